What follows belongs to an exercise in optimizing a design on an open flow for small area; a production flow would make more cautious choices. RTL that was checked went through simulation tests only; none was proved equivalent to the original. Runs are listed by start time; runs that overlapped did not see each other's results, and the first one shown may already differ from the original design. The series may have gaps, and a smaller design here may also do less where the tests do not look. No functional check of the RTL was part of runs 1 to 4, 8, 9, 13, 14 and 16 to 18. The clock port is modelled as an ideal driver; clocking choices that lean on that would not hold on a real chip.

## flow/design.v

```verilog
`timescale 1ns/1ps
module fir_12bit(
	input clk,
	input rst,
	input wire signed [11:0] signal_in,
	output wire signed [11:0] signal_out
);
reg signed [29:0] unit;
reg signed [11:0] delay_pipeline[63:0];
wire signed [15:0] coef[63:0];
    assign coef[0] = 3;
    assign coef[1] = -37;
    assign coef[2] = -33;
    assign coef[3] = -17;
    assign coef[4] = 22;
    assign coef[5] = 64;
    assign coef[6] = 77;
    assign coef[7] = 38;
    assign coef[8] = -46;
    assign coef[9] = -131;
    assign coef[10] = -154;
    assign coef[11] = -74;
    assign coef[12] = 87;
    assign coef[13] = 242;
    assign coef[14] = 279;
    assign coef[15] = 133;
    assign coef[16] = -153;
    assign coef[17] = -421;
    assign coef[18] = -482;
    assign coef[19] = -228;
    assign coef[20] = 262;
    assign coef[21] = 727;
    assign coef[22] = 838;
    assign coef[23] = 403;
    assign coef[24] = -473;
    assign coef[25] = -1357;
    assign coef[26] = -1645;
    assign coef[27] = -850;
    assign coef[28] = 1112;
    assign coef[29] = 3805;
    assign coef[30] = 6394;
    assign coef[31] = 7978;
    assign coef[32] = 7978;
    assign coef[33] = 6394;
    assign coef[34] = 3805;
    assign coef[35] = 1112;
    assign coef[36] = -850;
    assign coef[37] = -1645;
    assign coef[38] = -1357;
    assign coef[39] = -473;
    assign coef[40] = 403;
    assign coef[41] = 838;
    assign coef[42] = 727;
    assign coef[43] = 262;
    assign coef[44] = -228;
    assign coef[45] = -482;
    assign coef[46] = -421;
    assign coef[47] = -153;
    assign coef[48] = 133;
    assign coef[49] = 279;
    assign coef[50] = 242;
    assign coef[51] = 87;
    assign coef[52] = -74;
    assign coef[53] = -154;
    assign coef[54] = -131;
    assign coef[55] = -46;
    assign coef[56] = 38;
    assign coef[57] = 77;
    assign coef[58] = 64;
    assign coef[59] = 22;
    assign coef[60] = -17;
    assign coef[61] = -33;
    assign coef[62] = -37;
    assign coef[63] = 3;
   reg signed [29:0] product[63:0];
   reg signed [29:0] sum_buf;
   reg signed [11:0] data_in_buf;
   always @(posedge clk or negedge rst) begin
		if(!rst) begin
			data_in_buf <= 0;
		end
        else begin
		    data_in_buf <= signal_in;
		end
	end
	always @(posedge clk or negedge rst) begin
		if (!rst) begin
            delay_pipeline[0] <= 0;
	        delay_pipeline[1] <= 0;
			delay_pipeline[2] <= 0;
			delay_pipeline[3] <= 0;
			delay_pipeline[4] <= 0;
			delay_pipeline[5] <= 0;
			delay_pipeline[6] <= 0;
			delay_pipeline[7] <= 0;
			delay_pipeline[8] <= 0;
	        delay_pipeline[9] <= 0;
			delay_pipeline[10] <= 0;
			delay_pipeline[11] <= 0;
			delay_pipeline[12] <= 0;
			delay_pipeline[13] <= 0;
			delay_pipeline[14] <= 0;
			delay_pipeline[15] <= 0;
			delay_pipeline[16] <= 0;
	        delay_pipeline[17] <= 0;
			delay_pipeline[18] <= 0;
			delay_pipeline[19] <= 0;
			delay_pipeline[20] <= 0;
			delay_pipeline[21] <= 0;
			delay_pipeline[22] <= 0;
			delay_pipeline[23] <= 0;
			delay_pipeline[24] <= 0;
	        delay_pipeline[25] <= 0;
			delay_pipeline[26] <= 0;
			delay_pipeline[27] <= 0;
			delay_pipeline[28] <= 0;
			delay_pipeline[29] <= 0;
			delay_pipeline[30] <= 0;
			delay_pipeline[31] <= 0;
			delay_pipeline[32] <= 0;
	        delay_pipeline[33] <= 0;
			delay_pipeline[34] <= 0;
			delay_pipeline[35] <= 0;
			delay_pipeline[36] <= 0;
			delay_pipeline[37] <= 0;
			delay_pipeline[38] <= 0;
			delay_pipeline[39] <= 0;
			delay_pipeline[40] <= 0;
	        delay_pipeline[41] <= 0;
			delay_pipeline[42] <= 0;
			delay_pipeline[43] <= 0;
			delay_pipeline[44] <= 0;
			delay_pipeline[45] <= 0;
			delay_pipeline[46] <= 0;
			delay_pipeline[47] <= 0;
			delay_pipeline[48] <= 0;
	        delay_pipeline[49] <= 0;
			delay_pipeline[50] <= 0;
			delay_pipeline[51] <= 0;
			delay_pipeline[52] <= 0;
			delay_pipeline[53] <= 0;
			delay_pipeline[54] <= 0;
			delay_pipeline[55] <= 0;
			delay_pipeline[56] <= 0;
	        delay_pipeline[57] <= 0;
			delay_pipeline[58] <= 0;
			delay_pipeline[59] <= 0;
			delay_pipeline[60] <= 0;
			delay_pipeline[61] <= 0;
			delay_pipeline[62] <= 0;
			delay_pipeline[63] <= 0;
		end
		else begin
			delay_pipeline[0] <= data_in_buf;
	        delay_pipeline[1] <= delay_pipeline[0] ;
			delay_pipeline[2] <= delay_pipeline[1] ;
			delay_pipeline[3] <= delay_pipeline[2] ;
			delay_pipeline[4] <= delay_pipeline[3] ;
			delay_pipeline[5] <= delay_pipeline[4] ;
			delay_pipeline[6] <= delay_pipeline[5] ;
			delay_pipeline[7] <= delay_pipeline[6] ;
			delay_pipeline[8] <= delay_pipeline[7] ;
	        delay_pipeline[9] <= delay_pipeline[8] ;
			delay_pipeline[10] <=delay_pipeline[9] ;
			delay_pipeline[11] <=delay_pipeline[10];
			delay_pipeline[12] <=delay_pipeline[11];
			delay_pipeline[13] <=delay_pipeline[12];
			delay_pipeline[14] <=delay_pipeline[13];
			delay_pipeline[15] <=delay_pipeline[14];
			delay_pipeline[16] <=delay_pipeline[15];
	        delay_pipeline[17] <=delay_pipeline[16];
			delay_pipeline[18] <=delay_pipeline[17];
			delay_pipeline[19] <=delay_pipeline[18];
			delay_pipeline[20] <=delay_pipeline[19];
			delay_pipeline[21] <=delay_pipeline[20];
			delay_pipeline[22] <=delay_pipeline[21];
			delay_pipeline[23] <=delay_pipeline[22];
			delay_pipeline[24] <=delay_pipeline[23];
	        delay_pipeline[25] <=delay_pipeline[24];
			delay_pipeline[26] <=delay_pipeline[25];
			delay_pipeline[27] <=delay_pipeline[26];
			delay_pipeline[28] <=delay_pipeline[27];
			delay_pipeline[29] <=delay_pipeline[28];
			delay_pipeline[30] <=delay_pipeline[29];
			delay_pipeline[31] <=delay_pipeline[30];
			delay_pipeline[32] <=delay_pipeline[31];
	        delay_pipeline[33] <=delay_pipeline[32];
			delay_pipeline[34] <=delay_pipeline[33];
			delay_pipeline[35] <=delay_pipeline[34];
			delay_pipeline[36] <=delay_pipeline[35];
			delay_pipeline[37] <=delay_pipeline[36];
			delay_pipeline[38] <=delay_pipeline[37];
			delay_pipeline[39] <=delay_pipeline[38];
			delay_pipeline[40] <=delay_pipeline[39];
	        delay_pipeline[41] <=delay_pipeline[40];
			delay_pipeline[42] <=delay_pipeline[41];
			delay_pipeline[43] <=delay_pipeline[42];
			delay_pipeline[44] <=delay_pipeline[43];
			delay_pipeline[45] <=delay_pipeline[44];
			delay_pipeline[46] <=delay_pipeline[45];
			delay_pipeline[47] <=delay_pipeline[46];
			delay_pipeline[48] <=delay_pipeline[47];
	        delay_pipeline[49] <=delay_pipeline[48];
			delay_pipeline[50] <=delay_pipeline[49];
			delay_pipeline[51] <=delay_pipeline[50];
			delay_pipeline[52] <=delay_pipeline[51];
			delay_pipeline[53] <=delay_pipeline[52];
			delay_pipeline[54] <=delay_pipeline[53];
			delay_pipeline[55] <=delay_pipeline[54];
			delay_pipeline[56] <=delay_pipeline[55];
	        delay_pipeline[57] <=delay_pipeline[56];
			delay_pipeline[58] <=delay_pipeline[57];
			delay_pipeline[59] <=delay_pipeline[58];
			delay_pipeline[60] <=delay_pipeline[59];
			delay_pipeline[61] <=delay_pipeline[60];
			delay_pipeline[62] <=delay_pipeline[61];
			delay_pipeline[63] <=delay_pipeline[62];	
		end
	end
	always @(posedge clk or negedge rst) begin
		if (!rst) begin
			product[0] <= 0;
			product[1] <= 0;
			product[2] <= 0;
			product[3] <= 0;
			product[4] <= 0;
			product[5] <= 0;
			product[6] <= 0;
			product[7] <= 0;
			product[8] <= 0;
			product[9] <= 0;
			product[10] <= 0;
			product[11] <= 0;
			product[12] <= 0;
			product[13] <= 0;
			product[14] <= 0;
			product[15] <= 0;
			product[16] <= 0;
			product[17] <= 0;
			product[18] <= 0;
			product[19] <= 0;
			product[20] <= 0;
			product[21] <= 0;
			product[22] <= 0;
			product[23] <= 0;
			product[24] <= 0;
			product[25] <= 0;
			product[26] <= 0;
			product[27] <= 0;
			product[28] <= 0;
			product[29] <= 0;
			product[30] <= 0;
			product[31] <= 0;
			product[32] <= 0;
			product[33] <= 0;
			product[34] <= 0;
			product[35] <= 0;
			product[36] <= 0;
			product[37] <= 0;
			product[38] <= 0;
			product[39] <= 0;
			product[40] <= 0;
			product[41] <= 0;
			product[42] <= 0;
			product[43] <= 0;
			product[44] <= 0;
			product[45] <= 0;
			product[46] <= 0;
			product[47] <= 0;
			product[48] <= 0;
			product[49] <= 0;
			product[50] <= 0;
			product[51] <= 0;
			product[52] <= 0;
			product[53] <= 0;
			product[54] <= 0;
			product[55] <= 0;
			product[56] <= 0;
			product[57] <= 0;
			product[58] <= 0;
			product[59] <= 0;
			product[60] <= 0;
			product[61] <= 0;
			product[62] <= 0;
			product[63] <= 0;
		end
		else begin
			product[0] <=  coef[0]* delay_pipeline[0] ;
		    product[1] <=  coef[1]* delay_pipeline[1] ;
            product[2] <=  coef[2]* delay_pipeline[2] ;
            product[3] <=  coef[3]* delay_pipeline[3] ;
            product[4] <=  coef[4]* delay_pipeline[4] ;
            product[5] <=  coef[5]* delay_pipeline[5] ;
            product[6] <=  coef[6]* delay_pipeline[6] ;
            product[7] <=  coef[7]* delay_pipeline[7] ;
            product[8] <=  coef[8]* delay_pipeline[8] ;
            product[9] <=  coef[9]* delay_pipeline[9] ;
            product[10] <= coef[10]*delay_pipeline[10]; 
            product[11] <= coef[11]*delay_pipeline[11]; 
            product[12] <= coef[12]*delay_pipeline[12];
            product[13] <= coef[13]*delay_pipeline[13];
            product[14] <= coef[14]*delay_pipeline[14];
            product[15] <= coef[15]*delay_pipeline[15];
            product[16] <= coef[16]*delay_pipeline[16];
            product[17] <= coef[17]*delay_pipeline[17];
            product[18] <= coef[18]*delay_pipeline[18];
            product[19] <= coef[19]*delay_pipeline[19];
            product[20] <= coef[20]*delay_pipeline[20];
            product[21] <= coef[21]*delay_pipeline[21];
            product[22] <= coef[22]*delay_pipeline[22];
            product[23] <= coef[23]*delay_pipeline[23];
            product[24] <= coef[24]*delay_pipeline[24];
            product[25] <= coef[25]*delay_pipeline[25];
            product[26] <= coef[26]*delay_pipeline[26];
            product[27] <= coef[27]*delay_pipeline[27];
            product[28] <= coef[28]*delay_pipeline[28];
            product[29] <= coef[29]*delay_pipeline[29];
            product[30] <= coef[30]*delay_pipeline[30];
            product[31] <= coef[31]*delay_pipeline[31];
            product[32] <= coef[32]*delay_pipeline[32];
            product[33] <= coef[33]*delay_pipeline[33];
            product[34] <= coef[34]*delay_pipeline[34];
            product[35] <= coef[35]*delay_pipeline[35];
            product[36] <= coef[36]*delay_pipeline[36];
            product[37] <= coef[37]*delay_pipeline[37];
            product[38] <= coef[38]*delay_pipeline[38];
            product[39] <= coef[39]*delay_pipeline[39];
            product[40] <= coef[40]*delay_pipeline[40];
            product[41] <= coef[41]*delay_pipeline[41];
            product[42] <= coef[42]*delay_pipeline[42];
            product[43] <= coef[43]*delay_pipeline[43];
            product[44] <= coef[44]*delay_pipeline[44];
            product[45] <= coef[45]*delay_pipeline[45];
            product[46] <= coef[46]*delay_pipeline[46];
            product[47] <= coef[47]*delay_pipeline[47];
            product[48] <= coef[48]*delay_pipeline[48];
            product[49] <= coef[49]*delay_pipeline[49];
            product[50] <= coef[50]*delay_pipeline[50];
            product[51] <= coef[51]*delay_pipeline[51];
            product[52] <= coef[52]*delay_pipeline[52];
            product[53] <= coef[53]*delay_pipeline[53];
            product[54] <= coef[54]*delay_pipeline[54];
            product[55] <= coef[55]*delay_pipeline[55];
            product[56] <= coef[56]*delay_pipeline[56];
            product[57] <= coef[57]*delay_pipeline[57];
            product[58] <= coef[58]*delay_pipeline[58];
            product[59] <= coef[59]*delay_pipeline[59];
            product[60] <= coef[60]*delay_pipeline[60];
            product[61] <= coef[61]*delay_pipeline[61];
            product[62] <= coef[62]*delay_pipeline[62];
            product[63] <= coef[63]*delay_pipeline[63];
		end
	end
    always @(posedge clk or negedge rst) begin
		if (!rst) begin
			sum_buf <= 0;
		end
		else begin
			sum_buf <= product[0]+ product[1]+ product[2]+ product[3]
			+product[4]+product[5]+product[6]+product[7]
			+product[8]+product[9]+product[10]+product[11]
			+product[12]+product[13]+product[14]+product[15]
			+product[16]+product[17]+product[18]+product[19]
			+product[20]+product[21]+product[22]+product[23]
			+product[24]+product[25]+product[26]+product[27]
			+product[28]+product[29]+product[30]+product[31]
			+product[32]+product[33]+product[34]+product[35]
			+product[36]+product[37]+product[38]+product[39]
			+product[40]+product[41]+product[42]+product[43]
			+product[44]+product[45]+product[46]+product[47]
			+product[48]+product[49]+product[50]+product[51]
			+product[52]+product[53]+product[54]+product[55]
			+product[56]+product[57]+product[58]+product[59]
			+product[60]+product[61]+product[62]+product[63];
		end
	end	
	always @(*) begin
		if (!rst) begin
			unit = 0;
		end
		else begin
		    unit = (sum_buf >> 15);
		end
	end
	assign signal_out = unit[11:0];
endmodule	
```

## flow/run.sh

```bash
#!/bin/bash
# synth_recipe.tcl (not shown) runs the flow's synth.tcl, then flattens the netlist and writes it again
# the make line also repeats each setting of config.mk as NAME=value (left out here)
make -C /OpenROAD-flow-scripts/flow DESIGN_CONFIG=/design/flow/config.mk WORK_HOME=/design/flow/orfs CLKGATE_MAP_FILE= SYNTH_SCRIPT=/design/flow/synth_recipe.tcl finish
```

## flow/config.mk

```make
export PLATFORM = sky130hd
export DESIGN_NAME = fir_12bit
export DESIGN_NICKNAME = fir_12bit
export VERILOG_FILES = /design/flow/design.v
export SDC_FILE = /design/flow/constraint.sdc
export NUM_CORES = 4
export LEC_CHECK = 0
export CAP_MARGIN = 20
export CORE_MARGIN = 2
export CORE_UTILIZATION = 40
export SLEW_MARGIN = 20
```

## flow/constraint.sdc

```tcl
create_clock -name core_clock -period 12.0 [get_ports {clk}]
set_input_delay 2.4000 -clock core_clock [delete_from_list [all_inputs] [get_ports {clk}]]
set_output_delay 2.4000 -clock core_clock [all_outputs]
set_load 0.01 [all_outputs]
```

==> results of run 1 <==
## final cells by class
class                      instances  area (sq um)
timing repair buffer              64           643
antenna                            5          12.5
inverter                        6113         22900
tap                             7234          9050
clock buffer                     288          6450
fill                           51600        308000
multi-input combinational      11800        146000
clock inverter                   149          1940
sequential                      2003         50100
## worst max-delay path, delay by kind of cell (launching register included)
family                   cells  cell delay [ns]
XOR/XNOR                     2             0.28
flip-flops                   1             0.32
adder cells (fa/ha/maj)     14             6.41
AND/OR/NAND/NOR              2             0.24
AO/OA/AOI/OAI               11             2.73
buffers and inverters        4             0.19
## metal layers
layer / global-route usage / vias to the layer above / routed length [um] / share of wire
met5: 0 / - / 121 / 0.00022
met4: 0.0595 / 20 / 18700 / 0.034
met3: 0.0385 / 650 / 31500 / 0.057
met2: 0.330 / 2140 / 251000 / 0.46
met1: 0.285 / 67300 / 248000 / 0.45
li1: - / 61700 / - / -
## cell usage in the layout (no fill, tap or decap), types with 34 or more instances in the layout
cell / n
sky130_fd_sc_hd__a31oi_1: 91
sky130_fd_sc_hd__o21a_1: 106
sky130_fd_sc_hd__nor2_1: 459
sky130_fd_sc_hd__and3_1: 118
sky130_fd_sc_hd__ha_1: 3774
sky130_fd_sc_hd__bufinv_16: 34
sky130_fd_sc_hd__a21oi_1: 535
sky130_fd_sc_hd__clkbuf_16: 239
sky130_fd_sc_hd__o21ai_0: 148
sky130_fd_sc_hd__xnor2_1: 950
sky130_fd_sc_hd__or3_1: 90
sky130_fd_sc_hd__nor2b_1: 94
sky130_fd_sc_hd__xor2_1: 244
sky130_fd_sc_hd__o21bai_1: 134
sky130_fd_sc_hd__and2_1: 47
sky130_fd_sc_hd__nand2b_1: 67
sky130_fd_sc_hd__nand3_1: 210
sky130_fd_sc_hd__nand2_1: 254
sky130_fd_sc_hd__a21o_1: 190
sky130_fd_sc_hd__fa_1: 3358
sky130_fd_sc_hd__dfrtp_1: 2003
sky130_fd_sc_hd__nor3_1: 212
sky130_fd_sc_hd__a211o_1: 39
sky130_fd_sc_hd__o21ai_1: 85
sky130_fd_sc_hd__clkinv_2: 39
sky130_fd_sc_hd__inv_1: 6112
sky130_fd_sc_hd__or2_2: 98
sky130_fd_sc_hd__a211oi_1: 57
## kinds of logic after synthesis
kind of cell    synth area share
fa+ha+maj                  0.523
buf+inv                    0.105
flops                      0.229
simple gates              0.0394
compound gates            0.0522
xor+xnor                  0.0478
mux                      0.00275
## state kept, by name (all words and copies together), names as in the netlist
register / count
product: 1213
delay_pipeline: 766
data_in_buf: 12
sum_buf: 12
## path summary, 6_finish.rpt
path / startpoint / end / slack, ns / depth (start not counted)
worst max-delay path: product[0][2]$_DFF_PN0_ / sum_buf[26]$_DFF_PN0_ / 1.71 / 33
worst min-delay path: data_in_buf[5]$_DFF_PN0_ / delay_pipeline[0][5]$_DFF_PN0_ / 0.33 / 0
worst max register to register: product[0][2]$_DFF_PN0_ / sum_buf[26]$_DFF_PN0_ / 1.71 / 33
worst min register to register: data_in_buf[5]$_DFF_PN0_ / delay_pipeline[0][5]$_DFF_PN0_ / 0.33 / 0
max in group asynchronous: rst / delay_pipeline[13][5]$_DFF_PN0_ / 6.58 / 7
min in group asynchronous: rst / delay_pipeline[55][9]$_DFF_PN0_ / 1.26 / 1
## per-stage QoR
step / util / area (sq um) / cells / hold slack (ns) / setup slack (ns)
4_1_cts: 0.435 / 237000 / 27700 / 0.317 / 1.65
3_5_place_dp: 0.419 / 228000 / 27200 / 0.335 / 1.70
3_3_place_gp: 0.419 / 228000 / 27200 / 0.333 / 1.67
5_1_grt: 0.435 / 237000 / 27700 / 0.334 / 1.15
6_report: 0.435 / 237000 / 27700 / 0.326 / 1.71
2_1_floorplan: - / 219000 / 20000 / 0.331 / 2.62
==> results.txt, run 1 <==
Drt
After detailed routing, the number of vias per cell comes to 4.76. The average routed wire per standard cell is 19.8 um. The DRC marker count from the first detailed-route iteration is 7464.

The DRC violations left is 0. Wires add up to 549000 um. The number of vias after detailed routing is 132000.

In this run the remaining antenna-violating nets after routing total 0. The number of search-and-repair iterations in the first detailed-routing pass is 5.

Clocking
The later pin in the worst-skew pair is clocked with a latency of 1.00 ns. The largest buffer count on any clock path is 4. The CTS tree is yes. Clock-pin slew was measured on the worst setup and hold paths at 0.07 ns.

The total CTS buffers is 238. The root buffer selected by CTS is sky130_fd_sc_hd__clkbuf_16. Buffers inserted to repair hold after CTS numbered 0. Once the clock tree was built, the setup fixing pass inserted 0 buffers. The number of sinks on the clock net is 2003.

In this run the number of H-tree levels came out at 4. Post-CTS repair changed the size of 0 cells.

Worst setup path
The worst-path cell with the longest stage delay is sky130_fd_sc_hd__a221oi_1. The critical path's largest stage delay is 0.56 ns. Counting stages on the worst path, the most repeated cell is sky130_fd_sc_hd__fa_1. The startpoint type of the worst setup path is a register. The worst setup path is of the reg -> reg kind. The critical path data arrival time is 11.17 ns.

The kind of end point of the critical path is a register. The required time of the critical path is 12.89 ns. In this run the worst path has a maximum fanout of 4.

Global route
In the global route stage, overall resource usage came out at 0.206. For this run the aggregate overflow at the end of global routing stands at 0. The initial antenna violation count is 38. Entering global routing, the biggest net connects 143 pins. The first global-routing pass estimated 861000 um of wire.

The number of global-route vias before repair came to 143000.

Logic synthesis
Synthesis inferred 2003 register bits. The commonest cells after synthesis are sky130_fd_sc_hd__inv_1 (6112), sky130_fd_sc_hd__ha_1 (3774), sky130_fd_sc_hd__fa_1 (3358). The fraction of synthesis flops using an asynchronous set or reset pin is 1.00.

By area the synthesized netlist is led by sky130_fd_sc_hd__fa_1 (31%), sky130_fd_sc_hd__dfrtp_1 (23%), sky130_fd_sc_hd__ha_1 (22%). The proportion of netlist area held by the largest area contributor is 0.307. By instance count, the leading cell after synthesis is sky130_fd_sc_hd__inv_1.

The top flip-flop cell by instance count after synthesis is sky130_fd_sc_hd__dfrtp_1. In the synthesized netlist, the number of instances is 20000. In this run, synthesis inferred 0 flip-flops with an integrated enable.

In this run, distinct cell masters in the synthesized netlist total 84. The cell accounting for the most synthesized area is sky130_fd_sc_hd__fa_1. The Yosys step of the flow raised 3 warnings. The area of the mapped netlist is 219000 sq um. The average cell area after synthesis is 11.0 sq um.

For this run, the register share of the synthesized area comes to 0.229.

Floorplan
The starting density of the core is 0.402. The floorplan core area is 545000 sq um. From bottom edge to top edge, the die measures 743 um.

The floorplan step defined a die boundary enclosing 553000 sq um. The horizontal die dimension is 743 um. The number of top-level design ports is 26.

After floorplanning, the core was divided into 271 placement rows.

Timing
The count of endpoints failing hold in the final timing report is 0. The setup violation total in the final timing report is 0. The portion of the clock cycle consumed by the worst path in the final layout is 0.857. Setup total negative slack on the finished layout was measured at 0 ns. For the pin with the worst max-slew slack, the measured transition is 1.10 ns. The clock skew is 0.108 ns. Static timing analysis puts the maximum clock frequency at 0.0972 GHz.

Setup repair after global routing left no endpoint under its margin. The max-slew violation count is 0. The worst path needs 10.29 ns of the cycle, external delays included. Measured against its own limit, the worst slew margin works out to 0.260.

Place
Port buffering added 25 buffers. The placer congestion estimate is 0.991. The HPWL after detailed placement is 473000 um.

Outcome
The flow ran to the end and the layout has no timing, DRC or antenna violations.

Job
The tool flagged a number of max-cap violations equal to 0.

Finish
The final-stage net count is 27400. In the final layout, the share of cells above drive strength 1 is 0.0307. The area growth from synthesis to final layout is 8.23%.

Min path
The path class of the tightest hold or removal check is reg -> reg.
Power of run 1 is left out: the tool's default activity adds up to more than one toggle a clock period on the data nets, which glitch-free logic cannot reach.
## Run 2: large edit since run 1, in outline
flow/design.v: 386 -> 8087 lines; modules unchanged: 0
  fir_12bit: edited, 385 -> 8086 lines, shown in part
==> module fir_12bit, changes in run 2, first 65 of 8470 lines <==
@@ -1,385 +1,8086 @@
 module fir_12bit(
-	input clk,
-	input rst,
-	input wire signed [11:0] signal_in,
-	output wire signed [11:0] signal_out
+  input clk,
+  input rst,
+  input wire signed [11:0] signal_in,
+  output wire signed [11:0] signal_out
 );
-reg signed [29:0] unit;
-reg signed [11:0] delay_pipeline[63:0];
-wire signed [15:0] coef[63:0];
-    assign coef[0] = 3;
-    assign coef[1] = -37;
-    assign coef[2] = -33;
-    assign coef[3] = -17;
-    assign coef[4] = 22;
-    assign coef[5] = 64;
-    assign coef[6] = 77;
-    assign coef[7] = 38;
-    assign coef[8] = -46;
-    assign coef[9] = -131;
-    assign coef[10] = -154;
-    assign coef[11] = -74;
-    assign coef[12] = 87;
-    assign coef[13] = 242;
-    assign coef[14] = 279;
-    assign coef[15] = 133;
-    assign coef[16] = -153;
-    assign coef[17] = -421;
-    assign coef[18] = -482;
-    assign coef[19] = -228;
-    assign coef[20] = 262;
-    assign coef[21] = 727;
-    assign coef[22] = 838;
-    assign coef[23] = 403;
-    assign coef[24] = -473;
-    assign coef[25] = -1357;
-    assign coef[26] = -1645;
-    assign coef[27] = -850;
-    assign coef[28] = 1112;
-    assign coef[29] = 3805;
-    assign coef[30] = 6394;
-    assign coef[31] = 7978;
-    assign coef[32] = 7978;
-    assign coef[33] = 6394;
-    assign coef[34] = 3805;
-    assign coef[35] = 1112;
-    assign coef[36] = -850;
-    assign coef[37] = -1645;
-    assign coef[38] = -1357;
-    assign coef[39] = -473;
-    assign coef[40] = 403;
-    assign coef[41] = 838;
-    assign coef[42] = 727;
-    assign coef[43] = 262;
-    assign coef[44] = -228;
-    assign coef[45] = -482;
-    assign coef[46] = -421;
-    assign coef[47] = -153;
-    assign coef[48] = 133;
-    assign coef[49] = 279;
-    assign coef[50] = 242;
==> results.txt, run 2 <==
Outcome
The run finished, with violations left. The violated checks flagged are negative setup slack.

Drt
The number of search-and-repair iterations in the first detailed-routing pass came to 5 (unchanged). The via count normalized by instance count is 4.53 (-4.8%). The DRC violations left came to 0 (unchanged). The remaining antenna violation count after routing is 0 (unchanged). The total wire length is 236000 um (-57%). The average routed wire per standard cell is 29.5 um (+49%).

The number of vias after detailed routing is 36300 (-72%). The DRC marker count from the first detailed-route iteration is 2605 (-65%).

Global route
The number of global-route vias before repair came to 43400 (-70%). The wire length of the first global-routing pass came to 335000 um (-61%). The initial antenna violation count is 5 (-87%). The maximum number of pins on one net before global-route repair is 168 (+17%). The global route total overflow is 0 (unchanged). The global-route total usage across every layer came to 0.296 (+0.0900).

Timing
The worst-case hold slack is 0.312 ns (-0.0141 ns). The max-slew violation count is 0 (unchanged). The setup slack after layout came to -1.73 ns (-3.45 ns). The clock skew is 0.0991 ns (-0.00868 ns).

The transition time at the pin with the least slew margin came to 0.946 ns (-0.156 ns). The time the worst path needs with I/O delays and setup came to 13.73 ns (+3.45 ns). The relative max-transition margin was 0.370 (+0.109). The count of endpoints failing hold in the final timing report came to 0 (unchanged). The portion of the clock cycle consumed by the worst path in the final layout was 1.14 (+0.287). The achievable frequency came to 0.0728 GHz (-25%). The setup violation total in the final timing report is 9 (+9). Setup repair after global routing could not meet its margin everywhere.

Logic synthesis
The part of the Yosys area used for sequential elements is 0.303 (+0.0737). The post-synthesis cell type count is 17 (-80%). The average cell area after synthesis is 13.7 sq um (+25%). The area of the mapped netlist is 66400 sq um (-70%). The number of register bits inferred by synthesis is 804 (-60%). In the synthesized netlist, the cells that appear most often are sky130_fd_sc_hd__inv_1 (2076), sky130_fd_sc_hd__fa_1 (1870), sky130_fd_sc_hd__dfrtp_1 (804). The fraction of synthesis flops using an asynchronous set or reset pin is 1.00 (unchanged).

The post-synthesis instance total is 4847 (-76%). The most frequently used cell type in the post-synthesis netlist is sky130_fd_sc_hd__inv_1. The number of flops mapped to enable cells by yosys is 0 (unchanged). The proportion of netlist area held by the largest area contributor is 0.564 (+0.256).

For this run, the leading register cell type out of synthesis is sky130_fd_sc_hd__dfrtp_1. The yosys synthesis warning count is 1 (-2). Yosys attributes the largest share of cell area to sky130_fd_sc_hd__fa_1 (56%), sky130_fd_sc_hd__dfrtp_1 (30%), sky130_fd_sc_hd__inv_1 (12%). sky130_fd_sc_hd__fa_1 takes more of the synthesized area than any other cell.

Place
The instance count after placement with tap cells included was 7807 (-71%). The placer congestion estimate was 1.04 (+4.7%). The number of buffers added on ports is 25 (unchanged). The worst slack at placement was -2.41 ns (-4.12 ns).

The HPWL after detailed placement is 218000 um (-54%).

Worst setup path
The count of buffering cells on the critical path with inverters included is 10 (+6). The worst register-to-register path begins at r40[0]$_DFF_PN0_. The setup slack of the most critical reg-to-reg path was -1.73 ns (-3.45 ns). The critical path data arrival time came to 14.40 ns (+3.23 ns). The required time of the critical path came to 12.67 ns (-0.22 ns). The family with the most delay on the worst path is adder cells. The worst-path cell with the longest stage delay is sky130_fd_sc_hd__fa_2. The critical path's largest stage delay came to 0.61 ns (+0.05 ns). The cell seen most often among critical-path stages is sky130_fd_sc_hd__fa_2. The category of the most critical setup path is reg -> reg. The startpoint type of the worst setup path is a register. The worst register-to-register path ends at yout[11]$_DFF_PN0_. The maximum fanout encountered on the critical timing path is 4 (unchanged). The kind of end point of the critical path is a register. The number of cells on the worst reg-to-reg path is 46 (+39%).

Clocking
The root buffer selected by CTS is sky130_fd_sc_hd__clkbuf_16. The hold-fix buffer count after cts is 0 (unchanged). The insertion delay of the later-clocked pin in the worst-skew pair came to 0.75 ns (-0.25 ns). The number of sinks on the clock net came to 804 (-60%). The CTS H-tree depth is 3 (-1). The total CTS buffers is 89 (-63%).

The largest buffer count on any clock path is 3 (-1). The CTS tree is yes. The clock slew at the register clock pins of the worst setup and hold paths is 0.06 ns (about the same).

Min path
The worst hold path begins at r33[5]$_DFF_PN0_. The terminating pin of the worst hold path is r34[5]$_DFF_PN0_. The number of cells on the worst hold path is 0 (unchanged). The worst min-delay path class is reg -> reg.

Finish
The library cells used most frequently in the layout, excluding fill and tap cells, are sky130_fd_sc_hd__inv_1 (1993), sky130_fd_sc_hd__fa_1 (1580), sky130_fd_sc_hd__dfrtp_1 (802). The final-stage net count is 7691 (-72%). The library cell used most frequently in the layout, excluding fill and tap cells, is sky130_fd_sc_hd__inv_1. The post-route non-filler standard cell count is 8004 (-71%).

The area growth from synthesis to final layout is 20.0%. The fraction of final layout cells with drive strength greater than 1 came to 0.228 (+0.197).

Floorplan
The number of top-level design ports is 26 (unchanged). The horizontal die dimension is 411 um (-45%). The floorplan core area is 165000 sq um (-70%). The starting density of the core came to 0.403 (+0.000955). The die height is 411 um (-45%).

The standard-cell row count is 149 (-45%). The die area was 169000 sq um (-69%).

Job
The count of max-cap constraint violations is 0 (unchanged).
==> run 2: cell types whose count changed in the layout (fill, tap and decap cells not counted), moves of 709 or more <==
cell	before	now
sky130_fd_sc_hd__dfrtp_1	2003	802
sky130_fd_sc_hd__inv_1	6112	1993
sky130_fd_sc_hd__ha_1	3774	50
sky130_fd_sc_hd__fa_1	3358	1580
sky130_fd_sc_hd__xnor2_1	950	5
sky130_fd_sc_hd__buf_4	33	742
==> run 2: layout make-up <==
| cell class | instances | area (sq um) |
|---|---|---|
| fillers | 14700 | 85300 |
| multi-input cells | 1967 | 39500 |
| flip-flops and latches | 804 | 20100 |
| inverters | 2076 | 7800 |
| repair buffers | 798 | 6420 |
| well taps | 2189 | 2740 |
| clock buffers | 124 | 2560 |
| clock inverters | 41 | 597 |
| diodes | 5 | 12.5 |
==> run 2: logic make-up after synthesis <==
family | share of synthesized area
xor+xnor | 0.00105
compound gates | 0.00104
buf+inv | 0.117
simple gates | 0.000640
flops | 0.303
fa+ha+maj | 0.577
==> run 2: stage by stage <==
step	utilization	instance area (sq um)	setup TNS, ns
floorplan	-	66700	-2.32
global placement	0.458	75600	-12.13
detailed placement	0.458	75600	-13.08
CTS	0.481	79300	-7.60
global route	0.483	79700	-8.93
finish	0.483	79700	-6.90
==> run 2: timing repair <==
action / 4_1_cts / 5_1_grt
setup buffers: 15 / 11
pin swaps: 73 / 98
gates resized for setup: 196 / 129
endpoints found under the setup margin: 10 / 10
==> run 2: how the worst max path moves through the flow <==
stage / from / endpoint / slack, ns / depth (start not counted)
2_1_floorplan: r36[0]$_DFF_PN0_ / yout[11]$_DFF_PN0_ / -0.99 / 45
3_3_place_gp: r47[0]$_DFF_PN0_ / yout[11]$_DFF_PN0_ / -2.29 / 45
3_5_place_dp: r47[0]$_DFF_PN0_ / yout[11]$_DFF_PN0_ / -2.41 / 44
4_1_cts: r40[0]$_DFF_PN0_ / yout[11]$_DFF_PN0_ / -1.85 / 47
5_1_grt: r20[0]$_DFF_PN0_ / yout[11]$_DFF_PN0_ / -2.01 / 44
6_report: r40[0]$_DFF_PN0_ / yout[11]$_DFF_PN0_ / -1.73 / 46
==> run 2: per-layer routing <==
metal  vias to the layer above  track usage  share of wire
met5                         -            0       0.000059
met4                         2        0.179          0.081
met3                       490       0.0402          0.047
met2                      1140        0.489           0.49
met1                     20200        0.372           0.39
li1                      14500            -              -
Power of run 2 is left out for the same reason.
==> run 3: too many edits to list; what changed since run 2 <==
flow/design.v: 8087 -> 6510 lines; modules unchanged: 0
  fir_12bit: edited, 8086 -> 6501 lines, shown in part
  fir_fa: new, 4 lines
  fir_ha: new, 4 lines
==> module fir_12bit, changes in run 3, first 65 of 11752 lines <==
@@ -72,3 +72,21 @@
   reg [11:0] r65;
-  reg [11:0] yout;
+  reg q0;
+  reg q1;
+  reg q2;
+  reg q3;
+  reg q4;
+  reg q5;
+  reg q6;
+  reg q7;
+  reg q8;
+  reg q9;
+  reg q10;
+  reg q11;
+  reg q12;
+  reg q13;
+  reg q14;
+  reg q15;
+  reg q16;
+  reg q17;
+  reg q18;
   wire [26:0] sum;
@@ -76,48 +94,36 @@
   wire c2;
-  assign s1 = r2[0] ^ r65[0];
-  assign c2 = r2[0] & r65[0];
+  fir_ha u2 (.a(r2[0]), .b(r65[0]), .s(s1), .co(c2));
   wire s3;
   wire c4;
-  assign s3 = r2[1] ^ r65[1] ^ c2;
-  assign c4 = (r2[1] & r65[1]) | (c2 & (r2[1] ^ r65[1]));
+  fir_fa u4 (.a(r2[1]), .b(r65[1]), .c(c2), .s(s3), .co(c4));
   wire s5;
   wire c6;
-  assign s5 = r2[2] ^ r65[2] ^ c4;
-  assign c6 = (r2[2] & r65[2]) | (c4 & (r2[2] ^ r65[2]));
+  fir_fa u6 (.a(r2[2]), .b(r65[2]), .c(c4), .s(s5), .co(c6));
   wire s7;
   wire c8;
-  assign s7 = r2[3] ^ r65[3] ^ c6;
-  assign c8 = (r2[3] & r65[3]) | (c6 & (r2[3] ^ r65[3]));
+  fir_fa u8 (.a(r2[3]), .b(r65[3]), .c(c6), .s(s7), .co(c8));
   wire s9;
   wire c10;
-  assign s9 = r2[4] ^ r65[4] ^ c8;
-  assign c10 = (r2[4] & r65[4]) | (c8 & (r2[4] ^ r65[4]));
+  fir_fa u10 (.a(r2[4]), .b(r65[4]), .c(c8), .s(s9), .co(c10));
   wire s11;
   wire c12;
-  assign s11 = r2[5] ^ r65[5] ^ c10;
-  assign c12 = (r2[5] & r65[5]) | (c10 & (r2[5] ^ r65[5]));
+  fir_fa u12 (.a(r2[5]), .b(r65[5]), .c(c10), .s(s11), .co(c12));
   wire s13;
   wire c14;
-  assign s13 = r2[6] ^ r65[6] ^ c12;
-  assign c14 = (r2[6] & r65[6]) | (c12 & (r2[6] ^ r65[6]));
+  fir_fa u14 (.a(r2[6]), .b(r65[6]), .c(c12), .s(s13), .co(c14));
   wire s15;
   wire c16;
-  assign s15 = r2[7] ^ r65[7] ^ c14;
-  assign c16 = (r2[7] & r65[7]) | (c14 & (r2[7] ^ r65[7]));
+  fir_fa u16 (.a(r2[7]), .b(r65[7]), .c(c14), .s(s15), .co(c16));
   wire s17;
   wire c18;
==> module fir_fa as of run 3 <==
module fir_fa(input a, input b, input c, output s, output co);
  assign s = a ^ b ^ c;
  assign co = (a & b) | (c & (a ^ b));
endmodule
==> module fir_ha as of run 3 <==
module fir_ha(input a, input b, output s, output co);
  assign s = a ^ b;
  assign co = a & b;
endmodule
--- a/flow/config.mk
+++ b/flow/config.mk
@@ -11 +11,2 @@
 export SLEW_MARGIN = 20
+export SYNTH_HIERARCHICAL = 1
==> results.txt, run 3 <==
Outcome
The run finished with no timing, DRC or antenna violations.

Finish
The number of antenna cells inserted is 0 (-5). The most common cell after layout, fill and taps aside is sky130_fd_sc_hd__fa_1. The post-route non-filler standard cell count is 5297 (-34%). The share of the core filled with cells in the final layout came to 0.449 (-0.0343). The register area is 20300 sq um (+0.86%).

The library cells used most frequently in the layout, excluding fill and tap cells, are sky130_fd_sc_hd__fa_1 (1899), sky130_fd_sc_hd__dfrtp_1 (811), sky130_fd_sc_hd__inv_1 (156). The fraction of final layout cells with drive strength greater than 1 is 0.0859 (-0.142). The area growth from synthesis to final layout is 11.4%. The number of filler cells placed in the layout was 12700 (-13%). The area occupied by multi-input gates is 39400 sq um (about the same). The final-stage net count is 5176 (-33%).

Logic synthesis
The area of the mapped netlist is 60400 sq um (-9.1%). The average cell area after synthesis is 20.4 sq um (+49%). The fraction of synthesis flops using an asynchronous set or reset pin is 1.00 (unchanged). The yosys synthesis warning count is 7 (+6).

The part of the Yosys area used for sequential elements is 0.336 (+0.0333). Yosys instantiated no cell more often than sky130_fd_sc_hd__fa_1. The number of flops mapped to enable cells by yosys is 0 (unchanged).

The proportion of netlist area held by the largest area contributor came to 0.630 (+0.0663). The cell accounting for the most synthesized area is sky130_fd_sc_hd__fa_1. After synthesis, the most frequently instantiated cells are sky130_fd_sc_hd__fa_1 (1899), sky130_fd_sc_hd__dfrtp_1 (811), sky130_fd_sc_hd__inv_1 (156).

The number of register bits inferred by synthesis was 811 (+0.87%). For this run, the leading register cell type out of synthesis is sky130_fd_sc_hd__dfrtp_1. By area the synthesized netlist is led by sky130_fd_sc_hd__fa_1 (63%), sky130_fd_sc_hd__dfrtp_1 (34%), sky130_fd_sc_hd__xor3_1 (1.3%). The post-synthesis instance total came to 2959 (-39%). The post-synthesis cell type count was 8 (-9).

Worst setup path
The worst-path cell with the longest stage delay is sky130_fd_sc_hd__fa_1. The beginning of the worst register-to-register path is r27[0]$_DFF_PN0_. The number of cells on the worst reg-to-reg path is 25 (-46%). The worst reg2reg path endpoint is q10$_DFF_PN0_. The critical path's largest stage delay was 1.00 ns (+0.39 ns). The kind of end point of the critical path is a register. The most critical setup path has its startpoint at r27[0]$_DFF_PN0_. The startpoint type of the worst setup path is a register. The setup path with the least slack is of type reg -> reg. The required time of the critical path came to 12.56 ns (-0.11 ns). Among the stages of the critical path, the cell type that occurs most often is sky130_fd_sc_hd__fa_1. The setup slack of the most critical reg-to-reg path came to 0.35 ns (+2.08 ns).

The critical path data arrival time is 12.21 ns (-2.19 ns). The maximum fanout encountered on the critical timing path is 6 (+2).

Floorplan
The number of top-level design ports is 26 (unchanged). The die height is 392 um (-4.6%). The horizontal die dimension is 392 um (-4.6%).

The die area is 154000 sq um (-9.0%). The standard-cell row count is 142 (-4.7%). The starting density of the core was 0.403 (about the same).

The floorplan core area is 150000 sq um (-9.2%).

Min path
The tightest min-delay check is of the reg -> reg type. The worst hold path begins at r0[11]$_DFF_PN0_. The terminating pin of the worst hold path is r1[11]$_DFF_PN0_. The number of cells on the worst hold path is 0 (unchanged).

Place
The placer congestion estimate is 1.02 (-1.6%). The instance count after placement with tap cells included is 5139 (-34%). The number of buffers added on ports is 25 (unchanged). The HPWL after detailed placement is 183000 um (-16%). The worst slack at placement is 0.302 ns (+2.72 ns).

Clocking
The largest buffer count on any clock path is 3 (unchanged). The number of sinks on the clock net came to 811 (+0.87%). The CTS tree is yes. The clock slew at the register clock pins of the worst setup and hold paths is 0.06 ns (about the same). The setup fix buffers added after clock tree synthesis was 0 (-15).

The insertion delay of the later-clocked pin in the worst-skew pair is 0.72 ns (-0.03 ns). The hold-fix buffer count after cts is 0 (unchanged). The number of instances resized during post-cts repair is 0 (-100%). The CTS H-tree depth is 3 (unchanged). In this run the clock root is driven by a sky130_fd_sc_hd__clkbuf_16. The total CTS buffers is 90 (+1.1%).

Drt
The DRC violations left is 0 (unchanged). The total routed wire length on the met1 layer is 90400 um (-0.99%). The met3 wire length was 22900 um (+110%). The number of search-and-repair iterations in the first detailed-routing pass was 5 (unchanged).

The highest layer touched by signal routing is met4. The via count normalized by instance count is 5.22 (+15%). The remaining antenna violation count after routing was 0 (unchanged). The average routed wire per standard cell was 38.3 um (+30%). The DRC marker count from the first detailed-route iteration is 2996 (+15%). The number of vias after detailed routing is 27700 (-24%). The routed wire length on met2 was 86200 um (-25%). The total wire length was 203000 um (-14%).

Timing
The clock skew is 0.0314 ns (-0.0677 ns). The max-slew violation count is 0 (unchanged). Setup repair after global routing left no endpoint under its margin. The final sum of negative setup slack is 0 ns (+6.90 ns). The setup slack after layout is 0.348 ns (+2.08 ns). The portion of the clock cycle consumed by the worst path in the final layout is 0.971 (-0.173). The setup violation total in the final timing report is 0 (-9).

The count of endpoints failing hold in the final timing report came to 0 (unchanged). The relative max-transition margin is 0.343 (-0.0270). The achievable frequency was 0.0858 GHz (+18%). The transition time at the pin with the least slew margin is 0.986 ns (+0.0405 ns). The time the worst path needs with I/O delays and setup is 11.65 ns (-2.08 ns).

Global route
The global-route total usage across every layer came to 0.280 (-0.0161). The wire length of the first global-routing pass is 279000 um (-17%). The maximum number of pins on one net before global-route repair is 190 (+13%). The initial antenna violation count came to 3 (-2). The number of global-route vias before repair is 33800 (-22%).

The global route total overflow is 0 (unchanged).

Job
The count of max-cap constraint violations is 0 (unchanged).
run 3: cell count changes in the layout (fill, tap and decap cells not counted), moves of 17 or more:
cell and delta:
sky130_fd_sc_hd__buf_12 -23, sky130_fd_sc_hd__inv_2 -81, sky130_fd_sc_hd__fa_1 +319, sky130_fd_sc_hd__fa_2 -290
sky130_fd_sc_hd__inv_1 -1837, sky130_fd_sc_hd__conb_1 +17, sky130_fd_sc_hd__buf_4 -609, sky130_fd_sc_hd__xor3_1 +32
run 3: cell families (layout without fill, tap and decap cells):
group / after synthesis / in the layout / synth area share
other: 2 / 17 / 0.000124
DFF: 811 / 811 / 0.336
xor gates and xnor gates: 33 / 33 / 0.0130
adders and majority gates: 1945 / 1945 / 0.639
buffers and inverters: 168 / 475 / 0.0112
run 3: critical path: cells and delay by family (launching register included):
family                   cells  cell delay (ns)
adder cells (fa/ha/maj)     24            11.07
buffers and inverters        1             0.05
flip-flops                   1             0.38
run 3: worst max-delay path by stage:
| stage | to |
|---|---|
| after floorplan | q10$_DFF_PN0_ |
| after global placement | q14$_DFF_PN0_ |
| after detailed placement | q14$_DFF_PN0_ |
| after CTS | q10$_DFF_PN0_ |
| after global routing | q10$_DFF_PN0_ |
| final | q10$_DFF_PN0_ |
run 3: routing by layer:
| metal | track usage | vias to the layer above |
|---|---|---|
| li1 | - | 9407 |
| met1 | 0.434 | 16800 |
| met2 | 0.383 | 1300 |
| met3 | 0.100 | 152 |
| met4 | 0.0482 | 0 |
| met5 | 0 | - |
run 3: final cells by class:
class,count,area share
multi-input combinational,1995,0.587
sequential,811,0.302
clock buffer,122,0.0383
tap,2016,0.0375
timing repair buffer,163,0.0204
inverter,156,0.00871
clock inverter,34,0.00655
run 3: stage by stage:
stage | area, sq um | hold slack [ns]
after CTS | 67200 | 0.350
after floorplan | 60400 | 0.331
after global placement | 64200 | 0.340
final | 67200 | 0.347
after detailed placement | 64200 | 0.336
after global routing | 67200 | 0.358
run 3: per-module statistics from Yosys, one instance, submodules excluded:
module | cell area [sq um] | flip-flops and latches
fir_ha | 12.5 | 0
fir_12bit | 21800 | 811
fir_fa | 20.0 | 0
Power of run 3 is left out for the same reason.
==> run 4: too many edits to list; what changed since run 3 <==
flow/design.v: 6510 -> 5659 lines; modules unchanged: 1
  fir_12bit: edited, 6501 -> 5654 lines, shown in part
  removed: fir_ha
==> module fir_12bit, changes in run 4, first 62 of 8703 lines <==
@@ -93,4 +93,5 @@
   wire s1;
+  assign s1 = r2[0] ^ r65[0];
   wire c2;
-  fir_ha u2 (.a(r2[0]), .b(r65[0]), .s(s1), .co(c2));
+  assign c2 = r2[0] & r65[0];
   wire s3;
@@ -125,10 +126,11 @@
   fir_fa u22 (.a(r2[10]), .b(r65[10]), .c(c20), .s(s21), .co(c22));
-  wire s23;
-  wire c24;
-  fir_fa u24 (.a(r2[11]), .b(r65[11]), .c(c22), .s(s23), .co(c24));
-  wire s25;
-  assign s25 = r2[11] ^ r65[11] ^ c24;
+  wire i23;
+  assign i23 = ~c22;
+  wire s24;
+  wire c25;
+  fir_fa u25 (.a(r2[11]), .b(r65[11]), .c(i23), .s(s24), .co(c25));
   wire s26;
+  assign s26 = r3[0] ^ r64[0];
   wire c27;
-  fir_ha u27 (.a(r3[0]), .b(r64[0]), .s(s26), .co(c27));
+  assign c27 = r3[0] & r64[0];
   wire s28;
@@ -163,10 +165,11 @@
   fir_fa u47 (.a(r3[10]), .b(r64[10]), .c(c45), .s(s46), .co(c47));
-  wire s48;
-  wire c49;
-  fir_fa u49 (.a(r3[11]), .b(r64[11]), .c(c47), .s(s48), .co(c49));
-  wire s50;
-  assign s50 = r3[11] ^ r64[11] ^ c49;
+  wire i48;
+  assign i48 = ~c47;
+  wire s49;
+  wire c50;
+  fir_fa u50 (.a(r3[11]), .b(r64[11]), .c(i48), .s(s49), .co(c50));
   wire s51;
+  assign s51 = r4[0] ^ r63[0];
   wire c52;
-  fir_ha u52 (.a(r4[0]), .b(r63[0]), .s(s51), .co(c52));
+  assign c52 = r4[0] & r63[0];
   wire s53;
@@ -201,10 +204,11 @@
   fir_fa u72 (.a(r4[10]), .b(r63[10]), .c(c70), .s(s71), .co(c72));
-  wire s73;
-  wire c74;
-  fir_fa u74 (.a(r4[11]), .b(r63[11]), .c(c72), .s(s73), .co(c74));
-  wire s75;
-  assign s75 = r4[11] ^ r63[11] ^ c74;
+  wire i73;
+  assign i73 = ~c72;
+  wire s74;
+  wire c75;
+  fir_fa u75 (.a(r4[11]), .b(r63[11]), .c(i73), .s(s74), .co(c75));
   wire s76;
+  assign s76 = r5[0] ^ r62[0];
   wire c77;
-  fir_ha u77 (.a(r5[0]), .b(r62[0]), .s(s76), .co(c77));
+  assign c77 = r5[0] & r62[0];
   wire s78;
@@ -239,10 +243,11 @@
==> results.txt, run 4 <==
Worst setup path
The category of the most critical setup path is reg -> reg. The kind of end point of the critical path is a register. The critical path data arrival time came to 12.42 ns (+0.21 ns). The cell seen most often among critical-path stages is sky130_fd_sc_hd__fa_1. The critical path's largest stage delay is 0.66 ns (-0.34 ns). The family with the most delay on the worst path is adder cells. The beginning of the worst register-to-register path is r41[0]$_DFF_PN0_. The number of cells on the worst reg-to-reg path came to 27 (+8.0%). Among all stages on the critical path, the largest delay is contributed by sky130_fd_sc_hd__fa_1. The required time of the critical path came to 12.65 ns (+0.09 ns). The maximum fanout encountered on the critical timing path is 2 (-4).

STA classifies the critical path startpoint as a register. The total stage count of the critical path is 27 (+8.0%). The launching element of the worst setup path is r41[0]$_DFF_PN0_. The count of buffering cells on the critical path with inverters included is 2 (+1).

Floorplan
The die height is 362 um (-7.6%). The horizontal die dimension was 362 um (-7.6%). The starting density of the core is 0.403 (about the same). The die area is 131000 sq um (-15%). The number of top-level design ports is 26 (unchanged). The floorplan core area came to 128000 sq um (-15%). The standard-cell row count is 131 (-7.7%).

Timing
The portion of the clock cycle consumed by the worst path in the final layout is 0.981 (+0.0103). Setup repair after global routing could not meet its margin everywhere. The relative max-transition margin is 0.359 (+0.0159). The achievable frequency is 0.0849 GHz (-1.1%). The max-slew violation count came to 0 (unchanged). The transition time at the pin with the least slew margin was 0.962 ns (-0.0239 ns). The count of endpoints failing hold in the final timing report is 0 (unchanged).

The clock skew came to 0.0435 ns (+0.0121 ns). The time the worst path needs with I/O delays and setup came to 11.78 ns (+0.124 ns). The setup violation total in the final timing report came to 0 (unchanged).

Clocking
The root buffer selected by CTS is sky130_fd_sc_hd__clkbuf_16. The CTS tree is yes. The largest buffer count on any clock path is 3 (unchanged). The CTS H-tree depth came to 3 (unchanged).

The insertion delay of the later-clocked pin in the worst-skew pair is 0.73 ns (about the same). The total CTS buffers is 88 (-2.2%). The clock slew at the register clock pins of the worst setup and hold paths is 0.06 ns (about the same). The number of sinks on the clock net is 811 (unchanged). The hold-fix buffer count after cts is 0 (unchanged).

Place
The placer congestion estimate is 0.972 (-4.8%). The HPWL after detailed placement came to 145000 um (-21%). The number of buffers added on ports was 25 (unchanged). The instance count after placement with tap cells included is 4804 (-6.5%).

Logic synthesis
The part of the Yosys area used for sequential elements is 0.395 (+0.0586). The proportion of netlist area held by the largest area contributor came to 0.549 (-0.0807). Among all flip-flop cells after synthesis, the most frequent one is sky130_fd_sc_hd__dfrtp_1. The most frequently used cell type in the post-synthesis netlist is sky130_fd_sc_hd__fa_1. The yosys synthesis warning count came to 7 (unchanged). The cell accounting for the most synthesized area is sky130_fd_sc_hd__fa_1.

Ranked by total cell area, the synthesized netlist is headed by sky130_fd_sc_hd__fa_1 (55%), sky130_fd_sc_hd__dfrtp_1 (39%), sky130_fd_sc_hd__inv_1 (3.1%). After synthesis, the most frequently instantiated cells are sky130_fd_sc_hd__fa_1 (1410), sky130_fd_sc_hd__dfrtp_1 (811), sky130_fd_sc_hd__inv_1 (418). The fraction of synthesis flops using an asynchronous set or reset pin came to 1.00 (unchanged). The average cell area after synthesis came to 18.7 sq um (-8.4%).

The post-synthesis cell type count is 10 (+2). The area of the mapped netlist is 51400 sq um (-15%). The number of register bits inferred by synthesis is 811 (unchanged). The number of flops mapped to enable cells by yosys is 0 (unchanged). The post-synthesis instance total came to 2750 (-7.1%).

Global route
The initial antenna violation count is 6 (+3). The number of global-route vias before repair came to 30100 (-11%). The wire length of the first global-routing pass was 228000 um (-18%).

The global-route total usage across every layer is 0.261 (-0.0189). The maximum number of pins on one net before global-route repair came to 202 (+6.3%). The global route total overflow is 0 (unchanged).

Drt
The remaining antenna violation count after routing was 0 (unchanged). The DRC marker count from the first detailed-route iteration was 1650 (-45%). The average routed wire per standard cell is 32.7 um (-15%). The via count normalized by instance count came to 4.81 (-7.9%). The number of search-and-repair iterations in the first detailed-routing pass was 5 (unchanged). The number of vias after detailed routing is 23900 (-14%). The total wire length is 163000 um (-20%).

The DRC violations left is 0 (unchanged).

Finish
The post-route non-filler standard cell count is 4974 (-6.1%). The final-stage net count is 4757 (-8.1%). The register area is 20300 sq um (unchanged).

The share of the core filled with cells in the final layout was 0.472 (+0.0235). The number of filler cells placed in the layout came to 10800 (-15%). The library cell used most frequently in the layout, excluding fill and tap cells, is sky130_fd_sc_hd__fa_1. The area occupied by multi-input gates was 29800 sq um (-24%). Relative to the synthesized area, the layout overhead comes to 17.2%. The fraction of final layout cells with drive strength greater than 1 is 0.207 (+0.121). In the layout the commonest cells are sky130_fd_sc_hd__fa_1 (1264), sky130_fd_sc_hd__dfrtp_1 (811), sky130_fd_sc_hd__inv_1 (410).

Min path
The worst hold path belongs to the class reg -> reg. In this run the most critical hold path is launched from r0[11]$_DFF_PN0_. The number of cells on the worst hold path came to 0 (unchanged).

Job
The count of max-cap constraint violations was 0 (unchanged).

Outcome
The flow ran to the end and the layout has no timing, DRC or antenna violations.
## run 4: cell types whose count changed in the layout (fill, tap and decap cells not counted), sizes merged, moves of 3 or more
cell / delta
buf: +249
clkbuf: +3
clkinv: +7
clkinvlp: -3
conb: -17
fa: -489
ha: +47
inv: +258
xor3: -32
## run 4: path summary, 6_finish.rpt
check / end / slack, ns
setup reg to reg: q12$_DFF_PN0_ / 0.22
max in group asynchronous: r13[2]$_DFF_PN0_ / 7.75
hold reg to reg: r1[11]$_DFF_PN0_ / 0.35
hold / removal: r1[11]$_DFF_PN0_ / 0.35
min in group asynchronous: r32[11]$_DFF_PN0_ / 1.75
setup / recovery: q12$_DFF_PN0_ / 0.22
## run 4: area by class of cell
cell class                 count  share of cell area
clock buffer                 125              0.0415
clock inverter                36             0.00908
inverter                     418              0.0261
multi-input combinational   1509               0.495
tap                         1662              0.0345
timing repair buffer         412              0.0565
antenna                        1           0.0000415
sequential                   811               0.337
## run 4: timing repair
| item | 4_1_cts | 5_1_grt |
|---|---|---|
| endpoints found under the setup margin | 5 | 7 |
| gates resized for setup | 56 | 100 |
| pin swaps | 6 | 21 |
| setup buffers | 0 | 7 |
| gates cloned | 0 | 0 |
## run 4: worst register-to-register path, cell delays in order (launching register included)
cell	delay (ns)
sky130_fd_sc_hd__dfrtp_1	0.41
sky130_fd_sc_hd__ha_1	0.22
sky130_fd_sc_hd__fa_1	0.41
sky130_fd_sc_hd__fa_1	0.41
sky130_fd_sc_hd__fa_1	0.40
sky130_fd_sc_hd__fa_1	0.46
sky130_fd_sc_hd__fa_1	0.43
sky130_fd_sc_hd__fa_1	0.42
sky130_fd_sc_hd__fa_1	0.41
sky130_fd_sc_hd__fa_1	0.42
sky130_fd_sc_hd__fa_1	0.66
sky130_fd_sc_hd__fa_1	0.60
sky130_fd_sc_hd__fa_1	0.55
sky130_fd_sc_hd__fa_1	0.62
sky130_fd_sc_hd__fa_2	0.49
sky130_fd_sc_hd__fa_1	0.44
sky130_fd_sc_hd__fa_1	0.45
sky130_fd_sc_hd__fa_1	0.42
sky130_fd_sc_hd__fa_1	0.44
sky130_fd_sc_hd__fa_2	0.38
sky130_fd_sc_hd__fa_1	0.42
sky130_fd_sc_hd__fa_1	0.45
sky130_fd_sc_hd__fa_1	0.40
sky130_fd_sc_hd__fa_1	0.44
sky130_fd_sc_hd__fa_1	0.38
sky130_fd_sc_hd__inv_1	0.10
sky130_fd_sc_hd__fa_1	0.42
sky130_fd_sc_hd__inv_1	0.06
## run 4: layer usage
metal  track usage  vias to the layer above  share of wire
met5             0                        -        0.00015
met1         0.378                    14000           0.44
met2         0.379                      723           0.45
met4        0.0465                        4          0.015
met3         0.102                      126          0.099
li1              -                     9052              -
## run 4: per-stage QoR
stage,setup WS (ns),hold WS (ns),TNS [ns],cell area [sq um]
after global placement,-0.190,0.344,-0.397,56700
after floorplan,0.716,0.331,0,51400
after detailed placement,-0.278,0.336,-0.669,56700
after global routing,-0.0231,0.358,-0.0248,60200
final,0.225,0.346,0,60200
after CTS,0.00179,0.348,0,59900
## run 4: cells by family after synthesis
kind of cell,synth area share
adders and majority gates,0.572
DFF,0.395
buffers and inverters,0.0323
AOI/OAI and AO/OA,0.000341
xor gates and xnor gates,0.000341
and+or+nand+nor,0.000389
## run 4: modules after synthesis (local to each module, per instance)
module	copies in the design	area, sq um
fir_fa	1410	20.0
fir_12bit	1	23200
Power of run 4 is left out for the same reason.
--- run 5: outline of the changes from run 4 ---
flow/design.v: 5659 -> 5640 lines; modules unchanged: 1
  fir_12bit: edited, 5654 -> 5635 lines, shown in part
==> module fir_12bit, changes in run 5, first 54 of 6319 lines <==
@@ -91,2 +91,3 @@
   reg q18;
+  reg q19;
   wire [26:0] sum;
@@ -1898,3581 +1899,3559 @@
   wire s1140;
-  assign s1140 = c50 ^ s299;
+  assign s1140 = c200 ^ s1132;
   wire c1141;
-  assign c1141 = c50 & s299;
+  assign c1141 = ~c200 | s1132;
   wire s1142;
-  assign s1142 = s28 ^ s276;
+  assign s1142 = c1141 ^ s1134;
   wire c1143;
-  assign c1143 = s28 & s276;
+  assign c1143 = c1141 | s1134;
   wire s1144;
+  assign s1144 = c1143 ^ s1136;
   wire c1145;
-  fir_fa u1145 (.a(s30), .b(s278), .c(c1143), .s(s1144), .co(c1145));
+  assign c1145 = c1143 | ~s1136;
   wire s1146;
+  assign s1146 = c1145 ^ s1138;
   wire c1147;
-  fir_fa u1147 (.a(s32), .b(s280), .c(c1145), .s(s1146), .co(c1147));
+  assign c1147 = c1145 | s1138;
   wire s1148;
+  assign s1148 = s178 ^ s828;
   wire c1149;
-  fir_fa u1149 (.a(s34), .b(s282), .c(c1147), .s(s1148), .co(c1149));
+  assign c1149 = s178 & s828;
   wire s1150;
   wire c1151;
-  fir_fa u1151 (.a(s36), .b(s284), .c(c1149), .s(s1150), .co(c1151));
+  fir_fa u1151 (.a(s180), .b(s1102), .c(c1149), .s(s1150), .co(c1151));
   wire s1152;
   wire c1153;
-  fir_fa u1153 (.a(s38), .b(s286), .c(c1151), .s(s1152), .co(c1153));
+  fir_fa u1153 (.a(s182), .b(s1105), .c(c1151), .s(s1152), .co(c1153));
   wire s1154;
   wire c1155;
-  fir_fa u1155 (.a(s40), .b(s288), .c(c1153), .s(s1154), .co(c1155));
+  fir_fa u1155 (.a(s184), .b(s1108), .c(c1153), .s(s1154), .co(c1155));
   wire s1156;
   wire c1157;
-  fir_fa u1157 (.a(s42), .b(s290), .c(c1155), .s(s1156), .co(c1157));
+  fir_fa u1157 (.a(s186), .b(s1111), .c(c1155), .s(s1156), .co(c1157));
   wire s1158;
   wire c1159;
-  fir_fa u1159 (.a(s44), .b(s292), .c(c1157), .s(s1158), .co(c1159));
+  fir_fa u1159 (.a(s188), .b(s1114), .c(c1157), .s(s1158), .co(c1159));
   wire s1160;
   wire c1161;
==> results.txt, run 5 <==
Logic synthesis
The number of register bits inferred by synthesis came to 812 (+0.12%). The proportion of netlist area held by the largest area contributor is 0.535 (-0.0137). The top flip-flop cell by instance count after synthesis is sky130_fd_sc_hd__dfrtp_1. The average cell area after synthesis is 18.4 sq um (-1.8%).

The commonest cells after synthesis are sky130_fd_sc_hd__fa_1 (1356), sky130_fd_sc_hd__dfrtp_1 (812), sky130_fd_sc_hd__inv_1 (466). The number of flops mapped to enable cells by yosys was 0 (unchanged). The fraction of synthesis flops using an asynchronous set or reset pin is 1.00 (unchanged). The part of the Yosys area used for sequential elements is 0.401 (+0.00596). The post-synthesis instance total is 2761 (+0.40%). The area of the mapped netlist is 50700 sq um (-1.4%). The cell accounting for the most synthesized area is sky130_fd_sc_hd__fa_1. The post-synthesis cell type count is 12 (+2). sky130_fd_sc_hd__fa_1 is the most common cell in the netlist. After synthesis, the cell types taking the most area are sky130_fd_sc_hd__fa_1 (54%), sky130_fd_sc_hd__dfrtp_1 (40%), sky130_fd_sc_hd__inv_1 (3.5%). The yosys synthesis warning count is 7 (unchanged).

Floorplan
The standard-cell row count is 130 (-0.76%). The starting density of the core is 0.403 (about the same). The die area is 130000 sq um (-1.4%). The horizontal die dimension is 360 um (-0.68%). The number of top-level design ports was 26 (unchanged). The die height is 360 um (-0.68%). The floorplan core area was 126000 sq um (-1.4%).

Worst setup path
On the critical path the largest part of the delay comes from adder cells. The most critical setup path has its endpoint at q8$_DFF_PN0_. The critical path data arrival time is 12.40 ns (-0.02 ns). The count of buffering cells on the critical path with inverters included was 3 (+1). The endpoint identified for the worst register-to-register timing path is q8$_DFF_PN0_.

In this design, the critical path's most frequently occurring cell is sky130_fd_sc_hd__fa_1. The maximum fanout encountered on the critical timing path is 2 (unchanged). The slowest stage of the critical path is the sky130_fd_sc_hd__fa_1 cell.

Tracing the worst setup path back leads to its startpoint at r7[0]$_DFF_PN0_. The total stage count of the critical path was 27 (unchanged). The number of cells on the worst reg-to-reg path was 27 (unchanged). The setup slack of the most critical reg-to-reg path is 0.16 ns (-0.07 ns). The worst setup path is launched from a register.

The startpoint identified for the worst register-to-register timing path is r7[0]$_DFF_PN0_. STA classifies the critical path endpoint as a register. The critical path's largest stage delay is 0.59 ns (-0.07 ns). The category of the most critical setup path is reg -> reg. The required time of the critical path is 12.56 ns (-0.09 ns).

Place
The HPWL after detailed placement is 146000 um (+0.96%). The number of buffers added on ports is 25 (unchanged). The placer congestion estimate is 0.982 (+1.1%). The instance area after placement came to 56000 sq um (-1.2%).

Finish
The final cell area excluding filler cells is 60100 sq um (-0.16%). The number of filler cells placed in the layout is 10600 (-1.5%). The fraction of final layout cells with drive strength greater than 1 was 0.252 (+0.0454).

The number of antenna cells inserted is 0 (-1). The library cell used most frequently in the layout, excluding fill and tap cells, is sky130_fd_sc_hd__fa_1. The final-stage net count is 4731 (-0.55%). The library cells used most frequently in the layout, excluding fill and tap cells, are sky130_fd_sc_hd__fa_1 (1079), sky130_fd_sc_hd__dfrtp_1 (812), sky130_fd_sc_hd__inv_1 (454). The area growth from synthesis to final layout is 18.6%.

Timing
The max-slew violation count is 0 (unchanged). The count of endpoints failing hold in the final timing report came to 0 (unchanged). The clock skew is 0.0367 ns (-0.00686 ns). The transition time at the pin with the least slew margin is 1.17 ns (+0.209 ns).

The final sum of negative setup slack is 0 ns (unchanged). The achievable frequency is 0.0845 GHz (-0.56%). The relative max-transition margin is 0.219 (-0.140). Setup repair after global routing could not meet its margin everywhere. The setup violation total in the final timing report is 0 (unchanged). The portion of the clock cycle consumed by the worst path in the final layout is 0.987 (+0.00550). The time the worst path needs with I/O delays and setup was 11.84 ns (+0.0660 ns).

Clocking
TritonCTS built the clock tree. The number of sinks on the clock net is 812 (+0.12%). The hold-fix buffer count after cts came to 0 (unchanged). The cell sitting at the root of the clock tree is a sky130_fd_sc_hd__clkbuf_16.

The CTS H-tree depth is 3 (unchanged). The insertion delay of the later-clocked pin in the worst-skew pair was 0.72 ns (about the same). The total CTS buffers is 91 (+3.4%). The largest buffer count on any clock path was 3 (unchanged).

The clock slew at the register clock pins of the worst setup and hold paths came to 0.06 ns (about the same).

Min path
The tightest min-delay check is of the reg -> reg type. The hold path startpoint is r0[10]$_DFF_PN0_. The number of cells on the worst hold path is 0 (unchanged).

Global route
The initial antenna violation count is 1 (-5). The global-route total usage across every layer was 0.267 (+0.00658). The number of global-route vias before repair is 29800 (-0.94%). The wire length of the first global-routing pass is 236000 um (+3.7%). The maximum number of pins on one net before global-route repair is 184 (-8.9%).

The global route total overflow came to 0 (unchanged).

Job
The count of max-cap constraint violations is 0 (unchanged).

Drt
The DRC marker count from the first detailed-route iteration came to 1510 (-8.5%). The total wire length is 162000 um (-0.39%). The number of vias after detailed routing is 23700 (-1.1%). The DRC violations left is 0 (unchanged). The average routed wire per standard cell is 32.5 um (-0.51%). The number of search-and-repair iterations in the first detailed-routing pass is 5 (unchanged).

The remaining antenna violation count after routing was 0 (unchanged). The via count normalized by instance count is 4.75 (-1.2%).

Outcome
The run finished with no timing, DRC or antenna violations.
[run 5: per-layer routing]
layer	routed length [um]	global-route usage	vias to the layer above
li1	-	-	9048
met1	64700	0.353	13800
met2	83600	0.451	537
met3	6520	0.0439	242
met4	7140	0.0950	2
met5	14	0	-
[run 5: how the worst min path moves through the flow]
stage | slack, ns | endpoint
finish | 0.34 | r1[10]$_DFF_PN0_
CTS | 0.35 | r2[7]$_DFF_PN0_
floorplan | 0.33 | r1[0]$_DFF_PN0_
detailed placement | 0.34 | r1[9]$_DFF_PN0_
global placement | 0.33 | r2[10]$_DFF_PN0_
global route | 0.35 | r2[8]$_DFF_PN0_
[run 5: cells by family after synthesis]
kind of cell               synth area share
adders and majority gates             0.562
AOI/OAI and AO/OA                  0.000271
DFF                                   0.401
xor gates and xnor gates           0.000346
and+or+nand+nor                    0.000444
buffers and inverters                0.0363
[run 5: worst register-to-register path, cell delays in order, from the launching register on]
cell and delay [ns]:
sky130_fd_sc_hd__dfrtp_1 0.41, sky130_fd_sc_hd__ha_1 0.23, sky130_fd_sc_hd__fa_1 0.46, sky130_fd_sc_hd__fa_1 0.47, sky130_fd_sc_hd__fa_1 0.44, sky130_fd_sc_hd__fa_1 0.49, sky130_fd_sc_hd__buf_12 0.16, sky130_fd_sc_hd__fa_1 0.53
sky130_fd_sc_hd__fa_1 0.46, sky130_fd_sc_hd__fa_1 0.42, sky130_fd_sc_hd__fa_1 0.45, sky130_fd_sc_hd__fa_1 0.55, sky130_fd_sc_hd__fa_1 0.57, sky130_fd_sc_hd__fa_1 0.43, sky130_fd_sc_hd__fa_1 0.48, sky130_fd_sc_hd__fa_1 0.59
sky130_fd_sc_hd__fa_1 0.45, sky130_fd_sc_hd__fa_1 0.39, sky130_fd_sc_hd__fa_1 0.50, sky130_fd_sc_hd__inv_1 0.05, sky130_fd_sc_hd__fa_2 0.34, sky130_fd_sc_hd__fa_1 0.51, sky130_fd_sc_hd__inv_1 0.05, sky130_fd_sc_hd__fa_1 0.55
sky130_fd_sc_hd__fa_1 0.46, sky130_fd_sc_hd__fa_2 0.39, sky130_fd_sc_hd__fa_2 0.37, sky130_fd_sc_hd__fa_1 0.49
[run 5: final cells by class]
type | instances | area, sq um | area share
Inverter | 466 | 1750 | 0.0292
Timing Repair Buffer | 412 | 3510 | 0.0584
Clock buffer | 120 | 2540 | 0.0422
Clock inverter | 49 | 646 | 0.0107
Sequential cell | 812 | 20300 | 0.338
Tap cell | 1650 | 2060 | 0.0343
Multi-Input combinational cell | 1471 | 29300 | 0.487
[run 5: per-module statistics from Yosys (local to each module, per instance)]
| module | cells inside | copies in the design | flops+latches |
|---|---|---|---|
| fir_fa | 1 | 1356 | 0 |
| fir_12bit | 1405 | 1 | 812 |
[run 5: timing repair]
item,4_1_cts,5_1_grt
pin swaps,64,53
buffers inserted,9,11
setup endpoints to repair,10,8
resized for setup,193,106
gates cloned,0,0
[run 5: per-stage QoR]
step           hold WS [ns]  cells   util  setup slack (ns)
6_report              0.344   4980  0.478             0.159
5_1_grt               0.353   4980  0.478           -0.0740
4_1_cts               0.351   4968  0.475           0.00325
3_5_place_dp          0.337   4792  0.446            -0.745
3_3_place_gp          0.334   4792  0.446            -0.721
2_1_floorplan         0.331   2761      -             0.433
Power of run 5 is left out for the same reason.
==> inputs of run 6 (changes only) <==
--- a/flow/config.mk
+++ b/flow/config.mk
@@ -10,2 +10,6 @@
 export CORE_UTILIZATION = 40
+export CTS_BUF_LIST = sky130_fd_sc_hd__clkbuf_8
+export CTS_CLUSTER_SIZE = 30
+export GPL_TIMING_DRIVEN = 0
+export SETUP_SLACK_MARGIN = 0.05
 export SLEW_MARGIN = 20
==> results.txt, run 6 <==
Floorplan
The standard-cell row count is 130 (unchanged). The die height came to 360 um (unchanged). The die area is 130000 sq um (unchanged). The horizontal die dimension is 360 um (unchanged). The floorplan core area was 126000 sq um (unchanged). The number of top-level design ports is 26 (unchanged).

The starting density of the core is 0.403 (unchanged).

Clocking
The CTS H-tree depth is 4 (+1). The largest buffer count on any clock path is 3 (unchanged). The root buffer cell chosen for the clock tree is sky130_fd_sc_hd__clkbuf_8.

The number of sinks on the clock net came to 812 (unchanged). The hold-fix buffer count after cts is 0 (unchanged). The clock slew at the register clock pins of the worst setup and hold paths was 0.06 ns (about the same). The CTS tree is yes. The total CTS buffers is 139 (+53%). The insertion delay of the later-clocked pin in the worst-skew pair came to 0.93 ns (+0.21 ns).

Logic synthesis
In the synthesized netlist the dominant register cell turns out to be sky130_fd_sc_hd__dfrtp_1. The commonest cells after synthesis are sky130_fd_sc_hd__fa_1 (1356), sky130_fd_sc_hd__dfrtp_1 (812), sky130_fd_sc_hd__inv_1 (466). The area of the mapped netlist is 50700 sq um (unchanged). The post-synthesis cell type count is 12 (unchanged). The number of register bits inferred by synthesis is 812 (unchanged).

The yosys synthesis warning count is 7 (unchanged). The proportion of netlist area held by the largest area contributor is 0.535 (unchanged). The average cell area after synthesis came to 18.4 sq um (unchanged).

The part of the Yosys area used for sequential elements was 0.401 (unchanged). The fraction of synthesis flops using an asynchronous set or reset pin is 1.00 (unchanged). The most frequently used cell type in the post-synthesis netlist is sky130_fd_sc_hd__fa_1.

By area the synthesized netlist is led by sky130_fd_sc_hd__fa_1 (54%), sky130_fd_sc_hd__dfrtp_1 (40%), sky130_fd_sc_hd__inv_1 (3.5%). The cell accounting for the most synthesized area is sky130_fd_sc_hd__fa_1. The number of flops mapped to enable cells by yosys is 0 (unchanged). The post-synthesis instance total is 2761 (unchanged).

Place
The number of buffers added on ports is 25 (unchanged). The placer congestion estimate is 0.978 (-0.42%). The HPWL after detailed placement is 133000 um (-8.5%). The instance count after placement with tap cells included is 4444 (-7.3%).

Worst setup path
The maximum fanout encountered on the critical timing path is 2 (unchanged). The critical path's largest stage delay was 0.70 ns (+0.11 ns). The category of the most critical setup path is reg -> reg. The worst-path cell with the longest stage delay is sky130_fd_sc_hd__fa_2. The critical path data arrival time came to 12.61 ns (+0.21 ns). The cell seen most often among critical-path stages is sky130_fd_sc_hd__fa_2. The required time of the critical path is 12.77 ns (+0.21 ns). The kind of end point of the critical path is a register. The startpoint type of the worst setup path is a register.

Global route
The global route total overflow was 0 (unchanged). The wire length of the first global-routing pass came to 221000 um (-6.3%). The initial antenna violation count is 5 (+4). The number of global-route vias before repair is 28800 (-3.2%). The maximum number of pins on one net before global-route repair is 115 (-38%).

The global-route total usage across every layer is 0.250 (-0.0171).

Timing
The relative max-transition margin is 0.628 (+0.409). The worst-case hold slack is 0.347 ns (+0.00286 ns). The transition time at the pin with the least slew margin is 0.558 ns (-0.614 ns). Setup repair after global routing could not meet its margin everywhere. The portion of the clock cycle consumed by the worst path in the final layout was 0.987 (about the same).

The final sum of negative setup slack is 0 ns (unchanged). The time the worst path needs with I/O delays and setup was 11.84 ns (-0.00128 ns). The achievable frequency is 0.0845 GHz (about the same). The max-slew violation count is 0 (unchanged). The count of endpoints failing hold in the final timing report was 0 (unchanged). The clock skew is 0.0696 ns (+0.0329 ns). The setup violation total in the final timing report was 0 (unchanged).

Finish
Compared with the post-synthesis result, the final layout area differs by 14.0%. The library cell used most frequently in the layout, excluding fill and tap cells, is sky130_fd_sc_hd__fa_1. The final-stage net count was 4498 (-4.9%). The fraction of final layout cells with drive strength greater than 1 was 0.213 (-0.0387). The library cells used most frequently in the layout, excluding fill and tap cells, are sky130_fd_sc_hd__fa_1 (1034), sky130_fd_sc_hd__dfrtp_1 (812), sky130_fd_sc_hd__inv_1 (483).

The post-route non-filler standard cell count is 4779 (-4.0%).

Job
The count of max-cap constraint violations was 0 (unchanged).

Drt
The remaining antenna violation count after routing was 0 (unchanged). The number of vias after detailed routing is 22900 (-3.4%). The DRC violations left is 0 (unchanged). The average routed wire per standard cell is 31.4 um (-3.4%). The number of search-and-repair iterations in the first detailed-routing pass is 5 (unchanged). The routed wire length on met2 was 76400 um (-8.6%). The total wire length is 150000 um (-7.3%). The met3 wire length is 7470 um (+14%). The via count normalized by instance count was 4.79 (+0.67%).

The highest layer touched by signal routing is met5. The total routed wire length on the met1 layer is 60100 um (-7.1%). The DRC marker count from the first detailed-route iteration was 1673 (+11%).

Min path
The worst min-delay path class is reg -> reg.

Outcome
The flow ran to the end and the layout has no timing, DRC or antenna violations.
[run 6: cell counts after synthesis]
Identical to the previous run, type by type.
[run 6: cells by family after synthesis]
kind of cell	synth area share
adders and majority gates	0.562
DFF	0.401
buffers and inverters	0.0363
and+or+nand+nor	0.000444
AOI/OAI and AO/OA	0.000271
xor gates and xnor gates	0.000346
[run 6: cell type report]
class                   instances  area, sq um
plain buffers                  12         90.1
multi-input cells            1471        29400
repair buffers                119         1170
flip-flops and latches        812        20300
well taps                    1650         2060
clock inverters                79          663
clock buffers                 164         2260
fillers                     10700        68000
diodes                          6         15.0
inverters                     466         1760
[run 6: through the flow]
stage	instance area, sq um	setup WS [ns]	util
finish	57800	0.160	0.460
CTS	57100	0.00506	0.454
floorplan	50700	0.433	-
global placement	53000	-24.82	0.422
global route	57800	-0.0582	0.459
detailed placement	53200	-1.07	0.423
[run 6: metal layers]
layer  vias up  track usage
li1       8616            -
met1     13300        0.335
met2       659        0.410
met3       255       0.0472
met4         2       0.0947
met5         -            0
[run 6: path summary, 6_finish.rpt]
check / start / endpoint / slack (ns) / cells after the start
worst min-delay path: r0[6]$_DFF_PN0_ / r1[6]$_DFF_PN0_ / 0.35 / 0
worst max register to register: r14[0]$_DFF_PN0_ / q6$_DFF_PN0_ / 0.16 / 28
min in group asynchronous: rst / r2[6]$_DFF_PN0_ / 1.45 / 1
worst max-delay path: r14[0]$_DFF_PN0_ / q6$_DFF_PN0_ / 0.16 / 28
max in group asynchronous: rst / r25[11]$_DFF_PN0_ / 8.23 / 5
worst min register to register: r0[6]$_DFF_PN0_ / r1[6]$_DFF_PN0_ / 0.35 / 0
[run 6: worst max-delay path: cells and delay by family (launching register included)]
kind	cells	cell delay (ns)
fa+ha+maj	25	11.20
buf+inv	3	0.11
flops	1	0.40
[run 6: per-module statistics from Yosys, one instance, submodules excluded]
module,copies in the design,flops+latches,cells inside
fir_12bit,1,812,1405
fir_fa,1356,0,1
[run 6: what timing repair did]
item | 4_1_cts | 5_1_grt
buffers inserted | 47 | 39
resized for setup | 231 | 130
setup endpoints to repair | 11 | 9
endpoints found under the hold margin | 0 | 0
pin swaps | 64 | 102
Power of run 6 is left out for the same reason.
--- run 7: outline of the changes from run 6 ---
flow/design.v: 5640 -> 5458 lines; modules unchanged: 1
  fir_12bit: edited, 5635 -> 5453 lines, shown in part
==> module fir_12bit, changes in run 7, first 73 of 6281 lines <==
@@ -92,2 +92,21 @@
   reg q19;
+  reg q20;
+  reg q21;
+  reg q22;
+  reg q23;
+  reg q24;
+  reg q25;
+  reg q26;
+  reg q27;
+  reg q28;
+  reg q29;
+  reg q30;
+  reg q31;
+  reg q32;
+  reg q33;
+  reg q34;
+  reg q35;
+  reg q36;
+  reg q37;
+  reg q38;
   wire [26:0] sum;
@@ -1767,1347 +1786,1309 @@
   wire s1061;
-  assign s1061 = s751 ^ s866;
+  assign s1061 = c50 ^ s299;
   wire c1062;
-  assign c1062 = ~s751 | s866;
-  wire i1063;
-  assign i1063 = ~s753;
-  wire s1064;
-  wire c1065;
-  fir_fa u1065 (.a(i1063), .b(c1062), .c(s868), .s(s1064), .co(c1065));
-  wire i1066;
-  assign i1066 = ~s755;
+  assign c1062 = c50 & s299;
+  wire s1063;
+  assign s1063 = s28 ^ s276;
+  wire c1064;
+  assign c1064 = s28 & s276;
+  wire s1065;
+  wire c1066;
+  fir_fa u1066 (.a(s30), .b(s278), .c(c1064), .s(s1065), .co(c1066));
   wire s1067;
   wire c1068;
-  fir_fa u1068 (.a(i1066), .b(s870), .c(c1065), .s(s1067), .co(c1068));
-  wire i1069;
-  assign i1069 = ~s757;
-  wire s1070;
-  wire c1071;
-  fir_fa u1071 (.a(i1069), .b(s872), .c(c1068), .s(s1070), .co(c1071));
-  wire i1072;
-  assign i1072 = ~s759;
+  fir_fa u1068 (.a(s32), .b(s280), .c(c1066), .s(s1067), .co(c1068));
+  wire s1069;
+  wire c1070;
+  fir_fa u1070 (.a(s34), .b(s282), .c(c1068), .s(s1069), .co(c1070));
+  wire s1071;
+  wire c1072;
+  fir_fa u1072 (.a(s36), .b(s284), .c(c1070), .s(s1071), .co(c1072));
   wire s1073;
   wire c1074;
-  fir_fa u1074 (.a(i1072), .b(s874), .c(c1071), .s(s1073), .co(c1074));
-  wire i1075;
-  assign i1075 = ~s761;
-  wire s1076;
-  wire c1077;
-  fir_fa u1077 (.a(i1075), .b(s876), .c(c1074), .s(s1076), .co(c1077));
-  wire i1078;
-  assign i1078 = ~s763;
+  fir_fa u1074 (.a(s38), .b(s286), .c(c1072), .s(s1073), .co(c1074));
+  wire s1075;
+  wire c1076;
--- a/flow/config.mk
+++ b/flow/config.mk
@@ -10,4 +10,5 @@
 export CORE_UTILIZATION = 40
-export CTS_BUF_LIST = sky130_fd_sc_hd__clkbuf_8
-export CTS_CLUSTER_SIZE = 30
+export CTS_BUF_LIST = sky130_fd_sc_hd__clkbuf_16
+export CTS_CLUSTER_DIAMETER = 120
+export CTS_CLUSTER_SIZE = 25
 export GPL_TIMING_DRIVEN = 0
==> results.txt, run 7 <==
Worst setup path
Tracing the worst setup path back leads to its startpoint at r28[0]$_DFF_PN0_. The count of buffering cells on the critical path with inverters included is 2 (-1). In this run the critical register-to-register path is launched from r28[0]$_DFF_PN0_. The largest individual stage delay along the critical path comes from the cell sky130_fd_sc_hd__fa_2.

The family with the most delay on the worst path is adder cells. The maximum fanout encountered on the critical timing path came to 4 (+2). The number of cells on the worst reg-to-reg path is 27 (-3.6%). The cell seen most often among critical-path stages is sky130_fd_sc_hd__fa_1.

The setup slack of the most critical reg-to-reg path is 0.22 ns (+0.06 ns). The critical path's largest stage delay came to 0.67 ns (-0.03 ns). The critical path is of the reg -> reg type.

The critical path data arrival time came to 12.33 ns (-0.28 ns). The endpoint identified for the worst register-to-register timing path is q33$_DFF_PN0_. The startpoint type of the worst setup path is a register. The worst setup path is captured at a register. The required time of the critical path was 12.56 ns (-0.21 ns).

Outcome
The run finished with no timing, DRC or antenna violations.

Logic synthesis
The average cell area after synthesis is 19.4 sq um (+5.6%). After synthesis, the cell types taking the most area are sky130_fd_sc_hd__fa_1 (55%), sky130_fd_sc_hd__dfrtp_1 (40%), sky130_fd_sc_hd__ha_1 (2.2%). The cell accounting for the most synthesized area is sky130_fd_sc_hd__fa_1. The post-synthesis instance total is 2673 (-3.2%). The number of register bits inferred by synthesis is 831 (+2.3%).

The yosys synthesis warning count is 7 (unchanged). The post-synthesis cell type count is 8 (-4). The proportion of netlist area held by the largest area contributor is 0.552 (+0.0165). The number of flops mapped to enable cells by yosys is 0 (unchanged). The fraction of synthesis flops using an asynchronous set or reset pin came to 1.00 (unchanged).

Yosys instantiated no cell more often than sky130_fd_sc_hd__fa_1. For this run, the leading register cell type out of synthesis is sky130_fd_sc_hd__dfrtp_1. Ranked by instance count, the synthesized netlist is headed by sky130_fd_sc_hd__fa_1 (1429), sky130_fd_sc_hd__dfrtp_1 (831), sky130_fd_sc_hd__inv_1 (304). The area of the mapped netlist is 51800 sq um (+2.2%). The part of the Yosys area used for sequential elements is 0.401 (+0.000407).

Floorplan
The floorplan core area was 129000 sq um (+2.6%). The horizontal die dimension came to 364 um (+1.1%). The standard-cell row count is 132 (+1.5%). The starting density of the core came to 0.402 (-0.00139). The die height is 364 um (+1.1%). The number of top-level design ports is 26 (unchanged). The die area is 132000 sq um (+2.2%).

Drt
The total wire length is 153000 um (+2.1%). The via count normalized by instance count is 4.89 (+2.3%). The DRC marker count from the first detailed-route iteration is 1753 (+4.8%). The number of vias after detailed routing is 22000 (-3.7%). The average routed wire per standard cell came to 34.1 um (+8.5%).

The number of search-and-repair iterations in the first detailed-routing pass is 4 (-1). The DRC violations left is 0 (unchanged). The remaining antenna violation count after routing is 0 (unchanged).

Timing
The clock skew came to 0.0410 ns (-0.0286 ns). The max-slew violation count is 0 (unchanged). The transition time at the pin with the least slew margin came to 0.649 ns (+0.0906 ns). The worst-case hold slack is 0.353 ns (+0.00657 ns). The portion of the clock cycle consumed by the worst path in the final layout is 0.981 (-0.00530).

The achievable frequency is 0.0849 GHz (+0.54%). Setup repair after global routing left no endpoint under its margin. The count of endpoints failing hold in the final timing report is 0 (unchanged). The relative max-transition margin came to 0.567 (-0.0605).

The time the worst path needs with I/O delays and setup is 11.78 ns (-0.0636 ns). The final sum of negative setup slack is 0 ns (unchanged). The setup violation total in the final timing report is 0 (unchanged).

Clocking
The total CTS buffers is 41 (-71%). The CTS tree is yes. The hold-fix buffer count after cts was 0 (unchanged).

The cell sitting at the root of the clock tree is a sky130_fd_sc_hd__clkbuf_16. The number of sinks on the clock net came to 831 (+2.3%). The setup fix buffers added after clock tree synthesis is 0 (-100%). The CTS H-tree depth is 2 (-2). The clock slew at the register clock pins of the worst setup and hold paths came to 0.10 ns (+0.04 ns). The largest buffer count on any clock path was 3 (unchanged). The insertion delay of the later-clocked pin in the worst-skew pair came to 0.68 ns (-0.25 ns).

Min path
The worst hold path begins at r0[10]$_DFF_PN0_. The number of cells on the worst hold path is 0 (unchanged). The worst hold path belongs to the class reg -> reg. The terminating pin of the worst hold path is r1[10]$_DFF_PN0_.

Finish
The final-stage net count is 4285 (-4.7%). The area growth from synthesis to final layout is 7.45%. The library cells used most frequently in the layout, excluding fill and tap cells, are sky130_fd_sc_hd__fa_1 (1417), sky130_fd_sc_hd__dfrtp_1 (831), sky130_fd_sc_hd__inv_1 (304). Leaving out fill and tap cells, the most frequent cell in the layout is sky130_fd_sc_hd__fa_1.

The number of filler cells placed in the layout is 11200 (+4.3%). The fraction of final layout cells with drive strength greater than 1 came to 0.0305 (-0.183). The final cell area excluding filler cells was 55700 sq um (-3.6%).

Place
The number of buffers added on ports is 25 (unchanged). The placer congestion estimate is 0.976 (-0.26%). The instance area after placement is 54500 sq um (+2.3%). The HPWL after detailed placement came to 137000 um (+2.9%).

Global route
The initial antenna violation count came to 5 (unchanged). The global-route total usage across every layer is 0.245 (-0.00492). The number of global-route vias before repair is 28300 (-1.8%). The global route total overflow is 0 (unchanged). The maximum number of pins on one net before global-route repair is 114 (-0.87%).

The wire length of the first global-routing pass came to 215000 um (-2.7%).

Job
The count of max-cap constraint violations is 0 (unchanged).
[run 7: cell types whose count changed after synthesis, sizes merged, moves of 2 or more]
| cell | change |
|---|---|
| dfrtp | +19 |
| fa | +73 |
| xor2 | -2 |
| inv | -162 |
| ha | -14 |
[run 7: worst max-delay path by stage]
stage               slack, ns               to  depth (start not counted)
global route             0.06    q33$_DFF_PN0_                         27
CTS                      0.10    q33$_DFF_PN0_                         26
finish                   0.22    q33$_DFF_PN0_                         27
detailed placement       0.06    q33$_DFF_PN0_                         27
floorplan                1.33    q33$_DFF_PN0_                         27
global placement       -25.55  r0[0]$_DFF_PN0_                          1
[run 7: final cells by class]
type	count	area (sq um)	area share
Timing Repair Buffer	33	475	0.00854
Multi-Input combinational cell	1526	29800	0.536
Antenna cell	1	2.50	0.0000449
Inverter	304	1140	0.0205
Clock inverter	8	120	0.00216
Tap cell	1742	2180	0.0391
Sequential cell	831	20800	0.373
Clock buffer	42	1050	0.0189
Buffer	12	90.1	0.00162
[run 7: per-stage QoR]
stage / worst slack (ns) / cells / util
after global routing: 0.0609 / 4498 / 0.432
after global placement: -25.55 / 4440 / 0.421
after floorplan: 1.33 / 2673 / -
after CTS: 0.102 / 4498 / 0.432
final: 0.224 / 4499 / 0.432
after detailed placement: 0.0583 / 4448 / 0.422
[run 7: cell families after synthesis]
kind of cell               synth area share
adders and majority gates             0.574
DFF                                   0.401
buffers and inverters                0.0238
and+or+nand+nor                    0.000362
AOI/OAI and AO/OA                  0.000290
[run 7: worst reg2reg max path, stage by stage, from the launching register on]
cell                      delay [ns]
sky130_fd_sc_hd__dfrtp_1        0.40
sky130_fd_sc_hd__ha_1           0.22
sky130_fd_sc_hd__fa_1           0.54
sky130_fd_sc_hd__fa_2           0.67
sky130_fd_sc_hd__ha_2           0.41
sky130_fd_sc_hd__fa_1           0.49
sky130_fd_sc_hd__fa_1           0.41
sky130_fd_sc_hd__fa_1           0.42
sky130_fd_sc_hd__fa_1           0.42
sky130_fd_sc_hd__fa_1           0.43
sky130_fd_sc_hd__fa_1           0.58
sky130_fd_sc_hd__fa_1           0.44
sky130_fd_sc_hd__fa_1           0.41
sky130_fd_sc_hd__fa_1           0.42
sky130_fd_sc_hd__fa_1           0.45
sky130_fd_sc_hd__fa_1           0.56
sky130_fd_sc_hd__fa_1           0.49
sky130_fd_sc_hd__fa_1           0.48
sky130_fd_sc_hd__fa_1           0.47
sky130_fd_sc_hd__fa_1           0.46
sky130_fd_sc_hd__fa_1           0.39
sky130_fd_sc_hd__fa_1           0.39
sky130_fd_sc_hd__fa_1           0.47
sky130_fd_sc_hd__fa_1           0.43
sky130_fd_sc_hd__fa_1           0.49
sky130_fd_sc_hd__inv_1          0.04
sky130_fd_sc_hd__ha_1           0.26
sky130_fd_sc_hd__inv_1          0.04
[run 7: modules after synthesis (local to each module, per instance)]
module | area [sq um] | copies in the design | cells
fir_12bit | 23200 | 1 | 1244
fir_fa | 20.0 | 1429 | 1
[run 7: per-layer routing]
layer	vias up	GRT usage	share of wire
met3	80	0.0714	0.079
met5	-	0	0.000085
met1	13400	0.366	0.45
li1	7998	-	-
met2	552	0.369	0.46
met4	2	0.0305	0.011
[run 7: timing repair]
action,CTS,global route
pin swaps,0,1
resized for setup,1,12
setup endpoints to repair,1,3
cloned,0,0
Power of run 7 is left out for the same reason.
==> run 8: too many edits to list; what changed since run 7 <==
flow/design.v: 5458 -> 5380 lines; modules unchanged: 1
  fir_12bit: edited, 5453 -> 5375 lines, shown in part
==> module fir_12bit, changes in run 8, first 58 of 6578 lines <==
@@ -1405,63 +1405,63 @@
   wire c829;
-  assign c829 = s151 | ~s626;
+  assign c829 = ~(s151 | ~s626);
   wire i830;
-  assign i830 = ~s628;
+  assign i830 = ~s153;
   wire s831;
   wire c832;
-  fir_fa u832 (.a(c829), .b(s153), .c(i830), .s(s831), .co(c832));
+  fir_fa u832 (.a(c829), .b(i830), .c(s628), .s(s831), .co(c832));
   wire i833;
-  assign i833 = ~s630;
+  assign i833 = ~s155;
   wire s834;
   wire c835;
-  fir_fa u835 (.a(s155), .b(i833), .c(c832), .s(s834), .co(c835));
+  fir_fa u835 (.a(i833), .b(s630), .c(c832), .s(s834), .co(c835));
   wire i836;
-  assign i836 = ~s632;
+  assign i836 = ~s157;
   wire s837;
   wire c838;
-  fir_fa u838 (.a(s157), .b(i836), .c(c835), .s(s837), .co(c838));
+  fir_fa u838 (.a(i836), .b(s632), .c(c835), .s(s837), .co(c838));
   wire i839;
-  assign i839 = ~s634;
+  assign i839 = ~s159;
   wire s840;
   wire c841;
-  fir_fa u841 (.a(s159), .b(i839), .c(c838), .s(s840), .co(c841));
+  fir_fa u841 (.a(i839), .b(s634), .c(c838), .s(s840), .co(c841));
   wire i842;
-  assign i842 = ~s636;
+  assign i842 = ~s161;
   wire s843;
   wire c844;
-  fir_fa u844 (.a(s161), .b(i842), .c(c841), .s(s843), .co(c844));
+  fir_fa u844 (.a(i842), .b(s636), .c(c841), .s(s843), .co(c844));
   wire i845;
-  assign i845 = ~s638;
+  assign i845 = ~s163;
   wire s846;
   wire c847;
-  fir_fa u847 (.a(s163), .b(i845), .c(c844), .s(s846), .co(c847));
+  fir_fa u847 (.a(i845), .b(s638), .c(c844), .s(s846), .co(c847));
   wire i848;
-  assign i848 = ~s640;
+  assign i848 = ~s165;
   wire s849;
   wire c850;
-  fir_fa u850 (.a(s165), .b(i848), .c(c847), .s(s849), .co(c850));
+  fir_fa u850 (.a(i848), .b(s640), .c(c847), .s(s849), .co(c850));
   wire i851;
-  assign i851 = ~s642;
+  assign i851 = ~s167;
   wire s852;
   wire c853;
==> results.txt, run 8 <==
Floorplan
The number of top-level design ports came to 26 (unchanged). The die area is 132000 sq um (-0.37%). The die height was 363 um (-0.19%).

The horizontal die dimension was 363 um (-0.19%). The floorplan core area is 128000 sq um (-0.88%). The standard-cell row count is 131 (-0.76%).

The starting density of the core came to 0.404 (+0.00206).

Finish
Compared with the post-synthesis result, the final layout area differs by 7.97%. The number of antenna cells inserted was 0 (-1). Leaving out fill and tap cells, the most frequent cell in the layout is sky130_fd_sc_hd__fa_1. The fraction of final layout cells with drive strength greater than 1 is 0.0704 (+0.0399).

The final cell area excluding filler cells came to 55800 sq um (+0.11%). The final-stage net count is 4258 (-0.63%). In the layout the commonest cells are sky130_fd_sc_hd__fa_1 (1337), sky130_fd_sc_hd__dfrtp_1 (831), sky130_fd_sc_hd__inv_1 (249).

Timing
The count of endpoints failing hold in the final timing report is 0 (unchanged). The time the worst path needs with I/O delays and setup was 11.75 ns (-0.0215 ns). Setup repair after global routing left no endpoint under its margin.

The achievable frequency came to 0.0851 GHz (+0.18%). The relative max-transition margin was 0.561 (-0.00581). The portion of the clock cycle consumed by the worst path in the final layout is 0.980 (-0.00179). The transition time at the pin with the least slew margin is 0.657 ns (+0.00870 ns). The clock skew was 0.0291 ns (-0.0119 ns). The setup violation total in the final timing report is 0 (unchanged). The max-slew violation count is 0 (unchanged).

Min path
The hold path startpoint is r0[4]$_DFF_PN0_. The worst min-delay path class is reg -> reg. The number of cells on the worst hold path was 0 (unchanged).

The terminating pin of the worst hold path is r1[4]$_DFF_PN0_.

Logic synthesis
The yosys synthesis warning count is 7 (unchanged). The commonest cells after synthesis are sky130_fd_sc_hd__fa_1 (1429), sky130_fd_sc_hd__dfrtp_1 (831), sky130_fd_sc_hd__inv_1 (252). The number of flops mapped to enable cells by yosys is 0 (unchanged). In the synthesized netlist the dominant register cell turns out to be sky130_fd_sc_hd__dfrtp_1. By area the synthesized netlist is led by sky130_fd_sc_hd__fa_1 (55%), sky130_fd_sc_hd__dfrtp_1 (40%), sky130_fd_sc_hd__ha_1 (2.3%). The part of the Yosys area used for sequential elements is 0.403 (+0.00152). The area of the mapped netlist is 51600 sq um (-0.38%). The most frequently used cell type in the post-synthesis netlist is sky130_fd_sc_hd__fa_1. The average cell area after synthesis is 19.7 sq um (+1.6%). The post-synthesis instance total came to 2622 (-1.9%).

The number of register bits inferred by synthesis is 831 (unchanged). The post-synthesis cell type count was 9 (+1). The proportion of netlist area held by the largest area contributor is 0.554 (+0.00209). The fraction of synthesis flops using an asynchronous set or reset pin is 1.00 (unchanged).

The cell accounting for the most synthesized area is sky130_fd_sc_hd__fa_1.

Drt
The DRC violations left is 0 (unchanged). The total wire length is 154000 um (+0.34%). The DRC marker count from the first detailed-route iteration came to 1757 (+0.23%). The average routed wire per standard cell is 35.0 um (+2.8%). The remaining antenna violation count after routing came to 0 (unchanged). The via count normalized by instance count is 5.04 (+3.1%). The number of search-and-repair iterations in the first detailed-routing pass is 6 (+2). The number of vias after detailed routing is 22100 (+0.58%).

Clocking
The number of sinks on the clock net is 831 (unchanged). Clock tree synthesis selected as its root buffer the cell sky130_fd_sc_hd__clkbuf_16. The insertion delay of the later-clocked pin in the worst-skew pair is 0.67 ns (about the same). The CTS H-tree depth came to 2 (unchanged). The total CTS buffers is 40 (-2.4%).

The largest buffer count on any clock path came to 3 (unchanged). The clock slew at the register clock pins of the worst setup and hold paths came to 0.11 ns (about the same). The CTS tree is yes.

Global route
The global-route total usage across every layer was 0.250 (+0.00453). The wire length of the first global-routing pass is 222000 um (+3.0%). The global route total overflow is 0 (unchanged). The maximum number of pins on one net before global-route repair came to 101 (-11%). The initial antenna violation count is 3 (-2).

The number of global-route vias before repair is 28000 (-1.3%).

Worst setup path
The required time of the critical path is 12.55 ns (about the same). The worst setup path is captured at a register. The worst reg2reg path endpoint is q33$_DFF_PN0_.

The critical path data arrival time is 12.30 ns (-0.03 ns). The category of the most critical setup path is reg -> reg. The beginning of the worst register-to-register path is r18[0]$_DFF_PN0_. The maximum fanout encountered on the critical timing path is 3 (-1). The number of cells on the worst reg-to-reg path is 32 (+19%).

The slowest stage of the critical path belongs to the cell sky130_fd_sc_hd__fa_1. The critical path's largest stage delay was 0.73 ns (+0.06 ns). The startpoint type of the worst setup path is a register. The setup slack of the most critical reg-to-reg path was 0.25 ns (+0.02 ns). By instance count, the cell type seen most on the critical path is sky130_fd_sc_hd__fa_1.

Place
The HPWL after detailed placement came to 140000 um (+1.8%). The instance area after placement was 54200 sq um (-0.49%). The number of buffers added on ports is 25 (unchanged). The placer congestion estimate is 1.05 (+7.3%).

Outcome
The flow ran to the end and the layout has no timing, DRC or antenna violations.

Job
The count of max-cap constraint violations is 0 (unchanged).
-- run 8: cell count changes in the layout (fill, tap and decap cells not counted), moves of 2 or more --
cell and change:
sky130_fd_sc_hd__buf_4 +23, sky130_fd_sc_hd__clkbuf_16 -2, sky130_fd_sc_hd__clkinv_8 -3, sky130_fd_sc_hd__fa_1 -80, sky130_fd_sc_hd__fa_2 +80, sky130_fd_sc_hd__inv_1 -55
sky130_fd_sc_hd__inv_16 -2, sky130_fd_sc_hd__inv_2 +3, sky130_fd_sc_hd__inv_6 +3
-- run 8: kinds of logic (layout without fill, tap and decap cells) --
family	count (synthesis)	count (layout)	synth area share
adder cells (fa/ha/maj)	1522	1522	0.577
buffers and inverters	264	371	0.0201
AND/OR/NAND/NOR	4	4	0.000557
AO/OA/AOI/OAI	1	1	0.0000968
flip-flops	831	831	0.403
-- run 8: area by class of cell --
type | count | area (sq um)
repair buffers | 58 | 696
clock buffers | 40 | 1000
flip-flops and latches | 831 | 20800
fillers | 11100 | 72100
plain buffers | 12 | 90.1
inverters | 252 | 946
well taps | 1662 | 2080
multi-input cells | 1527 | 30000
clock inverters | 9 | 104
-- run 8: layer usage --
layer,track usage,share of wire
met2,0.398,0.49
met5,0,0.000065
met1,0.348,0.41
met4,0.0836,0.039
met3,0.0501,0.062
-- run 8: worst max path at each step --
stage	startpoint	to	slack, ns
final	r18[0]$_DFF_PN0_	q33$_DFF_PN0_	0.25
after global routing	r9[0]$_DFF_PN0_	q33$_DFF_PN0_	0.05
after CTS	r21[0]$_DFF_PN0_	q33$_DFF_PN0_	0.006
after detailed placement	r27[0]$_DFF_PN0_	q33$_DFF_PN0_	-0.22
after global placement	rst	r61[0]$_DFF_PN0_	-26.50
after floorplan	r18[0]$_DFF_PN0_	q33$_DFF_PN0_	1.06
-- run 8: modules after synthesis (local to each module, per instance) --
module	flip-flops and latches	cell area (sq um)	copies in the design
fir_12bit	831	23000	1
fir_fa	0	20.0	1429
-- run 8: worst max-delay path, delay by kind of cell (launching register included) --
family / cells / cell delay (ns)
buffers and inverters: 7 / 0.56
adder cells (fa/ha/maj): 25 / 10.64
flip-flops: 1 / 0.41
-- run 8: repair_timing --
item / in CTS / in global routing
cloned: 0 / 0
hold endpoints to repair: 0 / 0
resized for setup: 29 / 68
endpoints found under the setup margin: 4 / 4
buffers inserted: 0 / 24
pin swaps: 1 / 17
hold buffers: 0 / 0
-- run 8: stage by stage --
stage | hold slack, ns | cells | utilization | TNS (ns) | worst slack (ns)
2_1_floorplan | 0.331 | 2622 | - | 0 | 1.06
3_3_place_gp | 0.334 | 4309 | 0.422 | - | -26.50
3_5_place_dp | 0.336 | 4318 | 0.424 | -0.300 | -0.217
4_1_cts | 0.361 | 4367 | 0.433 | 0 | 0.00578
5_1_grt | 0.365 | 4391 | 0.436 | 0 | 0.0510
6_report | 0.358 | 4391 | 0.436 | 0 | 0.245
Power of run 8 is left out for the same reason.
==> inputs of run 9 (changes only) <==
--- a/flow/config.mk
+++ b/flow/config.mk
@@ -11,4 +11,4 @@
 export CTS_BUF_LIST = sky130_fd_sc_hd__clkbuf_16
-export CTS_CLUSTER_DIAMETER = 120
-export CTS_CLUSTER_SIZE = 25
+export CTS_CLUSTER_DIAMETER = 140
+export CTS_CLUSTER_SIZE = 30
 export GPL_TIMING_DRIVEN = 0
==> results.txt, run 9 <==
Outcome
The flow ran to the end and the layout has no timing, DRC or antenna violations.

Global route
The initial antenna violation count was 3 (unchanged). The wire length of the first global-routing pass is 223000 um (+0.37%). The global route total overflow is 0 (unchanged). The global-route total usage across every layer is 0.250 (about the same). The maximum number of pins on one net before global-route repair is 101 (unchanged).

The number of global-route vias before repair is 28000 (+0.039%).

Drt
The total wire length is 153000 um (-0.25%). The remaining antenna violation count after routing is 0 (unchanged). The via count normalized by instance count is 5.05 (about the same). The DRC marker count from the first detailed-route iteration is 1903 (+8.3%). The average routed wire per standard cell was 35.0 um (-0.12%). The DRC violations left came to 0 (unchanged).

The number of search-and-repair iterations in the first detailed-routing pass is 5 (-1). The number of vias after detailed routing is 22100 (-0.086%).

Timing
The setup violation total in the final timing report is 0 (unchanged). The time the worst path needs with I/O delays and setup came to 11.74 ns (-0.0133 ns). The clock skew is 0.0482 ns (+0.0191 ns).

The transition time at the pin with the least slew margin came to 0.652 ns (-0.00485 ns). The count of endpoints failing hold in the final timing report is 0 (unchanged). The portion of the clock cycle consumed by the worst path in the final layout is 0.978 (-0.00111). The max-slew violation count is 0 (unchanged). The relative max-transition margin was 0.565 (+0.00324). Setup repair after global routing left no endpoint under its margin.

The achievable frequency is 0.0852 GHz (+0.11%).

Floorplan
The die height is 363 um (unchanged). The standard-cell row count is 131 (unchanged). The horizontal die dimension was 363 um (unchanged). The die area came to 132000 sq um (unchanged). The starting density of the core is 0.404 (unchanged). The number of top-level design ports is 26 (unchanged). The floorplan core area is 128000 sq um (unchanged).

Logic synthesis
The part of the Yosys area used for sequential elements is 0.403 (unchanged). The number of flops mapped to enable cells by yosys is 0 (unchanged). The fraction of synthesis flops using an asynchronous set or reset pin is 1.00 (unchanged). The proportion of netlist area held by the largest area contributor was 0.554 (unchanged). The number of register bits inferred by synthesis was 831 (unchanged). By count the netlist is led by sky130_fd_sc_hd__fa_1 (1429), sky130_fd_sc_hd__dfrtp_1 (831), sky130_fd_sc_hd__inv_1 (252).

The yosys synthesis warning count is 7 (unchanged). The post-synthesis instance total was 2622 (unchanged). Yosys instantiated no cell more often than sky130_fd_sc_hd__fa_1. The average cell area after synthesis was 19.7 sq um (unchanged). By area the synthesized netlist is led by sky130_fd_sc_hd__fa_1 (55%), sky130_fd_sc_hd__dfrtp_1 (40%), sky130_fd_sc_hd__ha_1 (2.3%). Among all flip-flop cells after synthesis, the most frequent one is sky130_fd_sc_hd__dfrtp_1.

The post-synthesis cell type count is 9 (unchanged). The area of the mapped netlist is 51600 sq um (unchanged). The cell accounting for the most synthesized area is sky130_fd_sc_hd__fa_1.

Place
The instance area after placement is 54200 sq um (unchanged). The placer congestion estimate is 1.05 (unchanged). The number of buffers added on ports was 25 (unchanged). The HPWL after detailed placement was 140000 um (unchanged).

Clocking
The clock slew at the register clock pins of the worst setup and hold paths is 0.12 ns (about the same). The CTS H-tree depth is 2 (unchanged). The insertion delay of the later-clocked pin in the worst-skew pair is 0.64 ns (-0.03 ns). The cell sitting at the root of the clock tree is a sky130_fd_sc_hd__clkbuf_16.

TritonCTS built the clock tree. The total CTS buffers is 35 (-13%). The hold-fix buffer count after cts is 0 (unchanged). The number of sinks on the clock net is 831 (unchanged).

The largest buffer count on any clock path is 3 (unchanged).

Worst setup path
The startpoint type of the worst setup path is a register. The critical path's largest stage delay is 0.67 ns (-0.06 ns). The maximum fanout encountered on the critical timing path is 2 (-1).

The largest individual stage delay along the critical path comes from the cell sky130_fd_sc_hd__fa_2. The setup slack of the most critical reg-to-reg path is 0.26 ns (about the same). The cell seen most often among critical-path stages is sky130_fd_sc_hd__fa_1. The worst setup path is captured at a register.

The required time of the critical path was 12.53 ns (-0.02 ns). The critical path data arrival time is 12.27 ns (-0.03 ns). The category of the most critical setup path is reg -> reg.

Finish
The final-stage net count is 4253 (-0.12%). The number of antenna cells inserted came to 0 (unchanged). The area growth from synthesis to final layout is 7.73%. The most common cell after layout, fill and taps aside is sky130_fd_sc_hd__fa_1. The fraction of final layout cells with drive strength greater than 1 came to 0.0701 (-0.000212). The number of filler cells placed in the layout is 11100 (-0.063%).

The final cell area excluding filler cells is 55600 sq um (-0.22%). Leaving out fill and tap cells, the most frequent cells in the layout are sky130_fd_sc_hd__fa_1 (1333), sky130_fd_sc_hd__dfrtp_1 (831), sky130_fd_sc_hd__inv_1 (249).

Job
The count of max-cap constraint violations is 0 (unchanged).

Min path
In this run the worst hold path is classified as reg -> reg.
[run 9: changes by cell type in the layout (fill, tap and decap cells not counted), sizes merged]
cell	before	now
clkbuf	40	35
clkinv	3	4
clkinvlp	1	0
inv	257	256
[run 9: timing repair]
action	CTS	global route
resized for setup	30	71
buffers inserted	0	24
setup endpoints to repair	4	4
pin swaps	1	19
[run 9: cell type report]
type                            count  area (sq um)  share of cell area
Clock buffer                       35           876              0.0157
Multi-Input combinational cell   1527         30100               0.540
Sequential cell                   831         20800               0.374
Tap cell                         1662          2080              0.0374
Clock inverter                      8          95.1             0.00171
Buffer                             12          90.1             0.00162
Inverter                          252           946              0.0170
Timing Repair Buffer               58           696              0.0125
[run 9: worst max-delay path: cells and delay by family, from the launching register on]
| kind | cells | cell delay [ns] |
|---|---|---|
| fa+ha+maj | 25 | 10.96 |
| buf+inv | 4 | 0.28 |
| flops | 1 | 0.40 |
[run 9: worst paths after layout]
check / start / to / cells past startpoint
setup / recovery: r16[0]$_DFF_PN0_ / q33$_DFF_PN0_ / 29
hold / removal: r0[1]$_DFF_PN0_ / r1[1]$_DFF_PN0_ / 0
setup reg to reg: r16[0]$_DFF_PN0_ / q33$_DFF_PN0_ / 29
hold reg to reg: r0[1]$_DFF_PN0_ / r1[1]$_DFF_PN0_ / 0
max in group asynchronous: rst / r62[3]$_DFF_PN0_ / 5
min in group asynchronous: rst / r38[11]$_DFF_PN0_ / 1
[run 9: Yosys stat by module (local to each module, per instance)]
module     cells  flops+latches  area [sq um]
fir_12bit   1193            831         23000
fir_fa         1              0          20.0
[run 9: per-layer routing]
layer | share of wire | up-vias | track usage | wire (um)
li1 | - | 7941 | - | -
met1 | 0.41 | 13300 | 0.354 | 63300
met2 | 0.49 | 694 | 0.397 | 75000
met3 | 0.058 | 210 | 0.0435 | 8940
met4 | 0.040 | 2 | 0.0823 | 6140
met5 | 0.000078 | - | 0 | 12
[run 9: through the flow]
step | util | cells | hold slack [ns] | TNS, ns | setup slack [ns]
detailed placement | 0.424 | 4318 | 0.336 | -0.300 | -0.217
finish | 0.435 | 4385 | 0.346 | 0 | 0.258
global placement | 0.422 | 4309 | 0.334 | - | -26.50
floorplan | - | 2622 | 0.331 | 0 | 1.06
global route | 0.435 | 4385 | 0.366 | 0 | 0.0366
CTS | 0.432 | 4361 | 0.352 | 0 | 0.0154
[run 9: cell families after synthesis]
family / share of synthesized area
AO/OA/AOI/OAI: 0.0000968
adder cells (fa/ha/maj): 0.577
buffers and inverters: 0.0201
flip-flops: 0.403
AND/OR/NAND/NOR: 0.000557
Power of run 9 is left out for the same reason.
==> inputs of run 10 (changes only) <==
==> flow/design.v: back to that of run 7 <==
==> flow/config.mk (replaced) <==
export PLATFORM = sky130hd
export DESIGN_NAME = fir_12bit
export DESIGN_NICKNAME = fir_12bit
export VERILOG_FILES = /design/flow/design.v
export SDC_FILE = /design/flow/constraint.sdc
export NUM_CORES = 4
export LEC_CHECK = 0
export CAP_MARGIN = 5
export CORE_MARGIN = 2
export CORE_UTILIZATION = 55
export CTS_BUF_LIST = sky130_fd_sc_hd__clkbuf_16
export CTS_CLUSTER_DIAMETER = 120
export CTS_CLUSTER_SIZE = 25
export GPL_TIMING_DRIVEN = 0
export SETUP_SLACK_MARGIN = 0.05
export SLEW_MARGIN = 5
export SYNTH_HIERARCHICAL = 1
==> results.txt, run 10 <==
Outcome
The run finished with no timing, DRC or antenna violations.

Logic synthesis
The xor and xnor fraction of the mapped netlist area came to 0 (unchanged). The yosys synthesis warning count came to 7 (unchanged). The adder-cell share of the synthesized area is 0.574 (-0.00217). The part of the Yosys area used for sequential elements was 0.401 (-0.00152). The simple logic cell fraction of the synthesized area is 0.000362 (-0.000195). After synthesis, the most frequently instantiated cells are sky130_fd_sc_hd__fa_1 (1429), sky130_fd_sc_hd__dfrtp_1 (831), sky130_fd_sc_hd__inv_1 (304). By instance count, the leading cell after synthesis is sky130_fd_sc_hd__fa_1. The cell accounting for the most synthesized area is sky130_fd_sc_hd__fa_1. Among all flip-flop cells after synthesis, the most frequent one is sky130_fd_sc_hd__dfrtp_1.

The average cell area after synthesis was 19.4 sq um (-1.5%). The number of register bits inferred by synthesis is 831 (unchanged). The fraction of synthesis flops using an asynchronous set or reset pin was 1.00 (unchanged). The post-synthesis cell type count is 8 (-1). The synthesized-area fraction occupied by ao, oa, aoi and oai cells was 0.000290 (+0.000193). The area of the mapped netlist came to 51800 sq um (+0.38%). The proportion of synthesized area in mux cells came to 0 (unchanged). After synthesis, the largest family of logic cells by area is adder cells. The post-synthesis instance total was 2673 (+1.9%). The proportion of netlist area held by the largest area contributor is 0.552 (-0.00209). By area the synthesized netlist is led by sky130_fd_sc_hd__fa_1 (55%), sky130_fd_sc_hd__dfrtp_1 (40%), sky130_fd_sc_hd__ha_1 (2.2%). The number of flops mapped to enable cells by yosys is 0 (unchanged).

Global route
The maximum number of pins on one net before global-route repair is 126 (+25%). The number of global-route vias before repair is 28000 (+0.061%). The global-route total usage across every layer came to 0.362 (+0.112).

The global route total overflow is 0 (unchanged). The initial antenna violation count is 5 (+2). The wire length of the first global-routing pass is 228000 um (+2.4%).

Drt
The total wire length came to 163000 um (+6.4%). The average routed wire per standard cell is 40.6 um (+16%). The met3 wire length came to 20300 um (+130%). The routed wire length on met2 is 68700 um (-8.4%).

The via count normalized by instance count was 5.76 (+14%). The remaining antenna violation count after routing is 0 (unchanged). The DRC marker count from the first detailed-route iteration is 2565 (+35%). Routed signal wires occupy layers up through met5. The number of vias after detailed routing is 23100 (+4.6%).

The number of search-and-repair iterations in the first detailed-routing pass is 5 (unchanged). The total routed wire length on the met1 layer was 70700 um (+12%). The DRC violations left was 0 (unchanged).

Worst setup path
The critical path's largest stage delay came to 0.60 ns (-0.07 ns). The worst setup path is launched from a register. The worst-path cell with the longest stage delay is sky130_fd_sc_hd__fa_1. The worst setup path is captured at a register.

The required time of the critical path is 12.55 ns (+0.02 ns). The category of the most critical setup path is reg -> reg. The critical path data arrival time is 12.32 ns (+0.05 ns). The cell that appears most often on the critical path is sky130_fd_sc_hd__fa_1. The maximum fanout encountered on the critical timing path was 2 (unchanged).

Clocking
The largest buffer count on any clock path is 3 (unchanged). TritonCTS built the clock tree. The insertion delay of the later-clocked pin in the worst-skew pair is 0.66 ns (+0.02 ns).

The clock slew at the register clock pins of the worst setup and hold paths is 0.10 ns (-0.02 ns). The number of sinks on the clock net is 831 (unchanged). The total CTS buffers is 42 (+20%). The root buffer selected by CTS is sky130_fd_sc_hd__clkbuf_16. The CTS H-tree depth is 2 (unchanged).

Timing
The relative max-transition margin came to 0.439 (-0.126). The worst-case hold slack came to 0.353 ns (+0.00736 ns). The setup violation total in the final timing report is 0 (unchanged). The portion of the clock cycle consumed by the worst path in the final layout came to 0.981 (+0.00224). The time the worst path needs with I/O delays and setup is 11.77 ns (+0.0269 ns). The setup slack after layout is 0.232 ns (-0.0269 ns). The count of endpoints failing hold in the final timing report is 0 (unchanged). The transition time at the pin with the least slew margin is 0.842 ns (+0.189 ns). The max-slew violation count is 0 (unchanged). The clock skew is 0.0291 ns (-0.0191 ns).

The achievable frequency came to 0.0850 GHz (-0.23%). Setup repair after global routing left no endpoint under its margin.

Finish
Compared with the post-synthesis result, the final layout area differs by 6.56%. The fraction of final layout cells with drive strength greater than 1 is 0.0445 (-0.0256). Leaving out fill and tap cells, the most frequent cells in the layout are sky130_fd_sc_hd__fa_1 (1385), sky130_fd_sc_hd__dfrtp_1 (831), sky130_fd_sc_hd__inv_1 (304). The most common cell after layout, fill and taps aside is sky130_fd_sc_hd__fa_1. The register area came to 20800 sq um (unchanged). The number of filler cells placed in the layout was 6854 (-38%). The area occupied by multi-input gates came to 29900 sq um (-0.44%). The post-route non-filler standard cell count is 4017 (-8.4%). The final-stage net count came to 4292 (+0.92%).

Floorplan
The standard-cell row count came to 112 (-15%). The horizontal die dimension is 311 um (-14%). The die height is 311 um (-14%). The die area was 96700 sq um (-27%). The floorplan core area came to 93300 sq um (-27%).

The number of top-level design ports was 26 (unchanged). The starting density of the core is 0.555 (+0.151).

Place
The instance count after placement with tap cells included was 3959 (-8.3%). The placer congestion estimate is 1.08 (+3.3%). The number of buffers added on ports is 25 (unchanged). The HPWL after detailed placement is 148000 um (+6.2%). The worst slack at placement came to -0.166 ns (+0.0516 ns).

Job
The count of max-cap constraint violations is 0 (unchanged).

Min path
The tightest min-delay check is of the reg -> reg type.
## run 10: cell types whose count changed in the layout (fill, tap and decap cells not counted), sizes merged
cell and change:
o21ai -1, buf -19, inv +50, nor3 -1, a2111oi +1, diode +1, clkbuf +7, clkinv +2
## run 10: final cells by class
cell class                      instances  share of cell area
Multi-Input combinational cell       1526               0.542
Buffer                                 12             0.00163
Tap cell                             1254              0.0284
Antenna cell                            1           0.0000453
Clock buffer                           42              0.0190
Inverter                              304              0.0207
Timing Repair Buffer                   39             0.00906
Clock inverter                          8             0.00297
Sequential cell                       831               0.377
## run 10: Yosys stat by module, one instance, submodules excluded
module | area [sq um] | cells
fir_12bit | 23200 | 1244
fir_fa | 20.0 | 1
## run 10: kinds of logic (layout without fill, tap and decap cells)
family | after synthesis | in the layout
adder cells (fa/ha/maj) | 1522 | 1522
buffers and inverters | 316 | 405
AO/OA/AOI/OAI | 1 | 1
AND/OR/NAND/NOR | 3 | 3
other | 0 | 1
flip-flops | 831 | 831
## run 10: routing by layer
| layer | global-route usage | vias to the layer above |
|---|---|---|
| li1 | - | 8010 |
| met1 | 0.570 | 13800 |
| met2 | 0.486 | 1108 |
| met3 | 0.145 | 186 |
| met4 | 0.0707 | 6 |
| met5 | 0 | - |
## run 10: what timing repair did
action,4_1_cts,5_1_grt
pin swaps,0,5
endpoints found under the setup margin,2,4
hold buffers,0,0
resized for setup,2,43
setup buffers,0,7
cloned,0,0
## run 10: final timing paths
kind | startpoint | end | slack, ns | depth (start not counted)
max in group asynchronous | rst | r2[5]$_DFF_PN0_ | 7.77 | 5
min | r1[11]$_DFF_PN0_ | r2[11]$_DFF_PN0_ | 0.35 | 0
max | r6[0]$_DFF_PN0_ | q33$_DFF_PN0_ | 0.23 | 27
min in group asynchronous | rst | q32$_DFF_PN0_ | 1.72 | 1
max reg2reg | r6[0]$_DFF_PN0_ | q33$_DFF_PN0_ | 0.23 | 27
min reg2reg | r1[11]$_DFF_PN0_ | r2[11]$_DFF_PN0_ | 0.35 | 0
## run 10: worst max-delay path: cells and delay by family, from the launching register on
kind	cells	cell delay, ns
DFF	1	0.40
buffers and inverters	2	0.07
adders and majority gates	25	11.17
## run 10: through the flow
stage	TNS, ns	util	instance area (sq um)
3_5_place_dp	-0.205	0.577	53800
5_1_grt	0	0.592	55200
4_1_cts	0	0.590	55100
2_1_floorplan	0	-	51800
6_report	0	0.592	55200
3_3_place_gp	-	0.575	53700
Power of run 10 is left out for the same reason.
==> inputs of run 11 (changes only) <==
==> flow/config.mk (replaced) <==
export PLATFORM = sky130hd
export DESIGN_NAME = fir_12bit
export DESIGN_NICKNAME = fir_12bit
export VERILOG_FILES = /design/flow/design.v
export SDC_FILE = /design/flow/constraint.sdc
export NUM_CORES = 4
export LEC_CHECK = 0
export CAP_MARGIN = 20
export CORE_MARGIN = 2
export CORE_UTILIZATION = 40
export CTS_BUF_LIST = sky130_fd_sc_hd__clkbuf_8
export CTS_CLUSTER_DIAMETER = 90
export CTS_CLUSTER_SIZE = 16
export GPL_TIMING_DRIVEN = 0
export SETUP_SLACK_MARGIN = 0.05
export SLEW_MARGIN = 20
export SYNTH_HIERARCHICAL = 1
==> results.txt, run 11 <==
Timing
The transition time at the pin with the least slew margin is 0.699 ns (-0.143 ns). The count of endpoints failing hold in the final timing report is 0 (unchanged). The clock skew came to 0.0642 ns (+0.0351 ns).

The relative max-transition margin is 0.534 (+0.0946). The max-slew violation count was 0 (unchanged). Setup repair after global routing left no endpoint under its margin.

The setup violation total in the final timing report is 0 (unchanged). The time the worst path needs with I/O delays and setup was 11.79 ns (+0.0190 ns). The achievable frequency is 0.0848 GHz (-0.16%). The final sum of negative setup slack was 0 ns (unchanged).

The portion of the clock cycle consumed by the worst path in the final layout is 0.982 (+0.00158).

Clocking
The insertion delay of the later-clocked pin in the worst-skew pair is 0.82 ns (+0.16 ns). The number of instances resized during post-cts repair was 0 (-2). The largest buffer count on any clock path is 3 (unchanged). The setup fix buffers added after clock tree synthesis came to 0 (unchanged). The number of sinks on the clock net is 831 (unchanged). The CTS tree is yes. The hold-fix buffer count after cts is 0 (unchanged). The clock slew at the register clock pins of the worst setup and hold paths is 0.10 ns (about the same). The root buffer selected by CTS is sky130_fd_sc_hd__clkbuf_8. The CTS H-tree depth is 2 (unchanged). The total CTS buffers is 61 (+45%).

Global route
The number of global-route vias before repair is 28500 (+1.8%). The wire length of the first global-routing pass is 216000 um (-5.3%). The global-route total usage across every layer came to 0.246 (-0.116). The global route total overflow is 0 (unchanged). The initial antenna violation count came to 6 (+1). The maximum number of pins on one net before global-route repair is 114 (-9.5%).

Logic synthesis
The area of the mapped netlist is 51800 sq um (unchanged). The top flip-flop cell by instance count after synthesis is sky130_fd_sc_hd__dfrtp_1. The average cell area after synthesis is 19.4 sq um (unchanged). The yosys synthesis warning count is 7 (unchanged). The post-synthesis cell type count is 8 (unchanged). The cell accounting for the most synthesized area is sky130_fd_sc_hd__fa_1. The number of register bits inferred by synthesis came to 831 (unchanged).

The part of the Yosys area used for sequential elements is 0.401 (unchanged). By count the netlist is led by sky130_fd_sc_hd__fa_1 (1429), sky130_fd_sc_hd__dfrtp_1 (831), sky130_fd_sc_hd__inv_1 (304). The number of flops mapped to enable cells by yosys is 0 (unchanged).

The proportion of netlist area held by the largest area contributor is 0.552 (unchanged). Sorting the synthesized cells by area gives the leading types as sky130_fd_sc_hd__fa_1 (55%), sky130_fd_sc_hd__dfrtp_1 (40%), sky130_fd_sc_hd__ha_1 (2.2%). The fraction of synthesis flops using an asynchronous set or reset pin came to 1.00 (unchanged). The post-synthesis instance total came to 2673 (unchanged). By instance count, the leading cell after synthesis is sky130_fd_sc_hd__fa_1.

Outcome
The run finished with no timing, DRC or antenna violations.

Job
The count of max-cap constraint violations is 0 (unchanged).

Worst setup path
The category of the most critical setup path is reg -> reg. The worst setup path is captured at a register. In this run the critical register-to-register path is launched from r28[0]$_DFF_PN0_. The critical path's largest stage delay is 0.68 ns (+0.08 ns). The critical path data arrival time is 12.51 ns (+0.19 ns). The worst-path cell with the longest stage delay is sky130_fd_sc_hd__fa_2. Counting stages on the worst path, the most repeated cell is sky130_fd_sc_hd__fa_1.

STA classifies the critical path startpoint as a register. The maximum fanout encountered on the critical timing path is 4 (+2). On the critical path the largest part of the delay comes from adder cells. The count of buffering cells on the critical path with inverters included is 2 (unchanged). The most critical setup path has its startpoint at r28[0]$_DFF_PN0_. The required time of the critical path is 12.72 ns (+0.17 ns).

Drt
The remaining antenna violation count after routing is 0 (unchanged). The via count normalized by instance count is 4.89 (-15%). The DRC marker count from the first detailed-route iteration is 1772 (-31%).

The total wire length came to 153000 um (-6.0%). The number of search-and-repair iterations in the first detailed-routing pass is 4 (-1). The number of vias after detailed routing is 22100 (-4.3%). The average routed wire per standard cell is 33.9 um (-17%). The DRC violations left is 0 (unchanged).

Floorplan
The die area is 132000 sq um (+37%). The starting density of the core is 0.402 (-0.154). The standard-cell row count is 132 (+18%). The floorplan core area is 129000 sq um (+38%).

The horizontal die dimension is 364 um (+17%). The die height is 364 um (+17%). The number of top-level design ports is 26 (unchanged).

Min path
The hold path startpoint is r0[10]$_DFF_PN0_. The worst hold path belongs to the class reg -> reg.

Finish
The fraction of final layout cells with drive strength greater than 1 is 0.0392 (-0.00534). Leaving out fill and tap cells, the most frequent cell in the layout is sky130_fd_sc_hd__fa_1. The area occupied by multi-input gates was 29800 sq um (-0.27%). In the layout the commonest cells are sky130_fd_sc_hd__fa_1 (1417), sky130_fd_sc_hd__dfrtp_1 (831), sky130_fd_sc_hd__inv_1 (305). The area growth from synthesis to final layout is 7.17%. The number of filler cells placed in the layout is 11200 (+64%). The final-stage net count came to 4305 (+0.30%). The register area is 20800 sq um (unchanged). The post-route non-filler standard cell count is 4525 (+13%).

Place
The HPWL after detailed placement came to 137000 um (-7.5%). The placer congestion estimate is 0.976 (-9.8%). The instance count after placement with tap cells included is 4448 (+12%). The number of buffers added on ports is 25 (unchanged).
-- run 11: cell counts after synthesis --
Identical to the previous run, type by type.
-- run 11: cell families after synthesis --
group	share of synthesized area
AOI/OAI and AO/OA	0.000290
adders and majority gates	0.574
buffers and inverters	0.0238
DFF	0.401
and+or+nand+nor	0.000362
-- run 11: worst paths after layout --
check	to	slack (ns)	cells after the start
setup / recovery	q33$_DFF_PN0_	0.21	27
hold / removal	r1[10]$_DFF_PN0_	0.36	0
setup reg to reg	q33$_DFF_PN0_	0.21	27
hold reg to reg	r1[10]$_DFF_PN0_	0.36	0
max in group asynchronous	r0[0]$_DFF_PN0_	7.74	6
min in group asynchronous	q38$_DFF_PN0_	1.48	1
-- run 11: cell type report --
type	instances	share of cell area
multi-input combinational	1526	0.537
sequential	831	0.374
tap	1742	0.0392
inverter	304	0.0205
clock buffer	62	0.0154
timing repair buffer	33	0.00856
clock inverter	13	0.00309
buffer	12	0.00162
antenna	2	0.0000901
-- run 11: per-layer routing --
layer	wire (um)	global-route usage	up-vias	part of all wire
met1	69300	0.368	13500	0.45
met2	70900	0.369	506	0.46
met4	1690	0.0306	2	0.011
met5	13	0	-	0.000085
met3	11500	0.0710	78	0.075
li1	-	-	8048	-
-- run 11: modules after synthesis (local to each module, per instance) --
| module | cell area, sq um | times used |
|---|---|---|
| fir_12bit | 23200 | 1 |
| fir_fa | 20.0 | 1429 |
-- run 11: worst register-to-register path: cells and delay by family, from the launching register on --
kind | cells | cell delay, ns
buffers and inverters | 2 | 0.07
DFF | 1 | 0.40
adders and majority gates | 25 | 11.23
-- run 11: per-stage QoR --
stage / hold WS, ns / util / area (sq um) / worst slack (ns)
after floorplan: 0.331 / - / 51800 / 1.33
after global placement: 0.342 / 0.421 / 54300 / -25.55
after detailed placement: 0.336 / 0.422 / 54500 / 0.0583
after CTS: 0.361 / 0.430 / 55500 / 0.0539
after global routing: 0.365 / 0.431 / 55500 / 0.0627
final: 0.356 / 0.431 / 55500 / 0.213
Power of run 11 is left out for the same reason.
==> inputs of run 12 (changes only) <==
--- a/flow/config.mk
+++ b/flow/config.mk
@@ -14,2 +14,3 @@
 export GPL_TIMING_DRIVEN = 0
+export PLACE_DENSITY = 0.7
 export SETUP_SLACK_MARGIN = 0.05
==> results.txt, run 12 <==
Logic synthesis
The post-synthesis instance total is 2673 (unchanged). The average cell area after synthesis is 19.4 sq um (unchanged). Sorting the synthesized cells by how often they occur yields sky130_fd_sc_hd__fa_1 (1429), sky130_fd_sc_hd__dfrtp_1 (831), sky130_fd_sc_hd__inv_1 (304).

The part of the Yosys area used for sequential elements is 0.401 (unchanged). The area of the mapped netlist is 51800 sq um (unchanged). The xor and xnor fraction of the mapped netlist area came to 0 (unchanged). The fraction of synthesis flops using an asynchronous set or reset pin was 1.00 (unchanged). The yosys synthesis warning count is 7 (unchanged). The number of flops mapped to enable cells by yosys is 0 (unchanged).

The top flip-flop cell by instance count after synthesis is sky130_fd_sc_hd__dfrtp_1. The main combinational cell family by area after synthesis is adder cells. sky130_fd_sc_hd__fa_1 takes more of the synthesized area than any other cell. The adder-cell share of the synthesized area came to 0.574 (unchanged). The simple logic cell fraction of the synthesized area came to 0.000362 (unchanged). The proportion of synthesized area in mux cells was 0 (unchanged). The synthesized-area fraction occupied by ao, oa, aoi and oai cells is 0.000290 (unchanged). The number of register bits inferred by synthesis came to 831 (unchanged).

The most frequently used cell type in the post-synthesis netlist is sky130_fd_sc_hd__fa_1. In the post-synthesis netlist, the biggest area contributors are sky130_fd_sc_hd__fa_1 (55%), sky130_fd_sc_hd__dfrtp_1 (40%), sky130_fd_sc_hd__ha_1 (2.2%). The post-synthesis cell type count is 8 (unchanged).

The proportion of netlist area held by the largest area contributor is 0.552 (unchanged).

Clocking
The CTS H-tree depth is 2 (unchanged). The total CTS buffers is 60 (-1.6%). The number of sinks on the clock net is 831 (unchanged). The largest buffer count on any clock path came to 3 (unchanged). The hold-fix buffer count after cts was 0 (unchanged). The CTS tree is yes.

The insertion delay of the later-clocked pin in the worst-skew pair was 0.85 ns (+0.03 ns). The clock slew at the register clock pins of the worst setup and hold paths is 0.10 ns (about the same). The root buffer selected by CTS is sky130_fd_sc_hd__clkbuf_8.

Drt
The via count normalized by instance count is 4.96 (+1.4%). The number of vias after detailed routing is 22400 (+1.3%). The average routed wire per standard cell is 32.2 um (-5.2%). The DRC marker count from the first detailed-route iteration is 2099 (+18%). The DRC violations left is 0 (unchanged). The remaining antenna violation count after routing is 0 (unchanged). The total wire length was 145000 um (-5.2%). The number of search-and-repair iterations in the first detailed-routing pass is 5 (+1).

Finish
The area growth from synthesis to final layout is 7.05%. The fraction of final layout cells with drive strength greater than 1 came to 0.0382 (-0.00101). The number of filler cells placed in the layout was 11200 (-0.036%). The final-stage net count is 4303 (-0.046%). The most common cell after layout, fill and taps aside is sky130_fd_sc_hd__fa_1. The top cell types in the final layout, fill and taps aside, are sky130_fd_sc_hd__fa_1 (1415), sky130_fd_sc_hd__dfrtp_1 (831), sky130_fd_sc_hd__inv_1 (304).

Timing
The max-slew violation count is 0 (unchanged). The relative max-transition margin is 0.506 (-0.0278). Setup repair after global routing left no endpoint under its margin.

The final sum of negative setup slack is 0 ns (unchanged). The achievable frequency was 0.0855 GHz (+0.75%). The setup violation total in the final timing report came to 0 (unchanged).

The portion of the clock cycle consumed by the worst path in the final layout is 0.975 (-0.00727). The worst-case hold slack is 0.351 ns (-0.00492 ns). The count of endpoints failing hold in the final timing report came to 0 (unchanged). The transition time at the pin with the least slew margin is 0.741 ns (+0.0424 ns). The clock skew is 0.0845 ns (+0.0203 ns).

The time the worst path needs with I/O delays and setup is 11.70 ns (-0.0872 ns).

Floorplan
The floorplan core area came to 129000 sq um (unchanged). The die area was 132000 sq um (unchanged). The standard-cell row count was 132 (unchanged). The die height is 364 um (unchanged). The number of top-level design ports is 26 (unchanged). The horizontal die dimension is 364 um (unchanged). The starting density of the core is 0.402 (unchanged).

Worst setup path
The count of buffering cells on the critical path with inverters included was 3 (+1). The category of the most critical setup path is reg -> reg. The kind of end point of the critical path is a register. The maximum fanout encountered on the critical timing path is 4 (unchanged). Among the stages of the critical path, the cell type that occurs most often is sky130_fd_sc_hd__fa_1. Among cell families on the critical path, the largest total delay comes from adder cells. The required time of the critical path came to 12.68 ns (-0.04 ns). The worst-path cell with the longest stage delay is sky130_fd_sc_hd__fa_1. The critical path's largest stage delay is 0.73 ns (+0.05 ns). The critical path data arrival time is 12.38 ns (-0.13 ns).

The startpoint type of the worst setup path is a register.

Place
The HPWL after detailed placement is 132000 um (-4.2%). The number of buffers added on ports is 25 (unchanged). The placer congestion estimate is 1.02 (+4.8%).

Outcome
The run finished with no timing, DRC or antenna violations.

Min path
The worst min-delay path class is reg -> reg.

Global route
The maximum number of pins on one net before global-route repair was 139 (+22%). The initial antenna violation count came to 6 (unchanged). The global-route total usage across every layer is 0.236 (-0.00959). The wire length of the first global-routing pass is 211000 um (-2.2%).

The number of global-route vias before repair came to 27700 (-2.8%). The global route total overflow is 0 (unchanged).

Job
The count of max-cap constraint violations came to 0 (unchanged).
-- run 12: logic make-up (layout without fill, tap and decap cells) --
family,count (synthesis),in the layout
compound gates,1,1
buf+inv,316,419
other cells,0,4
flops,831,831
fa+ha+maj,1522,1522
simple gates,3,3
-- run 12: layout make-up --
| class | instances | area [sq um] | share of cell area |
|---|---|---|---|
| Antenna cell | 4 | 10.0 | 0.000180 |
| Tap cell | 1742 | 2180 | 0.0393 |
| Clock buffer | 61 | 840 | 0.0151 |
| Inverter | 304 | 1140 | 0.0206 |
| Clock inverter | 10 | 158 | 0.00284 |
| Buffer | 12 | 90.1 | 0.00162 |
| Timing Repair Buffer | 32 | 433 | 0.00780 |
| Multi-Input combinational cell | 1526 | 29800 | 0.538 |
| Sequential cell | 831 | 20800 | 0.375 |
-- run 12: modules after synthesis, one instance, submodules excluded --
module / cells / times used / cell area (sq um) / flops+latches
fir_12bit: 1244 / 1 / 23200 / 831
fir_fa: 1 / 1429 / 20.0 / 0
-- run 12: final timing paths --
kind	slack (ns)	cells past startpoint	from	endpoint
max	0.30	27	r27[0]$_DFF_PN0_	q33$_DFF_PN0_
min reg2reg	0.35	0	r1[3]$_DFF_PN0_	r2[3]$_DFF_PN0_
max in group asynchronous	7.79	5	rst	r10[1]$_DFF_PN0_
min in group asynchronous	1.52	1	rst	r0[11]$_DFF_PN0_
max reg2reg	0.30	27	r27[0]$_DFF_PN0_	q33$_DFF_PN0_
min	0.35	0	r1[3]$_DFF_PN0_	r2[3]$_DFF_PN0_
-- run 12: what timing repair did --
action,in CTS,in global routing
setup buffers,0,1
gates cloned,0,0
setup endpoints to repair,1,2
resized for setup,3,12
pin swaps,0,1
-- run 12: metrics by stage --
stage	utilization	setup WS, ns	area [sq um]	std cells
2_1_floorplan	-	1.33	51800	2673
6_report	0.430	0.300	55500	4522
5_1_grt	0.430	0.0522	55500	4521
3_5_place_dp	0.422	0.0692	54400	4446
3_3_place_gp	0.421	-27.82	54300	4440
4_1_cts	0.430	0.0632	55400	4517
-- run 12: per-layer routing --
| layer | vias up | GRT usage | routed length, um |
|---|---|---|---|
| li1 | 8046 | - | - |
| met1 | 13200 | 0.329 | 58600 |
| met2 | 845 | 0.359 | 68900 |
| met3 | 288 | 0.0621 | 11400 |
| met4 | 4 | 0.0906 | 6450 |
| met5 | - | 0 | 33 |
Power of run 12 is left out for the same reason.
==> inputs of run 13 (changes only) <==
--- a/flow/design.v
+++ b/flow/design.v
@@ -111,3 +111,2 @@
   reg q37;
-  reg q38;
   wire [26:0] sum;
@@ -4396,785 +4395,785 @@
   fir_fa u2738 (.a(s2729), .b(c2631), .c(s2733), .s(s2737), .co(c2738));
-  wire i2739;
-  assign i2739 = ~s782;
-  wire s2740;
-  wire c2741;
-  fir_fa u2741 (.a(i2739), .b(s661), .c(s638), .s(s2740), .co(c2741));
+  wire s2739;
+  wire c2740;
+  fir_fa u2740 (.a(c2629), .b(s2735), .c(c2634), .s(s2739), .co(c2740));
+  wire i2741;
+  assign i2741 = ~s782;
   wire s2742;
   wire c2743;
-  fir_fa u2743 (.a(s688), .b(c2642), .c(c2644), .s(s2742), .co(c2743));
+  fir_fa u2743 (.a(i2741), .b(s661), .c(s638), .s(s2742), .co(c2743));
   wire s2744;
   wire c2745;
-  fir_fa u2745 (.a(s1464), .b(s440), .c(c2646), .s(s2744), .co(c2745));
+  fir_fa u2745 (.a(s688), .b(c2642), .c(c2644), .s(s2744), .co(c2745));
   wire s2746;
   wire c2747;
-  fir_fa u2747 (.a(s2740), .b(s2742), .c(s492), .s(s2746), .co(c2747));
+  fir_fa u2747 (.a(s1464), .b(s440), .c(c2646), .s(s2746), .co(c2747));
   wire s2748;
   wire c2749;
-  fir_fa u2749 (.a(s542), .b(s642), .c(c2648), .s(s2748), .co(c2749));
+  fir_fa u2749 (.a(s2742), .b(s2744), .c(s492), .s(s2748), .co(c2749));
   wire s2750;
   wire c2751;
-  fir_fa u2751 (.a(s767), .b(s719), .c(c2652), .s(s2750), .co(c2751));
+  fir_fa u2751 (.a(s542), .b(s642), .c(c2648), .s(s2750), .co(c2751));
   wire s2752;
   wire c2753;
-  fir_fa u2753 (.a(c2650), .b(s1373), .c(c2654), .s(s2752), .co(c2753));
+  fir_fa u2753 (.a(s767), .b(s719), .c(c2652), .s(s2752), .co(c2753));
   wire s2754;
   wire c2755;
-  fir_fa u2755 (.a(s2744), .b(s1185), .c(c2656), .s(s2754), .co(c2755));
+  fir_fa u2755 (.a(c2650), .b(s1373), .c(c2654), .s(s2754), .co(c2755));
   wire s2756;
   wire c2757;
-  fir_fa u2757 (.a(s2746), .b(s2748), .c(c2658), .s(s2756), .co(c2757));
+  fir_fa u2757 (.a(s2746), .b(s1185), .c(c2656), .s(s2756), .co(c2757));
   wire s2758;
   wire c2759;
-  fir_fa u2759 (.a(s878), .b(s1020), .c(s146), .s(s2758), .co(c2759));
+  fir_fa u2759 (.a(s2748), .b(s2750), .c(c2658), .s(s2758), .co(c2759));
   wire s2760;
   wire c2761;
-  fir_fa u2761 (.a(s2752), .b(s1115), .c(c2662), .s(s2760), .co(c2761));
+  fir_fa u2761 (.a(s878), .b(s1020), .c(s146), .s(s2760), .co(c2761));
   wire s2762;
   wire c2763;
-  fir_fa u2763 (.a(s571), .b(c2660), .c(c2664), .s(s2762), .co(c2763));
+  fir_fa u2763 (.a(s2754), .b(s1115), .c(c2662), .s(s2762), .co(c2763));
   wire s2764;
   wire c2765;
-  fir_fa u2765 (.a(s2750), .b(c100), .c(s424), .s(s2764), .co(c2765));
+  fir_fa u2765 (.a(s571), .b(c2660), .c(c2664), .s(s2764), .co(c2765));
   wire s2766;
   wire c2767;
-  fir_fa u2767 (.a(s2754), .b(s2756), .c(c225), .s(s2766), .co(c2767));
+  fir_fa u2767 (.a(s2752), .b(c100), .c(s424), .s(s2766), .co(c2767));
   wire s2768;
   wire c2769;
-  fir_fa u2769 (.a(c2668), .b(s799), .c(s882), .s(s2768), .co(c2769));
+  fir_fa u2769 (.a(s2756), .b(s2758), .c(c225), .s(s2768), .co(c2769));
   wire s2770;
   wire c2771;
-  fir_fa u2771 (.a(c2666), .b(s2758), .c(s2762), .s(s2770), .co(c2771));
+  fir_fa u2771 (.a(c2668), .b(s799), .c(s882), .s(s2770), .co(c2771));
   wire s2772;
   wire c2773;
-  fir_fa u2773 (.a(s982), .b(c2672), .c(s1315), .s(s2772), .co(c2773));
+  fir_fa u2773 (.a(c2666), .b(s2760), .c(s2764), .s(s2772), .co(c2773));
   wire s2774;
   wire c2775;
-  fir_fa u2775 (.a(c2670), .b(s2760), .c(c2676), .s(s2774), .co(c2775));
+  fir_fa u2775 (.a(s982), .b(c2672), .c(s1315), .s(s2774), .co(c2775));
   wire s2776;
   wire c2777;
-  fir_fa u2777 (.a(c2674), .b(c2678), .c(c2680), .s(s2776), .co(c2777));
+  fir_fa u2777 (.a(c2670), .b(s2762), .c(c2676), .s(s2776), .co(c2777));
   wire s2778;
   wire c2779;
-  fir_fa u2779 (.a(s2766), .b(s1355), .c(s1382), .s(s2778), .co(c2779));
+  fir_fa u2779 (.a(c2674), .b(c2678), .c(c2680), .s(s2778), .co(c2779));
   wire s2780;
   wire c2781;
-  fir_fa u2781 (.a(s2764), .b(s2770), .c(s921), .s(s2780), .co(c2781));
+  fir_fa u2781 (.a(s2768), .b(s1355), .c(s1382), .s(s2780), .co(c2781));
   wire s2782;
   wire c2783;
-  fir_fa u2783 (.a(c2684), .b(s2772), .c(c2686), .s(s2782), .co(c2783));
+  fir_fa u2783 (.a(s2766), .b(s2772), .c(s921), .s(s2782), .co(c2783));
   wire s2784;
   wire c2785;
-  fir_fa u2785 (.a(s2768), .b(c2682), .c(s826), .s(s2784), .co(c2785));
+  fir_fa u2785 (.a(c2684), .b(s2774), .c(c2686), .s(s2784), .co(c2785));
   wire s2786;
   wire c2787;
-  fir_fa u2787 (.a(c2688), .b(s2774), .c(c2692), .s(s2786), .co(c2787));
+  fir_fa u2787 (.a(s2770), .b(c2682), .c(s826), .s(s2786), .co(c2787));
   wire s2788;
   wire c2789;
-  fir_fa u2789 (.a(c2690), .b(s2776), .c(s1523), .s(s2788), .co(c2789));
+  fir_fa u2789 (.a(c2688), .b(s2776), .c(c2692), .s(s2788), .co(c2789));
   wire s2790;
   wire c2791;
-  fir_fa u2791 (.a(s2778), .b(s987), .c(s1279), .s(s2790), .co(c2791));
+  fir_fa u2791 (.a(c2690), .b(s2778), .c(s1523), .s(s2790), .co(c2791));
   wire s2792;
   wire c2793;
-  fir_fa u2793 (.a(c2694), .b(s1416), .c(s2780), .s(s2792), .co(c2793));
+  fir_fa u2793 (.a(s2780), .b(s987), .c(s1279), .s(s2792), .co(c2793));
   wire s2794;
   wire c2795;
-  fir_fa u2795 (.a(c1090), .b(c2698), .c(s958), .s(s2794), .co(c2795));
+  fir_fa u2795 (.a(c2694), .b(s1416), .c(s2782), .s(s2794), .co(c2795));
   wire s2796;
   wire c2797;
-  fir_fa u2797 (.a(c2696), .b(s1202), .c(s1165), .s(s2796), .co(c2797));
+  fir_fa u2797 (.a(c1090), .b(c2698), .c(s958), .s(s2796), .co(c2797));
   wire s2798;
   wire c2799;
-  fir_fa u2799 (.a(c2700), .b(s2782), .c(c2702), .s(s2798), .co(c2799));
+  fir_fa u2799 (.a(c2696), .b(s1202), .c(s1165), .s(s2798), .co(c2799));
   wire s2800;
   wire c2801;
-  fir_fa u2801 (.a(s2784), .b(c2704), .c(s2786), .s(s2800), .co(c2801));
+  fir_fa u2801 (.a(c2700), .b(s2784), .c(c2702), .s(s2800), .co(c2801));
   wire s2802;
   wire c2803;
-  fir_fa u2803 (.a(s2788), .b(s926), .c(c2706), .s(s2802), .co(c2803));
+  fir_fa u2803 (.a(s2786), .b(c2704), .c(s2788), .s(s2802), .co(c2803));
   wire s2804;
   wire c2805;
-  fir_fa u2805 (.a(s2790), .b(c2710), .c(c929), .s(s2804), .co(c2805));
+  fir_fa u2805 (.a(s2790), .b(s926), .c(c2706), .s(s2804), .co(c2805));
   wire s2806;
   wire c2807;
-  fir_fa u2807 (.a(s2792), .b(c2708), .c(s2794), .s(s2806), .co(c2807));
+  fir_fa u2807 (.a(s2792), .b(c2710), .c(c929), .s(s2806), .co(c2807));
   wire s2808;
   wire c2809;
-  fir_fa u2809 (.a(c2712), .b(s2798), .c(s1206), .s(s2808), .co(c2809));
+  fir_fa u2809 (.a(s2794), .b(c2708), .c(s2796), .s(s2808), .co(c2809));
   wire s2810;
   wire c2811;
-  fir_fa u2811 (.a(c893), .b(s2796), .c(s2800), .s(s2810), .co(c2811));
+  fir_fa u2811 (.a(c2712), .b(s2800), .c(s1206), .s(s2810), .co(c2811));
   wire s2812;
   wire c2813;
-  fir_fa u2813 (.a(c2714), .b(s1494), .c(c2720), .s(s2812), .co(c2813));
+  fir_fa u2813 (.a(c893), .b(s2798), .c(s2802), .s(s2812), .co(c2813));
   wire s2814;
   wire c2815;
-  fir_fa u2815 (.a(s2802), .b(c2716), .c(s2806), .s(s2814), .co(c2815));
+  fir_fa u2815 (.a(c2714), .b(s1494), .c(c2720), .s(s2814), .co(c2815));
   wire s2816;
   wire c2817;
-  fir_fa u2817 (.a(c2718), .b(s2808), .c(c2724), .s(s2816), .co(c2817));
+  fir_fa u2817 (.a(s2804), .b(c2716), .c(s2808), .s(s2816), .co(c2817));
   wire s2818;
   wire c2819;
-  fir_fa u2819 (.a(s2804), .b(c2722), .c(s1250), .s(s2818), .co(c2819));
+  fir_fa u2819 (.a(c2718), .b(s2810), .c(c2724), .s(s2818), .co(c2819));
   wire s2820;
   wire c2821;
-  fir_fa u2821 (.a(s2810), .b(c2726), .c(s2812), .s(s2820), .co(c2821));
+  fir_fa u2821 (.a(s2806), .b(c2722), .c(s1250), .s(s2820), .co(c2821));
   wire s2822;
   wire c2823;
-  fir_fa u2823 (.a(s2814), .b(c2730), .c(s2816), .s(s2822), .co(c2823));
+  fir_fa u2823 (.a(s2812), .b(c2726), .c(s2814), .s(s2822), .co(c2823));
   wire s2824;
   wire c2825;
-  fir_fa u2825 (.a(c2728), .b(s2818), .c(c2732), .s(s2824), .co(c2825));
+  fir_fa u2825 (.a(s2816), .b(c2730), .c(s2818), .s(s2824), .co(c2825));
   wire s2826;
   wire c2827;
-  fir_fa u2827 (.a(s2820), .b(c2736), .c(s2824), .s(s2826), .co(c2827));
-  wire i2828;
-  assign i2828 = ~s784;
-  wire s2829;
-  wire c2830;
-  fir_fa u2830 (.a(i2828), .b(s663), .c(s640), .s(s2829), .co(c2830));
+  fir_fa u2827 (.a(c2728), .b(s2820), .c(c2732), .s(s2826), .co(c2827));
+  wire s2828;
+  wire c2829;
+  fir_fa u2829 (.a(s2822), .b(c2736), .c(s2826), .s(s2828), .co(c2829));
+  wire i2830;
+  assign i2830 = ~s784;
   wire s2831;
   wire c2832;
-  fir_fa u2832 (.a(s690), .b(c2741), .c(c2743), .s(s2831), .co(c2832));
+  fir_fa u2832 (.a(i2830), .b(s663), .c(s640), .s(s2831), .co(c2832));
   wire s2833;
   wire c2834;
-  fir_fa u2834 (.a(s1467), .b(s442), .c(c2745), .s(s2833), .co(c2834));
+  fir_fa u2834 (.a(s690), .b(c2743), .c(c2745), .s(s2833), .co(c2834));
   wire s2835;
   wire c2836;
-  fir_fa u2836 (.a(s2829), .b(s2831), .c(s494), .s(s2835), .co(c2836));
+  fir_fa u2836 (.a(s1467), .b(s442), .c(c2747), .s(s2835), .co(c2836));
   wire s2837;
   wire c2838;
-  fir_fa u2838 (.a(s544), .b(s644), .c(c2747), .s(s2837), .co(c2838));
+  fir_fa u2838 (.a(s2831), .b(s2833), .c(s494), .s(s2837), .co(c2838));
   wire s2839;
   wire c2840;
-  fir_fa u2840 (.a(s769), .b(s721), .c(c2751), .s(s2839), .co(c2840));
+  fir_fa u2840 (.a(s544), .b(s644), .c(c2749), .s(s2839), .co(c2840));
   wire s2841;
   wire c2842;
-  fir_fa u2842 (.a(c2749), .b(s1375), .c(c2753), .s(s2841), .co(c2842));
+  fir_fa u2842 (.a(s769), .b(s721), .c(c2753), .s(s2841), .co(c2842));
   wire s2843;
   wire c2844;
-  fir_fa u2844 (.a(s2833), .b(s1188), .c(c2755), .s(s2843), .co(c2844));
+  fir_fa u2844 (.a(c2751), .b(s1375), .c(c2755), .s(s2843), .co(c2844));
   wire s2845;
   wire c2846;
-  fir_fa u2846 (.a(s2835), .b(s2837), .c(c2757), .s(s2845), .co(c2846));
+  fir_fa u2846 (.a(s2835), .b(s1188), .c(c2757), .s(s2845), .co(c2846));
   wire s2847;
   wire c2848;
-  fir_fa u2848 (.a(s880), .b(s1023), .c(c425), .s(s2847), .co(c2848));
+  fir_fa u2848 (.a(s2837), .b(s2839), .c(c2759), .s(s2847), .co(c2848));
   wire s2849;
   wire c2850;
-  fir_fa u2850 (.a(s2841), .b(c800), .c(s149), .s(s2849), .co(c2850));
+  fir_fa u2850 (.a(s880), .b(s1023), .c(c425), .s(s2849), .co(c2850));
   wire s2851;
   wire c2852;
-  fir_fa u2852 (.a(c2759), .b(c2763), .c(s2839), .s(s2851), .co(c2852));
+  fir_fa u2852 (.a(s2843), .b(c800), .c(s149), .s(s2851), .co(c2852));
   wire s2853;
   wire c2854;
-  fir_fa u2854 (.a(s574), .b(s1118), .c(c2761), .s(s2853), .co(c2854));
+  fir_fa u2854 (.a(c2761), .b(c2765), .c(s2841), .s(s2853), .co(c2854));
   wire s2855;
   wire c2856;
-  fir_fa u2856 (.a(s2843), .b(s2845), .c(c2767), .s(s2855), .co(c2856));
+  fir_fa u2856 (.a(s574), .b(s1118), .c(c2763), .s(s2855), .co(c2856));
   wire s2857;
   wire c2858;
-  fir_fa u2858 (.a(c2765), .b(s2847), .c(c2771), .s(s2857), .co(c2858));
+  fir_fa u2858 (.a(s2845), .b(s2847), .c(c2769), .s(s2857), .co(c2858));
   wire s2859;
   wire c2860;
-  fir_fa u2860 (.a(s2849), .b(s884), .c(c2769), .s(s2859), .co(c2860));
+  fir_fa u2860 (.a(c2767), .b(s2849), .c(c2773), .s(s2859), .co(c2860));
   wire s2861;
   wire c2862;
-  fir_fa u2862 (.a(s2851), .b(s984), .c(s1318), .s(s2861), .co(c2862));
+  fir_fa u2862 (.a(s2851), .b(s884), .c(c2771), .s(s2861), .co(c2862));
   wire s2863;
   wire c2864;
-  fir_fa u2864 (.a(s2853), .b(c827), .c(c2775), .s(s2863), .co(c2864));
+  fir_fa u2864 (.a(s2853), .b(s984), .c(s1318), .s(s2863), .co(c2864));
   wire s2865;
   wire c2866;
-  fir_fa u2866 (.a(c2773), .b(c2777), .c(s2857), .s(s2865), .co(c2866));
+  fir_fa u2866 (.a(s2855), .b(c827), .c(c2777), .s(s2865), .co(c2866));
   wire s2867;
   wire c2868;
-  fir_fa u2868 (.a(s2855), .b(s1357), .c(s1384), .s(s2867), .co(c2868));
+  fir_fa u2868 (.a(c2775), .b(c2779), .c(s2859), .s(s2867), .co(c2868));
   wire s2869;
   wire c2870;
-  fir_fa u2870 (.a(c2779), .b(s2859), .c(c1166), .s(s2869), .co(c2870));
+  fir_fa u2870 (.a(s2857), .b(s1357), .c(s1384), .s(s2869), .co(c2870));
   wire s2871;
   wire c2872;
-  fir_fa u2872 (.a(c2781), .b(s924), .c(s2861), .s(s2871), .co(c2872));
+  fir_fa u2872 (.a(c2781), .b(s2861), .c(c1166), .s(s2871), .co(c2872));
   wire s2873;
   wire c2874;
-  fir_fa u2874 (.a(c959), .b(c2783), .c(s989), .s(s2873), .co(c2874));
+  fir_fa u2874 (.a(c2783), .b(s924), .c(s2863), .s(s2873), .co(c2874));
   wire s2875;
   wire c2876;
-  fir_fa u2876 (.a(s1281), .b(s1526), .c(c2789), .s(s2875), .co(c2876));
+  fir_fa u2876 (.a(c959), .b(c2785), .c(s989), .s(s2875), .co(c2876));
   wire s2877;
   wire c2878;
-  fir_fa u2878 (.a(c2785), .b(s2863), .c(c2787), .s(s2877), .co(c2878));
+  fir_fa u2878 (.a(s1281), .b(s1526), .c(c2791), .s(s2877), .co(c2878));
   wire s2879;
   wire c2880;
-  fir_fa u2880 (.a(s2867), .b(c2791), .c(s1204), .s(s2879), .co(c2880));
+  fir_fa u2880 (.a(c2787), .b(s2865), .c(c2789), .s(s2879), .co(c2880));
   wire s2881;
   wire c2882;
-  fir_fa u2882 (.a(s1418), .b(s2865), .c(c2793), .s(s2881), .co(c2882));
+  fir_fa u2882 (.a(s2869), .b(c2793), .c(s1204), .s(s2881), .co(c2882));
   wire s2883;
   wire c2884;
-  fir_fa u2884 (.a(s2871), .b(c2795), .c(s2873), .s(s2883), .co(c2884));
+  fir_fa u2884 (.a(s1418), .b(s2867), .c(c2795), .s(s2883), .co(c2884));
   wire s2885;
   wire c2886;
-  fir_fa u2886 (.a(c2797), .b(s2869), .c(c2801), .s(s2885), .co(c2886));
+  fir_fa u2886 (.a(s2873), .b(c2797), .c(s2875), .s(s2885), .co(c2886));
   wire s2887;
   wire c2888;
-  fir_fa u2888 (.a(c2799), .b(s2875), .c(s928), .s(s2887), .co(c2888));
+  fir_fa u2888 (.a(c2799), .b(s2871), .c(c2803), .s(s2887), .co(c2888));
   wire s2889;
   wire c2890;
-  fir_fa u2890 (.a(s2877), .b(s2879), .c(c2805), .s(s2889), .co(c2890));
+  fir_fa u2890 (.a(c2801), .b(s2877), .c(s928), .s(s2889), .co(c2890));
   wire s2891;
   wire c2892;
-  fir_fa u2892 (.a(c1207), .b(c2803), .c(s2881), .s(s2891), .co(c2892));
+  fir_fa u2892 (.a(s2879), .b(s2881), .c(c2807), .s(s2891), .co(c2892));
   wire s2893;
   wire c2894;
-  fir_fa u2894 (.a(c2807), .b(s2883), .c(c2809), .s(s2893), .co(c2894));
+  fir_fa u2894 (.a(c1207), .b(c2805), .c(s2883), .s(s2893), .co(c2894));
   wire s2895;
   wire c2896;
-  fir_fa u2896 (.a(c2811), .b(s2885), .c(c2813), .s(s2895), .co(c2896));
+  fir_fa u2896 (.a(c2809), .b(s2885), .c(c2811), .s(s2895), .co(c2896));
   wire s2897;
   wire c2898;
-  fir_fa u2898 (.a(s2887), .b(s2891), .c(c2815), .s(s2897), .co(c2898));
+  fir_fa u2898 (.a(c2813), .b(s2887), .c(c2815), .s(s2897), .co(c2898));
   wire s2899;
   wire c2900;
-  fir_fa u2900 (.a(s2889), .b(c2819), .c(c2821), .s(s2899), .co(c2900));
+  fir_fa u2900 (.a(s2889), .b(s2893), .c(c2817), .s(s2899), .co(c2900));
   wire s2901;
   wire c2902;
-  fir_fa u2902 (.a(s2893), .b(c2817), .c(s2897), .s(s2901), .co(c2902));
+  fir_fa u2902 (.a(s2891), .b(c2821), .c(c2823), .s(s2901), .co(c2902));
   wire s2903;
   wire c2904;
-  fir_fa u2904 (.a(s2895), .b(c2825), .c(s2899), .s(s2903), .co(c2904));
-  wire i2905;
-  assign i2905 = ~s786;
-  wire s2906;
-  wire c2907;
-  fir_fa u2907 (.a(i2905), .b(s665), .c(s642), .s(s2906), .co(c2907));
+  fir_fa u2904 (.a(s2895), .b(c2819), .c(s2899), .s(s2903), .co(c2904));
+  wire s2905;
+  wire c2906;
+  fir_fa u2906 (.a(s2897), .b(c2827), .c(s2901), .s(s2905), .co(c2906));
+  wire i2907;
+  assign i2907 = ~s786;
   wire s2908;
   wire c2909;
-  fir_fa u2909 (.a(s692), .b(c2830), .c(c2832), .s(s2908), .co(c2909));
+  fir_fa u2909 (.a(i2907), .b(s665), .c(s642), .s(s2908), .co(c2909));
   wire s2910;
   wire c2911;
-  fir_fa u2911 (.a(s1470), .b(s444), .c(c2834), .s(s2910), .co(c2911));
+  fir_fa u2911 (.a(s692), .b(c2832), .c(c2834), .s(s2910), .co(c2911));
   wire s2912;
   wire c2913;
-  fir_fa u2913 (.a(s2906), .b(s2908), .c(s496), .s(s2912), .co(c2913));
+  fir_fa u2913 (.a(s1470), .b(s444), .c(c2836), .s(s2912), .co(c2913));
   wire s2914;
   wire c2915;
-  fir_fa u2915 (.a(s546), .b(s646), .c(c2836), .s(s2914), .co(c2915));
+  fir_fa u2915 (.a(s2908), .b(s2910), .c(s496), .s(s2914), .co(c2915));
   wire s2916;
   wire c2917;
-  fir_fa u2917 (.a(s771), .b(c2840), .c(s882), .s(s2916), .co(c2917));
+  fir_fa u2917 (.a(s546), .b(s646), .c(c2838), .s(s2916), .co(c2917));
   wire s2918;
   wire c2919;
-  fir_fa u2919 (.a(c2838), .b(s1377), .c(c2842), .s(s2918), .co(c2919));
+  fir_fa u2919 (.a(s771), .b(c2842), .c(s882), .s(s2918), .co(c2919));
   wire s2920;
   wire c2921;
-  fir_fa u2921 (.a(s2910), .b(c150), .c(c575), .s(s2920), .co(c2921));
+  fir_fa u2921 (.a(c2840), .b(s1377), .c(c2844), .s(s2920), .co(c2921));
   wire s2922;
   wire c2923;
-  fir_fa u2923 (.a(s724), .b(s1191), .c(c2844), .s(s2922), .co(c2923));
+  fir_fa u2923 (.a(s2912), .b(c150), .c(c575), .s(s2922), .co(c2923));
   wire s2924;
   wire c2925;
-  fir_fa u2925 (.a(s2912), .b(s2914), .c(c2846), .s(s2924), .co(c2925));
+  fir_fa u2925 (.a(s724), .b(s1191), .c(c2846), .s(s2924), .co(c2925));
   wire s2926;
   wire c2927;
-  fir_fa u2927 (.a(s1026), .b(c2848), .c(c2852), .s(s2926), .co(c2927));
+  fir_fa u2927 (.a(s2914), .b(s2916), .c(c2848), .s(s2926), .co(c2927));
   wire s2928;
   wire c2929;
-  fir_fa u2929 (.a(s2918), .b(c2850), .c(s2920), .s(s2928), .co(c2929));
+  fir_fa u2929 (.a(s1026), .b(c2850), .c(c2854), .s(s2928), .co(c2929));
   wire s2930;
   wire c2931;
-  fir_fa u2931 (.a(s1121), .b(s2916), .c(c2858), .s(s2930), .co(c2931));
+  fir_fa u2931 (.a(s2920), .b(c2852), .c(s2922), .s(s2930), .co(c2931));
   wire s2932;
   wire c2933;
-  fir_fa u2933 (.a(c2854), .b(s2922), .c(s2924), .s(s2932), .co(c2933));
+  fir_fa u2933 (.a(s1121), .b(s2918), .c(c2860), .s(s2932), .co(c2933));
   wire s2934;
   wire c2935;
-  fir_fa u2935 (.a(c2856), .b(c1358), .c(c1385), .s(s2934), .co(c2935));
+  fir_fa u2935 (.a(c2856), .b(s2924), .c(s2926), .s(s2934), .co(c2935));
   wire s2936;
   wire c2937;
-  fir_fa u2937 (.a(s2926), .b(s1321), .c(c2862), .s(s2936), .co(c2937));
+  fir_fa u2937 (.a(c2858), .b(c1358), .c(c1385), .s(s2936), .co(c2937));
   wire s2938;
   wire c2939;
-  fir_fa u2939 (.a(s2928), .b(c2860), .c(s887), .s(s2938), .co(c2939));
+  fir_fa u2939 (.a(s2928), .b(s1321), .c(c2864), .s(s2938), .co(c2939));
   wire s2940;
   wire c2941;
-  fir_fa u2941 (.a(s987), .b(c1527), .c(c2866), .s(s2940), .co(c2941));
+  fir_fa u2941 (.a(s2930), .b(c2862), .c(s887), .s(s2940), .co(c2941));
   wire s2942;
   wire c2943;
-  fir_fa u2943 (.a(s2932), .b(c2864), .c(c2868), .s(s2942), .co(c2943));
+  fir_fa u2943 (.a(s987), .b(c1527), .c(c2868), .s(s2942), .co(c2943));
   wire s2944;
   wire c2945;
-  fir_fa u2945 (.a(s2934), .b(s2938), .c(c2870), .s(s2944), .co(c2945));
+  fir_fa u2945 (.a(s2934), .b(c2866), .c(c2870), .s(s2944), .co(c2945));
   wire s2946;
   wire c2947;
-  fir_fa u2947 (.a(s2930), .b(s926), .c(c2872), .s(s2946), .co(c2947));
+  fir_fa u2947 (.a(s2936), .b(s2940), .c(c2872), .s(s2946), .co(c2947));
   wire s2948;
   wire c2949;
-  fir_fa u2949 (.a(s2936), .b(c2874), .c(c2876), .s(s2948), .co(c2949));
+  fir_fa u2949 (.a(s2932), .b(s926), .c(c2874), .s(s2948), .co(c2949));
   wire s2950;
   wire c2951;
-  fir_fa u2951 (.a(c2878), .b(s2942), .c(c2880), .s(s2950), .co(c2951));
+  fir_fa u2951 (.a(s2938), .b(c2876), .c(c2878), .s(s2950), .co(c2951));
   wire s2952;
   wire c2953;
-  fir_fa u2953 (.a(s991), .b(s1283), .c(c929), .s(s2952), .co(c2953));
+  fir_fa u2953 (.a(c2880), .b(s2944), .c(c2882), .s(s2952), .co(c2953));
   wire s2954;
   wire c2955;
-  fir_fa u2955 (.a(s1420), .b(s2940), .c(c2882), .s(s2954), .co(c2955));
+  fir_fa u2955 (.a(s991), .b(s1283), .c(c929), .s(s2954), .co(c2955));
   wire s2956;
   wire c2957;
-  fir_fa u2957 (.a(s1206), .b(s2946), .c(c2884), .s(s2956), .co(c2957));
+  fir_fa u2957 (.a(s1420), .b(s2942), .c(c2884), .s(s2956), .co(c2957));
   wire s2958;
   wire c2959;
-  fir_fa u2959 (.a(c2886), .b(s2944), .c(s2950), .s(s2958), .co(c2959));
+  fir_fa u2959 (.a(s1206), .b(s2948), .c(c2886), .s(s2958), .co(c2959));
   wire s2960;
   wire c2961;
-  fir_fa u2961 (.a(s2948), .b(c2888), .c(s2952), .s(s2960), .co(c2961));
+  fir_fa u2961 (.a(c2888), .b(s2946), .c(s2952), .s(s2960), .co(c2961));
   wire s2962;
   wire c2963;
-  fir_fa u2963 (.a(c2892), .b(s2954), .c(s2956), .s(s2962), .co(c2963));
+  fir_fa u2963 (.a(s2950), .b(c2890), .c(s2954), .s(s2962), .co(c2963));
   wire s2964;
   wire c2965;
-  fir_fa u2965 (.a(c2890), .b(s2958), .c(c2896), .s(s2964), .co(c2965));
+  fir_fa u2965 (.a(c2894), .b(s2956), .c(s2958), .s(s2964), .co(c2965));
   wire s2966;
   wire c2967;
-  fir_fa u2967 (.a(c2894), .b(s2960), .c(c2898), .s(s2966), .co(c2967));
+  fir_fa u2967 (.a(c2892), .b(s2960), .c(c2898), .s(s2966), .co(c2967));
   wire s2968;
   wire c2969;
-  fir_fa u2969 (.a(s2962), .b(c2902), .c(s2966), .s(s2968), .co(c2969));
-  wire i2970;
-  assign i2970 = ~s788;
-  wire s2971;
-  wire c2972;
-  fir_fa u2972 (.a(i2970), .b(s667), .c(s644), .s(s2971), .co(c2972));
+  fir_fa u2969 (.a(c2896), .b(s2962), .c(c2900), .s(s2968), .co(c2969));
+  wire s2970;
+  wire c2971;
+  fir_fa u2971 (.a(s2964), .b(c2904), .c(s2968), .s(s2970), .co(c2971));
+  wire i2972;
+  assign i2972 = ~s788;
   wire s2973;
   wire c2974;
-  fir_fa u2974 (.a(s694), .b(c2907), .c(c2909), .s(s2973), .co(c2974));
+  fir_fa u2974 (.a(i2972), .b(s667), .c(s644), .s(s2973), .co(c2974));
   wire s2975;
   wire c2976;
-  fir_fa u2976 (.a(s1473), .b(s446), .c(c2911), .s(s2975), .co(c2976));
+  fir_fa u2976 (.a(s694), .b(c2909), .c(c2911), .s(s2975), .co(c2976));
   wire s2977;
   wire c2978;
-  fir_fa u2978 (.a(s2971), .b(s2973), .c(c725), .s(s2977), .co(c2978));
+  fir_fa u2978 (.a(s1473), .b(s446), .c(c2913), .s(s2977), .co(c2978));
   wire s2979;
   wire c2980;
-  fir_fa u2980 (.a(c2913), .b(c2915), .c(s774), .s(s2979), .co(c2980));
+  fir_fa u2980 (.a(s2973), .b(s2975), .c(c725), .s(s2979), .co(c2980));
   wire s2981;
   wire c2982;
-  fir_fa u2982 (.a(s499), .b(s549), .c(s649), .s(s2981), .co(c2982));
+  fir_fa u2982 (.a(c2915), .b(c2917), .c(s774), .s(s2981), .co(c2982));
   wire s2983;
   wire c2984;
-  fir_fa u2984 (.a(s1379), .b(c2919), .c(s2975), .s(s2983), .co(c2984));
+  fir_fa u2984 (.a(s499), .b(s549), .c(s649), .s(s2983), .co(c2984));
   wire s2985;
   wire c2986;
-  fir_fa u2986 (.a(c2921), .b(c2923), .c(s2977), .s(s2985), .co(c2986));
+  fir_fa u2986 (.a(s1379), .b(c2921), .c(s2977), .s(s2985), .co(c2986));
   wire s2987;
   wire c2988;
-  fir_fa u2988 (.a(s1194), .b(s2981), .c(s884), .s(s2987), .co(c2988));
+  fir_fa u2988 (.a(c2923), .b(c2925), .c(s2979), .s(s2987), .co(c2988));
   wire s2989;
   wire c2990;
-  fir_fa u2990 (.a(s2979), .b(c2925), .c(s2983), .s(s2989), .co(c2990));
+  fir_fa u2990 (.a(s1194), .b(s2983), .c(s884), .s(s2989), .co(c2990));
   wire s2991;
   wire c2992;
-  fir_fa u2992 (.a(c2917), .b(s1029), .c(c2927), .s(s2991), .co(c2992));
+  fir_fa u2992 (.a(s2981), .b(c2927), .c(s2985), .s(s2991), .co(c2992));
   wire s2993;
   wire c2994;
-  fir_fa u2994 (.a(c2929), .b(s1124), .c(s2985), .s(s2993), .co(c2994));
+  fir_fa u2994 (.a(c2919), .b(s1029), .c(c2929), .s(s2993), .co(c2994));
   wire s2995;
   wire c2996;
-  fir_fa u2996 (.a(s2987), .b(c2931), .c(s2991), .s(s2995), .co(c2996));
+  fir_fa u2996 (.a(c2931), .b(s1124), .c(s2987), .s(s2995), .co(c2996));
   wire s2997;
   wire c2998;
-  fir_fa u2998 (.a(c2933), .b(s2989), .c(c2935), .s(s2997), .co(c2998));
+  fir_fa u2998 (.a(s2989), .b(c2933), .c(s2993), .s(s2997), .co(c2998));
   wire s2999;
   wire c3000;
-  fir_fa u3000 (.a(s989), .b(s2993), .c(c2939), .s(s2999), .co(c3000));
+  fir_fa u3000 (.a(c2935), .b(s2991), .c(c2937), .s(s2999), .co(c3000));
   wire s3001;
   wire c3002;
-  fir_fa u3002 (.a(c2937), .b(s1324), .c(s890), .s(s3001), .co(c3002));
+  fir_fa u3002 (.a(s989), .b(s2995), .c(c2941), .s(s3001), .co(c3002));
   wire s3003;
   wire c3004;
-  fir_fa u3004 (.a(c2943), .b(s2997), .c(s2999), .s(s3003), .co(c3004));
+  fir_fa u3004 (.a(c2939), .b(s1324), .c(s890), .s(s3003), .co(c3004));
   wire s3005;
   wire c3006;
-  fir_fa u3006 (.a(c1421), .b(c2941), .c(s2995), .s(s3005), .co(c3006));
+  fir_fa u3006 (.a(c2945), .b(s2999), .c(s3001), .s(s3005), .co(c3006));
   wire s3007;
   wire c3008;
-  fir_fa u3008 (.a(s928), .b(c1207), .c(c2947), .s(s3007), .co(c3008));
+  fir_fa u3008 (.a(c1421), .b(c2943), .c(s2997), .s(s3007), .co(c3008));
   wire s3009;
   wire c3010;
-  fir_fa u3010 (.a(s3001), .b(c2949), .c(c2953), .s(s3009), .co(c3010));
+  fir_fa u3010 (.a(s928), .b(c1207), .c(c2949), .s(s3009), .co(c3010));
   wire s3011;
   wire c3012;
-  fir_fa u3012 (.a(c2945), .b(s994), .c(s1286), .s(s3011), .co(c3012));
+  fir_fa u3012 (.a(s3003), .b(c2951), .c(c2955), .s(s3011), .co(c3012));
   wire s3013;
   wire c3014;
-  fir_fa u3014 (.a(c2955), .b(s3005), .c(s3007), .s(s3013), .co(c3014));
+  fir_fa u3014 (.a(c2947), .b(s994), .c(s1286), .s(s3013), .co(c3014));
   wire s3015;
   wire c3016;
-  fir_fa u3016 (.a(c2951), .b(s3003), .c(s3011), .s(s3015), .co(c3016));
+  fir_fa u3016 (.a(c2957), .b(s3007), .c(s3009), .s(s3015), .co(c3016));
   wire s3017;
   wire c3018;
-  fir_fa u3018 (.a(c2957), .b(c2961), .c(s3009), .s(s3017), .co(c3018));
+  fir_fa u3018 (.a(c2953), .b(s3005), .c(s3013), .s(s3017), .co(c3018));
   wire s3019;
   wire c3020;
-  fir_fa u3020 (.a(c2959), .b(s3015), .c(c2965), .s(s3019), .co(c3020));
+  fir_fa u3020 (.a(c2959), .b(c2963), .c(s3011), .s(s3019), .co(c3020));
   wire s3021;
   wire c3022;
-  fir_fa u3022 (.a(s3013), .b(c2963), .c(s3017), .s(s3021), .co(c3022));
+  fir_fa u3022 (.a(c2961), .b(s3017), .c(c2967), .s(s3021), .co(c3022));
   wire s3023;
   wire c3024;
-  fir_fa u3024 (.a(c2967), .b(s3021), .c(c2969), .s(s3023), .co(c3024));
+  fir_fa u3024 (.a(s3015), .b(c2965), .c(s3019), .s(s3023), .co(c3024));
   wire s3025;
-  assign s3025 = s3019 ^ s3023;
   wire c3026;
-  assign c3026 = ~s3019 | s3023;
-  wire i3027;
-  assign i3027 = ~s790;
-  wire s3028;
-  wire c3029;
-  fir_fa u3029 (.a(i3027), .b(s669), .c(s646), .s(s3028), .co(c3029));
+  fir_fa u3026 (.a(c2969), .b(s3023), .c(c2971), .s(s3025), .co(c3026));
+  wire s3027;
+  assign s3027 = s3021 ^ s3025;
+  wire c3028;
+  assign c3028 = ~s3021 | s3025;
+  wire i3029;
+  assign i3029 = ~s790;
   wire s3030;
   wire c3031;
-  fir_fa u3031 (.a(s696), .b(c2972), .c(c2974), .s(s3030), .co(c3031));
+  fir_fa u3031 (.a(i3029), .b(s669), .c(s646), .s(s3030), .co(c3031));
   wire s3032;
   wire c3033;
-  fir_fa u3033 (.a(s1476), .b(c775), .c(c2976), .s(s3032), .co(c3033));
+  fir_fa u3033 (.a(s696), .b(c2974), .c(c2976), .s(s3032), .co(c3033));
   wire s3034;
   wire c3035;
-  fir_fa u3035 (.a(c500), .b(c550), .c(c650), .s(s3034), .co(c3035));
+  fir_fa u3035 (.a(s1476), .b(c775), .c(c2978), .s(s3034), .co(c3035));
   wire s3036;
   wire c3037;
-  fir_fa u3037 (.a(s449), .b(c2982), .c(s3034), .s(s3036), .co(c3037));
+  fir_fa u3037 (.a(c500), .b(c550), .c(c650), .s(s3036), .co(c3037));
   wire s3038;
   wire c3039;
-  fir_fa u3039 (.a(s3028), .b(s3030), .c(c2978), .s(s3038), .co(c3039));
+  fir_fa u3039 (.a(s449), .b(c2984), .c(s3036), .s(s3038), .co(c3039));
   wire s3040;
   wire c3041;
-  fir_fa u3041 (.a(c2980), .b(c2984), .c(s3032), .s(s3040), .co(c3041));
+  fir_fa u3041 (.a(s3030), .b(s3032), .c(c2980), .s(s3040), .co(c3041));
   wire s3042;
   wire c3043;
-  fir_fa u3043 (.a(s1382), .b(s3036), .c(c2988), .s(s3042), .co(c3043));
+  fir_fa u3043 (.a(c2982), .b(c2986), .c(s3034), .s(s3042), .co(c3043));
   wire s3044;
   wire c3045;
-  fir_fa u3045 (.a(c2986), .b(s3038), .c(s1196), .s(s3044), .co(c3045));
+  fir_fa u3045 (.a(s1382), .b(s3038), .c(c2990), .s(s3044), .co(c3045));
   wire s3046;
   wire c3047;
-  fir_fa u3047 (.a(s1032), .b(s887), .c(c2992), .s(s3046), .co(c3047));
+  fir_fa u3047 (.a(c2988), .b(s3040), .c(s1196), .s(s3046), .co(c3047));
   wire s3048;
   wire c3049;
-  fir_fa u3049 (.a(c2990), .b(s3040), .c(c2994), .s(s3048), .co(c3049));
+  fir_fa u3049 (.a(s1032), .b(s887), .c(c2994), .s(s3048), .co(c3049));
   wire s3050;
   wire c3051;
-  fir_fa u3051 (.a(s1127), .b(s3042), .c(c2996), .s(s3050), .co(c3051));
+  fir_fa u3051 (.a(c2992), .b(s3042), .c(c2996), .s(s3050), .co(c3051));
   wire s3052;
   wire c3053;
-  fir_fa u3053 (.a(s3044), .b(c2998), .c(s991), .s(s3052), .co(c3053));
+  fir_fa u3053 (.a(s1127), .b(s3044), .c(c2998), .s(s3052), .co(c3053));
   wire s3054;
   wire c3055;
-  fir_fa u3055 (.a(s3046), .b(c929), .c(s892), .s(s3054), .co(c3055));
+  fir_fa u3055 (.a(s3046), .b(c3000), .c(s991), .s(s3054), .co(c3055));
   wire s3056;
   wire c3057;
-  fir_fa u3057 (.a(s3048), .b(c3000), .c(s1328), .s(s3056), .co(c3057));
+  fir_fa u3057 (.a(s3048), .b(c929), .c(s892), .s(s3056), .co(c3057));
   wire s3058;
   wire c3059;
-  fir_fa u3059 (.a(c3002), .b(c3006), .c(s3050), .s(s3058), .co(c3059));
+  fir_fa u3059 (.a(s3050), .b(c3002), .c(s1328), .s(s3058), .co(c3059));
   wire s3060;
   wire c3061;
-  fir_fa u3061 (.a(s3052), .b(c3004), .c(s3056), .s(s3060), .co(c3061));
+  fir_fa u3061 (.a(c3004), .b(c3008), .c(s3052), .s(s3060), .co(c3061));
   wire s3062;
   wire c3063;
-  fir_fa u3063 (.a(c3008), .b(s3054), .c(c3010), .s(s3062), .co(c3063));
+  fir_fa u3063 (.a(s3054), .b(c3006), .c(s3058), .s(s3062), .co(c3063));
   wire s3064;
   wire c3065;
-  fir_fa u3065 (.a(c3012), .b(s3060), .c(c3016), .s(s3064), .co(c3065));
+  fir_fa u3065 (.a(c3010), .b(s3056), .c(c3012), .s(s3064), .co(c3065));
   wire s3066;
   wire c3067;
-  fir_fa u3067 (.a(s3058), .b(c3014), .c(c3018), .s(s3066), .co(c3067));
+  fir_fa u3067 (.a(c3014), .b(s3062), .c(c3018), .s(s3066), .co(c3067));
   wire s3068;
   wire c3069;
-  fir_fa u3069 (.a(s3062), .b(c3022), .c(s3066), .s(s3068), .co(c3069));
-  wire i3070;
-  assign i3070 = ~s3068;
-  wire s3071;
-  wire c3072;
-  fir_fa u3072 (.a(s3064), .b(c3020), .c(i3070), .s(s3071), .co(c3072));
-  wire i3073;
-  assign i3073 = ~s3071;
-  wire s3074;
-  wire c3075;
-  fir_fa u3075 (.a(c3024), .b(c3026), .c(i3073), .s(s3074), .co(c3075));
-  wire i3076;
-  assign i3076 = ~s671;
-  wire s3077;
-  wire c3078;
-  fir_fa u3078 (.a(s792), .b(i3076), .c(c450), .s(s3077), .co(c3078));
+  fir_fa u3069 (.a(s3060), .b(c3016), .c(c3020), .s(s3068), .co(c3069));
+  wire s3070;
+  wire c3071;
+  fir_fa u3071 (.a(s3064), .b(c3024), .c(s3068), .s(s3070), .co(c3071));
+  wire i3072;
+  assign i3072 = ~s3070;
+  wire s3073;
+  wire c3074;
+  fir_fa u3074 (.a(s3066), .b(c3022), .c(i3072), .s(s3073), .co(c3074));
+  wire i3075;
+  assign i3075 = ~s3073;
+  wire s3076;
+  wire c3077;
+  fir_fa u3077 (.a(c3026), .b(c3028), .c(i3075), .s(s3076), .co(c3077));
+  wire i3078;
+  assign i3078 = ~s671;
   wire s3079;
   wire c3080;
-  fir_fa u3080 (.a(c3029), .b(c3031), .c(s1479), .s(s3079), .co(c3080));
+  fir_fa u3080 (.a(s792), .b(i3078), .c(c450), .s(s3079), .co(c3080));
   wire s3081;
   wire c3082;
-  fir_fa u3082 (.a(s649), .b(s699), .c(c3035), .s(s3081), .co(c3082));
+  fir_fa u3082 (.a(c3031), .b(c3033), .c(s1479), .s(s3081), .co(c3082));
   wire s3083;
   wire c3084;
-  fir_fa u3084 (.a(c3033), .b(s3079), .c(c3039), .s(s3083), .co(c3084));
+  fir_fa u3084 (.a(s649), .b(s699), .c(c3037), .s(s3083), .co(c3084));
   wire s3085;
   wire c3086;
-  fir_fa u3086 (.a(s3077), .b(c3037), .c(s3081), .s(s3085), .co(c3086));
+  fir_fa u3086 (.a(c3035), .b(s3081), .c(c3041), .s(s3085), .co(c3086));
   wire s3087;
   wire c3088;
-  fir_fa u3088 (.a(c1033), .b(s1384), .c(c1128), .s(s3087), .co(c3088));
+  fir_fa u3088 (.a(s3079), .b(c3039), .c(s3083), .s(s3087), .co(c3088));
   wire s3089;
   wire c3090;
-  fir_fa u3090 (.a(c3041), .b(s3083), .c(c3045), .s(s3089), .co(c3090));
+  fir_fa u3090 (.a(c1033), .b(s1384), .c(c1128), .s(s3089), .co(c3090));
   wire s3091;
   wire c3092;
-  fir_fa u3092 (.a(s3085), .b(c3043), .c(s1202), .s(s3091), .co(c3092));
+  fir_fa u3092 (.a(c3043), .b(s3085), .c(c3047), .s(s3091), .co(c3092));
   wire s3093;
   wire c3094;
-  fir_fa u3094 (.a(s890), .b(c3049), .c(s3089), .s(s3093), .co(c3094));
+  fir_fa u3094 (.a(s3087), .b(c3045), .c(s1202), .s(s3093), .co(c3094));
   wire s3095;
   wire c3096;
-  fir_fa u3096 (.a(c3047), .b(s3087), .c(s3091), .s(s3095), .co(c3096));
+  fir_fa u3096 (.a(s890), .b(c3051), .c(s3091), .s(s3095), .co(c3096));
   wire s3097;
   wire c3098;
-  fir_fa u3098 (.a(c893), .b(c3051), .c(s994), .s(s3097), .co(c3098));
+  fir_fa u3098 (.a(c3049), .b(s3089), .c(s3093), .s(s3097), .co(c3098));
   wire s3099;
   wire c3100;
-  fir_fa u3100 (.a(c3053), .b(s3093), .c(c3057), .s(s3099), .co(c3100));
+  fir_fa u3100 (.a(c893), .b(c3053), .c(s994), .s(s3099), .co(c3100));
   wire s3101;
   wire c3102;
-  fir_fa u3102 (.a(s3095), .b(c3055), .c(c3059), .s(s3101), .co(c3102));
+  fir_fa u3102 (.a(c3055), .b(s3095), .c(c3059), .s(s3101), .co(c3102));
   wire s3103;
   wire c3104;
-  fir_fa u3104 (.a(s1330), .b(c3061), .c(s3099), .s(s3103), .co(c3104));
+  fir_fa u3104 (.a(s3097), .b(c3057), .c(c3061), .s(s3103), .co(c3104));
   wire s3105;
   wire c3106;
-  fir_fa u3106 (.a(s3097), .b(c3063), .c(s3101), .s(s3105), .co(c3106));
-  wire i3107;
-  assign i3107 = ~c3067;
-  wire s3108;
-  wire c3109;
-  fir_fa u3109 (.a(s3103), .b(i3107), .c(c3065), .s(s3108), .co(c3109));
+  fir_fa u3106 (.a(s1330), .b(c3063), .c(s3101), .s(s3105), .co(c3106));
+  wire s3107;
+  wire c3108;
+  fir_fa u3108 (.a(s3099), .b(c3065), .c(s3103), .s(s3107), .co(c3108));
+  wire i3109;
+  assign i3109 = ~c3069;
   wire s3110;
   wire c3111;
-  fir_fa u3111 (.a(s794), .b(c650), .c(c700), .s(s3110), .co(c3111));
+  fir_fa u3111 (.a(s3105), .b(i3109), .c(c3067), .s(s3110), .co(c3111));
   wire s3112;
   wire c3113;
-  fir_fa u3113 (.a(s674), .b(c3078), .c(s3110), .s(s3112), .co(c3113));
-  wire i3114;
-  assign i3114 = ~c3080;
-  wire s3115;
-  wire c3116;
-  fir_fa u3116 (.a(i3114), .b(s1482), .c(c3082), .s(s3115), .co(c3116));
+  fir_fa u3113 (.a(s794), .b(c650), .c(c700), .s(s3112), .co(c3113));
+  wire s3114;
+  wire c3115;
+  fir_fa u3115 (.a(s674), .b(c3080), .c(s3112), .s(s3114), .co(c3115));
+  wire i3116;
+  assign i3116 = ~c3082;
   wire s3117;
   wire c3118;
-  fir_fa u3118 (.a(c1385), .b(s3112), .c(c3086), .s(s3117), .co(c3118));
+  fir_fa u3118 (.a(i3116), .b(s1482), .c(c3084), .s(s3117), .co(c3118));
   wire s3119;
   wire c3120;
-  fir_fa u3120 (.a(c3084), .b(c3090), .c(s892), .s(s3119), .co(c3120));
+  fir_fa u3120 (.a(c1385), .b(s3114), .c(c3088), .s(s3119), .co(c3120));
   wire s3121;
   wire c3122;
-  fir_fa u3122 (.a(s3115), .b(s1204), .c(c3088), .s(s3121), .co(c3122));
+  fir_fa u3122 (.a(c3086), .b(c3092), .c(s892), .s(s3121), .co(c3122));
   wire s3123;
   wire c3124;
-  fir_fa u3124 (.a(s3117), .b(c3092), .c(s3121), .s(s3123), .co(c3124));
+  fir_fa u3124 (.a(s3117), .b(s1204), .c(c3090), .s(s3123), .co(c3124));
   wire s3125;
   wire c3126;
-  fir_fa u3126 (.a(c3094), .b(s3119), .c(c3100), .s(s3125), .co(c3126));
+  fir_fa u3126 (.a(s3119), .b(c3094), .c(s3123), .s(s3125), .co(c3126));
   wire s3127;
   wire c3128;
-  fir_fa u3128 (.a(c3096), .b(c3098), .c(s3123), .s(s3127), .co(c3128));
+  fir_fa u3128 (.a(c3096), .b(s3121), .c(c3102), .s(s3127), .co(c3128));
   wire s3129;
   wire c3130;
-  fir_fa u3130 (.a(c3102), .b(s3127), .c(c3106), .s(s3129), .co(c3130));
+  fir_fa u3130 (.a(c3098), .b(c3100), .c(s3125), .s(s3129), .co(c3130));
   wire s3131;
   wire c3132;
-  fir_fa u3132 (.a(c3104), .b(s3125), .c(c3109), .s(s3131), .co(c3132));
+  fir_fa u3132 (.a(c3104), .b(s3129), .c(c3108), .s(s3131), .co(c3132));
   wire s3133;
-  assign s3133 = s3129 ^ s3131;
   wire c3134;
-  assign c3134 = s3129 | ~s3131;
+  fir_fa u3134 (.a(c3106), .b(s3127), .c(c3111), .s(s3133), .co(c3134));
   wire s3135;
+  assign s3135 = s3131 ^ s3133;
   wire c3136;
-  fir_fa u3136 (.a(s796), .b(c675), .c(c3111), .s(s3135), .co(c3136));
+  assign c3136 = s3131 | ~s3133;
   wire s3137;
   wire c3138;
-  fir_fa u3138 (.a(c3113), .b(s3135), .c(c3116), .s(s3137), .co(c3138));
-  wire i3139;
-  assign i3139 = ~s1484;
-  wire s3140;
-  wire c3141;
-  fir_fa u3141 (.a(i3139), .b(c3118), .c(s3137), .s(s3140), .co(c3141));
+  fir_fa u3138 (.a(s796), .b(c675), .c(c3113), .s(s3137), .co(c3138));
+  wire s3139;
+  wire c3140;
+  fir_fa u3140 (.a(c3115), .b(s3137), .c(c3118), .s(s3139), .co(c3140));
+  wire i3141;
+  assign i3141 = ~s1484;
   wire s3142;
   wire c3143;
-  fir_fa u3143 (.a(c893), .b(s1206), .c(c3120), .s(s3142), .co(c3143));
+  fir_fa u3143 (.a(i3141), .b(c3120), .c(s3139), .s(s3142), .co(c3143));
   wire s3144;
   wire c3145;
-  fir_fa u3145 (.a(c3122), .b(s3140), .c(c3124), .s(s3144), .co(c3145));
-  wire i3146;
-  assign i3146 = ~s3142;
-  wire s3147;
-  wire c3148;
-  fir_fa u3148 (.a(i3146), .b(c3128), .c(s3144), .s(s3147), .co(c3148));
-  wire i3149;
-  assign i3149 = ~c3126;
-  wire s3150;
-  wire c3151;
-  fir_fa u3151 (.a(i3149), .b(s3147), .c(c3130), .s(s3150), .co(c3151));
-  wire i3152;
-  assign i3152 = ~c3132;
-  wire s3153;
-  wire c3154;
-  fir_fa u3154 (.a(i3152), .b(s3150), .c(c3134), .s(s3153), .co(c3154));
-  wire i3155;
-  assign i3155 = ~s799;
-  wire s3156;
-  wire c3157;
-  fir_fa u3157 (.a(i3155), .b(c3136), .c(s1490), .s(s3156), .co(c3157));
+  fir_fa u3145 (.a(c893), .b(s1206), .c(c3122), .s(s3144), .co(c3145));
+  wire s3146;
+  wire c3147;
+  fir_fa u3147 (.a(c3124), .b(s3142), .c(c3126), .s(s3146), .co(c3147));
+  wire i3148;
+  assign i3148 = ~s3144;
+  wire s3149;
+  wire c3150;
+  fir_fa u3150 (.a(i3148), .b(c3130), .c(s3146), .s(s3149), .co(c3150));
+  wire i3151;
+  assign i3151 = ~c3128;
+  wire s3152;
+  wire c3153;
+  fir_fa u3153 (.a(i3151), .b(s3149), .c(c3132), .s(s3152), .co(c3153));
+  wire i3154;
+  assign i3154 = ~c3134;
+  wire s3155;
+  wire c3156;
+  fir_fa u3156 (.a(i3154), .b(s3152), .c(c3136), .s(s3155), .co(c3156));
+  wire i3157;
+  assign i3157 = ~s799;
   wire s3158;
   wire c3159;
-  fir_fa u3159 (.a(c3138), .b(c3141), .c(s3156), .s(s3158), .co(c3159));
-  wire i3160;
-  assign i3160 = ~s3158;
-  wire s3161;
-  wire c3162;
-  fir_fa u3162 (.a(c1207), .b(i3160), .c(c3143), .s(s3161), .co(c3162));
-  wire i3163;
-  assign i3163 = ~s3161;
-  wire s3164;
-  wire c3165;
-  fir_fa u3165 (.a(c3145), .b(i3163), .c(c3148), .s(s3164), .co(c3165));
+  fir_fa u3159 (.a(i3157), .b(c3138), .c(s1490), .s(s3158), .co(c3159));
+  wire s3160;
+  wire c3161;
+  fir_fa u3161 (.a(c3140), .b(c3143), .c(s3158), .s(s3160), .co(c3161));
+  wire i3162;
+  assign i3162 = ~s3160;
+  wire s3163;
+  wire c3164;
+  fir_fa u3164 (.a(c1207), .b(i3162), .c(c3145), .s(s3163), .co(c3164));
+  wire i3165;
+  assign i3165 = ~s3163;
   wire s3166;
   wire c3167;
-  fir_fa u3167 (.a(s3164), .b(c3151), .c(c3154), .s(s3166), .co(c3167));
+  fir_fa u3167 (.a(c3147), .b(i3165), .c(c3150), .s(s3166), .co(c3167));
   wire s3168;
-  assign s3168 = s3153 ^ s3166;
   wire c3169;
-  assign c3169 = s3153 | s3166;
-  wire i3170;
-  assign i3170 = ~c800;
-  wire s3171;
-  wire c3172;
-  fir_fa u3172 (.a(i3170), .b(s1492), .c(c3157), .s(s3171), .co(c3172));
-  wire i3173;
-  assign i3173 = ~c3162;
-  wire s3174;
-  wire c3175;
-  fir_fa u3175 (.a(c3159), .b(s3171), .c(i3173), .s(s3174), .co(c3175));
+  fir_fa u3169 (.a(s3166), .b(c3153), .c(c3156), .s(s3168), .co(c3169));
+  wire s3170;
+  assign s3170 = s3155 ^ s3168;
+  wire c3171;
+  assign c3171 = s3155 | s3168;
+  wire i3172;
+  assign i3172 = ~c800;
+  wire s3173;
+  wire c3174;
+  fir_fa u3174 (.a(i3172), .b(s1492), .c(c3159), .s(s3173), .co(c3174));
+  wire i3175;
+  assign i3175 = ~c3164;
   wire s3176;
   wire c3177;
-  fir_fa u3177 (.a(s1494), .b(c3172), .c(c3175), .s(s3176), .co(c3177));
+  fir_fa u3177 (.a(c3161), .b(s3173), .c(i3175), .s(s3176), .co(c3177));
   wire s3178;
-  assign s3178 = s1533 ^ s1535;
   wire c3179;
-  assign c3179 = s1533 & ~s1535;
-  wire i3180;
-  assign i3180 = ~s1551;
-  wire s3181;
-  wire c3182;
-  fir_fa u3182 (.a(s1549), .b(i3180), .c(c3179), .s(s3181), .co(c3182));
-  wire i3183;
-  assign i3183 = ~s1577;
-  wire s3184;
-  wire c3185;
-  fir_fa u3185 (.a(s1573), .b(i3183), .c(c3182), .s(s3184), .co(c3185));
-  wire i3186;
-  assign i3186 = ~s1615;
-  wire s3187;
-  wire c3188;
-  fir_fa u3188 (.a(s1609), .b(i3186), .c(c3185), .s(s3187), .co(c3188));
-  wire i3189;
-  assign i3189 = ~s1663;
-  wire s3190;
-  wire c3191;
-  fir_fa u3191 (.a(s1659), .b(i3189), .c(c3188), .s(s3190), .co(c3191));
+  fir_fa u3179 (.a(s1494), .b(c3174), .c(c3177), .s(s3178), .co(c3179));
+  wire s3180;
+  assign s3180 = s1533 ^ s1535;
+  wire c3181;
+  assign c3181 = s1533 & ~s1535;
+  wire i3182;
+  assign i3182 = ~s1551;
+  wire s3183;
+  wire c3184;
+  fir_fa u3184 (.a(s1549), .b(i3182), .c(c3181), .s(s3183), .co(c3184));
+  wire i3185;
+  assign i3185 = ~s1577;
+  wire s3186;
+  wire c3187;
+  fir_fa u3187 (.a(s1573), .b(i3185), .c(c3184), .s(s3186), .co(c3187));
+  wire i3188;
+  assign i3188 = ~s1615;
+  wire s3189;
+  wire c3190;
+  fir_fa u3190 (.a(s1609), .b(i3188), .c(c3187), .s(s3189), .co(c3190));
+  wire i3191;
+  assign i3191 = ~s1663;
   wire s3192;
-  assign s3192 = s1726 ^ c3191;
   wire c3193;
-  assign c3193 = s1726 & c3191;
-  wire i3194;
-  assign i3194 = ~s1795;
-  wire s3195;
-  wire c3196;
-  fir_fa u3196 (.a(i3194), .b(s1798), .c(c3193), .s(s3195), .co(c3196));
+  fir_fa u3193 (.a(s1659), .b(i3191), .c(c3190), .s(s3192), .co(c3193));
+  wire s3194;
+  assign s3194 = s1726 ^ c3193;
+  wire c3195;
+  assign c3195 = s1726 & c3193;
+  wire i3196;
+  assign i3196 = ~s1795;
   wire s3197;
-  assign s3197 = s1881 ^ c3196;
   wire c3198;
-  assign c3198 = ~s1881 | c3196;
+  fir_fa u3198 (.a(i3196), .b(s1798), .c(c3195), .s(s3197), .co(c3198));
   wire s3199;
-  assign s3199 = s1974 ^ c3198;
+  assign s3199 = s1881 ^ c3198;
   wire c3200;
-  assign c3200 = ~s1974 & c3198;
+  assign c3200 = ~s1881 | c3198;
   wire s3201;
-  assign s3201 = s2075 ^ c3200;
+  assign s3201 = s1974 ^ c3200;
   wire c3202;
-  assign c3202 = ~s2075 & c3200;
+  assign c3202 = ~s1974 & c3200;
   wire s3203;
-  assign s3203 = s2182 ^ c3202;
+  assign s3203 = s2075 ^ c3202;
   wire c3204;
-  assign c3204 = ~s2182 & c3202;
-  wire i3205;
-  assign i3205 = ~s2293;
-  wire s3206;
-  wire c3207;
-  fir_fa u3207 (.a(s2291), .b(i3205), .c(c3204), .s(s3206), .co(c3207));
-  assign sum[0] = ~s3178;
-  assign sum[1] = s3181;
-  assign sum[2] = s3184;
-  assign sum[3] = s3187;
-  assign sum[4] = s3190;
-  assign sum[5] = s3192;
-  assign sum[6] = s3195;
-  assign sum[7] = s3197;
-  assign sum[8] = ~s3199;
-  assign sum[9] = ~s3201;
-  assign sum[10] = ~s3203;
-  assign sum[11] = s3206;
+  assign c3204 = ~s2075 & c3202;
+  wire s3205;
+  assign s3205 = s2182 ^ c3204;
+  wire c3206;
+  assign c3206 = ~s2182 & c3204;
+  wire i3207;
+  assign i3207 = ~s2293;
   wire s3208;
   wire c3209;
-  fir_fa u3209 (.a(q0), .b(q1), .c(q2), .s(s3208), .co(c3209));
+  fir_fa u3209 (.a(s2291), .b(i3207), .c(c3206), .s(s3208), .co(c3209));
+  assign sum[0] = ~s3180;
+  assign sum[1] = s3183;
+  assign sum[2] = s3186;
+  assign sum[3] = s3189;
+  assign sum[4] = s3192;
+  assign sum[5] = s3194;
+  assign sum[6] = s3197;
+  assign sum[7] = s3199;
+  assign sum[8] = ~s3201;
+  assign sum[9] = ~s3203;
+  assign sum[10] = ~s3205;
+  assign sum[11] = s3208;
   wire s3210;
   wire c3211;
-  fir_fa u3211 (.a(q5), .b(q6), .c(q7), .s(s3210), .co(c3211));
+  fir_fa u3211 (.a(q0), .b(q1), .c(q2), .s(s3210), .co(c3211));
   wire s3212;
   wire c3213;
-  fir_fa u3213 (.a(q8), .b(q9), .c(q10), .s(s3212), .co(c3213));
+  fir_fa u3213 (.a(q5), .b(q6), .c(q7), .s(s3212), .co(c3213));
   wire s3214;
   wire c3215;
-  fir_fa u3215 (.a(q11), .b(q12), .c(q13), .s(s3214), .co(c3215));
+  fir_fa u3215 (.a(q9), .b(q10), .c(q11), .s(s3214), .co(c3215));
   wire s3216;
   wire c3217;
-  fir_fa u3217 (.a(q14), .b(c3211), .c(c3213), .s(s3216), .co(c3217));
+  fir_fa u3217 (.a(q12), .b(q13), .c(c3213), .s(s3216), .co(c3217));
   wire s3218;
   wire c3219;
-  fir_fa u3219 (.a(q15), .b(q16), .c(q17), .s(s3218), .co(c3219));
+  fir_fa u3219 (.a(q14), .b(q15), .c(q16), .s(s3218), .co(c3219));
   wire s3220;
   wire c3221;
-  fir_fa u3221 (.a(q18), .b(c3215), .c(s3218), .s(s3220), .co(c3221));
+  fir_fa u3221 (.a(q17), .b(c3215), .c(s3218), .s(s3220), .co(c3221));
   wire s3222;
   wire c3223;
-  fir_fa u3223 (.a(q19), .b(q20), .c(q21), .s(s3222), .co(c3223));
+  fir_fa u3223 (.a(q18), .b(q19), .c(q20), .s(s3222), .co(c3223));
   wire s3224;
   wire c3225;
-  fir_fa u3225 (.a(q22), .b(c3219), .c(s3222), .s(s3224), .co(c3225));
+  fir_fa u3225 (.a(q21), .b(c3219), .c(s3222), .s(s3224), .co(c3225));
   wire s3226;
   wire c3227;
-  fir_fa u3227 (.a(q23), .b(c3223), .c(c3225), .s(s3226), .co(c3227));
+  fir_fa u3227 (.a(q22), .b(c3223), .c(c3225), .s(s3226), .co(c3227));
   wire s3228;
   wire c3229;
-  fir_fa u3229 (.a(q25), .b(q26), .c(q27), .s(s3228), .co(c3229));
+  fir_fa u3229 (.a(q24), .b(q25), .c(q26), .s(s3228), .co(c3229));
   wire s3230;
   wire c3231;
-  fir_fa u3231 (.a(q28), .b(q29), .c(q30), .s(s3230), .co(c3231));
+  fir_fa u3231 (.a(q27), .b(q28), .c(q29), .s(s3230), .co(c3231));
   wire s3232;
   wire c3233;
-  fir_fa u3233 (.a(q31), .b(c3229), .c(c3231), .s(s3232), .co(c3233));
+  fir_fa u3233 (.a(q30), .b(c3229), .c(c3231), .s(s3232), .co(c3233));
   wire s3234;
   wire c3235;
-  fir_fa u3235 (.a(q34), .b(q35), .c(q36), .s(s3234), .co(c3235));
+  fir_fa u3235 (.a(q33), .b(q34), .c(q35), .s(s3234), .co(c3235));
   wire s3236;
-  assign s3236 = q3 ^ c3209;
+  assign s3236 = q3 ^ c3211;
   wire c3237;
-  assign c3237 = q3 & c3209;
+  assign c3237 = q3 & c3211;
   wire s3238;
@@ -5185,3 +5184,3 @@
   wire c3241;
-  fir_fa u3241 (.a(s3210), .b(s3212), .c(c3239), .s(s3240), .co(c3241));
+  fir_fa u3241 (.a(q8), .b(s3212), .c(c3239), .s(s3240), .co(c3241));
   wire s3242;
@@ -5201,3 +5200,3 @@
   wire c3251;
-  fir_fa u3251 (.a(q24), .b(c3227), .c(c3249), .s(s3250), .co(c3251));
+  fir_fa u3251 (.a(q23), .b(c3227), .c(c3249), .s(s3250), .co(c3251));
   wire s3252;
@@ -5211,14 +5210,14 @@
   wire c3257;
-  fir_fa u3257 (.a(q32), .b(c3233), .c(c3255), .s(s3256), .co(c3257));
+  fir_fa u3257 (.a(q31), .b(c3233), .c(c3255), .s(s3256), .co(c3257));
   wire s3258;
-  assign s3258 = q33 ^ c3257;
+  assign s3258 = q32 ^ c3257;
   wire c3259;
-  assign c3259 = q33 & c3257;
+  assign c3259 = q32 & c3257;
   wire s3260;
   wire c3261;
-  fir_fa u3261 (.a(q37), .b(s3234), .c(c3259), .s(s3260), .co(c3261));
+  fir_fa u3261 (.a(q36), .b(s3234), .c(c3259), .s(s3260), .co(c3261));
   wire s3262;
   wire c3263;
-  fir_fa u3263 (.a(q38), .b(c3235), .c(c3261), .s(s3262), .co(c3263));
-  assign sum[12] = s3208;
+  fir_fa u3263 (.a(q37), .b(c3235), .c(c3261), .s(s3262), .co(c3263));
+  assign sum[12] = s3210;
   assign sum[13] = s3236;
@@ -5343,3 +5342,2 @@
       q37 <= 1'b0;
-      q38 <= 1'b0;
     end else begin
@@ -5411,3 +5409,3 @@
       r65 <= r64;
-      q0 <= c3207;
+      q0 <= c3209;
       q1 <= ~c2294;
@@ -5416,36 +5414,35 @@
       q4 <= s2638;
-      q5 <= ~c2629;
-      q6 <= ~c2634;
-      q7 <= ~c2637;
-      q8 <= c2639;
-      q9 <= ~s2735;
-      q10 <= s2737;
-      q11 <= c2734;
-      q12 <= c2738;
-      q13 <= s2822;
-      q14 <= ~s2826;
-      q15 <= c2823;
-      q16 <= ~c2827;
-      q17 <= s2901;
-      q18 <= ~s2903;
-      q19 <= ~c2900;
-      q20 <= ~c2904;
-      q21 <= ~s2964;
-      q22 <= s2968;
-      q23 <= s3025;
-      q24 <= ~s3074;
-      q25 <= c3069;
-      q26 <= ~c3072;
-      q27 <= c3075;
-      q28 <= s3074;
-      q29 <= s3105;
-      q30 <= ~s3108;
-      q31 <= s3133;
-      q32 <= ~s3153;
-      q33 <= ~s3168;
-      q34 <= c3165;
-      q35 <= c3167;
-      q36 <= c3169;
-      q37 <= s3174;
-      q38 <= ~s3176;
+      q5 <= ~c2637;
+      q6 <= c2639;
+      q7 <= s2737;
+      q8 <= ~s2739;
+      q9 <= c2734;
+      q10 <= c2738;
+      q11 <= ~c2740;
+      q12 <= s2824;
+      q13 <= ~s2828;
+      q14 <= c2825;
+      q15 <= ~c2829;
+      q16 <= s2903;
+      q17 <= ~s2905;
+      q18 <= ~c2902;
+      q19 <= ~c2906;
+      q20 <= ~s2966;
+      q21 <= s2970;
+      q22 <= s3027;
+      q23 <= ~s3076;
+      q24 <= c3071;
+      q25 <= ~c3074;
+      q26 <= c3077;
+      q27 <= s3076;
+      q28 <= s3107;
+      q29 <= ~s3110;
+      q30 <= s3135;
+      q31 <= ~s3155;
+      q32 <= ~s3170;
+      q33 <= c3167;
+      q34 <= c3169;
+      q35 <= c3171;
+      q36 <= s3176;
+      q37 <= ~s3178;
     end
==> results.txt, run 13 <==
Timing
The relative max-transition margin is 0.559 (+0.0537). The achievable frequency is 0.0853 GHz (-0.22%). The setup violation total in the final timing report is 0 (unchanged). The portion of the clock cycle consumed by the worst path in the final layout is 0.977 (+0.00214). The transition time at the pin with the least slew margin was 0.660 ns (-0.0814 ns). Setup repair after global routing left no endpoint under its margin.

The worst-case hold slack was 0.320 ns (-0.0309 ns). The max-slew violation count was 0 (unchanged). The time the worst path needs with I/O delays and setup is 11.73 ns (+0.0257 ns). The count of endpoints failing hold in the final timing report is 0 (unchanged). The clock skew is 0.102 ns (+0.0170 ns).

Logic synthesis
The fraction of synthesis flops using an asynchronous set or reset pin is 1.00 (unchanged). The post-synthesis cell type count is 8 (unchanged). The area of the mapped netlist is 51800 sq um (about the same).

The synthesized-area fraction occupied by ao, oa, aoi and oai cells came to 0.000290 (about the same). The xor and xnor fraction of the mapped netlist area is 0 (unchanged). The number of register bits inferred by synthesis came to 830 (-0.12%).

The part of the Yosys area used for sequential elements is 0.401 (about the same). The top flip-flop cell by instance count after synthesis is sky130_fd_sc_hd__dfrtp_1. The yosys synthesis warning count was 7 (unchanged). The most frequently used cell type in the post-synthesis netlist is sky130_fd_sc_hd__fa_1. The simple logic cell fraction of the synthesized area is 0.000362 (about the same).

The cell accounting for the most synthesized area is sky130_fd_sc_hd__fa_1. The adder-cell share of the synthesized area was 0.575 (about the same). The average cell area after synthesis is 19.4 sq um (about the same). Ranked by total cell area, the synthesized netlist is headed by sky130_fd_sc_hd__fa_1 (55%), sky130_fd_sc_hd__dfrtp_1 (40%), sky130_fd_sc_hd__ha_1 (2.2%). The post-synthesis instance total is 2671 (-0.075%). The number of flops mapped to enable cells by yosys is 0 (unchanged). In the synthesized netlist, the cells that appear most often are sky130_fd_sc_hd__fa_1 (1429), sky130_fd_sc_hd__dfrtp_1 (830), sky130_fd_sc_hd__inv_1 (303).

The proportion of synthesized area in mux cells came to 0 (unchanged). The proportion of netlist area held by the largest area contributor is 0.552 (about the same). By area, the combinational part of the netlist is dominated by adder cells.

Drt
The average routed wire per standard cell is 32.1 um (-0.15%). The number of vias after detailed routing came to 22700 (+1.2%). The via count normalized by instance count was 5.02 (+1.3%). The remaining antenna violation count after routing is 0 (unchanged). The total wire length is 145000 um (-0.24%).

The DRC marker count from the first detailed-route iteration is 1869 (-11%). The number of search-and-repair iterations in the first detailed-routing pass is 7 (+2). The DRC violations left is 0 (unchanged).

Worst setup path
The maximum fanout encountered on the critical timing path is 4 (unchanged). The worst register-to-register path ends at q32$_DFF_PN0_. The beginning of the worst register-to-register path is r28[0]$_DFF_PN0_.

The startpoint type of the worst setup path is a register. The count of buffering cells on the critical path with inverters included is 3 (unchanged). The setup slack of the most critical reg-to-reg path is 0.27 ns (-0.03 ns).

The critical path's largest stage delay is 0.85 ns (+0.12 ns). In this design, the largest share of critical-path delay is due to adder cells. The critical path data arrival time was 12.38 ns (about the same). The number of cells on the worst reg-to-reg path came to 28 (+3.7%).

The kind of end point of the critical path is a register. The total stage count of the critical path is 28 (+3.7%). The cell seen most often among critical-path stages is sky130_fd_sc_hd__fa_1. The critical path is of the reg -> reg type. On the critical path, the stage with the largest delay is an instance of sky130_fd_sc_hd__fa_1. The required time of the critical path is 12.66 ns (-0.02 ns).

Finish
The share of the core filled with cells in the final layout is 0.430 (about the same). The final-stage net count came to 4304 (+0.023%). The area growth from synthesis to final layout was 7.05% (about the same). The top cell types in the final layout, fill and taps aside, are sky130_fd_sc_hd__fa_1 (1410), sky130_fd_sc_hd__dfrtp_1 (830), sky130_fd_sc_hd__inv_1 (302). The post-route non-filler standard cell count is 4518 (-0.088%).

The register area came to 20800 sq um (-0.12%). The library cell used most frequently in the layout, excluding fill and tap cells, is sky130_fd_sc_hd__fa_1. The final cell area excluding filler cells is 55500 sq um (about the same).

The number of filler cells placed in the layout is 11200 (-0.40%). The area occupied by multi-input gates is 29900 sq um (about the same). The fraction of final layout cells with drive strength greater than 1 is 0.0407 (+0.00254).

Floorplan
The floorplan core area is 129000 sq um (unchanged). The die area is 132000 sq um (about the same). The horizontal die dimension is 364 um (about the same). The standard-cell row count came to 132 (unchanged).

The die height is 364 um (about the same). The starting density of the core is 0.402 (about the same). The number of top-level design ports is 26 (unchanged).

Global route
The number of global-route vias before repair was 27800 (+0.32%). The wire length of the first global-routing pass came to 210000 um (-0.68%). The maximum number of pins on one net before global-route repair is 104 (-25%). The global-route total usage across every layer is 0.234 (-0.00181). The global route total overflow is 0 (unchanged).

The initial antenna violation count came to 4 (-2).

Clocking
The root buffer selected by CTS is sky130_fd_sc_hd__clkbuf_8. The CTS tree is yes. The insertion delay of the later-clocked pin in the worst-skew pair is 0.82 ns (-0.03 ns). The largest buffer count on any clock path is 3 (unchanged). The number of sinks on the clock net came to 830 (-0.12%). The clock slew at the register clock pins of the worst setup and hold paths came to 0.10 ns (about the same). The hold-fix buffer count after cts is 0 (unchanged).

The CTS H-tree depth was 2 (unchanged). The total CTS buffers is 60 (unchanged).

Job
The count of max-cap constraint violations came to 0 (unchanged).

Min path
The min-delay analysis places its worst path in the category reg -> reg. The number of cells on the worst hold path is 0 (unchanged). The worst hold path terminates at r1[1]$_DFF_PN0_. The worst hold path begins at r0[1]$_DFF_PN0_.

Outcome
The run finished with no timing, DRC or antenna violations.

Place
The placer congestion estimate is 1.02 (-0.29%). The number of buffers added on ports came to 25 (unchanged). The HPWL after detailed placement is 131000 um (-0.41%). The instance count after placement with tap cells included came to 4446 (unchanged). The instance area after placement is 54500 sq um (about the same).
## run 13: per-stage QoR
step                setup TNS, ns  setup WS, ns
CTS                             0        0.0557
global route                    0        0.0560
detailed placement        -0.0451       -0.0451
finish                          0         0.274
global placement                -        -27.52
floorplan                       0          1.33
## run 13: repair_timing
item                                   CTS  global route
setup endpoints to repair                2             2
endpoints found under the hold margin    0             0
setup buffers                            1             1
gates resized for setup                  5            15
pin swaps                                1             2
## run 13: layout make-up
class,count,share of cell area
Multi-Input combinational cell,1526,0.538
Sequential cell,830,0.375
Tap cell,1742,0.0393
Inverter,303,0.0205
Clock buffer,60,0.0149
Timing Repair Buffer,35,0.00884
Clock inverter,9,0.00194
Buffer,12,0.00162
Antenna cell,1,0.0000451
## run 13: how the worst max path moves through the flow
stage,from,to,slack [ns]
finish,r28[0]$_DFF_PN0_,q32$_DFF_PN0_,0.27
global placement,rst,r0[10]$_DFF_PN0_,-27.52
detailed placement,r18[0]$_DFF_PN0_,q32$_DFF_PN0_,-0.05
CTS,r18[0]$_DFF_PN0_,q32$_DFF_PN0_,0.06
floorplan,r28[0]$_DFF_PN0_,q32$_DFF_PN0_,1.33
global route,r18[0]$_DFF_PN0_,q32$_DFF_PN0_,0.06
## run 13: cell families (layout without fill, tap and decap cells)
logic type / count (synthesis) / after routing
simple gates: 3 / 3
fa+ha+maj: 1522 / 1522
flops: 830 / 830
other cells: 0 / 1
buf+inv: 315 / 419
compound gates: 1 / 1
## run 13: modules after synthesis (local to each module, per instance)
module | cells | cell area [sq um] | copies in the design
fir_fa | 1 | 20.0 | 1429
fir_12bit | 1242 | 23200 | 1
## run 13: metal layers
layer	global-route usage	vias up	wire, um
li1	-	8061	-
met1	0.324	13400	57800
met2	0.357	927	68300
met3	0.0625	310	12000
met4	0.0923	2	6920
met5	0	-	15
## run 13: worst register-to-register path, delay by kind of cell (launching register included)
family                     cells  cell delay, ns
adders and majority gates     25           11.04
buffers and inverters          3            0.12
DFF                            1            0.41
Power of run 13 is left out for the same reason.
==> inputs of run 14 (changes only) <==
--- a/flow/design.v
+++ b/flow/design.v
@@ -105,8 +105,2 @@
   reg q31;
-  reg q32;
-  reg q33;
-  reg q34;
-  reg q35;
-  reg q36;
-  reg q37;
   wire [26:0] sum;
@@ -4532,706 +4526,714 @@
   fir_fa u2829 (.a(s2822), .b(c2736), .c(s2826), .s(s2828), .co(c2829));
-  wire i2830;
-  assign i2830 = ~s784;
-  wire s2831;
-  wire c2832;
-  fir_fa u2832 (.a(i2830), .b(s663), .c(s640), .s(s2831), .co(c2832));
+  wire s2830;
+  wire c2831;
+  fir_fa u2831 (.a(c2734), .b(s2824), .c(c2738), .s(s2830), .co(c2831));
+  wire i2832;
+  assign i2832 = ~s784;
   wire s2833;
   wire c2834;
-  fir_fa u2834 (.a(s690), .b(c2743), .c(c2745), .s(s2833), .co(c2834));
+  fir_fa u2834 (.a(i2832), .b(s663), .c(s640), .s(s2833), .co(c2834));
   wire s2835;
   wire c2836;
-  fir_fa u2836 (.a(s1467), .b(s442), .c(c2747), .s(s2835), .co(c2836));
+  fir_fa u2836 (.a(s690), .b(c2743), .c(c2745), .s(s2835), .co(c2836));
   wire s2837;
   wire c2838;
-  fir_fa u2838 (.a(s2831), .b(s2833), .c(s494), .s(s2837), .co(c2838));
+  fir_fa u2838 (.a(s1467), .b(s442), .c(c2747), .s(s2837), .co(c2838));
   wire s2839;
   wire c2840;
-  fir_fa u2840 (.a(s544), .b(s644), .c(c2749), .s(s2839), .co(c2840));
+  fir_fa u2840 (.a(s2833), .b(s2835), .c(s494), .s(s2839), .co(c2840));
   wire s2841;
   wire c2842;
-  fir_fa u2842 (.a(s769), .b(s721), .c(c2753), .s(s2841), .co(c2842));
+  fir_fa u2842 (.a(s544), .b(s644), .c(c2749), .s(s2841), .co(c2842));
   wire s2843;
   wire c2844;
-  fir_fa u2844 (.a(c2751), .b(s1375), .c(c2755), .s(s2843), .co(c2844));
+  fir_fa u2844 (.a(s769), .b(s721), .c(c2753), .s(s2843), .co(c2844));
   wire s2845;
   wire c2846;
-  fir_fa u2846 (.a(s2835), .b(s1188), .c(c2757), .s(s2845), .co(c2846));
+  fir_fa u2846 (.a(c2751), .b(s1375), .c(c2755), .s(s2845), .co(c2846));
   wire s2847;
   wire c2848;
-  fir_fa u2848 (.a(s2837), .b(s2839), .c(c2759), .s(s2847), .co(c2848));
+  fir_fa u2848 (.a(s2837), .b(s1188), .c(c2757), .s(s2847), .co(c2848));
   wire s2849;
   wire c2850;
-  fir_fa u2850 (.a(s880), .b(s1023), .c(c425), .s(s2849), .co(c2850));
+  fir_fa u2850 (.a(s2839), .b(s2841), .c(c2759), .s(s2849), .co(c2850));
   wire s2851;
   wire c2852;
-  fir_fa u2852 (.a(s2843), .b(c800), .c(s149), .s(s2851), .co(c2852));
+  fir_fa u2852 (.a(s880), .b(s1023), .c(c425), .s(s2851), .co(c2852));
   wire s2853;
   wire c2854;
-  fir_fa u2854 (.a(c2761), .b(c2765), .c(s2841), .s(s2853), .co(c2854));
+  fir_fa u2854 (.a(s2845), .b(c800), .c(s149), .s(s2853), .co(c2854));
   wire s2855;
   wire c2856;
-  fir_fa u2856 (.a(s574), .b(s1118), .c(c2763), .s(s2855), .co(c2856));
+  fir_fa u2856 (.a(c2761), .b(c2765), .c(s2843), .s(s2855), .co(c2856));
   wire s2857;
   wire c2858;
-  fir_fa u2858 (.a(s2845), .b(s2847), .c(c2769), .s(s2857), .co(c2858));
+  fir_fa u2858 (.a(s574), .b(s1118), .c(c2763), .s(s2857), .co(c2858));
   wire s2859;
   wire c2860;
-  fir_fa u2860 (.a(c2767), .b(s2849), .c(c2773), .s(s2859), .co(c2860));
+  fir_fa u2860 (.a(s2847), .b(s2849), .c(c2769), .s(s2859), .co(c2860));
   wire s2861;
   wire c2862;
-  fir_fa u2862 (.a(s2851), .b(s884), .c(c2771), .s(s2861), .co(c2862));
+  fir_fa u2862 (.a(c2767), .b(s2851), .c(c2773), .s(s2861), .co(c2862));
   wire s2863;
   wire c2864;
-  fir_fa u2864 (.a(s2853), .b(s984), .c(s1318), .s(s2863), .co(c2864));
+  fir_fa u2864 (.a(s2853), .b(s884), .c(c2771), .s(s2863), .co(c2864));
   wire s2865;
   wire c2866;
-  fir_fa u2866 (.a(s2855), .b(c827), .c(c2777), .s(s2865), .co(c2866));
+  fir_fa u2866 (.a(s2855), .b(s984), .c(s1318), .s(s2865), .co(c2866));
   wire s2867;
   wire c2868;
-  fir_fa u2868 (.a(c2775), .b(c2779), .c(s2859), .s(s2867), .co(c2868));
+  fir_fa u2868 (.a(s2857), .b(c827), .c(c2777), .s(s2867), .co(c2868));
   wire s2869;
   wire c2870;
-  fir_fa u2870 (.a(s2857), .b(s1357), .c(s1384), .s(s2869), .co(c2870));
+  fir_fa u2870 (.a(c2775), .b(c2779), .c(s2861), .s(s2869), .co(c2870));
   wire s2871;
   wire c2872;
-  fir_fa u2872 (.a(c2781), .b(s2861), .c(c1166), .s(s2871), .co(c2872));
+  fir_fa u2872 (.a(s2859), .b(s1357), .c(s1384), .s(s2871), .co(c2872));
   wire s2873;
   wire c2874;
-  fir_fa u2874 (.a(c2783), .b(s924), .c(s2863), .s(s2873), .co(c2874));
+  fir_fa u2874 (.a(c2781), .b(s2863), .c(c1166), .s(s2873), .co(c2874));
   wire s2875;
   wire c2876;
-  fir_fa u2876 (.a(c959), .b(c2785), .c(s989), .s(s2875), .co(c2876));
+  fir_fa u2876 (.a(c2783), .b(s924), .c(s2865), .s(s2875), .co(c2876));
   wire s2877;
   wire c2878;
-  fir_fa u2878 (.a(s1281), .b(s1526), .c(c2791), .s(s2877), .co(c2878));
+  fir_fa u2878 (.a(c959), .b(c2785), .c(s989), .s(s2877), .co(c2878));
   wire s2879;
   wire c2880;
-  fir_fa u2880 (.a(c2787), .b(s2865), .c(c2789), .s(s2879), .co(c2880));
+  fir_fa u2880 (.a(s1281), .b(s1526), .c(c2791), .s(s2879), .co(c2880));
   wire s2881;
   wire c2882;
-  fir_fa u2882 (.a(s2869), .b(c2793), .c(s1204), .s(s2881), .co(c2882));
+  fir_fa u2882 (.a(c2787), .b(s2867), .c(c2789), .s(s2881), .co(c2882));
   wire s2883;
   wire c2884;
-  fir_fa u2884 (.a(s1418), .b(s2867), .c(c2795), .s(s2883), .co(c2884));
+  fir_fa u2884 (.a(s2871), .b(c2793), .c(s1204), .s(s2883), .co(c2884));
   wire s2885;
   wire c2886;
-  fir_fa u2886 (.a(s2873), .b(c2797), .c(s2875), .s(s2885), .co(c2886));
+  fir_fa u2886 (.a(s1418), .b(s2869), .c(c2795), .s(s2885), .co(c2886));
   wire s2887;
   wire c2888;
-  fir_fa u2888 (.a(c2799), .b(s2871), .c(c2803), .s(s2887), .co(c2888));
+  fir_fa u2888 (.a(s2875), .b(c2797), .c(s2877), .s(s2887), .co(c2888));
   wire s2889;
   wire c2890;
-  fir_fa u2890 (.a(c2801), .b(s2877), .c(s928), .s(s2889), .co(c2890));
+  fir_fa u2890 (.a(c2799), .b(s2873), .c(c2803), .s(s2889), .co(c2890));
   wire s2891;
   wire c2892;
-  fir_fa u2892 (.a(s2879), .b(s2881), .c(c2807), .s(s2891), .co(c2892));
+  fir_fa u2892 (.a(c2801), .b(s2879), .c(s928), .s(s2891), .co(c2892));
   wire s2893;
   wire c2894;
-  fir_fa u2894 (.a(c1207), .b(c2805), .c(s2883), .s(s2893), .co(c2894));
+  fir_fa u2894 (.a(s2881), .b(s2883), .c(c2807), .s(s2893), .co(c2894));
   wire s2895;
   wire c2896;
-  fir_fa u2896 (.a(c2809), .b(s2885), .c(c2811), .s(s2895), .co(c2896));
+  fir_fa u2896 (.a(c1207), .b(c2805), .c(s2885), .s(s2895), .co(c2896));
   wire s2897;
   wire c2898;
-  fir_fa u2898 (.a(c2813), .b(s2887), .c(c2815), .s(s2897), .co(c2898));
+  fir_fa u2898 (.a(c2809), .b(s2887), .c(c2811), .s(s2897), .co(c2898));
   wire s2899;
   wire c2900;
-  fir_fa u2900 (.a(s2889), .b(s2893), .c(c2817), .s(s2899), .co(c2900));
+  fir_fa u2900 (.a(c2813), .b(s2889), .c(c2815), .s(s2899), .co(c2900));
   wire s2901;
   wire c2902;
-  fir_fa u2902 (.a(s2891), .b(c2821), .c(c2823), .s(s2901), .co(c2902));
+  fir_fa u2902 (.a(s2891), .b(s2895), .c(c2817), .s(s2901), .co(c2902));
   wire s2903;
   wire c2904;
-  fir_fa u2904 (.a(s2895), .b(c2819), .c(s2899), .s(s2903), .co(c2904));
+  fir_fa u2904 (.a(s2893), .b(c2821), .c(c2823), .s(s2903), .co(c2904));
   wire s2905;
   wire c2906;
-  fir_fa u2906 (.a(s2897), .b(c2827), .c(s2901), .s(s2905), .co(c2906));
-  wire i2907;
-  assign i2907 = ~s786;
-  wire s2908;
-  wire c2909;
-  fir_fa u2909 (.a(i2907), .b(s665), .c(s642), .s(s2908), .co(c2909));
+  fir_fa u2906 (.a(s2897), .b(c2819), .c(s2901), .s(s2905), .co(c2906));
+  wire s2907;
+  wire c2908;
+  fir_fa u2908 (.a(s2899), .b(c2827), .c(s2903), .s(s2907), .co(c2908));
+  wire i2909;
+  assign i2909 = ~c2829;
   wire s2910;
   wire c2911;
-  fir_fa u2911 (.a(s692), .b(c2832), .c(c2834), .s(s2910), .co(c2911));
-  wire s2912;
-  wire c2913;
-  fir_fa u2913 (.a(s1470), .b(s444), .c(c2836), .s(s2912), .co(c2913));
-  wire s2914;
-  wire c2915;
-  fir_fa u2915 (.a(s2908), .b(s2910), .c(s496), .s(s2914), .co(c2915));
-  wire s2916;
-  wire c2917;
-  fir_fa u2917 (.a(s546), .b(s646), .c(c2838), .s(s2916), .co(c2917));
-  wire s2918;
-  wire c2919;
-  fir_fa u2919 (.a(s771), .b(c2842), .c(s882), .s(s2918), .co(c2919));
-  wire s2920;
-  wire c2921;
-  fir_fa u2921 (.a(c2840), .b(s1377), .c(c2844), .s(s2920), .co(c2921));
-  wire s2922;
-  wire c2923;
-  fir_fa u2923 (.a(s2912), .b(c150), .c(c575), .s(s2922), .co(c2923));
-  wire s2924;
-  wire c2925;
-  fir_fa u2925 (.a(s724), .b(s1191), .c(c2846), .s(s2924), .co(c2925));
-  wire s2926;
-  wire c2927;
-  fir_fa u2927 (.a(s2914), .b(s2916), .c(c2848), .s(s2926), .co(c2927));
-  wire s2928;
-  wire c2929;
-  fir_fa u2929 (.a(s1026), .b(c2850), .c(c2854), .s(s2928), .co(c2929));
-  wire s2930;
-  wire c2931;
-  fir_fa u2931 (.a(s2920), .b(c2852), .c(s2922), .s(s2930), .co(c2931));
-  wire s2932;
-  wire c2933;
-  fir_fa u2933 (.a(s1121), .b(s2918), .c(c2860), .s(s2932), .co(c2933));
-  wire s2934;
-  wire c2935;
-  fir_fa u2935 (.a(c2856), .b(s2924), .c(s2926), .s(s2934), .co(c2935));
-  wire s2936;
-  wire c2937;
-  fir_fa u2937 (.a(c2858), .b(c1358), .c(c1385), .s(s2936), .co(c2937));
-  wire s2938;
-  wire c2939;
-  fir_fa u2939 (.a(s2928), .b(s1321), .c(c2864), .s(s2938), .co(c2939));
-  wire s2940;
-  wire c2941;
-  fir_fa u2941 (.a(s2930), .b(c2862), .c(s887), .s(s2940), .co(c2941));
-  wire s2942;
-  wire c2943;
-  fir_fa u2943 (.a(s987), .b(c1527), .c(c2868), .s(s2942), .co(c2943));
-  wire s2944;
-  wire c2945;
-  fir_fa u2945 (.a(s2934), .b(c2866), .c(c2870), .s(s2944), .co(c2945));
-  wire s2946;
-  wire c2947;
-  fir_fa u2947 (.a(s2936), .b(s2940), .c(c2872), .s(s2946), .co(c2947));
-  wire s2948;
-  wire c2949;
-  fir_fa u2949 (.a(s2932), .b(s926), .c(c2874), .s(s2948), .co(c2949));
-  wire s2950;
-  wire c2951;
-  fir_fa u2951 (.a(s2938), .b(c2876), .c(c2878), .s(s2950), .co(c2951));
-  wire s2952;
-  wire c2953;
-  fir_fa u2953 (.a(c2880), .b(s2944), .c(c2882), .s(s2952), .co(c2953));
-  wire s2954;
-  wire c2955;
-  fir_fa u2955 (.a(s991), .b(s1283), .c(c929), .s(s2954), .co(c2955));
-  wire s2956;
-  wire c2957;
-  fir_fa u2957 (.a(s1420), .b(s2942), .c(c2884), .s(s2956), .co(c2957));
-  wire s2958;
-  wire c2959;
-  fir_fa u2959 (.a(s1206), .b(s2948), .c(c2886), .s(s2958), .co(c2959));
-  wire s2960;
-  wire c2961;
-  fir_fa u2961 (.a(c2888), .b(s2946), .c(s2952), .s(s2960), .co(c2961));
-  wire s2962;
-  wire c2963;
-  fir_fa u2963 (.a(s2950), .b(c2890), .c(s2954), .s(s2962), .co(c2963));
-  wire s2964;
-  wire c2965;
-  fir_fa u2965 (.a(c2894), .b(s2956), .c(s2958), .s(s2964), .co(c2965));
-  wire s2966;
-  wire c2967;
-  fir_fa u2967 (.a(c2892), .b(s2960), .c(c2898), .s(s2966), .co(c2967));
-  wire s2968;
-  wire c2969;
-  fir_fa u2969 (.a(c2896), .b(s2962), .c(c2900), .s(s2968), .co(c2969));
-  wire s2970;
-  wire c2971;
-  fir_fa u2971 (.a(s2964), .b(c2904), .c(s2968), .s(s2970), .co(c2971));
-  wire i2972;
-  assign i2972 = ~s788;
+  fir_fa u2911 (.a(c2825), .b(s2905), .c(i2909), .s(s2910), .co(c2911));
+  wire i2912;
+  assign i2912 = ~s786;
+  wire s2913;
+  wire c2914;
+  fir_fa u2914 (.a(i2912), .b(s665), .c(s642), .s(s2913), .co(c2914));
+  wire s2915;
+  wire c2916;
+  fir_fa u2916 (.a(s692), .b(c2834), .c(c2836), .s(s2915), .co(c2916));
+  wire s2917;
+  wire c2918;
+  fir_fa u2918 (.a(s1470), .b(s444), .c(c2838), .s(s2917), .co(c2918));
+  wire s2919;
+  wire c2920;
+  fir_fa u2920 (.a(s2913), .b(s2915), .c(s496), .s(s2919), .co(c2920));
+  wire s2921;
+  wire c2922;
+  fir_fa u2922 (.a(s546), .b(s646), .c(c2840), .s(s2921), .co(c2922));
+  wire s2923;
+  wire c2924;
+  fir_fa u2924 (.a(s771), .b(c2844), .c(s882), .s(s2923), .co(c2924));
+  wire s2925;
+  wire c2926;
+  fir_fa u2926 (.a(c2842), .b(s1377), .c(c2846), .s(s2925), .co(c2926));
+  wire s2927;
+  wire c2928;
+  fir_fa u2928 (.a(s2917), .b(c150), .c(c575), .s(s2927), .co(c2928));
+  wire s2929;
+  wire c2930;
+  fir_fa u2930 (.a(s724), .b(s1191), .c(c2848), .s(s2929), .co(c2930));
+  wire s2931;
+  wire c2932;
+  fir_fa u2932 (.a(s2919), .b(s2921), .c(c2850), .s(s2931), .co(c2932));
+  wire s2933;
+  wire c2934;
+  fir_fa u2934 (.a(s1026), .b(c2852), .c(c2856), .s(s2933), .co(c2934));
+  wire s2935;
+  wire c2936;
+  fir_fa u2936 (.a(s2925), .b(c2854), .c(s2927), .s(s2935), .co(c2936));
+  wire s2937;
+  wire c2938;
+  fir_fa u2938 (.a(s1121), .b(s2923), .c(c2862), .s(s2937), .co(c2938));
+  wire s2939;
+  wire c2940;
+  fir_fa u2940 (.a(c2858), .b(s2929), .c(s2931), .s(s2939), .co(c2940));
+  wire s2941;
+  wire c2942;
+  fir_fa u2942 (.a(c2860), .b(c1358), .c(c1385), .s(s2941), .co(c2942));
+  wire s2943;
+  wire c2944;
+  fir_fa u2944 (.a(s2933), .b(s1321), .c(c2866), .s(s2943), .co(c2944));
+  wire s2945;
+  wire c2946;
+  fir_fa u2946 (.a(s2935), .b(c2864), .c(s887), .s(s2945), .co(c2946));
+  wire s2947;
+  wire c2948;
+  fir_fa u2948 (.a(s987), .b(c1527), .c(c2870), .s(s2947), .co(c2948));
+  wire s2949;
+  wire c2950;
+  fir_fa u2950 (.a(s2939), .b(c2868), .c(c2872), .s(s2949), .co(c2950));
+  wire s2951;
+  wire c2952;
+  fir_fa u2952 (.a(s2941), .b(s2945), .c(c2874), .s(s2951), .co(c2952));
+  wire s2953;
+  wire c2954;
+  fir_fa u2954 (.a(s2937), .b(s926), .c(c2876), .s(s2953), .co(c2954));
+  wire s2955;
+  wire c2956;
+  fir_fa u2956 (.a(s2943), .b(c2878), .c(c2880), .s(s2955), .co(c2956));
+  wire s2957;
+  wire c2958;
+  fir_fa u2958 (.a(c2882), .b(s2949), .c(c2884), .s(s2957), .co(c2958));
+  wire s2959;
+  wire c2960;
+  fir_fa u2960 (.a(s991), .b(s1283), .c(c929), .s(s2959), .co(c2960));
+  wire s2961;
+  wire c2962;
+  fir_fa u2962 (.a(s1420), .b(s2947), .c(c2886), .s(s2961), .co(c2962));
+  wire s2963;
+  wire c2964;
+  fir_fa u2964 (.a(s1206), .b(s2953), .c(c2888), .s(s2963), .co(c2964));
+  wire s2965;
+  wire c2966;
+  fir_fa u2966 (.a(c2890), .b(s2951), .c(s2957), .s(s2965), .co(c2966));
+  wire s2967;
+  wire c2968;
+  fir_fa u2968 (.a(s2955), .b(c2892), .c(s2959), .s(s2967), .co(c2968));
+  wire s2969;
+  wire c2970;
+  fir_fa u2970 (.a(c2896), .b(s2961), .c(s2963), .s(s2969), .co(c2970));
+  wire s2971;
+  wire c2972;
+  fir_fa u2972 (.a(c2894), .b(s2965), .c(c2900), .s(s2971), .co(c2972));
   wire s2973;
   wire c2974;
-  fir_fa u2974 (.a(i2972), .b(s667), .c(s644), .s(s2973), .co(c2974));
+  fir_fa u2974 (.a(c2898), .b(s2967), .c(c2902), .s(s2973), .co(c2974));
   wire s2975;
   wire c2976;
-  fir_fa u2976 (.a(s694), .b(c2909), .c(c2911), .s(s2975), .co(c2976));
+  fir_fa u2976 (.a(s2969), .b(c2906), .c(s2973), .s(s2975), .co(c2976));
   wire s2977;
   wire c2978;
-  fir_fa u2978 (.a(s1473), .b(s446), .c(c2913), .s(s2977), .co(c2978));
-  wire s2979;
-  wire c2980;
-  fir_fa u2980 (.a(s2973), .b(s2975), .c(c725), .s(s2979), .co(c2980));
-  wire s2981;
-  wire c2982;
-  fir_fa u2982 (.a(c2915), .b(c2917), .c(s774), .s(s2981), .co(c2982));
-  wire s2983;
-  wire c2984;
-  fir_fa u2984 (.a(s499), .b(s549), .c(s649), .s(s2983), .co(c2984));
-  wire s2985;
-  wire c2986;
-  fir_fa u2986 (.a(s1379), .b(c2921), .c(s2977), .s(s2985), .co(c2986));
-  wire s2987;
-  wire c2988;
-  fir_fa u2988 (.a(c2923), .b(c2925), .c(s2979), .s(s2987), .co(c2988));
-  wire s2989;
-  wire c2990;
-  fir_fa u2990 (.a(s1194), .b(s2983), .c(s884), .s(s2989), .co(c2990));
-  wire s2991;
-  wire c2992;
-  fir_fa u2992 (.a(s2981), .b(c2927), .c(s2985), .s(s2991), .co(c2992));
-  wire s2993;
-  wire c2994;
-  fir_fa u2994 (.a(c2919), .b(s1029), .c(c2929), .s(s2993), .co(c2994));
-  wire s2995;
-  wire c2996;
-  fir_fa u2996 (.a(c2931), .b(s1124), .c(s2987), .s(s2995), .co(c2996));
-  wire s2997;
-  wire c2998;
-  fir_fa u2998 (.a(s2989), .b(c2933), .c(s2993), .s(s2997), .co(c2998));
-  wire s2999;
-  wire c3000;
-  fir_fa u3000 (.a(c2935), .b(s2991), .c(c2937), .s(s2999), .co(c3000));
-  wire s3001;
-  wire c3002;
-  fir_fa u3002 (.a(s989), .b(s2995), .c(c2941), .s(s3001), .co(c3002));
-  wire s3003;
-  wire c3004;
-  fir_fa u3004 (.a(c2939), .b(s1324), .c(s890), .s(s3003), .co(c3004));
-  wire s3005;
-  wire c3006;
-  fir_fa u3006 (.a(c2945), .b(s2999), .c(s3001), .s(s3005), .co(c3006));
-  wire s3007;
-  wire c3008;
-  fir_fa u3008 (.a(c1421), .b(c2943), .c(s2997), .s(s3007), .co(c3008));
-  wire s3009;
-  wire c3010;
-  fir_fa u3010 (.a(s928), .b(c1207), .c(c2949), .s(s3009), .co(c3010));
-  wire s3011;
-  wire c3012;
-  fir_fa u3012 (.a(s3003), .b(c2951), .c(c2955), .s(s3011), .co(c3012));
-  wire s3013;
-  wire c3014;
-  fir_fa u3014 (.a(c2947), .b(s994), .c(s1286), .s(s3013), .co(c3014));
-  wire s3015;
-  wire c3016;
-  fir_fa u3016 (.a(c2957), .b(s3007), .c(s3009), .s(s3015), .co(c3016));
-  wire s3017;
-  wire c3018;
-  fir_fa u3018 (.a(c2953), .b(s3005), .c(s3013), .s(s3017), .co(c3018));
-  wire s3019;
-  wire c3020;
-  fir_fa u3020 (.a(c2959), .b(c2963), .c(s3011), .s(s3019), .co(c3020));
-  wire s3021;
-  wire c3022;
-  fir_fa u3022 (.a(c2961), .b(s3017), .c(c2967), .s(s3021), .co(c3022));
-  wire s3023;
-  wire c3024;
-  fir_fa u3024 (.a(s3015), .b(c2965), .c(s3019), .s(s3023), .co(c3024));
-  wire s3025;
-  wire c3026;
-  fir_fa u3026 (.a(c2969), .b(s3023), .c(c2971), .s(s3025), .co(c3026));
-  wire s3027;
-  assign s3027 = s3021 ^ s3025;
-  wire c3028;
-  assign c3028 = ~s3021 | s3025;
-  wire i3029;
-  assign i3029 = ~s790;
+  fir_fa u2978 (.a(c2904), .b(s2971), .c(c2908), .s(s2977), .co(c2978));
+  wire i2979;
+  assign i2979 = ~s788;
+  wire s2980;
+  wire c2981;
+  fir_fa u2981 (.a(i2979), .b(s667), .c(s644), .s(s2980), .co(c2981));
+  wire s2982;
+  wire c2983;
+  fir_fa u2983 (.a(s694), .b(c2914), .c(c2916), .s(s2982), .co(c2983));
+  wire s2984;
+  wire c2985;
+  fir_fa u2985 (.a(s1473), .b(s446), .c(c2918), .s(s2984), .co(c2985));
+  wire s2986;
+  wire c2987;
+  fir_fa u2987 (.a(s2980), .b(s2982), .c(c725), .s(s2986), .co(c2987));
+  wire s2988;
+  wire c2989;
+  fir_fa u2989 (.a(c2920), .b(c2922), .c(s774), .s(s2988), .co(c2989));
+  wire s2990;
+  wire c2991;
+  fir_fa u2991 (.a(s499), .b(s549), .c(s649), .s(s2990), .co(c2991));
+  wire s2992;
+  wire c2993;
+  fir_fa u2993 (.a(s1379), .b(c2926), .c(s2984), .s(s2992), .co(c2993));
+  wire s2994;
+  wire c2995;
+  fir_fa u2995 (.a(c2928), .b(c2930), .c(s2986), .s(s2994), .co(c2995));
+  wire s2996;
+  wire c2997;
+  fir_fa u2997 (.a(s1194), .b(s2990), .c(s884), .s(s2996), .co(c2997));
+  wire s2998;
+  wire c2999;
+  fir_fa u2999 (.a(s2988), .b(c2932), .c(s2992), .s(s2998), .co(c2999));
+  wire s3000;
+  wire c3001;
+  fir_fa u3001 (.a(c2924), .b(s1029), .c(c2934), .s(s3000), .co(c3001));
+  wire s3002;
+  wire c3003;
+  fir_fa u3003 (.a(c2936), .b(s1124), .c(s2994), .s(s3002), .co(c3003));
+  wire s3004;
+  wire c3005;
+  fir_fa u3005 (.a(s2996), .b(c2938), .c(s3000), .s(s3004), .co(c3005));
+  wire s3006;
+  wire c3007;
+  fir_fa u3007 (.a(c2940), .b(s2998), .c(c2942), .s(s3006), .co(c3007));
+  wire s3008;
+  wire c3009;
+  fir_fa u3009 (.a(s989), .b(s3002), .c(c2946), .s(s3008), .co(c3009));
+  wire s3010;
+  wire c3011;
+  fir_fa u3011 (.a(c2944), .b(s1324), .c(s890), .s(s3010), .co(c3011));
+  wire s3012;
+  wire c3013;
+  fir_fa u3013 (.a(c2950), .b(s3006), .c(s3008), .s(s3012), .co(c3013));
+  wire s3014;
+  wire c3015;
+  fir_fa u3015 (.a(c1421), .b(c2948), .c(s3004), .s(s3014), .co(c3015));
+  wire s3016;
+  wire c3017;
+  fir_fa u3017 (.a(s928), .b(c1207), .c(c2954), .s(s3016), .co(c3017));
+  wire s3018;
+  wire c3019;
+  fir_fa u3019 (.a(s3010), .b(c2956), .c(c2960), .s(s3018), .co(c3019));
+  wire s3020;
+  wire c3021;
+  fir_fa u3021 (.a(c2952), .b(s994), .c(s1286), .s(s3020), .co(c3021));
+  wire s3022;
+  wire c3023;
+  fir_fa u3023 (.a(c2962), .b(s3014), .c(s3016), .s(s3022), .co(c3023));
+  wire s3024;
+  wire c3025;
+  fir_fa u3025 (.a(c2958), .b(s3012), .c(s3020), .s(s3024), .co(c3025));
+  wire s3026;
+  wire c3027;
+  fir_fa u3027 (.a(c2964), .b(c2968), .c(s3018), .s(s3026), .co(c3027));
+  wire s3028;
+  wire c3029;
+  fir_fa u3029 (.a(c2966), .b(s3024), .c(c2972), .s(s3028), .co(c3029));
   wire s3030;
   wire c3031;
-  fir_fa u3031 (.a(i3029), .b(s669), .c(s646), .s(s3030), .co(c3031));
+  fir_fa u3031 (.a(s3022), .b(c2970), .c(s3026), .s(s3030), .co(c3031));
   wire s3032;
   wire c3033;
-  fir_fa u3033 (.a(s696), .b(c2974), .c(c2976), .s(s3032), .co(c3033));
-  wire s3034;
-  wire c3035;
-  fir_fa u3035 (.a(s1476), .b(c775), .c(c2978), .s(s3034), .co(c3035));
-  wire s3036;
-  wire c3037;
-  fir_fa u3037 (.a(c500), .b(c550), .c(c650), .s(s3036), .co(c3037));
+  fir_fa u3033 (.a(c2974), .b(s3030), .c(c2976), .s(s3032), .co(c3033));
+  wire i3034;
+  assign i3034 = ~s3032;
+  wire s3035;
+  wire c3036;
+  fir_fa u3036 (.a(s3028), .b(c2978), .c(i3034), .s(s3035), .co(c3036));
+  wire i3037;
+  assign i3037 = ~s790;
   wire s3038;
   wire c3039;
-  fir_fa u3039 (.a(s449), .b(c2984), .c(s3036), .s(s3038), .co(c3039));
+  fir_fa u3039 (.a(i3037), .b(s669), .c(s646), .s(s3038), .co(c3039));
   wire s3040;
   wire c3041;
-  fir_fa u3041 (.a(s3030), .b(s3032), .c(c2980), .s(s3040), .co(c3041));
+  fir_fa u3041 (.a(s696), .b(c2981), .c(c2983), .s(s3040), .co(c3041));
   wire s3042;
   wire c3043;
-  fir_fa u3043 (.a(c2982), .b(c2986), .c(s3034), .s(s3042), .co(c3043));
+  fir_fa u3043 (.a(s1476), .b(c775), .c(c2985), .s(s3042), .co(c3043));
   wire s3044;
   wire c3045;
-  fir_fa u3045 (.a(s1382), .b(s3038), .c(c2990), .s(s3044), .co(c3045));
+  fir_fa u3045 (.a(c500), .b(c550), .c(c650), .s(s3044), .co(c3045));
   wire s3046;
   wire c3047;
-  fir_fa u3047 (.a(c2988), .b(s3040), .c(s1196), .s(s3046), .co(c3047));
+  fir_fa u3047 (.a(s449), .b(c2991), .c(s3044), .s(s3046), .co(c3047));
   wire s3048;
   wire c3049;
-  fir_fa u3049 (.a(s1032), .b(s887), .c(c2994), .s(s3048), .co(c3049));
+  fir_fa u3049 (.a(s3038), .b(s3040), .c(c2987), .s(s3048), .co(c3049));
   wire s3050;
   wire c3051;
-  fir_fa u3051 (.a(c2992), .b(s3042), .c(c2996), .s(s3050), .co(c3051));
+  fir_fa u3051 (.a(c2989), .b(c2993), .c(s3042), .s(s3050), .co(c3051));
   wire s3052;
   wire c3053;
-  fir_fa u3053 (.a(s1127), .b(s3044), .c(c2998), .s(s3052), .co(c3053));
+  fir_fa u3053 (.a(s1382), .b(s3046), .c(c2997), .s(s3052), .co(c3053));
   wire s3054;
   wire c3055;
-  fir_fa u3055 (.a(s3046), .b(c3000), .c(s991), .s(s3054), .co(c3055));
+  fir_fa u3055 (.a(c2995), .b(s3048), .c(s1196), .s(s3054), .co(c3055));
   wire s3056;
   wire c3057;
-  fir_fa u3057 (.a(s3048), .b(c929), .c(s892), .s(s3056), .co(c3057));
+  fir_fa u3057 (.a(s1032), .b(s887), .c(c3001), .s(s3056), .co(c3057));
   wire s3058;
   wire c3059;
-  fir_fa u3059 (.a(s3050), .b(c3002), .c(s1328), .s(s3058), .co(c3059));
+  fir_fa u3059 (.a(c2999), .b(s3050), .c(c3003), .s(s3058), .co(c3059));
   wire s3060;
   wire c3061;
-  fir_fa u3061 (.a(c3004), .b(c3008), .c(s3052), .s(s3060), .co(c3061));
+  fir_fa u3061 (.a(s1127), .b(s3052), .c(c3005), .s(s3060), .co(c3061));
   wire s3062;
   wire c3063;
-  fir_fa u3063 (.a(s3054), .b(c3006), .c(s3058), .s(s3062), .co(c3063));
+  fir_fa u3063 (.a(s3054), .b(c3007), .c(s991), .s(s3062), .co(c3063));
   wire s3064;
   wire c3065;
-  fir_fa u3065 (.a(c3010), .b(s3056), .c(c3012), .s(s3064), .co(c3065));
+  fir_fa u3065 (.a(s3056), .b(c929), .c(s892), .s(s3064), .co(c3065));
   wire s3066;
   wire c3067;
-  fir_fa u3067 (.a(c3014), .b(s3062), .c(c3018), .s(s3066), .co(c3067));
+  fir_fa u3067 (.a(s3058), .b(c3009), .c(s1328), .s(s3066), .co(c3067));
   wire s3068;
   wire c3069;
-  fir_fa u3069 (.a(s3060), .b(c3016), .c(c3020), .s(s3068), .co(c3069));
+  fir_fa u3069 (.a(c3011), .b(c3015), .c(s3060), .s(s3068), .co(c3069));
   wire s3070;
   wire c3071;
-  fir_fa u3071 (.a(s3064), .b(c3024), .c(s3068), .s(s3070), .co(c3071));
-  wire i3072;
-  assign i3072 = ~s3070;
-  wire s3073;
-  wire c3074;
-  fir_fa u3074 (.a(s3066), .b(c3022), .c(i3072), .s(s3073), .co(c3074));
-  wire i3075;
-  assign i3075 = ~s3073;
+  fir_fa u3071 (.a(s3062), .b(c3013), .c(s3066), .s(s3070), .co(c3071));
+  wire s3072;
+  wire c3073;
+  fir_fa u3073 (.a(c3017), .b(s3064), .c(c3019), .s(s3072), .co(c3073));
+  wire s3074;
+  wire c3075;
+  fir_fa u3075 (.a(c3021), .b(s3070), .c(c3025), .s(s3074), .co(c3075));
   wire s3076;
   wire c3077;
-  fir_fa u3077 (.a(c3026), .b(c3028), .c(i3075), .s(s3076), .co(c3077));
-  wire i3078;
-  assign i3078 = ~s671;
-  wire s3079;
-  wire c3080;
-  fir_fa u3080 (.a(s792), .b(i3078), .c(c450), .s(s3079), .co(c3080));
+  fir_fa u3077 (.a(s3068), .b(c3023), .c(c3027), .s(s3076), .co(c3077));
+  wire s3078;
+  wire c3079;
+  fir_fa u3079 (.a(s3072), .b(c3031), .c(s3076), .s(s3078), .co(c3079));
+  wire i3080;
+  assign i3080 = ~s3078;
   wire s3081;
   wire c3082;
-  fir_fa u3082 (.a(c3031), .b(c3033), .c(s1479), .s(s3081), .co(c3082));
-  wire s3083;
-  wire c3084;
-  fir_fa u3084 (.a(s649), .b(s699), .c(c3037), .s(s3083), .co(c3084));
-  wire s3085;
-  wire c3086;
-  fir_fa u3086 (.a(c3035), .b(s3081), .c(c3041), .s(s3085), .co(c3086));
-  wire s3087;
-  wire c3088;
-  fir_fa u3088 (.a(s3079), .b(c3039), .c(s3083), .s(s3087), .co(c3088));
+  fir_fa u3082 (.a(s3074), .b(c3029), .c(i3080), .s(s3081), .co(c3082));
+  wire i3083;
+  assign i3083 = ~c3033;
+  wire s3084;
+  wire c3085;
+  fir_fa u3085 (.a(i3083), .b(s3081), .c(c3036), .s(s3084), .co(c3085));
+  wire s3086;
+  assign s3086 = s3035 ^ s3084;
+  wire c3087;
+  assign c3087 = s3035 & s3084;
+  wire i3088;
+  assign i3088 = ~s671;
   wire s3089;
   wire c3090;
-  fir_fa u3090 (.a(c1033), .b(s1384), .c(c1128), .s(s3089), .co(c3090));
+  fir_fa u3090 (.a(s792), .b(i3088), .c(c450), .s(s3089), .co(c3090));
   wire s3091;
   wire c3092;
-  fir_fa u3092 (.a(c3043), .b(s3085), .c(c3047), .s(s3091), .co(c3092));
+  fir_fa u3092 (.a(c3039), .b(c3041), .c(s1479), .s(s3091), .co(c3092));
   wire s3093;
   wire c3094;
-  fir_fa u3094 (.a(s3087), .b(c3045), .c(s1202), .s(s3093), .co(c3094));
+  fir_fa u3094 (.a(s649), .b(s699), .c(c3045), .s(s3093), .co(c3094));
   wire s3095;
   wire c3096;
-  fir_fa u3096 (.a(s890), .b(c3051), .c(s3091), .s(s3095), .co(c3096));
+  fir_fa u3096 (.a(c3043), .b(s3091), .c(c3049), .s(s3095), .co(c3096));
   wire s3097;
   wire c3098;
-  fir_fa u3098 (.a(c3049), .b(s3089), .c(s3093), .s(s3097), .co(c3098));
+  fir_fa u3098 (.a(s3089), .b(c3047), .c(s3093), .s(s3097), .co(c3098));
   wire s3099;
   wire c3100;
-  fir_fa u3100 (.a(c893), .b(c3053), .c(s994), .s(s3099), .co(c3100));
+  fir_fa u3100 (.a(c1033), .b(s1384), .c(c1128), .s(s3099), .co(c3100));
   wire s3101;
   wire c3102;
-  fir_fa u3102 (.a(c3055), .b(s3095), .c(c3059), .s(s3101), .co(c3102));
+  fir_fa u3102 (.a(c3051), .b(s3095), .c(c3055), .s(s3101), .co(c3102));
   wire s3103;
   wire c3104;
-  fir_fa u3104 (.a(s3097), .b(c3057), .c(c3061), .s(s3103), .co(c3104));
+  fir_fa u3104 (.a(s3097), .b(c3053), .c(s1202), .s(s3103), .co(c3104));
   wire s3105;
   wire c3106;
-  fir_fa u3106 (.a(s1330), .b(c3063), .c(s3101), .s(s3105), .co(c3106));
+  fir_fa u3106 (.a(s890), .b(c3059), .c(s3101), .s(s3105), .co(c3106));
   wire s3107;
   wire c3108;
-  fir_fa u3108 (.a(s3099), .b(c3065), .c(s3103), .s(s3107), .co(c3108));
-  wire i3109;
-  assign i3109 = ~c3069;
-  wire s3110;
-  wire c3111;
-  fir_fa u3111 (.a(s3105), .b(i3109), .c(c3067), .s(s3110), .co(c3111));
-  wire s3112;
-  wire c3113;
-  fir_fa u3113 (.a(s794), .b(c650), .c(c700), .s(s3112), .co(c3113));
-  wire s3114;
-  wire c3115;
-  fir_fa u3115 (.a(s674), .b(c3080), .c(s3112), .s(s3114), .co(c3115));
-  wire i3116;
-  assign i3116 = ~c3082;
+  fir_fa u3108 (.a(c3057), .b(s3099), .c(s3103), .s(s3107), .co(c3108));
+  wire s3109;
+  wire c3110;
+  fir_fa u3110 (.a(c893), .b(c3061), .c(s994), .s(s3109), .co(c3110));
+  wire s3111;
+  wire c3112;
+  fir_fa u3112 (.a(c3063), .b(s3105), .c(c3067), .s(s3111), .co(c3112));
+  wire s3113;
+  wire c3114;
+  fir_fa u3114 (.a(s3107), .b(c3065), .c(c3069), .s(s3113), .co(c3114));
+  wire s3115;
+  wire c3116;
+  fir_fa u3116 (.a(s1330), .b(c3071), .c(s3111), .s(s3115), .co(c3116));
   wire s3117;
   wire c3118;
-  fir_fa u3118 (.a(i3116), .b(s1482), .c(c3084), .s(s3117), .co(c3118));
-  wire s3119;
-  wire c3120;
-  fir_fa u3120 (.a(c1385), .b(s3114), .c(c3088), .s(s3119), .co(c3120));
-  wire s3121;
-  wire c3122;
-  fir_fa u3122 (.a(c3086), .b(c3092), .c(s892), .s(s3121), .co(c3122));
+  fir_fa u3118 (.a(s3109), .b(c3073), .c(s3113), .s(s3117), .co(c3118));
+  wire i3119;
+  assign i3119 = ~c3077;
+  wire s3120;
+  wire c3121;
+  fir_fa u3121 (.a(s3115), .b(i3119), .c(c3075), .s(s3120), .co(c3121));
+  wire i3122;
+  assign i3122 = ~s3120;
   wire s3123;
   wire c3124;
-  fir_fa u3124 (.a(s3117), .b(s1204), .c(c3090), .s(s3123), .co(c3124));
+  fir_fa u3124 (.a(s3117), .b(c3079), .c(i3122), .s(s3123), .co(c3124));
   wire s3125;
   wire c3126;
-  fir_fa u3126 (.a(s3119), .b(c3094), .c(s3123), .s(s3125), .co(c3126));
+  fir_fa u3126 (.a(s794), .b(c650), .c(c700), .s(s3125), .co(c3126));
   wire s3127;
   wire c3128;
-  fir_fa u3128 (.a(c3096), .b(s3121), .c(c3102), .s(s3127), .co(c3128));
-  wire s3129;
-  wire c3130;
-  fir_fa u3130 (.a(c3098), .b(c3100), .c(s3125), .s(s3129), .co(c3130));
-  wire s3131;
-  wire c3132;
-  fir_fa u3132 (.a(c3104), .b(s3129), .c(c3108), .s(s3131), .co(c3132));
-  wire s3133;
-  wire c3134;
-  fir_fa u3134 (.a(c3106), .b(s3127), .c(c3111), .s(s3133), .co(c3134));
-  wire s3135;
-  assign s3135 = s3131 ^ s3133;
-  wire c3136;
-  assign c3136 = s3131 | ~s3133;
-  wire s3137;
-  wire c3138;
-  fir_fa u3138 (.a(s796), .b(c675), .c(c3113), .s(s3137), .co(c3138));
-  wire s3139;
-  wire c3140;
-  fir_fa u3140 (.a(c3115), .b(s3137), .c(c3118), .s(s3139), .co(c3140));
-  wire i3141;
-  assign i3141 = ~s1484;
+  fir_fa u3128 (.a(s674), .b(c3090), .c(s3125), .s(s3127), .co(c3128));
+  wire i3129;
+  assign i3129 = ~c3092;
+  wire s3130;
+  wire c3131;
+  fir_fa u3131 (.a(i3129), .b(s1482), .c(c3094), .s(s3130), .co(c3131));
+  wire s3132;
+  wire c3133;
+  fir_fa u3133 (.a(c1385), .b(s3127), .c(c3098), .s(s3132), .co(c3133));
+  wire s3134;
+  wire c3135;
+  fir_fa u3135 (.a(c3096), .b(c3102), .c(s892), .s(s3134), .co(c3135));
+  wire s3136;
+  wire c3137;
+  fir_fa u3137 (.a(s3130), .b(s1204), .c(c3100), .s(s3136), .co(c3137));
+  wire s3138;
+  wire c3139;
+  fir_fa u3139 (.a(s3132), .b(c3104), .c(s3136), .s(s3138), .co(c3139));
+  wire s3140;
+  wire c3141;
+  fir_fa u3141 (.a(c3106), .b(s3134), .c(c3112), .s(s3140), .co(c3141));
   wire s3142;
   wire c3143;
-  fir_fa u3143 (.a(i3141), .b(c3120), .c(s3139), .s(s3142), .co(c3143));
+  fir_fa u3143 (.a(c3108), .b(c3110), .c(s3138), .s(s3142), .co(c3143));
   wire s3144;
   wire c3145;
-  fir_fa u3145 (.a(c893), .b(s1206), .c(c3122), .s(s3144), .co(c3145));
+  fir_fa u3145 (.a(c3114), .b(s3142), .c(c3118), .s(s3144), .co(c3145));
   wire s3146;
   wire c3147;
-  fir_fa u3147 (.a(c3124), .b(s3142), .c(c3126), .s(s3146), .co(c3147));
+  fir_fa u3147 (.a(c3116), .b(s3140), .c(c3121), .s(s3146), .co(c3147));
   wire i3148;
-  assign i3148 = ~s3144;
+  assign i3148 = ~s3146;
   wire s3149;
   wire c3150;
-  fir_fa u3150 (.a(i3148), .b(c3130), .c(s3146), .s(s3149), .co(c3150));
-  wire i3151;
-  assign i3151 = ~c3128;
-  wire s3152;
-  wire c3153;
-  fir_fa u3153 (.a(i3151), .b(s3149), .c(c3132), .s(s3152), .co(c3153));
-  wire i3154;
-  assign i3154 = ~c3134;
-  wire s3155;
-  wire c3156;
-  fir_fa u3156 (.a(i3154), .b(s3152), .c(c3136), .s(s3155), .co(c3156));
-  wire i3157;
-  assign i3157 = ~s799;
+  fir_fa u3150 (.a(s3144), .b(i3148), .c(c3124), .s(s3149), .co(c3150));
+  wire s3151;
+  wire c3152;
+  fir_fa u3152 (.a(s796), .b(c675), .c(c3126), .s(s3151), .co(c3152));
+  wire s3153;
+  wire c3154;
+  fir_fa u3154 (.a(c3128), .b(s3151), .c(c3131), .s(s3153), .co(c3154));
+  wire i3155;
+  assign i3155 = ~s1484;
+  wire s3156;
+  wire c3157;
+  fir_fa u3157 (.a(i3155), .b(c3133), .c(s3153), .s(s3156), .co(c3157));
   wire s3158;
   wire c3159;
-  fir_fa u3159 (.a(i3157), .b(c3138), .c(s1490), .s(s3158), .co(c3159));
+  fir_fa u3159 (.a(c893), .b(s1206), .c(c3135), .s(s3158), .co(c3159));
   wire s3160;
   wire c3161;
-  fir_fa u3161 (.a(c3140), .b(c3143), .c(s3158), .s(s3160), .co(c3161));
+  fir_fa u3161 (.a(c3137), .b(s3156), .c(c3139), .s(s3160), .co(c3161));
   wire i3162;
-  assign i3162 = ~s3160;
+  assign i3162 = ~s3158;
   wire s3163;
   wire c3164;
-  fir_fa u3164 (.a(c1207), .b(i3162), .c(c3145), .s(s3163), .co(c3164));
+  fir_fa u3164 (.a(i3162), .b(c3143), .c(s3160), .s(s3163), .co(c3164));
   wire i3165;
-  assign i3165 = ~s3163;
+  assign i3165 = ~c3141;
   wire s3166;
   wire c3167;
-  fir_fa u3167 (.a(c3147), .b(i3165), .c(c3150), .s(s3166), .co(c3167));
-  wire s3168;
-  wire c3169;
-  fir_fa u3169 (.a(s3166), .b(c3153), .c(c3156), .s(s3168), .co(c3169));
-  wire s3170;
-  assign s3170 = s3155 ^ s3168;
-  wire c3171;
-  assign c3171 = s3155 | s3168;
-  wire i3172;
-  assign i3172 = ~c800;
-  wire s3173;
-  wire c3174;
-  fir_fa u3174 (.a(i3172), .b(s1492), .c(c3159), .s(s3173), .co(c3174));
-  wire i3175;
-  assign i3175 = ~c3164;
+  fir_fa u3167 (.a(i3165), .b(s3163), .c(c3145), .s(s3166), .co(c3167));
+  wire i3168;
+  assign i3168 = ~c3147;
+  wire s3169;
+  wire c3170;
+  fir_fa u3170 (.a(i3168), .b(s3166), .c(c3150), .s(s3169), .co(c3170));
+  wire s3171;
+  assign s3171 = s3149 ^ s3169;
+  wire c3172;
+  assign c3172 = s3149 | s3169;
+  wire i3173;
+  assign i3173 = ~s799;
+  wire s3174;
+  wire c3175;
+  fir_fa u3175 (.a(i3173), .b(c3152), .c(s1490), .s(s3174), .co(c3175));
   wire s3176;
   wire c3177;
-  fir_fa u3177 (.a(c3161), .b(s3173), .c(i3175), .s(s3176), .co(c3177));
-  wire s3178;
-  wire c3179;
-  fir_fa u3179 (.a(s1494), .b(c3174), .c(c3177), .s(s3178), .co(c3179));
-  wire s3180;
-  assign s3180 = s1533 ^ s1535;
-  wire c3181;
-  assign c3181 = s1533 & ~s1535;
-  wire i3182;
-  assign i3182 = ~s1551;
-  wire s3183;
-  wire c3184;
-  fir_fa u3184 (.a(s1549), .b(i3182), .c(c3181), .s(s3183), .co(c3184));
-  wire i3185;
-  assign i3185 = ~s1577;
+  fir_fa u3177 (.a(c3154), .b(c3157), .c(s3174), .s(s3176), .co(c3177));
+  wire i3178;
+  assign i3178 = ~s3176;
+  wire s3179;
+  wire c3180;
+  fir_fa u3180 (.a(c1207), .b(i3178), .c(c3159), .s(s3179), .co(c3180));
+  wire i3181;
+  assign i3181 = ~s3179;
+  wire s3182;
+  wire c3183;
+  fir_fa u3183 (.a(c3161), .b(i3181), .c(c3164), .s(s3182), .co(c3183));
+  wire s3184;
+  wire c3185;
+  fir_fa u3185 (.a(s3182), .b(c3167), .c(c3170), .s(s3184), .co(c3185));
   wire s3186;
+  assign s3186 = c3172 ^ s3184;
   wire c3187;
-  fir_fa u3187 (.a(s1573), .b(i3185), .c(c3184), .s(s3186), .co(c3187));
+  assign c3187 = c3172 | s3184;
   wire i3188;
-  assign i3188 = ~s1615;
+  assign i3188 = ~c800;
   wire s3189;
   wire c3190;
-  fir_fa u3190 (.a(s1609), .b(i3188), .c(c3187), .s(s3189), .co(c3190));
+  fir_fa u3190 (.a(i3188), .b(s1492), .c(c3175), .s(s3189), .co(c3190));
   wire i3191;
-  assign i3191 = ~s1663;
+  assign i3191 = ~c3180;
   wire s3192;
   wire c3193;
-  fir_fa u3193 (.a(s1659), .b(i3191), .c(c3190), .s(s3192), .co(c3193));
+  fir_fa u3193 (.a(c3177), .b(s3189), .c(i3191), .s(s3192), .co(c3193));
   wire s3194;
-  assign s3194 = s1726 ^ c3193;
   wire c3195;
-  assign c3195 = s1726 & c3193;
-  wire i3196;
-  assign i3196 = ~s1795;
-  wire s3197;
-  wire c3198;
-  fir_fa u3198 (.a(i3196), .b(s1798), .c(c3195), .s(s3197), .co(c3198));
+  fir_fa u3195 (.a(s1494), .b(c3190), .c(c3193), .s(s3194), .co(c3195));
+  wire s3196;
+  assign s3196 = s1533 ^ s1535;
+  wire c3197;
+  assign c3197 = s1533 & ~s1535;
+  wire i3198;
+  assign i3198 = ~s1551;
   wire s3199;
-  assign s3199 = s1881 ^ c3198;
   wire c3200;
-  assign c3200 = ~s1881 | c3198;
-  wire s3201;
-  assign s3201 = s1974 ^ c3200;
-  wire c3202;
-  assign c3202 = ~s1974 & c3200;
-  wire s3203;
-  assign s3203 = s2075 ^ c3202;
-  wire c3204;
-  assign c3204 = ~s2075 & c3202;
+  fir_fa u3200 (.a(s1549), .b(i3198), .c(c3197), .s(s3199), .co(c3200));
+  wire i3201;
+  assign i3201 = ~s1577;
+  wire s3202;
+  wire c3203;
+  fir_fa u3203 (.a(s1573), .b(i3201), .c(c3200), .s(s3202), .co(c3203));
+  wire i3204;
+  assign i3204 = ~s1615;
   wire s3205;
-  assign s3205 = s2182 ^ c3204;
   wire c3206;
-  assign c3206 = ~s2182 & c3204;
+  fir_fa u3206 (.a(s1609), .b(i3204), .c(c3203), .s(s3205), .co(c3206));
   wire i3207;
-  assign i3207 = ~s2293;
+  assign i3207 = ~s1663;
   wire s3208;
   wire c3209;
-  fir_fa u3209 (.a(s2291), .b(i3207), .c(c3206), .s(s3208), .co(c3209));
-  assign sum[0] = ~s3180;
-  assign sum[1] = s3183;
-  assign sum[2] = s3186;
-  assign sum[3] = s3189;
-  assign sum[4] = s3192;
-  assign sum[5] = s3194;
-  assign sum[6] = s3197;
-  assign sum[7] = s3199;
-  assign sum[8] = ~s3201;
-  assign sum[9] = ~s3203;
-  assign sum[10] = ~s3205;
-  assign sum[11] = s3208;
+  fir_fa u3209 (.a(s1659), .b(i3207), .c(c3206), .s(s3208), .co(c3209));
   wire s3210;
+  assign s3210 = s1726 ^ c3209;
   wire c3211;
-  fir_fa u3211 (.a(q0), .b(q1), .c(q2), .s(s3210), .co(c3211));
-  wire s3212;
-  wire c3213;
-  fir_fa u3213 (.a(q5), .b(q6), .c(q7), .s(s3212), .co(c3213));
-  wire s3214;
-  wire c3215;
-  fir_fa u3215 (.a(q9), .b(q10), .c(q11), .s(s3214), .co(c3215));
-  wire s3216;
-  wire c3217;
-  fir_fa u3217 (.a(q12), .b(q13), .c(c3213), .s(s3216), .co(c3217));
-  wire s3218;
-  wire c3219;
-  fir_fa u3219 (.a(q14), .b(q15), .c(q16), .s(s3218), .co(c3219));
-  wire s3220;
-  wire c3221;
-  fir_fa u3221 (.a(q17), .b(c3215), .c(s3218), .s(s3220), .co(c3221));
-  wire s3222;
-  wire c3223;
-  fir_fa u3223 (.a(q18), .b(q19), .c(q20), .s(s3222), .co(c3223));
+  assign c3211 = s1726 & c3209;
+  wire i3212;
+  assign i3212 = ~s1795;
+  wire s3213;
+  wire c3214;
+  fir_fa u3214 (.a(i3212), .b(s1798), .c(c3211), .s(s3213), .co(c3214));
+  wire s3215;
+  assign s3215 = s1881 ^ c3214;
+  wire c3216;
+  assign c3216 = ~s1881 | c3214;
+  wire s3217;
+  assign s3217 = s1974 ^ c3216;
+  wire c3218;
+  assign c3218 = ~s1974 & c3216;
+  wire s3219;
+  assign s3219 = s2075 ^ c3218;
+  wire c3220;
+  assign c3220 = ~s2075 & c3218;
+  wire s3221;
+  assign s3221 = s2182 ^ c3220;
+  wire c3222;
+  assign c3222 = ~s2182 & c3220;
+  wire i3223;
+  assign i3223 = ~s2293;
   wire s3224;
   wire c3225;
-  fir_fa u3225 (.a(q21), .b(c3219), .c(s3222), .s(s3224), .co(c3225));
+  fir_fa u3225 (.a(s2291), .b(i3223), .c(c3222), .s(s3224), .co(c3225));
+  assign sum[0] = ~s3196;
+  assign sum[1] = s3199;
+  assign sum[2] = s3202;
+  assign sum[3] = s3205;
+  assign sum[4] = s3208;
+  assign sum[5] = s3210;
+  assign sum[6] = s3213;
+  assign sum[7] = s3215;
+  assign sum[8] = ~s3217;
+  assign sum[9] = ~s3219;
+  assign sum[10] = ~s3221;
+  assign sum[11] = s3224;
   wire s3226;
   wire c3227;
-  fir_fa u3227 (.a(q22), .b(c3223), .c(c3225), .s(s3226), .co(c3227));
+  fir_fa u3227 (.a(q0), .b(q1), .c(q2), .s(s3226), .co(c3227));
   wire s3228;
   wire c3229;
-  fir_fa u3229 (.a(q24), .b(q25), .c(q26), .s(s3228), .co(c3229));
+  fir_fa u3229 (.a(q5), .b(q6), .c(q7), .s(s3228), .co(c3229));
   wire s3230;
   wire c3231;
-  fir_fa u3231 (.a(q27), .b(q28), .c(q29), .s(s3230), .co(c3231));
+  fir_fa u3231 (.a(q9), .b(q10), .c(q11), .s(s3230), .co(c3231));
   wire s3232;
   wire c3233;
-  fir_fa u3233 (.a(q30), .b(c3229), .c(c3231), .s(s3232), .co(c3233));
+  fir_fa u3233 (.a(q12), .b(q13), .c(q14), .s(s3232), .co(c3233));
   wire s3234;
   wire c3235;
-  fir_fa u3235 (.a(q33), .b(q34), .c(q35), .s(s3234), .co(c3235));
+  fir_fa u3235 (.a(q15), .b(q16), .c(q17), .s(s3234), .co(c3235));
   wire s3236;
-  assign s3236 = q3 ^ c3211;
   wire c3237;
-  assign c3237 = q3 & c3211;
+  fir_fa u3237 (.a(q20), .b(q21), .c(q22), .s(s3236), .co(c3237));
   wire s3238;
-  assign s3238 = q4 ^ c3237;
   wire c3239;
-  assign c3239 = q4 & c3237;
+  fir_fa u3239 (.a(q27), .b(q28), .c(q29), .s(s3238), .co(c3239));
   wire s3240;
+  assign s3240 = q3 ^ c3227;
   wire c3241;
-  fir_fa u3241 (.a(q8), .b(s3212), .c(c3239), .s(s3240), .co(c3241));
+  assign c3241 = q3 & c3227;
   wire s3242;
+  assign s3242 = q4 ^ c3241;
   wire c3243;
-  fir_fa u3243 (.a(s3214), .b(s3216), .c(c3241), .s(s3242), .co(c3243));
+  assign c3243 = q4 & c3241;
   wire s3244;
   wire c3245;
-  fir_fa u3245 (.a(c3217), .b(s3220), .c(c3243), .s(s3244), .co(c3245));
+  fir_fa u3245 (.a(q8), .b(s3228), .c(c3243), .s(s3244), .co(c3245));
   wire s3246;
   wire c3247;
-  fir_fa u3247 (.a(c3221), .b(s3224), .c(c3245), .s(s3246), .co(c3247));
+  fir_fa u3247 (.a(c3229), .b(s3230), .c(c3245), .s(s3246), .co(c3247));
   wire s3248;
-  assign s3248 = s3226 ^ c3247;
   wire c3249;
-  assign c3249 = s3226 & c3247;
+  fir_fa u3249 (.a(c3231), .b(s3232), .c(c3247), .s(s3248), .co(c3249));
   wire s3250;
   wire c3251;
-  fir_fa u3251 (.a(q23), .b(c3227), .c(c3249), .s(s3250), .co(c3251));
+  fir_fa u3251 (.a(c3233), .b(s3234), .c(c3249), .s(s3250), .co(c3251));
   wire s3252;
   wire c3253;
-  fir_fa u3253 (.a(s3228), .b(s3230), .c(c3251), .s(s3252), .co(c3253));
+  fir_fa u3253 (.a(q18), .b(c3235), .c(c3251), .s(s3252), .co(c3253));
   wire s3254;
-  assign s3254 = s3232 ^ c3253;
+  assign s3254 = q19 ^ c3253;
   wire c3255;
-  assign c3255 = s3232 & c3253;
+  assign c3255 = q19 & c3253;
   wire s3256;
   wire c3257;
-  fir_fa u3257 (.a(q31), .b(c3233), .c(c3255), .s(s3256), .co(c3257));
+  fir_fa u3257 (.a(q23), .b(s3236), .c(c3255), .s(s3256), .co(c3257));
   wire s3258;
-  assign s3258 = q32 ^ c3257;
   wire c3259;
-  assign c3259 = q32 & c3257;
+  fir_fa u3259 (.a(q24), .b(c3237), .c(c3257), .s(s3258), .co(c3259));
   wire s3260;
+  assign s3260 = q25 ^ c3259;
   wire c3261;
-  fir_fa u3261 (.a(q36), .b(s3234), .c(c3259), .s(s3260), .co(c3261));
+  assign c3261 = q25 & c3259;
   wire s3262;
+  assign s3262 = q26 ^ c3261;
   wire c3263;
-  fir_fa u3263 (.a(q37), .b(c3235), .c(c3261), .s(s3262), .co(c3263));
-  assign sum[12] = s3210;
-  assign sum[13] = s3236;
-  assign sum[14] = s3238;
-  assign sum[15] = s3240;
-  assign sum[16] = s3242;
-  assign sum[17] = s3244;
-  assign sum[18] = s3246;
-  assign sum[19] = s3248;
-  assign sum[20] = s3250;
-  assign sum[21] = s3252;
-  assign sum[22] = s3254;
-  assign sum[23] = s3256;
-  assign sum[24] = s3258;
-  assign sum[25] = s3260;
-  assign sum[26] = s3262;
+  assign c3263 = q26 & c3261;
+  wire s3264;
+  wire c3265;
+  fir_fa u3265 (.a(q30), .b(s3238), .c(c3263), .s(s3264), .co(c3265));
+  wire s3266;
+  wire c3267;
+  fir_fa u3267 (.a(q31), .b(c3239), .c(c3265), .s(s3266), .co(c3267));
+  assign sum[12] = s3226;
+  assign sum[13] = s3240;
+  assign sum[14] = s3242;
+  assign sum[15] = s3244;
+  assign sum[16] = s3246;
+  assign sum[17] = s3248;
+  assign sum[18] = s3250;
+  assign sum[19] = s3252;
+  assign sum[20] = s3254;
+  assign sum[21] = s3256;
+  assign sum[22] = s3258;
+  assign sum[23] = s3260;
+  assign sum[24] = s3262;
+  assign sum[25] = s3264;
+  assign sum[26] = s3266;
   always @(posedge clk or negedge rst) begin
@@ -5336,8 +5338,2 @@
       q31 <= 1'b0;
-      q32 <= 1'b0;
-      q33 <= 1'b0;
-      q34 <= 1'b0;
-      q35 <= 1'b0;
-      q36 <= 1'b0;
-      q37 <= 1'b0;
     end else begin
@@ -5409,3 +5405,3 @@
       r65 <= r64;
-      q0 <= c3209;
+      q0 <= c3225;
       q1 <= ~c2294;
@@ -5418,31 +5414,25 @@
       q8 <= ~s2739;
-      q9 <= c2734;
-      q10 <= c2738;
-      q11 <= ~c2740;
-      q12 <= s2824;
-      q13 <= ~s2828;
-      q14 <= c2825;
-      q15 <= ~c2829;
-      q16 <= s2903;
-      q17 <= ~s2905;
-      q18 <= ~c2902;
-      q19 <= ~c2906;
-      q20 <= ~s2966;
-      q21 <= s2970;
-      q22 <= s3027;
-      q23 <= ~s3076;
-      q24 <= c3071;
-      q25 <= ~c3074;
-      q26 <= c3077;
-      q27 <= s3076;
-      q28 <= s3107;
-      q29 <= ~s3110;
-      q30 <= s3135;
-      q31 <= ~s3155;
-      q32 <= ~s3170;
-      q33 <= c3167;
-      q34 <= c3169;
-      q35 <= c3171;
-      q36 <= s3176;
-      q37 <= ~s3178;
+      q9 <= ~c2740;
+      q10 <= ~s2828;
+      q11 <= s2830;
+      q12 <= c2831;
+      q13 <= ~s2907;
+      q14 <= s2910;
+      q15 <= c2911;
+      q16 <= s2975;
+      q17 <= ~s2977;
+      q18 <= s3035;
+      q19 <= ~s3086;
+      q20 <= ~c3082;
+      q21 <= ~c3085;
+      q22 <= ~c3087;
+      q23 <= s3123;
+      q24 <= ~s3149;
+      q25 <= ~s3171;
+      q26 <= ~s3186;
+      q27 <= c3183;
+      q28 <= c3185;
+      q29 <= c3187;
+      q30 <= s3192;
+      q31 <= ~s3194;
     end
==> results.txt, run 14 <==
Clocking
The largest buffer count on any clock path is 3 (unchanged). The total CTS buffers is 59 (-1.7%). The CTS tree is yes.

The root buffer selected by CTS is sky130_fd_sc_hd__clkbuf_8. The CTS H-tree depth is 2 (unchanged). The insertion delay of the later-clocked pin in the worst-skew pair is 0.79 ns (-0.03 ns). The number of sinks on the clock net came to 824 (-0.72%). The clock slew at the register clock pins of the worst setup and hold paths is 0.11 ns (about the same). The hold-fix buffer count after cts came to 0 (unchanged).

Timing
The portion of the clock cycle consumed by the worst path in the final layout is 0.969 (-0.00804). The setup slack after layout was 0.371 ns (+0.0965 ns). Setup repair after global routing left no endpoint under its margin.

The clock skew was 0.0598 ns (-0.0417 ns). The count of endpoints failing hold in the final timing report was 0 (unchanged). The max-slew violation count is 0 (unchanged). The setup violation total in the final timing report came to 0 (unchanged). The achievable frequency is 0.0860 GHz (+0.83%). The relative max-transition margin is 0.569 (+0.00968). The final sum of negative setup slack is 0 ns (unchanged). The transition time at the pin with the least slew margin was 0.646 ns (-0.0145 ns). The worst-case hold slack was 0.356 ns (+0.0361 ns).

The time the worst path needs with I/O delays and setup is 11.63 ns (-0.0965 ns).

Finish
The area growth from synthesis to final layout is 7.57%. The final-stage net count is 4317 (+0.30%). The most common cell after layout, fill and taps aside is sky130_fd_sc_hd__fa_1. The fraction of final layout cells with drive strength greater than 1 came to 0.0782 (+0.0375). The library cells used most frequently in the layout, excluding fill and tap cells, are sky130_fd_sc_hd__fa_1 (1335), sky130_fd_sc_hd__dfrtp_1 (824), sky130_fd_sc_hd__inv_1 (293).

Global route
The number of global-route vias before repair is 27800 (-0.040%). The global-route total usage across every layer is 0.220 (-0.0144). The maximum number of pins on one net before global-route repair is 105 (+0.96%).

The wire length of the first global-routing pass is 197000 um (-6.3%). The initial antenna violation count is 6 (+2). The global route total overflow came to 0 (unchanged).

Job
The count of max-cap constraint violations was 0 (unchanged).

Logic synthesis
The number of flops mapped to enable cells by yosys is 0 (unchanged). The part of the Yosys area used for sequential elements is 0.399 (-0.00168). The post-synthesis instance total is 2663 (-0.30%). By instance count, the leading cell after synthesis is sky130_fd_sc_hd__fa_1. The fraction of synthesis flops using an asynchronous set or reset pin was 1.00 (unchanged). The area of the mapped netlist is 51600 sq um (-0.30%). The synthesized design spends more area on one cell type than any other, namely sky130_fd_sc_hd__fa_1. The average cell area after synthesis was 19.4 sq um (about the same). The number of register bits inferred by synthesis came to 824 (-0.72%).

The post-synthesis cell type count was 8 (unchanged). The yosys synthesis warning count is 7 (unchanged). The top flip-flop cell by instance count after synthesis is sky130_fd_sc_hd__dfrtp_1. The commonest cells after synthesis are sky130_fd_sc_hd__fa_1 (1429), sky130_fd_sc_hd__dfrtp_1 (824), sky130_fd_sc_hd__inv_1 (301).

Yosys attributes the largest share of cell area to sky130_fd_sc_hd__fa_1 (55%), sky130_fd_sc_hd__dfrtp_1 (40%), sky130_fd_sc_hd__ha_1 (2.3%). The proportion of netlist area held by the largest area contributor was 0.554 (+0.00169).

Floorplan
The die area is 132000 sq um (-0.30%). The horizontal die dimension came to 363 um (-0.15%). The number of top-level design ports is 26 (unchanged). The standard-cell row count is 131 (-0.76%). The die height is 363 um (-0.15%). The floorplan core area is 128000 sq um (-0.88%).

The starting density of the core is 0.404 (+0.00235).

Drt
The DRC violations left is 0 (unchanged). The via count normalized by instance count is 5.01 (-0.21%). The DRC marker count from the first detailed-route iteration is 2329 (+25%). The number of vias after detailed routing was 22300 (-1.7%).

The average routed wire per standard cell is 30.8 um (-4.0%). The total wire length is 137000 um (-5.4%). The remaining antenna violation count after routing is 0 (unchanged). The number of search-and-repair iterations in the first detailed-routing pass is 5 (-2).

Worst setup path
The most critical setup path has its startpoint at r14[0]$_DFF_PN0_. The critical path is of the reg -> reg type. The endpoint identified for the worst register-to-register timing path is q26$_DFF_PN0_. The setup slack of the most critical reg-to-reg path came to 0.37 ns (+0.10 ns). The number of cells on the worst reg-to-reg path is 33 (+18%).

The worst-path cell with the longest stage delay is sky130_fd_sc_hd__fa_2. The worst register-to-register path begins at r14[0]$_DFF_PN0_. The most numerous cell type found on the critical path is sky130_fd_sc_hd__fa_1. The critical path's largest stage delay was 0.68 ns (-0.17 ns). The maximum fanout encountered on the critical timing path came to 3 (-1).

The startpoint type of the worst setup path is a register. STA classifies the critical path endpoint as a register. The critical path data arrival time came to 12.31 ns (-0.07 ns).

The required time of the critical path is 12.68 ns (+0.02 ns).

Place
The HPWL after detailed placement was 122000 um (-7.2%). The placer congestion estimate came to 1.01 (-1.4%). The worst slack at placement was -0.327 ns (-0.282 ns). The number of buffers added on ports is 25 (unchanged).

Min path
The number of cells on the worst hold path is 0 (unchanged). The hold path startpoint is r0[1]$_DFF_PN0_. The worst hold path belongs to the class reg -> reg. The path with the worst hold slack has its endpoint at r1[1]$_DFF_PN0_.

Outcome
The run finished with no timing, DRC or antenna violations.
run 14: changes by cell type after synthesis, sizes merged:
cell,before,now
dfrtp,830,824
inv,303,301
run 14: worst max path at each step:
stage	endpoint	slack, ns	cells after the start
6_report	q26$_DFF_PN0_	0.37	33
5_1_grt	q26$_DFF_PN0_	0.04	29
4_1_cts	q26$_DFF_PN0_	0.05	28
3_5_place_dp	q26$_DFF_PN0_	-0.33	28
3_3_place_gp	r1[1]$_DFF_PN0_	-27.11	1
2_1_floorplan	q26$_DFF_PN0_	0.89	28
run 14: layer usage:
layer / vias to the layer above / GRT usage / wire [um]
met5: - / 0 / 23
met4: 4 / 0.0491 / 3270
met3: 149 / 0.0442 / 10100
met2: 735 / 0.346 / 66200
met1: 13300 / 0.320 / 57600
li1: 8068 / - / -
run 14: logic make-up after synthesis:
group                    after synthesis  share of synthesized area
adder cells (fa/ha/maj)             1522                      0.576
flip-flops                           824                      0.399
buffers and inverters                313                     0.0236
AND/OR/NAND/NOR                        3                   0.000363
AO/OA/AOI/OAI                          1                   0.000291
run 14: Yosys stat by module, one instance, submodules excluded:
module,flip-flops and latches,cells inside,copies in the design
fir_fa,0,1,1429
fir_12bit,824,1234,1
run 14: area by class of cell:
| type | count | area, sq um |
|---|---|---|
| repair buffers | 57 | 656 |
| inverters | 301 | 1140 |
| flip-flops and latches | 824 | 20600 |
| clock buffers | 60 | 826 |
| multi-input cells | 1526 | 30000 |
| fillers | 11100 | 72300 |
| diodes | 1 | 2.50 |
| clock inverters | 8 | 101 |
| well taps | 1662 | 2080 |
| plain buffers | 12 | 90.1 |
run 14: metrics by stage:
| stage | std cells | util | instance area, sq um |
|---|---|---|---|
| floorplan | 2663 | - | 51600 |
| global placement | 4350 | 0.422 | 54000 |
| detailed placement | 4358 | 0.424 | 54200 |
| CTS | 4429 | 0.432 | 55300 |
| global route | 4451 | 0.435 | 55600 |
| finish | 4451 | 0.435 | 55600 |
run 14: worst max-delay path, delay by kind of cell, from the launching register on:
kind       cells  cell delay, ns
flops          1            0.40
fa+ha+maj     27           10.86
buf+inv        6            0.30
run 14: repair_timing:
action	in CTS	in global routing
gates resized for setup	46	59
pin swaps	3	13
setup buffers	3	21
setup endpoints to repair	2	2
Power of run 14 is left out for the same reason.
## Run 15: large edit since run 14, in outline
flow/design.v: 5445 -> 5354 lines; modules unchanged: 1
  fir_12bit: edited, 5440 -> 5349 lines, shown in part
==> module fir_12bit, changes in run 15, first 67 of 5920 lines <==
@@ -92,14 +92,2 @@
   reg q19;
-  reg q20;
-  reg q21;
-  reg q22;
-  reg q23;
-  reg q24;
-  reg q25;
-  reg q26;
-  reg q27;
-  reg q28;
-  reg q29;
-  reg q30;
-  reg q31;
   wire [26:0] sum;
@@ -1779,3460 +1767,3405 @@
   wire s1061;
-  assign s1061 = c50 ^ s299;
+  assign s1061 = s751 ^ s866;
   wire c1062;
-  assign c1062 = c50 & s299;
-  wire s1063;
-  assign s1063 = s28 ^ s276;
-  wire c1064;
-  assign c1064 = s28 & s276;
-  wire s1065;
-  wire c1066;
-  fir_fa u1066 (.a(s30), .b(s278), .c(c1064), .s(s1065), .co(c1066));
+  assign c1062 = ~s751 | s866;
+  wire i1063;
+  assign i1063 = ~s753;
+  wire s1064;
+  wire c1065;
+  fir_fa u1065 (.a(i1063), .b(c1062), .c(s868), .s(s1064), .co(c1065));
+  wire i1066;
+  assign i1066 = ~s755;
   wire s1067;
   wire c1068;
-  fir_fa u1068 (.a(s32), .b(s280), .c(c1066), .s(s1067), .co(c1068));
-  wire s1069;
-  wire c1070;
-  fir_fa u1070 (.a(s34), .b(s282), .c(c1068), .s(s1069), .co(c1070));
-  wire s1071;
-  wire c1072;
-  fir_fa u1072 (.a(s36), .b(s284), .c(c1070), .s(s1071), .co(c1072));
+  fir_fa u1068 (.a(i1066), .b(s870), .c(c1065), .s(s1067), .co(c1068));
+  wire i1069;
+  assign i1069 = ~s757;
+  wire s1070;
+  wire c1071;
+  fir_fa u1071 (.a(i1069), .b(s872), .c(c1068), .s(s1070), .co(c1071));
+  wire i1072;
+  assign i1072 = ~s759;
   wire s1073;
   wire c1074;
-  fir_fa u1074 (.a(s38), .b(s286), .c(c1072), .s(s1073), .co(c1074));
-  wire s1075;
-  wire c1076;
-  fir_fa u1076 (.a(s40), .b(s288), .c(c1074), .s(s1075), .co(c1076));
-  wire s1077;
-  wire c1078;
-  fir_fa u1078 (.a(s42), .b(s290), .c(c1076), .s(s1077), .co(c1078));
+  fir_fa u1074 (.a(i1072), .b(s874), .c(c1071), .s(s1073), .co(c1074));
+  wire i1075;
+  assign i1075 = ~s761;
+  wire s1076;
+  wire c1077;
removed: flow/run.sh
==> flow/flow/run.sh (new file) <==
#!/bin/bash
# The standard layout, with one change after clock-tree synthesis (flow/skew.tcl):
# the clock of the carry-save result registers q* is delayed by a short buffer
# chain, giving the adder tree that feeds them more time (useful skew between
# registers inside the design). Timing repair then runs after global routing.
set -euo pipefail
export SKIP_CTS_REPAIR_TIMING=1
export POST_CTS_TCL="$PWD/flow/skew.tcl"
bash standard.sh > standard.log 2>&1
==> flow/flow/skew.tcl (new file) <==
# Useful skew (run after CTS): the registers q* capture the adder tree's
# carry-save result and only feed the output adder, which has ample slack.
# Each group of q* registers on one clock leaf net gets its clock through a
# chain of delay buffers placed at the group's centroid.
set db [ord::get_db]
set block [ord::get_db_block]
# two delay buffers, then a clock buffer to drive the registers with a sharp edge
set chain [list sky130_fd_sc_hd__clkdlybuf4s50_1 sky130_fd_sc_hd__clkdlybuf4s50_1 sky130_fd_sc_hd__clkbuf_4]
set groups [dict create]
foreach inst [$block getInsts] {
  if {[regexp {^q[0-9]+\$_DFF} [$inst getName]]} {
    set net [[$inst findITerm CLK] getNet]
    dict lappend groups [$net getName] $inst
  }
}
set idx 0
dict for {netname insts} $groups {
  set net [$block findNet $netname]
  set sx 0
  set sy 0
  foreach inst $insts {
    set loc [$inst getLocation]
    set sx [expr {$sx + [lindex $loc 0]}]
    set sy [expr {$sy + [lindex $loc 1]}]
  }
  set n [llength $insts]
  set cx [expr {$sx / $n}]
  set cy [expr {$sy / $n}]
  set prev $net
  set s 0
  foreach cell $chain {
    set buf [odb::dbInst_create $block [$db findMaster $cell] "skew_dly_${idx}_${s}"]
    set out [odb::dbNet_create $block "skew_clk_${idx}_${s}"]
    $out setSigType CLOCK
    [$buf findITerm A] connect $prev
    [$buf findITerm X] connect $out
    $buf setLocation $cx $cy
    $buf setPlacementStatus PLACED
    set prev $out
    incr s
  }
  foreach inst $insts {
    set it [$inst findITerm CLK]
    $it disconnect
    $it connect $prev
  }
  puts "skew: group $idx on $netname: [llength $insts] registers"
  incr idx
}
global_connect
detailed_placement
check_placement -verbose
estimate_parasitics -placement
report_clock_skew
report_worst_slack -max
report_worst_slack -min
==> flow/standard.sh (new file) <==
#!/bin/bash
# synth_recipe.tcl (not shown) runs the flow's synth.tcl, then flattens the netlist and writes it again
# the make line also repeats each setting of config.mk as NAME=value (left out here)
make -C /OpenROAD-flow-scripts/flow DESIGN_CONFIG=/design/flow/config.mk WORK_HOME=/design/flow/orfs CLKGATE_MAP_FILE= SYNTH_SCRIPT=/design/flow/synth_recipe.tcl "${@:-finish}"
==> results.txt, run 15 <==
Drt
The DRC marker count from the first detailed-route iteration came to 1923 (-17%). The average routed wire per standard cell is 28.7 um (-6.7%). The DRC violations left is 0 (unchanged). The via count normalized by instance count is 4.79 (-4.5%). The remaining antenna violation count after routing is 0 (unchanged).

The number of vias after detailed routing is 21100 (-5.2%). The number of search-and-repair iterations in the first detailed-routing pass is 5 (unchanged). The total wire length is 127000 um (-7.4%).

Place
The HPWL after detailed placement is 115000 um (-5.8%). The placer congestion estimate is 0.980 (-2.6%). The number of buffers added on ports is 25 (unchanged). The worst slack at placement is -0.906 ns (-0.578 ns).

Clocking
The clock slew at the register clock pins of the worst setup and hold paths was 0.10 ns (about the same). The insertion delay of the later-clocked pin in the worst-skew pair was 1.85 ns (+1.06 ns). The number of sinks on the clock net is 812 (-1.5%). The CTS tree is yes.

Global route
The wire length of the first global-routing pass is 194000 um (-1.3%). The global-route total usage across every layer came to 0.218 (-0.00233). The maximum number of pins on one net before global-route repair is 100 (-4.8%). The initial antenna violation count was 1 (-5).

The number of global-route vias before repair is 26300 (-5.2%). The global route total overflow came to 0 (unchanged).

Timing
The relative max-transition margin is 0.618 (+0.0491). The setup slack after layout is 0.337 ns (-0.0337 ns). The time the worst path needs with I/O delays and setup is 11.66 ns (+0.0337 ns). The achievable frequency is 0.0857 GHz (-0.29%). Setup repair after global routing left no endpoint under its margin.

The transition time at the pin with the least slew margin is 0.572 ns (-0.0736 ns). The count of endpoints failing hold in the final timing report was 0 (unchanged). The clock skew is 1.11 ns (+1.05 ns). The portion of the clock cycle consumed by the worst path in the final layout is 0.972 (+0.00281).

The setup violation total in the final timing report is 0 (unchanged). The max-slew violation count is 0 (unchanged).

Floorplan
The die area was 129000 sq um (-2.6%). The starting density of the core is 0.402 (-0.00209). The floorplan core area is 125000 sq um (-2.2%). The die height is 358 um (-1.3%).

The number of top-level design ports is 26 (unchanged). The horizontal die dimension came to 358 um (-1.3%). The standard-cell row count is 130 (-0.76%).

Logic synthesis
The post-synthesis instance total came to 2646 (-0.64%). The post-synthesis cell type count is 12 (+4). The part of the Yosys area used for sequential elements is 0.404 (+0.00498). The area of the mapped netlist is 50300 sq um (-2.7%).

The fraction of synthesis flops using an asynchronous set or reset pin is 1.00 (unchanged). The proportion of netlist area held by the largest area contributor was 0.540 (-0.0139). The commonest cells after synthesis are sky130_fd_sc_hd__fa_1 (1356), sky130_fd_sc_hd__dfrtp_1 (812), sky130_fd_sc_hd__inv_1 (351). The number of register bits inferred by synthesis is 812 (-1.5%). The number of flops mapped to enable cells by yosys is 0 (unchanged).

The synthesized design spends more area on one cell type than any other, namely sky130_fd_sc_hd__fa_1. By area the synthesized netlist is led by sky130_fd_sc_hd__fa_1 (54%), sky130_fd_sc_hd__dfrtp_1 (40%), sky130_fd_sc_hd__ha_1 (2.7%). The average cell area after synthesis is 19.0 sq um (-2.0%). In the post-synthesis netlist, the cell with the most instances is sky130_fd_sc_hd__fa_1.

The top flip-flop cell by instance count after synthesis is sky130_fd_sc_hd__dfrtp_1. The yosys synthesis warning count is 7 (unchanged).

Finish
The area growth from synthesis to final layout is 7.32%. The number of filler cells placed in the layout is 10900 (-1.7%). The final-stage net count is 4231 (-2.0%).

The library cell used most frequently in the layout, excluding fill and tap cells, is sky130_fd_sc_hd__fa_1. The share of the core filled with cells in the final layout is 0.431 (-0.00328). Leaving out fill and tap cells, the most frequent cells in the layout are sky130_fd_sc_hd__fa_1 (1353), sky130_fd_sc_hd__dfrtp_1 (812), sky130_fd_sc_hd__inv_1 (352).

The fraction of final layout cells with drive strength greater than 1 is 0.0365 (-0.0417).

Worst setup path
The critical path is of the reg -> reg type. In this design, the critical path's most frequently occurring cell is sky130_fd_sc_hd__fa_1. STA classifies the critical path endpoint as a register.

The beginning of the worst register-to-register path is r28[0]$_DFF_PN0_. The maximum fanout encountered on the critical timing path is 2 (-1). The worst setup path is launched from a register. The number of cells on the worst reg-to-reg path came to 30 (-9.1%). For this design, the slowest cell found on the critical path is sky130_fd_sc_hd__fa_1. The required time of the critical path is 13.73 ns (+1.05 ns). Tracing the worst setup path back leads to its startpoint at r28[0]$_DFF_PN0_.

The critical path's largest stage delay came to 0.76 ns (+0.08 ns). The critical path data arrival time is 13.40 ns (+1.09 ns).

Outcome
The run finished with no timing, DRC or antenna violations.

Min path
The hold path startpoint is r1[8]$_DFF_PN0_. The min-delay analysis places its worst path in the category reg -> reg. The number of cells on the worst hold path is 0 (unchanged).

Job
The count of max-cap constraint violations is 0 (unchanged).
## run 15: worst max-delay path, delay by kind of cell, from the launching register on
kind                     cells  cell delay [ns]
adder cells (fa/ha/maj)     26            12.01
flip-flops                   1             0.41
buffers and inverters        4             0.21
## run 15: routing by layer
metal	vias up	GRT usage	share of wire
li1	7956	-	-
met1	12400	0.309	0.41
met2	678	0.352	0.50
met3	145	0.0410	0.060
met4	0	0.0531	0.028
met5	-	0	0
## run 15: Yosys stat by module, one instance, submodules excluded
| module | area (sq um) | copies in the design | flops+latches | cells |
|---|---|---|---|---|
| fir_fa | 20.0 | 1356 | 0 | 1 |
| fir_12bit | 23100 | 1 | 812 | 1290 |
## run 15: path summary, 6_finish.rpt
path	endpoint	slack [ns]
min in group asynchronous	r4[2]$_DFF_PN0_	1.52
hold reg to reg	r2[8]$_DFF_PN0_	0.35
setup reg to reg	q8$_DFF_PN0_	0.34
setup / recovery	q8$_DFF_PN0_	0.34
hold / removal	r2[8]$_DFF_PN0_	0.35
max in group asynchronous	r37[11]$_DFF_PN0_	8.36
## run 15: cell families (layout without fill, tap and decap cells)
family,count (synthesis),count (layout),share of synthesized area
AOI/OAI and AO/OA,2,2,0.000274
DFF,812,812,0.404
xor gates and xnor gates,2,2,0.000349
and+or+nand+nor,4,4,0.000448
buffers and inverters,363,482,0.0280
adders and majority gates,1463,1463,0.567
other,0,2,0
## run 15: stage by stage
step	cells	hold slack (ns)	cell area [sq um]	setup TNS [ns]
after global routing	4417	0.363	53900	0
final	4417	0.351	53900	0
after detailed placement	4330	0.335	52800	-6.62
after floorplan	2646	0.331	50300	0
after global placement	4321	0.334	52600	-
## run 15: cell type report, without the clock buffers
type | count | area, sq um | area share
Sequential cell | 812 | 20300 | 0.377
Clock inverter | 13 | 163 | 0.00302
Inverter | 351 | 1320 | 0.0244
Timing Repair Buffer | 34 | 503 | 0.00932
Multi-Input combinational cell | 1471 | 28500 | 0.529
Antenna cell | 2 | 5.00 | 0.0000928
Buffer | 24 | 200 | 0.00371
Tap cell | 1650 | 2060 | 0.0383
Power of run 15 is left out for the same reason.
--- run 16: outline of the changes from run 15 ---
flow/design.v: 5354 -> 5312 lines; modules unchanged: 1
  fir_12bit: edited, 5349 -> 5307 lines, shown in part
==> module fir_12bit, changes in run 16, first 64 of 6288 lines <==
@@ -90,4 +90,2 @@
   reg q17;
-  reg q18;
-  reg q19;
   wire [26:0] sum;
@@ -1492,1030 +1490,1029 @@
   wire s894;
-  assign s894 = s251 ^ s831;
+  assign s894 = s26 ^ s426;
   wire c895;
-  assign c895 = ~s251 | s831;
-  wire i896;
-  assign i896 = ~s253;
-  wire s897;
-  wire c898;
-  fir_fa u898 (.a(i896), .b(c895), .c(s834), .s(s897), .co(c898));
-  wire i899;
-  assign i899 = ~s255;
+  assign c895 = s26 & s426;
+  wire s896;
+  wire c897;
+  fir_fa u897 (.a(s28), .b(s428), .c(c895), .s(s896), .co(c897));
+  wire s898;
+  wire c899;
+  fir_fa u899 (.a(s30), .b(s430), .c(c897), .s(s898), .co(c899));
   wire s900;
   wire c901;
-  fir_fa u901 (.a(i899), .b(s837), .c(c898), .s(s900), .co(c901));
-  wire i902;
-  assign i902 = ~s257;
-  wire s903;
-  wire c904;
-  fir_fa u904 (.a(i902), .b(s840), .c(c901), .s(s903), .co(c904));
-  wire i905;
-  assign i905 = ~s259;
+  fir_fa u901 (.a(s32), .b(s432), .c(c899), .s(s900), .co(c901));
+  wire s902;
+  wire c903;
+  fir_fa u903 (.a(s34), .b(s434), .c(c901), .s(s902), .co(c903));
+  wire s904;
+  wire c905;
+  fir_fa u905 (.a(s36), .b(s436), .c(c903), .s(s904), .co(c905));
   wire s906;
   wire c907;
-  fir_fa u907 (.a(i905), .b(s843), .c(c904), .s(s906), .co(c907));
-  wire i908;
-  assign i908 = ~s261;
-  wire s909;
-  wire c910;
-  fir_fa u910 (.a(i908), .b(s846), .c(c907), .s(s909), .co(c910));
-  wire i911;
-  assign i911 = ~s263;
+  fir_fa u907 (.a(s38), .b(s438), .c(c905), .s(s906), .co(c907));
+  wire s908;
+  wire c909;
+  fir_fa u909 (.a(s40), .b(s440), .c(c907), .s(s908), .co(c909));
+  wire s910;
+  wire c911;
+  fir_fa u911 (.a(s42), .b(s442), .c(c909), .s(s910), .co(c911));
   wire s912;
   wire c913;
-  fir_fa u913 (.a(i911), .b(s849), .c(c910), .s(s912), .co(c913));
-  wire i914;
-  assign i914 = ~s265;
--- a/flow/flow/skew.tcl
+++ b/flow/flow/skew.tcl
@@ -6,4 +6,4 @@
 set block [ord::get_db_block]
-# two delay buffers, then a clock buffer to drive the registers with a sharp edge
-set chain [list sky130_fd_sc_hd__clkdlybuf4s50_1 sky130_fd_sc_hd__clkdlybuf4s50_1 sky130_fd_sc_hd__clkbuf_4]
+# four delay buffers, then a clock buffer to drive the registers with a sharp edge
+set chain [list sky130_fd_sc_hd__clkdlybuf4s50_1 sky130_fd_sc_hd__clkdlybuf4s50_1 sky130_fd_sc_hd__clkdlybuf4s50_1 sky130_fd_sc_hd__clkdlybuf4s50_1 sky130_fd_sc_hd__clkbuf_4]
 set groups [dict create]
==> results.txt, run 16 <==
Drt
The number of search-and-repair iterations in the first detailed-routing pass came to 7 (+2). The via count normalized by instance count is 4.93 (+3.0%). The number of vias after detailed routing is 21800 (+2.9%). The total wire length is 125000 um (-1.3%). The remaining antenna violation count after routing is 0 (unchanged). The DRC violations left is 0 (unchanged). The average routed wire per standard cell came to 28.4 um (-1.2%). The DRC marker count from the first detailed-route iteration is 1911 (-0.62%).

Timing
The relative max-transition margin came to 0.518 (-0.101). The clock skew is 2.15 ns (+1.03 ns). The setup slack after layout is 0.599 ns (+0.262 ns). The max-slew violation count was 0 (unchanged). The setup violation total in the final timing report came to 0 (unchanged). The portion of the clock cycle consumed by the worst path in the final layout was 0.950 (-0.0219).

The time the worst path needs with I/O delays and setup was 11.40 ns (-0.262 ns). The transition time at the pin with the least slew margin is 0.724 ns (+0.152 ns). The count of endpoints failing hold in the final timing report is 5 (+5).

The achievable frequency is 0.0877 GHz (+2.3%). Setup repair after global routing left no endpoint under its margin. The worst-case hold slack was -0.104 ns (-0.455 ns).

Finish
The share of the core filled with cells in the final layout is 0.436 (+0.00511). The area growth from synthesis to final layout is 8.27%. The fraction of final layout cells with drive strength greater than 1 is 0.0725 (+0.0359). The post-route non-filler standard cell count came to 4413 (-0.091%).

The final-stage net count was 4227 (-0.095%). The top cell types in the final layout, fill and taps aside, are sky130_fd_sc_hd__fa_1 (1235), sky130_fd_sc_hd__dfrtp_1 (810), sky130_fd_sc_hd__inv_1 (352). Leaving out fill and tap cells, the most frequent cell in the layout is sky130_fd_sc_hd__fa_1.

Worst setup path
The critical path's largest stage delay is 0.76 ns (about the same). The maximum fanout encountered on the critical timing path is 3 (+1). The critical path data arrival time is 14.18 ns (+0.78 ns). The launching element of the worst setup path is r19[0]$_DFF_PN0_. The required time of the critical path is 14.78 ns (+1.05 ns). The setup slack of the most critical reg-to-reg path is 0.60 ns (+0.26 ns). The kind of end point of the critical path is a register. The worst reg2reg path endpoint is q9$_DFF_PN0_. The count of buffering cells on the critical path with inverters included is 3 (-1). The total stage count of the critical path was 33 (+10%).

By instance count, the cell type seen most on the critical path is sky130_fd_sc_hd__fa_1. STA classifies the critical path startpoint as a register. The worst-path cell with the longest stage delay is sky130_fd_sc_hd__fa_1.

The category of the most critical setup path is reg -> reg. The number of cells on the worst reg-to-reg path came to 33 (+10%). The startpoint identified for the worst register-to-register timing path is r19[0]$_DFF_PN0_. The destination of the critical timing path is q9$_DFF_PN0_. The kind of cell with the highest combined delay along the critical path is adder cells.

Place
The worst slack at placement came to -1.50 ns (-0.591 ns). The placer congestion estimate is 0.963 (-1.7%). The number of buffers added on ports is 25 (unchanged). The instance count after placement with tap cells included is 4300 (-0.69%). The HPWL after detailed placement was 111000 um (-3.2%).

Min path
The worst min-delay path class is reg -> reg.

Global route
The global route total overflow is 0 (unchanged). The initial antenna violation count came to 2 (+1). The wire length of the first global-routing pass is 183000 um (-5.8%). The maximum number of pins on one net before global-route repair was 102 (+2.0%). The number of global-route vias before repair was 26900 (+2.4%).

The global-route total usage across every layer is 0.209 (-0.00867).

Logic synthesis
By area the synthesized netlist is led by sky130_fd_sc_hd__fa_1 (54%), sky130_fd_sc_hd__dfrtp_1 (41%), sky130_fd_sc_hd__ha_1 (2.8%). The yosys synthesis warning count was 7 (unchanged). Counting instances in the post-synthesis netlist gives the leading cell types as sky130_fd_sc_hd__fa_1 (1336), sky130_fd_sc_hd__dfrtp_1 (810), sky130_fd_sc_hd__inv_1 (351).

The post-synthesis cell type count came to 11 (-1). The area of the mapped netlist is 49900 sq um (-0.73%). In the post-synthesis netlist, the cell with the most instances is sky130_fd_sc_hd__fa_1.

The proportion of netlist area held by the largest area contributor is 0.536 (-0.00403). The post-synthesis instance total is 2630 (-0.60%). The most used flip-flop cell after synthesis is sky130_fd_sc_hd__dfrtp_1.

The part of the Yosys area used for sequential elements came to 0.406 (+0.00199). The number of flops mapped to enable cells by yosys is 0 (unchanged). The fraction of synthesis flops using an asynchronous set or reset pin is 1.00 (unchanged). The cell accounting for the most synthesized area is sky130_fd_sc_hd__fa_1. The number of register bits inferred by synthesis is 810 (-0.25%).

The average cell area after synthesis is 19.0 sq um (-0.13%).

Floorplan
The die height is 357 um (-0.36%). The floorplan core area is 124000 sq um (-1.0%). The die area is 128000 sq um (-0.73%).

The horizontal die dimension came to 357 um (-0.36%). The starting density of the core is 0.403 (+0.00119). The standard-cell row count is 129 (-0.77%). The number of top-level design ports came to 26 (unchanged).

Clocking
The number of sinks on the clock net was 810 (-0.25%). The insertion delay of the later-clocked pin in the worst-skew pair is 2.85 ns (+1.00 ns). TritonCTS built the clock tree. The clock slew at the register clock pins of the worst setup and hold paths was 0.10 ns (about the same).

Job
The count of max-cap constraint violations is 0 (unchanged).

Outcome
The run did not pass the layout checks because of negative hold slack. The run finished, with violations left.
-- run 16: changes by cell type in the layout (fill, tap and decap cells not counted), moves of 2 or more --
cell	before	now
sky130_fd_sc_hd__fa_1	1353	1235
sky130_fd_sc_hd__ha_1	107	109
sky130_fd_sc_hd__nand2b_1	0	2
sky130_fd_sc_hd__ha_2	0	3
sky130_fd_sc_hd__dlygate4sd3_1	0	15
sky130_fd_sc_hd__clkdlybuf4s50_1	32	44
sky130_fd_sc_hd__fa_2	3	101
sky130_fd_sc_hd__bufinv_16	2	0
sky130_fd_sc_hd__dfrtp_1	812	810
sky130_fd_sc_hd__inv_12	0	3
sky130_fd_sc_hd__inv_6	6	2
sky130_fd_sc_hd__o211ai_1	0	2
-- run 16: stage by stage --
stage	hold WS [ns]	area [sq um]	TNS (ns)
after global routing	0.0247	54000	0
after global placement	0.335	52500	-
final	-0.104	54000	0
after detailed placement	0.339	52700	-12.79
after floorplan	0.331	50200	-1.98
-- run 16: kinds of logic after synthesis --
kind of cell	Yosys count	synth area share
adder cells (fa/ha/maj)	1448	0.564
XOR/XNOR	2	0.000351
AO/OA/AOI/OAI	3	0.000451
buffers and inverters	363	0.0282
flip-flops	810	0.406
AND/OR/NAND/NOR	4	0.000652
-- run 16: per-module statistics from Yosys (local to each module, per instance) --
module | flip-flops and latches | cell area (sq um)
fir_12bit | 810 | 23200
fir_fa | 0 | 20.0
-- run 16: worst min-delay path by stage --
stage	cells past startpoint	from	end	slack (ns)
final	8	r24[11]$_DFF_PN0_	q13$_DFF_PN0_	-0.10
after global routing	5	r44[11]$_DFF_PN0_	q15$_DFF_PN0_	0.02
after detailed placement	0	r1[0]$_DFF_PN0_	r2[0]$_DFF_PN0_	0.34
after global placement	0	r0[1]$_DFF_PN0_	r1[1]$_DFF_PN0_	0.33
after floorplan	0	r0[0]$_DFF_PN0_	r1[0]$_DFF_PN0_	0.33
-- run 16: tightest hold or removal path: cells and delay by family (launching register included) --
family,cells,cell delay (ns)
fa+ha+maj,7,1.51
flops,1,0.41
buf+inv,1,0.04
-- run 16: layout make-up, without the clock buffers --
cell class	instances	area, sq um
fill	10600	69800
multi-input combinational	1457	28500
sequential	810	20300
tap	1637	2050
inverter	351	1320
timing repair buffer	48	626
buffer	37	328
clock inverter	10	110
antenna	2	5.00
-- run 16: routing by layer --
layer | global-route usage | wire length (um)
met1 | 0.302 | 51600
met3 | 0.0418 | 9840
met2 | 0.330 | 60800
met4 | 0.0504 | 3080
met5 | 0 | 0
Power of run 16 is left out for the same reason.
==> run 17: too many edits to list; what changed since run 16 <==
flow/design.v: 5312 -> 5236 lines; modules unchanged: 1
  fir_12bit: edited, 5307 -> 5231 lines, shown in part
==> module fir_12bit, changes in run 17, first 58 of 6261 lines <==
@@ -1384,63 +1384,63 @@
   wire c829;
-  assign c829 = s151 | ~s626;
+  assign c829 = ~(s151 | ~s626);
   wire i830;
-  assign i830 = ~s628;
+  assign i830 = ~s153;
   wire s831;
   wire c832;
-  fir_fa u832 (.a(c829), .b(s153), .c(i830), .s(s831), .co(c832));
+  fir_fa u832 (.a(c829), .b(i830), .c(s628), .s(s831), .co(c832));
   wire i833;
-  assign i833 = ~s630;
+  assign i833 = ~s155;
   wire s834;
   wire c835;
-  fir_fa u835 (.a(s155), .b(i833), .c(c832), .s(s834), .co(c835));
+  fir_fa u835 (.a(i833), .b(s630), .c(c832), .s(s834), .co(c835));
   wire i836;
-  assign i836 = ~s632;
+  assign i836 = ~s157;
   wire s837;
   wire c838;
-  fir_fa u838 (.a(s157), .b(i836), .c(c835), .s(s837), .co(c838));
+  fir_fa u838 (.a(i836), .b(s632), .c(c835), .s(s837), .co(c838));
   wire i839;
-  assign i839 = ~s634;
+  assign i839 = ~s159;
   wire s840;
   wire c841;
-  fir_fa u841 (.a(s159), .b(i839), .c(c838), .s(s840), .co(c841));
+  fir_fa u841 (.a(i839), .b(s634), .c(c838), .s(s840), .co(c841));
   wire i842;
-  assign i842 = ~s636;
+  assign i842 = ~s161;
   wire s843;
   wire c844;
-  fir_fa u844 (.a(s161), .b(i842), .c(c841), .s(s843), .co(c844));
+  fir_fa u844 (.a(i842), .b(s636), .c(c841), .s(s843), .co(c844));
   wire i845;
-  assign i845 = ~s638;
+  assign i845 = ~s163;
   wire s846;
   wire c847;
-  fir_fa u847 (.a(s163), .b(i845), .c(c844), .s(s846), .co(c847));
+  fir_fa u847 (.a(i845), .b(s638), .c(c844), .s(s846), .co(c847));
   wire i848;
-  assign i848 = ~s640;
+  assign i848 = ~s165;
   wire s849;
   wire c850;
-  fir_fa u850 (.a(s165), .b(i848), .c(c847), .s(s849), .co(c850));
+  fir_fa u850 (.a(i848), .b(s640), .c(c847), .s(s849), .co(c850));
   wire i851;
-  assign i851 = ~s642;
+  assign i851 = ~s167;
   wire s852;
   wire c853;
--- a/flow/flow/run.sh
+++ b/flow/flow/run.sh
@@ -7,2 +7,4 @@
 export SKIP_CTS_REPAIR_TIMING=1
+# no setup repair on the unplaced netlist (the skew is added after CTS)
+export REMOVE_ABC_BUFFERS=1
 export POST_CTS_TCL="$PWD/flow/skew.tcl"
--- a/flow/flow/skew.tcl
+++ b/flow/flow/skew.tcl
@@ -6,4 +6,4 @@
 set block [ord::get_db_block]
-# four delay buffers, then a clock buffer to drive the registers with a sharp edge
-set chain [list sky130_fd_sc_hd__clkdlybuf4s50_1 sky130_fd_sc_hd__clkdlybuf4s50_1 sky130_fd_sc_hd__clkdlybuf4s50_1 sky130_fd_sc_hd__clkdlybuf4s50_1 sky130_fd_sc_hd__clkbuf_4]
+# three delay buffers, then a clock buffer to drive the registers with a sharp edge
+set chain [list sky130_fd_sc_hd__clkdlybuf4s50_1 sky130_fd_sc_hd__clkdlybuf4s50_1 sky130_fd_sc_hd__clkdlybuf4s50_1 sky130_fd_sc_hd__clkbuf_4]
 set groups [dict create]
--- a/flow/config.mk
+++ b/flow/config.mk
@@ -14,2 +14,3 @@
 export GPL_TIMING_DRIVEN = 0
+export HOLD_SLACK_MARGIN = 0.05
 export PLACE_DENSITY = 0.7
==> results.txt, run 17 <==
Floorplan
The die area is 127000 sq um (-0.39%). The die height is 356 um (-0.20%). The standard-cell row count came to 129 (unchanged). The horizontal die dimension was 356 um (-0.20%). The number of top-level design ports is 26 (unchanged). The floorplan core area was 123000 sq um (-0.26%).

The starting density of the core was 0.402 (-0.000557).

Min path
The startpoint identified for the worst hold timing path is r43[11]$_DFF_PN0_. The worst min-delay path class is reg -> reg.

Drt
The remaining antenna violation count after routing is 0 (unchanged). The average routed wire per standard cell is 28.9 um (+1.7%). The total wire length was 125000 um (-0.15%). The DRC marker count from the first detailed-route iteration was 1709 (-11%). The number of vias after detailed routing is 21100 (-3.0%). The DRC violations left is 0 (unchanged). The via count normalized by instance count came to 4.87 (-1.2%).

The number of search-and-repair iterations in the first detailed-routing pass is 5 (-2).

Place
The HPWL after detailed placement is 110000 um (-0.48%). The placer congestion estimate is 0.949 (-1.5%). The worst slack at placement is -1.61 ns (-0.113 ns). The number of buffers added on ports is 25 (unchanged).

Logic synthesis
The area of the mapped netlist came to 49700 sq um (-0.40%). The average cell area after synthesis came to 19.3 sq um (+1.6%). After synthesis, the cell types taking the most area are sky130_fd_sc_hd__fa_1 (54%), sky130_fd_sc_hd__dfrtp_1 (41%), sky130_fd_sc_hd__ha_1 (2.8%).

By count the netlist is led by sky130_fd_sc_hd__fa_1 (1336), sky130_fd_sc_hd__dfrtp_1 (810), sky130_fd_sc_hd__inv_1 (298). The number of register bits inferred by synthesis is 810 (unchanged). The fraction of synthesis flops using an asynchronous set or reset pin is 1.00 (unchanged). The part of the Yosys area used for sequential elements was 0.408 (+0.00163). The number of flops mapped to enable cells by yosys is 0 (unchanged). The synthesized design spends more area on one cell type than any other, namely sky130_fd_sc_hd__fa_1. The yosys synthesis warning count came to 7 (unchanged).

The proportion of netlist area held by the largest area contributor was 0.538 (+0.00215). The most frequently used cell type in the post-synthesis netlist is sky130_fd_sc_hd__fa_1. The post-synthesis instance total is 2578 (-2.0%). For this run, the leading register cell type out of synthesis is sky130_fd_sc_hd__dfrtp_1.

The post-synthesis cell type count came to 12 (+1).

Finish
The most common cell after layout, fill and taps aside is sky130_fd_sc_hd__fa_1. From synthesis to final layout, the design area changed by 7.37%. In the layout the commonest cells are sky130_fd_sc_hd__fa_1 (1308), sky130_fd_sc_hd__dfrtp_1 (810), sky130_fd_sc_hd__inv_1 (299). The final-stage net count is 4146 (-1.9%). The fraction of final layout cells with drive strength greater than 1 is 0.0430 (-0.0294). The share of the core filled with cells in the final layout is 0.432 (-0.00423).

Timing
The setup violation total in the final timing report is 0 (unchanged). The worst-case hold slack is -0.0168 ns (+0.0871 ns). The max-slew violation count is 0 (unchanged). Setup repair after global routing could not meet its margin everywhere. The count of endpoints failing hold in the final timing report is 1 (-4). The portion of the clock cycle consumed by the worst path in the final layout is 0.973 (+0.0232). The achievable frequency was 0.0856 GHz (-2.4%). The setup slack after layout is 0.320 ns (-0.279 ns). The clock skew is 1.66 ns (-0.482 ns). The transition time at the pin with the least slew margin was 0.607 ns (-0.117 ns). The time the worst path needs with I/O delays and setup is 11.68 ns (+0.279 ns).

The relative max-transition margin is 0.595 (+0.0775).

Worst setup path
The critical path's largest stage delay was 0.89 ns (+0.13 ns). STA classifies the critical path endpoint as a register. The critical path data arrival time is 13.94 ns (-0.24 ns). The cell seen most often among critical-path stages is sky130_fd_sc_hd__fa_1. The startpoint type of the worst setup path is a register. The required time of the critical path was 14.26 ns (-0.52 ns). The slowest stage of the critical path is the sky130_fd_sc_hd__fa_1 cell. The count of buffering cells on the critical path with inverters included is 2 (-1). The worst register-to-register path begins at r27[0]$_DFF_PN0_. The maximum fanout encountered on the critical timing path is 3 (unchanged). The critical path starts at r27[0]$_DFF_PN0_. Grouping stages by cell kind, the critical path spends the most delay in adder cells. The category of the most critical setup path is reg -> reg.

Clocking
The CTS tree is yes. The clock slew at the register clock pins of the worst setup and hold paths is 0.09 ns (about the same). The number of sinks on the clock net is 810 (unchanged).

The insertion delay of the later-clocked pin in the worst-skew pair is 2.39 ns (-0.46 ns).

Global route
The global-route total usage across every layer is 0.210 (+0.00102). The maximum number of pins on one net before global-route repair is 104 (+2.0%). The global route total overflow is 0 (unchanged).

The wire length of the first global-routing pass is 183000 um (-0.22%). The initial antenna violation count is 1 (-1). The number of global-route vias before repair is 27000 (+0.34%).

Job
The count of max-cap constraint violations is 0 (unchanged).

Outcome
The run finished, with violations left. The checks that failed were negative hold slack.
run 17: cell types whose count changed after synthesis, sizes merged:
| cell | before | now |
|---|---|---|
| inv | 351 | 298 |
| o211ai | 2 | 0 |
| a21o | 0 | 1 |
| a221oi | 0 | 1 |
| nand2b | 2 | 3 |
| nand3 | 1 | 0 |
| nand4bb | 0 | 1 |
| nor2 | 0 | 1 |
| nor3 | 0 | 1 |
| nor4b | 1 | 0 |
| o21bai | 1 | 0 |
run 17: cell type report, without the clock buffers:
class                   instances  area [sq um]
repair buffers                 36           500
multi-input cells            1458         28300
clock inverters                13           118
fillers                     10700         70100
well taps                    1637          2050
inverters                     298          1120
flip-flops and latches        810         20300
plain buffers                  20           188
diodes                          1          2.50
run 17: worst reg2reg max path, delay by kind of cell, from the launching register on:
kind	cells	cell delay (ns)
adder cells (fa/ha/maj)	29	12.72
buffers and inverters	2	0.08
flip-flops	1	0.40
run 17: through the flow:
step | cells | hold WS [ns] | instance area, sq um | setup TNS (ns)
3_5_place_dp | 4236 | 0.336 | 52100 | -12.04
3_3_place_gp | 4228 | 0.336 | 51900 | -
6_report | 4333 | -0.0168 | 53400 | 0
2_1_floorplan | 2566 | 0.331 | 49600 | -0.983
5_1_grt | 4333 | 0.0952 | 53400 | 0
run 17: kinds of logic (layout without fill, tap and decap cells):
| group | after synthesis | count (layout) | synth area share |
|---|---|---|---|
| AO/OA/AOI/OAI | 2 | 2 | 0.000327 |
| XOR/XNOR | 2 | 2 | 0.000353 |
| adder cells (fa/ha/maj) | 1448 | 1448 | 0.566 |
| buffers and inverters | 310 | 427 | 0.0243 |
| flip-flops | 810 | 810 | 0.408 |
| other | 0 | 1 | 0 |
| AND/OR/NAND/NOR | 6 | 6 | 0.000780 |
run 17: worst paths after layout:
| kind | to | slack (ns) | cells after the start |
|---|---|---|---|
| setup / recovery | q11$_DFF_PN0_ | 0.32 | 31 |
| hold / removal | q15$_DFF_PN0_ | -0.02 | 6 |
| setup reg to reg | q11$_DFF_PN0_ | 0.32 | 31 |
| hold reg to reg | q15$_DFF_PN0_ | -0.02 | 6 |
| max in group asynchronous | r0[0]$_DFF_PN0_ | 7.14 | 7 |
| min in group asynchronous | q16$_DFF_PN0_ | 0.59 | 2 |
run 17: routing by layer:
| layer | share of wire | up-vias | wire length, um | global-route usage |
|---|---|---|---|---|
| met5 | 0 | - | 0 | 0 |
| met4 | 0.030 | 0 | 3730 | 0.0554 |
| met3 | 0.098 | 184 | 12200 | 0.0723 |
| met2 | 0.48 | 701 | 60200 | 0.328 |
| met1 | 0.39 | 12400 | 48900 | 0.283 |
| li1 | - | 7846 | - | - |
run 17: per-module statistics from Yosys (local to each module, per instance):
module | flops+latches | copies in the design | cells | area, sq um
fir_12bit | 810 | 1 | 1242 | 23000
fir_fa | 0 | 1336 | 1 | 20.0
Power of run 17 is left out for the same reason.
==> inputs of run 18 (changes only) <==
--- a/flow/config.mk
+++ b/flow/config.mk
@@ -14,3 +14,3 @@
 export GPL_TIMING_DRIVEN = 0
-export HOLD_SLACK_MARGIN = 0.05
+export HOLD_SLACK_MARGIN = 0.15
 export PLACE_DENSITY = 0.7
==> results.txt, run 18 <==
Floorplan
The floorplan core area was 123000 sq um (unchanged). The horizontal die dimension is 356 um (unchanged). The standard-cell row count came to 129 (unchanged). The starting density of the core came to 0.402 (unchanged). The number of top-level design ports came to 26 (unchanged). The die area is 127000 sq um (unchanged). The die height came to 356 um (unchanged).

Timing
The time the worst path needs with I/O delays and setup is 11.66 ns (-0.0159 ns). The relative max-transition margin is 0.617 (+0.0219). The clock skew came to 1.67 ns (+0.00397 ns). The portion of the clock cycle consumed by the worst path in the final layout came to 0.972 (-0.00132). The max-slew violation count came to 0 (unchanged). The transition time at the pin with the least slew margin is 0.574 ns (-0.0327 ns). Setup repair after global routing could not meet its margin everywhere. The worst-case hold slack is 0.0704 ns (+0.0871 ns).

The achievable frequency was 0.0857 GHz (+0.14%). The setup violation total in the final timing report was 0 (unchanged). The setup slack after layout is 0.336 ns (+0.0159 ns). The count of endpoints failing hold in the final timing report came to 0 (-1).

Logic synthesis
The proportion of netlist area held by the largest area contributor came to 0.538 (unchanged). The yosys synthesis warning count is 7 (unchanged). The biggest area contributor in the post-synthesis netlist is sky130_fd_sc_hd__fa_1. The post-synthesis instance total is 2578 (unchanged). The fraction of synthesis flops using an asynchronous set or reset pin is 1.00 (unchanged). The post-synthesis cell type count came to 12 (unchanged). The average cell area after synthesis came to 19.3 sq um (unchanged).

sky130_fd_sc_hd__fa_1 is the most common cell in the netlist. The area of the mapped netlist is 49700 sq um (unchanged). The number of flops mapped to enable cells by yosys is 0 (unchanged).

Sorting the synthesized cells by area gives the leading types as sky130_fd_sc_hd__fa_1 (54%), sky130_fd_sc_hd__dfrtp_1 (41%), sky130_fd_sc_hd__ha_1 (2.8%). The commonest cells after synthesis are sky130_fd_sc_hd__fa_1 (1336), sky130_fd_sc_hd__dfrtp_1 (810), sky130_fd_sc_hd__inv_1 (298). The top flip-flop cell by instance count after synthesis is sky130_fd_sc_hd__dfrtp_1. The number of register bits inferred by synthesis is 810 (unchanged). The part of the Yosys area used for sequential elements is 0.408 (unchanged).

Min path
The number of cells on the worst hold path was 6 (unchanged). The terminating pin of the worst hold path is q17$_DFF_PN0_. The worst min-delay path class is reg -> reg. The hold path startpoint is r39[11]$_DFF_PN0_.

Worst setup path
The category of the most critical setup path is reg -> reg. In this run the critical register-to-register path is launched from r28[0]$_DFF_PN0_. Counting stages on the worst path, the most repeated cell is sky130_fd_sc_hd__fa_1. The critical path data arrival time came to 13.92 ns (-0.02 ns). The worst register-to-register path ends at q11$_DFF_PN0_. The number of cells on the worst reg-to-reg path is 29 (-6.5%). The required time of the critical path was 14.26 ns (about the same). The startpoint type of the worst setup path is a register.

The maximum fanout encountered on the critical timing path is 2 (-1). The worst-path cell with the longest stage delay is sky130_fd_sc_hd__fa_2. The setup slack of the most critical reg-to-reg path came to 0.34 ns (+0.02 ns). The critical path's largest stage delay is 0.64 ns (-0.25 ns). The kind of end point of the critical path is a register.

Drt
The total wire length is 125000 um (about the same). The number of vias after detailed routing is 21100 (+0.0047%). The remaining antenna violation count after routing came to 0 (unchanged). The via count normalized by instance count was 4.87 (about the same). The average routed wire per standard cell is 28.9 um (about the same). The DRC violations left is 0 (unchanged). The DRC marker count from the first detailed-route iteration is 1741 (+1.9%). The number of search-and-repair iterations in the first detailed-routing pass is 5 (unchanged).

Global route
The wire length of the first global-routing pass is 183000 um (unchanged). The initial antenna violation count came to 1 (unchanged). The global-route total usage across every layer is 0.210 (unchanged). The global route total overflow is 0 (unchanged).

The number of global-route vias before repair came to 27000 (unchanged). The maximum number of pins on one net before global-route repair came to 104 (unchanged).

Clocking
The CTS tree is yes. The insertion delay of the later-clocked pin in the worst-skew pair was 2.39 ns (about the same). The number of sinks on the clock net is 810 (unchanged). The clock slew at the register clock pins of the worst setup and hold paths is 0.11 ns (+0.02 ns).

Outcome
The run finished with no timing, DRC or antenna violations.

Finish
The fraction of final layout cells with drive strength greater than 1 is 0.0430 (about the same). The most common cell after layout, fill and taps aside is sky130_fd_sc_hd__fa_1. The area growth from synthesis to final layout came to 7.41% (about the same). In the layout the commonest cells are sky130_fd_sc_hd__fa_1 (1308), sky130_fd_sc_hd__dfrtp_1 (810), sky130_fd_sc_hd__inv_1 (299). The final-stage net count is 4148 (+0.048%).

Place
The placer congestion estimate is 0.949 (unchanged). The number of buffers added on ports is 25 (unchanged). The HPWL after detailed placement is 110000 um (unchanged).

The worst slack at placement came to -1.61 ns (unchanged).

Job
The count of max-cap constraint violations is 0 (unchanged).
## run 18: how the worst max path moves through the flow
stage / start / end / slack (ns) / cells after the start
2_1_floorplan: r28[0]$_DFF_PN0_ / q11$_DFF_PN0_ / -0.38 / 29
3_3_place_gp: rst / r3[0]$_DFF_PN0_ / -26.42 / 1
3_5_place_dp: r27[0]$_DFF_PN0_ / q11$_DFF_PN0_ / -1.61 / 31
5_1_grt: r28[0]$_DFF_PN0_ / q11$_DFF_PN0_ / 0.02 / 29
6_report: r28[0]$_DFF_PN0_ / q11$_DFF_PN0_ / 0.34 / 29
## run 18: final cells by class, without the clock buffers
type,count,area (sq um)
diodes,1,2.50
plain buffers,20,188
clock inverters,13,118
fillers,10700,70100
inverters,298,1120
multi-input cells,1458,28300
flip-flops and latches,810,20300
well taps,1637,2050
repair buffers,38,520
## run 18: cells by family after synthesis
family / count (synthesis) / share of synthesized area
fa+ha+maj: 1448 / 0.566
compound gates: 2 / 0.000327
buf+inv: 310 / 0.0243
xor+xnor: 2 / 0.000353
simple gates: 6 / 0.000780
flops: 810 / 0.408
## run 18: critical path: cells and delay by family (launching register included)
kind	cells	cell delay [ns]
adder cells (fa/ha/maj)	28	12.71
flip-flops	1	0.41
buffers and inverters	1	0.04
## run 18: per-module statistics from Yosys (local to each module, per instance)
module	cell area [sq um]	cells inside
fir_12bit	23000	1242
fir_fa	20.0	1
## run 18: metal layers
layer | global-route usage | wire (um) | part of all wire
met1 | 0.283 | 49100 | 0.39
met2 | 0.328 | 60200 | 0.48
met3 | 0.0723 | 12000 | 0.096
met4 | 0.0554 | 3770 | 0.030
met5 | 0 | 0 | 0
## run 18: through the flow
stage               area [sq um]  utilization  TNS (ns)  cells
finish                     53400        0.432         0   4335
global route               53400        0.432         0   4335
floorplan                  49600            -    -0.983   2566
global placement           51900        0.420         -   4228
detailed placement         52100        0.422    -12.04   4236
Power of run 18 is left out for the same reason.
## Run 19: large edit since run 18, in outline
flow/design.v: 5236 -> 5210 lines; modules unchanged: 1
  fir_12bit: edited, 5231 -> 5205 lines, shown in part
==> module fir_12bit, changes in run 19, first 60 of 6285 lines <==
@@ -90,2 +90,4 @@
   reg q17;
+  reg q18;
+  reg q19;
   wire [26:0] sum;
@@ -1384,63 +1386,63 @@
   wire c829;
-  assign c829 = ~(s151 | ~s626);
+  assign c829 = s151 | ~s626;
   wire i830;
-  assign i830 = ~s153;
+  assign i830 = ~s628;
   wire s831;
   wire c832;
-  fir_fa u832 (.a(c829), .b(i830), .c(s628), .s(s831), .co(c832));
+  fir_fa u832 (.a(c829), .b(s153), .c(i830), .s(s831), .co(c832));
   wire i833;
-  assign i833 = ~s155;
+  assign i833 = ~s630;
   wire s834;
   wire c835;
-  fir_fa u835 (.a(i833), .b(s630), .c(c832), .s(s834), .co(c835));
+  fir_fa u835 (.a(s155), .b(i833), .c(c832), .s(s834), .co(c835));
   wire i836;
-  assign i836 = ~s157;
+  assign i836 = ~s632;
   wire s837;
   wire c838;
-  fir_fa u838 (.a(i836), .b(s632), .c(c835), .s(s837), .co(c838));
+  fir_fa u838 (.a(s157), .b(i836), .c(c835), .s(s837), .co(c838));
   wire i839;
-  assign i839 = ~s159;
+  assign i839 = ~s634;
   wire s840;
   wire c841;
-  fir_fa u841 (.a(i839), .b(s634), .c(c838), .s(s840), .co(c841));
+  fir_fa u841 (.a(s159), .b(i839), .c(c838), .s(s840), .co(c841));
   wire i842;
-  assign i842 = ~s161;
+  assign i842 = ~s636;
   wire s843;
   wire c844;
-  fir_fa u844 (.a(i842), .b(s636), .c(c841), .s(s843), .co(c844));
+  fir_fa u844 (.a(s161), .b(i842), .c(c841), .s(s843), .co(c844));
   wire i845;
-  assign i845 = ~s163;
+  assign i845 = ~s638;
   wire s846;
   wire c847;
-  fir_fa u847 (.a(i845), .b(s638), .c(c844), .s(s846), .co(c847));
+  fir_fa u847 (.a(s163), .b(i845), .c(c844), .s(s846), .co(c847));
   wire i848;
-  assign i848 = ~s165;
+  assign i848 = ~s640;
   wire s849;
   wire c850;
-  fir_fa u850 (.a(i848), .b(s640), .c(c847), .s(s849), .co(c850));
+  fir_fa u850 (.a(s165), .b(i848), .c(c847), .s(s849), .co(c850));
   wire i851;
-  assign i851 = ~s167;
==> results.txt, run 19 <==
Finish
The final-stage net count came to 4122 (-0.63%). The most common cell after layout, fill and taps aside is sky130_fd_sc_hd__fa_1. Relative to the synthesized area, the layout overhead comes to 7.54%. In the layout the commonest cells are sky130_fd_sc_hd__fa_1 (1302), sky130_fd_sc_hd__dfrtp_1 (812), sky130_fd_sc_hd__inv_1 (337). The share of the core filled with cells in the final layout is 0.434 (+0.00189). The fraction of final layout cells with drive strength greater than 1 came to 0.0333 (-0.00971).

Floorplan
The floorplan core area is 122000 sq um (-1.3%). The starting density of the core is 0.404 (+0.00125). The die height is 355 um (-0.49%).

The die area is 126000 sq um (-0.97%). The horizontal die dimension is 355 um (-0.49%). The standard-cell row count is 128 (-0.78%). The number of top-level design ports is 26 (unchanged).

Worst setup path
The beginning of the worst register-to-register path is r14[0]$_DFF_PN0_. The count of buffering cells on the critical path with inverters included is 3 (+2). STA classifies the critical path startpoint as a register. The maximum fanout encountered on the critical timing path came to 2 (unchanged). The worst setup path is of the reg -> reg kind. The critical path's largest stage delay is 0.76 ns (+0.12 ns). In this design, the largest share of critical-path delay is due to adder cells. The launching element of the worst setup path is r14[0]$_DFF_PN0_. The required time of the critical path is 14.21 ns (-0.05 ns). The cell that appears most often on the critical path is sky130_fd_sc_hd__fa_1. For this design, the slowest cell found on the critical path is sky130_fd_sc_hd__fa_1. The kind of end point of the critical path is a register. The critical path data arrival time is 13.84 ns (-0.08 ns).

Global route
The initial antenna violation count is 2 (+1). The met2 demand-to-capacity share in global routing is 0.318 (-0.00935). The maximum number of pins on one net before global-route repair is 105 (+0.96%). The met1 routing resource usage after global routing was 0.305 (+0.0219). The met3 routing resource usage after global routing came to 0.0408 (-0.0315). The peak-usage layer in the global routing report is met2.

The wire length of the first global-routing pass is 179000 um (-2.0%). The global route total overflow is 0 (unchanged). The global-route total usage across every layer was 0.205 (-0.00457). The number of global-route vias before repair is 26300 (-2.9%).

Logic synthesis
The part of the Yosys area used for sequential elements is 0.413 (+0.00508). The fraction of synthesis flops using an asynchronous set or reset pin is 1.00 (unchanged). The top flip-flop cell by instance count after synthesis is sky130_fd_sc_hd__dfrtp_1. The area of the mapped netlist is 49200 sq um (-0.99%).

The number of flops mapped to enable cells by yosys was 0 (unchanged). The most frequently used cell type in the post-synthesis netlist is sky130_fd_sc_hd__fa_1. The post-synthesis instance total is 2582 (+0.16%).

The number of register bits inferred by synthesis is 812 (+0.25%). The proportion of netlist area held by the largest area contributor is 0.530 (-0.00847). After synthesis, the cell types taking the most area are sky130_fd_sc_hd__fa_1 (53%), sky130_fd_sc_hd__dfrtp_1 (41%), sky130_fd_sc_hd__ha_1 (2.9%). The average cell area after synthesis is 19.1 sq um (-1.1%).

Of all cell types, the one taking the most synthesized area is sky130_fd_sc_hd__fa_1. The yosys synthesis warning count is 7 (unchanged). The post-synthesis cell type count was 10 (-2). Ranked by instance count, the synthesized netlist is headed by sky130_fd_sc_hd__fa_1 (1302), sky130_fd_sc_hd__dfrtp_1 (812), sky130_fd_sc_hd__inv_1 (337).

Timing
The setup violation total in the final timing report was 0 (unchanged). Setup repair after global routing left no endpoint under its margin. The relative max-transition margin is 0.630 (+0.0135). The clock skew is 1.62 ns (-0.0497 ns).

The achievable frequency is 0.0860 GHz (+0.32%). The transition time at the pin with the least slew margin is 0.554 ns (-0.0202 ns). The count of endpoints failing hold in the final timing report was 0 (unchanged). The time the worst path needs with I/O delays and setup is 11.63 ns (-0.0373 ns). The max-slew violation count is 0 (unchanged). The portion of the clock cycle consumed by the worst path in the final layout came to 0.969 (-0.00311).

Drt
The DRC violations left is 0 (unchanged). The remaining antenna violation count after routing was 0 (unchanged). The DRC marker count from the first detailed-route iteration is 2128 (+22%).

The average routed wire per standard cell is 28.0 um (-2.8%). The number of vias after detailed routing was 21100 (+0.14%). The via count normalized by instance count came to 4.88 (+0.28%). The number of search-and-repair iterations in the first detailed-routing pass is 5 (unchanged).

The total wire length is 121000 um (-3.0%).

Outcome
The flow ran to the end and the layout has no timing, DRC or antenna violations.

Clocking
The insertion delay of the later-clocked pin in the worst-skew pair is 2.34 ns (-0.05 ns). The number of sinks on the clock net is 812 (+0.25%). The CTS tree is yes.

The clock slew at the register clock pins of the worst setup and hold paths is 0.09 ns (-0.02 ns).

Place
The number of buffers added on ports is 25 (unchanged). The placer congestion estimate is 0.959 (+1.1%). The HPWL after detailed placement was 108000 um (-2.3%).

Min path
The hold path startpoint is r47[11]$_DFF_PN0_. The worst min-delay path class is reg -> reg.

Job
The count of max-cap constraint violations is 0 (unchanged).
==> run 19: final cells by class, without the clock buffers <==
cell class	instances	area, sq um
diodes	1	2.50
plain buffers	20	188
clock inverters	11	149
fillers	10500	69000
inverters	337	1260
multi-input cells	1421	27500
flip-flops and latches	812	20300
well taps	1625	2030
repair buffers	41	591
==> run 19: logic make-up (layout without fill, tap and decap cells) <==
logic type / Yosys count / in the layout / share of synthesized area
AOI/OAI and AO/OA: 1 / 1 / 0.000102
xor gates and xnor gates: 2 / 2 / 0.000356
DFF: 812 / 812 / 0.413
adders and majority gates: 1415 / 1415 / 0.558
and+or+nand+nor: 3 / 3 / 0.000635
other: 0 / 1 / 0
buffers and inverters: 349 / 470 / 0.0275
==> run 19: worst paths after layout <==
kind / end / slack, ns / depth (start not counted)
worst min register to register: q17$_DFF_PN0_ / 0.16 / 5
worst max register to register: q6$_DFF_PN0_ / 0.37 / 31
worst min-delay path: q17$_DFF_PN0_ / 0.16 / 5
max in group asynchronous: r7[1]$_DFF_PN0_ / 7.93 / 6
worst max-delay path: q6$_DFF_PN0_ / 0.37 / 31
min in group asynchronous: q18$_DFF_PN0_ / 0.27 / 2
==> run 19: Yosys stat by module, one instance, submodules excluded <==
module | area [sq um] | copies in the design | cells
fir_12bit | 23100 | 1 | 1280
fir_fa | 20.0 | 1302 | 1
==> run 19: layer usage <==
layer  part of all wire  vias up
li1                   -     7800
met1               0.42    12600
met2               0.48      644
met3              0.075      128
met4              0.022        0
met5                  0        -
==> run 19: worst reg2reg max path, delay by kind of cell, from the launching register on <==
| kind | cells | cell delay (ns) |
|---|---|---|
| adder cells (fa/ha/maj) | 28 | 12.54 |
| buffers and inverters | 3 | 0.15 |
| flip-flops | 1 | 0.41 |
==> run 19: through the flow <==
step	std cells	worst slack, ns	instance area [sq um]	hold WS (ns)	TNS (ns)
detailed placement	4230	-1.24	51700	0.335	-12.05
finish	4329	0.374	52900	0.162	0
global placement	4220	-26.73	51400	0.336	-
floorplan	2570	-0.131	49100	0.331	-0.131
global route	4329	0.111	52900	0.193	0
Power of run 19 is left out for the same reason.
==> inputs of run 20 (changes only) <==
--- a/flow/flow/skew.tcl
+++ b/flow/flow/skew.tcl
@@ -49,2 +49,16 @@
 }
+# The port buffers need no delay cell: use a small buffer instead.
+set small [$db findMaster sky130_fd_sc_hd__buf_2]
+foreach inst [$block getInsts] {
+  if {[regexp {^(input|output)[0-9]+$} [$inst getName]] &&
+      [[$inst getMaster] getName] eq "sky130_fd_sc_hd__clkdlybuf4s50_1"} {
+    $inst swapMaster $small
+  }
+}
+# Drop the clock tree's dummy loads (cells that only load a clock net).
+foreach inst [$block getInsts] {
+  if {[regexp {^clkload[0-9]+$} [$inst getName]]} {
+    odb::dbInst_destroy $inst
+  }
+}
 global_connect
==> results.txt, run 20 <==
Worst setup path
The setup slack of the most critical reg-to-reg path was 0.38 ns (about the same). In this run the critical register-to-register path is launched from r53[0]$_DFF_PN0_. The maximum fanout encountered on the critical timing path came to 2 (unchanged). The required time of the critical path is 14.14 ns (-0.07 ns). The worst reg2reg path endpoint is q6$_DFF_PN0_. The startpoint type of the worst setup path is a register. The number of cells on the worst reg-to-reg path is 31 (unchanged). The critical path is of the reg -> reg type. The cell that appears most often on the critical path is sky130_fd_sc_hd__fa_1.

The worst-path cell with the longest stage delay is sky130_fd_sc_hd__fa_1. The critical path's largest stage delay is 0.73 ns (-0.03 ns). The kind of end point of the critical path is a register.

The critical path data arrival time is 13.76 ns (-0.08 ns).

Place
The instance area after placement is 51700 sq um (unchanged). The number of buffers added on ports is 25 (unchanged). The HPWL after detailed placement is 108000 um (unchanged). The placer congestion estimate is 0.959 (unchanged).

Timing
The clock skew is 1.64 ns (+0.0183 ns). The portion of the clock cycle consumed by the worst path in the final layout is 0.968 (about the same). The relative max-transition margin came to 0.632 (+0.00143). The time the worst path needs with I/O delays and setup is 11.62 ns (-0.00747 ns). The transition time at the pin with the least slew margin is 0.551 ns (-0.00315 ns).

The setup violation total in the final timing report came to 0 (unchanged). The max-slew violation count is 0 (unchanged). The achievable frequency was 0.0861 GHz (about the same). The count of endpoints failing hold in the final timing report was 0 (unchanged).

Setup repair after global routing left no endpoint under its margin.

Logic synthesis
Ranked by total cell area, the synthesized netlist is headed by sky130_fd_sc_hd__fa_1 (53%), sky130_fd_sc_hd__dfrtp_1 (41%), sky130_fd_sc_hd__ha_1 (2.9%). The post-synthesis cell type count was 10 (unchanged). The proportion of synthesized area in mux cells is 0 (unchanged). In the synthesized netlist the dominant register cell turns out to be sky130_fd_sc_hd__dfrtp_1. The cell accounting for the most synthesized area is sky130_fd_sc_hd__fa_1.

The main combinational cell family by area after synthesis is adder cells. The fraction of synthesis flops using an asynchronous set or reset pin came to 1.00 (unchanged). The part of the Yosys area used for sequential elements came to 0.413 (unchanged). The xor and xnor fraction of the mapped netlist area is 0.000356 (unchanged). The simple logic cell fraction of the synthesized area was 0.000636 (unchanged). The proportion of netlist area held by the largest area contributor is 0.530 (unchanged).

The area of the mapped netlist was 49200 sq um (unchanged). The post-synthesis instance total was 2582 (unchanged). The average cell area after synthesis is 19.1 sq um (unchanged). The number of flops mapped to enable cells by yosys came to 0 (unchanged).

Counting instances in the post-synthesis netlist gives the leading cell types as sky130_fd_sc_hd__fa_1 (1302), sky130_fd_sc_hd__dfrtp_1 (812), sky130_fd_sc_hd__inv_1 (337). The number of register bits inferred by synthesis is 812 (unchanged). The most common cell in the synthesized netlist is sky130_fd_sc_hd__fa_1. The yosys synthesis warning count is 7 (unchanged). The adder-cell share of the synthesized area is 0.558 (unchanged). The synthesized-area fraction occupied by ao, oa, aoi and oai cells is 0.000102 (unchanged).

Global route
The global route total overflow was 0 (unchanged). The peak-usage layer in the global routing report is met2. The number of global-route vias before repair is 26200 (-0.38%). The met1 routing resource usage after global routing came to 0.306 (+0.000360). The global-route total usage across every layer is 0.205 (about the same). The initial antenna violation count came to 2 (unchanged).

The wire length of the first global-routing pass is 179000 um (-0.13%). The met3 routing resource usage after global routing is 0.0402 (-0.000566). The maximum number of pins on one net before global-route repair is 105 (unchanged).

The met2 demand-to-capacity share in global routing is 0.319 (+0.000508).

Floorplan
The starting density of the core is 0.404 (unchanged). The die height is 355 um (unchanged). The floorplan core area was 122000 sq um (unchanged).

The die area is 126000 sq um (unchanged). The standard-cell row count is 128 (unchanged). The number of top-level design ports is 26 (unchanged). The horizontal die dimension is 355 um (unchanged).

Clocking
The number of sinks on the clock net is 812 (unchanged). The CTS tree is yes. The clock slew at the register clock pins of the worst setup and hold paths is 0.10 ns (about the same). The insertion delay of the later-clocked pin in the worst-skew pair is 2.30 ns (-0.04 ns).

Job
The count of max-cap constraint violations was 0 (unchanged).

Finish
The most common cell after layout, fill and taps aside is sky130_fd_sc_hd__fa_1. The final cell area excluding filler cells is 52600 sq um (-0.52%). The final-stage net count is 4122 (unchanged). The fraction of final layout cells with drive strength greater than 1 is 0.0386 (+0.00535). The top cell types in the final layout, fill and taps aside, are sky130_fd_sc_hd__fa_1 (1300), sky130_fd_sc_hd__dfrtp_1 (812), sky130_fd_sc_hd__inv_1 (337).

The area growth from synthesis to final layout is 6.98%.

Min path
The worst min-delay path class is reg -> reg. The number of cells on the worst hold path is 5 (unchanged). The startpoint identified for the worst hold timing path is r47[11]$_DFF_PN0_. For hold timing, the worst endpoint is q17$_DFF_PN0_.

Outcome
The run finished with no timing, DRC or antenna violations.

Drt
The number of search-and-repair iterations in the first detailed-routing pass came to 5 (unchanged). The total wire length is 121000 um (-0.20%). The average routed wire per standard cell came to 28.1 um (about the same). The via count normalized by instance count is 4.89 (about the same). The remaining antenna violation count after routing came to 0 (unchanged).

The DRC marker count from the first detailed-route iteration is 2081 (-2.2%). The DRC violations left is 0 (unchanged). The number of vias after detailed routing is 21100 (-0.24%).
-- run 20: cell counts after synthesis --
No cell type changed its count.
-- run 20: cell type report, without the clock buffers --
class | instances | area, sq um
tap | 1625 | 2030
fill | 10600 | 69200
multi-input combinational | 1421 | 27500
inverter | 337 | 1260
timing repair buffer | 41 | 470
antenna | 1 | 2.50
buffer | 20 | 188
sequential | 812 | 20300
-- run 20: cell families (layout without fill, tap and decap cells) --
| logic type | count (synthesis) | in the layout |
|---|---|---|
| and+or+nand+nor | 3 | 3 |
| DFF | 812 | 812 |
| buffers and inverters | 349 | 458 |
| adders and majority gates | 1415 | 1415 |
| xor gates and xnor gates | 2 | 2 |
| other | 0 | 1 |
| AOI/OAI and AO/OA | 1 | 1 |
-- run 20: modules after synthesis (local to each module, per instance) --
module     flip-flops and latches  cells inside
fir_12bit                     812          1280
fir_fa                          0             1
-- run 20: how the worst max path moves through the flow --
stage	start	endpoint	slack [ns]	cells past startpoint
after detailed placement	r14[0]$_DFF_PN0_	q6$_DFF_PN0_	-1.24	31
after floorplan	r14[0]$_DFF_PN0_	q6$_DFF_PN0_	-0.13	31
final	r53[0]$_DFF_PN0_	q6$_DFF_PN0_	0.38	31
after global placement	rst	r1[1]$_DFF_PN0_	-26.73	1
after global routing	r27[0]$_DFF_PN0_	q6$_DFF_PN0_	0.05	32
-- run 20: critical path, delay by kind of cell, from the launching register on --
kind,cells,cell delay [ns]
fa+ha+maj,28,12.43
buf+inv,3,0.15
flops,1,0.39
-- run 20: stage by stage --
stage / setup slack (ns) / setup TNS, ns / hold WS, ns / util / std cells
2_1_floorplan: -0.131 / -0.131 / 0.331 / - / 2570
3_3_place_gp: -26.73 / - / 0.336 / 0.422 / 4220
3_5_place_dp: -1.24 / -12.05 / 0.335 / 0.424 / 4230
5_1_grt: 0.0509 / 0 / 0.193 / 0.432 / 4317
6_report: 0.381 / 0 / 0.178 / 0.432 / 4317
-- run 20: routing by layer --
| metal | wire length [um] | share of wire |
|---|---|---|
| met4 | 2450 | 0.020 |
| met5 | 0 | 0 |
| met1 | 51900 | 0.43 |
| met3 | 8560 | 0.071 |
| met2 | 58200 | 0.48 |
Power of run 20 is left out for the same reason.
==> inputs of run 21 (changes only) <==
--- a/flow/config.mk
+++ b/flow/config.mk
@@ -15,3 +15,3 @@
 export HOLD_SLACK_MARGIN = 0.15
-export PLACE_DENSITY = 0.7
+export PLACE_DENSITY = 0.75
 export SETUP_SLACK_MARGIN = 0.05
==> results.txt, run 21 <==
Finish
The fraction of final layout cells with drive strength greater than 1 came to 0.0401 (+0.00150). The area growth from synthesis to final layout is 6.93% (about the same). The most common cell after layout, fill and taps aside is sky130_fd_sc_hd__fa_1. The area occupied by multi-input gates is 27600 sq um (about the same). The final-stage net count came to 4121 (-0.024%). In the layout the commonest cells are sky130_fd_sc_hd__fa_1 (1295), sky130_fd_sc_hd__dfrtp_1 (812), sky130_fd_sc_hd__inv_1 (337).

The register area came to 20300 sq um (unchanged). The number of filler cells placed in the layout is 10500 (-0.63%).

Drt
The DRC marker count from the first detailed-route iteration was 1766 (-15%). The number of vias after detailed routing was 20900 (-1.0%). The number of search-and-repair iterations in the first detailed-routing pass is 5 (unchanged). The via count normalized by instance count is 4.84 (-1.0%). The total wire length is 120000 um (-1.0%). The remaining antenna violation count after routing was 0 (unchanged).

The average routed wire per standard cell was 27.8 um (-1.0%). The DRC violations left is 0 (unchanged).

Logic synthesis
The simple logic cell fraction of the synthesized area is 0.000636 (unchanged). The yosys synthesis warning count is 7 (unchanged). The adder-cell share of the synthesized area is 0.558 (unchanged). The main combinational cell family by area after synthesis is adder cells. The top flip-flop cell by instance count after synthesis is sky130_fd_sc_hd__dfrtp_1. The post-synthesis cell type count is 10 (unchanged).

The post-synthesis instance total is 2582 (unchanged). The cell accounting for the most synthesized area is sky130_fd_sc_hd__fa_1. By area the synthesized netlist is led by sky130_fd_sc_hd__fa_1 (53%), sky130_fd_sc_hd__dfrtp_1 (41%), sky130_fd_sc_hd__ha_1 (2.9%).

The xor and xnor fraction of the mapped netlist area is 0.000356 (unchanged). The proportion of netlist area held by the largest area contributor is 0.530 (unchanged). The commonest cells after synthesis are sky130_fd_sc_hd__fa_1 (1302), sky130_fd_sc_hd__dfrtp_1 (812), sky130_fd_sc_hd__inv_1 (337). The number of register bits inferred by synthesis is 812 (unchanged). The most frequently used cell type in the post-synthesis netlist is sky130_fd_sc_hd__fa_1. The proportion of synthesized area in mux cells was 0 (unchanged).

The fraction of synthesis flops using an asynchronous set or reset pin is 1.00 (unchanged). The average cell area after synthesis is 19.1 sq um (unchanged). The part of the Yosys area used for sequential elements was 0.413 (unchanged). The area of the mapped netlist is 49200 sq um (unchanged). The synthesized-area fraction occupied by ao, oa, aoi and oai cells is 0.000102 (unchanged). The number of flops mapped to enable cells by yosys was 0 (unchanged).

Worst setup path
The startpoint type of the worst setup path is a register. The critical path in this run is classified as reg -> reg. The critical path's largest stage delay is 0.68 ns (-0.05 ns). The maximum fanout encountered on the critical timing path is 2 (unchanged). The critical path data arrival time is 13.84 ns (+0.08 ns).

The worst setup path is captured at a register. The required time of the critical path is 14.15 ns (about the same). The worst-path cell with the longest stage delay is sky130_fd_sc_hd__fa_1. The cell seen most often among critical-path stages is sky130_fd_sc_hd__fa_1.

Floorplan
The floorplan core area came to 122000 sq um (unchanged). The horizontal die dimension is 355 um (unchanged). The number of top-level design ports is 26 (unchanged).

The die height is 355 um (unchanged). The starting density of the core is 0.404 (unchanged). The standard-cell row count was 128 (unchanged).

The die area is 126000 sq um (unchanged).

Global route
The number of global-route vias before repair was 26500 (+1.1%). The global route total overflow came to 0 (unchanged). The maximum number of pins on one net before global-route repair is 107 (+1.9%).

The wire length of the first global-routing pass is 176000 um (-1.6%). The global-route total usage across every layer is 0.202 (-0.00325). The initial antenna violation count is 1 (-1).

Place
The HPWL after detailed placement is 106000 um (-1.6%). The number of buffers added on ports is 25 (unchanged). The worst slack at placement is -1.32 ns (-0.0849 ns).

The placer congestion estimate came to 0.975 (+1.7%).

Timing
The portion of the clock cycle consumed by the worst path in the final layout is 0.974 (+0.00605). The final sum of negative setup slack came to 0 ns (unchanged). The time the worst path needs with I/O delays and setup is 11.69 ns (+0.0726 ns).

The setup slack after layout is 0.308 ns (-0.0727 ns). The transition time at the pin with the least slew margin is 0.615 ns (+0.0641 ns). The count of endpoints failing hold in the final timing report is 0 (unchanged). The max-slew violation count came to 0 (unchanged). Setup repair after global routing left no endpoint under its margin.

The relative max-transition margin is 0.590 (-0.0416). The clock skew is 1.66 ns (+0.0233 ns). The setup violation total in the final timing report was 0 (unchanged). The achievable frequency came to 0.0855 GHz (-0.62%).

Clocking
The insertion delay of the later-clocked pin in the worst-skew pair is 2.32 ns (+0.02 ns). The clock slew at the register clock pins of the worst setup and hold paths is 0.09 ns (about the same). The number of sinks on the clock net is 812 (unchanged). TritonCTS built the clock tree.

Job
The count of max-cap constraint violations is 0 (unchanged).

Min path
The worst min-delay path class is reg -> reg.

Outcome
The run finished with no timing, DRC or antenna violations.
run 21: cell types whose count changed in the layout (fill, tap and decap cells not counted), sizes merged:
cell / previous run / this run
buf: 35 / 33
clkbuf: 65 / 66
diode: 1 / 2
run 21: final timing paths:
path / start / end / slack, ns / cells after the start
max: r14[0]$_DFF_PN0_ / q6$_DFF_PN0_ / 0.31 / 31
min reg2reg: r34[11]$_DFF_PN0_ / q18$_DFF_PN0_ / 0.17 / 6
min: r34[11]$_DFF_PN0_ / q18$_DFF_PN0_ / 0.17 / 6
min in group asynchronous: rst / q19$_DFF_PN0_ / 0.61 / 2
max reg2reg: r14[0]$_DFF_PN0_ / q6$_DFF_PN0_ / 0.31 / 31
max in group asynchronous: rst / r22[1]$_DFF_PN0_ / 7.15 / 7
run 21: final cells by class, without the clock buffers:
cell class,count,share of cell area
buffer,20,0.00357
antenna,2,0.0000951
tap,1625,0.0386
timing repair buffer,39,0.00789
multi-input combinational,1421,0.524
sequential,812,0.386
inverter,337,0.0240
run 21: critical path: cells and delay by family (launching register included):
family / cells / cell delay (ns)
fa+ha+maj: 28 / 12.48
flops: 1 / 0.40
buf+inv: 3 / 0.17
run 21: routing by layer:
| layer | global-route usage | share of wire | vias up |
|---|---|---|---|
| met2 | 0.316 | 0.48 | 686 |
| li1 | - | - | 7789 |
| met3 | 0.0671 | 0.095 | 155 |
| met5 | 0 | 0 | - |
| met4 | 0.0512 | 0.027 | 0 |
| met1 | 0.274 | 0.40 | 12200 |
run 21: stage by stage:
| step | util | cell area, sq um | hold slack [ns] | instances |
|---|---|---|---|---|
| after global routing | 0.432 | 52600 | 0.200 | 4316 |
| final | 0.432 | 52600 | 0.172 | 4317 |
| after floorplan | - | 49100 | 0.331 | 2570 |
| after detailed placement | 0.424 | 51600 | 0.335 | 4228 |
| after global placement | 0.422 | 51400 | 0.336 | 4220 |
run 21: cells by family (layout without fill, tap and decap cells):
| group | Yosys count | count (layout) |
|---|---|---|
| flip-flops | 812 | 812 |
| XOR/XNOR | 2 | 2 |
| other | 0 | 2 |
| adder cells (fa/ha/maj) | 1415 | 1415 |
| buffers and inverters | 349 | 457 |
| AND/OR/NAND/NOR | 3 | 3 |
| AO/OA/AOI/OAI | 1 | 1 |
run 21: modules after synthesis, one instance, submodules excluded:
module	flops+latches	cells inside
fir_12bit	812	1280
fir_fa	0	1
Power of run 21 is left out for the same reason.
==> inputs of run 22 (changes only) <==
--- a/flow/config.mk
+++ b/flow/config.mk
@@ -11,7 +11,7 @@
 export CTS_BUF_LIST = sky130_fd_sc_hd__clkbuf_8
-export CTS_CLUSTER_DIAMETER = 90
-export CTS_CLUSTER_SIZE = 16
+export CTS_CLUSTER_DIAMETER = 95
+export CTS_CLUSTER_SIZE = 18
 export GPL_TIMING_DRIVEN = 0
 export HOLD_SLACK_MARGIN = 0.15
-export PLACE_DENSITY = 0.75
+export PLACE_DENSITY = 0.7
 export SETUP_SLACK_MARGIN = 0.05
==> results.txt, run 22 <==
Timing
The transition time at the pin with the least slew margin is 0.554 ns (-0.0603 ns). The max-slew violation count came to 0 (unchanged). The portion of the clock cycle consumed by the worst path in the final layout is 0.968 (-0.00651).

The achievable frequency is 0.0861 GHz (+0.67%). Setup repair after global routing left no endpoint under its margin. The relative max-transition margin came to 0.630 (+0.0398).

The time the worst path needs with I/O delays and setup is 11.61 ns (-0.0781 ns). The setup violation total in the final timing report came to 0 (unchanged). The clock skew is 1.63 ns (-0.0301 ns).

The count of endpoints failing hold in the final timing report is 0 (unchanged).

Outcome
The flow ran to the end and the layout has no timing, DRC or antenna violations.

Min path
The path class of the tightest hold or removal check is reg -> reg. The terminating pin of the worst hold path is q17$_DFF_PN0_. The hold path startpoint is r47[11]$_DFF_PN0_. The number of cells on the worst hold path is 5 (-1).

Clocking
The number of sinks on the clock net is 812 (unchanged). The clock slew at the register clock pins of the worst setup and hold paths is 0.10 ns (about the same). TritonCTS built the clock tree.

The insertion delay of the later-clocked pin in the worst-skew pair is 2.30 ns (-0.02 ns).

Worst setup path
The category of the most critical setup path is reg -> reg. The critical path's largest stage delay was 0.68 ns (about the same). The worst setup path is captured at a register. In this design, the critical path's most frequently occurring cell is sky130_fd_sc_hd__fa_1.

The required time of the critical path is 14.11 ns (-0.04 ns). The number of cells on the worst reg-to-reg path is 31 (unchanged). The setup slack of the most critical reg-to-reg path is 0.39 ns (+0.08 ns). For this design, the slowest cell found on the critical path is sky130_fd_sc_hd__fa_1. The worst setup path is launched from a register. The critical path data arrival time is 13.73 ns (-0.11 ns). In this run the critical register-to-register path is launched from r19[0]$_DFF_PN0_. The maximum fanout encountered on the critical timing path came to 2 (unchanged). The worst reg2reg path endpoint is q6$_DFF_PN0_.

Place
The number of buffers added on ports is 25 (unchanged). The HPWL after detailed placement is 108000 um (+1.6%). The placer congestion estimate is 0.959 (-1.6%).

The instance area after placement is 51700 sq um (+0.11%).

Drt
The total wire length is 121000 um (+1.0%). The number of vias after detailed routing is 21100 (+1.1%). The DRC marker count from the first detailed-route iteration came to 1879 (+6.4%). The via count normalized by instance count is 4.89 (+1.2%). The number of search-and-repair iterations in the first detailed-routing pass is 5 (unchanged). The DRC violations left is 0 (unchanged). The average routed wire per standard cell came to 28.1 um (+1.2%). The remaining antenna violation count after routing was 0 (unchanged).

Logic synthesis
The part of the Yosys area used for sequential elements is 0.413 (unchanged). The cell accounting for the most synthesized area is sky130_fd_sc_hd__fa_1. The proportion of netlist area held by the largest area contributor was 0.530 (unchanged). The top flip-flop cell by instance count after synthesis is sky130_fd_sc_hd__dfrtp_1. The yosys synthesis warning count is 7 (unchanged). The number of register bits inferred by synthesis came to 812 (unchanged). By area the synthesized netlist is led by sky130_fd_sc_hd__fa_1 (53%), sky130_fd_sc_hd__dfrtp_1 (41%), sky130_fd_sc_hd__ha_1 (2.9%). The average cell area after synthesis is 19.1 sq um (unchanged).

The post-synthesis cell type count is 10 (unchanged). The most frequently used cell type in the post-synthesis netlist is sky130_fd_sc_hd__fa_1. The commonest cells after synthesis are sky130_fd_sc_hd__fa_1 (1302), sky130_fd_sc_hd__dfrtp_1 (812), sky130_fd_sc_hd__inv_1 (337). The post-synthesis instance total is 2582 (unchanged). The number of flops mapped to enable cells by yosys is 0 (unchanged). The area of the mapped netlist is 49200 sq um (unchanged).

The fraction of synthesis flops using an asynchronous set or reset pin is 1.00 (unchanged).

Finish
The top cell types in the final layout, fill and taps aside, are sky130_fd_sc_hd__fa_1 (1286), sky130_fd_sc_hd__dfrtp_1 (812), sky130_fd_sc_hd__inv_1 (337). The fraction of final layout cells with drive strength greater than 1 was 0.0421 (+0.00192). The final-stage net count was 4117 (-0.097%).

Leaving out fill and tap cells, the most frequent cell in the layout is sky130_fd_sc_hd__fa_1. The final cell area excluding filler cells is 52600 sq um (about the same). The area growth from synthesis to final layout is 6.91% (about the same).

Global route
The initial antenna violation count is 2 (+1). The met1 routing resource usage after global routing is 0.302 (+0.0272). The global-route total usage across every layer came to 0.205 (+0.00324). The wire length of the first global-routing pass is 179000 um (+1.6%). The met3 routing resource usage after global routing is 0.0429 (-0.0242). After global routing, the most crowded layer is met2. The met2 demand-to-capacity share in global routing is 0.319 (+0.00312). The global route total overflow is 0 (unchanged). The maximum number of pins on one net before global-route repair came to 105 (-1.9%). The number of global-route vias before repair was 26200 (-0.85%).

Floorplan
The horizontal die dimension is 355 um (unchanged). The standard-cell row count is 128 (unchanged). The floorplan core area is 122000 sq um (unchanged). The die height is 355 um (unchanged). The number of top-level design ports was 26 (unchanged). The die area is 126000 sq um (unchanged). The starting density of the core is 0.404 (unchanged).

Job
The count of max-cap constraint violations was 0 (unchanged).
-- run 22: cell counts after synthesis --
No cell type changed its count.
-- run 22: worst max path at each step --
stage	start	end	slack [ns]	cells after the start
after global placement	rst	r1[1]$_DFF_PN0_	-26.73	1
after global routing	r19[0]$_DFF_PN0_	q6$_DFF_PN0_	0.05	35
final	r19[0]$_DFF_PN0_	q6$_DFF_PN0_	0.39	31
after floorplan	r14[0]$_DFF_PN0_	q6$_DFF_PN0_	-0.13	31
after detailed placement	r14[0]$_DFF_PN0_	q6$_DFF_PN0_	-1.24	31
-- run 22: layout make-up, without the clock buffers --
cell class | count | area [sq um]
fill | 10600 | 69300
antenna | 1 | 2.50
inverter | 337 | 1260
timing repair buffer | 41 | 470
multi-input combinational | 1421 | 27600
buffer | 20 | 188
tap | 1625 | 2030
sequential | 812 | 20300
-- run 22: modules after synthesis (local to each module, per instance) --
module | times used | cells | cell area, sq um | flops+latches
fir_fa | 1302 | 1 | 20.0 | 0
fir_12bit | 1 | 1280 | 23100 | 812
-- run 22: critical path: cells and delay by family (launching register included) --
| family | cells | cell delay (ns) |
|---|---|---|
| fa+ha+maj | 28 | 12.45 |
| buf+inv | 3 | 0.17 |
| flops | 1 | 0.40 |
-- run 22: per-stage QoR --
step	instances	setup WS [ns]	utilization	hold slack (ns)	TNS (ns)
6_report	4312	0.386	0.432	0.164	0
5_1_grt	4312	0.0546	0.432	0.214	0
3_5_place_dp	4230	-1.24	0.424	0.335	-12.05
3_3_place_gp	4220	-26.73	0.422	0.336	-
2_1_floorplan	2570	-0.131	-	0.331	-0.131
-- run 22: logic make-up (layout without fill, tap and decap cells) --
family | after synthesis | in the layout | synth area share
simple gates | 3 | 3 | 0.000635
compound gates | 1 | 1 | 0.000102
other cells | 0 | 1 | 0
fa+ha+maj | 1415 | 1415 | 0.558
buf+inv | 349 | 453 | 0.0275
xor+xnor | 2 | 2 | 0.000356
flops | 812 | 812 | 0.413
-- run 22: layer usage --
layer / vias to the layer above / wire (um) / share of wire
met5: - / 0 / 0
met3: 123 / 8960 / 0.074
met2: 615 / 58200 / 0.48
li1: 7782 / - / -
met1: 12600 / 51300 / 0.42
met4: 0 / 2720 / 0.022
Power of run 22 is left out for the same reason.

static timing again, ports no longer ideal:
The flow's constraints put no driver on any port. The routed layouts listed below were extracted and timed again, unchanged, in two steps. Step 1: set_driving_cell puts a clkbuf_16 on clk and a buf_2 on each other input, an assumption about the parent block. Step 2, shift: input delay + t, output delay - t, t = (earliest + latest rising clock arrival at the registers) / 2. This alone moves slack from input paths to output paths. a / b / c = no drivers / after step 1 / after step 2; a / b = the first two.
| run | t, ns | setup slack, ns | hold slack, ns | clock arrival spread, ns |
|---|---|---|---|---|
| run 1 | 1.076 | 1.713 / 1.713 / 1.713 | 0.326 / 0.326 / 0.326 | 0.129 / 0.130 |
| run 2 | 0.787 | -1.733 / -1.733 / -1.733 | 0.312 / 0.312 / 0.312 | 0.101 / 0.101 |
| run 3 | 0.779 | 0.348 / 0.348 / 0.348 | 0.347 / 0.347 / 0.347 | 0.033 / 0.032 |
| run 4 | 0.778 | 0.225 / 0.225 / 0.225 | 0.346 / 0.346 / 0.346 | 0.045 / 0.045 |
| run 5 | 0.770 | 0.159 / 0.159 / 0.159 | 0.344 / 0.344 / 0.344 | 0.040 / 0.040 |
| run 6 | 0.960 | 0.160 / 0.160 / 0.160 | 0.347 / 0.347 / 0.347 | 0.071 / 0.070 |
| run 7 | 0.724 | 0.224 / 0.224 / 0.224 | 0.353 / 0.353 / 0.353 | 0.050 / 0.049 |
| run 8 | 0.720 | 0.245 / 0.245 / 0.245 | 0.358 / 0.358 / 0.358 | 0.034 / 0.033 |
| run 9 | 0.687 | 0.258 / 0.258 / 0.258 | 0.346 / 0.346 / 0.346 | 0.054 / 0.054 |
| run 10 | 0.724 | 0.232 / 0.232 / 0.232 | 0.353 / 0.353 / 0.353 | 0.037 / 0.037 |
| run 11 | 0.859 | 0.213 / 0.213 / 0.213 | 0.356 / 0.356 / 0.356 | 0.071 / 0.071 |
| run 12 | 0.873 | 0.300 / 0.300 / 0.300 | 0.351 / 0.351 / 0.351 | 0.088 / 0.089 |
| run 13 | 0.852 | 0.274 / 0.274 / 0.274 | 0.320 / 0.320 / 0.320 | 0.102 / 0.101 |
| run 14 | 0.829 | 0.371 / 0.371 / 0.371 | 0.356 / 0.356 / 0.356 | 0.060 / 0.060 |
| run 15 | 1.363 | 0.337 / 0.337 / 0.337 | 0.351 / 0.351 / 0.351 | 1.112 / 1.112 |
| run 16 | 1.853 | 0.599 / 0.599 / 0.599 | -0.104 / -0.104 / -0.104 | 2.145 / 2.146 |
| run 17 | 1.623 | 0.320 / 0.320 / 0.320 | -0.017 / -0.017 / -0.017 | 1.665 / 1.664 |
| run 18 | 1.625 | 0.336 / 0.336 / 0.336 | 0.070 / 0.070 / 0.070 | 1.669 / 1.669 |
| run 19 | 1.601 | 0.374 / 0.374 / 0.374 | 0.162 / 0.162 / 0.162 | 1.619 / 1.618 |
| run 20 | 1.545 | 0.381 / 0.381 / 0.381 | 0.178 / 0.178 / 0.178 | 1.637 / 1.637 |
| run 21 | 1.549 | 0.308 / 0.308 / 0.308 | 0.172 / 0.172 / 0.172 | 1.660 / 1.660 |
| run 22 | 1.554 | 0.386 / 0.386 / 0.386 | 0.164 / 0.164 / 0.164 | 1.630 / 1.630 |
In 8 of these runs the clock reaches the registers at very different times; t lies between them, and the last value is a rough guide only.
